Background: an optimization exercise with open tools, aiming at small area, a short achievable clock period and few clock cycles. Do not read the settings as production practice.
RTL that was checked went through simulation tests only; none was proved equivalent to the original.
The runs stand in the order in which they began. Some may have run side by side, so a run need not build on the results above it, and the first need not be the original design.
The series may have gaps, and a smaller design here may also do less where the tests do not look.
No functional check of the RTL was part of runs 2 to 6, 9 to 11 and 13.
Power and IR drop assume default switching activity.

==> flow/design.v <==
module sys_array_cell
#(parameter DATA_WIDTH=8)
(
input  clock,
    input  reset_n,
    input  param_load,
    input  signed [DATA_WIDTH - 1:0] input_data,
    input  signed [2*DATA_WIDTH-1:0] prop_data,
    input  signed [DATA_WIDTH-1:0] param_data,
    output reg signed [2*DATA_WIDTH-1:0] out_data,
    output reg signed [DATA_WIDTH-1:0] prop_param
);
	reg signed [DATA_WIDTH-1:0] param;
	always @(posedge clock)
	begin
		if (~reset_n) begin
			out_data <= {2 * DATA_WIDTH{1'b0}};
			param <= {DATA_WIDTH{1'b0}};
		end
		else if (param_load) begin
			param <= param_data;
		end
		else begin
			out_data <= prop_data + input_data * param;
			prop_param <= input_data;
		end
	end
endmodule
module sys_array_basic
#(parameter DATA_WIDTH=8,
parameter ARRAY_W=4,  
parameter ARRAY_L=4)  
(
    input  clk,
    input  reset_n,
    input  param_load,
    input [DATA_WIDTH*ARRAY_L-1:0] input_module,
    input [DATA_WIDTH*ARRAY_W*ARRAY_L-1:0] parameter_data,
    output [2*DATA_WIDTH*ARRAY_W-1:0] out_module
);
wire [2*DATA_WIDTH*ARRAY_W*ARRAY_L-1:0] output_data;
wire [DATA_WIDTH*ARRAY_W*ARRAY_L-1:0] propagate_module;
genvar i;
genvar j;
genvar t;
generate
	for(i = 0; i < ARRAY_W; i = i + 1) begin : generate_array_proc
		 for (j = 0; j < ARRAY_L; j = j + 1) begin : generate_array_proc2
		 if ((i === 0) && (j === 0))
		 begin
			  sys_array_cell #(.DATA_WIDTH(DATA_WIDTH)) cell_inst ( 
			  .clock(clk),
			  .reset_n(reset_n),
			  .param_load(param_load),
			  .input_data(input_module[DATA_WIDTH-1:0]),
			  .prop_data({2*DATA_WIDTH{1'b0}}),
			  .param_data(parameter_data[DATA_WIDTH-1:0]),
			  .out_data(output_data[2*DATA_WIDTH-1:0]),
			  .prop_param(propagate_module[DATA_WIDTH-1:0])
			  );
		 end
		 else if (i === 0)
		 begin
			  sys_array_cell #(.DATA_WIDTH(DATA_WIDTH)) cell_inst (
			  .clock(clk),
			  .reset_n(reset_n),
			  .param_load(param_load),
			  .input_data(input_module[DATA_WIDTH*(j+1)-1:DATA_WIDTH*j]),
			  .prop_data(output_data[2*DATA_WIDTH*(ARRAY_L*i+j)-1:2*DATA_WIDTH*(ARRAY_L*i+j-1)]),
			  .param_data(parameter_data[DATA_WIDTH*(ARRAY_L*i+j+1)-1:DATA_WIDTH*(ARRAY_L*i+j)]),
			  .out_data(output_data[2*DATA_WIDTH*(ARRAY_L*i+j+1)-1:2*DATA_WIDTH*(ARRAY_L*i+j)]),
			  .prop_param(propagate_module[DATA_WIDTH*(ARRAY_L*i+j+1)-1:DATA_WIDTH*(ARRAY_L*i+j)])
			  );
		 end
		 else if (j === 0)
		 begin
			  sys_array_cell #(.DATA_WIDTH(DATA_WIDTH)) cell_inst (
			  .clock(clk),
			  .reset_n(reset_n),
			  .param_load(param_load),
			  .input_data(propagate_module[DATA_WIDTH*(ARRAY_L*(i-1)+j+1)-1:DATA_WIDTH*(ARRAY_L*(i-1)+j)]),
			  .prop_data({2*DATA_WIDTH{1'b0}}),
			  .param_data(parameter_data[DATA_WIDTH*(ARRAY_L*i+j+1)-1:DATA_WIDTH*(ARRAY_L*i+j)]),
			  .out_data(output_data[2*DATA_WIDTH*(ARRAY_L*i+j+1)-1:2*DATA_WIDTH*(ARRAY_L*i+j)]),
			  .prop_param(propagate_module[DATA_WIDTH*(ARRAY_L*i+j+1)-1:DATA_WIDTH*(ARRAY_L*i+j)])
			  );
		 end
		 else
		 begin
			  sys_array_cell #(.DATA_WIDTH(DATA_WIDTH)) cell_inst (
			  .clock(clk),
			  .reset_n(reset_n),
			  .param_load(param_load),
			  .input_data(propagate_module[DATA_WIDTH*(ARRAY_L*(i-1)+j+1)-1:DATA_WIDTH*(ARRAY_L*(i-1)+j)]),
			  .prop_data(output_data[2*DATA_WIDTH*(ARRAY_L*i+j)-1:2*DATA_WIDTH*(ARRAY_L*i+j-1)]),
			  .param_data(parameter_data[DATA_WIDTH*(ARRAY_L*i+j+1)-1:DATA_WIDTH*(ARRAY_L*i+j)]),
			  .out_data(output_data[2*DATA_WIDTH*(ARRAY_L*i+j+1)-1:2*DATA_WIDTH*(ARRAY_L*i+j)]),
			  .prop_param(propagate_module[DATA_WIDTH*(ARRAY_L*i+j+1)-1:DATA_WIDTH*(ARRAY_L*i+j)])
			  );
		 end
		 end
	end
endgenerate
generate
	for (t=0;t<ARRAY_W;t=t+1) begin: output_prop
		 assign out_module[2*DATA_WIDTH*(t+1)-1:2*DATA_WIDTH*t] = output_data[2*DATA_WIDTH*(ARRAY_L*(t+1))-1:2*DATA_WIDTH*(ARRAY_L*(t+1)-1)];
	end
endgenerate
endmodule
module shift_reg
#(parameter DATA_WIDTH=8,
parameter LENGTH=4)
(
	input clock,
	input reset_n,
	input [1:0] ctrl_code,
	input [DATA_WIDTH*LENGTH-1:0] data_in,
	input [DATA_WIDTH-1:0] data_write,
	output reg [DATA_WIDTH-1:0] data_read,
	output reg [DATA_WIDTH*LENGTH-1:0] data_out
);
localparam REG_UPLOAD = 0,
    REG_LOAD = 1,
    REG_WRITE = 2,
    REG_READ = 3;  
reg [DATA_WIDTH*LENGTH-1:0] contents;
always @(posedge clock)
begin
    if (~reset_n)
    begin
        contents <= {DATA_WIDTH*LENGTH{1'b0}};
    end
    else
    begin
    case (ctrl_code)
    REG_UPLOAD: data_out <= contents;
    REG_LOAD: contents <= data_in;
    REG_READ: begin contents <= {contents[DATA_WIDTH-1:0],contents[DATA_WIDTH*LENGTH-1:DATA_WIDTH]}; data_read <= contents[DATA_WIDTH-1:0]; end
    REG_WRITE: contents <= {data_write,contents[DATA_WIDTH*LENGTH-1:DATA_WIDTH]};
    endcase
    end
end
endmodule
module sys_array_fetcher
#(parameter DATA_WIDTH=8,
parameter ARRAY_W=4,  
parameter ARRAY_L=4)  
(input  clock,
    input  reset_n,
    input  load_params,
    input  start_comp,
    input  [DATA_WIDTH*ARRAY_W*ARRAY_L - 1:0] input_data_a,
    input  [DATA_WIDTH*ARRAY_W*ARRAY_L - 1:0] input_data_b,
    output reg ready,
    output reg [2*DATA_WIDTH*ARRAY_W*ARRAY_W-1:0] out_data);
localparam FETCH_LENGTH = ARRAY_L+ARRAY_W*2+1;  
reg [15:0] cnt;  
reg [ARRAY_L*2-1:0] control_sr_read;
reg [ARRAY_W*2-1:0] control_sr_write;
reg [ARRAY_L*2-1:0] next_sr_read;  
reg [ARRAY_W*2-1:0] next_sr_write;
wire [DATA_WIDTH*ARRAY_L - 1:0] input_sys_array;
wire [DATA_WIDTH*ARRAY_L - 1:0] empty_wire_reads = {DATA_WIDTH*ARRAY_L{1'b0}};  
wire [DATA_WIDTH*ARRAY_W*ARRAY_L-1:0] empty_wire2_reads;  
wire [2*DATA_WIDTH*ARRAY_W*ARRAY_W-1:0] empty_wire_writes = {2*DATA_WIDTH*ARRAY_W*ARRAY_W{1'b0}};  
wire [2*DATA_WIDTH*ARRAY_W - 1:0] empty_wire2_writes;  
wire [2*DATA_WIDTH*ARRAY_W - 1:0] output_sys_array;
wire [2*DATA_WIDTH*ARRAY_W*ARRAY_W-1:0] output_wire;  
genvar i,j;
wire [DATA_WIDTH*ARRAY_W*ARRAY_L-1:0] transposed_a;  
generate
    for (i=0;i<ARRAY_W;i=i+1) begin: transpose_i
        for (j=0;j<ARRAY_L;j=j+1) begin: transpose_j
            assign transposed_a [DATA_WIDTH*(ARRAY_W*j+i) +: DATA_WIDTH] = input_data_a [DATA_WIDTH*(ARRAY_L*i+j) +: DATA_WIDTH];
        end
    end
endgenerate
generate
    for (i=0;i<ARRAY_L;i=i+1) begin: reads
        shift_reg #(.DATA_WIDTH(DATA_WIDTH), .LENGTH(ARRAY_W)) sr (clock, reset_n, control_sr_read[2*i +: 2], transposed_a[DATA_WIDTH*ARRAY_W*i +: DATA_WIDTH*ARRAY_W], empty_wire_reads[DATA_WIDTH*i +: DATA_WIDTH], input_sys_array[DATA_WIDTH*i +: DATA_WIDTH], empty_wire2_reads[DATA_WIDTH*ARRAY_W*i +: DATA_WIDTH*ARRAY_W]);  
    end
    for (i=0;i<ARRAY_W;i=i+1) begin: writes
        shift_reg #(.DATA_WIDTH(2*DATA_WIDTH), .LENGTH(ARRAY_W)) sr (clock, reset_n, control_sr_write[2*i +: 2], empty_wire_writes[2*DATA_WIDTH*ARRAY_W*i +: 2*DATA_WIDTH*ARRAY_W], output_sys_array[2*DATA_WIDTH*i +: 2*DATA_WIDTH], empty_wire2_writes[2*DATA_WIDTH*i +: 2*DATA_WIDTH], output_wire[2*DATA_WIDTH*ARRAY_W*i +: 2*DATA_WIDTH*ARRAY_W]);  
    end
endgenerate
sys_array_basic #(.DATA_WIDTH(DATA_WIDTH), .ARRAY_W(ARRAY_W), .ARRAY_L(ARRAY_L)) systolic_array
(
    .clk(clock),
    .reset_n(reset_n),
    .param_load(load_params),
    .parameter_data(input_data_b),
    .input_module(input_sys_array),
    .out_module(output_sys_array)
);
always @(posedge clock)
begin
    if (~reset_n) begin 
        cnt <= 15'd0;
        control_sr_read <= {ARRAY_L*2{1'b0}};
        control_sr_write <= {ARRAY_W*2{1'b0}};
        ready <= 1'b0;
    end
    else if(start_comp) begin 
        cnt <= 15'd1;
        control_sr_read <= {ARRAY_L{2'b01}};  
        ready <= 1'b0;  
    end
    else if (cnt>0) begin  
        if (cnt == 1) begin  
            control_sr_read[2*ARRAY_L-1:2] <= {2*(ARRAY_L-1){1'b0}};  
            control_sr_read[1:0] <= 2'b11;  
            cnt <= cnt+1'b1; end
        else begin  
            next_sr_read = control_sr_read;
            next_sr_write = control_sr_write;
            if (cnt < ARRAY_L+1)  
                next_sr_read[2*(cnt-1) +: 2] = 2'b11; 
            if ((cnt > ARRAY_W) && (cnt < ARRAY_L+ARRAY_W+1))  
                next_sr_read[2*(cnt-ARRAY_W-1) +: 2] = 2'b00;
            if ((cnt > ARRAY_L+1) && (cnt < ARRAY_L+ARRAY_W+2))  
                next_sr_write[2*(cnt-ARRAY_L-2) +: 2] = 2'b10;
            if ((cnt>ARRAY_L+ARRAY_W+1) && (cnt<=FETCH_LENGTH))  
                next_sr_write[2*(cnt-(ARRAY_L+ARRAY_W)-2) +: 2] = 2'b00;
            control_sr_read <= next_sr_read;
            control_sr_write <= next_sr_write;
            if (cnt <= FETCH_LENGTH+1)
                cnt <= cnt+1'b1;
            else begin 
                cnt <= 15'd0;
                out_data <= output_wire;
                ready <= 1'b1;
            end
        end
    end
end
endmodule
==> flow/run.sh <==
#!/bin/bash
# synth_recipe.tcl (not shown) runs the flow's synth.tcl, then flattens the netlist and writes it again
# the make line also repeats each setting of config.mk as NAME=value (left out here)
make -C /OpenROAD-flow-scripts/flow DESIGN_CONFIG=/design/flow/config.mk WORK_HOME=/design/flow/orfs CLKGATE_MAP_FILE= SYNTH_SCRIPT=/design/flow/synth_recipe.tcl finish
==> flow/config.mk <==
export PLATFORM = sky130hd
export DESIGN_NAME = sys_array_fetcher
export DESIGN_NICKNAME = sys_array_fetcher
export VERILOG_FILES = /design/flow/design.v
export SDC_FILE = /design/flow/constraint.sdc
export NUM_CORES = 4
export LEC_CHECK = 0
export CAP_MARGIN = 20
export CORE_MARGIN = 2
export CORE_UTILIZATION = 40
export SLEW_MARGIN = 20
==> flow/constraint.sdc <==
create_clock -name core_clock -period 6.5 [get_ports {clock}]
set_input_delay 1.3000 -clock core_clock [delete_from_list [all_inputs] [get_ports {clock}]]
set_output_delay 1.3000 -clock core_clock [all_outputs]
set_load 0.01 [all_outputs]
==> results.py, run 1 <==
metrics = {
    "sta": {
        "finalCritPeriodShare": 0.825,
        "final_hold_viol_count": 0,
        "finalSetupViolCount": 0,
        "clock_skew_ns": 0.0511,
        "finalMaxSlewViolations": 0,
        "hold_ws_ns": 0.415,
        "tightest_slew_ns": 1.10,
        "period_minus_slack_ns": 5.36,
        "grt_setup_unrepaired": "no",
        "worst_slew_margin_rel": 0.270,
        "fmax_ghz": 0.187,
        "setup_tns_ns": 0,
    },
    "setup_path": {
        "cp.arrival_ns": 6.03,
        "worstSetupPathType": "flip-flop to flip-flop",
        "endpoint_kind": "flip-flop",
        "required_ns": 7.17,
        "cp_max_fo": 9,
        "crit_chain": "nand2_1 -> inv_1 -> fa_1 -> fa_1 -> fa_1 -> fa_1 -> fa_1 -> ha_1 -> a21oi_1 -> o21bai_1 -> a21oi_1 -> o21bai_1 -> a41oi_1 -> nor4_1 -> a211o_1",
        "critPathMostFrequentCell": "fa_1",
        "slowest_stage": "edfxtp_1",
        "slowest_delay_ns": 0.54,
        "critPathLaunchType": "flip-flop",
    },
    "place": {
        "portBuffers": 516,
        "place_inst": 12100,
        "gp_congestion": 0.879,
        "dpl.hpwl_mm": 174,
    },
    "detailed_routing": {
        "firstDrtPassIters": 5,
        "avgRoutedWirePerCell_um": 18.0,
        "wirelength_mm": 225,
        "drt-initial-drc-count": 3422,
        "vias": 61900,
        "drc_errors": 0,
        "via_per_inst": 4.97,
        "ant_nets": 0,
    },
    "cts": {
        "cts_root_buffer": "clkbuf_16",
        "cts_resized": 0,
        "cts_buffers": 162,
        "cts_buffer_depth": 3,
        "cts_tree": "yes",
        "cts_hold_buf": 0,
        "htreeDepth": 4,
        "cts_setup_buffers": 0,
        "clk_pin_slew_ns": 0.07,
        "insertion_delay_ns": 0.81,
        "cts.sink_count": 1441,
    },
    "floorplan": {
        "fp.dieH_um": 490,
        "start_util": 0.403,
        "rows": 178,
        "die-area_sq_um": 241000,
        "io_pins": 517,
        "core_area_sq_um": 235000,
        "fp.dieW_um": 490,
    },
    "yosys": {
        "seq_area_frac_synth": 0.372,
        "yosys.area.top_type": "fa_1",
        "async_reset_ff_frac": 0,
        "synth-main-ff-cell": "dfxtp_1",
        "synthesis.area_sq_um": 94700,
        "ys_types": 77,
        "synth-edff-count": 640,
        "yosysWarnings": 4,
        "yosys-top-cells-area": "fa_1, edfxtp_1, dfxtp_1",
        "synth.top_cell.area_share": 0.227,
        "synth_cells": 8737,
        "syn_area_per_cell_sq_um": 10.8,
        "ys_ff_latch": 1441,
    },
    "global_routing": {
        "antenna_found_initial": 22,
        "grt_max_degree": 156,
        "grt_pass1_vias": 65100,
        "grt_first_pass_wirelength_mm": 363,
        "overflow": 0,
        "grt_use_total": 0.190,
    },
    "final_layout": {
        "syn2layout_area_growth_pct": 14.9,
        "finalNonFillerCells": 12500,
        "nFillCells": 22000,
        "post_route_cells_drive_above_1_share": 0.0448,
        "nets": 11100,
        "final_core_util": 0.463,
        "multi_input_area_sq_um": 53200,
        "regArea_sq_um": 35300,
    },
    "power": {
        "p_per_area_nw_per_um2": 276,
        "vdd_drop_max_uv": 214,
        "p_leak_nw": 46.9,
    },
    "flow_run": {
        "max_cap_viol_count": 0,
    },
    "status": {
        "status": "timing/DRC/antenna clean",
    },
    "worst_hold_path": {
        "min_path_type": "flip-flop to flip-flop",
    },
}
## cell type report
class                   count  share of cell area
well taps                3150              0.0362
flip-flops and latches   1441               0.324
inverters                1355              0.0469
clock buffers             224              0.0428
clock inverters            80             0.00913
repair buffers            572              0.0519
diodes                      8            0.000184
multi-input cells        5628               0.489
## metrics by stage
step	setup WS, ns	cell area (sq um)	power, W
2_1_floorplan	0.0844	94700	0.0180
3_3_place_gp	1.19	103000	0.0207
3_5_place_dp	1.10	103000	0.0209
4_1_cts	1.08	109000	0.0306
5_1_grt	0.769	109000	0.0323
6_report	1.14	109000	0.0301
## kinds of logic (layout without fill, tap and decap cells)
group | Yosys count | in the layout | synth area share
and+or+nand+nor | 2272 | 2272 | 0.115
buffers and inverters | 1677 | 2231 | 0.0668
adders and majority gates | 1651 | 1651 | 0.303
DFF | 1441 | 1441 | 0.372
AOI/OAI and AO/OA | 954 | 954 | 0.0674
muxes | 428 | 428 | 0.0459
xor gates and xnor gates | 313 | 313 | 0.0290
other | 1 | 18 | 0.0000396
## cells in the mapped netlist (10+ instances only)
| master | instances |
|---|---|
| inv_1 | 1354 |
| fa_1 | 1072 |
| dfxtp_1 | 801 |
| nor2_1 | 776 |
| edfxtp_1 | 640 |
| ha_1 | 579 |
| nand2_1 | 539 |
| and2_1 | 493 |
| mux2i_1 | 378 |
| a21oi_1 | 367 |
| clkbuf_1 | 285 |
| xnor2_1 | 269 |
| a22o_1 | 192 |
| nand2b_1 | 121 |
| o21ai_0 | 102 |
| nand3_1 | 93 |
| mux2_2 | 50 |
| nor3_1 | 50 |
| xor2_1 | 43 |
| o21bai_1 | 41 |
| a22oi_1 | 40 |
| a21o_1 | 34 |
| buf_1 | 29 |
| nand4_1 | 28 |
| nor2b_1 | 27 |
| or3_1 | 27 |
| nor3b_1 | 26 |
| a41oi_1 | 24 |
| nor4_1 | 19 |
| and3_1 | 18 |
| o311ai_0 | 18 |
| a211o_1 | 15 |
| nor4b_1 | 15 |
| a31oi_1 | 14 |
| o211ai_1 | 14 |
| o21a_1 | 13 |
| o31ai_1 | 12 |
| a211oi_1 | 10 |
| or4_1 | 10 |
## per-layer routing
layer | global-route usage | up-vias | wire length, um
met3 | 0.0314 | 353 | 10400
met2 | 0.326 | 1345 | 110000
li1 | - | 29200 | -
met1 | 0.244 | 31000 | 95700
met5 | 0 | - | 180
met4 | 0.0642 | 26 | 8200
## layout by cell type, fill, tap and decap left out, types with 33 or more instances in the layout
cell type        instances
mux2_2                  50
dfxtp_1                791
nand2_1                538
clkdlybuf4s50_1        514
a22o_1                 192
nor3_1                  46
a21o_1                  34
mux2i_1                378
o21ai_0                102
edfxtp_1               640
a22oi_1                 40
buf_4                   52
a21oi_1                367
nand2b_1               121
clkbuf_1                33
inv_1                 1352
nor2_1                 775
ha_1                   579
xor2_1                  43
o21bai_1                41
nand3_1                 93
clkbuf_16              169
and2_1                 491
xnor2_1                269
fa_1                  1072
## critical path, delay by kind of cell, from the launching register on
family / cells / cell delay, ns
adders and majority gates: 6 / 2.78
and+or+nand+nor: 2 / 0.50
AOI/OAI and AO/OA: 6 / 1.25
DFF: 1 / 0.54
buffers and inverters: 1 / 0.14
## worst paths after layout
| kind | startpoint | end | slack [ns] | cells past startpoint |
|---|---|---|---|---|
| setup reg to reg | flip-flop | flip-flop | 1.14 | 15 |
| setup / recovery | flip-flop | flip-flop | 1.14 | 15 |
| hold / removal | writes[0].sr.data_out[15] | out_data[15] | 0.42 | 0 |
| hold reg to reg | writes[0].sr.data_out[15] | out_data[15] | 0.42 | 0 |
## power breakdown
part           internal [W]  total [W]  switching, W  leakage, nW
Combinational       0.00426    0.00978       0.00552         31.2
Clock               0.00563    0.00952       0.00389         2.73
Sequential           0.0101     0.0108      0.000670         12.9
Total                0.0200     0.0301        0.0101         46.9
Testbench counts, summed over its fixed seeds: cycles 8,264.
==> inputs of run 2 (changes only) <==
==> flow/design.v (replaced) <==
module fa_cell (input a, input b, input c, output s, output co);
assign s = a ^ b ^ c;
assign co = (a & b) | (a & c) | (b & c);
endmodule
module dot4_s1 (input [31:0] a, input [31:0] b, output [32:0] cs);
wire s1_1 = (a[0] & b[0]);
wire s1_2 = (a[0] & b[1]);
wire s1_3 = (a[0] & b[2]);
wire s1_4 = (a[0] & b[3]);
wire s1_5 = (a[0] & b[4]);
wire s1_6 = (a[0] & b[5]);
wire s1_7 = (a[0] & b[6]);
wire s1_8 = ~(a[0] & b[7]);
wire s1_9 = (a[1] & b[0]);
wire s1_10 = (a[1] & b[1]);
wire s1_11 = (a[1] & b[2]);
wire s1_12 = (a[1] & b[3]);
wire s1_13 = (a[1] & b[4]);
wire s1_14 = (a[1] & b[5]);
wire s1_15 = (a[1] & b[6]);
wire s1_16 = ~(a[1] & b[7]);
wire s1_17 = (a[2] & b[0]);
wire s1_18 = (a[2] & b[1]);
wire s1_19 = (a[2] & b[2]);
wire s1_20 = (a[2] & b[3]);
wire s1_21 = (a[2] & b[4]);
wire s1_22 = (a[2] & b[5]);
wire s1_23 = (a[2] & b[6]);
wire s1_24 = ~(a[2] & b[7]);
wire s1_25 = (a[3] & b[0]);
wire s1_26 = (a[3] & b[1]);
wire s1_27 = (a[3] & b[2]);
wire s1_28 = (a[3] & b[3]);
wire s1_29 = (a[3] & b[4]);
wire s1_30 = (a[3] & b[5]);
wire s1_31 = (a[3] & b[6]);
wire s1_32 = ~(a[3] & b[7]);
wire s1_33 = (a[4] & b[0]);
wire s1_34 = (a[4] & b[1]);
wire s1_35 = (a[4] & b[2]);
wire s1_36 = (a[4] & b[3]);
wire s1_37 = (a[4] & b[4]);
wire s1_38 = (a[4] & b[5]);
wire s1_39 = (a[4] & b[6]);
wire s1_40 = ~(a[4] & b[7]);
wire s1_41 = (a[5] & b[0]);
wire s1_42 = (a[5] & b[1]);
wire s1_43 = (a[5] & b[2]);
wire s1_44 = (a[5] & b[3]);
wire s1_45 = (a[5] & b[4]);
wire s1_46 = (a[5] & b[5]);
wire s1_47 = (a[5] & b[6]);
wire s1_48 = ~(a[5] & b[7]);
wire s1_49 = (a[6] & b[0]);
wire s1_50 = (a[6] & b[1]);
wire s1_51 = (a[6] & b[2]);
wire s1_52 = (a[6] & b[3]);
wire s1_53 = (a[6] & b[4]);
wire s1_54 = (a[6] & b[5]);
wire s1_55 = (a[6] & b[6]);
wire s1_56 = ~(a[6] & b[7]);
wire s1_57 = ~(a[7] & b[0]);
wire s1_58 = ~(a[7] & b[1]);
wire s1_59 = ~(a[7] & b[2]);
wire s1_60 = ~(a[7] & b[3]);
wire s1_61 = ~(a[7] & b[4]);
wire s1_62 = ~(a[7] & b[5]);
wire s1_63 = ~(a[7] & b[6]);
wire s1_64 = (a[7] & b[7]);
wire s1_65 = (a[8] & b[8]);
wire s1_66 = (a[8] & b[9]);
wire s1_67 = (a[8] & b[10]);
wire s1_68 = (a[8] & b[11]);
wire s1_69 = (a[8] & b[12]);
wire s1_70 = (a[8] & b[13]);
wire s1_71 = (a[8] & b[14]);
wire s1_72 = ~(a[8] & b[15]);
wire s1_73 = (a[9] & b[8]);
wire s1_74 = (a[9] & b[9]);
wire s1_75 = (a[9] & b[10]);
wire s1_76 = (a[9] & b[11]);
wire s1_77 = (a[9] & b[12]);
wire s1_78 = (a[9] & b[13]);
wire s1_79 = (a[9] & b[14]);
wire s1_80 = ~(a[9] & b[15]);
wire s1_81 = (a[10] & b[8]);
wire s1_82 = (a[10] & b[9]);
wire s1_83 = (a[10] & b[10]);
wire s1_84 = (a[10] & b[11]);
wire s1_85 = (a[10] & b[12]);
wire s1_86 = (a[10] & b[13]);
wire s1_87 = (a[10] & b[14]);
wire s1_88 = ~(a[10] & b[15]);
wire s1_89 = (a[11] & b[8]);
wire s1_90 = (a[11] & b[9]);
wire s1_91 = (a[11] & b[10]);
wire s1_92 = (a[11] & b[11]);
wire s1_93 = (a[11] & b[12]);
wire s1_94 = (a[11] & b[13]);
wire s1_95 = (a[11] & b[14]);
wire s1_96 = ~(a[11] & b[15]);
wire s1_97 = (a[12] & b[8]);
wire s1_98 = (a[12] & b[9]);
wire s1_99 = (a[12] & b[10]);
wire s1_100 = (a[12] & b[11]);
wire s1_101 = (a[12] & b[12]);
wire s1_102 = (a[12] & b[13]);
wire s1_103 = (a[12] & b[14]);
wire s1_104 = ~(a[12] & b[15]);
wire s1_105 = (a[13] & b[8]);
wire s1_106 = (a[13] & b[9]);
wire s1_107 = (a[13] & b[10]);
wire s1_108 = (a[13] & b[11]);
wire s1_109 = (a[13] & b[12]);
wire s1_110 = (a[13] & b[13]);
wire s1_111 = (a[13] & b[14]);
wire s1_112 = ~(a[13] & b[15]);
wire s1_113 = (a[14] & b[8]);
wire s1_114 = (a[14] & b[9]);
wire s1_115 = (a[14] & b[10]);
wire s1_116 = (a[14] & b[11]);
wire s1_117 = (a[14] & b[12]);
wire s1_118 = (a[14] & b[13]);
wire s1_119 = (a[14] & b[14]);
wire s1_120 = ~(a[14] & b[15]);
wire s1_121 = ~(a[15] & b[8]);
wire s1_122 = ~(a[15] & b[9]);
wire s1_123 = ~(a[15] & b[10]);
wire s1_124 = ~(a[15] & b[11]);
wire s1_125 = ~(a[15] & b[12]);
wire s1_126 = ~(a[15] & b[13]);
wire s1_127 = ~(a[15] & b[14]);
wire s1_128 = (a[15] & b[15]);
wire s1_129 = (a[16] & b[16]);
wire s1_130 = (a[16] & b[17]);
wire s1_131 = (a[16] & b[18]);
wire s1_132 = (a[16] & b[19]);
wire s1_133 = (a[16] & b[20]);
wire s1_134 = (a[16] & b[21]);
wire s1_135 = (a[16] & b[22]);
wire s1_136 = ~(a[16] & b[23]);
wire s1_137 = (a[17] & b[16]);
wire s1_138 = (a[17] & b[17]);
wire s1_139 = (a[17] & b[18]);
wire s1_140 = (a[17] & b[19]);
wire s1_141 = (a[17] & b[20]);
wire s1_142 = (a[17] & b[21]);
wire s1_143 = (a[17] & b[22]);
wire s1_144 = ~(a[17] & b[23]);
wire s1_145 = (a[18] & b[16]);
wire s1_146 = (a[18] & b[17]);
wire s1_147 = (a[18] & b[18]);
wire s1_148 = (a[18] & b[19]);
wire s1_149 = (a[18] & b[20]);
wire s1_150 = (a[18] & b[21]);
wire s1_151 = (a[18] & b[22]);
wire s1_152 = ~(a[18] & b[23]);
wire s1_153 = (a[19] & b[16]);
wire s1_154 = (a[19] & b[17]);
wire s1_155 = (a[19] & b[18]);
wire s1_156 = (a[19] & b[19]);
wire s1_157 = (a[19] & b[20]);
wire s1_158 = (a[19] & b[21]);
wire s1_159 = (a[19] & b[22]);
wire s1_160 = ~(a[19] & b[23]);
wire s1_161 = (a[20] & b[16]);
wire s1_162 = (a[20] & b[17]);
wire s1_163 = (a[20] & b[18]);
wire s1_164 = (a[20] & b[19]);
wire s1_165 = (a[20] & b[20]);
wire s1_166 = (a[20] & b[21]);
wire s1_167 = (a[20] & b[22]);
wire s1_168 = ~(a[20] & b[23]);
wire s1_169 = (a[21] & b[16]);
wire s1_170 = (a[21] & b[17]);
wire s1_171 = (a[21] & b[18]);
wire s1_172 = (a[21] & b[19]);
wire s1_173 = (a[21] & b[20]);
wire s1_174 = (a[21] & b[21]);
wire s1_175 = (a[21] & b[22]);
wire s1_176 = ~(a[21] & b[23]);
wire s1_177 = (a[22] & b[16]);
wire s1_178 = (a[22] & b[17]);
wire s1_179 = (a[22] & b[18]);
wire s1_180 = (a[22] & b[19]);
wire s1_181 = (a[22] & b[20]);
wire s1_182 = (a[22] & b[21]);
wire s1_183 = (a[22] & b[22]);
wire s1_184 = ~(a[22] & b[23]);
wire s1_185 = ~(a[23] & b[16]);
wire s1_186 = ~(a[23] & b[17]);
wire s1_187 = ~(a[23] & b[18]);
wire s1_188 = ~(a[23] & b[19]);
wire s1_189 = ~(a[23] & b[20]);
wire s1_190 = ~(a[23] & b[21]);
wire s1_191 = ~(a[23] & b[22]);
wire s1_192 = (a[23] & b[23]);
wire s1_193 = (a[24] & b[24]);
wire s1_194 = (a[24] & b[25]);
wire s1_195 = (a[24] & b[26]);
wire s1_196 = (a[24] & b[27]);
wire s1_197 = (a[24] & b[28]);
wire s1_198 = (a[24] & b[29]);
wire s1_199 = (a[24] & b[30]);
wire s1_200 = ~(a[24] & b[31]);
wire s1_201 = (a[25] & b[24]);
wire s1_202 = (a[25] & b[25]);
wire s1_203 = (a[25] & b[26]);
wire s1_204 = (a[25] & b[27]);
wire s1_205 = (a[25] & b[28]);
wire s1_206 = (a[25] & b[29]);
wire s1_207 = (a[25] & b[30]);
wire s1_208 = ~(a[25] & b[31]);
wire s1_209 = (a[26] & b[24]);
wire s1_210 = (a[26] & b[25]);
wire s1_211 = (a[26] & b[26]);
wire s1_212 = (a[26] & b[27]);
wire s1_213 = (a[26] & b[28]);
wire s1_214 = (a[26] & b[29]);
wire s1_215 = (a[26] & b[30]);
wire s1_216 = ~(a[26] & b[31]);
wire s1_217 = (a[27] & b[24]);
wire s1_218 = (a[27] & b[25]);
wire s1_219 = (a[27] & b[26]);
wire s1_220 = (a[27] & b[27]);
wire s1_221 = (a[27] & b[28]);
wire s1_222 = (a[27] & b[29]);
wire s1_223 = (a[27] & b[30]);
wire s1_224 = ~(a[27] & b[31]);
wire s1_225 = (a[28] & b[24]);
wire s1_226 = (a[28] & b[25]);
wire s1_227 = (a[28] & b[26]);
wire s1_228 = (a[28] & b[27]);
wire s1_229 = (a[28] & b[28]);
wire s1_230 = (a[28] & b[29]);
wire s1_231 = (a[28] & b[30]);
wire s1_232 = ~(a[28] & b[31]);
wire s1_233 = (a[29] & b[24]);
wire s1_234 = (a[29] & b[25]);
wire s1_235 = (a[29] & b[26]);
wire s1_236 = (a[29] & b[27]);
wire s1_237 = (a[29] & b[28]);
wire s1_238 = (a[29] & b[29]);
wire s1_239 = (a[29] & b[30]);
wire s1_240 = ~(a[29] & b[31]);
wire s1_241 = (a[30] & b[24]);
wire s1_242 = (a[30] & b[25]);
wire s1_243 = (a[30] & b[26]);
wire s1_244 = (a[30] & b[27]);
wire s1_245 = (a[30] & b[28]);
wire s1_246 = (a[30] & b[29]);
wire s1_247 = (a[30] & b[30]);
wire s1_248 = ~(a[30] & b[31]);
wire s1_249 = ~(a[31] & b[24]);
wire s1_250 = ~(a[31] & b[25]);
wire s1_251 = ~(a[31] & b[26]);
wire s1_252 = ~(a[31] & b[27]);
wire s1_253 = ~(a[31] & b[28]);
wire s1_254 = ~(a[31] & b[29]);
wire s1_255 = ~(a[31] & b[30]);
wire s1_256 = (a[31] & b[31]);
wire s1_257, s1_258;
fa_cell s1_257_u (.a(s1_129), .b(s1_65), .c(s1_1), .s(s1_257), .co(s1_258));
wire s1_259, s1_260;
fa_cell s1_259_u (.a(s1_66), .b(s1_9), .c(s1_2), .s(s1_259), .co(s1_260));
wire s1_261, s1_262;
fa_cell s1_261_u (.a(s1_137), .b(s1_130), .c(s1_73), .s(s1_261), .co(s1_262));
wire s1_263, s1_264;
fa_cell s1_263_u (.a(s1_258), .b(s1_201), .c(s1_194), .s(s1_263), .co(s1_264));
wire s1_265, s1_266;
fa_cell s1_265_u (.a(s1_263), .b(s1_261), .c(s1_259), .s(s1_265), .co(s1_266));
wire s1_267, s1_268;
fa_cell s1_267_u (.a(s1_17), .b(s1_10), .c(s1_3), .s(s1_267), .co(s1_268));
wire s1_269, s1_270;
fa_cell s1_269_u (.a(s1_81), .b(s1_74), .c(s1_67), .s(s1_269), .co(s1_270));
wire s1_271, s1_272;
fa_cell s1_271_u (.a(s1_145), .b(s1_138), .c(s1_131), .s(s1_271), .co(s1_272));
wire s1_273, s1_274;
fa_cell s1_273_u (.a(s1_209), .b(s1_202), .c(s1_195), .s(s1_273), .co(s1_274));
wire s1_275, s1_276;
fa_cell s1_275_u (.a(s1_267), .b(s1_262), .c(s1_260), .s(s1_275), .co(s1_276));
wire s1_277, s1_278;
fa_cell s1_277_u (.a(s1_273), .b(s1_271), .c(s1_269), .s(s1_277), .co(s1_278));
wire s1_279, s1_280;
fa_cell s1_279_u (.a(s1_277), .b(s1_275), .c(s1_264), .s(s1_279), .co(s1_280));
wire s1_281, s1_282;
fa_cell s1_281_u (.a(s1_18), .b(s1_11), .c(s1_4), .s(s1_281), .co(s1_282));
wire s1_283, s1_284;
fa_cell s1_283_u (.a(s1_75), .b(s1_68), .c(s1_25), .s(s1_283), .co(s1_284));
wire s1_285, s1_286;
fa_cell s1_285_u (.a(s1_132), .b(s1_89), .c(s1_82), .s(s1_285), .co(s1_286));
wire s1_287, s1_288;
fa_cell s1_287_u (.a(s1_153), .b(s1_146), .c(s1_139), .s(s1_287), .co(s1_288));
wire s1_289, s1_290;
fa_cell s1_289_u (.a(s1_210), .b(s1_203), .c(s1_196), .s(s1_289), .co(s1_290));
wire s1_291, s1_292;
fa_cell s1_291_u (.a(s1_270), .b(s1_268), .c(s1_217), .s(s1_291), .co(s1_292));
wire s1_293, s1_294;
fa_cell s1_293_u (.a(s1_281), .b(s1_274), .c(s1_272), .s(s1_293), .co(s1_294));
wire s1_295, s1_296;
fa_cell s1_295_u (.a(s1_287), .b(s1_285), .c(s1_283), .s(s1_295), .co(s1_296));
wire s1_297, s1_298;
fa_cell s1_297_u (.a(s1_278), .b(s1_276), .c(s1_289), .s(s1_297), .co(s1_298));
wire s1_299, s1_300;
fa_cell s1_299_u (.a(s1_295), .b(s1_293), .c(s1_291), .s(s1_299), .co(s1_300));
wire s1_301, s1_302;
fa_cell s1_301_u (.a(s1_299), .b(s1_297), .c(s1_280), .s(s1_301), .co(s1_302));
wire s1_303, s1_304;
fa_cell s1_303_u (.a(s1_19), .b(s1_12), .c(s1_5), .s(s1_303), .co(s1_304));
wire s1_305, s1_306;
fa_cell s1_305_u (.a(s1_69), .b(s1_33), .c(s1_26), .s(s1_305), .co(s1_306));
wire s1_307, s1_308;
fa_cell s1_307_u (.a(s1_90), .b(s1_83), .c(s1_76), .s(s1_307), .co(s1_308));
wire s1_309, s1_310;
fa_cell s1_309_u (.a(s1_140), .b(s1_133), .c(s1_97), .s(s1_309), .co(s1_310));
wire s1_311, s1_312;
fa_cell s1_311_u (.a(s1_161), .b(s1_154), .c(s1_147), .s(s1_311), .co(s1_312));
wire s1_313, s1_314;
fa_cell s1_313_u (.a(s1_211), .b(s1_204), .c(s1_197), .s(s1_313), .co(s1_314));
wire s1_315, s1_316;
fa_cell s1_315_u (.a(s1_282), .b(s1_225), .c(s1_218), .s(s1_315), .co(s1_316));
wire s1_317, s1_318;
fa_cell s1_317_u (.a(s1_288), .b(s1_286), .c(s1_284), .s(s1_317), .co(s1_318));
wire s1_319, s1_320;
fa_cell s1_319_u (.a(s1_305), .b(s1_303), .c(s1_290), .s(s1_319), .co(s1_320));
wire s1_321, s1_322;
fa_cell s1_321_u (.a(s1_311), .b(s1_309), .c(s1_307), .s(s1_321), .co(s1_322));
wire s1_323, s1_324;
fa_cell s1_323_u (.a(s1_294), .b(s1_292), .c(s1_313), .s(s1_323), .co(s1_324));
wire s1_325, s1_326;
fa_cell s1_325_u (.a(s1_317), .b(s1_315), .c(s1_296), .s(s1_325), .co(s1_326));
wire s1_327, s1_328;
fa_cell s1_327_u (.a(s1_298), .b(s1_321), .c(s1_319), .s(s1_327), .co(s1_328));
wire s1_329, s1_330;
fa_cell s1_329_u (.a(s1_325), .b(s1_323), .c(s1_300), .s(s1_329), .co(s1_330));
wire s1_331, s1_332;
fa_cell s1_331_u (.a(s1_329), .b(s1_302), .c(s1_327), .s(s1_331), .co(s1_332));
wire s1_333, s1_334;
fa_cell s1_333_u (.a(s1_20), .b(s1_13), .c(s1_6), .s(s1_333), .co(s1_334));
wire s1_335, s1_336;
fa_cell s1_335_u (.a(s1_41), .b(s1_34), .c(s1_27), .s(s1_335), .co(s1_336));
wire s1_337, s1_338;
fa_cell s1_337_u (.a(s1_84), .b(s1_77), .c(s1_70), .s(s1_337), .co(s1_338));
wire s1_339, s1_340;
fa_cell s1_339_u (.a(s1_105), .b(s1_98), .c(s1_91), .s(s1_339), .co(s1_340));
wire s1_341, s1_342;
fa_cell s1_341_u (.a(s1_148), .b(s1_141), .c(s1_134), .s(s1_341), .co(s1_342));
wire s1_343, s1_344;
fa_cell s1_343_u (.a(s1_169), .b(s1_162), .c(s1_155), .s(s1_343), .co(s1_344));
wire s1_345, s1_346;
fa_cell s1_345_u (.a(s1_212), .b(s1_205), .c(s1_198), .s(s1_345), .co(s1_346));
wire s1_347, s1_348;
fa_cell s1_347_u (.a(s1_233), .b(s1_226), .c(s1_219), .s(s1_347), .co(s1_348));
wire s1_349, s1_350;
fa_cell s1_349_u (.a(s1_308), .b(s1_306), .c(s1_304), .s(s1_349), .co(s1_350));
wire s1_351, s1_352;
fa_cell s1_351_u (.a(s1_314), .b(s1_312), .c(s1_310), .s(s1_351), .co(s1_352));
wire s1_353, s1_354;
fa_cell s1_353_u (.a(s1_337), .b(s1_335), .c(s1_333), .s(s1_353), .co(s1_354));
wire s1_355, s1_356;
fa_cell s1_355_u (.a(s1_343), .b(s1_341), .c(s1_339), .s(s1_355), .co(s1_356));
wire s1_357, s1_358;
fa_cell s1_357_u (.a(s1_316), .b(s1_347), .c(s1_345), .s(s1_357), .co(s1_358));
wire s1_359, s1_360;
fa_cell s1_359_u (.a(s1_322), .b(s1_320), .c(s1_318), .s(s1_359), .co(s1_360));
wire s1_361, s1_362;
fa_cell s1_361_u (.a(s1_353), .b(s1_351), .c(s1_349), .s(s1_361), .co(s1_362));
wire s1_363, s1_364;
fa_cell s1_363_u (.a(s1_326), .b(s1_324), .c(s1_355), .s(s1_363), .co(s1_364));
wire s1_365, s1_366;
fa_cell s1_365_u (.a(s1_361), .b(s1_359), .c(s1_357), .s(s1_365), .co(s1_366));
wire s1_367, s1_368;
fa_cell s1_367_u (.a(s1_330), .b(s1_363), .c(s1_328), .s(s1_367), .co(s1_368));
wire s1_369, s1_370;
fa_cell s1_369_u (.a(s1_367), .b(s1_332), .c(s1_365), .s(s1_369), .co(s1_370));
wire s1_371, s1_372;
fa_cell s1_371_u (.a(s1_21), .b(s1_14), .c(s1_7), .s(s1_371), .co(s1_372));
wire s1_373, s1_374;
fa_cell s1_373_u (.a(s1_42), .b(s1_35), .c(s1_28), .s(s1_373), .co(s1_374));
wire s1_375, s1_376;
fa_cell s1_375_u (.a(s1_78), .b(s1_71), .c(s1_49), .s(s1_375), .co(s1_376));
wire s1_377, s1_378;
fa_cell s1_377_u (.a(s1_99), .b(s1_92), .c(s1_85), .s(s1_377), .co(s1_378));
wire s1_379, s1_380;
fa_cell s1_379_u (.a(s1_135), .b(s1_113), .c(s1_106), .s(s1_379), .co(s1_380));
wire s1_381, s1_382;
fa_cell s1_381_u (.a(s1_156), .b(s1_149), .c(s1_142), .s(s1_381), .co(s1_382));
wire s1_383, s1_384;
fa_cell s1_383_u (.a(s1_177), .b(s1_170), .c(s1_163), .s(s1_383), .co(s1_384));
wire s1_385, s1_386;
fa_cell s1_385_u (.a(s1_213), .b(s1_206), .c(s1_199), .s(s1_385), .co(s1_386));
wire s1_387, s1_388;
fa_cell s1_387_u (.a(s1_234), .b(s1_227), .c(s1_220), .s(s1_387), .co(s1_388));
wire s1_389, s1_390;
fa_cell s1_389_u (.a(s1_336), .b(s1_334), .c(s1_241), .s(s1_389), .co(s1_390));
wire s1_391, s1_392;
fa_cell s1_391_u (.a(s1_342), .b(s1_340), .c(s1_338), .s(s1_391), .co(s1_392));
wire s1_393, s1_394;
fa_cell s1_393_u (.a(s1_348), .b(s1_346), .c(s1_344), .s(s1_393), .co(s1_394));
wire s1_395, s1_396;
fa_cell s1_395_u (.a(s1_375), .b(s1_373), .c(s1_371), .s(s1_395), .co(s1_396));
wire s1_397, s1_398;
fa_cell s1_397_u (.a(s1_381), .b(s1_379), .c(s1_377), .s(s1_397), .co(s1_398));
wire s1_399, s1_400;
fa_cell s1_399_u (.a(s1_387), .b(s1_385), .c(s1_383), .s(s1_399), .co(s1_400));
wire s1_401, s1_402;
fa_cell s1_401_u (.a(s1_354), .b(s1_352), .c(s1_350), .s(s1_401), .co(s1_402));
wire s1_403, s1_404;
fa_cell s1_403_u (.a(s1_391), .b(s1_389), .c(s1_356), .s(s1_403), .co(s1_404));
wire s1_405, s1_406;
fa_cell s1_405_u (.a(s1_397), .b(s1_395), .c(s1_393), .s(s1_405), .co(s1_406));
wire s1_407, s1_408;
fa_cell s1_407_u (.a(s1_360), .b(s1_358), .c(s1_399), .s(s1_407), .co(s1_408));
wire s1_409, s1_410;
fa_cell s1_409_u (.a(s1_403), .b(s1_401), .c(s1_362), .s(s1_409), .co(s1_410));
wire s1_411, s1_412;
fa_cell s1_411_u (.a(s1_407), .b(s1_364), .c(s1_405), .s(s1_411), .co(s1_412));
wire s1_413, s1_414;
fa_cell s1_413_u (.a(s1_368), .b(s1_409), .c(s1_366), .s(s1_413), .co(s1_414));
wire s1_415, s1_416;
fa_cell s1_415_u (.a(s1_22), .b(s1_15), .c(s1_8), .s(s1_415), .co(s1_416));
wire s1_417, s1_418;
fa_cell s1_417_u (.a(s1_43), .b(s1_36), .c(s1_29), .s(s1_417), .co(s1_418));
wire s1_419, s1_420;
fa_cell s1_419_u (.a(s1_72), .b(s1_57), .c(s1_50), .s(s1_419), .co(s1_420));
wire s1_421, s1_422;
fa_cell s1_421_u (.a(s1_93), .b(s1_86), .c(s1_79), .s(s1_421), .co(s1_422));
wire s1_423, s1_424;
fa_cell s1_423_u (.a(s1_114), .b(s1_107), .c(s1_100), .s(s1_423), .co(s1_424));
wire s1_425, s1_426;
fa_cell s1_425_u (.a(s1_143), .b(s1_136), .c(s1_121), .s(s1_425), .co(s1_426));
wire s1_427, s1_428;
fa_cell s1_427_u (.a(s1_164), .b(s1_157), .c(s1_150), .s(s1_427), .co(s1_428));
wire s1_429, s1_430;
fa_cell s1_429_u (.a(s1_185), .b(s1_178), .c(s1_171), .s(s1_429), .co(s1_430));
wire s1_431, s1_432;
fa_cell s1_431_u (.a(s1_214), .b(s1_207), .c(s1_200), .s(s1_431), .co(s1_432));
wire s1_433, s1_434;
fa_cell s1_433_u (.a(s1_235), .b(s1_228), .c(s1_221), .s(s1_433), .co(s1_434));
wire s1_435, s1_436;
fa_cell s1_435_u (.a(s1_372), .b(s1_249), .c(s1_242), .s(s1_435), .co(s1_436));
wire s1_437, s1_438;
fa_cell s1_437_u (.a(s1_378), .b(s1_376), .c(s1_374), .s(s1_437), .co(s1_438));
wire s1_439, s1_440;
fa_cell s1_439_u (.a(s1_384), .b(s1_382), .c(s1_380), .s(s1_439), .co(s1_440));
wire s1_441, s1_442;
fa_cell s1_441_u (.a(s1_415), .b(s1_388), .c(s1_386), .s(s1_441), .co(s1_442));
wire s1_443, s1_444;
fa_cell s1_443_u (.a(s1_421), .b(s1_419), .c(s1_417), .s(s1_443), .co(s1_444));
wire s1_445, s1_446;
fa_cell s1_445_u (.a(s1_427), .b(s1_425), .c(s1_423), .s(s1_445), .co(s1_446));
wire s1_447, s1_448;
fa_cell s1_447_u (.a(s1_433), .b(s1_431), .c(s1_429), .s(s1_447), .co(s1_448));
wire s1_449, s1_450;
fa_cell s1_449_u (.a(s1_394), .b(s1_392), .c(s1_390), .s(s1_449), .co(s1_450));
wire s1_451, s1_452;
fa_cell s1_451_u (.a(s1_400), .b(s1_398), .c(s1_396), .s(s1_451), .co(s1_452));
wire s1_453, s1_454;
fa_cell s1_453_u (.a(s1_439), .b(s1_437), .c(s1_435), .s(s1_453), .co(s1_454));
wire s1_455, s1_456;
fa_cell s1_455_u (.a(s1_445), .b(s1_443), .c(s1_441), .s(s1_455), .co(s1_456));
wire s1_457, s1_458;
fa_cell s1_457_u (.a(s1_404), .b(s1_402), .c(s1_447), .s(s1_457), .co(s1_458));
wire s1_459, s1_460;
fa_cell s1_459_u (.a(s1_451), .b(s1_406), .c(s1_449), .s(s1_459), .co(s1_460));
wire s1_461, s1_462;
fa_cell s1_461_u (.a(s1_408), .b(s1_455), .c(s1_453), .s(s1_461), .co(s1_462));
wire s1_463, s1_464;
fa_cell s1_463_u (.a(s1_459), .b(s1_410), .c(s1_457), .s(s1_463), .co(s1_464));
wire s1_465, s1_466;
fa_cell s1_465_u (.a(s1_463), .b(s1_461), .c(s1_412), .s(s1_465), .co(s1_466));
wire s1_467, s1_468;
fa_cell s1_467_u (.a(s1_30), .b(s1_23), .c(s1_16), .s(s1_467), .co(s1_468));
wire s1_469, s1_470;
fa_cell s1_469_u (.a(s1_51), .b(s1_44), .c(s1_37), .s(s1_469), .co(s1_470));
wire s1_471, s1_472;
fa_cell s1_471_u (.a(s1_87), .b(s1_80), .c(s1_58), .s(s1_471), .co(s1_472));
wire s1_473, s1_474;
fa_cell s1_473_u (.a(s1_108), .b(s1_101), .c(s1_94), .s(s1_473), .co(s1_474));
wire s1_475, s1_476;
fa_cell s1_475_u (.a(s1_144), .b(s1_122), .c(s1_115), .s(s1_475), .co(s1_476));
wire s1_477, s1_478;
fa_cell s1_477_u (.a(s1_165), .b(s1_158), .c(s1_151), .s(s1_477), .co(s1_478));
wire s1_479, s1_480;
fa_cell s1_479_u (.a(s1_186), .b(s1_179), .c(s1_172), .s(s1_479), .co(s1_480));
wire s1_481, s1_482;
fa_cell s1_481_u (.a(s1_222), .b(s1_215), .c(s1_208), .s(s1_481), .co(s1_482));
wire s1_483, s1_484;
fa_cell s1_483_u (.a(s1_243), .b(s1_236), .c(s1_229), .s(s1_483), .co(s1_484));
wire s1_485, s1_486;
fa_cell s1_485_u (.a(s1_418), .b(s1_416), .c(s1_250), .s(s1_485), .co(s1_486));
wire s1_487, s1_488;
fa_cell s1_487_u (.a(s1_424), .b(s1_422), .c(s1_420), .s(s1_487), .co(s1_488));
wire s1_489, s1_490;
fa_cell s1_489_u (.a(s1_430), .b(s1_428), .c(s1_426), .s(s1_489), .co(s1_490));
wire s1_491, s1_492;
fa_cell s1_491_u (.a(s1_467), .b(s1_434), .c(s1_432), .s(s1_491), .co(s1_492));
wire s1_493, s1_494;
fa_cell s1_493_u (.a(s1_473), .b(s1_471), .c(s1_469), .s(s1_493), .co(s1_494));
wire s1_495, s1_496;
fa_cell s1_495_u (.a(s1_479), .b(s1_477), .c(s1_475), .s(s1_495), .co(s1_496));
wire s1_497, s1_498;
fa_cell s1_497_u (.a(s1_436), .b(s1_483), .c(s1_481), .s(s1_497), .co(s1_498));
wire s1_499, s1_500;
fa_cell s1_499_u (.a(s1_442), .b(s1_440), .c(s1_438), .s(s1_499), .co(s1_500));
wire s1_501, s1_502;
fa_cell s1_501_u (.a(s1_448), .b(s1_446), .c(s1_444), .s(s1_501), .co(s1_502));
wire s1_503, s1_504;
fa_cell s1_503_u (.a(s1_489), .b(s1_487), .c(s1_485), .s(s1_503), .co(s1_504));
wire s1_505, s1_506;
fa_cell s1_505_u (.a(s1_495), .b(s1_493), .c(s1_491), .s(s1_505), .co(s1_506));
wire s1_507, s1_508;
fa_cell s1_507_u (.a(s1_454), .b(s1_452), .c(s1_450), .s(s1_507), .co(s1_508));
wire s1_509, s1_510;
fa_cell s1_509_u (.a(s1_499), .b(s1_456), .c(s1_497), .s(s1_509), .co(s1_510));
wire s1_511, s1_512;
fa_cell s1_511_u (.a(s1_505), .b(s1_503), .c(s1_501), .s(s1_511), .co(s1_512));
wire s1_513, s1_514;
fa_cell s1_513_u (.a(s1_460), .b(s1_507), .c(s1_458), .s(s1_513), .co(s1_514));
wire s1_515, s1_516;
fa_cell s1_515_u (.a(s1_462), .b(s1_511), .c(s1_509), .s(s1_515), .co(s1_516));
wire s1_517, s1_518;
fa_cell s1_517_u (.a(s1_515), .b(s1_513), .c(s1_464), .s(s1_517), .co(s1_518));
wire s1_519, s1_520;
fa_cell s1_519_u (.a(s1_38), .b(s1_31), .c(s1_24), .s(s1_519), .co(s1_520));
wire s1_521, s1_522;
fa_cell s1_521_u (.a(s1_59), .b(s1_52), .c(s1_45), .s(s1_521), .co(s1_522));
wire s1_523, s1_524;
fa_cell s1_523_u (.a(s1_102), .b(s1_95), .c(s1_88), .s(s1_523), .co(s1_524));
wire s1_525, s1_526;
fa_cell s1_525_u (.a(s1_123), .b(s1_116), .c(s1_109), .s(s1_525), .co(s1_526));
wire s1_527, s1_528;
fa_cell s1_527_u (.a(s1_166), .b(s1_159), .c(s1_152), .s(s1_527), .co(s1_528));
wire s1_529, s1_530;
fa_cell s1_529_u (.a(s1_187), .b(s1_180), .c(s1_173), .s(s1_529), .co(s1_530));
wire s1_531, s1_532;
fa_cell s1_531_u (.a(s1_230), .b(s1_223), .c(s1_216), .s(s1_531), .co(s1_532));
wire s1_533, s1_534;
fa_cell s1_533_u (.a(s1_251), .b(s1_244), .c(s1_237), .s(s1_533), .co(s1_534));
wire s1_535, s1_536;
fa_cell s1_535_u (.a(s1_472), .b(s1_470), .c(s1_468), .s(s1_535), .co(s1_536));
wire s1_537, s1_538;
fa_cell s1_537_u (.a(s1_478), .b(s1_476), .c(s1_474), .s(s1_537), .co(s1_538));
wire s1_539, s1_540;
fa_cell s1_539_u (.a(s1_484), .b(s1_482), .c(s1_480), .s(s1_539), .co(s1_540));
wire s1_541, s1_542;
fa_cell s1_541_u (.a(s1_523), .b(s1_521), .c(s1_519), .s(s1_541), .co(s1_542));
wire s1_543, s1_544;
fa_cell s1_543_u (.a(s1_529), .b(s1_527), .c(s1_525), .s(s1_543), .co(s1_544));
wire s1_545, s1_546;
fa_cell s1_545_u (.a(s1_486), .b(s1_533), .c(s1_531), .s(s1_545), .co(s1_546));
wire s1_547, s1_548;
fa_cell s1_547_u (.a(s1_492), .b(s1_490), .c(s1_488), .s(s1_547), .co(s1_548));
wire s1_549, s1_550;
fa_cell s1_549_u (.a(s1_535), .b(s1_496), .c(s1_494), .s(s1_549), .co(s1_550));
wire s1_551, s1_552;
fa_cell s1_551_u (.a(s1_541), .b(s1_539), .c(s1_537), .s(s1_551), .co(s1_552));
wire s1_553, s1_554;
fa_cell s1_553_u (.a(s1_500), .b(s1_498), .c(s1_543), .s(s1_553), .co(s1_554));
wire s1_555, s1_556;
fa_cell s1_555_u (.a(s1_545), .b(s1_504), .c(s1_502), .s(s1_555), .co(s1_556));
wire s1_557, s1_558;
fa_cell s1_557_u (.a(s1_549), .b(s1_547), .c(s1_506), .s(s1_557), .co(s1_558));
wire s1_559, s1_560;
fa_cell s1_559_u (.a(s1_553), .b(s1_508), .c(s1_551), .s(s1_559), .co(s1_560));
wire s1_561, s1_562;
fa_cell s1_561_u (.a(s1_512), .b(s1_510), .c(s1_555), .s(s1_561), .co(s1_562));
wire s1_563, s1_564;
fa_cell s1_563_u (.a(s1_559), .b(s1_514), .c(s1_557), .s(s1_563), .co(s1_564));
wire s1_565, s1_566;
fa_cell s1_565_u (.a(s1_39), .b(s1_32), .c(1'b1), .s(s1_565), .co(s1_566));
wire s1_567, s1_568;
fa_cell s1_567_u (.a(s1_60), .b(s1_53), .c(s1_46), .s(s1_567), .co(s1_568));
wire s1_569, s1_570;
fa_cell s1_569_u (.a(s1_110), .b(s1_103), .c(s1_96), .s(s1_569), .co(s1_570));
wire s1_571, s1_572;
fa_cell s1_571_u (.a(s1_160), .b(s1_124), .c(s1_117), .s(s1_571), .co(s1_572));
wire s1_573, s1_574;
fa_cell s1_573_u (.a(s1_181), .b(s1_174), .c(s1_167), .s(s1_573), .co(s1_574));
wire s1_575, s1_576;
fa_cell s1_575_u (.a(s1_231), .b(s1_224), .c(s1_188), .s(s1_575), .co(s1_576));
wire s1_577, s1_578;
fa_cell s1_577_u (.a(s1_252), .b(s1_245), .c(s1_238), .s(s1_577), .co(s1_578));
wire s1_579, s1_580;
fa_cell s1_579_u (.a(s1_524), .b(s1_522), .c(s1_520), .s(s1_579), .co(s1_580));
wire s1_581, s1_582;
fa_cell s1_581_u (.a(s1_530), .b(s1_528), .c(s1_526), .s(s1_581), .co(s1_582));
wire s1_583, s1_584;
fa_cell s1_583_u (.a(s1_565), .b(s1_534), .c(s1_532), .s(s1_583), .co(s1_584));
wire s1_585, s1_586;
fa_cell s1_585_u (.a(s1_571), .b(s1_569), .c(s1_567), .s(s1_585), .co(s1_586));
wire s1_587, s1_588;
fa_cell s1_587_u (.a(s1_577), .b(s1_575), .c(s1_573), .s(s1_587), .co(s1_588));
wire s1_589, s1_590;
fa_cell s1_589_u (.a(s1_540), .b(s1_538), .c(s1_536), .s(s1_589), .co(s1_590));
wire s1_591, s1_592;
fa_cell s1_591_u (.a(s1_579), .b(s1_544), .c(s1_542), .s(s1_591), .co(s1_592));
wire s1_593, s1_594;
fa_cell s1_593_u (.a(s1_585), .b(s1_583), .c(s1_581), .s(s1_593), .co(s1_594));
wire s1_595, s1_596;
fa_cell s1_595_u (.a(s1_548), .b(s1_546), .c(s1_587), .s(s1_595), .co(s1_596));
wire s1_597, s1_598;
fa_cell s1_597_u (.a(s1_552), .b(s1_589), .c(s1_550), .s(s1_597), .co(s1_598));
wire s1_599, s1_600;
fa_cell s1_599_u (.a(s1_554), .b(s1_593), .c(s1_591), .s(s1_599), .co(s1_600));
wire s1_601, s1_602;
fa_cell s1_601_u (.a(s1_558), .b(s1_595), .c(s1_556), .s(s1_601), .co(s1_602));
wire s1_603, s1_604;
fa_cell s1_603_u (.a(s1_599), .b(s1_560), .c(s1_597), .s(s1_603), .co(s1_604));
wire s1_605, s1_606;
fa_cell s1_605_u (.a(s1_564), .b(s1_601), .c(s1_562), .s(s1_605), .co(s1_606));
wire s1_607, s1_608;
fa_cell s1_607_u (.a(s1_54), .b(s1_47), .c(s1_40), .s(s1_607), .co(s1_608));
wire s1_609, s1_610;
fa_cell s1_609_u (.a(s1_111), .b(s1_104), .c(s1_61), .s(s1_609), .co(s1_610));
wire s1_611, s1_612;
fa_cell s1_611_u (.a(s1_168), .b(s1_125), .c(s1_118), .s(s1_611), .co(s1_612));
wire s1_613, s1_614;
fa_cell s1_613_u (.a(s1_189), .b(s1_182), .c(s1_175), .s(s1_613), .co(s1_614));
wire s1_615, s1_616;
fa_cell s1_615_u (.a(s1_246), .b(s1_239), .c(s1_232), .s(s1_615), .co(s1_616));
wire s1_617, s1_618;
fa_cell s1_617_u (.a(s1_568), .b(s1_566), .c(s1_253), .s(s1_617), .co(s1_618));
wire s1_619, s1_620;
fa_cell s1_619_u (.a(s1_574), .b(s1_572), .c(s1_570), .s(s1_619), .co(s1_620));
wire s1_621, s1_622;
fa_cell s1_621_u (.a(s1_607), .b(s1_578), .c(s1_576), .s(s1_621), .co(s1_622));
wire s1_623, s1_624;
fa_cell s1_623_u (.a(s1_613), .b(s1_611), .c(s1_609), .s(s1_623), .co(s1_624));
wire s1_625, s1_626;
fa_cell s1_625_u (.a(s1_582), .b(s1_580), .c(s1_615), .s(s1_625), .co(s1_626));
wire s1_627, s1_628;
fa_cell s1_627_u (.a(s1_588), .b(s1_586), .c(s1_584), .s(s1_627), .co(s1_628));
wire s1_629, s1_630;
fa_cell s1_629_u (.a(s1_621), .b(s1_619), .c(s1_617), .s(s1_629), .co(s1_630));
wire s1_631, s1_632;
fa_cell s1_631_u (.a(s1_592), .b(s1_590), .c(s1_623), .s(s1_631), .co(s1_632));
wire s1_633, s1_634;
fa_cell s1_633_u (.a(s1_627), .b(s1_594), .c(s1_625), .s(s1_633), .co(s1_634));
wire s1_635, s1_636;
fa_cell s1_635_u (.a(s1_631), .b(s1_596), .c(s1_629), .s(s1_635), .co(s1_636));
wire s1_637, s1_638;
fa_cell s1_637_u (.a(s1_600), .b(s1_633), .c(s1_598), .s(s1_637), .co(s1_638));
wire s1_639, s1_640;
fa_cell s1_639_u (.a(s1_604), .b(s1_635), .c(s1_602), .s(s1_639), .co(s1_640));
wire s1_641, s1_642;
fa_cell s1_641_u (.a(s1_62), .b(s1_55), .c(s1_48), .s(s1_641), .co(s1_642));
wire s1_643, s1_644;
fa_cell s1_643_u (.a(s1_126), .b(s1_119), .c(s1_112), .s(s1_643), .co(s1_644));
wire s1_645, s1_646;
fa_cell s1_645_u (.a(s1_190), .b(s1_183), .c(s1_176), .s(s1_645), .co(s1_646));
wire s1_647, s1_648;
fa_cell s1_647_u (.a(s1_254), .b(s1_247), .c(s1_240), .s(s1_647), .co(s1_648));
wire s1_649, s1_650;
fa_cell s1_649_u (.a(s1_612), .b(s1_610), .c(s1_608), .s(s1_649), .co(s1_650));
wire s1_651, s1_652;
fa_cell s1_651_u (.a(s1_641), .b(s1_616), .c(s1_614), .s(s1_651), .co(s1_652));
wire s1_653, s1_654;
fa_cell s1_653_u (.a(s1_647), .b(s1_645), .c(s1_643), .s(s1_653), .co(s1_654));
wire s1_655, s1_656;
fa_cell s1_655_u (.a(s1_622), .b(s1_620), .c(s1_618), .s(s1_655), .co(s1_656));
wire s1_657, s1_658;
fa_cell s1_657_u (.a(s1_651), .b(s1_649), .c(s1_624), .s(s1_657), .co(s1_658));
wire s1_659, s1_660;
fa_cell s1_659_u (.a(s1_628), .b(s1_626), .c(s1_653), .s(s1_659), .co(s1_660));
wire s1_661, s1_662;
fa_cell s1_661_u (.a(s1_657), .b(s1_655), .c(s1_630), .s(s1_661), .co(s1_662));
wire s1_663, s1_664;
fa_cell s1_663_u (.a(s1_634), .b(s1_659), .c(s1_632), .s(s1_663), .co(s1_664));
wire s1_665, s1_666;
fa_cell s1_665_u (.a(s1_663), .b(s1_636), .c(s1_661), .s(s1_665), .co(s1_666));
wire s1_667, s1_668;
fa_cell s1_667_u (.a(s1_120), .b(s1_63), .c(s1_56), .s(s1_667), .co(s1_668));
wire s1_669, s1_670;
fa_cell s1_669_u (.a(s1_191), .b(s1_184), .c(s1_127), .s(s1_669), .co(s1_670));
wire s1_671, s1_672;
fa_cell s1_671_u (.a(s1_642), .b(s1_255), .c(s1_248), .s(s1_671), .co(s1_672));
wire s1_673, s1_674;
fa_cell s1_673_u (.a(s1_648), .b(s1_646), .c(s1_644), .s(s1_673), .co(s1_674));
wire s1_675, s1_676;
fa_cell s1_675_u (.a(s1_650), .b(s1_669), .c(s1_667), .s(s1_675), .co(s1_676));
wire s1_677, s1_678;
fa_cell s1_677_u (.a(s1_671), .b(s1_654), .c(s1_652), .s(s1_677), .co(s1_678));
wire s1_679, s1_680;
fa_cell s1_679_u (.a(s1_675), .b(s1_656), .c(s1_673), .s(s1_679), .co(s1_680));
wire s1_681, s1_682;
fa_cell s1_681_u (.a(s1_660), .b(s1_677), .c(s1_658), .s(s1_681), .co(s1_682));
wire s1_683, s1_684;
fa_cell s1_683_u (.a(s1_664), .b(s1_662), .c(s1_679), .s(s1_683), .co(s1_684));
wire s1_685, s1_686;
fa_cell s1_685_u (.a(s1_192), .b(s1_128), .c(s1_64), .s(s1_685), .co(s1_686));
wire s1_687, s1_688;
fa_cell s1_687_u (.a(s1_670), .b(s1_668), .c(s1_256), .s(s1_687), .co(s1_688));
wire s1_689, s1_690;
fa_cell s1_689_u (.a(s1_674), .b(s1_672), .c(s1_685), .s(s1_689), .co(s1_690));
wire s1_691, s1_692;
fa_cell s1_691_u (.a(s1_678), .b(s1_676), .c(s1_687), .s(s1_691), .co(s1_692));
wire s1_693, s1_694;
fa_cell s1_693_u (.a(s1_691), .b(s1_680), .c(s1_689), .s(s1_693), .co(s1_694));
wire s1_695, s1_696;
fa_cell s1_695_u (.a(s1_684), .b(s1_693), .c(s1_682), .s(s1_695), .co(s1_696));
wire s1_697 = s1_690 ^ s1_688 ^ s1_686;
wire s1_698 = s1_694 ^ s1_697 ^ s1_692;
assign cs[0] = s1_193;
assign cs[1] = s1_257;
assign cs[2] = s1_265;
assign cs[3] = s1_266;
assign cs[4] = s1_279;
assign cs[5] = s1_301;
assign cs[6] = s1_331;
assign cs[7] = s1_369;
assign cs[8] = s1_411;
assign cs[9] = s1_370;
assign cs[10] = s1_413;
assign cs[11] = s1_414;
assign cs[12] = s1_465;
assign cs[13] = s1_466;
assign cs[14] = s1_517;
assign cs[15] = s1_561;
assign cs[16] = s1_516;
assign cs[17] = s1_563;
assign cs[18] = s1_518;
assign cs[19] = s1_603;
assign cs[20] = s1_605;
assign cs[21] = s1_637;
assign cs[22] = s1_606;
assign cs[23] = s1_639;
assign cs[24] = s1_638;
assign cs[25] = s1_665;
assign cs[26] = s1_640;
assign cs[27] = s1_681;
assign cs[28] = s1_666;
assign cs[29] = s1_683;
assign cs[30] = s1_695;
assign cs[31] = s1_698;
assign cs[32] = s1_696;
endmodule
module dot4_s2 (input [32:0] cs, output [15:0] y);
wire s2_1, s2_2;
fa_cell s2_1_u (.a(cs[10]), .b(cs[9]), .c(cs[8]), .s(s2_1), .co(s2_2));
wire s2_3, s2_4;
fa_cell s2_3_u (.a(s2_2), .b(cs[12]), .c(cs[11]), .s(s2_3), .co(s2_4));
wire s2_5, s2_6;
fa_cell s2_5_u (.a(s2_4), .b(cs[14]), .c(cs[13]), .s(s2_5), .co(s2_6));
wire s2_7, s2_8;
fa_cell s2_7_u (.a(cs[17]), .b(cs[16]), .c(cs[15]), .s(s2_7), .co(s2_8));
wire s2_9, s2_10;
fa_cell s2_9_u (.a(s2_6), .b(s2_7), .c(cs[18]), .s(s2_9), .co(s2_10));
wire s2_11, s2_12;
fa_cell s2_11_u (.a(s2_8), .b(cs[20]), .c(cs[19]), .s(s2_11), .co(s2_12));
wire s2_13, s2_14;
fa_cell s2_13_u (.a(cs[23]), .b(cs[22]), .c(cs[21]), .s(s2_13), .co(s2_14));
wire s2_15, s2_16;
fa_cell s2_15_u (.a(cs[26]), .b(cs[25]), .c(cs[24]), .s(s2_15), .co(s2_16));
wire s2_17, s2_18;
fa_cell s2_17_u (.a(cs[29]), .b(cs[28]), .c(cs[27]), .s(s2_17), .co(s2_18));
wire [15:0] r0 = {cs[31], cs[30], s2_16, s2_14, s2_13, s2_11, s2_9, s2_5, s2_3, s2_1, cs[7], cs[6], cs[5], cs[3], cs[2], cs[0]};
wire [15:0] r1 = {cs[32], s2_18, s2_17, s2_15, s2_12, s2_10, 1'b0, 1'b0, 1'b0, 1'b0, 1'b0, 1'b0, 1'b0, cs[4], 1'b0, cs[1]};
assign y = r0 + r1;
endmodule
module sys_array_fetcher
#(parameter DATA_WIDTH=8,
parameter ARRAY_W=4,
parameter ARRAY_L=4)
(input  clock,
    input  reset_n,
    input  load_params,
    input  start_comp,
    input  [DATA_WIDTH*ARRAY_W*ARRAY_L - 1:0] input_data_a,
    input  [DATA_WIDTH*ARRAY_W*ARRAY_L - 1:0] input_data_b,
    output reg ready,
    output [2*DATA_WIDTH*ARRAY_W*ARRAY_W-1:0] out_data);
localparam CSW = 33;
reg [127:0] param;                
reg [16*CSW-1:0] cs;              
wire [16*CSW-1:0] cs_next;
genvar i, j;
generate
    for (i = 0; i < 4; i = i + 1) begin : row
        for (j = 0; j < 4; j = j + 1) begin : col
            dot4_s1 s1 (.a(input_data_a[32*j +: 32]), .b(param[32*i +: 32]),
                        .cs(cs_next[CSW*(4*i+j) +: CSW]));
            dot4_s2 s2 (.cs(cs[CSW*(4*i+j) +: CSW]), .y(out_data[16*(4*i+j) +: 16]));
        end
    end
endgenerate
always @(posedge clock) begin
    if (~reset_n) begin
        param <= 128'd0;
        ready <= 1'b0;
    end else begin
        if (load_params) param <= input_data_b;
        if (start_comp) ready <= 1'b1;
    end
    if (start_comp) cs <= cs_next;
end
endmodule
--- a/flow/config.mk
+++ b/flow/config.mk
@@ -9,3 +9,4 @@
 export CORE_MARGIN = 2
 export CORE_UTILIZATION = 40
 export SLEW_MARGIN = 20
+export SYNTH_HIERARCHICAL = 1
==> results.py, run 2 <==
metrics = {
    "yosys": {
        "synth_top_family_by_area": "adder cells",
        "yosys.area.top_type": "fa_1",
        "synth_adder_area_share": 0.576,
        "synth-main-ff-cell": "edfxtp_1",
        "ys_types": 38,
        "synth_cells": 10300,
        "ys_ff_latch": 657,
        "seq_area_frac_synth": 0.142,
        "synthMuxAreaShare": 0.00985,
        "yosysWarnings": 7,
        "synth-edff-count": 528,
        "syn_area_per_cell_sq_um": 12.6,
        "synth_common_cells": "fa_1, and2_1, nand2_1",
        "synth_most_common_cell": "fa_1",
        "synth_compound_area_frac": 0.0116,
        "yosys-top-cells-area": "fa_1, and2_1, edfxtp_1",
        "async_reset_ff_frac": 0,
        "synthSimpleGateAreaFrac": 0.206,
        "synthesis.area_sq_um": 130000,
        "synth.top_cell.area_share": 0.564,
        "synth_xor_xnor_area_share": 0.0189,
    },
    "place": {
        "place_inst": 14900,
        "dpl.hpwl_mm": 349,
        "dp_slack_ns": 0.416,
        "portBuffers": 516,
        "gp_congestion": 0.936,
    },
    "floorplan": {
        "fp.dieW_um": 574,
        "start_util": 0.402,
        "core_area_sq_um": 324000,
        "rows": 209,
        "die-area_sq_um": 330000,
        "io_pins": 517,
        "fp.dieH_um": 574,
    },
    "final_layout": {
        "finalNonFillerCells": 15100,
        "nFillCells": 29400,
        "layout_common_cells": "fa_1, and2_1, nand2_1",
        "final_common_cell": "fa_1",
        "final_core_util": 0.445,
        "largest_register_ffs": 528,
        "reg.largest.list": "cs: 528 flops, param: 128 flops, ready: 1 flops",
        "largest_register": "cs",
        "post_route_cells_drive_above_1_share": 0.0664,
        "nets": 14700,
        "syn2layout_area_growth_pct": 10.9,
    },
    "detailed_routing": {
        "firstDrtPassIters": 8,
        "avgRoutedWirePerCell_um": 33.1,
        "vias": 90000,
        "drc_errors": 0,
        "ant_nets": 0,
        "drt-initial-drc-count": 9933,
        "wirelength_mm": 502,
        "via_per_inst": 5.95,
    },
    "power": {
        "p_per_area_nw_per_um2": 409,
        "clkPwrFrac": 0.093,
        "power_frac_comb": 0.749,
        "swShare": 0.468,
        "vdd_drop_max_uv": 990,
        "intPower_w": 0.0313,
        "total_power_w": 0.0589,
        "power_frac_seq": 0.159,
        "p_leak_nw": 60.4,
        "netSwitchingPower_w": 0.0276,
    },
    "setup_path": {
        "slowest_delay_ns": 0.59,
        "crit_chain": "fa_1 -> fa_1 -> fa_1 -> fa_1 -> ha_1 -> and4_1 -> nand4_1 -> a21oi_1 -> xor2_2 -> clkdlybuf4s50_1",
        "cp_max_fo": 3,
        "reg2reg_depth": 9,
        "ff2ff_setup_slack_ns": 1.26,
        "worst_r2r_endpoint": "cs[315]",
        "endpoint_kind": "output pin",
        "worstSetupPathType": "flip-flop to output pin",
        "cp.arrival_ns": 5.06,
        "slowest_stage": "clkdlybuf4s50_1",
        "r2r_start": "param[81]",
        "critPathMostFrequentCell": "fa_1",
        "critPathLaunchType": "flip-flop",
        "required_ns": 5.20,
    },
    "global_routing": {
        "antenna_found_initial": 93,
        "grt_first_pass_wirelength_mm": 727,
        "grt_pass1_vias": 104000,
        "overflow": 0,
        "grt_max_degree": 119,
        "grt_use_total": 0.307,
    },
    "worst_hold_path": {
        "hold_end": "ready",
        "worstHoldPathCells": 1,
        "min_path_type": "flip-flop to flip-flop",
        "hp-start": "ready",
    },
    "cts": {
        "cts_tree": "yes",
        "insertion_delay_ns": 0.76,
        "htreeDepth": 3,
        "cts_buffers": 90,
        "clk_pin_slew_ns": 0.06,
        "cts.sink_count": 657,
        "cts_root_buffer": "clkbuf_16",
        "cts_buffer_depth": 3,
        "cts_hold_buf": 0,
    },
    "sta": {
        "clock_skew_ns": 0.0377,
        "finalMaxSlewViolations": 0,
        "worst_slew_margin_rel": 0.129,
        "hold_ws_ns": 0.477,
        "fmax_ghz": 0.157,
        "finalSetupViolCount": 0,
        "finalCritPeriodShare": 0.979,
        "tightest_slew_ns": 1.31,
        "period_minus_slack_ns": 6.36,
        "final_hold_viol_count": 0,
        "worst_slack_ns": 0.137,
    },
    "status": {
        "status": "timing/DRC/antenna clean",
    },
    "flow_run": {
        "max_cap_viol_count": 0,
    },
}
-- run 2: changes by cell type after synthesis, sizes merged, moves of 506 or more --
cell | previous run | this run
inv | 1355 | 32
and2 | 493 | 3248
buf | 37 | 543
dfxtp | 801 | 129
nor2 | 776 | 64
fa | 1072 | 3664
-- run 2: routing by layer --
layer  vias to the layer above  share of wire  routed length (um)  GRT usage
met5                         -        0.00019                  93          0
met4                        14          0.067               33600      0.178
met3                      1936           0.12               57700     0.0880
met2                      7218           0.46              232000      0.484
met1                     48100           0.36              179000      0.378
li1                      32800              -                   -          -
-- run 2: area by class of cell --
cell class / count / area (sq um) / share of cell area
antenna: 60 / 150 / 0.00104
multi-input combinational: 9009 / 107000 / 0.743
clock buffer: 118 / 2530 / 0.0176
inverter: 32 / 120 / 0.000833
timing repair buffer: 881 / 9640 / 0.0669
sequential: 657 / 18600 / 0.129
clock inverter: 51 / 641 / 0.00444
tap: 4325 / 5410 / 0.0375
-- run 2: how the worst max path moves through the flow --
stage                                 from       endpoint  slack, ns  cells past startpoint
final                              cs[109]   out_data[62]       0.14                     10
after global placement    input_data_a[33]        cs[317]       0.50                     10
after CTS                          cs[307]  out_data[158]      -0.04                     10
after detailed placement  input_data_a[84]        cs[212]       0.42                     10
after floorplan           input_data_a[98]        cs[119]       1.31                      9
after global routing               cs[307]  out_data[158]      -0.01                     11
-- run 2: cell families after synthesis --
| kind of cell | after synthesis |
|---|---|
| and+or+nand+nor | 4608 |
| other | 16 |
| buffers and inverters | 636 |
| muxes | 128 |
| xor gates and xnor gates | 256 |
| AOI/OAI and AO/OA | 209 |
| adders and majority gates | 3792 |
| DFF | 657 |
-- run 2: power by group through the flow --
stage | Clock [W] | Combinational [W] | Sequential, W
floorplan | 0 | 0.0310 | 0.00890
global placement | 0 | 0.0430 | 0.00934
detailed placement | 0 | 0.0436 | 0.00940
CTS | 0.00556 | 0.0441 | 0.00933
global route | 0.00570 | 0.0479 | 0.00954
finish | 0.00545 | 0.0441 | 0.00935
-- run 2: timing repair --
| item | in CTS | in global routing |
|---|---|---|
| endpoints found under the setup margin | 7 | 13 |
| buffers inserted | 1 | 1 |
| resized for setup | 9 | 11 |
| endpoints found under the hold margin | 0 | 0 |
| pin swaps | 2 | 8 |
-- run 2: per-module statistics from Yosys (local to each module, per instance) --
module | flops+latches | cells inside
dot4_s2 | 0 | 60
sys_array_fetcher | 657 | 942
fa_cell | 0 | 1
dot4_s1 | 0 | 296
-- run 2: metrics by stage --
| stage | TNS, ns | area [sq um] |
|---|---|---|
| after detailed placement | 0 | 141000 |
| after global routing | -0.0122 | 144000 |
| final | 0 | 144000 |
| after CTS | -0.0384 | 144000 |
| after global placement | 0 | 141000 |
| after floorplan | 0 | 130000 |
-- run 2: critical path, delay by kind of cell (launching register included) --
kind,cells,cell delay [ns]
flip-flops,1,0.40
AO/OA/AOI/OAI,1,0.35
XOR/XNOR,1,0.24
adder cells (fa/ha/maj),5,2.17
buffers and inverters,1,0.59
AND/OR/NAND/NOR,2,0.57
==> inputs of run 3 (changes only) <==
==> flow/design.v (replaced) <==
module fa_cell (input a, input b, input c, output s, output co);
assign s = a ^ b ^ c;
assign co = (a & b) | (a & c) | (b & c);
endmodule
module ha_cell (input a, input b, output s, output co);
assign s = a ^ b;
assign co = a & b;
endmodule
module dot4_s1 (input [31:0] a, input [31:0] b, input [47:0] sel, output [34:0] cs);
wire s1_1 = ((sel[0] & a[0])) ^ sel[2];
wire s1_2 = ((sel[0] & a[1]) | (sel[1] & a[0])) ^ sel[2];
wire s1_3 = ((sel[0] & a[2]) | (sel[1] & a[1])) ^ sel[2];
wire s1_4 = ((sel[0] & a[3]) | (sel[1] & a[2])) ^ sel[2];
wire s1_5 = ((sel[0] & a[4]) | (sel[1] & a[3])) ^ sel[2];
wire s1_6 = ((sel[0] & a[5]) | (sel[1] & a[4])) ^ sel[2];
wire s1_7 = ((sel[0] & a[6]) | (sel[1] & a[5])) ^ sel[2];
wire s1_8 = ((sel[0] & a[7]) | (sel[1] & a[6])) ^ sel[2];
wire s1_9 = ~(((sel[0] & a[7]) | (sel[1] & a[7])) ^ sel[2]);
wire s1_10 = ((sel[3] & a[0])) ^ sel[5];
wire s1_11 = ((sel[3] & a[1]) | (sel[4] & a[0])) ^ sel[5];
wire s1_12 = ((sel[3] & a[2]) | (sel[4] & a[1])) ^ sel[5];
wire s1_13 = ((sel[3] & a[3]) | (sel[4] & a[2])) ^ sel[5];
wire s1_14 = ((sel[3] & a[4]) | (sel[4] & a[3])) ^ sel[5];
wire s1_15 = ((sel[3] & a[5]) | (sel[4] & a[4])) ^ sel[5];
wire s1_16 = ((sel[3] & a[6]) | (sel[4] & a[5])) ^ sel[5];
wire s1_17 = ((sel[3] & a[7]) | (sel[4] & a[6])) ^ sel[5];
wire s1_18 = ~(((sel[3] & a[7]) | (sel[4] & a[7])) ^ sel[5]);
wire s1_19 = ((sel[6] & a[0])) ^ sel[8];
wire s1_20 = ((sel[6] & a[1]) | (sel[7] & a[0])) ^ sel[8];
wire s1_21 = ((sel[6] & a[2]) | (sel[7] & a[1])) ^ sel[8];
wire s1_22 = ((sel[6] & a[3]) | (sel[7] & a[2])) ^ sel[8];
wire s1_23 = ((sel[6] & a[4]) | (sel[7] & a[3])) ^ sel[8];
wire s1_24 = ((sel[6] & a[5]) | (sel[7] & a[4])) ^ sel[8];
wire s1_25 = ((sel[6] & a[6]) | (sel[7] & a[5])) ^ sel[8];
wire s1_26 = ((sel[6] & a[7]) | (sel[7] & a[6])) ^ sel[8];
wire s1_27 = ~(((sel[6] & a[7]) | (sel[7] & a[7])) ^ sel[8]);
wire s1_28 = ((sel[9] & a[0])) ^ sel[11];
wire s1_29 = ((sel[9] & a[1]) | (sel[10] & a[0])) ^ sel[11];
wire s1_30 = ((sel[9] & a[2]) | (sel[10] & a[1])) ^ sel[11];
wire s1_31 = ((sel[9] & a[3]) | (sel[10] & a[2])) ^ sel[11];
wire s1_32 = ((sel[9] & a[4]) | (sel[10] & a[3])) ^ sel[11];
wire s1_33 = ((sel[9] & a[5]) | (sel[10] & a[4])) ^ sel[11];
wire s1_34 = ((sel[9] & a[6]) | (sel[10] & a[5])) ^ sel[11];
wire s1_35 = ((sel[9] & a[7]) | (sel[10] & a[6])) ^ sel[11];
wire s1_36 = ~(((sel[9] & a[7]) | (sel[10] & a[7])) ^ sel[11]);
wire s1_37 = ((sel[12] & a[8])) ^ sel[14];
wire s1_38 = ((sel[12] & a[9]) | (sel[13] & a[8])) ^ sel[14];
wire s1_39 = ((sel[12] & a[10]) | (sel[13] & a[9])) ^ sel[14];
wire s1_40 = ((sel[12] & a[11]) | (sel[13] & a[10])) ^ sel[14];
wire s1_41 = ((sel[12] & a[12]) | (sel[13] & a[11])) ^ sel[14];
wire s1_42 = ((sel[12] & a[13]) | (sel[13] & a[12])) ^ sel[14];
wire s1_43 = ((sel[12] & a[14]) | (sel[13] & a[13])) ^ sel[14];
wire s1_44 = ((sel[12] & a[15]) | (sel[13] & a[14])) ^ sel[14];
wire s1_45 = ~(((sel[12] & a[15]) | (sel[13] & a[15])) ^ sel[14]);
wire s1_46 = ((sel[15] & a[8])) ^ sel[17];
wire s1_47 = ((sel[15] & a[9]) | (sel[16] & a[8])) ^ sel[17];
wire s1_48 = ((sel[15] & a[10]) | (sel[16] & a[9])) ^ sel[17];
wire s1_49 = ((sel[15] & a[11]) | (sel[16] & a[10])) ^ sel[17];
wire s1_50 = ((sel[15] & a[12]) | (sel[16] & a[11])) ^ sel[17];
wire s1_51 = ((sel[15] & a[13]) | (sel[16] & a[12])) ^ sel[17];
wire s1_52 = ((sel[15] & a[14]) | (sel[16] & a[13])) ^ sel[17];
wire s1_53 = ((sel[15] & a[15]) | (sel[16] & a[14])) ^ sel[17];
wire s1_54 = ~(((sel[15] & a[15]) | (sel[16] & a[15])) ^ sel[17]);
wire s1_55 = ((sel[18] & a[8])) ^ sel[20];
wire s1_56 = ((sel[18] & a[9]) | (sel[19] & a[8])) ^ sel[20];
wire s1_57 = ((sel[18] & a[10]) | (sel[19] & a[9])) ^ sel[20];
wire s1_58 = ((sel[18] & a[11]) | (sel[19] & a[10])) ^ sel[20];
wire s1_59 = ((sel[18] & a[12]) | (sel[19] & a[11])) ^ sel[20];
wire s1_60 = ((sel[18] & a[13]) | (sel[19] & a[12])) ^ sel[20];
wire s1_61 = ((sel[18] & a[14]) | (sel[19] & a[13])) ^ sel[20];
wire s1_62 = ((sel[18] & a[15]) | (sel[19] & a[14])) ^ sel[20];
wire s1_63 = ~(((sel[18] & a[15]) | (sel[19] & a[15])) ^ sel[20]);
wire s1_64 = ((sel[21] & a[8])) ^ sel[23];
wire s1_65 = ((sel[21] & a[9]) | (sel[22] & a[8])) ^ sel[23];
wire s1_66 = ((sel[21] & a[10]) | (sel[22] & a[9])) ^ sel[23];
wire s1_67 = ((sel[21] & a[11]) | (sel[22] & a[10])) ^ sel[23];
wire s1_68 = ((sel[21] & a[12]) | (sel[22] & a[11])) ^ sel[23];
wire s1_69 = ((sel[21] & a[13]) | (sel[22] & a[12])) ^ sel[23];
wire s1_70 = ((sel[21] & a[14]) | (sel[22] & a[13])) ^ sel[23];
wire s1_71 = ((sel[21] & a[15]) | (sel[22] & a[14])) ^ sel[23];
wire s1_72 = ~(((sel[21] & a[15]) | (sel[22] & a[15])) ^ sel[23]);
wire s1_73 = ((sel[24] & a[16])) ^ sel[26];
wire s1_74 = ((sel[24] & a[17]) | (sel[25] & a[16])) ^ sel[26];
wire s1_75 = ((sel[24] & a[18]) | (sel[25] & a[17])) ^ sel[26];
wire s1_76 = ((sel[24] & a[19]) | (sel[25] & a[18])) ^ sel[26];
wire s1_77 = ((sel[24] & a[20]) | (sel[25] & a[19])) ^ sel[26];
wire s1_78 = ((sel[24] & a[21]) | (sel[25] & a[20])) ^ sel[26];
wire s1_79 = ((sel[24] & a[22]) | (sel[25] & a[21])) ^ sel[26];
wire s1_80 = ((sel[24] & a[23]) | (sel[25] & a[22])) ^ sel[26];
wire s1_81 = ~(((sel[24] & a[23]) | (sel[25] & a[23])) ^ sel[26]);
wire s1_82 = ((sel[27] & a[16])) ^ sel[29];
wire s1_83 = ((sel[27] & a[17]) | (sel[28] & a[16])) ^ sel[29];
wire s1_84 = ((sel[27] & a[18]) | (sel[28] & a[17])) ^ sel[29];
wire s1_85 = ((sel[27] & a[19]) | (sel[28] & a[18])) ^ sel[29];
wire s1_86 = ((sel[27] & a[20]) | (sel[28] & a[19])) ^ sel[29];
wire s1_87 = ((sel[27] & a[21]) | (sel[28] & a[20])) ^ sel[29];
wire s1_88 = ((sel[27] & a[22]) | (sel[28] & a[21])) ^ sel[29];
wire s1_89 = ((sel[27] & a[23]) | (sel[28] & a[22])) ^ sel[29];
wire s1_90 = ~(((sel[27] & a[23]) | (sel[28] & a[23])) ^ sel[29]);
wire s1_91 = ((sel[30] & a[16])) ^ sel[32];
wire s1_92 = ((sel[30] & a[17]) | (sel[31] & a[16])) ^ sel[32];
wire s1_93 = ((sel[30] & a[18]) | (sel[31] & a[17])) ^ sel[32];
wire s1_94 = ((sel[30] & a[19]) | (sel[31] & a[18])) ^ sel[32];
wire s1_95 = ((sel[30] & a[20]) | (sel[31] & a[19])) ^ sel[32];
wire s1_96 = ((sel[30] & a[21]) | (sel[31] & a[20])) ^ sel[32];
wire s1_97 = ((sel[30] & a[22]) | (sel[31] & a[21])) ^ sel[32];
wire s1_98 = ((sel[30] & a[23]) | (sel[31] & a[22])) ^ sel[32];
wire s1_99 = ~(((sel[30] & a[23]) | (sel[31] & a[23])) ^ sel[32]);
wire s1_100 = ((sel[33] & a[16])) ^ sel[35];
wire s1_101 = ((sel[33] & a[17]) | (sel[34] & a[16])) ^ sel[35];
wire s1_102 = ((sel[33] & a[18]) | (sel[34] & a[17])) ^ sel[35];
wire s1_103 = ((sel[33] & a[19]) | (sel[34] & a[18])) ^ sel[35];
wire s1_104 = ((sel[33] & a[20]) | (sel[34] & a[19])) ^ sel[35];
wire s1_105 = ((sel[33] & a[21]) | (sel[34] & a[20])) ^ sel[35];
wire s1_106 = ((sel[33] & a[22]) | (sel[34] & a[21])) ^ sel[35];
wire s1_107 = ((sel[33] & a[23]) | (sel[34] & a[22])) ^ sel[35];
wire s1_108 = ~(((sel[33] & a[23]) | (sel[34] & a[23])) ^ sel[35]);
wire s1_109 = ((sel[36] & a[24])) ^ sel[38];
wire s1_110 = ((sel[36] & a[25]) | (sel[37] & a[24])) ^ sel[38];
wire s1_111 = ((sel[36] & a[26]) | (sel[37] & a[25])) ^ sel[38];
wire s1_112 = ((sel[36] & a[27]) | (sel[37] & a[26])) ^ sel[38];
wire s1_113 = ((sel[36] & a[28]) | (sel[37] & a[27])) ^ sel[38];
wire s1_114 = ((sel[36] & a[29]) | (sel[37] & a[28])) ^ sel[38];
wire s1_115 = ((sel[36] & a[30]) | (sel[37] & a[29])) ^ sel[38];
wire s1_116 = ((sel[36] & a[31]) | (sel[37] & a[30])) ^ sel[38];
wire s1_117 = ~(((sel[36] & a[31]) | (sel[37] & a[31])) ^ sel[38]);
wire s1_118 = ((sel[39] & a[24])) ^ sel[41];
wire s1_119 = ((sel[39] & a[25]) | (sel[40] & a[24])) ^ sel[41];
wire s1_120 = ((sel[39] & a[26]) | (sel[40] & a[25])) ^ sel[41];
wire s1_121 = ((sel[39] & a[27]) | (sel[40] & a[26])) ^ sel[41];
wire s1_122 = ((sel[39] & a[28]) | (sel[40] & a[27])) ^ sel[41];
wire s1_123 = ((sel[39] & a[29]) | (sel[40] & a[28])) ^ sel[41];
wire s1_124 = ((sel[39] & a[30]) | (sel[40] & a[29])) ^ sel[41];
wire s1_125 = ((sel[39] & a[31]) | (sel[40] & a[30])) ^ sel[41];
wire s1_126 = ~(((sel[39] & a[31]) | (sel[40] & a[31])) ^ sel[41]);
wire s1_127 = ((sel[42] & a[24])) ^ sel[44];
wire s1_128 = ((sel[42] & a[25]) | (sel[43] & a[24])) ^ sel[44];
wire s1_129 = ((sel[42] & a[26]) | (sel[43] & a[25])) ^ sel[44];
wire s1_130 = ((sel[42] & a[27]) | (sel[43] & a[26])) ^ sel[44];
wire s1_131 = ((sel[42] & a[28]) | (sel[43] & a[27])) ^ sel[44];
wire s1_132 = ((sel[42] & a[29]) | (sel[43] & a[28])) ^ sel[44];
wire s1_133 = ((sel[42] & a[30]) | (sel[43] & a[29])) ^ sel[44];
wire s1_134 = ((sel[42] & a[31]) | (sel[43] & a[30])) ^ sel[44];
wire s1_135 = ~(((sel[42] & a[31]) | (sel[43] & a[31])) ^ sel[44]);
wire s1_136 = ((sel[45] & a[24])) ^ sel[47];
wire s1_137 = ((sel[45] & a[25]) | (sel[46] & a[24])) ^ sel[47];
wire s1_138 = ((sel[45] & a[26]) | (sel[46] & a[25])) ^ sel[47];
wire s1_139 = ((sel[45] & a[27]) | (sel[46] & a[26])) ^ sel[47];
wire s1_140 = ((sel[45] & a[28]) | (sel[46] & a[27])) ^ sel[47];
wire s1_141 = ((sel[45] & a[29]) | (sel[46] & a[28])) ^ sel[47];
wire s1_142 = ((sel[45] & a[30]) | (sel[46] & a[29])) ^ sel[47];
wire s1_143 = ((sel[45] & a[31]) | (sel[46] & a[30])) ^ sel[47];
wire s1_144 = ~(((sel[45] & a[31]) | (sel[46] & a[31])) ^ sel[47]);
wire s1_145, s1_146;
fa_cell s1_145_u (.a(sel[26]), .b(sel[14]), .c(sel[2]), .s(s1_145), .co(s1_146));
wire s1_147, s1_148;
fa_cell s1_147_u (.a(s1_37), .b(s1_1), .c(sel[38]), .s(s1_147), .co(s1_148));
wire s1_149, s1_150;
fa_cell s1_149_u (.a(s1_145), .b(s1_109), .c(s1_73), .s(s1_149), .co(s1_150));
wire s1_151, s1_152;
ha_cell s1_151_u (.a(s1_149), .b(s1_147), .s(s1_151), .co(s1_152));
wire s1_153, s1_154;
fa_cell s1_153_u (.a(s1_74), .b(s1_38), .c(s1_2), .s(s1_153), .co(s1_154));
wire s1_155, s1_156;
fa_cell s1_155_u (.a(s1_148), .b(s1_146), .c(s1_110), .s(s1_155), .co(s1_156));
wire s1_157, s1_158;
fa_cell s1_157_u (.a(s1_152), .b(s1_150), .c(s1_153), .s(s1_157), .co(s1_158));
wire s1_159, s1_160;
ha_cell s1_159_u (.a(s1_157), .b(s1_155), .s(s1_159), .co(s1_160));
wire s1_161, s1_162;
fa_cell s1_161_u (.a(sel[29]), .b(sel[17]), .c(sel[5]), .s(s1_161), .co(s1_162));
wire s1_163, s1_164;
fa_cell s1_163_u (.a(s1_10), .b(s1_3), .c(sel[41]), .s(s1_163), .co(s1_164));
wire s1_165, s1_166;
fa_cell s1_165_u (.a(s1_75), .b(s1_46), .c(s1_39), .s(s1_165), .co(s1_166));
wire s1_167, s1_168;
fa_cell s1_167_u (.a(s1_118), .b(s1_111), .c(s1_82), .s(s1_167), .co(s1_168));
wire s1_169, s1_170;
fa_cell s1_169_u (.a(s1_163), .b(s1_154), .c(s1_161), .s(s1_169), .co(s1_170));
wire s1_171, s1_172;
fa_cell s1_171_u (.a(s1_156), .b(s1_167), .c(s1_165), .s(s1_171), .co(s1_172));
wire s1_173, s1_174;
fa_cell s1_173_u (.a(s1_171), .b(s1_158), .c(s1_169), .s(s1_173), .co(s1_174));
wire s1_175, s1_176;
ha_cell s1_175_u (.a(s1_173), .b(s1_160), .s(s1_175), .co(s1_176));
wire s1_177, s1_178;
fa_cell s1_177_u (.a(s1_40), .b(s1_11), .c(s1_4), .s(s1_177), .co(s1_178));
wire s1_179, s1_180;
fa_cell s1_179_u (.a(s1_83), .b(s1_76), .c(s1_47), .s(s1_179), .co(s1_180));
wire s1_181, s1_182;
fa_cell s1_181_u (.a(s1_162), .b(s1_119), .c(s1_112), .s(s1_181), .co(s1_182));
wire s1_183, s1_184;
fa_cell s1_183_u (.a(s1_168), .b(s1_166), .c(s1_164), .s(s1_183), .co(s1_184));
wire s1_185, s1_186;
fa_cell s1_185_u (.a(s1_181), .b(s1_179), .c(s1_177), .s(s1_185), .co(s1_186));
wire s1_187, s1_188;
fa_cell s1_187_u (.a(s1_185), .b(s1_183), .c(s1_170), .s(s1_187), .co(s1_188));
wire s1_189, s1_190;
fa_cell s1_189_u (.a(s1_174), .b(s1_187), .c(s1_172), .s(s1_189), .co(s1_190));
wire s1_191, s1_192;
ha_cell s1_191_u (.a(s1_189), .b(s1_176), .s(s1_191), .co(s1_192));
wire s1_193, s1_194;
fa_cell s1_193_u (.a(sel[32]), .b(sel[20]), .c(sel[8]), .s(s1_193), .co(s1_194));
wire s1_195, s1_196;
fa_cell s1_195_u (.a(s1_12), .b(s1_5), .c(sel[44]), .s(s1_195), .co(s1_196));
wire s1_197, s1_198;
fa_cell s1_197_u (.a(s1_48), .b(s1_41), .c(s1_19), .s(s1_197), .co(s1_198));
wire s1_199, s1_200;
fa_cell s1_199_u (.a(s1_84), .b(s1_77), .c(s1_55), .s(s1_199), .co(s1_200));
wire s1_201, s1_202;
fa_cell s1_201_u (.a(s1_120), .b(s1_113), .c(s1_91), .s(s1_201), .co(s1_202));
wire s1_203, s1_204;
fa_cell s1_203_u (.a(s1_178), .b(s1_193), .c(s1_127), .s(s1_203), .co(s1_204));
wire s1_205, s1_206;
fa_cell s1_205_u (.a(s1_197), .b(s1_195), .c(s1_180), .s(s1_205), .co(s1_206));
wire s1_207, s1_208;
fa_cell s1_207_u (.a(s1_182), .b(s1_201), .c(s1_199), .s(s1_207), .co(s1_208));
wire s1_209, s1_210;
fa_cell s1_209_u (.a(s1_205), .b(s1_203), .c(s1_184), .s(s1_209), .co(s1_210));
wire s1_211, s1_212;
fa_cell s1_211_u (.a(s1_209), .b(s1_207), .c(s1_186), .s(s1_211), .co(s1_212));
wire s1_213, s1_214;
fa_cell s1_213_u (.a(s1_20), .b(s1_13), .c(s1_6), .s(s1_213), .co(s1_214));
wire s1_215, s1_216;
fa_cell s1_215_u (.a(s1_56), .b(s1_49), .c(s1_42), .s(s1_215), .co(s1_216));
wire s1_217, s1_218;
fa_cell s1_217_u (.a(s1_92), .b(s1_85), .c(s1_78), .s(s1_217), .co(s1_218));
wire s1_219, s1_220;
fa_cell s1_219_u (.a(s1_128), .b(s1_121), .c(s1_114), .s(s1_219), .co(s1_220));
wire s1_221, s1_222;
fa_cell s1_221_u (.a(s1_198), .b(s1_196), .c(s1_194), .s(s1_221), .co(s1_222));
wire s1_223, s1_224;
fa_cell s1_223_u (.a(s1_213), .b(s1_202), .c(s1_200), .s(s1_223), .co(s1_224));
wire s1_225, s1_226;
fa_cell s1_225_u (.a(s1_219), .b(s1_217), .c(s1_215), .s(s1_225), .co(s1_226));
wire s1_227, s1_228;
fa_cell s1_227_u (.a(s1_221), .b(s1_206), .c(s1_204), .s(s1_227), .co(s1_228));
wire s1_229, s1_230;
fa_cell s1_229_u (.a(s1_208), .b(s1_225), .c(s1_223), .s(s1_229), .co(s1_230));
wire s1_231, s1_232;
fa_cell s1_231_u (.a(s1_229), .b(s1_210), .c(s1_227), .s(s1_231), .co(s1_232));
wire s1_233, s1_234;
fa_cell s1_233_u (.a(sel[35]), .b(sel[23]), .c(sel[11]), .s(s1_233), .co(s1_234));
wire s1_235, s1_236;
fa_cell s1_235_u (.a(s1_14), .b(s1_7), .c(sel[47]), .s(s1_235), .co(s1_236));
wire s1_237, s1_238;
fa_cell s1_237_u (.a(s1_43), .b(s1_28), .c(s1_21), .s(s1_237), .co(s1_238));
wire s1_239, s1_240;
fa_cell s1_239_u (.a(s1_64), .b(s1_57), .c(s1_50), .s(s1_239), .co(s1_240));
wire s1_241, s1_242;
fa_cell s1_241_u (.a(s1_93), .b(s1_86), .c(s1_79), .s(s1_241), .co(s1_242));
wire s1_243, s1_244;
fa_cell s1_243_u (.a(s1_122), .b(s1_115), .c(s1_100), .s(s1_243), .co(s1_244));
wire s1_245, s1_246;
fa_cell s1_245_u (.a(s1_233), .b(s1_136), .c(s1_129), .s(s1_245), .co(s1_246));
wire s1_247, s1_248;
fa_cell s1_247_u (.a(s1_218), .b(s1_216), .c(s1_214), .s(s1_247), .co(s1_248));
wire s1_249, s1_250;
fa_cell s1_249_u (.a(s1_237), .b(s1_235), .c(s1_220), .s(s1_249), .co(s1_250));
wire s1_251, s1_252;
fa_cell s1_251_u (.a(s1_243), .b(s1_241), .c(s1_239), .s(s1_251), .co(s1_252));
wire s1_253, s1_254;
fa_cell s1_253_u (.a(s1_224), .b(s1_222), .c(s1_245), .s(s1_253), .co(s1_254));
wire s1_255, s1_256;
fa_cell s1_255_u (.a(s1_249), .b(s1_247), .c(s1_226), .s(s1_255), .co(s1_256));
wire s1_257, s1_258;
fa_cell s1_257_u (.a(s1_253), .b(s1_228), .c(s1_251), .s(s1_257), .co(s1_258));
wire s1_259, s1_260;
fa_cell s1_259_u (.a(s1_257), .b(s1_255), .c(s1_230), .s(s1_259), .co(s1_260));
wire s1_261, s1_262;
fa_cell s1_261_u (.a(s1_22), .b(s1_15), .c(s1_8), .s(s1_261), .co(s1_262));
wire s1_263, s1_264;
fa_cell s1_263_u (.a(s1_51), .b(s1_44), .c(s1_29), .s(s1_263), .co(s1_264));
wire s1_265, s1_266;
fa_cell s1_265_u (.a(s1_80), .b(s1_65), .c(s1_58), .s(s1_265), .co(s1_266));
wire s1_267, s1_268;
fa_cell s1_267_u (.a(s1_101), .b(s1_94), .c(s1_87), .s(s1_267), .co(s1_268));
wire s1_269, s1_270;
fa_cell s1_269_u (.a(s1_130), .b(s1_123), .c(s1_116), .s(s1_269), .co(s1_270));
wire s1_271, s1_272;
fa_cell s1_271_u (.a(s1_236), .b(s1_234), .c(s1_137), .s(s1_271), .co(s1_272));
wire s1_273, s1_274;
fa_cell s1_273_u (.a(s1_242), .b(s1_240), .c(s1_238), .s(s1_273), .co(s1_274));
wire s1_275, s1_276;
fa_cell s1_275_u (.a(s1_263), .b(s1_261), .c(s1_244), .s(s1_275), .co(s1_276));
wire s1_277, s1_278;
fa_cell s1_277_u (.a(s1_269), .b(s1_267), .c(s1_265), .s(s1_277), .co(s1_278));
wire s1_279, s1_280;
fa_cell s1_279_u (.a(s1_250), .b(s1_248), .c(s1_246), .s(s1_279), .co(s1_280));
wire s1_281, s1_282;
fa_cell s1_281_u (.a(s1_273), .b(s1_271), .c(s1_252), .s(s1_281), .co(s1_282));
wire s1_283, s1_284;
fa_cell s1_283_u (.a(s1_254), .b(s1_277), .c(s1_275), .s(s1_283), .co(s1_284));
wire s1_285, s1_286;
fa_cell s1_285_u (.a(s1_256), .b(s1_281), .c(s1_279), .s(s1_285), .co(s1_286));
wire s1_287, s1_288;
fa_cell s1_287_u (.a(s1_285), .b(s1_258), .c(s1_283), .s(s1_287), .co(s1_288));
wire s1_289, s1_290;
fa_cell s1_289_u (.a(s1_23), .b(s1_16), .c(s1_9), .s(s1_289), .co(s1_290));
wire s1_291, s1_292;
fa_cell s1_291_u (.a(s1_52), .b(s1_45), .c(s1_30), .s(s1_291), .co(s1_292));
wire s1_293, s1_294;
fa_cell s1_293_u (.a(s1_81), .b(s1_66), .c(s1_59), .s(s1_293), .co(s1_294));
wire s1_295, s1_296;
fa_cell s1_295_u (.a(s1_102), .b(s1_95), .c(s1_88), .s(s1_295), .co(s1_296));
wire s1_297, s1_298;
fa_cell s1_297_u (.a(s1_131), .b(s1_124), .c(s1_117), .s(s1_297), .co(s1_298));
wire s1_299, s1_300;
fa_cell s1_299_u (.a(s1_264), .b(s1_262), .c(s1_138), .s(s1_299), .co(s1_300));
wire s1_301, s1_302;
fa_cell s1_301_u (.a(s1_270), .b(s1_268), .c(s1_266), .s(s1_301), .co(s1_302));
wire s1_303, s1_304;
fa_cell s1_303_u (.a(s1_293), .b(s1_291), .c(s1_289), .s(s1_303), .co(s1_304));
wire s1_305, s1_306;
fa_cell s1_305_u (.a(s1_272), .b(s1_297), .c(s1_295), .s(s1_305), .co(s1_306));
wire s1_307, s1_308;
fa_cell s1_307_u (.a(s1_278), .b(s1_276), .c(s1_274), .s(s1_307), .co(s1_308));
wire s1_309, s1_310;
fa_cell s1_309_u (.a(s1_303), .b(s1_301), .c(s1_299), .s(s1_309), .co(s1_310));
wire s1_311, s1_312;
fa_cell s1_311_u (.a(s1_305), .b(s1_282), .c(s1_280), .s(s1_311), .co(s1_312));
wire s1_313, s1_314;
fa_cell s1_313_u (.a(s1_284), .b(s1_309), .c(s1_307), .s(s1_313), .co(s1_314));
wire s1_315, s1_316;
fa_cell s1_315_u (.a(s1_31), .b(s1_24), .c(s1_17), .s(s1_315), .co(s1_316));
wire s1_317, s1_318;
fa_cell s1_317_u (.a(s1_67), .b(s1_60), .c(s1_53), .s(s1_317), .co(s1_318));
wire s1_319, s1_320;
fa_cell s1_319_u (.a(s1_103), .b(s1_96), .c(s1_89), .s(s1_319), .co(s1_320));
wire s1_321, s1_322;
fa_cell s1_321_u (.a(s1_139), .b(s1_132), .c(s1_125), .s(s1_321), .co(s1_322));
wire s1_323, s1_324;
fa_cell s1_323_u (.a(s1_294), .b(s1_292), .c(s1_290), .s(s1_323), .co(s1_324));
wire s1_325, s1_326;
fa_cell s1_325_u (.a(s1_315), .b(s1_298), .c(s1_296), .s(s1_325), .co(s1_326));
wire s1_327, s1_328;
fa_cell s1_327_u (.a(s1_321), .b(s1_319), .c(s1_317), .s(s1_327), .co(s1_328));
wire s1_329, s1_330;
fa_cell s1_329_u (.a(s1_304), .b(s1_302), .c(s1_300), .s(s1_329), .co(s1_330));
wire s1_331, s1_332;
fa_cell s1_331_u (.a(s1_327), .b(s1_325), .c(s1_323), .s(s1_331), .co(s1_332));
wire s1_333, s1_334;
fa_cell s1_333_u (.a(s1_329), .b(s1_308), .c(s1_306), .s(s1_333), .co(s1_334));
wire s1_335, s1_336;
fa_cell s1_335_u (.a(s1_312), .b(s1_331), .c(s1_310), .s(s1_335), .co(s1_336));
wire s1_337, s1_338;
ha_cell s1_337_u (.a(s1_314), .b(s1_333), .s(s1_337), .co(s1_338));
wire s1_339, s1_340;
assign s1_339 = ~(s1_25 ^ s1_18);
assign s1_340 = s1_25 | s1_18;
wire s1_341, s1_342;
fa_cell s1_341_u (.a(s1_61), .b(s1_54), .c(s1_32), .s(s1_341), .co(s1_342));
wire s1_343, s1_344;
fa_cell s1_343_u (.a(s1_97), .b(s1_90), .c(s1_68), .s(s1_343), .co(s1_344));
wire s1_345, s1_346;
fa_cell s1_345_u (.a(s1_133), .b(s1_126), .c(s1_104), .s(s1_345), .co(s1_346));
wire s1_347, s1_348;
fa_cell s1_347_u (.a(s1_318), .b(s1_316), .c(s1_140), .s(s1_347), .co(s1_348));
wire s1_349, s1_350;
fa_cell s1_349_u (.a(s1_339), .b(s1_322), .c(s1_320), .s(s1_349), .co(s1_350));
wire s1_351, s1_352;
fa_cell s1_351_u (.a(s1_345), .b(s1_343), .c(s1_341), .s(s1_351), .co(s1_352));
wire s1_353, s1_354;
fa_cell s1_353_u (.a(s1_328), .b(s1_326), .c(s1_324), .s(s1_353), .co(s1_354));
wire s1_355, s1_356;
fa_cell s1_355_u (.a(s1_351), .b(s1_349), .c(s1_347), .s(s1_355), .co(s1_356));
wire s1_357, s1_358;
fa_cell s1_357_u (.a(s1_332), .b(s1_353), .c(s1_330), .s(s1_357), .co(s1_358));
wire s1_359, s1_360;
fa_cell s1_359_u (.a(s1_357), .b(s1_334), .c(s1_355), .s(s1_359), .co(s1_360));
wire s1_361, s1_362;
assign s1_361 = ~(s1_33 ^ s1_26);
assign s1_362 = s1_33 | s1_26;
wire s1_363, s1_364;
fa_cell s1_363_u (.a(s1_98), .b(s1_69), .c(s1_62), .s(s1_363), .co(s1_364));
wire s1_365, s1_366;
fa_cell s1_365_u (.a(s1_141), .b(s1_134), .c(s1_105), .s(s1_365), .co(s1_366));
wire s1_367, s1_368;
fa_cell s1_367_u (.a(s1_344), .b(s1_342), .c(s1_340), .s(s1_367), .co(s1_368));
wire s1_369, s1_370;
fa_cell s1_369_u (.a(s1_363), .b(s1_361), .c(s1_346), .s(s1_369), .co(s1_370));
wire s1_371, s1_372;
fa_cell s1_371_u (.a(s1_350), .b(s1_348), .c(s1_365), .s(s1_371), .co(s1_372));
wire s1_373, s1_374;
fa_cell s1_373_u (.a(s1_369), .b(s1_367), .c(s1_352), .s(s1_373), .co(s1_374));
wire s1_375, s1_376;
fa_cell s1_375_u (.a(s1_356), .b(s1_371), .c(s1_354), .s(s1_375), .co(s1_376));
wire s1_377, s1_378;
fa_cell s1_377_u (.a(s1_375), .b(s1_358), .c(s1_373), .s(s1_377), .co(s1_378));
wire s1_379, s1_380;
fa_cell s1_379_u (.a(s1_63), .b(s1_34), .c(s1_27), .s(s1_379), .co(s1_380));
wire s1_381, s1_382;
fa_cell s1_381_u (.a(s1_106), .b(s1_99), .c(s1_70), .s(s1_381), .co(s1_382));
wire s1_383, s1_384;
fa_cell s1_383_u (.a(s1_362), .b(s1_142), .c(s1_135), .s(s1_383), .co(s1_384));
wire s1_385, s1_386;
fa_cell s1_385_u (.a(s1_379), .b(s1_366), .c(s1_364), .s(s1_385), .co(s1_386));
wire s1_387, s1_388;
fa_cell s1_387_u (.a(s1_370), .b(s1_368), .c(s1_381), .s(s1_387), .co(s1_388));
wire s1_389, s1_390;
fa_cell s1_389_u (.a(s1_372), .b(s1_385), .c(s1_383), .s(s1_389), .co(s1_390));
wire s1_391, s1_392;
fa_cell s1_391_u (.a(s1_389), .b(s1_374), .c(s1_387), .s(s1_391), .co(s1_392));
wire s1_393, s1_394;
ha_cell s1_393_u (.a(s1_391), .b(s1_376), .s(s1_393), .co(s1_394));
wire s1_395, s1_396;
assign s1_395 = ~(s1_71 ^ s1_35);
assign s1_396 = s1_71 | s1_35;
wire s1_397, s1_398;
fa_cell s1_397_u (.a(s1_380), .b(s1_143), .c(s1_107), .s(s1_397), .co(s1_398));
wire s1_399, s1_400;
fa_cell s1_399_u (.a(s1_384), .b(s1_395), .c(s1_382), .s(s1_399), .co(s1_400));
wire s1_401, s1_402;
fa_cell s1_401_u (.a(s1_388), .b(s1_397), .c(s1_386), .s(s1_401), .co(s1_402));
wire s1_403, s1_404;
fa_cell s1_403_u (.a(s1_401), .b(s1_390), .c(s1_399), .s(s1_403), .co(s1_404));
wire s1_405, s1_406;
ha_cell s1_405_u (.a(s1_403), .b(s1_392), .s(s1_405), .co(s1_406));
wire s1_407, s1_408;
fa_cell s1_407_u (.a(s1_108), .b(s1_72), .c(s1_36), .s(s1_407), .co(s1_408));
wire s1_409, s1_410;
fa_cell s1_409_u (.a(s1_407), .b(s1_396), .c(s1_144), .s(s1_409), .co(s1_410));
wire s1_411, s1_412;
fa_cell s1_411_u (.a(s1_400), .b(s1_409), .c(s1_398), .s(s1_411), .co(s1_412));
wire s1_413 = s1_410 ^ s1_408 ^ 1'b1;
assign cs[0] = s1_151;
assign cs[1] = s1_159;
assign cs[2] = s1_175;
assign cs[3] = s1_191;
assign cs[4] = s1_188;
assign cs[5] = s1_211;
assign cs[6] = s1_190;
assign cs[7] = s1_192;
assign cs[8] = s1_212;
assign cs[9] = s1_231;
assign cs[10] = s1_232;
assign cs[11] = s1_259;
assign cs[12] = s1_260;
assign cs[13] = s1_287;
assign cs[14] = s1_286;
assign cs[15] = s1_311;
assign cs[16] = s1_313;
assign cs[17] = s1_288;
assign cs[18] = s1_335;
assign cs[19] = s1_337;
assign cs[20] = s1_336;
assign cs[21] = s1_359;
assign cs[22] = s1_338;
assign cs[23] = s1_360;
assign cs[24] = s1_377;
assign cs[25] = s1_378;
assign cs[26] = s1_393;
assign cs[27] = s1_394;
assign cs[28] = s1_405;
assign cs[29] = s1_402;
assign cs[30] = s1_411;
assign cs[31] = s1_404;
assign cs[32] = s1_406;
assign cs[33] = s1_413;
assign cs[34] = s1_412;
endmodule
module dot4_s2 (input [34:0] cs, output [15:0] y);
wire s2_1, s2_2;
fa_cell s2_1_u (.a(cs[6]), .b(cs[5]), .c(cs[4]), .s(s2_1), .co(s2_2));
wire s2_3, s2_4;
ha_cell s2_3_u (.a(cs[9]), .b(cs[8]), .s(s2_3), .co(s2_4));
wire s2_5, s2_6;
ha_cell s2_5_u (.a(cs[11]), .b(cs[10]), .s(s2_5), .co(s2_6));
wire s2_7, s2_8;
ha_cell s2_7_u (.a(cs[13]), .b(cs[12]), .s(s2_7), .co(s2_8));
wire s2_9, s2_10;
fa_cell s2_9_u (.a(cs[16]), .b(cs[15]), .c(cs[14]), .s(s2_9), .co(s2_10));
wire s2_11, s2_12;
ha_cell s2_11_u (.a(s2_8), .b(cs[17]), .s(s2_11), .co(s2_12));
wire s2_13, s2_14;
fa_cell s2_13_u (.a(s2_10), .b(cs[19]), .c(cs[18]), .s(s2_13), .co(s2_14));
wire s2_15, s2_16;
fa_cell s2_15_u (.a(cs[22]), .b(cs[21]), .c(cs[20]), .s(s2_15), .co(s2_16));
wire s2_17, s2_18;
ha_cell s2_17_u (.a(cs[24]), .b(cs[23]), .s(s2_17), .co(s2_18));
wire s2_19, s2_20;
ha_cell s2_19_u (.a(cs[26]), .b(cs[25]), .s(s2_19), .co(s2_20));
wire s2_21, s2_22;
ha_cell s2_21_u (.a(cs[28]), .b(cs[27]), .s(s2_21), .co(s2_22));
wire s2_23, s2_24;
fa_cell s2_23_u (.a(cs[31]), .b(cs[30]), .c(cs[29]), .s(s2_23), .co(s2_24));
wire s2_25, s2_26;
ha_cell s2_25_u (.a(s2_22), .b(cs[32]), .s(s2_25), .co(s2_26));
wire s2_27 = s2_24 ^ cs[34] ^ cs[33];
wire [11:0] r0 = {s2_26, s2_23, s2_20, s2_18, s2_17, s2_15, s2_12, s2_9, s2_6, s2_4, s2_3, cs[7]};
wire [11:0] r1 = {s2_27, s2_25, s2_21, s2_19, s2_16, s2_14, s2_13, s2_11, s2_7, s2_5, s2_2, s2_1};
assign y = {r0 + r1, cs[3], cs[2], cs[1], cs[0]};
endmodule
module sys_array_fetcher
#(parameter DATA_WIDTH=8,
parameter ARRAY_W=4,
parameter ARRAY_L=4)
(input  clock,
    input  reset_n,
    input  load_params,
    input  start_comp,
    input  [DATA_WIDTH*ARRAY_W*ARRAY_L - 1:0] input_data_a,
    input  [DATA_WIDTH*ARRAY_W*ARRAY_L - 1:0] input_data_b,
    output reg ready,
    output [2*DATA_WIDTH*ARRAY_W*ARRAY_W-1:0] out_data);
localparam CSW = 35;
reg [127:0] param;                
reg [16*CSW-1:0] cs;              
wire [16*CSW-1:0] cs_next;
wire [191:0] sel;                 
genvar i, j;
generate
    for (i = 0; i < 64; i = i + 1) begin : booth
        wire b1 = param[2*i+1];
        wire b0 = param[2*i];
        wire bm;
        if (i % 4 == 0) begin : lsb
            assign bm = 1'b0;
        end else begin : mid
            assign bm = param[2*i-1];
        end
        assign sel[3*i]   = b0 ^ bm;
        assign sel[3*i+1] = (b1 & ~b0 & ~bm) | (~b1 & b0 & bm);
        assign sel[3*i+2] = b1 & ~(b0 & bm);
    end
endgenerate
generate
    for (i = 0; i < 4; i = i + 1) begin : row
        for (j = 0; j < 4; j = j + 1) begin : col
            dot4_s1 s1 (.a(input_data_a[32*j +: 32]), .b(param[32*i +: 32]), .sel(sel[48*i +: 48]),
                        .cs(cs_next[CSW*(4*i+j) +: CSW]));
            dot4_s2 s2 (.cs(cs[CSW*(4*i+j) +: CSW]), .y(out_data[16*(4*i+j) +: 16]));
        end
    end
endgenerate
always @(posedge clock) begin
    if (~reset_n) begin
        param <= 128'd0;
        ready <= 1'b0;
    end else begin
        if (load_params) param <= input_data_b;
        if (start_comp) ready <= 1'b1;
    end
    if (start_comp) cs <= cs_next;
end
endmodule
==> results.py, run 3 <==
metrics = {
    "global_routing": {
        "grt_max_degree": 118,
        "antenna_found_initial": 48,
        "grt_pass1_vias": 102000,
        "grt_use_total": 0.319,
        "grt_first_pass_wirelength_mm": 757,
        "overflow": 0,
    },
    "yosys": {
        "yosysWarnings": 7,
        "synth_cells": 11300,
        "yosys.area.top_type": "fa_1",
        "synth.top_cell.area_share": 0.317,
        "synth-main-ff-cell": "edfxtp_1",
        "synthesis.area_sq_um": 131000,
        "seq_area_frac_synth": 0.148,
        "synth-edff-count": 560,
        "ys_ff_latch": 689,
        "async_reset_ff_frac": 0,
        "syn_area_per_cell_sq_um": 11.6,
        "synth_most_common_cell": "xnor2_1",
        "ys_types": 42,
        "yosys-top-cells-area": "fa_1, xnor2_1, edfxtp_1",
        "synth_common_cells": "xnor2_1, fa_1, a22oi_1",
    },
    "sta": {
        "clock_skew_ns": 0.0597,
        "grt_setup_unrepaired": "no",
        "final_hold_viol_count": 0,
        "fmax_ghz": 0.165,
        "worst_slew_margin_rel": 0.111,
        "period_minus_slack_ns": 6.05,
        "tightest_slew_ns": 1.33,
        "finalMaxSlewViolations": 0,
        "finalSetupViolCount": 0,
        "finalCritPeriodShare": 0.930,
        "setup_tns_ns": 0,
    },
    "power": {
        "clkPwrFrac": 0.064,
        "vdd_drop_max_uv": 969,
        "total_power_w": 0.0846,
        "p_leak_nw": 49.4,
        "p_per_area_nw_per_um2": 624,
        "swShare": 0.485,
        "intPower_w": 0.0435,
        "power_frac_seq": 0.131,
        "netSwitchingPower_w": 0.0411,
        "power_frac_comb": 0.805,
    },
    "setup_path": {
        "slowest_delay_ns": 0.81,
        "critPathMostFrequentCell": "fa_1",
        "path_delay_family": "adder cells",
        "endpoint_kind": "output pin",
        "worstSetupPathType": "flip-flop to output pin",
        "required_ns": 5.20,
        "worst-path-buf-inv": 2,
        "cp.arrival_ns": 4.75,
        "slowest_stage": "a311oi_1",
        "cp_max_fo": 4,
        "crit_chain": "fa_1 -> fa_1 -> ha_1 -> inv_2 -> a21o_1 -> a21boi_2 -> nor4_1 -> a311oi_1 -> clkdlybuf4s50_1",
        "critPathLaunchType": "flip-flop",
    },
    "cts": {
        "cts_root_buffer": "clkbuf_16",
        "cts_buffer_depth": 4,
        "cts_setup_buffers": 0,
        "cts.sink_count": 689,
        "cts_buffers": 98,
        "cts_hold_buf": 0,
        "htreeDepth": 3,
        "cts_tree": "yes",
        "cts_resized": 0,
        "insertion_delay_ns": 0.91,
        "clk_pin_slew_ns": 0.06,
    },
    "final_layout": {
        "nFillCells": 30700,
        "multi_input_area_sq_um": 96200,
        "regArea_sq_um": 19400,
        "layout_common_cells": "xnor2_1, fa_1, a22oi_1",
        "final_common_cell": "xnor2_1",
        "largest_register_ffs": 560,
        "largest_register": "cs",
        "syn2layout_area_growth_pct": 3.38,
        "reg.largest.list": "cs: 560 flops, param: 128 flops, ready: 1 flops",
        "post_route_cells_drive_above_1_share": 0.120,
        "nets": 13400,
    },
    "floorplan": {
        "die-area_sq_um": 333000,
        "fp.dieH_um": 577,
        "io_pins": 517,
        "core_area_sq_um": 327000,
        "start_util": 0.401,
        "rows": 210,
        "fp.dieW_um": 577,
    },
    "detailed_routing": {
        "avgRoutedWirePerCell_um": 36.1,
        "wl_met2_mm": 230,
        "via_per_inst": 6.39,
        "wl_met3_mm": 73.6,
        "drt-initial-drc-count": 13200,
        "wirelength_mm": 541,
        "drt-met1-wl_mm": 199,
        "drc_errors": 0,
        "firstDrtPassIters": 9,
        "vias": 96000,
        "maxUsedRoutingLayer": "met5",
        "ant_nets": 0,
    },
    "status": {
        "status": "timing/DRC/antenna clean",
    },
    "worst_hold_path": {
        "min_path_type": "flip-flop to flip-flop",
    },
    "place": {
        "dpl.hpwl_mm": 372,
        "portBuffers": 516,
        "gp_congestion": 0.965,
    },
    "flow_run": {
        "max_cap_viol_count": 0,
    },
}
-- run 3: cell types whose count changed in the layout (fill, tap and decap cells not counted), moves of 354 or more --
| cell | change |
|---|---|
| a22oi_1 | +1504 |
| fa_1 | -1584 |
| xnor2_1 | +1925 |
| ha_1 | +354 |
| and2_1 | -3232 |
| nand2_1 | -609 |
-- run 3: cell type report --
cell class / instances / area share
clock buffers: 123 / 0.0197
flip-flops and latches: 689 / 0.143
inverters: 128 / 0.00354
diodes: 14 / 0.000258
clock inverters: 56 / 0.00356
well taps: 4346 / 0.0401
repair buffers: 1032 / 0.0804
multi-input cells: 8625 / 0.709
-- run 3: cells by family (layout without fill, tap and decap cells) --
group	count (synthesis)	count (layout)	synth area share
buffers and inverters	2028	1339	0.126
adders and majority gates	2592	2592	0.366
xor gates and xnor gates	2480	2480	0.166
and+or+nand+nor	944	944	0.0368
AOI/OAI and AO/OA	2465	2465	0.147
DFF	689	689	0.148
other	0	14	0
muxes	144	144	0.0110
-- run 3: stage by stage --
stage | hold slack (ns) | utilization | cells | setup slack, ns | cell area (sq um)
4_1_cts | 0.472 | 0.415 | 15000 | 0.409 | 136000
6_report | 0.466 | 0.415 | 15000 | 0.453 | 136000
3_3_place_gp | 0.451 | 0.405 | 14800 | 0.833 | 132000
5_1_grt | 0.500 | 0.415 | 15000 | 0.344 | 136000
3_5_place_dp | 0.457 | 0.405 | 14800 | 0.844 | 132000
2_1_floorplan | 0.509 | - | 11300 | 1.70 | 131000
-- run 3: worst reg2reg max path, cell delays in order (launching register included) --
cell     delay, ns
dfxtp_1       0.79
ha_2          1.03
buf_4         0.37
a22oi_1       0.11
xnor2_1       0.23
fa_1          0.47
fa_1          0.56
fa_1          0.48
fa_1          0.55
fa_1          0.51
-- run 3: layer usage --
layer / vias to the layer above / GRT usage
li1: 36700 / -
met5: - / 0
met3: 1963 / 0.115
met2: 7946 / 0.471
met4: 40 / 0.191
met1: 49300 / 0.398
-- run 3: path summary, 6_finish.rpt --
| kind | start | depth (start not counted) | slack, ns | to |
|---|---|---|---|---|
| worst max-delay path | cs[156] | 9 | 0.45 | out_data[77] |
| worst min-delay path | ready | 1 | 0.47 | ready |
| worst max register to register | param[53] | 9 | 1.14 | cs[269] |
| worst min register to register | ready | 1 | 0.47 | ready |
-- run 3: modules after synthesis, one instance, submodules excluded --
module / area [sq um] / cells inside
sys_array_fetcher: 23600 / 1230
dot4_s1: 3330 / 409
dot4_s2: 624 / 79
fa_cell: 20.0 / 1
ha_cell: 12.5 / 1
-- run 3: power by group through the flow --
stage / combinational, W / sequential (W) / clock (W)
finish: 0.0681 / 0.0111 / 0.00545
global route: 0.0741 / 0.0113 / 0.00570
CTS: 0.0680 / 0.0111 / 0.00556
detailed placement: 0.0673 / 0.0112 / 0
global placement: 0.0663 / 0.0111 / 0
floorplan: 0.0551 / 0.0108 / 0
==> inputs of run 4 (changes only) <==
--- a/flow/design.v
+++ b/flow/design.v
@@ -6,7 +6,7 @@
 assign s = a ^ b;
 assign co = a & b;
 endmodule
-module dot4_s1 (input [31:0] a, input [31:0] b, input [47:0] sel, output [34:0] cs);
+module dot4_s1 (input [31:0] a, input [31:0] b, input [47:0] sel, output [25:0] cs);
 wire s1_1 = ((sel[0] & a[0])) ^ sel[2];
 wire s1_2 = ((sel[0] & a[1]) | (sel[1] & a[0])) ^ sel[2];
 wire s1_3 = ((sel[0] & a[2]) | (sel[1] & a[1])) ^ sel[2];
@@ -220,276 +220,263 @@
 wire s1_211, s1_212;
 fa_cell s1_211_u (.a(s1_209), .b(s1_207), .c(s1_186), .s(s1_211), .co(s1_212));
 wire s1_213, s1_214;
-fa_cell s1_213_u (.a(s1_20), .b(s1_13), .c(s1_6), .s(s1_213), .co(s1_214));
+fa_cell s1_213_u (.a(s1_190), .b(s1_211), .c(s1_188), .s(s1_213), .co(s1_214));
 wire s1_215, s1_216;
-fa_cell s1_215_u (.a(s1_56), .b(s1_49), .c(s1_42), .s(s1_215), .co(s1_216));
+ha_cell s1_215_u (.a(s1_213), .b(s1_192), .s(s1_215), .co(s1_216));
 wire s1_217, s1_218;
-fa_cell s1_217_u (.a(s1_92), .b(s1_85), .c(s1_78), .s(s1_217), .co(s1_218));
+fa_cell s1_217_u (.a(s1_20), .b(s1_13), .c(s1_6), .s(s1_217), .co(s1_218));
 wire s1_219, s1_220;
-fa_cell s1_219_u (.a(s1_128), .b(s1_121), .c(s1_114), .s(s1_219), .co(s1_220));
+fa_cell s1_219_u (.a(s1_56), .b(s1_49), .c(s1_42), .s(s1_219), .co(s1_220));
 wire s1_221, s1_222;
-fa_cell s1_221_u (.a(s1_198), .b(s1_196), .c(s1_194), .s(s1_221), .co(s1_222));
+fa_cell s1_221_u (.a(s1_92), .b(s1_85), .c(s1_78), .s(s1_221), .co(s1_222));
 wire s1_223, s1_224;
-fa_cell s1_223_u (.a(s1_213), .b(s1_202), .c(s1_200), .s(s1_223), .co(s1_224));
+fa_cell s1_223_u (.a(s1_128), .b(s1_121), .c(s1_114), .s(s1_223), .co(s1_224));
 wire s1_225, s1_226;
-fa_cell s1_225_u (.a(s1_219), .b(s1_217), .c(s1_215), .s(s1_225), .co(s1_226));
+fa_cell s1_225_u (.a(s1_198), .b(s1_196), .c(s1_194), .s(s1_225), .co(s1_226));
 wire s1_227, s1_228;
-fa_cell s1_227_u (.a(s1_221), .b(s1_206), .c(s1_204), .s(s1_227), .co(s1_228));
+fa_cell s1_227_u (.a(s1_217), .b(s1_202), .c(s1_200), .s(s1_227), .co(s1_228));
 wire s1_229, s1_230;
-fa_cell s1_229_u (.a(s1_208), .b(s1_225), .c(s1_223), .s(s1_229), .co(s1_230));
+fa_cell s1_229_u (.a(s1_223), .b(s1_221), .c(s1_219), .s(s1_229), .co(s1_230));
 wire s1_231, s1_232;
-fa_cell s1_231_u (.a(s1_229), .b(s1_210), .c(s1_227), .s(s1_231), .co(s1_232));
+fa_cell s1_231_u (.a(s1_225), .b(s1_206), .c(s1_204), .s(s1_231), .co(s1_232));
 wire s1_233, s1_234;
-fa_cell s1_233_u (.a(sel[35]), .b(sel[23]), .c(sel[11]), .s(s1_233), .co(s1_234));
+fa_cell s1_233_u (.a(s1_208), .b(s1_229), .c(s1_227), .s(s1_233), .co(s1_234));
 wire s1_235, s1_236;
-fa_cell s1_235_u (.a(s1_14), .b(s1_7), .c(sel[47]), .s(s1_235), .co(s1_236));
+fa_cell s1_235_u (.a(s1_233), .b(s1_210), .c(s1_231), .s(s1_235), .co(s1_236));
 wire s1_237, s1_238;
-fa_cell s1_237_u (.a(s1_43), .b(s1_28), .c(s1_21), .s(s1_237), .co(s1_238));
+fa_cell s1_237_u (.a(s1_214), .b(s1_235), .c(s1_212), .s(s1_237), .co(s1_238));
 wire s1_239, s1_240;
-fa_cell s1_239_u (.a(s1_64), .b(s1_57), .c(s1_50), .s(s1_239), .co(s1_240));
+fa_cell s1_239_u (.a(sel[35]), .b(sel[23]), .c(sel[11]), .s(s1_239), .co(s1_240));
 wire s1_241, s1_242;
-fa_cell s1_241_u (.a(s1_93), .b(s1_86), .c(s1_79), .s(s1_241), .co(s1_242));
+fa_cell s1_241_u (.a(s1_14), .b(s1_7), .c(sel[47]), .s(s1_241), .co(s1_242));
 wire s1_243, s1_244;
-fa_cell s1_243_u (.a(s1_122), .b(s1_115), .c(s1_100), .s(s1_243), .co(s1_244));
+fa_cell s1_243_u (.a(s1_43), .b(s1_28), .c(s1_21), .s(s1_243), .co(s1_244));
 wire s1_245, s1_246;
-fa_cell s1_245_u (.a(s1_233), .b(s1_136), .c(s1_129), .s(s1_245), .co(s1_246));
+fa_cell s1_245_u (.a(s1_64), .b(s1_57), .c(s1_50), .s(s1_245), .co(s1_246));
 wire s1_247, s1_248;
-fa_cell s1_247_u (.a(s1_218), .b(s1_216), .c(s1_214), .s(s1_247), .co(s1_248));
+fa_cell s1_247_u (.a(s1_93), .b(s1_86), .c(s1_79), .s(s1_247), .co(s1_248));
 wire s1_249, s1_250;
-fa_cell s1_249_u (.a(s1_237), .b(s1_235), .c(s1_220), .s(s1_249), .co(s1_250));
+fa_cell s1_249_u (.a(s1_122), .b(s1_115), .c(s1_100), .s(s1_249), .co(s1_250));
 wire s1_251, s1_252;
-fa_cell s1_251_u (.a(s1_243), .b(s1_241), .c(s1_239), .s(s1_251), .co(s1_252));
+fa_cell s1_251_u (.a(s1_239), .b(s1_136), .c(s1_129), .s(s1_251), .co(s1_252));
 wire s1_253, s1_254;
-fa_cell s1_253_u (.a(s1_224), .b(s1_222), .c(s1_245), .s(s1_253), .co(s1_254));
+fa_cell s1_253_u (.a(s1_222), .b(s1_220), .c(s1_218), .s(s1_253), .co(s1_254));
 wire s1_255, s1_256;
-fa_cell s1_255_u (.a(s1_249), .b(s1_247), .c(s1_226), .s(s1_255), .co(s1_256));
+fa_cell s1_255_u (.a(s1_243), .b(s1_241), .c(s1_224), .s(s1_255), .co(s1_256));
 wire s1_257, s1_258;
-fa_cell s1_257_u (.a(s1_253), .b(s1_228), .c(s1_251), .s(s1_257), .co(s1_258));
+fa_cell s1_257_u (.a(s1_249), .b(s1_247), .c(s1_245), .s(s1_257), .co(s1_258));
 wire s1_259, s1_260;
-fa_cell s1_259_u (.a(s1_257), .b(s1_255), .c(s1_230), .s(s1_259), .co(s1_260));
+fa_cell s1_259_u (.a(s1_228), .b(s1_226), .c(s1_251), .s(s1_259), .co(s1_260));
 wire s1_261, s1_262;
-fa_cell s1_261_u (.a(s1_22), .b(s1_15), .c(s1_8), .s(s1_261), .co(s1_262));
+fa_cell s1_261_u (.a(s1_255), .b(s1_253), .c(s1_230), .s(s1_261), .co(s1_262));
 wire s1_263, s1_264;
-fa_cell s1_263_u (.a(s1_51), .b(s1_44), .c(s1_29), .s(s1_263), .co(s1_264));
+fa_cell s1_263_u (.a(s1_259), .b(s1_232), .c(s1_257), .s(s1_263), .co(s1_264));
 wire s1_265, s1_266;
-fa_cell s1_265_u (.a(s1_80), .b(s1_65), .c(s1_58), .s(s1_265), .co(s1_266));
+fa_cell s1_265_u (.a(s1_263), .b(s1_261), .c(s1_234), .s(s1_265), .co(s1_266));
 wire s1_267, s1_268;
-fa_cell s1_267_u (.a(s1_101), .b(s1_94), .c(s1_87), .s(s1_267), .co(s1_268));
+ha_cell s1_267_u (.a(s1_265), .b(s1_236), .s(s1_267), .co(s1_268));
 wire s1_269, s1_270;
-fa_cell s1_269_u (.a(s1_130), .b(s1_123), .c(s1_116), .s(s1_269), .co(s1_270));
+fa_cell s1_269_u (.a(s1_22), .b(s1_15), .c(s1_8), .s(s1_269), .co(s1_270));
 wire s1_271, s1_272;
-fa_cell s1_271_u (.a(s1_236), .b(s1_234), .c(s1_137), .s(s1_271), .co(s1_272));
+fa_cell s1_271_u (.a(s1_51), .b(s1_44), .c(s1_29), .s(s1_271), .co(s1_272));
 wire s1_273, s1_274;
-fa_cell s1_273_u (.a(s1_242), .b(s1_240), .c(s1_238), .s(s1_273), .co(s1_274));
+fa_cell s1_273_u (.a(s1_80), .b(s1_65), .c(s1_58), .s(s1_273), .co(s1_274));
 wire s1_275, s1_276;
-fa_cell s1_275_u (.a(s1_263), .b(s1_261), .c(s1_244), .s(s1_275), .co(s1_276));
+fa_cell s1_275_u (.a(s1_101), .b(s1_94), .c(s1_87), .s(s1_275), .co(s1_276));
 wire s1_277, s1_278;
-fa_cell s1_277_u (.a(s1_269), .b(s1_267), .c(s1_265), .s(s1_277), .co(s1_278));
+fa_cell s1_277_u (.a(s1_130), .b(s1_123), .c(s1_116), .s(s1_277), .co(s1_278));
 wire s1_279, s1_280;
-fa_cell s1_279_u (.a(s1_250), .b(s1_248), .c(s1_246), .s(s1_279), .co(s1_280));
+fa_cell s1_279_u (.a(s1_242), .b(s1_240), .c(s1_137), .s(s1_279), .co(s1_280));
 wire s1_281, s1_282;
-fa_cell s1_281_u (.a(s1_273), .b(s1_271), .c(s1_252), .s(s1_281), .co(s1_282));
+fa_cell s1_281_u (.a(s1_248), .b(s1_246), .c(s1_244), .s(s1_281), .co(s1_282));
 wire s1_283, s1_284;
-fa_cell s1_283_u (.a(s1_254), .b(s1_277), .c(s1_275), .s(s1_283), .co(s1_284));
+fa_cell s1_283_u (.a(s1_271), .b(s1_269), .c(s1_250), .s(s1_283), .co(s1_284));
 wire s1_285, s1_286;
-fa_cell s1_285_u (.a(s1_256), .b(s1_281), .c(s1_279), .s(s1_285), .co(s1_286));
+fa_cell s1_285_u (.a(s1_277), .b(s1_275), .c(s1_273), .s(s1_285), .co(s1_286));
 wire s1_287, s1_288;
-fa_cell s1_287_u (.a(s1_285), .b(s1_258), .c(s1_283), .s(s1_287), .co(s1_288));
+fa_cell s1_287_u (.a(s1_256), .b(s1_254), .c(s1_252), .s(s1_287), .co(s1_288));
 wire s1_289, s1_290;
-fa_cell s1_289_u (.a(s1_23), .b(s1_16), .c(s1_9), .s(s1_289), .co(s1_290));
+fa_cell s1_289_u (.a(s1_281), .b(s1_279), .c(s1_258), .s(s1_289), .co(s1_290));
 wire s1_291, s1_292;
-fa_cell s1_291_u (.a(s1_52), .b(s1_45), .c(s1_30), .s(s1_291), .co(s1_292));
+fa_cell s1_291_u (.a(s1_260), .b(s1_285), .c(s1_283), .s(s1_291), .co(s1_292));
 wire s1_293, s1_294;
-fa_cell s1_293_u (.a(s1_81), .b(s1_66), .c(s1_59), .s(s1_293), .co(s1_294));
+fa_cell s1_293_u (.a(s1_262), .b(s1_289), .c(s1_287), .s(s1_293), .co(s1_294));
 wire s1_295, s1_296;
-fa_cell s1_295_u (.a(s1_102), .b(s1_95), .c(s1_88), .s(s1_295), .co(s1_296));
+fa_cell s1_295_u (.a(s1_293), .b(s1_264), .c(s1_291), .s(s1_295), .co(s1_296));
 wire s1_297, s1_298;
-fa_cell s1_297_u (.a(s1_131), .b(s1_124), .c(s1_117), .s(s1_297), .co(s1_298));
+ha_cell s1_297_u (.a(s1_295), .b(s1_266), .s(s1_297), .co(s1_298));
 wire s1_299, s1_300;
-fa_cell s1_299_u (.a(s1_264), .b(s1_262), .c(s1_138), .s(s1_299), .co(s1_300));
+fa_cell s1_299_u (.a(s1_23), .b(s1_16), .c(s1_9), .s(s1_299), .co(s1_300));
 wire s1_301, s1_302;
-fa_cell s1_301_u (.a(s1_270), .b(s1_268), .c(s1_266), .s(s1_301), .co(s1_302));
+fa_cell s1_301_u (.a(s1_52), .b(s1_45), .c(s1_30), .s(s1_301), .co(s1_302));
 wire s1_303, s1_304;
-fa_cell s1_303_u (.a(s1_293), .b(s1_291), .c(s1_289), .s(s1_303), .co(s1_304));
+fa_cell s1_303_u (.a(s1_81), .b(s1_66), .c(s1_59), .s(s1_303), .co(s1_304));
 wire s1_305, s1_306;
-fa_cell s1_305_u (.a(s1_272), .b(s1_297), .c(s1_295), .s(s1_305), .co(s1_306));
+fa_cell s1_305_u (.a(s1_102), .b(s1_95), .c(s1_88), .s(s1_305), .co(s1_306));
 wire s1_307, s1_308;
-fa_cell s1_307_u (.a(s1_278), .b(s1_276), .c(s1_274), .s(s1_307), .co(s1_308));
+fa_cell s1_307_u (.a(s1_131), .b(s1_124), .c(s1_117), .s(s1_307), .co(s1_308));
 wire s1_309, s1_310;
-fa_cell s1_309_u (.a(s1_303), .b(s1_301), .c(s1_299), .s(s1_309), .co(s1_310));
+fa_cell s1_309_u (.a(s1_272), .b(s1_270), .c(s1_138), .s(s1_309), .co(s1_310));
 wire s1_311, s1_312;
-fa_cell s1_311_u (.a(s1_305), .b(s1_282), .c(s1_280), .s(s1_311), .co(s1_312));
+fa_cell s1_311_u (.a(s1_278), .b(s1_276), .c(s1_274), .s(s1_311), .co(s1_312));
 wire s1_313, s1_314;
-fa_cell s1_313_u (.a(s1_284), .b(s1_309), .c(s1_307), .s(s1_313), .co(s1_314));
+fa_cell s1_313_u (.a(s1_303), .b(s1_301), .c(s1_299), .s(s1_313), .co(s1_314));
 wire s1_315, s1_316;
-fa_cell s1_315_u (.a(s1_31), .b(s1_24), .c(s1_17), .s(s1_315), .co(s1_316));
+fa_cell s1_315_u (.a(s1_280), .b(s1_307), .c(s1_305), .s(s1_315), .co(s1_316));
 wire s1_317, s1_318;
-fa_cell s1_317_u (.a(s1_67), .b(s1_60), .c(s1_53), .s(s1_317), .co(s1_318));
+fa_cell s1_317_u (.a(s1_286), .b(s1_284), .c(s1_282), .s(s1_317), .co(s1_318));
 wire s1_319, s1_320;
-fa_cell s1_319_u (.a(s1_103), .b(s1_96), .c(s1_89), .s(s1_319), .co(s1_320));
+fa_cell s1_319_u (.a(s1_313), .b(s1_311), .c(s1_309), .s(s1_319), .co(s1_320));
 wire s1_321, s1_322;
-fa_cell s1_321_u (.a(s1_139), .b(s1_132), .c(s1_125), .s(s1_321), .co(s1_322));
+fa_cell s1_321_u (.a(s1_315), .b(s1_290), .c(s1_288), .s(s1_321), .co(s1_322));
 wire s1_323, s1_324;
-fa_cell s1_323_u (.a(s1_294), .b(s1_292), .c(s1_290), .s(s1_323), .co(s1_324));
+fa_cell s1_323_u (.a(s1_292), .b(s1_319), .c(s1_317), .s(s1_323), .co(s1_324));
 wire s1_325, s1_326;
-fa_cell s1_325_u (.a(s1_315), .b(s1_298), .c(s1_296), .s(s1_325), .co(s1_326));
+fa_cell s1_325_u (.a(s1_323), .b(s1_321), .c(s1_294), .s(s1_325), .co(s1_326));
 wire s1_327, s1_328;
-fa_cell s1_327_u (.a(s1_321), .b(s1_319), .c(s1_317), .s(s1_327), .co(s1_328));
+ha_cell s1_327_u (.a(s1_298), .b(s1_296), .s(s1_327), .co(s1_328));
 wire s1_329, s1_330;
-fa_cell s1_329_u (.a(s1_304), .b(s1_302), .c(s1_300), .s(s1_329), .co(s1_330));
+fa_cell s1_329_u (.a(s1_31), .b(s1_24), .c(s1_17), .s(s1_329), .co(s1_330));
 wire s1_331, s1_332;
-fa_cell s1_331_u (.a(s1_327), .b(s1_325), .c(s1_323), .s(s1_331), .co(s1_332));
+fa_cell s1_331_u (.a(s1_67), .b(s1_60), .c(s1_53), .s(s1_331), .co(s1_332));
 wire s1_333, s1_334;
-fa_cell s1_333_u (.a(s1_329), .b(s1_308), .c(s1_306), .s(s1_333), .co(s1_334));
+fa_cell s1_333_u (.a(s1_103), .b(s1_96), .c(s1_89), .s(s1_333), .co(s1_334));
 wire s1_335, s1_336;
-fa_cell s1_335_u (.a(s1_312), .b(s1_331), .c(s1_310), .s(s1_335), .co(s1_336));
+fa_cell s1_335_u (.a(s1_139), .b(s1_132), .c(s1_125), .s(s1_335), .co(s1_336));
 wire s1_337, s1_338;
-ha_cell s1_337_u (.a(s1_314), .b(s1_333), .s(s1_337), .co(s1_338));
+fa_cell s1_337_u (.a(s1_304), .b(s1_302), .c(s1_300), .s(s1_337), .co(s1_338));
 wire s1_339, s1_340;
-assign s1_339 = ~(s1_25 ^ s1_18);
-assign s1_340 = s1_25 | s1_18;
+fa_cell s1_339_u (.a(s1_329), .b(s1_308), .c(s1_306), .s(s1_339), .co(s1_340));
 wire s1_341, s1_342;
-fa_cell s1_341_u (.a(s1_61), .b(s1_54), .c(s1_32), .s(s1_341), .co(s1_342));
+fa_cell s1_341_u (.a(s1_335), .b(s1_333), .c(s1_331), .s(s1_341), .co(s1_342));
 wire s1_343, s1_344;
-fa_cell s1_343_u (.a(s1_97), .b(s1_90), .c(s1_68), .s(s1_343), .co(s1_344));
+fa_cell s1_343_u (.a(s1_314), .b(s1_312), .c(s1_310), .s(s1_343), .co(s1_344));
 wire s1_345, s1_346;
-fa_cell s1_345_u (.a(s1_133), .b(s1_126), .c(s1_104), .s(s1_345), .co(s1_346));
+fa_cell s1_345_u (.a(s1_341), .b(s1_339), .c(s1_337), .s(s1_345), .co(s1_346));
 wire s1_347, s1_348;
-fa_cell s1_347_u (.a(s1_318), .b(s1_316), .c(s1_140), .s(s1_347), .co(s1_348));
+fa_cell s1_347_u (.a(s1_343), .b(s1_318), .c(s1_316), .s(s1_347), .co(s1_348));
 wire s1_349, s1_350;
-fa_cell s1_349_u (.a(s1_339), .b(s1_322), .c(s1_320), .s(s1_349), .co(s1_350));
+fa_cell s1_349_u (.a(s1_322), .b(s1_345), .c(s1_320), .s(s1_349), .co(s1_350));
 wire s1_351, s1_352;
-fa_cell s1_351_u (.a(s1_345), .b(s1_343), .c(s1_341), .s(s1_351), .co(s1_352));
+fa_cell s1_351_u (.a(s1_349), .b(s1_324), .c(s1_347), .s(s1_351), .co(s1_352));
 wire s1_353, s1_354;
-fa_cell s1_353_u (.a(s1_328), .b(s1_326), .c(s1_324), .s(s1_353), .co(s1_354));
+ha_cell s1_353_u (.a(s1_351), .b(s1_326), .s(s1_353), .co(s1_354));
 wire s1_355, s1_356;
-fa_cell s1_355_u (.a(s1_351), .b(s1_349), .c(s1_347), .s(s1_355), .co(s1_356));
+assign s1_355 = ~(s1_25 ^ s1_18);
+assign s1_356 = s1_25 | s1_18;
 wire s1_357, s1_358;
-fa_cell s1_357_u (.a(s1_332), .b(s1_353), .c(s1_330), .s(s1_357), .co(s1_358));
+fa_cell s1_357_u (.a(s1_61), .b(s1_54), .c(s1_32), .s(s1_357), .co(s1_358));
 wire s1_359, s1_360;
-fa_cell s1_359_u (.a(s1_357), .b(s1_334), .c(s1_355), .s(s1_359), .co(s1_360));
+fa_cell s1_359_u (.a(s1_97), .b(s1_90), .c(s1_68), .s(s1_359), .co(s1_360));
 wire s1_361, s1_362;
-assign s1_361 = ~(s1_33 ^ s1_26);
-assign s1_362 = s1_33 | s1_26;
+fa_cell s1_361_u (.a(s1_133), .b(s1_126), .c(s1_104), .s(s1_361), .co(s1_362));
 wire s1_363, s1_364;
-fa_cell s1_363_u (.a(s1_98), .b(s1_69), .c(s1_62), .s(s1_363), .co(s1_364));
+fa_cell s1_363_u (.a(s1_332), .b(s1_330), .c(s1_140), .s(s1_363), .co(s1_364));
 wire s1_365, s1_366;
-fa_cell s1_365_u (.a(s1_141), .b(s1_134), .c(s1_105), .s(s1_365), .co(s1_366));
+fa_cell s1_365_u (.a(s1_355), .b(s1_336), .c(s1_334), .s(s1_365), .co(s1_366));
 wire s1_367, s1_368;
-fa_cell s1_367_u (.a(s1_344), .b(s1_342), .c(s1_340), .s(s1_367), .co(s1_368));
+fa_cell s1_367_u (.a(s1_361), .b(s1_359), .c(s1_357), .s(s1_367), .co(s1_368));
 wire s1_369, s1_370;
-fa_cell s1_369_u (.a(s1_363), .b(s1_361), .c(s1_346), .s(s1_369), .co(s1_370));
+fa_cell s1_369_u (.a(s1_342), .b(s1_340), .c(s1_338), .s(s1_369), .co(s1_370));
 wire s1_371, s1_372;
-fa_cell s1_371_u (.a(s1_350), .b(s1_348), .c(s1_365), .s(s1_371), .co(s1_372));
+fa_cell s1_371_u (.a(s1_367), .b(s1_365), .c(s1_363), .s(s1_371), .co(s1_372));
 wire s1_373, s1_374;
-fa_cell s1_373_u (.a(s1_369), .b(s1_367), .c(s1_352), .s(s1_373), .co(s1_374));
+fa_cell s1_373_u (.a(s1_346), .b(s1_369), .c(s1_344), .s(s1_373), .co(s1_374));
 wire s1_375, s1_376;
-fa_cell s1_375_u (.a(s1_356), .b(s1_371), .c(s1_354), .s(s1_375), .co(s1_376));
+fa_cell s1_375_u (.a(s1_373), .b(s1_348), .c(s1_371), .s(s1_375), .co(s1_376));
 wire s1_377, s1_378;
-fa_cell s1_377_u (.a(s1_375), .b(s1_358), .c(s1_373), .s(s1_377), .co(s1_378));
+fa_cell s1_377_u (.a(s1_352), .b(s1_375), .c(s1_350), .s(s1_377), .co(s1_378));
 wire s1_379, s1_380;
-fa_cell s1_379_u (.a(s1_63), .b(s1_34), .c(s1_27), .s(s1_379), .co(s1_380));
+assign s1_379 = ~(s1_33 ^ s1_26);
+assign s1_380 = s1_33 | s1_26;
 wire s1_381, s1_382;
-fa_cell s1_381_u (.a(s1_106), .b(s1_99), .c(s1_70), .s(s1_381), .co(s1_382));
+fa_cell s1_381_u (.a(s1_98), .b(s1_69), .c(s1_62), .s(s1_381), .co(s1_382));
 wire s1_383, s1_384;
-fa_cell s1_383_u (.a(s1_362), .b(s1_142), .c(s1_135), .s(s1_383), .co(s1_384));
+fa_cell s1_383_u (.a(s1_141), .b(s1_134), .c(s1_105), .s(s1_383), .co(s1_384));
 wire s1_385, s1_386;
-fa_cell s1_385_u (.a(s1_379), .b(s1_366), .c(s1_364), .s(s1_385), .co(s1_386));
+fa_cell s1_385_u (.a(s1_360), .b(s1_358), .c(s1_356), .s(s1_385), .co(s1_386));
 wire s1_387, s1_388;
-fa_cell s1_387_u (.a(s1_370), .b(s1_368), .c(s1_381), .s(s1_387), .co(s1_388));
+fa_cell s1_387_u (.a(s1_381), .b(s1_379), .c(s1_362), .s(s1_387), .co(s1_388));
 wire s1_389, s1_390;
-fa_cell s1_389_u (.a(s1_372), .b(s1_385), .c(s1_383), .s(s1_389), .co(s1_390));
+fa_cell s1_389_u (.a(s1_366), .b(s1_364), .c(s1_383), .s(s1_389), .co(s1_390));
 wire s1_391, s1_392;
-fa_cell s1_391_u (.a(s1_389), .b(s1_374), .c(s1_387), .s(s1_391), .co(s1_392));
+fa_cell s1_391_u (.a(s1_387), .b(s1_385), .c(s1_368), .s(s1_391), .co(s1_392));
 wire s1_393, s1_394;
-ha_cell s1_393_u (.a(s1_391), .b(s1_376), .s(s1_393), .co(s1_394));
+fa_cell s1_393_u (.a(s1_372), .b(s1_389), .c(s1_370), .s(s1_393), .co(s1_394));
 wire s1_395, s1_396;
-assign s1_395 = ~(s1_71 ^ s1_35);
-assign s1_396 = s1_71 | s1_35;
+fa_cell s1_395_u (.a(s1_393), .b(s1_374), .c(s1_391), .s(s1_395), .co(s1_396));
 wire s1_397, s1_398;
-fa_cell s1_397_u (.a(s1_380), .b(s1_143), .c(s1_107), .s(s1_397), .co(s1_398));
+ha_cell s1_397_u (.a(s1_395), .b(s1_376), .s(s1_397), .co(s1_398));
 wire s1_399, s1_400;
-fa_cell s1_399_u (.a(s1_384), .b(s1_395), .c(s1_382), .s(s1_399), .co(s1_400));
+fa_cell s1_399_u (.a(s1_63), .b(s1_34), .c(s1_27), .s(s1_399), .co(s1_400));
 wire s1_401, s1_402;
-fa_cell s1_401_u (.a(s1_388), .b(s1_397), .c(s1_386), .s(s1_401), .co(s1_402));
+fa_cell s1_401_u (.a(s1_106), .b(s1_99), .c(s1_70), .s(s1_401), .co(s1_402));
 wire s1_403, s1_404;
-fa_cell s1_403_u (.a(s1_401), .b(s1_390), .c(s1_399), .s(s1_403), .co(s1_404));
+fa_cell s1_403_u (.a(s1_380), .b(s1_142), .c(s1_135), .s(s1_403), .co(s1_404));
 wire s1_405, s1_406;
-ha_cell s1_405_u (.a(s1_403), .b(s1_392), .s(s1_405), .co(s1_406));
+fa_cell s1_405_u (.a(s1_399), .b(s1_384), .c(s1_382), .s(s1_405), .co(s1_406));
 wire s1_407, s1_408;
-fa_cell s1_407_u (.a(s1_108), .b(s1_72), .c(s1_36), .s(s1_407), .co(s1_408));
+fa_cell s1_407_u (.a(s1_388), .b(s1_386), .c(s1_401), .s(s1_407), .co(s1_408));
 wire s1_409, s1_410;
-fa_cell s1_409_u (.a(s1_407), .b(s1_396), .c(s1_144), .s(s1_409), .co(s1_410));
+fa_cell s1_409_u (.a(s1_390), .b(s1_405), .c(s1_403), .s(s1_409), .co(s1_410));
 wire s1_411, s1_412;
-fa_cell s1_411_u (.a(s1_400), .b(s1_409), .c(s1_398), .s(s1_411), .co(s1_412));
-wire s1_413 = s1_410 ^ s1_408 ^ 1'b1;
+fa_cell s1_411_u (.a(s1_409), .b(s1_392), .c(s1_407), .s(s1_411), .co(s1_412));
+wire s1_413, s1_414;
+fa_cell s1_413_u (.a(s1_396), .b(s1_411), .c(s1_394), .s(s1_413), .co(s1_414));
+wire s1_415, s1_416;
+assign s1_415 = ~(s1_71 ^ s1_35);
+assign s1_416 = s1_71 | s1_35;
+wire s1_417, s1_418;
+fa_cell s1_417_u (.a(s1_400), .b(s1_143), .c(s1_107), .s(s1_417), .co(s1_418));
+wire s1_419, s1_420;
+fa_cell s1_419_u (.a(s1_404), .b(s1_415), .c(s1_402), .s(s1_419), .co(s1_420));
+wire s1_421, s1_422;
+fa_cell s1_421_u (.a(s1_408), .b(s1_417), .c(s1_406), .s(s1_421), .co(s1_422));
+wire s1_423, s1_424;
+fa_cell s1_423_u (.a(s1_421), .b(s1_410), .c(s1_419), .s(s1_423), .co(s1_424));
+wire s1_425, s1_426;
+ha_cell s1_425_u (.a(s1_423), .b(s1_412), .s(s1_425), .co(s1_426));
+wire s1_427, s1_428;
+fa_cell s1_427_u (.a(s1_108), .b(s1_72), .c(s1_36), .s(s1_427), .co(s1_428));
+wire s1_429, s1_430;
+fa_cell s1_429_u (.a(s1_427), .b(s1_416), .c(s1_144), .s(s1_429), .co(s1_430));
+wire s1_431, s1_432;
+fa_cell s1_431_u (.a(s1_420), .b(s1_429), .c(s1_418), .s(s1_431), .co(s1_432));
+wire s1_433, s1_434;
+fa_cell s1_433_u (.a(s1_424), .b(s1_431), .c(s1_422), .s(s1_433), .co(s1_434));
+wire s1_435 = s1_430 ^ s1_428 ^ 1'b1;
+wire s1_436 = s1_434 ^ s1_432 ^ s1_435;
 assign cs[0] = s1_151;
 assign cs[1] = s1_159;
 assign cs[2] = s1_175;
 assign cs[3] = s1_191;
-assign cs[4] = s1_188;
-assign cs[5] = s1_211;
-assign cs[6] = s1_190;
-assign cs[7] = s1_192;
-assign cs[8] = s1_212;
-assign cs[9] = s1_231;
-assign cs[10] = s1_232;
-assign cs[11] = s1_259;
-assign cs[12] = s1_260;
-assign cs[13] = s1_287;
-assign cs[14] = s1_286;
-assign cs[15] = s1_311;
-assign cs[16] = s1_313;
-assign cs[17] = s1_288;
-assign cs[18] = s1_335;
-assign cs[19] = s1_337;
-assign cs[20] = s1_336;
-assign cs[21] = s1_359;
-assign cs[22] = s1_338;
-assign cs[23] = s1_360;
-assign cs[24] = s1_377;
-assign cs[25] = s1_378;
-assign cs[26] = s1_393;
-assign cs[27] = s1_394;
-assign cs[28] = s1_405;
-assign cs[29] = s1_402;
-assign cs[30] = s1_411;
-assign cs[31] = s1_404;
-assign cs[32] = s1_406;
-assign cs[33] = s1_413;
-assign cs[34] = s1_412;
+assign cs[4] = s1_215;
+assign cs[5] = s1_216;
+assign cs[6] = s1_237;
+assign cs[7] = s1_267;
+assign cs[8] = s1_238;
+assign cs[9] = s1_268;
+assign cs[10] = s1_297;
+assign cs[11] = s1_325;
+assign cs[12] = s1_327;
+assign cs[13] = s1_328;
+assign cs[14] = s1_353;
+assign cs[15] = s1_354;
+assign cs[16] = s1_377;
+assign cs[17] = s1_397;
+assign cs[18] = s1_378;
+assign cs[19] = s1_398;
+assign cs[20] = s1_413;
+assign cs[21] = s1_425;
+assign cs[22] = s1_414;
+assign cs[23] = s1_426;
+assign cs[24] = s1_433;
+assign cs[25] = s1_436;
 endmodule
-module dot4_s2 (input [34:0] cs, output [15:0] y);
-wire s2_1, s2_2;
-fa_cell s2_1_u (.a(cs[6]), .b(cs[5]), .c(cs[4]), .s(s2_1), .co(s2_2));
-wire s2_3, s2_4;
-ha_cell s2_3_u (.a(cs[9]), .b(cs[8]), .s(s2_3), .co(s2_4));
-wire s2_5, s2_6;
-ha_cell s2_5_u (.a(cs[11]), .b(cs[10]), .s(s2_5), .co(s2_6));
-wire s2_7, s2_8;
-ha_cell s2_7_u (.a(cs[13]), .b(cs[12]), .s(s2_7), .co(s2_8));
-wire s2_9, s2_10;
-fa_cell s2_9_u (.a(cs[16]), .b(cs[15]), .c(cs[14]), .s(s2_9), .co(s2_10));
-wire s2_11, s2_12;
-ha_cell s2_11_u (.a(s2_8), .b(cs[17]), .s(s2_11), .co(s2_12));
-wire s2_13, s2_14;
-fa_cell s2_13_u (.a(s2_10), .b(cs[19]), .c(cs[18]), .s(s2_13), .co(s2_14));
-wire s2_15, s2_16;
-fa_cell s2_15_u (.a(cs[22]), .b(cs[21]), .c(cs[20]), .s(s2_15), .co(s2_16));
-wire s2_17, s2_18;
-ha_cell s2_17_u (.a(cs[24]), .b(cs[23]), .s(s2_17), .co(s2_18));
-wire s2_19, s2_20;
-ha_cell s2_19_u (.a(cs[26]), .b(cs[25]), .s(s2_19), .co(s2_20));
-wire s2_21, s2_22;
-ha_cell s2_21_u (.a(cs[28]), .b(cs[27]), .s(s2_21), .co(s2_22));
-wire s2_23, s2_24;
-fa_cell s2_23_u (.a(cs[31]), .b(cs[30]), .c(cs[29]), .s(s2_23), .co(s2_24));
-wire s2_25, s2_26;
-ha_cell s2_25_u (.a(s2_22), .b(cs[32]), .s(s2_25), .co(s2_26));
-wire s2_27 = s2_24 ^ cs[34] ^ cs[33];
-wire [11:0] r0 = {s2_26, s2_23, s2_20, s2_18, s2_17, s2_15, s2_12, s2_9, s2_6, s2_4, s2_3, cs[7]};
-wire [11:0] r1 = {s2_27, s2_25, s2_21, s2_19, s2_16, s2_14, s2_13, s2_11, s2_7, s2_5, s2_2, s2_1};
-assign y = {r0 + r1, cs[3], cs[2], cs[1], cs[0]};
+module dot4_s2 (input [25:0] cs, output [15:0] y);
+wire [10:0] r0 = {cs[25], cs[23], cs[21], cs[19], cs[17], cs[15], cs[13], cs[11], cs[9], cs[7], cs[5]};
+wire [10:0] r1 = {1'b0, cs[24], cs[22], cs[20], cs[18], cs[16], cs[14], cs[12], cs[10], cs[8], cs[6]};
+assign y = {r0 + r1, cs[4], cs[3], cs[2], cs[1], cs[0]};
 endmodule
 module sys_array_fetcher
 #(parameter DATA_WIDTH=8,
@@ -503,7 +490,7 @@
     input  [DATA_WIDTH*ARRAY_W*ARRAY_L - 1:0] input_data_b,
     output reg ready,
     output [2*DATA_WIDTH*ARRAY_W*ARRAY_W-1:0] out_data);
-localparam CSW = 35;
+localparam CSW = 26;
 reg [127:0] param;                
 reg [16*CSW-1:0] cs;              
 wire [16*CSW-1:0] cs_next;
==> results.py, run 4 <==
metrics = {
    "detailed_routing": {
        "via_per_inst": 6.22,
        "vias": 90900,
        "avgRoutedWirePerCell_um": 36.0,
        "drt-initial-drc-count": 11100,
        "wirelength_mm": 526,
        "ant_nets": 0,
        "firstDrtPassIters": 6,
        "drc_errors": 0,
    },
    "yosys": {
        "synth_xor_xnor_area_share": 0.172,
        "synth_top_family_by_area": "adder cells",
        "synth_common_cells": "fa_1, xnor2_1, a22oi_1, a22oi_2, buf_6",
        "syn_area_per_cell_sq_um": 11.7,
        "synthMuxAreaShare": 0.0101,
        "async_reset_ff_frac": 0,
        "yosysWarnings": 7,
        "yosys-top-cells-area": "fa_1, xnor2_1, edfxtp_1",
        "synth_cells": 10800,
        "synth-main-ff-cell": "edfxtp_1",
        "synth_compound_area_frac": 0.166,
        "yosys.area.top_type": "fa_1",
        "synth_adder_area_share": 0.374,
        "synth-edff-count": 416,
        "ys_ff_latch": 545,
        "synthesis.area_sq_um": 127000,
        "synthSimpleGateAreaFrac": 0.0324,
        "ys_types": 34,
        "seq_area_frac_synth": 0.118,
        "synth.top_cell.area_share": 0.332,
    },
    "cts": {
        "htreeDepth": 3,
        "cts_buffers": 83,
        "cts_tree": "yes",
        "cts_buffer_depth": 4,
        "insertion_delay_ns": 0.87,
        "cts_setup_buffers": 0,
        "cts.sink_count": 545,
        "cts_hold_buf": 0,
        "cts_root_buffer": "clkbuf_16",
        "clk_pin_slew_ns": 0.07,
        "cts_resized": 0,
    },
    "sta": {
        "fmax_ghz": 0.172,
        "finalCritPeriodShare": 0.896,
        "grt_setup_unrepaired": "no",
        "finalMaxSlewViolations": 0,
        "clock_skew_ns": 0.0679,
        "period_minus_slack_ns": 5.82,
        "hold_ws_ns": 0.476,
        "setup_tns_ns": 0,
        "final_hold_viol_count": 0,
        "worst_slew_margin_rel": 0.194,
        "finalSetupViolCount": 0,
        "tightest_slew_ns": 1.21,
    },
    "final_layout": {
        "largest_register": "cs",
        "reg.largest.list": "cs: 416 flops, param: 128 flops, ready: 1 flops",
        "nFillCells": 29500,
        "post_route_cells_drive_above_1_share": 0.194,
        "final_core_util": 0.420,
        "regArea_sq_um": 15100,
        "layout_common_cells": "xnor2_1, fa_1, a22oi_2, a22oi_1, buf_4",
        "nets": 13200,
        "largest_register_ffs": 416,
        "syn2layout_area_growth_pct": 4.57,
        "multi_input_area_sq_um": 97100,
    },
    "floorplan": {
        "fp.dieH_um": 568,
        "start_util": 0.401,
        "core_area_sq_um": 317000,
        "rows": 207,
        "die-area_sq_um": 323000,
        "fp.dieW_um": 568,
        "io_pins": 517,
    },
    "global_routing": {
        "grt_pass1_vias": 97700,
        "grt_first_pass_wirelength_mm": 740,
        "grt_max_degree": 110,
        "overflow": 0,
        "grt_use_total": 0.321,
        "antenna_found_initial": 30,
    },
    "power": {
        "power_frac_seq": 0.132,
        "power_frac_comb": 0.809,
        "p_per_area_nw_per_um2": 623,
        "swShare": 0.480,
        "netSwitchingPower_w": 0.0398,
        "clkPwrFrac": 0.059,
        "vdd_drop_max_uv": 519,
        "p_leak_nw": 47.7,
        "intPower_w": 0.0432,
    },
    "setup_path": {
        "required_ns": 7.07,
        "endpoint_kind": "flip-flop",
        "cp_max_fo": 16,
        "worstSetupPathType": "flip-flop to flip-flop",
        "critPathLaunchType": "flip-flop",
        "cp.arrival_ns": 6.40,
    },
    "place": {
        "gp_congestion": 0.948,
        "portBuffers": 516,
        "dpl.hpwl_mm": 361,
    },
    "flow_run": {
        "max_cap_viol_count": 0,
    },
    "worst_hold_path": {
        "min_path_type": "flip-flop to flip-flop",
    },
    "status": {
        "status": "timing/DRC/antenna clean",
    },
}
-- run 4: cell count changes after synthesis, moves of 80 or more --
| cell | delta |
|---|---|
| buf_4 | -80 |
| ha_1 | -80 |
| a22oi_2 | +624 |
| a22oi_1 | -624 |
| edfxtp_1 | -144 |
| inv_1 | +96 |
| buf_2 | -128 |
-- run 4: kinds of logic (layout without fill, tap and decap cells) --
family          after synthesis  in the layout
flops                       545            545
xor+xnor                   2496           2496
compound gates             2337           2337
fa+ha+maj                  2544           2544
other cells                   0             21
simple gates                848            848
mux                         128            128
buf+inv                    1948           1512
-- run 4: worst paths after layout --
check,from,endpoint,slack (ns),depth (start not counted)
min reg2reg,ready,ready,0.48,1
min,ready,ready,0.48,1
max,param[67],cs[224],0.68,10
max reg2reg,param[67],cs[224],0.68,10
-- run 4: layer usage --
layer	vias to the layer above	share of wire	track usage
met5	-	0.00037	0
met4	32	0.070	0.194
met3	1542	0.12	0.107
met2	6627	0.42	0.467
met1	47500	0.39	0.412
li1	35200	-	-
-- run 4: cell type report --
| cell class | instances | share of cell area |
|---|---|---|
| antenna | 21 | 0.000395 |
| clock buffer | 115 | 0.0180 |
| clock inverter | 34 | 0.00294 |
| inverter | 208 | 0.00586 |
| multi-input combinational | 8353 | 0.729 |
| sequential | 545 | 0.113 |
| tap | 4180 | 0.0393 |
| timing repair buffer | 1155 | 0.0908 |
-- run 4: power groups by stage --
stage	Combinational, W	Sequential (W)	Clock, W
detailed placement	0.0660	0.0110	0
CTS	0.0667	0.0109	0.00499
global placement	0.0648	0.0110	0
global route	0.0736	0.0110	0.00509
floorplan	0.0614	0.0107	0
finish	0.0671	0.0109	0.00489
-- run 4: per-stage QoR --
step           total power (W)  worst slack (ns)  instance area (sq um)  std cells
2_1_floorplan           0.0721              1.11                 127000      10800
3_3_place_gp            0.0758             0.339                 130000      14400
3_5_place_dp            0.0770             0.308                 130000      14400
4_1_cts                 0.0827             0.770                 133000      14600
5_1_grt                 0.0898             0.600                 133000      14600
6_report                0.0829             0.677                 133000      14600
-- run 4: Yosys stat by module, one instance, submodules excluded --
module | copies in the design | cell area (sq um)
sys_array_fetcher | 1 | 19300
dot4_s1 | 16 | 3510
ha_cell | 176 | 12.5
dot4_s2 | 16 | 482
fa_cell | 2096 | 20.0
-- run 4: worst max-delay path, cell delays in order (launching register included) --
cell and delay [ns]:
dfxtp_1 0.67, ha_1 1.01, buf_4 0.39, a22oi_2 0.11, xnor2_1 0.34, fa_1 0.50, fa_1 0.54, fa_1 0.45
fa_1 0.52, fa_1 0.59, fa_1 0.42
==> inputs of run 5 (changes only) <==
--- a/flow/design.v
+++ b/flow/design.v
@@ -6,7 +6,7 @@
 assign s = a ^ b;
 assign co = a & b;
 endmodule
-module dot4_s1 (input [31:0] a, input [31:0] b, input [47:0] sel, output [25:0] cs);
+module dot4_s1 (input [31:0] a, input [47:0] sel, output [25:0] cs);
 wire s1_1 = ((sel[0] & a[0])) ^ sel[2];
 wire s1_2 = ((sel[0] & a[1]) | (sel[1] & a[0])) ^ sel[2];
 wire s1_3 = ((sel[0] & a[2]) | (sel[1] & a[1])) ^ sel[2];
@@ -491,30 +491,30 @@
     output reg ready,
     output [2*DATA_WIDTH*ARRAY_W*ARRAY_W-1:0] out_data);
 localparam CSW = 26;
-reg [127:0] param;                
+reg [191:0] sel;                  
+wire [191:0] sel_next;
 reg [16*CSW-1:0] cs;              
 wire [16*CSW-1:0] cs_next;
-wire [191:0] sel;                 
 genvar i, j;
 generate
     for (i = 0; i < 64; i = i + 1) begin : booth
-        wire b1 = param[2*i+1];
-        wire b0 = param[2*i];
+        wire b1 = input_data_b[2*i+1];
+        wire b0 = input_data_b[2*i];
         wire bm;
         if (i % 4 == 0) begin : lsb
             assign bm = 1'b0;
         end else begin : mid
-            assign bm = param[2*i-1];
+            assign bm = input_data_b[2*i-1];
         end
-        assign sel[3*i]   = b0 ^ bm;
-        assign sel[3*i+1] = (b1 & ~b0 & ~bm) | (~b1 & b0 & bm);
-        assign sel[3*i+2] = b1 & ~(b0 & bm);
+        assign sel_next[3*i]   = b0 ^ bm;
+        assign sel_next[3*i+1] = (b1 & ~b0 & ~bm) | (~b1 & b0 & bm);
+        assign sel_next[3*i+2] = b1 & ~(b0 & bm);
     end
 endgenerate
 generate
     for (i = 0; i < 4; i = i + 1) begin : row
         for (j = 0; j < 4; j = j + 1) begin : col
-            dot4_s1 s1 (.a(input_data_a[32*j +: 32]), .b(param[32*i +: 32]), .sel(sel[48*i +: 48]),
+            dot4_s1 s1 (.a(input_data_a[32*j +: 32]), .sel(sel[48*i +: 48]),
                         .cs(cs_next[CSW*(4*i+j) +: CSW]));
             dot4_s2 s2 (.cs(cs[CSW*(4*i+j) +: CSW]), .y(out_data[16*(4*i+j) +: 16]));
         end
@@ -522,10 +522,10 @@
 endgenerate
 always @(posedge clock) begin
     if (~reset_n) begin
-        param <= 128'd0;
+        sel <= 192'd0;
         ready <= 1'b0;
     end else begin
-        if (load_params) param <= input_data_b;
+        if (load_params) sel <= sel_next;
         if (start_comp) ready <= 1'b1;
     end
     if (start_comp) cs <= cs_next;
==> results.py, run 5 <==
metrics = {
    "yosys": {
        "yosys.area.top_type": "fa_1",
        "ys_ff_latch": 609,
        "synth_top_family_by_area": "adder cells",
        "synth_xor_xnor_area_share": 0.169,
        "ys_types": 38,
        "syn_area_per_cell_sq_um": 11.7,
        "synthSimpleGateAreaFrac": 0.0356,
        "synth.top_cell.area_share": 0.327,
        "seq_area_frac_synth": 0.126,
        "async_reset_ff_frac": 0,
        "synth-main-ff-cell": "edfxtp_1",
        "synth_adder_area_share": 0.369,
        "yosys-top-cells-area": "fa_1, xnor2_1, edfxtp_1",
        "synth_common_cells": "fa_1, xnor2_1, a22oi_1, a22oi_2, buf_6",
        "synthMuxAreaShare": 0.00619,
        "synth_cells": 11000,
        "synth_compound_area_frac": 0.169,
        "yosysWarnings": 7,
        "synth-edff-count": 416,
        "synthesis.area_sq_um": 129000,
    },
    "setup_path": {
        "slowest_delay_ns": 0.53,
        "worstSetupPathType": "primary input to flip-flop",
        "critPathLaunchType": "primary input",
        "worst-path-buf-inv": 3,
        "r2r_start": "sel[27]",
        "crit_chain": "clkdlybuf4s50_1 -> buf_12 -> buf_4 -> a22oi_1 -> xnor2_1 -> fa_1 -> fa_1 -> fa_1 -> fa_1 -> fa_1 -> fa_1 -> fa_1",
        "reg2reg_depth": 10,
        "cp_max_fo": 25,
        "slowest_stage": "fa_1",
        "endpoint_kind": "flip-flop",
        "ff2ff_setup_slack_ns": 1.04,
        "path_delay_family": "adder cells",
        "cp.arrival_ns": 5.99,
        "critPathMostFrequentCell": "fa_1",
        "worst_r2r_endpoint": "cs[94]",
        "required_ns": 6.97,
    },
    "final_layout": {
        "syn2layout_area_growth_pct": 4.04,
        "largest_register_ffs": 416,
        "final_core_util": 0.419,
        "finalNonFillerCells": 14900,
        "layout_common_cells": "xnor2_1, fa_1, a22oi_2, a22oi_1, buf_4",
        "nFillCells": 30200,
        "largest_register": "cs",
        "post_route_cells_drive_above_1_share": 0.198,
        "nets": 13400,
        "reg.largest.list": "cs: 416 flops, sel: 192 flops, ready: 1 flops",
    },
    "detailed_routing": {
        "via_per_inst": 6.24,
        "wirelength_mm": 527,
        "vias": 93300,
        "firstDrtPassIters": 7,
        "drc_errors": 0,
        "drt-initial-drc-count": 12000,
        "ant_nets": 0,
        "avgRoutedWirePerCell_um": 35.3,
    },
    "sta": {
        "finalMaxSlewViolations": 0,
        "finalCritPeriodShare": 0.850,
        "clock_skew_ns": 0.0515,
        "period_minus_slack_ns": 5.53,
        "setup_tns_ns": 0,
        "fmax_ghz": 0.181,
        "hold_ws_ns": 0.479,
        "tightest_slew_ns": 1.33,
        "grt_setup_unrepaired": "no",
        "finalSetupViolCount": 0,
        "worst_slew_margin_rel": 0.111,
        "final_hold_viol_count": 0,
    },
    "global_routing": {
        "grt_max_degree": 162,
        "grt_first_pass_wirelength_mm": 742,
        "overflow": 0,
        "grt_use_total": 0.318,
        "antenna_found_initial": 32,
        "grt_pass1_vias": 100000,
    },
    "floorplan": {
        "rows": 208,
        "fp.dieW_um": 573,
        "core_area_sq_um": 321000,
        "start_util": 0.402,
        "io_pins": 517,
        "die-area_sq_um": 328000,
        "fp.dieH_um": 573,
    },
    "power": {
        "power_frac_seq": 0.151,
        "clkPwrFrac": 0.071,
        "total_power_w": 0.0695,
        "netSwitchingPower_w": 0.0328,
        "power_frac_comb": 0.778,
        "swShare": 0.472,
        "vdd_drop_max_uv": 588,
        "p_leak_nw": 48.3,
        "p_per_area_nw_per_um2": 516,
        "intPower_w": 0.0367,
    },
    "cts": {
        "cts_setup_buffers": 0,
        "cts_hold_buf": 0,
        "insertion_delay_ns": 0.75,
        "cts_tree": "yes",
        "cts_resized": 0,
        "cts_buffers": 82,
        "htreeDepth": 3,
        "cts.sink_count": 609,
        "cts_root_buffer": "clkbuf_16",
        "clk_pin_slew_ns": 0.06,
        "cts_buffer_depth": 3,
    },
    "place": {
        "dpl.hpwl_mm": 369,
        "place_inst": 14800,
        "portBuffers": 516,
        "gp_congestion": 0.975,
    },
    "worst_hold_path": {
        "hp-start": "ready",
        "min_path_type": "flip-flop to flip-flop",
        "worstHoldPathCells": 1,
        "hold_end": "ready",
    },
    "status": {
        "status": "timing/DRC/antenna clean",
    },
    "flow_run": {
        "max_cap_viol_count": 0,
    },
}
run 5: final cells by class:
cell class / count / area [sq um] / share of cell area
antenna: 28 / 70.1 / 0.000521
clock buffer: 119 / 2430 / 0.0181
clock inverter: 32 / 367 / 0.00273
inverter: 208 / 781 / 0.00580
multi-input combinational: 8433 / 96800 / 0.720
sequential: 609 / 16500 / 0.123
tap: 4305 / 5390 / 0.0400
timing repair buffer: 1213 / 12100 / 0.0902
run 5: power by group through the flow:
stage          clock network (W)  logic, W  registers (W)
3_5_place_dp                   0    0.0534         0.0105
2_1_floorplan                  0    0.0484        0.00987
3_3_place_gp                   0    0.0524         0.0105
4_1_cts                  0.00503    0.0540         0.0105
5_1_grt                  0.00514    0.0594         0.0106
6_report                 0.00492    0.0540         0.0105
run 5: worst max path at each step:
stage	start	to	slack (ns)	cells after the start
2_1_floorplan	input_data_a[4]	cs[120]	1.11	11
3_3_place_gp	input_data_a[116]	cs[94]	0.27	12
3_5_place_dp	input_data_a[116]	cs[94]	0.28	12
4_1_cts	input_data_a[116]	cs[94]	1.07	12
5_1_grt	input_data_a[116]	cs[94]	0.91	12
6_report	input_data_a[116]	cs[94]	0.97	12
run 5: per-module statistics from Yosys (local to each module, per instance):
module	flip-flops and latches	cells inside
dot4_s2	0	66
ha_cell	0	1
dot4_s1	0	402
sys_array_fetcher	609	1257
fa_cell	0	1
run 5: metrics by stage:
step / instance area, sq um / worst slack, ns
finish: 135000 / 0.974
global route: 134000 / 0.911
CTS: 134000 / 1.07
detailed placement: 132000 / 0.278
global placement: 132000 / 0.267
floorplan: 129000 / 1.11
run 5: cell families (layout without fill, tap and decap cells):
kind of cell / after synthesis / after routing
AO/OA/AOI/OAI: 2449 / 2449
XOR/XNOR: 2496 / 2496
adder cells (fa/ha/maj): 2544 / 2544
buffers and inverters: 1975 / 1572
flip-flops: 609 / 609
multiplexers: 80 / 80
other: 0 / 28
AND/OR/NAND/NOR: 864 / 864
run 5: routing by layer:
| layer | share of wire | track usage | vias up | routed length (um) |
|---|---|---|---|---|
| li1 | - | - | 35900 | - |
| met1 | 0.37 | 0.394 | 48300 | 194000 |
| met2 | 0.42 | 0.459 | 7274 | 221000 |
| met3 | 0.14 | 0.124 | 1748 | 72000 |
| met4 | 0.076 | 0.205 | 22 | 40200 |
| met5 | 0.00036 | 0 | - | 189 |
run 5: worst reg2reg max path: cells and delay by family, from the launching register on:
kind / cells / cell delay (ns)
AO/OA/AOI/OAI: 1 / 0.11
adder cells (fa/ha/maj): 7 / 3.37
XOR/XNOR: 1 / 0.23
buffers and inverters: 1 / 0.37
flip-flops: 1 / 1.13
==> inputs of run 6 (changes only) <==
==> flow/flow/run.sh (new file) <==
#!/bin/bash
# The standard ORFS layout (standard.sh, standard synthesis included),
# except that the input and output ports are buffered with buf_4 cells
# instead of buffer_ports' default choice.
set -euo pipefail
export BUFFER_PORTS_ARGS="-buffer_cell sky130_fd_sc_hd__buf_4"
bash standard.sh finish > standard.log 2>&1
==> flow/standard.sh (new file) <==
#!/bin/bash
# synth_recipe.tcl (not shown) runs the flow's synth.tcl, then flattens the netlist and writes it again
# the make line also repeats each setting of config.mk as NAME=value (left out here)
make -C /OpenROAD-flow-scripts/flow DESIGN_CONFIG=/design/flow/config.mk WORK_HOME=/design/flow/orfs CLKGATE_MAP_FILE= SYNTH_SCRIPT=/design/flow/synth_recipe.tcl "${@:-finish}"
removed: flow/run.sh
==> results.py, run 6 <==
metrics = {
    "setup_path": {
        "cp_max_fo": 24,
        "worstSetupPathType": "primary input to flip-flop",
        "required_ns": 7.00,
        "critPathLaunchType": "primary input",
        "cp.arrival_ns": 5.81,
        "endpoint_kind": "flip-flop",
    },
    "cts": {
        "cts_setup_buffers": 0,
        "insertion_delay_ns": 0.77,
        "cts_hold_buf": 0,
        "cts_tree": "yes",
        "cts.sink_count": 609,
        "htreeDepth": 3,
        "cts_buffers": 82,
        "clk_pin_slew_ns": 0.06,
        "cts_buffer_depth": 3,
        "cts_resized": 0,
        "cts_root_buffer": "clkbuf_16",
    },
    "sta": {
        "tightest_slew_ns": 1.24,
        "worst_slew_margin_rel": 0.175,
        "finalSetupViolCount": 0,
        "finalMaxSlewViolations": 0,
        "final_hold_viol_count": 0,
        "fmax_ghz": 0.188,
        "finalCritPeriodShare": 0.817,
        "clock_skew_ns": 0.0644,
        "setup_tns_ns": 0,
        "period_minus_slack_ns": 5.31,
        "grt_setup_unrepaired": "no",
    },
    "floorplan": {
        "rows": 208,
        "fp.dieH_um": 573,
        "die-area_sq_um": 328000,
        "io_pins": 517,
        "core_area_sq_um": 321000,
        "fp.dieW_um": 573,
        "start_util": 0.402,
    },
    "final_layout": {
        "largest_register_ffs": 416,
        "design_area_sq_um": 134000,
        "reg.largest.list": "cs: 416 flops, sel: 192 flops, ready: 1 flops",
        "layout_common_cells": "xnor2_1, fa_1, buf_4",
        "nets": 13400,
        "largest_register": "cs",
        "post_route_cells_drive_above_1_share": 0.240,
        "final_core_util": 0.416,
        "finalNonFillerCells": 15000,
        "syn2layout_area_growth_pct": 3.29,
        "nFillCells": 30400,
    },
    "power": {
        "p_per_area_nw_per_um2": 514,
        "vdd_drop_max_uv": 554,
        "p_leak_nw": 48.7,
    },
    "global_routing": {
        "globalRouteMet3Util": 0.120,
        "overflow": 0,
        "grt_use_met1": 0.393,
        "antenna_found_initial": 46,
        "grt_first_pass_wirelength_mm": 738,
        "grt_busiest_layer": "met2",
        "grt_pass1_vias": 99100,
        "grt_use_total": 0.318,
        "met2_usage": 0.463,
        "grt_max_degree": 136,
    },
    "detailed_routing": {
        "via_per_inst": 6.19,
        "drc_errors": 0,
        "ant_nets": 0,
        "vias": 92900,
        "avgRoutedWirePerCell_um": 35.2,
        "firstDrtPassIters": 10,
        "drt-initial-drc-count": 12300,
        "wirelength_mm": 528,
    },
    "yosys": {
        "synth_cells": 11000,
        "synth-edff-count": 416,
        "seq_area_frac_synth": 0.126,
        "yosys.area.top_type": "fa_1",
        "synthesis.area_sq_um": 129000,
        "ys_ff_latch": 609,
        "async_reset_ff_frac": 0,
        "synth.top_cell.area_share": 0.327,
        "yosys-top-cells-area": "fa_1, xnor2_1, edfxtp_1",
        "ys_types": 38,
        "synth_common_cells": "fa_1, xnor2_1, a22oi_1, a22oi_2, buf_6",
        "yosysWarnings": 7,
        "syn_area_per_cell_sq_um": 11.7,
        "synth-main-ff-cell": "edfxtp_1",
    },
    "place": {
        "gp_congestion": 0.992,
        "place_inst": 14800,
        "portBuffers": 516,
        "dpl_cell_area_sq_um": 131000,
        "dpl.hpwl_mm": 379,
    },
    "flow_run": {
        "max_cap_viol_count": 0,
    },
    "worst_hold_path": {
        "min_path_type": "flip-flop to flip-flop",
    },
    "status": {
        "status": "timing/DRC/antenna clean",
    },
}
-- run 6: logic make-up (layout without fill, tap and decap cells) --
kind of cell / count (synthesis) / in the layout / synth area share
buffers and inverters: 1975 / 1638 / 0.125
multiplexers: 80 / 80 / 0.00619
AND/OR/NAND/NOR: 864 / 864 / 0.0356
flip-flops: 609 / 609 / 0.126
adder cells (fa/ha/maj): 2544 / 2544 / 0.369
AO/OA/AOI/OAI: 2449 / 2449 / 0.169
other: 0 / 21 / 0
XOR/XNOR: 2496 / 2496 / 0.169
-- run 6: final timing paths --
| check | from | to | slack [ns] | cells past startpoint |
|---|---|---|---|---|
| max | input_data_a[108] | cs[207] | 1.19 | 12 |
| min | sel[25] | sel[25] | 0.48 | 2 |
| max reg2reg | sel[135] | cs[259] | 1.19 | 11 |
| min reg2reg | sel[25] | sel[25] | 0.48 | 2 |
-- run 6: per-stage QoR --
step                total power, W  setup WS, ns  hold slack (ns)
CTS                         0.0685          1.30            0.483
global route                0.0742          1.05            0.504
finish                      0.0686          1.19            0.478
detailed placement          0.0629         0.531            0.468
global placement            0.0622         0.533            0.457
floorplan                   0.0583          1.11            0.470
-- run 6: worst max-delay path, stage by stage --
cell and delay (ns):
buf_4 0.52, buf_4 0.26, a22oi_2 0.09, xnor2_1 0.24
fa_1 0.48, fa_1 0.46, fa_1 0.47, fa_1 0.53
fa_1 0.48, fa_1 0.45, xnor2_1 0.15, xnor2_1 0.35
-- run 6: power breakdown --
group	internal, W	leakage (nW)	switching [W]
logic	0.0235	41.6	0.0297
clock network	0.00274	1.34	0.00213
registers	0.00930	5.78	0.00115
total	0.0356	48.7	0.0330
-- run 6: area by class of cell --
class                      instances  area, sq um  share of cell area
sequential                       609        16600               0.124
clock inverter                    39          397             0.00297
tap                             4305         5390              0.0403
timing repair buffer            1280        11200              0.0841
inverter                         208          781             0.00585
multi-input combinational       8433        96800               0.725
clock buffer                     111         2340              0.0175
antenna                           21         52.6            0.000393
-- run 6: modules after synthesis, one instance, submodules excluded --
| module | flops+latches | cells |
|---|---|---|
| dot4_s1 | 0 | 402 |
| dot4_s2 | 0 | 66 |
| fa_cell | 0 | 1 |
| sys_array_fetcher | 609 | 1257 |
| ha_cell | 0 | 1 |
-- run 6: routing by layer --
| layer | part of all wire | up-vias |
|---|---|---|
| li1 | - | 36100 |
| met5 | 0.00039 | - |
| met3 | 0.13 | 1661 |
| met2 | 0.42 | 6919 |
| met1 | 0.37 | 48200 |
| met4 | 0.076 | 30 |
==> inputs of run 7 (changes only) <==
==> flow/design.v (replaced) <==
module fa_cell (input a, input b, input c, output s, output co);
assign s = a ^ b ^ c;
assign co = (a & b) | (a & c) | (b & c);
endmodule
module ha_cell (input a, input b, output s, output co);
assign s = a ^ b;
assign co = a & b;
endmodule
module hainv_cell (input a, input b, output s, output co);
assign s = ~(a ^ b);
assign co = a | b;
endmodule
module dot4_s1 (input [31:0] a, input [47:0] sel, output [29:0] cs);
wire s1_1 = a[0] ^ sel[2];
wire s1_2 = a[1] ^ sel[2];
wire s1_3 = a[2] ^ sel[2];
wire s1_4 = a[3] ^ sel[2];
wire s1_5 = a[4] ^ sel[2];
wire s1_6 = a[5] ^ sel[2];
wire s1_7 = a[6] ^ sel[2];
wire s1_8 = a[7] ^ sel[2];
wire s1_9 = ~((sel[0] & s1_1) | (sel[1] & sel[2]));
wire s1_10 = ~((sel[0] & s1_2) | (sel[1] & s1_1));
wire s1_11 = ~((sel[0] & s1_3) | (sel[1] & s1_2));
wire s1_12 = ~((sel[0] & s1_4) | (sel[1] & s1_3));
wire s1_13 = ~((sel[0] & s1_5) | (sel[1] & s1_4));
wire s1_14 = ~((sel[0] & s1_6) | (sel[1] & s1_5));
wire s1_15 = ~((sel[0] & s1_7) | (sel[1] & s1_6));
wire s1_16 = ~((sel[0] & s1_8) | (sel[1] & s1_7));
wire s1_17 = (sel[0] | sel[1]) & s1_8;
wire s1_18 = a[0] ^ sel[5];
wire s1_19 = a[1] ^ sel[5];
wire s1_20 = a[2] ^ sel[5];
wire s1_21 = a[3] ^ sel[5];
wire s1_22 = a[4] ^ sel[5];
wire s1_23 = a[5] ^ sel[5];
wire s1_24 = a[6] ^ sel[5];
wire s1_25 = a[7] ^ sel[5];
wire s1_26 = ~((sel[3] & s1_18) | (sel[4] & sel[5]));
wire s1_27 = ~((sel[3] & s1_19) | (sel[4] & s1_18));
wire s1_28 = ~((sel[3] & s1_20) | (sel[4] & s1_19));
wire s1_29 = ~((sel[3] & s1_21) | (sel[4] & s1_20));
wire s1_30 = ~((sel[3] & s1_22) | (sel[4] & s1_21));
wire s1_31 = ~((sel[3] & s1_23) | (sel[4] & s1_22));
wire s1_32 = ~((sel[3] & s1_24) | (sel[4] & s1_23));
wire s1_33 = ~((sel[3] & s1_25) | (sel[4] & s1_24));
wire s1_34 = (sel[3] | sel[4]) & s1_25;
wire s1_35 = a[0] ^ sel[8];
wire s1_36 = a[1] ^ sel[8];
wire s1_37 = a[2] ^ sel[8];
wire s1_38 = a[3] ^ sel[8];
wire s1_39 = a[4] ^ sel[8];
wire s1_40 = a[5] ^ sel[8];
wire s1_41 = a[6] ^ sel[8];
wire s1_42 = a[7] ^ sel[8];
wire s1_43 = ~((sel[6] & s1_35) | (sel[7] & sel[8]));
wire s1_44 = ~((sel[6] & s1_36) | (sel[7] & s1_35));
wire s1_45 = ~((sel[6] & s1_37) | (sel[7] & s1_36));
wire s1_46 = ~((sel[6] & s1_38) | (sel[7] & s1_37));
wire s1_47 = ~((sel[6] & s1_39) | (sel[7] & s1_38));
wire s1_48 = ~((sel[6] & s1_40) | (sel[7] & s1_39));
wire s1_49 = ~((sel[6] & s1_41) | (sel[7] & s1_40));
wire s1_50 = ~((sel[6] & s1_42) | (sel[7] & s1_41));
wire s1_51 = (sel[6] | sel[7]) & s1_42;
wire s1_52 = a[0] ^ sel[11];
wire s1_53 = a[1] ^ sel[11];
wire s1_54 = a[2] ^ sel[11];
wire s1_55 = a[3] ^ sel[11];
wire s1_56 = a[4] ^ sel[11];
wire s1_57 = a[5] ^ sel[11];
wire s1_58 = a[6] ^ sel[11];
wire s1_59 = a[7] ^ sel[11];
wire s1_60 = ~((sel[9] & s1_52) | (sel[10] & sel[11]));
wire s1_61 = ~((sel[9] & s1_53) | (sel[10] & s1_52));
wire s1_62 = ~((sel[9] & s1_54) | (sel[10] & s1_53));
wire s1_63 = ~((sel[9] & s1_55) | (sel[10] & s1_54));
wire s1_64 = ~((sel[9] & s1_56) | (sel[10] & s1_55));
wire s1_65 = ~((sel[9] & s1_57) | (sel[10] & s1_56));
wire s1_66 = ~((sel[9] & s1_58) | (sel[10] & s1_57));
wire s1_67 = ~((sel[9] & s1_59) | (sel[10] & s1_58));
wire s1_68 = (sel[9] | sel[10]) & s1_59;
wire s1_69 = a[8] ^ sel[14];
wire s1_70 = a[9] ^ sel[14];
wire s1_71 = a[10] ^ sel[14];
wire s1_72 = a[11] ^ sel[14];
wire s1_73 = a[12] ^ sel[14];
wire s1_74 = a[13] ^ sel[14];
wire s1_75 = a[14] ^ sel[14];
wire s1_76 = a[15] ^ sel[14];
wire s1_77 = ~((sel[12] & s1_69) | (sel[13] & sel[14]));
wire s1_78 = ~((sel[12] & s1_70) | (sel[13] & s1_69));
wire s1_79 = ~((sel[12] & s1_71) | (sel[13] & s1_70));
wire s1_80 = ~((sel[12] & s1_72) | (sel[13] & s1_71));
wire s1_81 = ~((sel[12] & s1_73) | (sel[13] & s1_72));
wire s1_82 = ~((sel[12] & s1_74) | (sel[13] & s1_73));
wire s1_83 = ~((sel[12] & s1_75) | (sel[13] & s1_74));
wire s1_84 = ~((sel[12] & s1_76) | (sel[13] & s1_75));
wire s1_85 = (sel[12] | sel[13]) & s1_76;
wire s1_86 = a[8] ^ sel[17];
wire s1_87 = a[9] ^ sel[17];
wire s1_88 = a[10] ^ sel[17];
wire s1_89 = a[11] ^ sel[17];
wire s1_90 = a[12] ^ sel[17];
wire s1_91 = a[13] ^ sel[17];
wire s1_92 = a[14] ^ sel[17];
wire s1_93 = a[15] ^ sel[17];
wire s1_94 = ~((sel[15] & s1_86) | (sel[16] & sel[17]));
wire s1_95 = ~((sel[15] & s1_87) | (sel[16] & s1_86));
wire s1_96 = ~((sel[15] & s1_88) | (sel[16] & s1_87));
wire s1_97 = ~((sel[15] & s1_89) | (sel[16] & s1_88));
wire s1_98 = ~((sel[15] & s1_90) | (sel[16] & s1_89));
wire s1_99 = ~((sel[15] & s1_91) | (sel[16] & s1_90));
wire s1_100 = ~((sel[15] & s1_92) | (sel[16] & s1_91));
wire s1_101 = ~((sel[15] & s1_93) | (sel[16] & s1_92));
wire s1_102 = (sel[15] | sel[16]) & s1_93;
wire s1_103 = a[8] ^ sel[20];
wire s1_104 = a[9] ^ sel[20];
wire s1_105 = a[10] ^ sel[20];
wire s1_106 = a[11] ^ sel[20];
wire s1_107 = a[12] ^ sel[20];
wire s1_108 = a[13] ^ sel[20];
wire s1_109 = a[14] ^ sel[20];
wire s1_110 = a[15] ^ sel[20];
wire s1_111 = ~((sel[18] & s1_103) | (sel[19] & sel[20]));
wire s1_112 = ~((sel[18] & s1_104) | (sel[19] & s1_103));
wire s1_113 = ~((sel[18] & s1_105) | (sel[19] & s1_104));
wire s1_114 = ~((sel[18] & s1_106) | (sel[19] & s1_105));
wire s1_115 = ~((sel[18] & s1_107) | (sel[19] & s1_106));
wire s1_116 = ~((sel[18] & s1_108) | (sel[19] & s1_107));
wire s1_117 = ~((sel[18] & s1_109) | (sel[19] & s1_108));
wire s1_118 = ~((sel[18] & s1_110) | (sel[19] & s1_109));
wire s1_119 = (sel[18] | sel[19]) & s1_110;
wire s1_120 = a[8] ^ sel[23];
wire s1_121 = a[9] ^ sel[23];
wire s1_122 = a[10] ^ sel[23];
wire s1_123 = a[11] ^ sel[23];
wire s1_124 = a[12] ^ sel[23];
wire s1_125 = a[13] ^ sel[23];
wire s1_126 = a[14] ^ sel[23];
wire s1_127 = a[15] ^ sel[23];
wire s1_128 = ~((sel[21] & s1_120) | (sel[22] & sel[23]));
wire s1_129 = ~((sel[21] & s1_121) | (sel[22] & s1_120));
wire s1_130 = ~((sel[21] & s1_122) | (sel[22] & s1_121));
wire s1_131 = ~((sel[21] & s1_123) | (sel[22] & s1_122));
wire s1_132 = ~((sel[21] & s1_124) | (sel[22] & s1_123));
wire s1_133 = ~((sel[21] & s1_125) | (sel[22] & s1_124));
wire s1_134 = ~((sel[21] & s1_126) | (sel[22] & s1_125));
wire s1_135 = ~((sel[21] & s1_127) | (sel[22] & s1_126));
wire s1_136 = (sel[21] | sel[22]) & s1_127;
wire s1_137 = a[16] ^ sel[26];
wire s1_138 = a[17] ^ sel[26];
wire s1_139 = a[18] ^ sel[26];
wire s1_140 = a[19] ^ sel[26];
wire s1_141 = a[20] ^ sel[26];
wire s1_142 = a[21] ^ sel[26];
wire s1_143 = a[22] ^ sel[26];
wire s1_144 = a[23] ^ sel[26];
wire s1_145 = ~((sel[24] & s1_137) | (sel[25] & sel[26]));
wire s1_146 = ~((sel[24] & s1_138) | (sel[25] & s1_137));
wire s1_147 = ~((sel[24] & s1_139) | (sel[25] & s1_138));
wire s1_148 = ~((sel[24] & s1_140) | (sel[25] & s1_139));
wire s1_149 = ~((sel[24] & s1_141) | (sel[25] & s1_140));
wire s1_150 = ~((sel[24] & s1_142) | (sel[25] & s1_141));
wire s1_151 = ~((sel[24] & s1_143) | (sel[25] & s1_142));
wire s1_152 = ~((sel[24] & s1_144) | (sel[25] & s1_143));
wire s1_153 = (sel[24] | sel[25]) & s1_144;
wire s1_154 = a[16] ^ sel[29];
wire s1_155 = a[17] ^ sel[29];
wire s1_156 = a[18] ^ sel[29];
wire s1_157 = a[19] ^ sel[29];
wire s1_158 = a[20] ^ sel[29];
wire s1_159 = a[21] ^ sel[29];
wire s1_160 = a[22] ^ sel[29];
wire s1_161 = a[23] ^ sel[29];
wire s1_162 = ~((sel[27] & s1_154) | (sel[28] & sel[29]));
wire s1_163 = ~((sel[27] & s1_155) | (sel[28] & s1_154));
wire s1_164 = ~((sel[27] & s1_156) | (sel[28] & s1_155));
wire s1_165 = ~((sel[27] & s1_157) | (sel[28] & s1_156));
wire s1_166 = ~((sel[27] & s1_158) | (sel[28] & s1_157));
wire s1_167 = ~((sel[27] & s1_159) | (sel[28] & s1_158));
wire s1_168 = ~((sel[27] & s1_160) | (sel[28] & s1_159));
wire s1_169 = ~((sel[27] & s1_161) | (sel[28] & s1_160));
wire s1_170 = (sel[27] | sel[28]) & s1_161;
wire s1_171 = a[16] ^ sel[32];
wire s1_172 = a[17] ^ sel[32];
wire s1_173 = a[18] ^ sel[32];
wire s1_174 = a[19] ^ sel[32];
wire s1_175 = a[20] ^ sel[32];
wire s1_176 = a[21] ^ sel[32];
wire s1_177 = a[22] ^ sel[32];
wire s1_178 = a[23] ^ sel[32];
wire s1_179 = ~((sel[30] & s1_171) | (sel[31] & sel[32]));
wire s1_180 = ~((sel[30] & s1_172) | (sel[31] & s1_171));
wire s1_181 = ~((sel[30] & s1_173) | (sel[31] & s1_172));
wire s1_182 = ~((sel[30] & s1_174) | (sel[31] & s1_173));
wire s1_183 = ~((sel[30] & s1_175) | (sel[31] & s1_174));
wire s1_184 = ~((sel[30] & s1_176) | (sel[31] & s1_175));
wire s1_185 = ~((sel[30] & s1_177) | (sel[31] & s1_176));
wire s1_186 = ~((sel[30] & s1_178) | (sel[31] & s1_177));
wire s1_187 = (sel[30] | sel[31]) & s1_178;
wire s1_188 = a[16] ^ sel[35];
wire s1_189 = a[17] ^ sel[35];
wire s1_190 = a[18] ^ sel[35];
wire s1_191 = a[19] ^ sel[35];
wire s1_192 = a[20] ^ sel[35];
wire s1_193 = a[21] ^ sel[35];
wire s1_194 = a[22] ^ sel[35];
wire s1_195 = a[23] ^ sel[35];
wire s1_196 = ~((sel[33] & s1_188) | (sel[34] & sel[35]));
wire s1_197 = ~((sel[33] & s1_189) | (sel[34] & s1_188));
wire s1_198 = ~((sel[33] & s1_190) | (sel[34] & s1_189));
wire s1_199 = ~((sel[33] & s1_191) | (sel[34] & s1_190));
wire s1_200 = ~((sel[33] & s1_192) | (sel[34] & s1_191));
wire s1_201 = ~((sel[33] & s1_193) | (sel[34] & s1_192));
wire s1_202 = ~((sel[33] & s1_194) | (sel[34] & s1_193));
wire s1_203 = ~((sel[33] & s1_195) | (sel[34] & s1_194));
wire s1_204 = (sel[33] | sel[34]) & s1_195;
wire s1_205 = a[24] ^ sel[38];
wire s1_206 = a[25] ^ sel[38];
wire s1_207 = a[26] ^ sel[38];
wire s1_208 = a[27] ^ sel[38];
wire s1_209 = a[28] ^ sel[38];
wire s1_210 = a[29] ^ sel[38];
wire s1_211 = a[30] ^ sel[38];
wire s1_212 = a[31] ^ sel[38];
wire s1_213 = ~((sel[36] & s1_205) | (sel[37] & sel[38]));
wire s1_214 = ~((sel[36] & s1_206) | (sel[37] & s1_205));
wire s1_215 = ~((sel[36] & s1_207) | (sel[37] & s1_206));
wire s1_216 = ~((sel[36] & s1_208) | (sel[37] & s1_207));
wire s1_217 = ~((sel[36] & s1_209) | (sel[37] & s1_208));
wire s1_218 = ~((sel[36] & s1_210) | (sel[37] & s1_209));
wire s1_219 = ~((sel[36] & s1_211) | (sel[37] & s1_210));
wire s1_220 = ~((sel[36] & s1_212) | (sel[37] & s1_211));
wire s1_221 = (sel[36] | sel[37]) & s1_212;
wire s1_222 = a[24] ^ sel[41];
wire s1_223 = a[25] ^ sel[41];
wire s1_224 = a[26] ^ sel[41];
wire s1_225 = a[27] ^ sel[41];
wire s1_226 = a[28] ^ sel[41];
wire s1_227 = a[29] ^ sel[41];
wire s1_228 = a[30] ^ sel[41];
wire s1_229 = a[31] ^ sel[41];
wire s1_230 = ~((sel[39] & s1_222) | (sel[40] & sel[41]));
wire s1_231 = ~((sel[39] & s1_223) | (sel[40] & s1_222));
wire s1_232 = ~((sel[39] & s1_224) | (sel[40] & s1_223));
wire s1_233 = ~((sel[39] & s1_225) | (sel[40] & s1_224));
wire s1_234 = ~((sel[39] & s1_226) | (sel[40] & s1_225));
wire s1_235 = ~((sel[39] & s1_227) | (sel[40] & s1_226));
wire s1_236 = ~((sel[39] & s1_228) | (sel[40] & s1_227));
wire s1_237 = ~((sel[39] & s1_229) | (sel[40] & s1_228));
wire s1_238 = (sel[39] | sel[40]) & s1_229;
wire s1_239 = a[24] ^ sel[44];
wire s1_240 = a[25] ^ sel[44];
wire s1_241 = a[26] ^ sel[44];
wire s1_242 = a[27] ^ sel[44];
wire s1_243 = a[28] ^ sel[44];
wire s1_244 = a[29] ^ sel[44];
wire s1_245 = a[30] ^ sel[44];
wire s1_246 = a[31] ^ sel[44];
wire s1_247 = ~((sel[42] & s1_239) | (sel[43] & sel[44]));
wire s1_248 = ~((sel[42] & s1_240) | (sel[43] & s1_239));
wire s1_249 = ~((sel[42] & s1_241) | (sel[43] & s1_240));
wire s1_250 = ~((sel[42] & s1_242) | (sel[43] & s1_241));
wire s1_251 = ~((sel[42] & s1_243) | (sel[43] & s1_242));
wire s1_252 = ~((sel[42] & s1_244) | (sel[43] & s1_243));
wire s1_253 = ~((sel[42] & s1_245) | (sel[43] & s1_244));
wire s1_254 = ~((sel[42] & s1_246) | (sel[43] & s1_245));
wire s1_255 = (sel[42] | sel[43]) & s1_246;
wire s1_256 = a[24] ^ sel[47];
wire s1_257 = a[25] ^ sel[47];
wire s1_258 = a[26] ^ sel[47];
wire s1_259 = a[27] ^ sel[47];
wire s1_260 = a[28] ^ sel[47];
wire s1_261 = a[29] ^ sel[47];
wire s1_262 = a[30] ^ sel[47];
wire s1_263 = a[31] ^ sel[47];
wire s1_264 = ~((sel[45] & s1_256) | (sel[46] & sel[47]));
wire s1_265 = ~((sel[45] & s1_257) | (sel[46] & s1_256));
wire s1_266 = ~((sel[45] & s1_258) | (sel[46] & s1_257));
wire s1_267 = ~((sel[45] & s1_259) | (sel[46] & s1_258));
wire s1_268 = ~((sel[45] & s1_260) | (sel[46] & s1_259));
wire s1_269 = ~((sel[45] & s1_261) | (sel[46] & s1_260));
wire s1_270 = ~((sel[45] & s1_262) | (sel[46] & s1_261));
wire s1_271 = ~((sel[45] & s1_263) | (sel[46] & s1_262));
wire s1_272 = (sel[45] | sel[46]) & s1_263;
wire s1_273, s1_274;
fa_cell s1_273_u (.a(~sel[26]), .b(~sel[14]), .c(~sel[2]), .s(s1_273), .co(s1_274));
wire s1_275, s1_276;
fa_cell s1_275_u (.a(s1_77), .b(s1_9), .c(~sel[38]), .s(s1_275), .co(s1_276));
wire s1_277, s1_278;
fa_cell s1_277_u (.a(s1_273), .b(s1_213), .c(s1_145), .s(s1_277), .co(s1_278));
wire s1_279, s1_280;
hainv_cell s1_279_u (.a(s1_277), .b(s1_275), .s(s1_279), .co(s1_280));
wire s1_281, s1_282;
fa_cell s1_281_u (.a(s1_146), .b(s1_78), .c(s1_10), .s(s1_281), .co(s1_282));
wire s1_283, s1_284;
fa_cell s1_283_u (.a(s1_276), .b(s1_274), .c(s1_214), .s(s1_283), .co(s1_284));
wire s1_285, s1_286;
fa_cell s1_285_u (.a(s1_280), .b(s1_278), .c(s1_281), .s(s1_285), .co(s1_286));
wire s1_287, s1_288;
hainv_cell s1_287_u (.a(s1_285), .b(s1_283), .s(s1_287), .co(s1_288));
wire s1_289, s1_290;
fa_cell s1_289_u (.a(~sel[29]), .b(~sel[17]), .c(~sel[5]), .s(s1_289), .co(s1_290));
wire s1_291, s1_292;
fa_cell s1_291_u (.a(s1_26), .b(s1_11), .c(~sel[41]), .s(s1_291), .co(s1_292));
wire s1_293, s1_294;
fa_cell s1_293_u (.a(s1_147), .b(s1_94), .c(s1_79), .s(s1_293), .co(s1_294));
wire s1_295, s1_296;
fa_cell s1_295_u (.a(s1_230), .b(s1_215), .c(s1_162), .s(s1_295), .co(s1_296));
wire s1_297, s1_298;
fa_cell s1_297_u (.a(s1_291), .b(s1_282), .c(s1_289), .s(s1_297), .co(s1_298));
wire s1_299, s1_300;
fa_cell s1_299_u (.a(s1_284), .b(s1_295), .c(s1_293), .s(s1_299), .co(s1_300));
wire s1_301, s1_302;
fa_cell s1_301_u (.a(s1_299), .b(s1_286), .c(s1_297), .s(s1_301), .co(s1_302));
wire s1_303, s1_304;
hainv_cell s1_303_u (.a(s1_301), .b(s1_288), .s(s1_303), .co(s1_304));
wire s1_305, s1_306;
fa_cell s1_305_u (.a(s1_80), .b(s1_27), .c(s1_12), .s(s1_305), .co(s1_306));
wire s1_307, s1_308;
fa_cell s1_307_u (.a(s1_163), .b(s1_148), .c(s1_95), .s(s1_307), .co(s1_308));
wire s1_309, s1_310;
fa_cell s1_309_u (.a(s1_290), .b(s1_231), .c(s1_216), .s(s1_309), .co(s1_310));
wire s1_311, s1_312;
fa_cell s1_311_u (.a(s1_296), .b(s1_294), .c(s1_292), .s(s1_311), .co(s1_312));
wire s1_313, s1_314;
fa_cell s1_313_u (.a(s1_309), .b(s1_307), .c(s1_305), .s(s1_313), .co(s1_314));
wire s1_315, s1_316;
fa_cell s1_315_u (.a(s1_313), .b(s1_311), .c(s1_298), .s(s1_315), .co(s1_316));
wire s1_317, s1_318;
fa_cell s1_317_u (.a(s1_302), .b(s1_315), .c(s1_300), .s(s1_317), .co(s1_318));
wire s1_319, s1_320;
hainv_cell s1_319_u (.a(s1_317), .b(s1_304), .s(s1_319), .co(s1_320));
wire s1_321, s1_322;
fa_cell s1_321_u (.a(~sel[32]), .b(~sel[20]), .c(~sel[8]), .s(s1_321), .co(s1_322));
wire s1_323, s1_324;
fa_cell s1_323_u (.a(s1_28), .b(s1_13), .c(~sel[44]), .s(s1_323), .co(s1_324));
wire s1_325, s1_326;
fa_cell s1_325_u (.a(s1_96), .b(s1_81), .c(s1_43), .s(s1_325), .co(s1_326));
wire s1_327, s1_328;
fa_cell s1_327_u (.a(s1_164), .b(s1_149), .c(s1_111), .s(s1_327), .co(s1_328));
wire s1_329, s1_330;
fa_cell s1_329_u (.a(s1_232), .b(s1_217), .c(s1_179), .s(s1_329), .co(s1_330));
wire s1_331, s1_332;
fa_cell s1_331_u (.a(s1_306), .b(s1_321), .c(s1_247), .s(s1_331), .co(s1_332));
wire s1_333, s1_334;
fa_cell s1_333_u (.a(s1_325), .b(s1_323), .c(s1_308), .s(s1_333), .co(s1_334));
wire s1_335, s1_336;
fa_cell s1_335_u (.a(s1_310), .b(s1_329), .c(s1_327), .s(s1_335), .co(s1_336));
wire s1_337, s1_338;
fa_cell s1_337_u (.a(s1_333), .b(s1_331), .c(s1_312), .s(s1_337), .co(s1_338));
wire s1_339, s1_340;
fa_cell s1_339_u (.a(s1_337), .b(s1_335), .c(s1_314), .s(s1_339), .co(s1_340));
wire s1_341, s1_342;
fa_cell s1_341_u (.a(s1_318), .b(s1_339), .c(s1_316), .s(s1_341), .co(s1_342));
wire s1_343, s1_344;
fa_cell s1_343_u (.a(s1_44), .b(s1_29), .c(s1_14), .s(s1_343), .co(s1_344));
wire s1_345, s1_346;
fa_cell s1_345_u (.a(s1_112), .b(s1_97), .c(s1_82), .s(s1_345), .co(s1_346));
wire s1_347, s1_348;
fa_cell s1_347_u (.a(s1_180), .b(s1_165), .c(s1_150), .s(s1_347), .co(s1_348));
wire s1_349, s1_350;
fa_cell s1_349_u (.a(s1_248), .b(s1_233), .c(s1_218), .s(s1_349), .co(s1_350));
wire s1_351, s1_352;
fa_cell s1_351_u (.a(s1_326), .b(s1_324), .c(s1_322), .s(s1_351), .co(s1_352));
wire s1_353, s1_354;
fa_cell s1_353_u (.a(s1_343), .b(s1_330), .c(s1_328), .s(s1_353), .co(s1_354));
wire s1_355, s1_356;
fa_cell s1_355_u (.a(s1_349), .b(s1_347), .c(s1_345), .s(s1_355), .co(s1_356));
wire s1_357, s1_358;
fa_cell s1_357_u (.a(s1_351), .b(s1_334), .c(s1_332), .s(s1_357), .co(s1_358));
wire s1_359, s1_360;
fa_cell s1_359_u (.a(s1_336), .b(s1_355), .c(s1_353), .s(s1_359), .co(s1_360));
wire s1_361, s1_362;
fa_cell s1_361_u (.a(s1_359), .b(s1_338), .c(s1_357), .s(s1_361), .co(s1_362));
wire s1_363, s1_364;
hainv_cell s1_363_u (.a(s1_361), .b(s1_340), .s(s1_363), .co(s1_364));
wire s1_365, s1_366;
fa_cell s1_365_u (.a(~sel[35]), .b(~sel[23]), .c(~sel[11]), .s(s1_365), .co(s1_366));
wire s1_367, s1_368;
fa_cell s1_367_u (.a(s1_30), .b(s1_15), .c(~sel[47]), .s(s1_367), .co(s1_368));
wire s1_369, s1_370;
fa_cell s1_369_u (.a(s1_83), .b(s1_60), .c(s1_45), .s(s1_369), .co(s1_370));
wire s1_371, s1_372;
fa_cell s1_371_u (.a(s1_128), .b(s1_113), .c(s1_98), .s(s1_371), .co(s1_372));
wire s1_373, s1_374;
fa_cell s1_373_u (.a(s1_181), .b(s1_166), .c(s1_151), .s(s1_373), .co(s1_374));
wire s1_375, s1_376;
fa_cell s1_375_u (.a(s1_234), .b(s1_219), .c(s1_196), .s(s1_375), .co(s1_376));
wire s1_377, s1_378;
fa_cell s1_377_u (.a(s1_365), .b(s1_264), .c(s1_249), .s(s1_377), .co(s1_378));
wire s1_379, s1_380;
fa_cell s1_379_u (.a(s1_348), .b(s1_346), .c(s1_344), .s(s1_379), .co(s1_380));
wire s1_381, s1_382;
fa_cell s1_381_u (.a(s1_369), .b(s1_367), .c(s1_350), .s(s1_381), .co(s1_382));
wire s1_383, s1_384;
fa_cell s1_383_u (.a(s1_375), .b(s1_373), .c(s1_371), .s(s1_383), .co(s1_384));
wire s1_385, s1_386;
fa_cell s1_385_u (.a(s1_354), .b(s1_352), .c(s1_377), .s(s1_385), .co(s1_386));
wire s1_387, s1_388;
fa_cell s1_387_u (.a(s1_381), .b(s1_379), .c(s1_356), .s(s1_387), .co(s1_388));
wire s1_389, s1_390;
fa_cell s1_389_u (.a(s1_385), .b(s1_358), .c(s1_383), .s(s1_389), .co(s1_390));
wire s1_391, s1_392;
fa_cell s1_391_u (.a(s1_389), .b(s1_387), .c(s1_360), .s(s1_391), .co(s1_392));
wire s1_393, s1_394;
hainv_cell s1_393_u (.a(s1_364), .b(s1_362), .s(s1_393), .co(s1_394));
wire s1_395, s1_396;
fa_cell s1_395_u (.a(s1_46), .b(s1_31), .c(s1_16), .s(s1_395), .co(s1_396));
wire s1_397, s1_398;
fa_cell s1_397_u (.a(s1_99), .b(s1_84), .c(s1_61), .s(s1_397), .co(s1_398));
wire s1_399, s1_400;
fa_cell s1_399_u (.a(s1_152), .b(s1_129), .c(s1_114), .s(s1_399), .co(s1_400));
wire s1_401, s1_402;
fa_cell s1_401_u (.a(s1_197), .b(s1_182), .c(s1_167), .s(s1_401), .co(s1_402));
wire s1_403, s1_404;
fa_cell s1_403_u (.a(s1_250), .b(s1_235), .c(s1_220), .s(s1_403), .co(s1_404));
wire s1_405, s1_406;
fa_cell s1_405_u (.a(s1_368), .b(s1_366), .c(s1_265), .s(s1_405), .co(s1_406));
wire s1_407, s1_408;
fa_cell s1_407_u (.a(s1_374), .b(s1_372), .c(s1_370), .s(s1_407), .co(s1_408));
wire s1_409, s1_410;
fa_cell s1_409_u (.a(s1_397), .b(s1_395), .c(s1_376), .s(s1_409), .co(s1_410));
wire s1_411, s1_412;
fa_cell s1_411_u (.a(s1_403), .b(s1_401), .c(s1_399), .s(s1_411), .co(s1_412));
wire s1_413, s1_414;
fa_cell s1_413_u (.a(s1_382), .b(s1_380), .c(s1_378), .s(s1_413), .co(s1_414));
wire s1_415, s1_416;
fa_cell s1_415_u (.a(s1_407), .b(s1_405), .c(s1_384), .s(s1_415), .co(s1_416));
wire s1_417, s1_418;
fa_cell s1_417_u (.a(s1_386), .b(s1_411), .c(s1_409), .s(s1_417), .co(s1_418));
wire s1_419, s1_420;
fa_cell s1_419_u (.a(s1_388), .b(s1_415), .c(s1_413), .s(s1_419), .co(s1_420));
wire s1_421, s1_422;
fa_cell s1_421_u (.a(s1_419), .b(s1_390), .c(s1_417), .s(s1_421), .co(s1_422));
wire s1_423, s1_424;
hainv_cell s1_423_u (.a(s1_421), .b(s1_392), .s(s1_423), .co(s1_424));
wire s1_425, s1_426;
fa_cell s1_425_u (.a(s1_47), .b(s1_32), .c(s1_17), .s(s1_425), .co(s1_426));
wire s1_427, s1_428;
fa_cell s1_427_u (.a(s1_100), .b(s1_85), .c(s1_62), .s(s1_427), .co(s1_428));
wire s1_429, s1_430;
fa_cell s1_429_u (.a(s1_153), .b(s1_130), .c(s1_115), .s(s1_429), .co(s1_430));
wire s1_431, s1_432;
fa_cell s1_431_u (.a(s1_198), .b(s1_183), .c(s1_168), .s(s1_431), .co(s1_432));
wire s1_433, s1_434;
fa_cell s1_433_u (.a(s1_251), .b(s1_236), .c(s1_221), .s(s1_433), .co(s1_434));
wire s1_435, s1_436;
fa_cell s1_435_u (.a(s1_398), .b(s1_396), .c(s1_266), .s(s1_435), .co(s1_436));
wire s1_437, s1_438;
fa_cell s1_437_u (.a(s1_404), .b(s1_402), .c(s1_400), .s(s1_437), .co(s1_438));
wire s1_439, s1_440;
fa_cell s1_439_u (.a(s1_429), .b(s1_427), .c(s1_425), .s(s1_439), .co(s1_440));
wire s1_441, s1_442;
fa_cell s1_441_u (.a(s1_406), .b(s1_433), .c(s1_431), .s(s1_441), .co(s1_442));
wire s1_443, s1_444;
fa_cell s1_443_u (.a(s1_412), .b(s1_410), .c(s1_408), .s(s1_443), .co(s1_444));
wire s1_445, s1_446;
fa_cell s1_445_u (.a(s1_439), .b(s1_437), .c(s1_435), .s(s1_445), .co(s1_446));
wire s1_447, s1_448;
fa_cell s1_447_u (.a(s1_441), .b(s1_416), .c(s1_414), .s(s1_447), .co(s1_448));
wire s1_449, s1_450;
fa_cell s1_449_u (.a(s1_418), .b(s1_445), .c(s1_443), .s(s1_449), .co(s1_450));
wire s1_451, s1_452;
fa_cell s1_451_u (.a(s1_449), .b(s1_447), .c(s1_420), .s(s1_451), .co(s1_452));
wire s1_453, s1_454;
fa_cell s1_453_u (.a(s1_63), .b(s1_48), .c(s1_33), .s(s1_453), .co(s1_454));
wire s1_455, s1_456;
fa_cell s1_455_u (.a(s1_131), .b(s1_116), .c(s1_101), .s(s1_455), .co(s1_456));
wire s1_457, s1_458;
fa_cell s1_457_u (.a(s1_199), .b(s1_184), .c(s1_169), .s(s1_457), .co(s1_458));
wire s1_459, s1_460;
fa_cell s1_459_u (.a(s1_267), .b(s1_252), .c(s1_237), .s(s1_459), .co(s1_460));
wire s1_461, s1_462;
fa_cell s1_461_u (.a(s1_430), .b(s1_428), .c(s1_426), .s(s1_461), .co(s1_462));
wire s1_463, s1_464;
fa_cell s1_463_u (.a(s1_453), .b(s1_434), .c(s1_432), .s(s1_463), .co(s1_464));
wire s1_465, s1_466;
fa_cell s1_465_u (.a(s1_459), .b(s1_457), .c(s1_455), .s(s1_465), .co(s1_466));
wire s1_467, s1_468;
fa_cell s1_467_u (.a(s1_440), .b(s1_438), .c(s1_436), .s(s1_467), .co(s1_468));
wire s1_469, s1_470;
fa_cell s1_469_u (.a(s1_465), .b(s1_463), .c(s1_461), .s(s1_469), .co(s1_470));
wire s1_471, s1_472;
fa_cell s1_471_u (.a(s1_467), .b(s1_444), .c(s1_442), .s(s1_471), .co(s1_472));
wire s1_473, s1_474;
fa_cell s1_473_u (.a(s1_448), .b(s1_469), .c(s1_446), .s(s1_473), .co(s1_474));
wire s1_475, s1_476;
fa_cell s1_475_u (.a(s1_473), .b(s1_450), .c(s1_471), .s(s1_475), .co(s1_476));
wire s1_477, s1_478;
assign s1_477 = s1_49 ^ s1_34;
assign s1_478 = s1_49 & s1_34;
wire s1_479, s1_480;
fa_cell s1_479_u (.a(s1_117), .b(s1_102), .c(s1_64), .s(s1_479), .co(s1_480));
wire s1_481, s1_482;
fa_cell s1_481_u (.a(s1_185), .b(s1_170), .c(s1_132), .s(s1_481), .co(s1_482));
wire s1_483, s1_484;
fa_cell s1_483_u (.a(s1_253), .b(s1_238), .c(s1_200), .s(s1_483), .co(s1_484));
wire s1_485, s1_486;
fa_cell s1_485_u (.a(s1_456), .b(s1_454), .c(s1_268), .s(s1_485), .co(s1_486));
wire s1_487, s1_488;
fa_cell s1_487_u (.a(s1_477), .b(s1_460), .c(s1_458), .s(s1_487), .co(s1_488));
wire s1_489, s1_490;
fa_cell s1_489_u (.a(s1_483), .b(s1_481), .c(s1_479), .s(s1_489), .co(s1_490));
wire s1_491, s1_492;
fa_cell s1_491_u (.a(s1_466), .b(s1_464), .c(s1_462), .s(s1_491), .co(s1_492));
wire s1_493, s1_494;
fa_cell s1_493_u (.a(s1_489), .b(s1_487), .c(s1_485), .s(s1_493), .co(s1_494));
wire s1_495, s1_496;
fa_cell s1_495_u (.a(s1_470), .b(s1_491), .c(s1_468), .s(s1_495), .co(s1_496));
wire s1_497, s1_498;
fa_cell s1_497_u (.a(s1_495), .b(s1_472), .c(s1_493), .s(s1_497), .co(s1_498));
wire s1_499, s1_500;
hainv_cell s1_499_u (.a(s1_497), .b(s1_474), .s(s1_499), .co(s1_500));
wire s1_501, s1_502;
assign s1_501 = s1_65 ^ s1_50;
assign s1_502 = s1_65 & s1_50;
wire s1_503, s1_504;
fa_cell s1_503_u (.a(s1_186), .b(s1_133), .c(s1_118), .s(s1_503), .co(s1_504));
wire s1_505, s1_506;
fa_cell s1_505_u (.a(s1_269), .b(s1_254), .c(s1_201), .s(s1_505), .co(s1_506));
wire s1_507, s1_508;
fa_cell s1_507_u (.a(s1_482), .b(s1_480), .c(s1_478), .s(s1_507), .co(s1_508));
wire s1_509, s1_510;
fa_cell s1_509_u (.a(s1_503), .b(s1_501), .c(s1_484), .s(s1_509), .co(s1_510));
wire s1_511, s1_512;
fa_cell s1_511_u (.a(s1_488), .b(s1_486), .c(s1_505), .s(s1_511), .co(s1_512));
wire s1_513, s1_514;
fa_cell s1_513_u (.a(s1_509), .b(s1_507), .c(s1_490), .s(s1_513), .co(s1_514));
wire s1_515, s1_516;
fa_cell s1_515_u (.a(s1_494), .b(s1_511), .c(s1_492), .s(s1_515), .co(s1_516));
wire s1_517, s1_518;
fa_cell s1_517_u (.a(s1_515), .b(s1_496), .c(s1_513), .s(s1_517), .co(s1_518));
wire s1_519, s1_520;
hainv_cell s1_519_u (.a(s1_517), .b(s1_498), .s(s1_519), .co(s1_520));
wire s1_521, s1_522;
fa_cell s1_521_u (.a(s1_119), .b(s1_66), .c(s1_51), .s(s1_521), .co(s1_522));
wire s1_523, s1_524;
fa_cell s1_523_u (.a(s1_202), .b(s1_187), .c(s1_134), .s(s1_523), .co(s1_524));
wire s1_525, s1_526;
fa_cell s1_525_u (.a(s1_502), .b(s1_270), .c(s1_255), .s(s1_525), .co(s1_526));
wire s1_527, s1_528;
fa_cell s1_527_u (.a(s1_521), .b(s1_506), .c(s1_504), .s(s1_527), .co(s1_528));
wire s1_529, s1_530;
fa_cell s1_529_u (.a(s1_510), .b(s1_508), .c(s1_523), .s(s1_529), .co(s1_530));
wire s1_531, s1_532;
fa_cell s1_531_u (.a(s1_512), .b(s1_527), .c(s1_525), .s(s1_531), .co(s1_532));
wire s1_533, s1_534;
fa_cell s1_533_u (.a(s1_531), .b(s1_514), .c(s1_529), .s(s1_533), .co(s1_534));
wire s1_535, s1_536;
fa_cell s1_535_u (.a(s1_518), .b(s1_533), .c(s1_516), .s(s1_535), .co(s1_536));
wire s1_537, s1_538;
assign s1_537 = s1_135 ^ s1_67;
assign s1_538 = s1_135 & s1_67;
wire s1_539, s1_540;
fa_cell s1_539_u (.a(s1_522), .b(s1_271), .c(s1_203), .s(s1_539), .co(s1_540));
wire s1_541, s1_542;
fa_cell s1_541_u (.a(s1_526), .b(s1_537), .c(s1_524), .s(s1_541), .co(s1_542));
wire s1_543, s1_544;
fa_cell s1_543_u (.a(s1_530), .b(s1_539), .c(s1_528), .s(s1_543), .co(s1_544));
wire s1_545, s1_546;
fa_cell s1_545_u (.a(s1_543), .b(s1_532), .c(s1_541), .s(s1_545), .co(s1_546));
wire s1_547, s1_548;
hainv_cell s1_547_u (.a(s1_545), .b(s1_534), .s(s1_547), .co(s1_548));
wire s1_549, s1_550;
fa_cell s1_549_u (.a(s1_204), .b(s1_136), .c(s1_68), .s(s1_549), .co(s1_550));
wire s1_551, s1_552;
fa_cell s1_551_u (.a(s1_549), .b(s1_538), .c(s1_272), .s(s1_551), .co(s1_552));
wire s1_553, s1_554;
fa_cell s1_553_u (.a(s1_542), .b(s1_551), .c(s1_540), .s(s1_553), .co(s1_554));
wire s1_555, s1_556;
fa_cell s1_555_u (.a(s1_546), .b(s1_553), .c(s1_544), .s(s1_555), .co(s1_556));
wire s1_557 = s1_552 ^ s1_550 ^ 1'b0;
assign cs[0] = s1_279;
assign cs[1] = s1_287;
assign cs[2] = s1_303;
assign cs[3] = s1_319;
assign cs[4] = s1_320;
assign cs[5] = s1_341;
assign cs[6] = s1_363;
assign cs[7] = s1_342;
assign cs[8] = s1_391;
assign cs[9] = s1_393;
assign cs[10] = s1_394;
assign cs[11] = s1_423;
assign cs[12] = s1_422;
assign cs[13] = s1_424;
assign cs[14] = s1_451;
assign cs[15] = s1_452;
assign cs[16] = s1_475;
assign cs[17] = s1_476;
assign cs[18] = s1_499;
assign cs[19] = s1_500;
assign cs[20] = s1_519;
assign cs[21] = s1_520;
assign cs[22] = s1_535;
assign cs[23] = s1_547;
assign cs[24] = s1_536;
assign cs[25] = s1_548;
assign cs[26] = s1_555;
assign cs[27] = s1_557;
assign cs[28] = s1_554;
assign cs[29] = s1_556;
endmodule
module dot4_s2 (input [29:0] cs, output [15:0] y);
wire s2_1, s2_2;
fa_cell s2_1_u (.a(cs[14]), .b(cs[13]), .c(cs[12]), .s(s2_1), .co(s2_2));
wire s2_3, s2_4;
hainv_cell s2_3_u (.a(cs[16]), .b(cs[15]), .s(s2_3), .co(s2_4));
wire s2_5, s2_6;
hainv_cell s2_5_u (.a(cs[18]), .b(cs[17]), .s(s2_5), .co(s2_6));
wire s2_7, s2_8;
hainv_cell s2_7_u (.a(cs[20]), .b(cs[19]), .s(s2_7), .co(s2_8));
wire s2_9, s2_10;
hainv_cell s2_9_u (.a(cs[22]), .b(cs[21]), .s(s2_9), .co(s2_10));
wire s2_11, s2_12;
hainv_cell s2_11_u (.a(cs[24]), .b(cs[23]), .s(s2_11), .co(s2_12));
wire s2_13, s2_14;
hainv_cell s2_13_u (.a(cs[26]), .b(cs[25]), .s(s2_13), .co(s2_14));
wire s2_15 = cs[29] ^ cs[28] ^ cs[27];
wire [11:0] r0 = {~s2_14, ~s2_12, ~s2_10, ~s2_8, ~s2_6, ~s2_4, ~s2_3, ~s2_1, ~cs[10], ~cs[8], ~cs[6], ~cs[4]};
wire [11:0] r1 = {~s2_15, ~s2_13, ~s2_11, ~s2_9, ~s2_7, ~s2_5, ~s2_2, 1'b0, ~cs[11], ~cs[9], ~cs[7], ~cs[5]};
assign y = {r0 + r1, ~cs[3], ~cs[2], ~cs[1], ~cs[0]};
endmodule
module sys_array_fetcher
#(parameter DATA_WIDTH=8,
parameter ARRAY_W=4,
parameter ARRAY_L=4)
(input  clock,
    input  reset_n,
    input  load_params,
    input  start_comp,
    input  [DATA_WIDTH*ARRAY_W*ARRAY_L - 1:0] input_data_a,
    input  [DATA_WIDTH*ARRAY_W*ARRAY_L - 1:0] input_data_b,
    output reg ready,
    output [2*DATA_WIDTH*ARRAY_W*ARRAY_W-1:0] out_data);
localparam CSW = 30;
reg [191:0] sel;                  
wire [191:0] sel_next;
reg [16*CSW-1:0] cs;              
wire [16*CSW-1:0] cs_next;
genvar i, j;
generate
    for (i = 0; i < 64; i = i + 1) begin : booth
        wire b1 = input_data_b[2*i+1];
        wire b0 = input_data_b[2*i];
        wire bm;
        if (i % 4 == 0) begin : lsb
            assign bm = 1'b0;
        end else begin : mid
            assign bm = input_data_b[2*i-1];
        end
        assign sel_next[3*i]   = b0 ^ bm;
        assign sel_next[3*i+1] = (b1 & ~b0 & ~bm) | (~b1 & b0 & bm);
        assign sel_next[3*i+2] = b1 & ~(b0 & bm);
    end
endgenerate
generate
    for (i = 0; i < 4; i = i + 1) begin : row
        for (j = 0; j < 4; j = j + 1) begin : col
            dot4_s1 s1 (.a(input_data_a[32*j +: 32]), .sel(sel[48*i +: 48]),
                        .cs(cs_next[CSW*(4*i+j) +: CSW]));
            dot4_s2 s2 (.cs(cs[CSW*(4*i+j) +: CSW]), .y(out_data[16*(4*i+j) +: 16]));
        end
    end
endgenerate
always @(posedge clock) begin
    if (~reset_n) begin
        sel <= 192'd0;
        ready <= 1'b0;
    end else begin
        if (load_params) sel <= sel_next;
        if (start_comp) ready <= 1'b1;
    end
    if (start_comp) cs <= cs_next;
end
endmodule
==> results.py, run 7 <==
metrics = {
    "yosys": {
        "seq_area_frac_synth": 0.140,
        "synthSimpleGateAreaFrac": 0.0525,
        "async_reset_ff_frac": 0,
        "ys_ff_latch": 673,
        "yosysWarnings": 7,
        "synth-main-ff-cell": "edfxtp_1",
        "yosys-top-cells-area": "fa_1, xor2_1, edfxtp_1",
        "syn_area_per_cell_sq_um": 10.1,
        "ys_types": 50,
        "synth.top_cell.area_share": 0.322,
        "yosys.area.top_type": "fa_1",
        "synth-edff-count": 480,
        "synth_most_common_cell": "fa_1",
        "synth_xor_xnor_area_share": 0.140,
        "synth_common_cells": "fa_1, xor2_1, inv_1",
        "synth_top_family_by_area": "adder cells",
        "synth_cells": 12900,
        "synth_compound_area_frac": 0.158,
        "synthMuxAreaShare": 0.00860,
        "synth_adder_area_share": 0.371,
        "synthesis.area_sq_um": 130000,
    },
    "detailed_routing": {
        "drt-initial-drc-count": 11800,
        "drc_errors": 0,
        "vias": 96700,
        "wirelength_mm": 460,
        "via_per_inst": 5.78,
        "firstDrtPassIters": 8,
        "ant_nets": 0,
        "avgRoutedWirePerCell_um": 27.5,
    },
    "final_layout": {
        "syn2layout_area_growth_pct": 3.83,
        "post_route_cells_drive_above_1_share": 0.0942,
        "largest_register": "cs",
        "largest_register_ffs": 480,
        "nFillCells": 31900,
        "reg.largest.list": "cs: 480 flops, sel: 192 flops, ready: 1 flops",
        "final_common_cell": "fa_1",
        "nets": 15200,
        "layout_common_cells": "fa_1, xor2_1, inv_1",
    },
    "setup_path": {
        "cp.arrival_ns": 3.83,
        "crit_chain": "fa_1 -> inv_1 -> ha_1 -> and3b_1 -> o2111ai_1 -> o21ai_0 -> a21oi_1 -> xnor2_1 -> buf_4",
        "worst-path-buf-inv": 2,
        "worstSetupPathType": "flip-flop to output pin",
        "slowest_delay_ns": 0.53,
        "ff2ff_setup_slack_ns": 1.44,
        "slowest_stage": "fa_1",
        "critPathLaunchType": "flip-flop",
        "path_delay_family": "adder cells",
        "cp_max_fo": 4,
        "endpoint_kind": "output pin",
        "required_ns": 5.20,
    },
    "worst_hold_path": {
        "min_path_type": "flip-flop to flip-flop",
    },
    "status": {
        "status": "timing/DRC/antenna clean",
    },
    "cts": {
        "cts_setup_buffers": 0,
        "cts.sink_count": 673,
        "cts_buffer_depth": 4,
        "cts_tree": "yes",
        "cts_hold_buf": 0,
        "clk_pin_slew_ns": 0.06,
        "cts_root_buffer": "clkbuf_16",
        "cts_resized": 0,
        "insertion_delay_ns": 0.85,
        "cts_buffers": 98,
        "htreeDepth": 3,
    },
    "floorplan": {
        "start_util": 0.402,
        "fp.dieH_um": 575,
        "fp.dieW_um": 575,
        "core_area_sq_um": 324000,
        "io_pins": 517,
        "die-area_sq_um": 330000,
        "rows": 209,
    },
    "sta": {
        "fmax_ghz": 0.195,
        "period_minus_slack_ns": 5.13,
        "clock_skew_ns": 0.0455,
        "finalCritPeriodShare": 0.790,
        "tightest_slew_ns": 1.28,
        "worst_slew_margin_rel": 0.150,
        "setup_tns_ns": 0,
        "final_hold_viol_count": 0,
        "finalMaxSlewViolations": 0,
        "grt_setup_unrepaired": "no",
        "finalSetupViolCount": 0,
    },
    "place": {
        "gp_congestion": 0.938,
        "portBuffers": 516,
        "dpl.hpwl_mm": 363,
    },
    "power": {
        "p_leak_nw": 53.0,
        "vdd_drop_max_uv": 556,
        "total_power_w": 0.0556,
        "p_per_area_nw_per_um2": 411,
    },
    "global_routing": {
        "grt_first_pass_wirelength_mm": 670,
        "grt_use_total": 0.274,
        "overflow": 0,
        "grt_max_degree": 124,
        "grt_pass1_vias": 98500,
        "antenna_found_initial": 36,
    },
    "flow_run": {
        "max_cap_viol_count": 0,
    },
}
run 7: cell count changes after synthesis, sizes merged, moves of 224 or more:
| cell | delta |
|---|---|
| xnor2 | -1776 |
| inv | +1568 |
| xor2 | +1360 |
| buf | -511 |
| nor2 | +448 |
| nand2 | -288 |
| nor2b | +224 |
run 7: path summary, 6_finish.rpt:
check | end | depth (start not counted) | startpoint
hold / removal | sel[152] | 2 | sel[152]
setup / recovery | out_data[15] | 9 | cs[14]
setup reg to reg | cs[164] | 9 | sel[56]
hold reg to reg | sel[152] | 2 | sel[152]
run 7: per-layer routing:
| metal | track usage | up-vias | share of wire |
|---|---|---|---|
| met5 | 0 | - | 0.00028 |
| met4 | 0.161 | 18 | 0.067 |
| met3 | 0.0605 | 1108 | 0.10 |
| met2 | 0.419 | 5743 | 0.44 |
| met1 | 0.356 | 48500 | 0.39 |
| li1 | - | 41300 | - |
run 7: final cells by class:
| cell class | instances | area (sq um) | share of cell area |
|---|---|---|---|
| Antenna cell | 26 | 65.1 | 0.000481 |
| Timing Repair Buffer | 779 | 6330 | 0.0468 |
| Multi-Input combinational cell | 8977 | 95200 | 0.703 |
| Inverter | 1776 | 6670 | 0.0493 |
| Clock inverter | 46 | 450 | 0.00333 |
| Sequential cell | 673 | 18400 | 0.136 |
| Tap cell | 4325 | 5410 | 0.0400 |
| Clock buffer | 133 | 2790 | 0.0206 |
run 7: where the power goes:
| part | internal (W) | leakage [nW] | switching (W) | total, W |
|---|---|---|---|---|
| clock network | 0.00329 | 1.60 | 0.00227 | 0.00556 |
| logic | 0.0176 | 45.3 | 0.0232 | 0.0409 |
| registers | 0.00810 | 6.07 | 0.00110 | 0.00920 |
| total | 0.0290 | 53.0 | 0.0266 | 0.0556 |
run 7: cells by family (layout without fill, tap and decap cells):
family                     Yosys count  count (layout)
xor gates and xnor gates          2080            2080
and+or+nand+nor                   1248            1248
buffers and inverters             3239            2734
AOI/OAI and AO/OA                 2929            2929
other                                0              26
DFF                                673             673
adders and majority gates         2608            2608
muxes                              112             112
run 7: worst min-delay path, delay by kind of cell, from the launching register on:
kind | cells | cell delay [ns]
AOI/OAI and AO/OA | 1 | 0.07
DFF | 1 | 0.31
and+or+nand+nor | 1 | 0.06
run 7: through the flow:
step,setup slack [ns],cell area (sq um),std cells,hold WS (ns),util
floorplan,1.49,130000,12900,0.478,-
global placement,1.03,132000,16500,0.466,0.407
detailed placement,1.02,132000,16500,0.472,0.407
CTS,1.31,135000,16700,0.480,0.417
global route,1.16,135000,16700,0.505,0.417
finish,1.37,135000,16700,0.478,0.417
run 7: per-module statistics from Yosys (local to each module, per instance):
module             cell area [sq um]  copies in the design
dot4_s1                         3020                    16
dot4_s2                          629                    16
fa_cell                         20.0                  2080
hainv_cell                      27.5                   256
sys_array_fetcher              23200                     1
Testbench counts for the RTL of run 7, summed over its fixed seeds: cycles 584.
==> inputs of run 8 (changes only) <==
--- a/flow/config.mk
+++ b/flow/config.mk
@@ -8,5 +8,6 @@
 export CAP_MARGIN = 20
 export CORE_MARGIN = 2
 export CORE_UTILIZATION = 40
+export SETUP_SLACK_MARGIN = 1.5
 export SLEW_MARGIN = 20
 export SYNTH_HIERARCHICAL = 1
==> results.py, run 8 <==
metrics = {
    "sta": {
        "grt_setup_unrepaired": "no",
        "tightest_slew_ns": 1.27,
        "final_hold_viol_count": 0,
        "fmax_ghz": 0.204,
        "finalMaxSlewViolations": 0,
        "finalCritPeriodShare": 0.754,
        "worst_slew_margin_rel": 0.155,
        "period_minus_slack_ns": 4.90,
        "clock_skew_ns": 0.0710,
        "setup_tns_ns": 0,
        "finalSetupViolCount": 0,
    },
    "setup_path": {
        "cp.depth": 11,
        "required_ns": 7.12,
        "critPathMostFrequentCell": "fa_1",
        "worst_r2r_endpoint": "cs[48]",
        "worstSetupPathType": "flip-flop to flip-flop",
        "slowest_delay_ns": 1.04,
        "cp.arrival_ns": 5.52,
        "ff2ff_setup_slack_ns": 1.60,
        "endpoint_kind": "flip-flop",
        "cp_max_fo": 18,
        "slowest_stage": "dfxtp_1",
        "reg2reg_depth": 11,
        "critPathLaunchType": "flip-flop",
        "worst-path-buf-inv": 3,
        "r2r_start": "sel[25]",
        "crit_chain": "buf_4 -> nor2_1 -> nor2_1 -> fa_1 -> fa_1 -> fa_1 -> fa_1 -> fa_1 -> inv_1 -> ha_1 -> inv_1",
        "startpoint": "sel[25]",
        "path_delay_family": "adder cells",
        "worstSetupEndpoint": "cs[48]",
    },
    "floorplan": {
        "fp.dieH_um": 575,
        "start_util": 0.402,
        "rows": 209,
        "core_area_sq_um": 324000,
        "fp.dieW_um": 575,
        "io_pins": 517,
        "die-area_sq_um": 330000,
    },
    "yosys": {
        "ys_ff_latch": 673,
        "yosysWarnings": 7,
        "async_reset_ff_frac": 0,
        "yosys-top-cells-area": "fa_1, xor2_1, edfxtp_1",
        "synth_most_common_cell": "fa_1",
        "synth_common_cells": "fa_1, xor2_1, inv_1",
        "seq_area_frac_synth": 0.140,
        "synth_cells": 12900,
        "synth-main-ff-cell": "edfxtp_1",
        "yosys.area.top_type": "fa_1",
        "synth.top_cell.area_share": 0.322,
        "synth-edff-count": 480,
        "synthesis.area_sq_um": 130000,
        "syn_area_per_cell_sq_um": 10.1,
        "ys_types": 50,
    },
    "detailed_routing": {
        "firstDrtPassIters": 9,
        "via_per_inst": 5.84,
        "drt-initial-drc-count": 12600,
        "wirelength_mm": 481,
        "avgRoutedWirePerCell_um": 28.8,
        "ant_nets": 0,
        "drc_errors": 0,
        "vias": 97700,
    },
    "final_layout": {
        "nets": 15200,
        "largest_register_ffs": 480,
        "reg.largest.list": "cs: 480 flops, sel: 192 flops, ready: 1 flops",
        "largest_register": "cs",
        "finalNonFillerCells": 16700,
        "final_common_cell": "fa_1",
        "layout_common_cells": "fa_1, xor2_1, inv_1",
        "syn2layout_area_growth_pct": 3.99,
        "post_route_cells_drive_above_1_share": 0.101,
    },
    "power": {
        "total_power_w": 0.0567,
        "p_per_area_nw_per_um2": 418,
        "p_leak_nw": 53.0,
        "vdd_drop_max_uv": 586,
    },
    "global_routing": {
        "grt_pass1_vias": 98700,
        "grt_max_degree": 138,
        "grt_use_total": 0.287,
        "antenna_found_initial": 37,
        "overflow": 0,
        "grt_first_pass_wirelength_mm": 693,
    },
    "worst_hold_path": {
        "min_path_type": "flip-flop to flip-flop",
    },
    "cts": {
        "cts.sink_count": 673,
        "cts_tree": "yes",
        "htreeDepth": 3,
        "cts_buffer_depth": 4,
        "cts_root_buffer": "clkbuf_16",
        "cts_setup_buffers": 0,
        "insertion_delay_ns": 0.87,
        "clk_pin_slew_ns": 0.06,
        "cts_buffers": 99,
        "cts_hold_buf": 0,
    },
    "status": {
        "status": "timing/DRC/antenna clean",
    },
    "place": {
        "portBuffers": 516,
        "gp_congestion": 0.952,
        "place_inst": 16500,
        "dpl.hpwl_mm": 362,
    },
    "flow_run": {
        "max_cap_viol_count": 0,
    },
}
## run 8: cell counts after synthesis
No cell type changed its count.
## run 8: area by class of cell
| type | instances | area (sq um) |
|---|---|---|
| Fill cell | 31800 | 189000 |
| Multi-Input combinational cell | 8977 | 95300 |
| Sequential cell | 673 | 18500 |
| Inverter | 1776 | 6670 |
| Timing Repair Buffer | 775 | 6160 |
| Tap cell | 4325 | 5410 |
| Clock buffer | 131 | 2890 |
| Clock inverter | 50 | 503 |
| Antenna cell | 21 | 52.6 |
## run 8: stage by stage
stage                util  hold slack (ns)  setup WS [ns]  area, sq um
CTS                 0.418            0.478           1.52       135000
floorplan               -            0.478           1.52       130000
global placement    0.407            0.456          0.854       132000
global route        0.418            0.528           1.51       135000
finish              0.418            0.481           1.60       136000
detailed placement  0.407            0.469          0.911       132000
## run 8: power breakdown
group	internal, W	switching (W)
clock network	0.00345	0.00240
registers	0.00810	0.00130
logic	0.0177	0.0237
## run 8: kinds of logic (layout without fill, tap and decap cells)
family,Yosys count,count (layout),share of synthesized area
xor+xnor,2080,2080,0.140
simple gates,1248,1248,0.0525
buf+inv,3239,2732,0.129
flops,673,673,0.140
compound gates,2929,2929,0.158
fa+ha+maj,2608,2608,0.371
mux,112,112,0.00860
other cells,0,21,0
## run 8: modules after synthesis (local to each module, per instance)
module	flip-flops and latches	cells	cell area, sq um
dot4_s2	0	96	629
hainv_cell	0	5	27.5
sys_array_fetcher	673	1321	23200
fa_cell	0	1	20.0
dot4_s1	0	417	3020
## run 8: worst min-delay path by stage
stage / startpoint / to / slack, ns / depth (start not counted)
final: sel[59] / sel[59] / 0.48 / 2
after global routing: sel[59] / sel[59] / 0.53 / 2
after CTS: sel[59] / sel[59] / 0.48 / 2
after detailed placement: sel[59] / sel[59] / 0.47 / 2
after global placement: ready / ready / 0.46 / 1
after floorplan: sel[85] / sel[85] / 0.48 / 2
## run 8: routing by layer
layer  part of all wire  GRT usage  vias to the layer above
li1                   -          -                    41200
met1               0.40      0.383                    48800
met2               0.42      0.418                     6432
met3               0.12     0.0836                     1133
met4              0.065      0.153                       30
met5            0.00070    0.00344                        -
## run 8: worst register-to-register path, cell delays in order (launching register included)
cell and delay [ns]:
dfxtp_1 1.04, buf_4 0.37, nor2_1 0.08, nor2_1 0.30, fa_1 0.49, fa_1 0.47
fa_1 0.53, fa_1 0.49, fa_1 0.54, inv_1 0.05, ha_1 0.27, inv_1 0.03
## run 8: timing repair
| item | 4_1_cts | 5_1_grt |
|---|---|---|
| resized for setup | 5 | 23 |
| setup endpoints to repair | 5 | 64 |
| pin swaps | 0 | 0 |
==> inputs of run 9 (changes only) <==
--- a/flow/design.v
+++ b/flow/design.v
@@ -6,10 +6,6 @@
 assign s = a ^ b;
 assign co = a & b;
 endmodule
-module hainv_cell (input a, input b, output s, output co);
-assign s = ~(a ^ b);
-assign co = a | b;
-endmodule
 module dot4_s1 (input [31:0] a, input [47:0] sel, output [29:0] cs);
 wire s1_1 = a[0] ^ sel[2];
 wire s1_2 = a[1] ^ sel[2];
@@ -290,7 +286,7 @@
 wire s1_277, s1_278;
 fa_cell s1_277_u (.a(s1_273), .b(s1_213), .c(s1_145), .s(s1_277), .co(s1_278));
 wire s1_279, s1_280;
-hainv_cell s1_279_u (.a(s1_277), .b(s1_275), .s(s1_279), .co(s1_280));
+fa_cell s1_279_u (.a(s1_277), .b(s1_275), .c(1'b1), .s(s1_279), .co(s1_280));
 wire s1_281, s1_282;
 fa_cell s1_281_u (.a(s1_146), .b(s1_78), .c(s1_10), .s(s1_281), .co(s1_282));
 wire s1_283, s1_284;
@@ -298,7 +294,7 @@
 wire s1_285, s1_286;
 fa_cell s1_285_u (.a(s1_280), .b(s1_278), .c(s1_281), .s(s1_285), .co(s1_286));
 wire s1_287, s1_288;
-hainv_cell s1_287_u (.a(s1_285), .b(s1_283), .s(s1_287), .co(s1_288));
+fa_cell s1_287_u (.a(s1_285), .b(s1_283), .c(1'b1), .s(s1_287), .co(s1_288));
 wire s1_289, s1_290;
 fa_cell s1_289_u (.a(~sel[29]), .b(~sel[17]), .c(~sel[5]), .s(s1_289), .co(s1_290));
 wire s1_291, s1_292;
@@ -314,7 +310,7 @@
 wire s1_301, s1_302;
 fa_cell s1_301_u (.a(s1_299), .b(s1_286), .c(s1_297), .s(s1_301), .co(s1_302));
 wire s1_303, s1_304;
-hainv_cell s1_303_u (.a(s1_301), .b(s1_288), .s(s1_303), .co(s1_304));
+fa_cell s1_303_u (.a(s1_301), .b(s1_288), .c(1'b1), .s(s1_303), .co(s1_304));
 wire s1_305, s1_306;
 fa_cell s1_305_u (.a(s1_80), .b(s1_27), .c(s1_12), .s(s1_305), .co(s1_306));
 wire s1_307, s1_308;
@@ -330,7 +326,7 @@
 wire s1_317, s1_318;
 fa_cell s1_317_u (.a(s1_302), .b(s1_315), .c(s1_300), .s(s1_317), .co(s1_318));
 wire s1_319, s1_320;
-hainv_cell s1_319_u (.a(s1_317), .b(s1_304), .s(s1_319), .co(s1_320));
+fa_cell s1_319_u (.a(s1_317), .b(s1_304), .c(1'b1), .s(s1_319), .co(s1_320));
 wire s1_321, s1_322;
 fa_cell s1_321_u (.a(~sel[32]), .b(~sel[20]), .c(~sel[8]), .s(s1_321), .co(s1_322));
 wire s1_323, s1_324;
@@ -374,7 +370,7 @@
 wire s1_361, s1_362;
 fa_cell s1_361_u (.a(s1_359), .b(s1_338), .c(s1_357), .s(s1_361), .co(s1_362));
 wire s1_363, s1_364;
-hainv_cell s1_363_u (.a(s1_361), .b(s1_340), .s(s1_363), .co(s1_364));
+fa_cell s1_363_u (.a(s1_361), .b(s1_340), .c(1'b1), .s(s1_363), .co(s1_364));
 wire s1_365, s1_366;
 fa_cell s1_365_u (.a(~sel[35]), .b(~sel[23]), .c(~sel[11]), .s(s1_365), .co(s1_366));
 wire s1_367, s1_368;
@@ -404,7 +400,7 @@
 wire s1_391, s1_392;
 fa_cell s1_391_u (.a(s1_389), .b(s1_387), .c(s1_360), .s(s1_391), .co(s1_392));
 wire s1_393, s1_394;
-hainv_cell s1_393_u (.a(s1_364), .b(s1_362), .s(s1_393), .co(s1_394));
+fa_cell s1_393_u (.a(s1_364), .b(s1_362), .c(1'b1), .s(s1_393), .co(s1_394));
 wire s1_395, s1_396;
 fa_cell s1_395_u (.a(s1_46), .b(s1_31), .c(s1_16), .s(s1_395), .co(s1_396));
 wire s1_397, s1_398;
@@ -434,7 +430,7 @@
 wire s1_421, s1_422;
 fa_cell s1_421_u (.a(s1_419), .b(s1_390), .c(s1_417), .s(s1_421), .co(s1_422));
 wire s1_423, s1_424;
-hainv_cell s1_423_u (.a(s1_421), .b(s1_392), .s(s1_423), .co(s1_424));
+fa_cell s1_423_u (.a(s1_421), .b(s1_392), .c(1'b1), .s(s1_423), .co(s1_424));
 wire s1_425, s1_426;
 fa_cell s1_425_u (.a(s1_47), .b(s1_32), .c(s1_17), .s(s1_425), .co(s1_426));
 wire s1_427, s1_428;
@@ -511,7 +507,7 @@
 wire s1_497, s1_498;
 fa_cell s1_497_u (.a(s1_495), .b(s1_472), .c(s1_493), .s(s1_497), .co(s1_498));
 wire s1_499, s1_500;
-hainv_cell s1_499_u (.a(s1_497), .b(s1_474), .s(s1_499), .co(s1_500));
+fa_cell s1_499_u (.a(s1_497), .b(s1_474), .c(1'b1), .s(s1_499), .co(s1_500));
 wire s1_501, s1_502;
 assign s1_501 = s1_65 ^ s1_50;
 assign s1_502 = s1_65 & s1_50;
@@ -532,7 +528,7 @@
 wire s1_517, s1_518;
 fa_cell s1_517_u (.a(s1_515), .b(s1_496), .c(s1_513), .s(s1_517), .co(s1_518));
 wire s1_519, s1_520;
-hainv_cell s1_519_u (.a(s1_517), .b(s1_498), .s(s1_519), .co(s1_520));
+fa_cell s1_519_u (.a(s1_517), .b(s1_498), .c(1'b1), .s(s1_519), .co(s1_520));
 wire s1_521, s1_522;
 fa_cell s1_521_u (.a(s1_119), .b(s1_66), .c(s1_51), .s(s1_521), .co(s1_522));
 wire s1_523, s1_524;
@@ -561,7 +557,7 @@
 wire s1_545, s1_546;
 fa_cell s1_545_u (.a(s1_543), .b(s1_532), .c(s1_541), .s(s1_545), .co(s1_546));
 wire s1_547, s1_548;
-hainv_cell s1_547_u (.a(s1_545), .b(s1_534), .s(s1_547), .co(s1_548));
+fa_cell s1_547_u (.a(s1_545), .b(s1_534), .c(1'b1), .s(s1_547), .co(s1_548));
 wire s1_549, s1_550;
 fa_cell s1_549_u (.a(s1_204), .b(s1_136), .c(s1_68), .s(s1_549), .co(s1_550));
 wire s1_551, s1_552;
@@ -606,21 +602,22 @@
 wire s2_1, s2_2;
 fa_cell s2_1_u (.a(cs[14]), .b(cs[13]), .c(cs[12]), .s(s2_1), .co(s2_2));
 wire s2_3, s2_4;
-hainv_cell s2_3_u (.a(cs[16]), .b(cs[15]), .s(s2_3), .co(s2_4));
+fa_cell s2_3_u (.a(cs[16]), .b(cs[15]), .c(1'b1), .s(s2_3), .co(s2_4));
 wire s2_5, s2_6;
-hainv_cell s2_5_u (.a(cs[18]), .b(cs[17]), .s(s2_5), .co(s2_6));
+fa_cell s2_5_u (.a(cs[18]), .b(cs[17]), .c(1'b1), .s(s2_5), .co(s2_6));
 wire s2_7, s2_8;
-hainv_cell s2_7_u (.a(cs[20]), .b(cs[19]), .s(s2_7), .co(s2_8));
+fa_cell s2_7_u (.a(cs[20]), .b(cs[19]), .c(1'b1), .s(s2_7), .co(s2_8));
 wire s2_9, s2_10;
-hainv_cell s2_9_u (.a(cs[22]), .b(cs[21]), .s(s2_9), .co(s2_10));
+fa_cell s2_9_u (.a(cs[22]), .b(cs[21]), .c(1'b1), .s(s2_9), .co(s2_10));
 wire s2_11, s2_12;
-hainv_cell s2_11_u (.a(cs[24]), .b(cs[23]), .s(s2_11), .co(s2_12));
+fa_cell s2_11_u (.a(cs[24]), .b(cs[23]), .c(1'b1), .s(s2_11), .co(s2_12));
 wire s2_13, s2_14;
-hainv_cell s2_13_u (.a(cs[26]), .b(cs[25]), .s(s2_13), .co(s2_14));
+fa_cell s2_13_u (.a(cs[26]), .b(cs[25]), .c(1'b1), .s(s2_13), .co(s2_14));
 wire s2_15 = cs[29] ^ cs[28] ^ cs[27];
-wire [11:0] r0 = {~s2_14, ~s2_12, ~s2_10, ~s2_8, ~s2_6, ~s2_4, ~s2_3, ~s2_1, ~cs[10], ~cs[8], ~cs[6], ~cs[4]};
-wire [11:0] r1 = {~s2_15, ~s2_13, ~s2_11, ~s2_9, ~s2_7, ~s2_5, ~s2_2, 1'b0, ~cs[11], ~cs[9], ~cs[7], ~cs[5]};
-assign y = {r0 + r1, ~cs[3], ~cs[2], ~cs[1], ~cs[0]};
+wire [11:0] r0 = {s2_14, s2_12, s2_10, s2_8, s2_6, s2_4, s2_3, s2_1, cs[10], cs[8], cs[6], cs[4]};
+wire [11:0] r1 = {s2_15, s2_13, s2_11, s2_9, s2_7, s2_5, s2_2, 1'b1, cs[11], cs[9], cs[7], cs[5]};
+wire [11:0] hi = ~(r0 + r1 + 1'b1);
+assign y = {hi, ~{cs[3], cs[2], cs[1], cs[0]}};
 endmodule
 module sys_array_fetcher
 #(parameter DATA_WIDTH=8,
==> results.py, run 9 <==
metrics = {
    "floorplan": {
        "rows": 207,
        "fp.dieH_um": 568,
        "start_util": 0.401,
        "die-area_sq_um": 323000,
        "core_area_sq_um": 317000,
        "fp.dieW_um": 568,
        "io_pins": 517,
    },
    "final_layout": {
        "nets": 14100,
        "regArea_sq_um": 18600,
        "post_route_cells_drive_above_1_share": 0.126,
        "largest_register": "cs",
        "syn2layout_area_growth_pct": 4.98,
        "layout_common_cells": "fa_1, xor2_1, a22oi_1",
        "nFillCells": 30000,
        "multi_input_area_sq_um": 98600,
        "largest_register_ffs": 480,
        "final_common_cell": "fa_1",
        "reg.largest.list": "cs: 480 flops, sel: 192 flops, ready: 1 flops",
    },
    "yosys": {
        "async_reset_ff_frac": 0,
        "synth_cells": 11600,
        "yosysWarnings": 7,
        "seq_area_frac_synth": 0.144,
        "synth.top_cell.area_share": 0.370,
        "synth_xor_xnor_area_share": 0.145,
        "synth_compound_area_frac": 0.159,
        "synth-edff-count": 480,
        "yosys-top-cells-area": "fa_1, xor2_1, edfxtp_1",
        "synth_common_cells": "fa_1, xor2_1, a22oi_1",
        "synth-main-ff-cell": "edfxtp_1",
        "synthesis.area_sq_um": 127000,
        "ys_ff_latch": 673,
        "synth_top_family_by_area": "adder cells",
        "synth_adder_area_share": 0.395,
        "synth_most_common_cell": "fa_1",
        "synthSimpleGateAreaFrac": 0.0557,
        "syn_area_per_cell_sq_um": 11.0,
        "synthMuxAreaShare": 0.00629,
        "yosys.area.top_type": "fa_1",
        "ys_types": 52,
    },
    "global_routing": {
        "grt_first_pass_wirelength_mm": 702,
        "grt_pass1_vias": 99800,
        "grt_max_degree": 144,
        "antenna_found_initial": 50,
        "overflow": 0,
        "grt_use_total": 0.299,
    },
    "detailed_routing": {
        "drc_errors": 0,
        "via_per_inst": 6.15,
        "drt-initial-drc-count": 13300,
        "ant_nets": 0,
        "avgRoutedWirePerCell_um": 31.8,
        "wirelength_mm": 492,
        "vias": 95000,
        "firstDrtPassIters": 10,
    },
    "setup_path": {
        "cp.arrival_ns": 5.55,
        "worstSetupPathType": "flip-flop to flip-flop",
        "cp_max_fo": 29,
        "endpoint_kind": "flip-flop",
        "critPathLaunchType": "flip-flop",
        "required_ns": 7.04,
    },
    "worst_hold_path": {
        "min_path_type": "flip-flop to flip-flop",
    },
    "cts": {
        "cts_tree": "yes",
        "cts.sink_count": 673,
        "clk_pin_slew_ns": 0.06,
        "cts_buffers": 97,
        "htreeDepth": 3,
        "cts_root_buffer": "clkbuf_16",
        "cts_buffer_depth": 4,
        "insertion_delay_ns": 0.88,
    },
    "power": {
        "p_leak_nw": 46.8,
        "vdd_drop_max_uv": 631,
        "p_per_area_nw_per_um2": 475,
    },
    "sta": {
        "grt_setup_unrepaired": "no",
        "setup_tns_ns": 0,
        "period_minus_slack_ns": 5.01,
        "final_hold_viol_count": 0,
        "hold_ws_ns": 0.498,
        "finalMaxSlewViolations": 0,
        "fmax_ghz": 0.200,
        "tightest_slew_ns": 1.28,
        "worst_slew_margin_rel": 0.146,
        "clock_skew_ns": 0.0791,
        "finalCritPeriodShare": 0.770,
        "finalSetupViolCount": 0,
    },
    "place": {
        "dpl.hpwl_mm": 373,
        "portBuffers": 516,
        "gp_congestion": 1.00,
    },
    "flow_run": {
        "max_cap_viol_count": 0,
    },
    "status": {
        "status": "timing/DRC/antenna clean",
    },
}
## run 9: cell count changes after synthesis, moves of 32 or more
cell,before,now
conb_1,0,32
fa_1,2096,2352
ha_1,512,256
inv_1,1728,384
mux2i_1,112,80
nand2b_1,64,96
nand3_1,0,32
nor2_1,496,448
o21ai_0,202,170
xnor2_1,336,272
xor2_1,1744,1840
## run 9: worst paths after layout
check,start,to,slack (ns),depth (start not counted)
worst max register to register,sel[4],cs[41],1.49,8
worst max-delay path,sel[4],cs[41],1.49,8
worst min register to register,ready,ready,0.50,1
worst min-delay path,ready,ready,0.50,1
## run 9: layout make-up
cell class | instances | area share
clock inverters | 44 | 0.00352
diodes | 24 | 0.000450
inverters | 432 | 0.0121
well taps | 4180 | 0.0391
multi-input cells | 9201 | 0.738
repair buffers | 777 | 0.0475
flip-flops and latches | 673 | 0.139
clock buffers | 132 | 0.0202
## run 9: Yosys stat by module (local to each module, per instance)
module,cell area [sq um],cells inside
dot4_s1,3030,418
fa_cell,20.0,1
sys_array_fetcher,23200,1321
dot4_s2,556,76
## run 9: through the flow
step / cells / setup WS [ns] / instance area, sq um / util / total power [W]
2_1_floorplan: 11800 / 1.48 / 129000 / - / 0.0487
6_report: 15500 / 1.49 / 134000 / 0.421 / 0.0635
5_1_grt: 15500 / 1.50 / 134000 / 0.421 / 0.0691
3_3_place_gp: 15300 / 0.809 / 130000 / 0.410 / 0.0572
4_1_cts: 15400 / 1.47 / 133000 / 0.420 / 0.0640
3_5_place_dp: 15300 / 0.829 / 130000 / 0.410 / 0.0580
## run 9: kinds of logic (layout without fill, tap and decap cells)
kind of cell	Yosys count	after routing
buffers and inverters	1911	1385
muxes	80	80
AOI/OAI and AO/OA	2849	2849
DFF	673	673
xor gates and xnor gates	2112	2112
other	32	280
and+or+nand+nor	1296	1296
adders and majority gates	2608	2608
## run 9: timing repair
item	in CTS	in global routing
buffers inserted	0	5
cloned	0	0
setup endpoints to repair	27	104
hold buffers	0	0
hold endpoints to repair	0	0
pin swaps	1	5
resized for setup	16	33
## run 9: worst max-delay path, stage by stage, from the launching register on
cell	delay, ns
dfxtp_2	1.03
buf_4	0.33
a22oi_1	0.13
fa_1	0.62
fa_1	0.53
fa_1	0.47
fa_1	0.52
fa_1	0.52
fa_1	0.48
## run 9: where the power goes
group	total (W)	internal (W)	switching, W
Combinational	0.0480	0.0210	0.0270
Clock	0.00547	0.00320	0.00227
Sequential	0.0100	0.00843	0.00160
## run 9: routing by layer
metal  wire length (um)  vias up  GRT usage
met1             186000    48500      0.380
met2             209000     6621      0.443
met5                323        -    0.00208
met4              38800       35      0.194
met3              57200     1500     0.0865
li1                   -    38400          -
==> inputs of run 10 (changes only) <==
--- a/flow/config.mk
+++ b/flow/config.mk
@@ -7,7 +7,7 @@
 export LEC_CHECK = 0
 export CAP_MARGIN = 20
 export CORE_MARGIN = 2
-export CORE_UTILIZATION = 40
+export CORE_UTILIZATION = 55
 export SETUP_SLACK_MARGIN = 1.5
 export SLEW_MARGIN = 20
 export SYNTH_HIERARCHICAL = 1
==> results.py, run 10 <==
metrics = {
    "global_routing": {
        "grt_first_pass_wirelength_mm": 682,
        "grt_max_degree": 140,
        "grt_use_total": 0.400,
        "grt_pass1_vias": 99800,
        "antenna_found_initial": 19,
        "overflow": 0,
    },
    "flow_run": {
        "max_cap_viol_count": 0,
    },
    "cts": {
        "htreeDepth": 3,
        "cts_buffer_depth": 3,
        "insertion_delay_ns": 0.82,
        "clk_pin_slew_ns": 0.06,
        "cts_root_buffer": "clkbuf_16",
        "cts_tree": "yes",
        "cts_hold_buf": 0,
        "cts_buffers": 93,
        "cts.sink_count": 673,
    },
    "sta": {
        "worst_slew_margin_rel": 0.140,
        "worst_slack_ns": 1.52,
        "final_hold_viol_count": 0,
        "fmax_ghz": 0.201,
        "tightest_slew_ns": 1.29,
        "finalSetupViolCount": 0,
        "finalMaxSlewViolations": 0,
        "period_minus_slack_ns": 4.98,
        "grt_setup_unrepaired": "yes",
        "finalCritPeriodShare": 0.767,
        "clock_skew_ns": 0.0564,
        "setup_tns_ns": 0,
    },
    "yosys": {
        "synth_common_cells": "fa_1, xor2_1, a22oi_1",
        "synth_adder_area_share": 0.395,
        "synth_most_common_cell": "fa_1",
        "synthesis.area_sq_um": 127000,
        "synth_top_family_by_area": "adder cells",
        "ys_ff_latch": 673,
        "synthMuxAreaShare": 0.00629,
        "async_reset_ff_frac": 0,
        "yosys-top-cells-area": "fa_1, xor2_1, edfxtp_1",
        "ys_types": 52,
        "seq_area_frac_synth": 0.144,
        "synth_xor_xnor_area_share": 0.145,
        "yosys.area.top_type": "fa_1",
        "synth_cells": 11600,
        "synth.top_cell.area_share": 0.370,
        "yosysWarnings": 7,
        "synth-main-ff-cell": "edfxtp_1",
        "syn_area_per_cell_sq_um": 11.0,
        "synth-edff-count": 480,
        "synth_compound_area_frac": 0.159,
        "synthSimpleGateAreaFrac": 0.0557,
    },
    "detailed_routing": {
        "vias": 94900,
        "drt-initial-drc-count": 12100,
        "firstDrtPassIters": 8,
        "drc_errors": 0,
        "ant_nets": 0,
        "wirelength_mm": 472,
        "avgRoutedWirePerCell_um": 33.1,
        "via_per_inst": 6.65,
    },
    "power": {
        "vdd_drop_max_uv": 765,
        "p_leak_nw": 46.7,
        "p_per_area_nw_per_um2": 476,
        "total_power_w": 0.0628,
    },
    "setup_path": {
        "worstSetupPathType": "flip-flop to output pin",
        "endpoint_kind": "output pin",
        "slowest_stage": "o211ai_1",
        "cp.arrival_ns": 3.68,
        "required_ns": 5.20,
        "cp_max_fo": 6,
        "crit_chain": "fa_1 -> ha_1 -> nand4_1 -> a21oi_2 -> nor3_4 -> o211ai_1 -> buf_4",
        "critPathLaunchType": "flip-flop",
        "slowest_delay_ns": 0.76,
        "ff2ff_setup_slack_ns": 1.53,
    },
    "floorplan": {
        "fp.dieW_um": 485,
        "io_pins": 517,
        "fp.dieH_um": 485,
        "rows": 176,
        "die-area_sq_um": 235000,
        "core_area_sq_um": 230000,
        "start_util": 0.553,
    },
    "final_layout": {
        "nFillCells": 19700,
        "layout_common_cells": "fa_1, xor2_1, a22oi_1",
        "reg.largest.list": "cs: 480 flops, sel: 192 flops, ready: 1 flops",
        "post_route_cells_drive_above_1_share": 0.123,
        "nets": 14000,
        "design_area_sq_um": 132000,
        "syn2layout_area_growth_pct": 3.74,
        "largest_register_ffs": 480,
        "largest_register": "cs",
        "final_common_cell": "fa_1",
    },
    "status": {
        "status": "timing/DRC/antenna clean",
    },
    "place": {
        "gp_congestion": 1.00,
        "portBuffers": 516,
        "dp_slack_ns": 0.890,
        "dpl.hpwl_mm": 348,
        "dpl_cell_area_sq_um": 129000,
    },
    "worst_hold_path": {
        "min_path_type": "flip-flop to flip-flop",
    },
}
## run 10: path summary, 6_finish.rpt
check	depth (start not counted)	from	end
setup / recovery	7	cs[196]	out_data[111]
hold / removal	1	ready	ready
setup reg to reg	9	sel[128]	cs[341]
hold reg to reg	1	ready	ready
## run 10: worst max-delay path, delay by kind of cell, from the launching register on
kind / cells / cell delay, ns
buffers and inverters: 1 / 0.27
AO/OA/AOI/OAI: 2 / 1.04
adder cells (fa/ha/maj): 2 / 0.91
AND/OR/NAND/NOR: 2 / 0.25
flip-flops: 1 / 0.40
## run 10: kinds of logic after synthesis
group | after synthesis
flops | 673
fa+ha+maj | 2608
mux | 80
simple gates | 1296
xor+xnor | 2112
other cells | 32
buf+inv | 1911
compound gates | 2849
## run 10: what timing repair did
item | in CTS | in global routing
buffers inserted | 0 | 0
endpoints found under the setup margin | 11 | 74
pin swaps | 1 | 3
gates resized for setup | 7 | 25
endpoints found under the hold margin | 0 | 0
gates cloned | 0 | 0
## run 10: area by class of cell
class                      count  area, sq um  share of cell area
antenna                       10         25.0            0.000190
clock buffer                 118         2590              0.0196
multi-input combinational   9201        98600               0.747
tap                         3026         3790              0.0287
inverter                     432         1620              0.0123
clock inverter                56          603             0.00457
sequential                   673        18500               0.140
timing repair buffer         764         6300              0.0478
## run 10: per-layer routing
layer / vias up / share of wire / track usage / routed length [um]
met2: 6598 / 0.43 / 0.600 / 205000
li1: 38400 / - / - / -
met1: 48300 / 0.37 / 0.509 / 173000
met3: 1676 / 0.11 / 0.104 / 54100
met4: 4 / 0.085 / 0.274 / 40300
met5: - / 0.000044 / 0 / 21
## run 10: per-stage QoR
step           utilization  std cells  hold WS [ns]
6_report             0.574      14300         0.470
5_1_grt              0.574      14300         0.496
4_1_cts              0.573      14300         0.477
3_5_place_dp         0.559      14100         0.463
3_3_place_gp         0.559      14100         0.456
2_1_floorplan            -      11800         0.478
## run 10: per-module statistics from Yosys (local to each module, per instance)
module / flops+latches / copies in the design / cells inside / area [sq um]
dot4_s1: 0 / 16 / 418 / 3030
dot4_s2: 0 / 16 / 76 / 556
fa_cell: 0 / 2336 / 1 / 20.0
sys_array_fetcher: 673 / 1 / 1321 / 23200
## run 10: where the power goes
part | switching [W] | internal [W] | total, W
clock network | 0.00242 | 0.00313 | 0.00555
logic | 0.0263 | 0.0209 | 0.0472
registers | 0.00161 | 0.00843 | 0.0100
==> inputs of run 11 (changes only) <==
--- a/flow/design.v
+++ b/flow/design.v
@@ -7,15 +7,15 @@
 assign co = a & b;
 endmodule
 module dot4_s1 (input [31:0] a, input [47:0] sel, output [29:0] cs);
-wire s1_1 = a[0] ^ sel[2];
-wire s1_2 = a[1] ^ sel[2];
-wire s1_3 = a[2] ^ sel[2];
-wire s1_4 = a[3] ^ sel[2];
-wire s1_5 = a[4] ^ sel[2];
-wire s1_6 = a[5] ^ sel[2];
-wire s1_7 = a[6] ^ sel[2];
-wire s1_8 = a[7] ^ sel[2];
-wire s1_9 = ~((sel[0] & s1_1) | (sel[1] & sel[2]));
+wire s1_1 = ~(a[0] ^ sel[2]);
+wire s1_2 = ~(a[1] ^ sel[2]);
+wire s1_3 = ~(a[2] ^ sel[2]);
+wire s1_4 = ~(a[3] ^ sel[2]);
+wire s1_5 = ~(a[4] ^ sel[2]);
+wire s1_6 = ~(a[5] ^ sel[2]);
+wire s1_7 = ~(a[6] ^ sel[2]);
+wire s1_8 = ~(a[7] ^ sel[2]);
+wire s1_9 = ~((sel[0] & s1_1) | (sel[1] & ~sel[2]));
 wire s1_10 = ~((sel[0] & s1_2) | (sel[1] & s1_1));
 wire s1_11 = ~((sel[0] & s1_3) | (sel[1] & s1_2));
 wire s1_12 = ~((sel[0] & s1_4) | (sel[1] & s1_3));
@@ -24,15 +24,15 @@
 wire s1_15 = ~((sel[0] & s1_7) | (sel[1] & s1_6));
 wire s1_16 = ~((sel[0] & s1_8) | (sel[1] & s1_7));
 wire s1_17 = (sel[0] | sel[1]) & s1_8;
-wire s1_18 = a[0] ^ sel[5];
-wire s1_19 = a[1] ^ sel[5];
-wire s1_20 = a[2] ^ sel[5];
-wire s1_21 = a[3] ^ sel[5];
-wire s1_22 = a[4] ^ sel[5];
-wire s1_23 = a[5] ^ sel[5];
-wire s1_24 = a[6] ^ sel[5];
-wire s1_25 = a[7] ^ sel[5];
-wire s1_26 = ~((sel[3] & s1_18) | (sel[4] & sel[5]));
+wire s1_18 = ~(a[0] ^ sel[5]);
+wire s1_19 = ~(a[1] ^ sel[5]);
+wire s1_20 = ~(a[2] ^ sel[5]);
+wire s1_21 = ~(a[3] ^ sel[5]);
+wire s1_22 = ~(a[4] ^ sel[5]);
+wire s1_23 = ~(a[5] ^ sel[5]);
+wire s1_24 = ~(a[6] ^ sel[5]);
+wire s1_25 = ~(a[7] ^ sel[5]);
+wire s1_26 = ~((sel[3] & s1_18) | (sel[4] & ~sel[5]));
 wire s1_27 = ~((sel[3] & s1_19) | (sel[4] & s1_18));
 wire s1_28 = ~((sel[3] & s1_20) | (sel[4] & s1_19));
 wire s1_29 = ~((sel[3] & s1_21) | (sel[4] & s1_20));
@@ -41,15 +41,15 @@
 wire s1_32 = ~((sel[3] & s1_24) | (sel[4] & s1_23));
 wire s1_33 = ~((sel[3] & s1_25) | (sel[4] & s1_24));
 wire s1_34 = (sel[3] | sel[4]) & s1_25;
-wire s1_35 = a[0] ^ sel[8];
-wire s1_36 = a[1] ^ sel[8];
-wire s1_37 = a[2] ^ sel[8];
-wire s1_38 = a[3] ^ sel[8];
-wire s1_39 = a[4] ^ sel[8];
-wire s1_40 = a[5] ^ sel[8];
-wire s1_41 = a[6] ^ sel[8];
-wire s1_42 = a[7] ^ sel[8];
-wire s1_43 = ~((sel[6] & s1_35) | (sel[7] & sel[8]));
+wire s1_35 = ~(a[0] ^ sel[8]);
+wire s1_36 = ~(a[1] ^ sel[8]);
+wire s1_37 = ~(a[2] ^ sel[8]);
+wire s1_38 = ~(a[3] ^ sel[8]);
+wire s1_39 = ~(a[4] ^ sel[8]);
+wire s1_40 = ~(a[5] ^ sel[8]);
+wire s1_41 = ~(a[6] ^ sel[8]);
+wire s1_42 = ~(a[7] ^ sel[8]);
+wire s1_43 = ~((sel[6] & s1_35) | (sel[7] & ~sel[8]));
 wire s1_44 = ~((sel[6] & s1_36) | (sel[7] & s1_35));
 wire s1_45 = ~((sel[6] & s1_37) | (sel[7] & s1_36));
 wire s1_46 = ~((sel[6] & s1_38) | (sel[7] & s1_37));
@@ -58,15 +58,15 @@
 wire s1_49 = ~((sel[6] & s1_41) | (sel[7] & s1_40));
 wire s1_50 = ~((sel[6] & s1_42) | (sel[7] & s1_41));
 wire s1_51 = (sel[6] | sel[7]) & s1_42;
-wire s1_52 = a[0] ^ sel[11];
-wire s1_53 = a[1] ^ sel[11];
-wire s1_54 = a[2] ^ sel[11];
-wire s1_55 = a[3] ^ sel[11];
-wire s1_56 = a[4] ^ sel[11];
-wire s1_57 = a[5] ^ sel[11];
-wire s1_58 = a[6] ^ sel[11];
-wire s1_59 = a[7] ^ sel[11];
-wire s1_60 = ~((sel[9] & s1_52) | (sel[10] & sel[11]));
+wire s1_52 = ~(a[0] ^ sel[11]);
+wire s1_53 = ~(a[1] ^ sel[11]);
+wire s1_54 = ~(a[2] ^ sel[11]);
+wire s1_55 = ~(a[3] ^ sel[11]);
+wire s1_56 = ~(a[4] ^ sel[11]);
+wire s1_57 = ~(a[5] ^ sel[11]);
+wire s1_58 = ~(a[6] ^ sel[11]);
+wire s1_59 = ~(a[7] ^ sel[11]);
+wire s1_60 = ~((sel[9] & s1_52) | (sel[10] & ~sel[11]));
 wire s1_61 = ~((sel[9] & s1_53) | (sel[10] & s1_52));
 wire s1_62 = ~((sel[9] & s1_54) | (sel[10] & s1_53));
 wire s1_63 = ~((sel[9] & s1_55) | (sel[10] & s1_54));
@@ -75,15 +75,15 @@
 wire s1_66 = ~((sel[9] & s1_58) | (sel[10] & s1_57));
 wire s1_67 = ~((sel[9] & s1_59) | (sel[10] & s1_58));
 wire s1_68 = (sel[9] | sel[10]) & s1_59;
-wire s1_69 = a[8] ^ sel[14];
-wire s1_70 = a[9] ^ sel[14];
-wire s1_71 = a[10] ^ sel[14];
-wire s1_72 = a[11] ^ sel[14];
-wire s1_73 = a[12] ^ sel[14];
-wire s1_74 = a[13] ^ sel[14];
-wire s1_75 = a[14] ^ sel[14];
-wire s1_76 = a[15] ^ sel[14];
-wire s1_77 = ~((sel[12] & s1_69) | (sel[13] & sel[14]));
+wire s1_69 = ~(a[8] ^ sel[14]);
+wire s1_70 = ~(a[9] ^ sel[14]);
+wire s1_71 = ~(a[10] ^ sel[14]);
+wire s1_72 = ~(a[11] ^ sel[14]);
+wire s1_73 = ~(a[12] ^ sel[14]);
+wire s1_74 = ~(a[13] ^ sel[14]);
+wire s1_75 = ~(a[14] ^ sel[14]);
+wire s1_76 = ~(a[15] ^ sel[14]);
+wire s1_77 = ~((sel[12] & s1_69) | (sel[13] & ~sel[14]));
 wire s1_78 = ~((sel[12] & s1_70) | (sel[13] & s1_69));
 wire s1_79 = ~((sel[12] & s1_71) | (sel[13] & s1_70));
 wire s1_80 = ~((sel[12] & s1_72) | (sel[13] & s1_71));
@@ -92,15 +92,15 @@
 wire s1_83 = ~((sel[12] & s1_75) | (sel[13] & s1_74));
 wire s1_84 = ~((sel[12] & s1_76) | (sel[13] & s1_75));
 wire s1_85 = (sel[12] | sel[13]) & s1_76;
-wire s1_86 = a[8] ^ sel[17];
-wire s1_87 = a[9] ^ sel[17];
-wire s1_88 = a[10] ^ sel[17];
-wire s1_89 = a[11] ^ sel[17];
-wire s1_90 = a[12] ^ sel[17];
-wire s1_91 = a[13] ^ sel[17];
-wire s1_92 = a[14] ^ sel[17];
-wire s1_93 = a[15] ^ sel[17];
-wire s1_94 = ~((sel[15] & s1_86) | (sel[16] & sel[17]));
+wire s1_86 = ~(a[8] ^ sel[17]);
+wire s1_87 = ~(a[9] ^ sel[17]);
+wire s1_88 = ~(a[10] ^ sel[17]);
+wire s1_89 = ~(a[11] ^ sel[17]);
+wire s1_90 = ~(a[12] ^ sel[17]);
+wire s1_91 = ~(a[13] ^ sel[17]);
+wire s1_92 = ~(a[14] ^ sel[17]);
+wire s1_93 = ~(a[15] ^ sel[17]);
+wire s1_94 = ~((sel[15] & s1_86) | (sel[16] & ~sel[17]));
 wire s1_95 = ~((sel[15] & s1_87) | (sel[16] & s1_86));
 wire s1_96 = ~((sel[15] & s1_88) | (sel[16] & s1_87));
 wire s1_97 = ~((sel[15] & s1_89) | (sel[16] & s1_88));
@@ -109,15 +109,15 @@
 wire s1_100 = ~((sel[15] & s1_92) | (sel[16] & s1_91));
 wire s1_101 = ~((sel[15] & s1_93) | (sel[16] & s1_92));
 wire s1_102 = (sel[15] | sel[16]) & s1_93;
-wire s1_103 = a[8] ^ sel[20];
-wire s1_104 = a[9] ^ sel[20];
-wire s1_105 = a[10] ^ sel[20];
-wire s1_106 = a[11] ^ sel[20];
-wire s1_107 = a[12] ^ sel[20];
-wire s1_108 = a[13] ^ sel[20];
-wire s1_109 = a[14] ^ sel[20];
-wire s1_110 = a[15] ^ sel[20];
-wire s1_111 = ~((sel[18] & s1_103) | (sel[19] & sel[20]));
+wire s1_103 = ~(a[8] ^ sel[20]);
+wire s1_104 = ~(a[9] ^ sel[20]);
+wire s1_105 = ~(a[10] ^ sel[20]);
+wire s1_106 = ~(a[11] ^ sel[20]);
+wire s1_107 = ~(a[12] ^ sel[20]);
+wire s1_108 = ~(a[13] ^ sel[20]);
+wire s1_109 = ~(a[14] ^ sel[20]);
+wire s1_110 = ~(a[15] ^ sel[20]);
+wire s1_111 = ~((sel[18] & s1_103) | (sel[19] & ~sel[20]));
 wire s1_112 = ~((sel[18] & s1_104) | (sel[19] & s1_103));
 wire s1_113 = ~((sel[18] & s1_105) | (sel[19] & s1_104));
 wire s1_114 = ~((sel[18] & s1_106) | (sel[19] & s1_105));
@@ -126,15 +126,15 @@
 wire s1_117 = ~((sel[18] & s1_109) | (sel[19] & s1_108));
 wire s1_118 = ~((sel[18] & s1_110) | (sel[19] & s1_109));
 wire s1_119 = (sel[18] | sel[19]) & s1_110;
-wire s1_120 = a[8] ^ sel[23];
-wire s1_121 = a[9] ^ sel[23];
-wire s1_122 = a[10] ^ sel[23];
-wire s1_123 = a[11] ^ sel[23];
-wire s1_124 = a[12] ^ sel[23];
-wire s1_125 = a[13] ^ sel[23];
-wire s1_126 = a[14] ^ sel[23];
-wire s1_127 = a[15] ^ sel[23];
-wire s1_128 = ~((sel[21] & s1_120) | (sel[22] & sel[23]));
+wire s1_120 = ~(a[8] ^ sel[23]);
+wire s1_121 = ~(a[9] ^ sel[23]);
+wire s1_122 = ~(a[10] ^ sel[23]);
+wire s1_123 = ~(a[11] ^ sel[23]);
+wire s1_124 = ~(a[12] ^ sel[23]);
+wire s1_125 = ~(a[13] ^ sel[23]);
+wire s1_126 = ~(a[14] ^ sel[23]);
+wire s1_127 = ~(a[15] ^ sel[23]);
+wire s1_128 = ~((sel[21] & s1_120) | (sel[22] & ~sel[23]));
 wire s1_129 = ~((sel[21] & s1_121) | (sel[22] & s1_120));
 wire s1_130 = ~((sel[21] & s1_122) | (sel[22] & s1_121));
 wire s1_131 = ~((sel[21] & s1_123) | (sel[22] & s1_122));
@@ -143,15 +143,15 @@
 wire s1_134 = ~((sel[21] & s1_126) | (sel[22] & s1_125));
 wire s1_135 = ~((sel[21] & s1_127) | (sel[22] & s1_126));
 wire s1_136 = (sel[21] | sel[22]) & s1_127;
-wire s1_137 = a[16] ^ sel[26];
-wire s1_138 = a[17] ^ sel[26];
-wire s1_139 = a[18] ^ sel[26];
-wire s1_140 = a[19] ^ sel[26];
-wire s1_141 = a[20] ^ sel[26];
-wire s1_142 = a[21] ^ sel[26];
-wire s1_143 = a[22] ^ sel[26];
-wire s1_144 = a[23] ^ sel[26];
-wire s1_145 = ~((sel[24] & s1_137) | (sel[25] & sel[26]));
+wire s1_137 = ~(a[16] ^ sel[26]);
+wire s1_138 = ~(a[17] ^ sel[26]);
+wire s1_139 = ~(a[18] ^ sel[26]);
+wire s1_140 = ~(a[19] ^ sel[26]);
+wire s1_141 = ~(a[20] ^ sel[26]);
+wire s1_142 = ~(a[21] ^ sel[26]);
+wire s1_143 = ~(a[22] ^ sel[26]);
+wire s1_144 = ~(a[23] ^ sel[26]);
+wire s1_145 = ~((sel[24] & s1_137) | (sel[25] & ~sel[26]));
 wire s1_146 = ~((sel[24] & s1_138) | (sel[25] & s1_137));
 wire s1_147 = ~((sel[24] & s1_139) | (sel[25] & s1_138));
 wire s1_148 = ~((sel[24] & s1_140) | (sel[25] & s1_139));
@@ -160,15 +160,15 @@
 wire s1_151 = ~((sel[24] & s1_143) | (sel[25] & s1_142));
 wire s1_152 = ~((sel[24] & s1_144) | (sel[25] & s1_143));
 wire s1_153 = (sel[24] | sel[25]) & s1_144;
-wire s1_154 = a[16] ^ sel[29];
-wire s1_155 = a[17] ^ sel[29];
-wire s1_156 = a[18] ^ sel[29];
-wire s1_157 = a[19] ^ sel[29];
-wire s1_158 = a[20] ^ sel[29];
-wire s1_159 = a[21] ^ sel[29];
-wire s1_160 = a[22] ^ sel[29];
-wire s1_161 = a[23] ^ sel[29];
-wire s1_162 = ~((sel[27] & s1_154) | (sel[28] & sel[29]));
+wire s1_154 = ~(a[16] ^ sel[29]);
+wire s1_155 = ~(a[17] ^ sel[29]);
+wire s1_156 = ~(a[18] ^ sel[29]);
+wire s1_157 = ~(a[19] ^ sel[29]);
+wire s1_158 = ~(a[20] ^ sel[29]);
+wire s1_159 = ~(a[21] ^ sel[29]);
+wire s1_160 = ~(a[22] ^ sel[29]);
+wire s1_161 = ~(a[23] ^ sel[29]);
+wire s1_162 = ~((sel[27] & s1_154) | (sel[28] & ~sel[29]));
 wire s1_163 = ~((sel[27] & s1_155) | (sel[28] & s1_154));
 wire s1_164 = ~((sel[27] & s1_156) | (sel[28] & s1_155));
 wire s1_165 = ~((sel[27] & s1_157) | (sel[28] & s1_156));
@@ -177,15 +177,15 @@
 wire s1_168 = ~((sel[27] & s1_160) | (sel[28] & s1_159));
 wire s1_169 = ~((sel[27] & s1_161) | (sel[28] & s1_160));
 wire s1_170 = (sel[27] | sel[28]) & s1_161;
-wire s1_171 = a[16] ^ sel[32];
-wire s1_172 = a[17] ^ sel[32];
-wire s1_173 = a[18] ^ sel[32];
-wire s1_174 = a[19] ^ sel[32];
-wire s1_175 = a[20] ^ sel[32];
-wire s1_176 = a[21] ^ sel[32];
-wire s1_177 = a[22] ^ sel[32];
-wire s1_178 = a[23] ^ sel[32];
-wire s1_179 = ~((sel[30] & s1_171) | (sel[31] & sel[32]));
+wire s1_171 = ~(a[16] ^ sel[32]);
+wire s1_172 = ~(a[17] ^ sel[32]);
+wire s1_173 = ~(a[18] ^ sel[32]);
+wire s1_174 = ~(a[19] ^ sel[32]);
+wire s1_175 = ~(a[20] ^ sel[32]);
+wire s1_176 = ~(a[21] ^ sel[32]);
+wire s1_177 = ~(a[22] ^ sel[32]);
+wire s1_178 = ~(a[23] ^ sel[32]);
+wire s1_179 = ~((sel[30] & s1_171) | (sel[31] & ~sel[32]));
 wire s1_180 = ~((sel[30] & s1_172) | (sel[31] & s1_171));
 wire s1_181 = ~((sel[30] & s1_173) | (sel[31] & s1_172));
 wire s1_182 = ~((sel[30] & s1_174) | (sel[31] & s1_173));
@@ -194,15 +194,15 @@
 wire s1_185 = ~((sel[30] & s1_177) | (sel[31] & s1_176));
 wire s1_186 = ~((sel[30] & s1_178) | (sel[31] & s1_177));
 wire s1_187 = (sel[30] | sel[31]) & s1_178;
-wire s1_188 = a[16] ^ sel[35];
-wire s1_189 = a[17] ^ sel[35];
-wire s1_190 = a[18] ^ sel[35];
-wire s1_191 = a[19] ^ sel[35];
-wire s1_192 = a[20] ^ sel[35];
-wire s1_193 = a[21] ^ sel[35];
-wire s1_194 = a[22] ^ sel[35];
-wire s1_195 = a[23] ^ sel[35];
-wire s1_196 = ~((sel[33] & s1_188) | (sel[34] & sel[35]));
+wire s1_188 = ~(a[16] ^ sel[35]);
+wire s1_189 = ~(a[17] ^ sel[35]);
+wire s1_190 = ~(a[18] ^ sel[35]);
+wire s1_191 = ~(a[19] ^ sel[35]);
+wire s1_192 = ~(a[20] ^ sel[35]);
+wire s1_193 = ~(a[21] ^ sel[35]);
+wire s1_194 = ~(a[22] ^ sel[35]);
+wire s1_195 = ~(a[23] ^ sel[35]);
+wire s1_196 = ~((sel[33] & s1_188) | (sel[34] & ~sel[35]));
 wire s1_197 = ~((sel[33] & s1_189) | (sel[34] & s1_188));
 wire s1_198 = ~((sel[33] & s1_190) | (sel[34] & s1_189));
 wire s1_199 = ~((sel[33] & s1_191) | (sel[34] & s1_190));
@@ -211,15 +211,15 @@
 wire s1_202 = ~((sel[33] & s1_194) | (sel[34] & s1_193));
 wire s1_203 = ~((sel[33] & s1_195) | (sel[34] & s1_194));
 wire s1_204 = (sel[33] | sel[34]) & s1_195;
-wire s1_205 = a[24] ^ sel[38];
-wire s1_206 = a[25] ^ sel[38];
-wire s1_207 = a[26] ^ sel[38];
-wire s1_208 = a[27] ^ sel[38];
-wire s1_209 = a[28] ^ sel[38];
-wire s1_210 = a[29] ^ sel[38];
-wire s1_211 = a[30] ^ sel[38];
-wire s1_212 = a[31] ^ sel[38];
-wire s1_213 = ~((sel[36] & s1_205) | (sel[37] & sel[38]));
+wire s1_205 = ~(a[24] ^ sel[38]);
+wire s1_206 = ~(a[25] ^ sel[38]);
+wire s1_207 = ~(a[26] ^ sel[38]);
+wire s1_208 = ~(a[27] ^ sel[38]);
+wire s1_209 = ~(a[28] ^ sel[38]);
+wire s1_210 = ~(a[29] ^ sel[38]);
+wire s1_211 = ~(a[30] ^ sel[38]);
+wire s1_212 = ~(a[31] ^ sel[38]);
+wire s1_213 = ~((sel[36] & s1_205) | (sel[37] & ~sel[38]));
 wire s1_214 = ~((sel[36] & s1_206) | (sel[37] & s1_205));
 wire s1_215 = ~((sel[36] & s1_207) | (sel[37] & s1_206));
 wire s1_216 = ~((sel[36] & s1_208) | (sel[37] & s1_207));
@@ -228,15 +228,15 @@
 wire s1_219 = ~((sel[36] & s1_211) | (sel[37] & s1_210));
 wire s1_220 = ~((sel[36] & s1_212) | (sel[37] & s1_211));
 wire s1_221 = (sel[36] | sel[37]) & s1_212;
-wire s1_222 = a[24] ^ sel[41];
-wire s1_223 = a[25] ^ sel[41];
-wire s1_224 = a[26] ^ sel[41];
-wire s1_225 = a[27] ^ sel[41];
-wire s1_226 = a[28] ^ sel[41];
-wire s1_227 = a[29] ^ sel[41];
-wire s1_228 = a[30] ^ sel[41];
-wire s1_229 = a[31] ^ sel[41];
-wire s1_230 = ~((sel[39] & s1_222) | (sel[40] & sel[41]));
+wire s1_222 = ~(a[24] ^ sel[41]);
+wire s1_223 = ~(a[25] ^ sel[41]);
+wire s1_224 = ~(a[26] ^ sel[41]);
+wire s1_225 = ~(a[27] ^ sel[41]);
+wire s1_226 = ~(a[28] ^ sel[41]);
+wire s1_227 = ~(a[29] ^ sel[41]);
+wire s1_228 = ~(a[30] ^ sel[41]);
+wire s1_229 = ~(a[31] ^ sel[41]);
+wire s1_230 = ~((sel[39] & s1_222) | (sel[40] & ~sel[41]));
 wire s1_231 = ~((sel[39] & s1_223) | (sel[40] & s1_222));
 wire s1_232 = ~((sel[39] & s1_224) | (sel[40] & s1_223));
 wire s1_233 = ~((sel[39] & s1_225) | (sel[40] & s1_224));
@@ -245,15 +245,15 @@
 wire s1_236 = ~((sel[39] & s1_228) | (sel[40] & s1_227));
 wire s1_237 = ~((sel[39] & s1_229) | (sel[40] & s1_228));
 wire s1_238 = (sel[39] | sel[40]) & s1_229;
-wire s1_239 = a[24] ^ sel[44];
-wire s1_240 = a[25] ^ sel[44];
-wire s1_241 = a[26] ^ sel[44];
-wire s1_242 = a[27] ^ sel[44];
-wire s1_243 = a[28] ^ sel[44];
-wire s1_244 = a[29] ^ sel[44];
-wire s1_245 = a[30] ^ sel[44];
-wire s1_246 = a[31] ^ sel[44];
-wire s1_247 = ~((sel[42] & s1_239) | (sel[43] & sel[44]));
+wire s1_239 = ~(a[24] ^ sel[44]);
+wire s1_240 = ~(a[25] ^ sel[44]);
+wire s1_241 = ~(a[26] ^ sel[44]);
+wire s1_242 = ~(a[27] ^ sel[44]);
+wire s1_243 = ~(a[28] ^ sel[44]);
+wire s1_244 = ~(a[29] ^ sel[44]);
+wire s1_245 = ~(a[30] ^ sel[44]);
+wire s1_246 = ~(a[31] ^ sel[44]);
+wire s1_247 = ~((sel[42] & s1_239) | (sel[43] & ~sel[44]));
 wire s1_248 = ~((sel[42] & s1_240) | (sel[43] & s1_239));
 wire s1_249 = ~((sel[42] & s1_241) | (sel[43] & s1_240));
 wire s1_250 = ~((sel[42] & s1_242) | (sel[43] & s1_241));
@@ -262,15 +262,15 @@
 wire s1_253 = ~((sel[42] & s1_245) | (sel[43] & s1_244));
 wire s1_254 = ~((sel[42] & s1_246) | (sel[43] & s1_245));
 wire s1_255 = (sel[42] | sel[43]) & s1_246;
-wire s1_256 = a[24] ^ sel[47];
-wire s1_257 = a[25] ^ sel[47];
-wire s1_258 = a[26] ^ sel[47];
-wire s1_259 = a[27] ^ sel[47];
-wire s1_260 = a[28] ^ sel[47];
-wire s1_261 = a[29] ^ sel[47];
-wire s1_262 = a[30] ^ sel[47];
-wire s1_263 = a[31] ^ sel[47];
-wire s1_264 = ~((sel[45] & s1_256) | (sel[46] & sel[47]));
+wire s1_256 = ~(a[24] ^ sel[47]);
+wire s1_257 = ~(a[25] ^ sel[47]);
+wire s1_258 = ~(a[26] ^ sel[47]);
+wire s1_259 = ~(a[27] ^ sel[47]);
+wire s1_260 = ~(a[28] ^ sel[47]);
+wire s1_261 = ~(a[29] ^ sel[47]);
+wire s1_262 = ~(a[30] ^ sel[47]);
+wire s1_263 = ~(a[31] ^ sel[47]);
+wire s1_264 = ~((sel[45] & s1_256) | (sel[46] & ~sel[47]));
 wire s1_265 = ~((sel[45] & s1_257) | (sel[46] & s1_256));
 wire s1_266 = ~((sel[45] & s1_258) | (sel[46] & s1_257));
 wire s1_267 = ~((sel[45] & s1_259) | (sel[46] & s1_258));
@@ -280,9 +280,9 @@
 wire s1_271 = ~((sel[45] & s1_263) | (sel[46] & s1_262));
 wire s1_272 = (sel[45] | sel[46]) & s1_263;
 wire s1_273, s1_274;
-fa_cell s1_273_u (.a(~sel[26]), .b(~sel[14]), .c(~sel[2]), .s(s1_273), .co(s1_274));
+fa_cell s1_273_u (.a(sel[26]), .b(sel[14]), .c(sel[2]), .s(s1_273), .co(s1_274));
 wire s1_275, s1_276;
-fa_cell s1_275_u (.a(s1_77), .b(s1_9), .c(~sel[38]), .s(s1_275), .co(s1_276));
+fa_cell s1_275_u (.a(s1_77), .b(s1_9), .c(sel[38]), .s(s1_275), .co(s1_276));
 wire s1_277, s1_278;
 fa_cell s1_277_u (.a(s1_273), .b(s1_213), .c(s1_145), .s(s1_277), .co(s1_278));
 wire s1_279, s1_280;
@@ -296,9 +296,9 @@
 wire s1_287, s1_288;
 fa_cell s1_287_u (.a(s1_285), .b(s1_283), .c(1'b1), .s(s1_287), .co(s1_288));
 wire s1_289, s1_290;
-fa_cell s1_289_u (.a(~sel[29]), .b(~sel[17]), .c(~sel[5]), .s(s1_289), .co(s1_290));
+fa_cell s1_289_u (.a(sel[29]), .b(sel[17]), .c(sel[5]), .s(s1_289), .co(s1_290));
 wire s1_291, s1_292;
-fa_cell s1_291_u (.a(s1_26), .b(s1_11), .c(~sel[41]), .s(s1_291), .co(s1_292));
+fa_cell s1_291_u (.a(s1_26), .b(s1_11), .c(sel[41]), .s(s1_291), .co(s1_292));
 wire s1_293, s1_294;
 fa_cell s1_293_u (.a(s1_147), .b(s1_94), .c(s1_79), .s(s1_293), .co(s1_294));
 wire s1_295, s1_296;
@@ -328,9 +328,9 @@
 wire s1_319, s1_320;
 fa_cell s1_319_u (.a(s1_317), .b(s1_304), .c(1'b1), .s(s1_319), .co(s1_320));
 wire s1_321, s1_322;
-fa_cell s1_321_u (.a(~sel[32]), .b(~sel[20]), .c(~sel[8]), .s(s1_321), .co(s1_322));
+fa_cell s1_321_u (.a(sel[32]), .b(sel[20]), .c(sel[8]), .s(s1_321), .co(s1_322));
 wire s1_323, s1_324;
-fa_cell s1_323_u (.a(s1_28), .b(s1_13), .c(~sel[44]), .s(s1_323), .co(s1_324));
+fa_cell s1_323_u (.a(s1_28), .b(s1_13), .c(sel[44]), .s(s1_323), .co(s1_324));
 wire s1_325, s1_326;
 fa_cell s1_325_u (.a(s1_96), .b(s1_81), .c(s1_43), .s(s1_325), .co(s1_326));
 wire s1_327, s1_328;
@@ -372,9 +372,9 @@
 wire s1_363, s1_364;
 fa_cell s1_363_u (.a(s1_361), .b(s1_340), .c(1'b1), .s(s1_363), .co(s1_364));
 wire s1_365, s1_366;
-fa_cell s1_365_u (.a(~sel[35]), .b(~sel[23]), .c(~sel[11]), .s(s1_365), .co(s1_366));
+fa_cell s1_365_u (.a(sel[35]), .b(sel[23]), .c(sel[11]), .s(s1_365), .co(s1_366));
 wire s1_367, s1_368;
-fa_cell s1_367_u (.a(s1_30), .b(s1_15), .c(~sel[47]), .s(s1_367), .co(s1_368));
+fa_cell s1_367_u (.a(s1_30), .b(s1_15), .c(sel[47]), .s(s1_367), .co(s1_368));
 wire s1_369, s1_370;
 fa_cell s1_369_u (.a(s1_83), .b(s1_60), .c(s1_45), .s(s1_369), .co(s1_370));
 wire s1_371, s1_372;
@@ -649,7 +649,7 @@
         end
         assign sel_next[3*i]   = b0 ^ bm;
         assign sel_next[3*i+1] = (b1 & ~b0 & ~bm) | (~b1 & b0 & bm);
-        assign sel_next[3*i+2] = b1 & ~(b0 & bm);
+        assign sel_next[3*i+2] = ~b1 | (b0 & bm);
     end
 endgenerate
 generate
@@ -663,7 +663,7 @@
 endgenerate
 always @(posedge clock) begin
     if (~reset_n) begin
-        sel <= 192'd0;
+        sel <= {64{3'b100}};      
         ready <= 1'b0;
     end else begin
         if (load_params) sel <= sel_next;
--- a/flow/config.mk
+++ b/flow/config.mk
@@ -8,6 +8,6 @@
 export CAP_MARGIN = 20
 export CORE_MARGIN = 2
 export CORE_UTILIZATION = 55
-export SETUP_SLACK_MARGIN = 1.5
+export SETUP_SLACK_MARGIN = 2.0
 export SLEW_MARGIN = 20
 export SYNTH_HIERARCHICAL = 1
==> results.py, run 11 <==
metrics = {
    "sta": {
        "final_hold_viol_count": 0,
        "worst_slew_margin_rel": 0.269,
        "fmax_ghz": 0.214,
        "period_minus_slack_ns": 4.67,
        "finalCritPeriodShare": 0.718,
        "hold_ws_ns": 0.521,
        "clock_skew_ns": 0.0361,
        "finalMaxSlewViolations": 0,
        "setup_tns_ns": 0,
        "grt_setup_unrepaired": "yes",
        "tightest_slew_ns": 1.10,
        "finalSetupViolCount": 0,
    },
    "global_routing": {
        "grt_max_degree": 141,
        "overflow": 0,
        "antenna_found_initial": 13,
        "grt_use_total": 0.430,
        "grt_first_pass_wirelength_mm": 724,
        "grt_pass1_vias": 102000,
    },
    "final_layout": {
        "final_common_cell": "fa_1",
        "final_core_util": 0.650,
        "syn2layout_area_growth_pct": 17.3,
        "largest_register_ffs": 480,
        "nets": 14700,
        "reg.largest.list": "cs: 480 flops, sel: 192 flops, ready: 1 flops",
        "layout_common_cells": "fa_1, a22oi_1, xnor2_1",
        "post_route_cells_drive_above_1_share": 0.319,
        "design_area_sq_um": 149000,
        "largest_register": "cs",
    },
    "yosys": {
        "synthesis.area_sq_um": 127000,
        "seq_area_frac_synth": 0.143,
        "synth_common_cells": "fa_1, xnor2_1, a22oi_1",
        "yosys.area.top_type": "fa_1",
        "ys_types": 49,
        "yosysWarnings": 7,
        "synth_cells": 12200,
        "synth.top_cell.area_share": 0.369,
        "synth-edff-count": 480,
        "synth_most_common_cell": "fa_1",
        "syn_area_per_cell_sq_um": 10.4,
        "synth-main-ff-cell": "edfxtp_1",
        "async_reset_ff_frac": 0,
        "yosys-top-cells-area": "fa_1, xnor2_1, edfxtp_1",
        "ys_ff_latch": 673,
    },
    "setup_path": {
        "cp_max_fo": 6,
        "endpoint_kind": "output pin",
        "startpoint": "cs[345]",
        "critPathLaunchType": "flip-flop",
        "r2r_start": "sel[23]",
        "worstSetupEndpoint": "out_data[191]",
        "worst_r2r_endpoint": "cs[80]",
        "cp.arrival_ns": 3.37,
        "worstSetupPathType": "flip-flop to output pin",
        "reg2reg_depth": 9,
        "required_ns": 5.20,
        "ff2ff_setup_slack_ns": 2.02,
    },
    "floorplan": {
        "fp.dieH_um": 485,
        "die-area_sq_um": 236000,
        "core_area_sq_um": 230000,
        "rows": 176,
        "start_util": 0.554,
        "fp.dieW_um": 485,
        "io_pins": 517,
    },
    "power": {
        "vdd_drop_max_uv": 776,
        "p_per_area_nw_per_um2": 451,
        "p_leak_nw": 49.6,
    },
    "place": {
        "gp_congestion": 0.985,
        "portBuffers": 516,
        "dpl.hpwl_mm": 361,
        "dpl_cell_area_sq_um": 139000,
    },
    "cts": {
        "insertion_delay_ns": 0.78,
        "cts_buffer_depth": 3,
        "cts_tree": "yes",
        "cts.sink_count": 673,
        "htreeDepth": 3,
        "clk_pin_slew_ns": 0.06,
        "cts_root_buffer": "clkbuf_16",
        "cts_buffers": 89,
    },
    "detailed_routing": {
        "via_per_inst": 6.59,
        "firstDrtPassIters": 10,
        "wirelength_mm": 516,
        "drt-initial-drc-count": 11800,
        "ant_nets": 0,
        "drc_errors": 0,
        "vias": 98600,
        "avgRoutedWirePerCell_um": 34.5,
    },
    "flow_run": {
        "max_cap_viol_count": 0,
    },
    "worst_hold_path": {
        "min_path_type": "flip-flop to flip-flop",
    },
    "status": {
        "status": "timing/DRC/antenna clean",
    },
}
run 11: per-layer routing:
metal  vias up  share of wire  GRT usage
met5         -        0.00047          0
li1      40000              -          -
met2      6463           0.42      0.625
met3      1379           0.12      0.146
met1     50700           0.37      0.549
met4         4          0.083      0.282
run 11: logic make-up (layout without fill, tap and decap cells):
logic type / Yosys count / in the layout / synth area share
other: 32 / 267 / 0.000943
AO/OA/AOI/OAI: 2849 / 2849 / 0.151
multiplexers: 64 / 64 / 0.00503
XOR/XNOR: 2128 / 2128 / 0.146
buffers and inverters: 2184 / 1680 / 0.0922
adder cells (fa/ha/maj): 2608 / 2608 / 0.395
flip-flops: 673 / 673 / 0.143
AND/OR/NAND/NOR: 1664 / 1664 / 0.0665
run 11: timing repair:
item	CTS	global route
hold buffers	0	0
endpoints found under the setup margin	332	164
cloned	2	9
gates resized for setup	432	460
buffers inserted	109	170
pin swaps	40	71
run 11: worst min-delay path by stage:
stage | start | endpoint | cells after the start
finish | sel[68] | sel[68] | 2
global route | ready | ready | 1
CTS | ready | ready | 1
detailed placement | ready | ready | 1
global placement | ready | ready | 1
floorplan | sel[13] | sel[13] | 2
run 11: critical path, stage by stage, from the launching register on:
cell and delay, ns:
edfxtp_1 0.41, fa_1 0.54, ha_4 0.32, nand4_1 0.10
a21oi_2 0.27, nor3_4 0.11, o211ai_1 0.60, buf_4 0.24
run 11: power by group:
part	internal, W	leakage, nW	switching (W)
sequential	0.00845	6.24	0.00136
combinational	0.0241	41.8	0.0280
clock	0.00318	1.53	0.00229
run 11: Yosys stat by module (local to each module, per instance):
module | cells | area [sq um]
dot4_s1 | 457 | 3050
sys_array_fetcher | 1338 | 23000
dot4_s2 | 76 | 556
fa_cell | 1 | 20.0
run 11: stage by stage:
stage / instances / worst slack [ns] / total power, W
3_5_place_dp: 14500 / 0.806 / 0.0589
4_1_cts: 14800 / 1.88 / 0.0660
3_3_place_gp: 14500 / 0.786 / 0.0577
5_1_grt: 15000 / 1.81 / 0.0723
2_1_floorplan: 12400 / 1.52 / 0.0507
6_report: 15000 / 1.83 / 0.0674
run 11: final cells by class:
class	instances	area [sq um]
clock buffers	119	2570
clock inverters	49	579
fillers	17800	80600
well taps	3026	3790
flip-flops and latches	673	18800
diodes	11	27.5
inverters	384	1440
repair buffers	1128	12200
multi-input cells	9569	110000
==> inputs of run 12 (changes only) <==
==> flow/design.v: back to that of run 7 <==
--- a/flow/config.mk
+++ b/flow/config.mk
@@ -7,7 +7,7 @@
 export LEC_CHECK = 0
 export CAP_MARGIN = 20
 export CORE_MARGIN = 2
-export CORE_UTILIZATION = 55
-export SETUP_SLACK_MARGIN = 2.0
+export CORE_UTILIZATION = 40
+export SETUP_SLACK_MARGIN = 2.2
 export SLEW_MARGIN = 20
 export SYNTH_HIERARCHICAL = 1
==> results.py, run 12 <==
metrics = {
    "sta": {
        "fmax_ghz": 0.223,
        "worst_slew_margin_rel": 0.253,
        "final_hold_viol_count": 0,
        "worst_slack_ns": 2.02,
        "finalCritPeriodShare": 0.689,
        "finalSetupViolCount": 0,
        "finalMaxSlewViolations": 0,
        "grt_setup_unrepaired": "yes",
        "tightest_slew_ns": 1.11,
        "period_minus_slack_ns": 4.48,
        "clock_skew_ns": 0.0394,
        "setup_tns_ns": 0,
    },
    "cts": {
        "cts_buffer_depth": 3,
        "clk_pin_slew_ns": 0.07,
        "cts_tree": "yes",
        "cts.sink_count": 673,
        "insertion_delay_ns": 0.80,
        "htreeDepth": 3,
        "cts_root_buffer": "clkbuf_16",
        "cts_hold_buf": 0,
        "cts_buffers": 88,
    },
    "setup_path": {
        "cp_max_fo": 5,
        "path_delay_family": "adder cells",
        "critPathMostFrequentCell": "inv_1",
        "worst-path-buf-inv": 4,
        "required_ns": 5.20,
        "reg2reg_depth": 10,
        "ff2ff_setup_slack_ns": 2.22,
        "worstSetupPathType": "flip-flop to output pin",
        "slowest_stage": "xnor2_4",
        "cp.arrival_ns": 3.18,
        "crit_chain": "inv_1 -> ha_1 -> inv_1 -> inv_1 -> ha_4 -> and3b_2 -> o2111ai_2 -> o21ai_2 -> a21oi_4 -> xnor2_4 -> buf_6",
        "cp.depth": 11,
        "endpoint_kind": "output pin",
        "slowest_delay_ns": 0.47,
        "critPathLaunchType": "flip-flop",
    },
    "yosys": {
        "syn_area_per_cell_sq_um": 10.1,
        "synth_common_cells": "fa_1, xor2_1, inv_1",
        "synth-edff-count": 480,
        "yosysWarnings": 7,
        "synthesis.area_sq_um": 130000,
        "ys_ff_latch": 673,
        "yosys.area.top_type": "fa_1",
        "yosys-top-cells-area": "fa_1, xor2_1, edfxtp_1",
        "async_reset_ff_frac": 0,
        "synth_most_common_cell": "fa_1",
        "synth-main-ff-cell": "edfxtp_1",
        "synth.top_cell.area_share": 0.322,
        "synth_cells": 12900,
        "seq_area_frac_synth": 0.140,
        "ys_types": 50,
    },
    "final_layout": {
        "post_route_cells_drive_above_1_share": 0.241,
        "largest_register": "cs",
        "final_common_cell": "inv_1",
        "finalNonFillerCells": 17000,
        "layout_common_cells": "inv_1, a22oi_1, xor2_1",
        "syn2layout_area_growth_pct": 14.0,
        "largest_register_ffs": 480,
        "reg.largest.list": "cs: 480 flops, sel: 192 flops, ready: 1 flops",
        "nets": 15400,
        "final_core_util": 0.458,
    },
    "place": {
        "dpl.hpwl_mm": 377,
        "dp_slack_ns": 1.16,
        "gp_congestion": 0.947,
        "portBuffers": 516,
        "place_inst": 16600,
    },
    "detailed_routing": {
        "avgRoutedWirePerCell_um": 31.5,
        "wirelength_mm": 536,
        "drt-initial-drc-count": 14600,
        "drc_errors": 0,
        "ant_nets": 0,
        "via_per_inst": 5.95,
        "firstDrtPassIters": 10,
        "vias": 101000,
    },
    "global_routing": {
        "antenna_found_initial": 53,
        "grt_max_degree": 149,
        "overflow": 0,
        "grt_first_pass_wirelength_mm": 737,
        "grt_pass1_vias": 101000,
        "grt_use_total": 0.312,
    },
    "flow_run": {
        "max_cap_viol_count": 0,
    },
    "floorplan": {
        "start_util": 0.402,
        "fp.dieH_um": 575,
        "io_pins": 517,
        "core_area_sq_um": 324000,
        "die-area_sq_um": 330000,
        "fp.dieW_um": 575,
        "rows": 209,
    },
    "worst_hold_path": {
        "min_path_type": "flip-flop to flip-flop",
        "worstHoldPathCells": 1,
    },
    "power": {
        "p_leak_nw": 56.4,
        "vdd_drop_max_uv": 546,
        "p_per_area_nw_per_um2": 431,
        "total_power_w": 0.0641,
    },
    "status": {
        "status": "timing/DRC/antenna clean",
    },
}
run 12: repair_timing:
action	4_1_cts	5_1_grt
buffers inserted	156	106
gates resized for setup	675	703
pin swaps	133	163
endpoints found under the setup margin	466	223
run 12: through the flow:
| step | hold WS (ns) | instance area (sq um) |
|---|---|---|
| 6_report | 0.493 | 149000 |
| 4_1_cts | 0.489 | 144000 |
| 5_1_grt | 0.520 | 148000 |
| 3_3_place_gp | 0.461 | 136000 |
| 2_1_floorplan | 0.478 | 135000 |
| 3_5_place_dp | 0.468 | 136000 |
run 12: worst register-to-register path, cell delays in order (launching register included):
cell	delay, ns
dfxtp_1	0.71
buf_4	0.38
a22oi_1	0.17
fa_1	0.49
fa_2	0.37
fa_2	0.60
fa_1	0.46
fa_2	0.54
inv_1	0.04
ha_1	0.26
inv_1	0.03
run 12: per-module statistics from Yosys, one instance, submodules excluded:
module	area [sq um]	cells	times used	flip-flops and latches
dot4_s1	3020	417	16	0
dot4_s2	629	96	16	0
fa_cell	20.0	1	2080	0
hainv_cell	27.5	5	256	0
sys_array_fetcher	23200	1321	1	673
run 12: layer usage:
metal,part of all wire,wire (um),vias up,global-route usage
met4,0.074,39800,8,0.191
met5,0.00045,239,-,0
met2,0.43,228000,6974,0.463
li1,-,-,41800,-
met1,0.37,199000,51200,0.397
met3,0.13,68600,1288,0.0986
run 12: final timing paths:
kind | startpoint | to
worst max-delay path | cs[288] | out_data[159]
worst min-delay path | ready | ready
worst min register to register | ready | ready
worst max register to register | sel[129] | cs[350]
run 12: logic make-up after synthesis:
group / after synthesis / synth area share
AO/OA/AOI/OAI: 2929 / 0.158
adder cells (fa/ha/maj): 2608 / 0.371
flip-flops: 673 / 0.140
XOR/XNOR: 2080 / 0.140
buffers and inverters: 3239 / 0.129
AND/OR/NAND/NOR: 1248 / 0.0525
multiplexers: 112 / 0.00860
run 12: area by class of cell:
class | count | area (sq um)
Antenna cell | 40 | 100
Clock buffer | 100 | 2320
Clock inverter | 63 | 708
Fill cell | 30500 | 176000
Inverter | 1776 | 6670
Multi-Input combinational cell | 8977 | 102000
Sequential cell | 673 | 18800
Tap cell | 4325 | 5410
Timing Repair Buffer | 1061 | 12100
run 12: where the power goes:
| group | total [W] | internal, W | leakage (nW) | switching, W |
|---|---|---|---|---|
| registers | 0.00923 | 0.00808 | 6.13 | 0.00115 |
| logic | 0.0494 | 0.0222 | 48.7 | 0.0273 |
| clock network | 0.00540 | 0.00300 | 1.49 | 0.00240 |
Testbench counts for the RTL of run 12, summed over its fixed seeds: cycles 584.
==> inputs of run 13 (changes only) <==
==> flow/design.v: back to that of run 11 <==
--- a/flow/config.mk
+++ b/flow/config.mk
@@ -8,6 +8,6 @@
 export CAP_MARGIN = 20
 export CORE_MARGIN = 2
 export CORE_UTILIZATION = 40
-export SETUP_SLACK_MARGIN = 2.2
+export SETUP_SLACK_MARGIN = 1.8
 export SLEW_MARGIN = 20
 export SYNTH_HIERARCHICAL = 1
==> results.py, run 13 <==
metrics = {
    "sta": {
        "finalCritPeriodShare": 0.736,
        "clock_skew_ns": 0.133,
        "finalSetupViolCount": 0,
        "final_hold_viol_count": 0,
        "finalMaxSlewViolations": 0,
        "period_minus_slack_ns": 4.78,
        "worst_slew_margin_rel": 0.195,
        "tightest_slew_ns": 1.21,
        "setup_tns_ns": 0,
        "grt_setup_unrepaired": "yes",
        "fmax_ghz": 0.209,
    },
    "cts": {
        "cts_tree": "yes",
        "cts_buffer_depth": 4,
        "cts.sink_count": 673,
        "cts_root_buffer": "clkbuf_16",
        "cts_buffers": 96,
        "htreeDepth": 3,
        "insertion_delay_ns": 0.91,
        "cts_hold_buf": 0,
        "clk_pin_slew_ns": 0.06,
    },
    "yosys": {
        "synth_cells": 12200,
        "yosysWarnings": 7,
        "synth-main-ff-cell": "edfxtp_1",
        "async_reset_ff_frac": 0,
        "synth_common_cells": "fa_1, xnor2_1, a22oi_1",
        "yosys.area.top_type": "fa_1",
        "seq_area_frac_synth": 0.143,
        "synthesis.area_sq_um": 127000,
        "synth_most_common_cell": "fa_1",
        "synth-edff-count": 480,
        "ys_ff_latch": 673,
        "synth.top_cell.area_share": 0.369,
        "yosys-top-cells-area": "fa_1, xnor2_1, edfxtp_1",
        "ys_types": 49,
        "syn_area_per_cell_sq_um": 10.4,
    },
    "final_layout": {
        "post_route_cells_drive_above_1_share": 0.250,
        "largest_register_ffs": 480,
        "final_core_util": 0.449,
        "layout_common_cells": "fa_1, a22oi_1, xnor2_1",
        "nets": 14500,
        "nFillCells": 29400,
        "multi_input_area_sq_um": 106000,
        "final_common_cell": "fa_1",
        "syn2layout_area_growth_pct": 11.8,
        "regArea_sq_um": 18700,
        "finalNonFillerCells": 15900,
        "largest_register": "cs",
        "reg.largest.list": "cs: 480 flops, sel: 192 flops, ready: 1 flops",
    },
    "global_routing": {
        "grt_max_degree": 140,
        "antenna_found_initial": 23,
        "grt_first_pass_wirelength_mm": 732,
        "grt_use_total": 0.313,
        "overflow": 0,
        "grt_pass1_vias": 102000,
    },
    "power": {
        "intPower_w": 0.0346,
        "power_frac_seq": 0.148,
        "swShare": 0.479,
        "vdd_drop_max_uv": 699,
        "p_leak_nw": 46.2,
        "clkPwrFrac": 0.085,
        "netSwitchingPower_w": 0.0319,
        "power_frac_comb": 0.767,
        "p_per_area_nw_per_um2": 467,
    },
    "place": {
        "dpl.hpwl_mm": 393,
        "portBuffers": 516,
        "gp_congestion": 0.960,
        "place_inst": 15600,
    },
    "flow_run": {
        "max_cap_viol_count": 0,
    },
    "floorplan": {
        "die-area_sq_um": 323000,
        "fp.dieW_um": 568,
        "rows": 207,
        "fp.dieH_um": 568,
        "start_util": 0.401,
        "core_area_sq_um": 318000,
        "io_pins": 517,
    },
    "setup_path": {
        "ff2ff_setup_slack_ns": 1.79,
        "critPathLaunchType": "flip-flop",
        "worst_r2r_endpoint": "cs[101]",
        "startpoint": "cs[198]",
        "required_ns": 5.20,
        "endpoint_kind": "output pin",
        "worstSetupEndpoint": "out_data[111]",
        "cp.arrival_ns": 3.48,
        "worstSetupPathType": "flip-flop to output pin",
        "reg2reg_depth": 7,
        "r2r_start": "sel[40]",
        "cp_max_fo": 7,
    },
    "detailed_routing": {
        "drc_errors": 0,
        "vias": 96800,
        "firstDrtPassIters": 7,
        "drt-initial-drc-count": 11400,
        "via_per_inst": 6.09,
        "ant_nets": 0,
        "avgRoutedWirePerCell_um": 32.3,
        "wirelength_mm": 514,
    },
    "status": {
        "status": "timing/DRC/antenna clean",
    },
    "worst_hold_path": {
        "min_path_type": "flip-flop to flip-flop",
    },
}
==> run 13: cell count changes after synthesis, sizes merged, moves of 236 or more <==
cell / delta
inv: -1392
buf: -236
a21oi: +240
ha: -256
fa: +256
xor2: -1392
xnor2: +1440
clkbuf: +573
==> run 13: power groups by stage <==
stage | Sequential (W) | Clock, W | Combinational, W
after floorplan | 0.00922 | 0 | 0.0408
after global placement | 0.00999 | 0 | 0.0491
after detailed placement | 0.0100 | 0 | 0.0499
after CTS | 0.00992 | 0.00575 | 0.0509
after global routing | 0.0100 | 0.00590 | 0.0560
final | 0.00988 | 0.00562 | 0.0510
==> run 13: area by class of cell <==
class,instances,share of cell area
diodes,13,0.000228
repair buffers,905,0.0566
multi-input cells,9569,0.743
flip-flops and latches,673,0.131
inverters,384,0.0101
well taps,4180,0.0367
clock inverters,44,0.00400
clock buffers,128,0.0186
==> run 13: cells by family (layout without fill, tap and decap cells) <==
family / after synthesis / in the layout / share of synthesized area
AO/OA/AOI/OAI: 2849 / 2849 / 0.151
XOR/XNOR: 2128 / 2128 / 0.146
adder cells (fa/ha/maj): 2608 / 2608 / 0.395
buffers and inverters: 2184 / 1461 / 0.0922
flip-flops: 673 / 673 / 0.143
multiplexers: 64 / 64 / 0.00503
other: 32 / 269 / 0.000943
AND/OR/NAND/NOR: 1664 / 1664 / 0.0665
==> run 13: worst min path at each step <==
stage | from | end | slack, ns | cells after the start
2_1_floorplan | sel[13] | sel[13] | 0.49 | 2
3_3_place_gp | ready | ready | 0.47 | 1
3_5_place_dp | sel[109] | sel[109] | 0.47 | 2
4_1_cts | sel[109] | sel[109] | 0.48 | 2
5_1_grt | ready | ready | 0.51 | 1
6_report | sel[97] | sel[97] | 0.48 | 2
==> run 13: through the flow <==
step / setup slack [ns] / hold slack (ns) / power, W / area, sq um
after floorplan: 1.52 / 0.488 / 0.0500 / 137000
after global placement: 0.915 / 0.465 / 0.0591 / 137000
after detailed placement: 0.913 / 0.471 / 0.0600 / 137000
after CTS: 1.72 / 0.481 / 0.0666 / 141000
after global routing: 1.66 / 0.514 / 0.0720 / 142000
final: 1.72 / 0.483 / 0.0665 / 142000
==> run 13: Yosys stat by module (local to each module, per instance) <==
module,times used,area (sq um),cells inside
sys_array_fetcher,1,23000,1338
dot4_s2,16,556,76
dot4_s1,16,3050,457
fa_cell,2336,20.0,1
==> run 13: what timing repair did <==
item	CTS	global route
pin swaps	19	18
setup buffers	20	71
resized for setup	102	133
endpoints found under the hold margin	0	0
setup endpoints to repair	212	107
==> run 13: critical path, cell delays in order (launching register included) <==
cell,delay (ns)
edfxtp_1,0.41
fa_1,0.55
ha_4,0.23
o211a_1,0.16
a41o_1,0.25
nor3_4,0.26
a211oi_2,0.13
o211ai_1,0.37
buf_4,0.24
==> run 13: per-layer routing <==
metal  share of wire  track usage  vias to the layer above
li1                -            -                    39500
met5         0.00024            0                        -
met1            0.38        0.397                    49900
met4           0.065        0.166                       18
met3            0.10       0.0770                     1321
met2            0.45        0.492                     5938

-- separate check: timing with driven ports --
No port has a modelled driver above. Below, the same layouts with a new extraction and two added sets of constraints. Step 1, drivers: a clkbuf_16 drives clock and a buf_2 each remaining input, both assumed. Step 2 times the ports against the registers' clock, not the clock port: input delays grow and output delays shrink by t, the midpoint of the rising clock arrivals with the driver on. Slacks: ideal / step 1 / step 2; pairs: ideal / step 1.
| run | t, ns | setup WS [ns] | worst setup path after step 2 | worst register clock-pin slew, ns |
|---|---|---|---|---|
| run 1 | 0.885 | 1.138 / 1.138 / 1.138 | register to register | 0.07 / 0.07 |
| run 2 | 0.857 | 0.137 / 0.027 / 0.387 | input to register | 0.07 / 0.07 |
| run 3 | 0.963 | 0.453 / 0.363 / 0.728 | input to register | 0.07 / 0.07 |
| run 4 | 0.946 | 0.677 / 0.677 / 0.124 | input to register | 0.07 / 0.07 |
| run 5 | 0.837 | 0.974 / 1.039 / 0.212 | input to register | 0.07 / 0.07 |
| run 6 | 0.841 | 1.189 / 1.144 / 0.303 | input to register | 0.08 / 0.08 |
| run 7 | 0.937 | 1.366 / 1.258 / 0.864 | input to register | 0.07 / 0.07 |
| run 8 | 0.957 | 1.599 / 1.509 / 0.784 | input to register | 0.07 / 0.07 |
| run 9 | 0.943 | 1.493 / 1.452 / 0.620 | input to register | 0.07 / 0.07 |
| run 10 | 0.885 | 1.516 / 1.421 / 0.741 | input to register | 0.08 / 0.08 |
| run 11 | 0.870 | 1.831 / 1.725 / 0.954 | input to register | 0.07 / 0.07 |
| run 12 | 0.883 | 2.021 / 1.915 / 1.318 | input to register | 0.07 / 0.07 |
| run 13 | 0.954 | 1.716 / 1.608 / 0.779 | input to register | 0.07 / 0.07 |
After both steps every run listed still meets setup and hold. For run 13, which loses most, drivers alone change the setup slack by -0.108 ns; drivers and shift together by -0.937 ns.
